Context: an optimization exercise on an open-source flow, tuned for small area and a short achievable clock period. The choices shown serve that exercise and are no tape-out recipe.
At most, simulation tests tie the RTL to the original design; equivalence was not proved.
Order is by start time. A run may have started before the one above it ended, and the first run may already hold edits.
Some runs may be left out. An edit can pass the tests and still lose a function that they never use.
For runs 2 to 12, 16, 20, 22 and 26, only the layout was checked, not whether the RTL still works.
Power and IR drop assume default switching activity.

### design/flow/config.mk
export PLATFORM = sky130hd
export DESIGN_NAME = adder_tree45
export DESIGN_NICKNAME = adder_tree45
export VERILOG_FILES = /design/flow/design.v
export SDC_FILE = /design/flow/constraint.sdc
export NUM_CORES = 4
export LEC_CHECK = 0
export CAP_MARGIN = 20
export CORE_MARGIN = 2
export CORE_UTILIZATION = 40
export SLEW_MARGIN = 20
### design/flow/constraint.sdc
create_clock -name core_clock -period 5.5 [get_ports {i_clk}]
set_input_delay 1.1000 -clock core_clock [delete_from_list [all_inputs] [get_ports {i_clk}]]
set_output_delay 1.1000 -clock core_clock [all_outputs]
set_load 0.01 [all_outputs]
### design/flow/design.v
module MultiInputAdder_wInputEnable #(
    parameter int NUM_INPUT    = 8,
    parameter int WIDTH_IN     = 16,
    parameter bit IS_SIGNED    = 1,
    parameter int OUTPUT_DELAY = 1,
    parameter int WIDTH_OUT = WIDTH_IN + $clog2(NUM_INPUT)
)
(
    input  logic i_clk, i_ena,
    input  logic [NUM_INPUT-1:0][WIDTH_IN-1:0] i_data,
    input  logic [NUM_INPUT-1:0] i_input_i_enable,
    output logic [WIDTH_OUT-1:0] o_data
);
    generate
        if (WIDTH_IN <= 0) begin : gen_error_DATA_WIDTH_IN
            initial begin
                $error("DATA_WIDTH_IN must be > 0");
            end
        end
    endgenerate
    localparam int TotalLevels      = $clog2(NUM_INPUT);
    localparam int NumLevelPerCycle = (OUTPUT_DELAY > 0) ?
                        (TotalLevels + OUTPUT_DELAY - 1) / OUTPUT_DELAY : TotalLevels;
    logic [WIDTH_OUT-1:0] tree_nodes [TotalLevels+1][NUM_INPUT];
    always_comb begin
        for (int i=0; i<NUM_INPUT; i++) begin
            if (!IS_SIGNED) begin
                if (i_input_i_enable[i] == 1'b1)
                    tree_nodes[0][i] = {{(WIDTH_OUT-WIDTH_IN){1'b0}} , i_data[i]};
                else
                    tree_nodes[0][i] = {(WIDTH_IN){1'b0}};
            end
            else begin
                if (i_input_i_enable[i] == 1'b1)
                    tree_nodes[0][i] = {{(WIDTH_OUT-WIDTH_IN){i_data[i][WIDTH_IN-1]}} , i_data[i]};
                else
                    tree_nodes[0][i] = {(WIDTH_IN){1'b0}};
            end
        end
    end
    generate
        genvar i_level, i_add;
        for (i_level=0; i_level<TotalLevels; i_level++) begin : gen_tree
            localparam int NumInput    = (NUM_INPUT + (1<<i_level) - 1) >> i_level;
            localparam int NumAdd      = NumInput >> 1;
            localparam bit PassThrough = NumInput[0] === 1;
            if ((OUTPUT_DELAY>0) && (i_level+1)%NumLevelPerCycle == 0) begin : gen_seq
                for (i_add=0; i_add<NumAdd; i_add++) begin : gen_seq_add
                    always_ff @(posedge i_clk) begin
                        if (i_ena) begin
                            tree_nodes[i_level+1][i_add] <= tree_nodes[i_level][2*i_add] +
                                                            tree_nodes[i_level][2*i_add+1];
                        end
                    end
                end
                if (PassThrough) begin : gen_seq_passthrough
                    always_ff @(posedge i_clk) begin
                        if (i_ena) begin
                            tree_nodes[i_level+1][NumAdd] <= tree_nodes[i_level][2*NumAdd];
                        end
                    end
                end
            end
            else begin : gen_comb
                for (i_add=0; i_add<NumAdd; i_add++) begin : gen_comb_add
                    always_comb begin
                        tree_nodes[i_level+1][i_add] = tree_nodes[i_level][2*i_add] +
                                                        tree_nodes[i_level][2*i_add+1];
                    end
                end
                if (PassThrough) begin : gen_comb_passthrough
                    always_comb begin
                        tree_nodes[i_level+1][NumAdd] = tree_nodes[i_level][2*NumAdd];
                    end
                end
            end
        end
    endgenerate
    assign o_data = tree_nodes[TotalLevels][0];
endmodule
module adder_tree45 (
    input  logic          i_clk,
    input  logic          i_ena,
    input  logic [719:0]  i_data,
    input  logic [44:0]   i_input_enable,
    output logic [21:0]   o_data
);
    MultiInputAdder_wInputEnable #(
        .NUM_INPUT(45),
        .WIDTH_IN(16),
        .IS_SIGNED(1),
        .OUTPUT_DELAY(5)
    ) u_adder (
        .i_clk(i_clk),
        .i_ena(i_ena),
        .i_data(i_data),
        .i_input_i_enable(i_input_enable),
        .o_data(o_data)
    );
endmodule
### design/flow/run.sh
#!/bin/bash
# synth_recipe.tcl (not shown) runs the flow's synth.tcl, then flattens the netlist and writes it again
# the make line also repeats each setting of config.mk as NAME=value (left out here)
make -C /OpenROAD-flow-scripts/flow DESIGN_CONFIG=/design/flow/config.mk WORK_HOME=/design/flow/orfs CLKGATE_MAP_FILE= SYNTH_SCRIPT=/design/flow/synth_recipe.tcl finish
==> results by group, run 1 <==
STA
  – Worst rel slew slack: between 50% and 60%
  – Period utilization: 89.0%
  – Maximum clock rate: ~200 MHz
  – Hold Vio Cnt, Final: 0
  – Final min period: roughly 4.9 ns
  – Fin Clk Skew: around 0.018 ns
  – Final setup viols: 0
  – Worst slew pin tran: around 0.74 ns
  – Max-slew violation count: 0
  – Fin Setup TNS: 0 ns
  – RSZ-0062 raised after global routing: false

Synthesis
  – Syn_nets: around 5.7k
  – Synth Area per Inst: a little under 10 sq um
  – Number of synthesized register bits: approximately 350
  – Synth unique cells: between 60 and 70
  – Cell taking the most area after synthesis: edfxtp_1
  – Async S/R FF share, synth: 0%
  – Synth Flop Type: edfxtp_1
  – Number of synthesized flops with an enable pin: around 350
  – Sequential area share after synthesis: 26.1%
  – Area share of the largest cell type after synthesis: 26.1%
  – Post-Syn Area: between 0.03 and 0.04 sq mm
  – Synth warnings: 2
  – Largest cells by area after synthesis: edfxtp_1 (26%), fa_1 (26%), inv_1 (9.6%)
  – Post-Syn Instances: ~4.1k

Floorplanning
  – Die H: 320 um
  – Core area: around 0.1 sq mm
  – Top Ports: 789
  – Std-Cell Rows: approximately 120
  – Initial core utilization: approximately two fifths
  – Full die area: between 0.1 and 0.15 sq mm
  – Die width: between 300 and 400 um

Critical path
  – Largest stage delay on the critical path: approximately 0.56 ns
  – Data required time of the critical path: around 5.8 ns
  – CP Launch Type: input port
  – Max FO, Critical Path: 4
  – CP delay by family, top: adder cells
  – CP bufs+invs: 1
  – Most used cell, CP: fa_1
  – Slowest cell on the critical path: fa_1
  – Worst R2R Path Depth: 15
  – Crit-path cells: clkdlybuf4s50_1 > and2_1 > fa_1 > fa_1 > ha_1 > fa_1 > a21o_1 > a211oi_1 > o21ai_1 > o21ba_1 > o221ai_1 > a21oi_1 > a211oi_1 > xnor2_1
  – Crit end category: flip-flop
  – Critical setup path kind: in -> reg
  – Worst Path Arrival: 5.19 ns
  – Critical path depth in cells: 14

CTS
  – Clock latency on the worst-skew pair: 0.56 ns
  – Setup bufs post-CTS: 0
  – Clk pin slew, worst setup/hold paths: 0.06 ns
  – Post-CTS Resized: 0
  – Hold_buf cts: 0
  – Clk sink count: 346
  – H-tree depth: 2
  – CTS Buffer Depth: 3
  – CTS buffer count: between 40 and 50
  – CTS tree: done
  – Root Buffer: clkbuf_16

Global route
  – GRT overflow: 0
  – Initial antenna violation count: 11
  – Number of global-route vias before repair: 31.5k
  – Largest net degree at the start of global routing: 96
  – Gr usage total: a little over a fifth
  – First-pass GRT wire length: roughly 170 mm

Power
  – P per Cell Area: around 540 mW/mm^2
  – Int Power: between 15 and 20 mW
  – Clock network power share: about a tenth
  – Sw Share: between 40% and 50%
  – Cell leakage power: approximately 24 nW
  – Psw: 12.3 mW
  – Flop pwr share: 20.7%
  – Comb power frac: 69.7%
  – Worst IR Drop VDD: 489 uV

Final layout
  – Biggest register: u_adder.tree_nodes
  – Max FFs per register: ~350
  – Seq. cell area: 0.0104 sq mm
  – Most frequent cells in the layout: inv_1 (1,022), clkdlybuf4s50_1 (787), fa_1 (511), and2_1 (508), edfxtp_1 (346)
  – Regs by FF count: u_adder.tree_nodes x346
  – Layout Nets: 6,532
  – Layout cells sized above 1: under 10%
  – Util after Layout: between 50% and 60%
  – Area Overhead vs Synth: 27.8%
  – Most common cell after layout, fill and taps aside: inv_1
  – Multi-input logic area: ~0.025 sq mm
  – Filler cells: a little over 9k

Placed design
  – DP HPWL: 95.7 mm
  – Number of port buffers: between 700 and 800
  – Routability cong.: around 0.90

Status
  – Run status: no timing/DRC/antenna violations

Routing
  – DR vias: 29.8k
  – Routed WL per cell: ~17 um
  – 1st-iter DRT viols: between 1k and 1.5k
  – WL final: approximately 110 mm
  – DRC Markers: 0
  – Routed vias/inst: around 4.7
  – DR pass1 iterations: 5
  – Final antenna-violating net count: 0

Min path
  – Worst hold path class: reg -> reg
  – Hold depth: 1

Job
  – Max-Cap Viols: 0
power groups by stage:
stage | combinational (mW) | clock [mW] | sequential, mW
3_3_place_gp | 19.1 | 0 | 5.71
4_1_cts | 19.3 | 2.73 | 5.69
2_1_floorplan | 13.8 | 0 | 5.51
6_report | 19.1 | 2.65 | 5.67
5_1_grt | 21.7 | 2.83 | 5.76
3_5_place_dp | 19.2 | 0 | 5.73
cells in the mapped netlist, types with 5 or more instances:
cell       instances
o211ai_1          14
a21o_1           104
a31o_1             8
o31ai_1           12
a21oi_1          180
o21ai_0           47
and2_1           508
fa_1             511
ha_1             281
xor2_1            59
a221o_1            5
nand4_1           17
o21bai_1          30
nor2b_1           33
a2111oi_0          5
nand2_1          287
and3_1            12
a211o_1            5
clkbuf_1          49
edfxtp_1         346
nand2b_1          32
a21boi_1           6
inv_1           1022
nor3_1            32
xnor2_1          179
o21ai_1           50
o21a_1            43
nand3_1           22
o41ai_1            8
a31oi_1           27
nor2_1           126
a211oi_1          16
worst paths after layout:
path	slack (ns)	startpoint	end
setup reg to reg	1.47	u_adder.tree_nodes[92][1]	u_adder.tree_nodes[180][21]
hold / removal	0.55	u_adder.tree_nodes[98][0]	u_adder.tree_nodes[182][0]
hold reg to reg	0.55	u_adder.tree_nodes[98][0]	u_adder.tree_nodes[182][0]
setup / recovery	0.61	i_input_enable[5]	u_adder.tree_nodes[91][17]
area by class of cell:
class	count	share of cell area [%]
Antenna cell	8	0.0393
Clock buffer	44	2.04
Clock inverter	26	0.474
Inverter	1022	7.53
Multi-Input combinational cell	2716	50.0
Sequential cell	346	20.4
Tap cell	1287	3.16
Timing Repair Buffer	846	16.4
stage by stage:
stage	total power, mW	cell area (sq um)	hold slack (ns)	worst slack, ns	cells
after global routing	30.3	50900	0.577	0.397	6295
after floorplan	19.3	39900	0.526	0.746	4133
after detailed placement	24.9	49600	0.557	0.0337	6217
after global placement	24.8	49600	0.544	0.0663	6217
after CTS	27.8	50900	0.555	0.643	6287
final	27.4	50900	0.551	0.607	6295
routing by layer:
layer,up-vias,track usage (%),part of all wire [%]
met5,-,0,0
met4,0,6.31,3.0
met3,132,3.69,5.3
met2,704,37.2,49
met1,14300,27.2,42
li1,14700,-,-
logic make-up (layout without fill, tap and decap cells):
logic type | after synthesis | after routing | share of synthesized area [%]
AND/OR/NAND/NOR | 1088 | 1088 | 14.4
XOR/XNOR | 238 | 238 | 5.23
adder cells (fa/ha/maj) | 792 | 792 | 34.5
AO/OA/AOI/OAI | 598 | 598 | 9.76
flip-flops | 346 | 346 | 26.1
other | 0 | 8 | 0
buffers and inverters | 1071 | 1938 | 10.1
worst reg2reg max path, cell delays in order, from the launching register on:
cell	delay, ns
edfxtp_1	0.37
inv_1	0.14
fa_1	0.46
fa_1	0.44
inv_1	0.06
ha_1	0.18
inv_1	0.07
fa_1	0.45
nand2b_1	0.18
a21oi_1	0.29
o211ai_1	0.15
a21boi_1	0.25
a311oi_1	0.20
o21ai_1	0.27
o41ai_1	0.12
a31oi_1	0.22
==> run 2: too many edits to list; what changed since run 1 <==
design/flow/design.v: 100 -> 3998 lines; modules unchanged: 0
  adder_tree45: edited, 20 -> 3998 lines, shown in part
  removed: MultiInputAdder_wInputEnable
==> module adder_tree45, changes in run 2, first 97 of 4006 lines <==
@@ -6,15 +6,3993 @@
     output logic [21:0]   o_data
 );
-    MultiInputAdder_wInputEnable #(
-        .NUM_INPUT(45),
-        .WIDTH_IN(16),
-        .IS_SIGNED(1),
-        .OUTPUT_DELAY(5)
-    ) u_adder (
-        .i_clk(i_clk),
-        .i_ena(i_ena),
-        .i_data(i_data),
-        .i_input_i_enable(i_input_enable),
-        .o_data(o_data)
-    );
+    logic m0_0;
+    logic m0_1;
+    logic m0_2;
+    logic m0_3;
+    logic m0_4;
+    logic m0_5;
+    logic m0_6;
+    logic m0_7;
+    logic m0_8;
+    logic m0_9;
+    logic m0_10;
+    logic m0_11;
+    logic m0_12;
+    logic m0_13;
+    logic m0_14;
+    logic m0_15;
+    logic m1_0;
+    logic m1_1;
+    logic m1_2;
+    logic m1_3;
+    logic m1_4;
+    logic m1_5;
+    logic m1_6;
+    logic m1_7;
+    logic m1_8;
+    logic m1_9;
+    logic m1_10;
+    logic m1_11;
+    logic m1_12;
+    logic m1_13;
+    logic m1_14;
+    logic m1_15;
+    logic m2_0;
+    logic m2_1;
+    logic m2_2;
+    logic m2_3;
+    logic m2_4;
+    logic m2_5;
+    logic m2_6;
+    logic m2_7;
+    logic m2_8;
+    logic m2_9;
+    logic m2_10;
+    logic m2_11;
+    logic m2_12;
+    logic m2_13;
+    logic m2_14;
+    logic m2_15;
+    logic m3_0;
+    logic m3_1;
+    logic m3_2;
+    logic m3_3;
+    logic m3_4;
+    logic m3_5;
+    logic m3_6;
+    logic m3_7;
+    logic m3_8;
+    logic m3_9;
+    logic m3_10;
+    logic m3_11;
+    logic m3_12;
+    logic m3_13;
+    logic m3_14;
+    logic m3_15;
+    logic m4_0;
+    logic m4_1;
+    logic m4_2;
+    logic m4_3;
+    logic m4_4;
+    logic m4_5;
+    logic m4_6;
+    logic m4_7;
+    logic m4_8;
+    logic m4_9;
+    logic m4_10;
+    logic m4_11;
+    logic m4_12;
+    logic m4_13;
+    logic m4_14;
+    logic m4_15;
+    logic m5_0;
+    logic m5_1;
==> run 2 against run 1 <==
Die area fell by 29%. Highest routed layer is now met5. Worst hold slack got worse by 0.037 ns. Cell count fell by 33%. Largest cell class unchanged. Sequential cell count fell by 127. Still clean on timing, DRC and antenna. Critical endpoint is now r1_c10_6. Via count fell by 30%. Wire length rose by 19%. Combinational power fell by about 40%. Fmax rose by 9.6%.
==> results by group, run 2 <==
Status
  – Run status: no timing/DRC/antenna violations

Synthesis
  – Post-Syn Instances: between 2k and 2.5k
  – Synth Area per Inst: about 12 sq um
  – Number of synthesized flops with an enable pin: approximately 220
  – Sequential area share after synthesis: approximately a quarter
  – Area share of the largest cell type after synthesis: just under 50%
  – Async S/R FF share, synth: 0%
  – Most instantiated cells after synthesis: fa_1 (683), inv_1 (604), and2_1 (540)
  – Cell taking the most area after synthesis: fa_1
  – Synth unique cells: around 50
  – Synth warnings: 1
  – Number of synthesized register bits: roughly 220
  – Largest cells by area after synthesis: fa_1 (49%), edfxtp_1 (23%), and2_1 (12%)
  – Synth Flop Type: edfxtp_1
  – Post-Syn Area: ~0.028 sq mm
  – Most common cell in the netlist: fa_1
  – Syn_nets: just under 4k

STA
  – RSZ-0062 raised after global routing: false
  – Hold Vio Cnt, Final: 0
  – Fin Clk Skew: 0.0125 ns
  – Final min period: between 4 and 5 ns
  – Maximum clock rate: ~220 MHz
  – Final setup viols: 0
  – Worst setup margin: around 1.0 ns
  – Fin Setup TNS: 0 ns
  – Period utilization: around 80%
  – Worst slew pin tran: ~1.1 ns
  – Worst rel slew slack: between 20% and 30%
  – Max-slew violation count: 0

Global route
  – GRT overflow: 0
  – First-pass GRT wire length: between 150 and 200 mm
  – Number of global-route vias before repair: approximately 24k
  – Gr usage total: 36.1%
  – Largest net degree at the start of global routing: 107
  – Initial antenna violation count: 27

CTS
  – Root Buffer: clkbuf_16
  – Setup bufs post-CTS: 0
  – CTS Buffer Depth: 3
  – Hold_buf cts: 0
  – CTS buffer count: 26
  – Post-CTS Resized: 0
  – CTS tree: done
  – Clock latency on the worst-skew pair: roughly 0.55 ns
  – H-tree depth: 1
  – Clk pin slew, worst setup/hold paths: 0.06 ns
  – Clk sink count: about 220

Critical path
  – Data required time of the critical path: 5.79 ns
  – Worst R2R Path Depth: 7
  – R2R Setup Slk: 2.10 ns
  – Max FO, Critical Path: 10
  – Reg2reg start: r1_c8_4
  – Reg2Reg Capture Point: r2_c9_1
  – Crit end category: flip-flop
  – CP Launch Type: input port
  – Critical setup path kind: in -> reg
  – Worst Path Arrival: ~4.8 ns

Routing
  – Final antenna-violating net count: 0
  – DR vias: roughly 21k
  – DR pass1 iterations: 5
  – 1st-iter DRT viols: roughly 1.9k
  – WL final: between 100 and 150 mm
  – Routed WL per cell: 30.7 um
  – DRC Markers: 0
  – Routed vias/inst: 4.96

Min path
  – Hold depth: 1
  – Hold EP: r3_o1
  – Hold Crit Start: r2_c1_0
  – Worst hold path class: reg -> reg

Final layout
  – Layout cells sized above 1: 3.20%
  – Filler cells: 6,097
  – Util after Layout: about 55%
  – Most frequent cells in the layout: clkdlybuf4s50_1 (787), fa_1 (683), inv_1 (604), and2_1 (540), edfxtp_1 (219)
  – Final Instance Area: between 0.03 and 0.04 sq mm
  – Area Overhead vs Synth: 36.0%
  – Layout Nets: 4,720
  – Most common cell after layout, fill and taps aside: clkdlybuf4s50_1

Power
  – P per Cell Area: 454 mW/mm^2
  – Cell leakage power: between 15 and 20 nW
  – Worst IR Drop VDD: slightly above 500 uV

Placed design
  – Placed cell areas: about 0.037 sq mm
  – Number of port buffers: a little under 800
  – Routability cong.: a little over 1
  – DP HPWL: about 110 mm
  – DP Worst Slack: just over 0.5 ns

Floorplanning
  – Top Ports: approximately 790
  – Std-Cell Rows: 97
  – Initial core utilization: slightly above 40%
  – Die width: around 270 um
  – Die H: between 200 and 300 um
  – Full die area: ~0.072 sq mm
  – Core area: around 0.07 sq mm

Job
  – Max-Cap Viols: 0
## run 2: cell count changes in the layout (fill, tap and decap cells not counted), sizes merged, moves of 55 or more
cell    before  now
fa         511  683
ha         281   36
nand2      287  190
a21oi      181   16
a21o       105    6
xnor2      179    9
edfxtp     346  219
xor2        59    4
inv       1023  605
o21ai       97    8
nor2       126    6
## run 2: worst max path at each step
stage          endpoint                from  cells past startpoint  slack (ns)
3_5_place_dp    r1_c8_6   i_input_enable[0]                      8        0.52
2_1_floorplan   r1_c1_2  i_input_enable[26]                      9        1.70
5_1_grt        r1_c10_6   i_input_enable[0]                      8        1.06
4_1_cts         r1_c9_7   i_input_enable[0]                      8        1.10
6_report       r1_c10_6   i_input_enable[0]                      7        1.04
3_3_place_gp   r1_c10_6   i_input_enable[0]                      7        0.56
## run 2: power breakdown
part,total (mW),leakage [nW],switching (mW),internal [mW]
Sequential,4.11,2.15,0.387,3.72
Clock,1.86,0.446,0.733,1.13
Combinational,11.4,13.8,6.41,4.94
## run 2: area by class of cell
type	count	area, sq um	share of cell area, %
Sequential cell	219	6580	17.2
Tap cell	940	1180	3.08
Inverter	604	2270	5.94
Clock buffer	29	683	1.79
Antenna cell	23	57.6	0.151
Timing Repair Buffer	844	8340	21.8
Clock inverter	19	224	0.587
Multi-Input combinational cell	1539	18800	49.4
## run 2: stage by stage
| step | total power, mW | instances | hold WS, ns |
|---|---|---|---|
| 2_1_floorplan | 11.0 | 2435 | 0.400 |
| 3_3_place_gp | 15.2 | 4146 | 0.503 |
| 3_5_place_dp | 15.5 | 4146 | 0.502 |
| 4_1_cts | 17.4 | 4194 | 0.515 |
| 5_1_grt | 19.1 | 4202 | 0.555 |
| 6_report | 17.3 | 4217 | 0.515 |
## run 2: metal layers
layer | vias to the layer above | global-route usage (%) | part of all wire, %
li1 | 8660 | - | -
met1 | 10900 | 48.4 | 40
met2 | 1139 | 58.9 | 47
met3 | 186 | 7.36 | 8.8
met4 | 20 | 12.3 | 3.7
met5 | - | 0 | 0.096
## run 2: kinds of logic after synthesis
group | count (synthesis) | share of synthesized area [%]
compound gates | 54 | 1.40
buf+inv | 677 | 9.44
flops | 219 | 23.4
fa+ha+maj | 719 | 50.3
xor+xnor | 13 | 0.406
simple gates | 753 | 15.0
## run 2: critical path: stages
cell,delay [ns]
clkdlybuf4s50_1,0.99
and2_1,0.47
fa_1,0.59
fa_1,0.57
inv_1,0.05
fa_1,0.51
fa_1,0.45
==> run 3, diff against run 2 <==
--- a/design/flow/design.v
+++ b/design/flow/design.v
@@ -1293,14 +1293,57 @@
     logic s17_566, c17_566;
     logic s17_567, c17_567;
+    logic s1_568, c1_568;
+    logic s2_569, c2_569;
+    logic s2_570, c2_570;
+    logic s3_571, c3_571;
+    logic s3_572, c3_572;
+    logic s3_573, c3_573;
+    logic s4_574, c4_574;
+    logic s4_575, c4_575;
+    logic s4_576, c4_576;
+    logic s5_577, c5_577;
+    logic s5_578, c5_578;
+    logic s5_579, c5_579;
+    logic s6_580, c6_580;
+    logic s6_581, c6_581;
+    logic s6_582, c6_582;
+    logic s7_583, c7_583;
+    logic s7_584, c7_584;
+    logic s7_585, c7_585;
+    logic s8_586, c8_586;
+    logic s8_587, c8_587;
+    logic s8_588, c8_588;
+    logic s9_589, c9_589;
+    logic s9_590, c9_590;
+    logic s9_591, c9_591;
+    logic s10_592, c10_592;
+    logic s10_593, c10_593;
+    logic s10_594, c10_594;
+    logic s11_595, c11_595;
+    logic s11_596, c11_596;
+    logic s11_597, c11_597;
+    logic s12_598, c12_598;
+    logic s12_599, c12_599;
+    logic s12_600, c12_600;
+    logic s13_601, c13_601;
+    logic s13_602, c13_602;
+    logic s13_603, c13_603;
+    logic s14_604, c14_604;
+    logic s14_605, c14_605;
+    logic s14_606, c14_606;
+    logic s15_607, c15_607;
+    logic s15_608, c15_608;
+    logic s15_609, c15_609;
+    logic s16_610, c16_610;
+    logic s16_611, c16_611;
+    logic s16_612, c16_612;
+    logic s17_613, c17_613;
+    logic s17_614, c17_614;
+    logic s18_615, c18_615;
     logic r1_c0_0;
     logic r1_c1_0;
-    logic r1_c1_1;
-    logic r1_c1_2;
     logic r1_c2_0;
     logic r1_c2_1;
     logic r1_c2_2;
-    logic r1_c2_3;
-    logic r1_c2_4;
-    logic r1_c2_5;
     logic r1_c3_0;
     logic r1_c3_1;
@@ -1309,8 +1352,4 @@
     logic r1_c3_4;
     logic r1_c3_5;
-    logic r1_c3_6;
-    logic r1_c3_7;
-    logic r1_c3_8;
-    logic r1_c3_9;
     logic r1_c4_0;
     logic r1_c4_1;
@@ -1319,7 +1358,4 @@
     logic r1_c4_4;
     logic r1_c4_5;
-    logic r1_c4_6;
-    logic r1_c4_7;
-    logic r1_c4_8;
     logic r1_c5_0;
     logic r1_c5_1;
@@ -1329,7 +1365,4 @@
     logic r1_c5_5;
     logic r1_c5_6;
-    logic r1_c5_7;
-    logic r1_c5_8;
-    logic r1_c5_9;
     logic r1_c6_0;
     logic r1_c6_1;
@@ -1338,7 +1371,4 @@
     logic r1_c6_4;
     logic r1_c6_5;
-    logic r1_c6_6;
-    logic r1_c6_7;
-    logic r1_c6_8;
     logic r1_c7_0;
     logic r1_c7_1;
@@ -1349,7 +1379,4 @@
     logic r1_c7_6;
     logic r1_c7_7;
-    logic r1_c7_8;
-    logic r1_c7_9;
-    logic r1_c7_10;
     logic r1_c8_0;
     logic r1_c8_1;
@@ -1359,7 +1386,4 @@
     logic r1_c8_5;
     logic r1_c8_6;
-    logic r1_c8_7;
-    logic r1_c8_8;
-    logic r1_c8_9;
     logic r1_c9_0;
     logic r1_c9_1;
@@ -1369,7 +1393,4 @@
     logic r1_c9_5;
     logic r1_c9_6;
-    logic r1_c9_7;
-    logic r1_c9_8;
-    logic r1_c9_9;
     logic r1_c10_0;
     logic r1_c10_1;
@@ -1379,7 +1400,4 @@
     logic r1_c10_5;
     logic r1_c10_6;
-    logic r1_c10_7;
-    logic r1_c10_8;
-    logic r1_c10_9;
     logic r1_c11_0;
     logic r1_c11_1;
@@ -1389,7 +1407,4 @@
     logic r1_c11_5;
     logic r1_c11_6;
-    logic r1_c11_7;
-    logic r1_c11_8;
-    logic r1_c11_9;
     logic r1_c12_0;
     logic r1_c12_1;
@@ -1399,7 +1414,4 @@
     logic r1_c12_5;
     logic r1_c12_6;
-    logic r1_c12_7;
-    logic r1_c12_8;
-    logic r1_c12_9;
     logic r1_c13_0;
     logic r1_c13_1;
@@ -1409,7 +1421,4 @@
     logic r1_c13_5;
     logic r1_c13_6;
-    logic r1_c13_7;
-    logic r1_c13_8;
-    logic r1_c13_9;
     logic r1_c14_0;
     logic r1_c14_1;
@@ -1419,7 +1428,4 @@
     logic r1_c14_5;
     logic r1_c14_6;
-    logic r1_c14_7;
-    logic r1_c14_8;
-    logic r1_c14_9;
     logic r1_c15_0;
     logic r1_c15_1;
@@ -1428,7 +1434,4 @@
     logic r1_c15_4;
     logic r1_c15_5;
-    logic r1_c15_6;
-    logic r1_c15_7;
-    logic r1_c15_8;
     logic r1_c16_0;
     logic r1_c16_1;
@@ -1437,7 +1440,4 @@
     logic r1_c16_4;
     logic r1_c16_5;
-    logic r1_c16_6;
-    logic r1_c16_7;
-    logic r1_c16_8;
     logic r1_c17_0;
     logic r1_c17_1;
@@ -1447,56 +1447,8 @@
     logic r1_c17_5;
     logic r1_c17_6;
-    logic r1_c17_7;
     logic r1_c18_0;
     logic r1_c18_1;
     logic r1_c18_2;
-    logic s1_568, c1_568;
-    logic s2_569, c2_569;
-    logic s2_570, c2_570;
-    logic s3_571, c3_571;
-    logic s3_572, c3_572;
-    logic s3_573, c3_573;
-    logic s4_574, c4_574;
-    logic s4_575, c4_575;
-    logic s4_576, c4_576;
-    logic s5_577, c5_577;
-    logic s5_578, c5_578;
-    logic s5_579, c5_579;
-    logic s6_580, c6_580;
-    logic s6_581, c6_581;
-    logic s6_582, c6_582;
-    logic s7_583, c7_583;
-    logic s7_584, c7_584;
-    logic s7_585, c7_585;
-    logic s8_586, c8_586;
-    logic s8_587, c8_587;
-    logic s8_588, c8_588;
-    logic s9_589, c9_589;
-    logic s9_590, c9_590;
-    logic s9_591, c9_591;
-    logic s10_592, c10_592;
-    logic s10_593, c10_593;
-    logic s10_594, c10_594;
-    logic s11_595, c11_595;
-    logic s11_596, c11_596;
-    logic s11_597, c11_597;
-    logic s12_598, c12_598;
-    logic s12_599, c12_599;
-    logic s12_600, c12_600;
-    logic s13_601, c13_601;
-    logic s13_602, c13_602;
-    logic s13_603, c13_603;
-    logic s14_604, c14_604;
-    logic s14_605, c14_605;
-    logic s14_606, c14_606;
-    logic s15_607, c15_607;
-    logic s15_608, c15_608;
-    logic s15_609, c15_609;
-    logic s16_610, c16_610;
-    logic s16_611, c16_611;
-    logic s16_612, c16_612;
-    logic s17_613, c17_613;
-    logic s17_614, c17_614;
-    logic s18_615, c18_615;
+    logic r1_c19_0;
     logic s2_616, c2_616;
     logic s3_617, c3_617;
@@ -3501,198 +3453,198 @@
     assign s17_567 = c16_498 ^ c16_497 ^ c16_496;
     assign c17_567 = (c16_498 & c16_497) | (c16_498 & c16_496) | (c16_497 & c16_496);
-    assign s1_568 = r1_c1_2 ^ r1_c1_1 ^ r1_c1_0;
-    assign c1_568 = (r1_c1_2 & r1_c1_1) | (r1_c1_2 & r1_c1_0) | (r1_c1_1 & r1_c1_0);
-    assign s2_569 = r1_c2_2 ^ r1_c2_1 ^ r1_c2_0;
-    assign c2_569 = (r1_c2_2 & r1_c2_1) | (r1_c2_2 & r1_c2_0) | (r1_c2_1 & r1_c2_0);
-    assign s2_570 = r1_c2_5 ^ r1_c2_4 ^ r1_c2_3;
-    assign c2_570 = (r1_c2_5 & r1_c2_4) | (r1_c2_5 & r1_c2_3) | (r1_c2_4 & r1_c2_3);
-    assign s3_571 = r1_c3_2 ^ r1_c3_1 ^ r1_c3_0;
-    assign c3_571 = (r1_c3_2 & r1_c3_1) | (r1_c3_2 & r1_c3_0) | (r1_c3_1 & r1_c3_0);
-    assign s3_572 = r1_c3_5 ^ r1_c3_4 ^ r1_c3_3;
-    assign c3_572 = (r1_c3_5 & r1_c3_4) | (r1_c3_5 & r1_c3_3) | (r1_c3_4 & r1_c3_3);
-    assign s3_573 = r1_c3_8 ^ r1_c3_7 ^ r1_c3_6;
-    assign c3_573 = (r1_c3_8 & r1_c3_7) | (r1_c3_8 & r1_c3_6) | (r1_c3_7 & r1_c3_6);
-    assign s4_574 = r1_c4_2 ^ r1_c4_1 ^ r1_c4_0;
-    assign c4_574 = (r1_c4_2 & r1_c4_1) | (r1_c4_2 & r1_c4_0) | (r1_c4_1 & r1_c4_0);
-    assign s4_575 = r1_c4_5 ^ r1_c4_4 ^ r1_c4_3;
-    assign c4_575 = (r1_c4_5 & r1_c4_4) | (r1_c4_5 & r1_c4_3) | (r1_c4_4 & r1_c4_3);
-    assign s4_576 = r1_c4_8 ^ r1_c4_7 ^ r1_c4_6;
-    assign c4_576 = (r1_c4_8 & r1_c4_7) | (r1_c4_8 & r1_c4_6) | (r1_c4_7 & r1_c4_6);
-    assign s5_577 = r1_c5_2 ^ r1_c5_1 ^ r1_c5_0;
-    assign c5_577 = (r1_c5_2 & r1_c5_1) | (r1_c5_2 & r1_c5_0) | (r1_c5_1 & r1_c5_0);
-    assign s5_578 = r1_c5_5 ^ r1_c5_4 ^ r1_c5_3;
-    assign c5_578 = (r1_c5_5 & r1_c5_4) | (r1_c5_5 & r1_c5_3) | (r1_c5_4 & r1_c5_3);
-    assign s5_579 = r1_c5_8 ^ r1_c5_7 ^ r1_c5_6;
-    assign c5_579 = (r1_c5_8 & r1_c5_7) | (r1_c5_8 & r1_c5_6) | (r1_c5_7 & r1_c5_6);
-    assign s6_580 = r1_c6_2 ^ r1_c6_1 ^ r1_c6_0;
-    assign c6_580 = (r1_c6_2 & r1_c6_1) | (r1_c6_2 & r1_c6_0) | (r1_c6_1 & r1_c6_0);
-    assign s6_581 = r1_c6_5 ^ r1_c6_4 ^ r1_c6_3;
-    assign c6_581 = (r1_c6_5 & r1_c6_4) | (r1_c6_5 & r1_c6_3) | (r1_c6_4 & r1_c6_3);
-    assign s6_582 = r1_c6_8 ^ r1_c6_7 ^ r1_c6_6;
-    assign c6_582 = (r1_c6_8 & r1_c6_7) | (r1_c6_8 & r1_c6_6) | (r1_c6_7 & r1_c6_6);
-    assign s7_583 = r1_c7_10 ^ r1_c7_1 ^ r1_c7_0;
-    assign c7_583 = (r1_c7_10 & r1_c7_1) | (r1_c7_10 & r1_c7_0) | (r1_c7_1 & r1_c7_0);
-    assign s7_584 = r1_c7_4 ^ r1_c7_3 ^ r1_c7_2;
-    assign c7_584 = (r1_c7_4 & r1_c7_3) | (r1_c7_4 & r1_c7_2) | (r1_c7_3 & r1_c7_2);
-    assign s7_585 = r1_c7_7 ^ r1_c7_6 ^ r1_c7_5;
-    assign c7_585 = (r1_c7_7 & r1_c7_6) | (r1_c7_7 & r1_c7_5) | (r1_c7_6 & r1_c7_5);
-    assign s8_586 = r1_c8_2 ^ r1_c8_1 ^ r1_c8_0;
-    assign c8_586 = (r1_c8_2 & r1_c8_1) | (r1_c8_2 & r1_c8_0) | (r1_c8_1 & r1_c8_0);
-    assign s8_587 = r1_c8_5 ^ r1_c8_4 ^ r1_c8_3;
-    assign c8_587 = (r1_c8_5 & r1_c8_4) | (r1_c8_5 & r1_c8_3) | (r1_c8_4 & r1_c8_3);
-    assign s8_588 = r1_c8_8 ^ r1_c8_7 ^ r1_c8_6;
-    assign c8_588 = (r1_c8_8 & r1_c8_7) | (r1_c8_8 & r1_c8_6) | (r1_c8_7 & r1_c8_6);
-    assign s9_589 = r1_c9_2 ^ r1_c9_1 ^ r1_c9_0;
-    assign c9_589 = (r1_c9_2 & r1_c9_1) | (r1_c9_2 & r1_c9_0) | (r1_c9_1 & r1_c9_0);
-    assign s9_590 = r1_c9_5 ^ r1_c9_4 ^ r1_c9_3;
-    assign c9_590 = (r1_c9_5 & r1_c9_4) | (r1_c9_5 & r1_c9_3) | (r1_c9_4 & r1_c9_3);
-    assign s9_591 = r1_c9_8 ^ r1_c9_7 ^ r1_c9_6;
-    assign c9_591 = (r1_c9_8 & r1_c9_7) | (r1_c9_8 & r1_c9_6) | (r1_c9_7 & r1_c9_6);
-    assign s10_592 = r1_c10_2 ^ r1_c10_1 ^ r1_c10_0;
-    assign c10_592 = (r1_c10_2 & r1_c10_1) | (r1_c10_2 & r1_c10_0) | (r1_c10_1 & r1_c10_0);
-    assign s10_593 = r1_c10_5 ^ r1_c10_4 ^ r1_c10_3;
-    assign c10_593 = (r1_c10_5 & r1_c10_4) | (r1_c10_5 & r1_c10_3) | (r1_c10_4 & r1_c10_3);
-    assign s10_594 = r1_c10_8 ^ r1_c10_7 ^ r1_c10_6;
-    assign c10_594 = (r1_c10_8 & r1_c10_7) | (r1_c10_8 & r1_c10_6) | (r1_c10_7 & r1_c10_6);
-    assign s11_595 = r1_c11_2 ^ r1_c11_1 ^ r1_c11_0;
-    assign c11_595 = (r1_c11_2 & r1_c11_1) | (r1_c11_2 & r1_c11_0) | (r1_c11_1 & r1_c11_0);
-    assign s11_596 = r1_c11_5 ^ r1_c11_4 ^ r1_c11_3;
-    assign c11_596 = (r1_c11_5 & r1_c11_4) | (r1_c11_5 & r1_c11_3) | (r1_c11_4 & r1_c11_3);
-    assign s11_597 = r1_c11_8 ^ r1_c11_7 ^ r1_c11_6;
-    assign c11_597 = (r1_c11_8 & r1_c11_7) | (r1_c11_8 & r1_c11_6) | (r1_c11_7 & r1_c11_6);
-    assign s12_598 = r1_c12_2 ^ r1_c12_1 ^ r1_c12_0;
-    assign c12_598 = (r1_c12_2 & r1_c12_1) | (r1_c12_2 & r1_c12_0) | (r1_c12_1 & r1_c12_0);
-    assign s12_599 = r1_c12_5 ^ r1_c12_4 ^ r1_c12_3;
-    assign c12_599 = (r1_c12_5 & r1_c12_4) | (r1_c12_5 & r1_c12_3) | (r1_c12_4 & r1_c12_3);
-    assign s12_600 = r1_c12_8 ^ r1_c12_7 ^ r1_c12_6;
-    assign c12_600 = (r1_c12_8 & r1_c12_7) | (r1_c12_8 & r1_c12_6) | (r1_c12_7 & r1_c12_6);
-    assign s13_601 = r1_c13_2 ^ r1_c13_1 ^ r1_c13_0;
-    assign c13_601 = (r1_c13_2 & r1_c13_1) | (r1_c13_2 & r1_c13_0) | (r1_c13_1 & r1_c13_0);
-    assign s13_602 = r1_c13_5 ^ r1_c13_4 ^ r1_c13_3;
-    assign c13_602 = (r1_c13_5 & r1_c13_4) | (r1_c13_5 & r1_c13_3) | (r1_c13_4 & r1_c13_3);
-    assign s13_603 = r1_c13_8 ^ r1_c13_7 ^ r1_c13_6;
-    assign c13_603 = (r1_c13_8 & r1_c13_7) | (r1_c13_8 & r1_c13_6) | (r1_c13_7 & r1_c13_6);
-    assign s14_604 = r1_c14_2 ^ r1_c14_1 ^ r1_c14_0;
-    assign c14_604 = (r1_c14_2 & r1_c14_1) | (r1_c14_2 & r1_c14_0) | (r1_c14_1 & r1_c14_0);
-    assign s14_605 = r1_c14_5 ^ r1_c14_4 ^ r1_c14_3;
-    assign c14_605 = (r1_c14_5 & r1_c14_4) | (r1_c14_5 & r1_c14_3) | (r1_c14_4 & r1_c14_3);
-    assign s14_606 = r1_c14_8 ^ r1_c14_7 ^ r1_c14_6;
-    assign c14_606 = (r1_c14_8 & r1_c14_7) | (r1_c14_8 & r1_c14_6) | (r1_c14_7 & r1_c14_6);
-    assign s15_607 = r1_c15_2 ^ r1_c15_1 ^ r1_c15_0;
-    assign c15_607 = (r1_c15_2 & r1_c15_1) | (r1_c15_2 & r1_c15_0) | (r1_c15_1 & r1_c15_0);
-    assign s15_608 = r1_c15_5 ^ r1_c15_4 ^ r1_c15_3;
-    assign c15_608 = (r1_c15_5 & r1_c15_4) | (r1_c15_5 & r1_c15_3) | (r1_c15_4 & r1_c15_3);
-    assign s15_609 = r1_c15_8 ^ r1_c15_7 ^ r1_c15_6;
-    assign c15_609 = (r1_c15_8 & r1_c15_7) | (r1_c15_8 & r1_c15_6) | (r1_c15_7 & r1_c15_6);
-    assign s16_610 = r1_c16_2 ^ r1_c16_1 ^ r1_c16_0;
-    assign c16_610 = (r1_c16_2 & r1_c16_1) | (r1_c16_2 & r1_c16_0) | (r1_c16_1 & r1_c16_0);
-    assign s16_611 = r1_c16_5 ^ r1_c16_4 ^ r1_c16_3;
-    assign c16_611 = (r1_c16_5 & r1_c16_4) | (r1_c16_5 & r1_c16_3) | (r1_c16_4 & r1_c16_3);
-    assign s16_612 = r1_c16_8 ^ r1_c16_7 ^ r1_c16_6;
-    assign c16_612 = (r1_c16_8 & r1_c16_7) | (r1_c16_8 & r1_c16_6) | (r1_c16_7 & r1_c16_6);
-    assign s17_613 = r1_c17_2 ^ r1_c17_1 ^ r1_c17_0;
-    assign c17_613 = (r1_c17_2 & r1_c17_1) | (r1_c17_2 & r1_c17_0) | (r1_c17_1 & r1_c17_0);
-    assign s17_614 = r1_c17_5 ^ r1_c17_4 ^ r1_c17_3;
-    assign c17_614 = (r1_c17_5 & r1_c17_4) | (r1_c17_5 & r1_c17_3) | (r1_c17_4 & r1_c17_3);
-    assign s18_615 = r1_c18_2 ^ r1_c18_1 ^ r1_c18_0;
-    assign c18_615 = (r1_c18_2 & r1_c18_1) | (r1_c18_2 & r1_c18_0) | (r1_c18_1 & r1_c18_0);
-    assign s2_616 = s2_570 ^ s2_569 ^ c1_568;
-    assign c2_616 = (s2_570 & s2_569) | (s2_570 & c1_568) | (s2_569 & c1_568);
-    assign s3_617 = c2_570 ^ c2_569 ^ r1_c3_9;
-    assign c3_617 = (c2_570 & c2_569) | (c2_570 & r1_c3_9) | (c2_569 & r1_c3_9);
-    assign s3_618 = s3_573 ^ s3_572 ^ s3_571;
-    assign c3_618 = (s3_573 & s3_572) | (s3_573 & s3_571) | (s3_572 & s3_571);
-    assign s4_619 = c3_573 ^ c3_572 ^ c3_571;
-    assign c4_619 = (c3_573 & c3_572) | (c3_573 & c3_571) | (c3_572 & c3_571);
-    assign s4_620 = s4_576 ^ s4_575 ^ s4_574;
-    assign c4_620 = (s4_576 & s4_575) | (s4_576 & s4_574) | (s4_575 & s4_574);
-    assign s5_621 = c4_575 ^ c4_574 ^ r1_c5_9;
-    assign c5_621 = (c4_575 & c4_574) | (c4_575 & r1_c5_9) | (c4_574 & r1_c5_9);
-    assign s5_622 = s5_578 ^ s5_577 ^ c4_576;
-    assign c5_622 = (s5_578 & s5_577) | (s5_578 & c4_576) | (s5_577 & c4_576);
-    assign s6_623 = c5_579 ^ c5_578 ^ c5_577;
-    assign c6_623 = (c5_579 & c5_578) | (c5_579 & c5_577) | (c5_578 & c5_577);
-    assign s6_624 = s6_582 ^ s6_581 ^ s6_580;
-    assign c6_624 = (s6_582 & s6_581) | (s6_582 & s6_580) | (s6_581 & s6_580);
-    assign s7_625 = c6_580 ^ r1_c7_9 ^ r1_c7_8;
-    assign c7_625 = (c6_580 & r1_c7_9) | (c6_580 & r1_c7_8) | (r1_c7_9 & r1_c7_8);
-    assign s7_626 = s7_583 ^ c6_582 ^ c6_581;
-    assign c7_626 = (s7_583 & c6_582) | (s7_583 & c6_581) | (c6_582 & c6_581);
-    assign s8_627 = c7_584 ^ c7_583 ^ r1_c8_9;
-    assign c8_627 = (c7_584 & c7_583) | (c7_584 & r1_c8_9) | (c7_583 & r1_c8_9);
-    assign s8_628 = s8_587 ^ s8_586 ^ c7_585;
-    assign c8_628 = (s8_587 & s8_586) | (s8_587 & c7_585) | (s8_586 & c7_585);
-    assign s9_629 = c8_587 ^ c8_586 ^ r1_c9_9;
-    assign c9_629 = (c8_587 & c8_586) | (c8_587 & r1_c9_9) | (c8_586 & r1_c9_9);
-    assign s9_630 = s9_590 ^ s9_589 ^ c8_588;
-    assign c9_630 = (s9_590 & s9_589) | (s9_590 & c8_588) | (s9_589 & c8_588);
-    assign s10_631 = c9_590 ^ c9_589 ^ r1_c10_9;
-    assign c10_631 = (c9_590 & c9_589) | (c9_590 & r1_c10_9) | (c9_589 & r1_c10_9);
-    assign s10_632 = s10_593 ^ s10_592 ^ c9_591;
-    assign c10_632 = (s10_593 & s10_592) | (s10_593 & c9_591) | (s10_592 & c9_591);
-    assign s11_633 = c10_593 ^ c10_592 ^ r1_c11_9;
-    assign c11_633 = (c10_593 & c10_592) | (c10_593 & r1_c11_9) | (c10_592 & r1_c11_9);
-    assign s11_634 = s11_596 ^ s11_595 ^ c10_594;
-    assign c11_634 = (s11_596 & s11_595) | (s11_596 & c10_594) | (s11_595 & c10_594);
-    assign s12_635 = c11_596 ^ c11_595 ^ r1_c12_9;
-    assign c12_635 = (c11_596 & c11_595) | (c11_596 & r1_c12_9) | (c11_595 & r1_c12_9);
-    assign s12_636 = s12_599 ^ s12_598 ^ c11_597;
-    assign c12_636 = (s12_599 & s12_598) | (s12_599 & c11_597) | (s12_598 & c11_597);
-    assign s13_637 = c12_599 ^ c12_598 ^ r1_c13_9;
-    assign c13_637 = (c12_599 & c12_598) | (c12_599 & r1_c13_9) | (c12_598 & r1_c13_9);
-    assign s13_638 = s13_602 ^ s13_601 ^ c12_600;
-    assign c13_638 = (s13_602 & s13_601) | (s13_602 & c12_600) | (s13_601 & c12_600);
-    assign s14_639 = c13_602 ^ c13_601 ^ r1_c14_9;
-    assign c14_639 = (c13_602 & c13_601) | (c13_602 & r1_c14_9) | (c13_601 & r1_c14_9);
-    assign s14_640 = s14_605 ^ s14_604 ^ c13_603;
-    assign c14_640 = (s14_605 & s14_604) | (s14_605 & c13_603) | (s14_604 & c13_603);
-    assign s15_641 = c14_606 ^ c14_605 ^ c14_604;
-    assign c15_641 = (c14_606 & c14_605) | (c14_606 & c14_604) | (c14_605 & c14_604);
-    assign s15_642 = s15_609 ^ s15_608 ^ s15_607;
-    assign c15_642 = (s15_609 & s15_608) | (s15_609 & s15_607) | (s15_608 & s15_607);
-    assign s16_643 = c15_609 ^ c15_608 ^ c15_607;
-    assign c16_643 = (c15_609 & c15_608) | (c15_609 & c15_607) | (c15_608 & c15_607);
-    assign s16_644 = s16_612 ^ s16_611 ^ s16_610;
-    assign c16_644 = (s16_612 & s16_611) | (s16_612 & s16_610) | (s16_611 & s16_610);
-    assign s17_645 = c16_610 ^ r1_c17_7 ^ r1_c17_6;
-    assign c17_645 = (c16_610 & r1_c17_7) | (c16_610 & r1_c17_6) | (r1_c17_7 & r1_c17_6);
-    assign s17_646 = s17_613 ^ c16_612 ^ c16_611;
-    assign c17_646 = (s17_613 & c16_612) | (s17_613 & c16_611) | (c16_612 & c16_611);
-    assign s18_647 = s18_615 ^ c17_614 ^ c17_613;
-    assign c18_647 = (s18_615 & c17_614) | (s18_615 & c17_613) | (c17_614 & c17_613);
-    assign hs5_1 = c4_619 ^ s5_579;
-    assign hc5_1 = c4_619 & s5_579;
+    assign s1_568 = s1_503 ^ s1_502 ^ c0_501;
+    assign c1_568 = (s1_503 & s1_502) | (s1_503 & c0_501) | (s1_502 & c0_501);
+    assign s2_569 = c1_503 ^ s2_504 ^ c1_502;
+    assign c2_569 = (c1_503 & s2_504) | (c1_503 & c1_502) | (s2_504 & c1_502);
+    assign s2_570 = s2_507 ^ s2_506 ^ s2_505;
+    assign c2_570 = (s2_507 & s2_506) | (s2_507 & s2_505) | (s2_506 & s2_505);
+    assign s3_571 = c2_504 ^ s3_420 ^ s3_419;
+    assign c3_571 = (c2_504 & s3_420) | (c2_504 & s3_419) | (s3_420 & s3_419);
+    assign s3_572 = s3_508 ^ c2_506 ^ c2_505;
+    assign c3_572 = (s3_508 & c2_506) | (s3_508 & c2_505) | (c2_506 & c2_505);
+    assign s3_573 = s3_510 ^ c2_507 ^ s3_509;
+    assign c3_573 = (s3_510 & c2_507) | (s3_510 & s3_509) | (c2_507 & s3_509);
+    assign s4_574 = s4_512 ^ c3_509 ^ c3_508;
+    assign c4_574 = (s4_512 & c3_509) | (s4_512 & c3_508) | (c3_509 & c3_508);
+    assign s4_575 = s4_513 ^ c3_511 ^ c3_510;
+    assign c4_575 = (s4_513 & c3_511) | (s4_513 & c3_510) | (c3_511 & c3_510);
+    assign s4_576 = s4_516 ^ s4_515 ^ s4_514;
+    assign c4_576 = (s4_516 & s4_515) | (s4_516 & s4_514) | (s4_515 & s4_514);
+    assign s5_577 = c4_513 ^ c4_512 ^ s5_433;
+    assign c5_577 = (c4_513 & c4_512) | (c4_513 & s5_433) | (c4_512 & s5_433);
+    assign s5_578 = s5_517 ^ c4_515 ^ c4_514;
+    assign c5_578 = (s5_517 & c4_515) | (s5_517 & c4_514) | (c4_515 & c4_514);
+    assign s5_579 = s5_519 ^ c4_516 ^ s5_518;
+    assign c5_579 = (s5_519 & c4_516) | (s5_519 & s5_518) | (c4_516 & s5_518);
+    assign s6_580 = s6_521 ^ c5_518 ^ c5_517;
+    assign c6_580 = (s6_521 & c5_518) | (s6_521 & c5_517) | (c5_518 & c5_517);
+    assign s6_581 = c5_520 ^ s6_522 ^ c5_519;
+    assign c6_581 = (c5_520 & s6_522) | (c5_520 & c5_519) | (s6_522 & c5_519);
+    assign s6_582 = s6_525 ^ s6_524 ^ s6_523;
+    assign c6_582 = (s6_525 & s6_524) | (s6_525 & s6_523) | (s6_524 & s6_523);
+    assign s7_583 = c6_521 ^ s7_445 ^ s7_444;
+    assign c7_583 = (c6_521 & s7_445) | (c6_521 & s7_444) | (s7_445 & s7_444);
+    assign s7_584 = c6_523 ^ s7_526 ^ c6_522;
+    assign c7_584 = (c6_523 & s7_526) | (c6_523 & c6_522) | (s7_526 & c6_522);
+    assign s7_585 = c6_525 ^ s7_527 ^ c6_524;
+    assign c7_585 = (c6_525 & s7_527) | (c6_525 & c6_524) | (s7_527 & c6_524);
+    assign s8_586 = c7_526 ^ s8_451 ^ s8_450;
+    assign c8_586 = (c7_526 & s8_451) | (c7_526 & s8_450) | (s8_451 & s8_450);
+    assign s8_587 = c7_528 ^ s8_530 ^ c7_527;
+    assign c8_587 = (c7_528 & s8_530) | (c7_528 & c7_527) | (s8_530 & c7_527);
+    assign s8_588 = s8_532 ^ s8_531 ^ c7_529;
+    assign c8_588 = (s8_532 & s8_531) | (s8_532 & c7_529) | (s8_531 & c7_529);
+    assign s9_589 = c8_530 ^ s9_457 ^ s9_456;
+    assign c9_589 = (c8_530 & s9_457) | (c8_530 & s9_456) | (s9_457 & s9_456);
+    assign s9_590 = c8_532 ^ s9_534 ^ c8_531;
+    assign c9_590 = (c8_532 & s9_534) | (c8_532 & c8_531) | (s9_534 & c8_531);
+    assign s9_591 = s9_536 ^ s9_535 ^ c8_533;
+    assign c9_591 = (s9_536 & s9_535) | (s9_536 & c8_533) | (s9_535 & c8_533);
+    assign s10_592 = c9_534 ^ s10_463 ^ s10_462;
+    assign c10_592 = (c9_534 & s10_463) | (c9_534 & s10_462) | (s10_463 & s10_462);
+    assign s10_593 = c9_536 ^ s10_538 ^ c9_535;
+    assign c10_593 = (c9_536 & s10_538) | (c9_536 & c9_535) | (s10_538 & c9_535);
+    assign s10_594 = s10_540 ^ s10_539 ^ c9_537;
+    assign c10_594 = (s10_540 & s10_539) | (s10_540 & c9_537) | (s10_539 & c9_537);
+    assign s11_595 = c10_538 ^ s11_469 ^ s11_468;
+    assign c11_595 = (c10_538 & s11_469) | (c10_538 & s11_468) | (s11_469 & s11_468);
+    assign s11_596 = c10_540 ^ s11_542 ^ c10_539;
+    assign c11_596 = (c10_540 & s11_542) | (c10_540 & c10_539) | (s11_542 & c10_539);
+    assign s11_597 = s11_544 ^ s11_543 ^ c10_541;
+    assign c11_597 = (s11_544 & s11_543) | (s11_544 & c10_541) | (s11_543 & c10_541);
+    assign s12_598 = c11_542 ^ s12_475 ^ s12_474;
+    assign c12_598 = (c11_542 & s12_475) | (c11_542 & s12_474) | (s12_475 & s12_474);
+    assign s12_599 = c11_544 ^ s12_546 ^ c11_543;
+    assign c12_599 = (c11_544 & s12_546) | (c11_544 & c11_543) | (s12_546 & c11_543);
+    assign s12_600 = s12_548 ^ s12_547 ^ c11_545;
+    assign c12_600 = (s12_548 & s12_547) | (s12_548 & c11_545) | (s12_547 & c11_545);
+    assign s13_601 = c12_546 ^ s13_481 ^ s13_480;
+    assign c13_601 = (c12_546 & s13_481) | (c12_546 & s13_480) | (s13_481 & s13_480);
+    assign s13_602 = c12_548 ^ s13_550 ^ c12_547;
+    assign c13_602 = (c12_548 & s13_550) | (c12_548 & c12_547) | (s13_550 & c12_547);
+    assign s13_603 = s13_552 ^ s13_551 ^ c12_549;
+    assign c13_603 = (s13_552 & s13_551) | (s13_552 & c12_549) | (s13_551 & c12_549);
+    assign s14_604 = c13_550 ^ s14_487 ^ s14_486;
+    assign c14_604 = (c13_550 & s14_487) | (c13_550 & s14_486) | (s14_487 & s14_486);
+    assign s14_605 = c13_552 ^ s14_554 ^ c13_551;
+    assign c14_605 = (c13_552 & s14_554) | (c13_552 & c13_551) | (s14_554 & c13_551);
+    assign s14_606 = s14_556 ^ s14_555 ^ c13_553;
+    assign c14_606 = (s14_556 & s14_555) | (s14_556 & c13_553) | (s14_555 & c13_553);
+    assign s15_607 = c14_555 ^ c14_554 ^ s15_494;
+    assign c15_607 = (c14_555 & c14_554) | (c14_555 & s15_494) | (c14_554 & s15_494);
+    assign s15_608 = s15_558 ^ c14_557 ^ c14_556;
+    assign c15_608 = (s15_558 & c14_557) | (s15_558 & c14_556) | (c14_557 & c14_556);
+    assign s15_609 = s15_561 ^ s15_560 ^ s15_559;
+    assign c15_609 = (s15_561 & s15_560) | (s15_561 & s15_559) | (s15_560 & s15_559);
+    assign s16_610 = c15_559 ^ c15_558 ^ s16_499;
+    assign c16_610 = (c15_559 & c15_558) | (c15_559 & s16_499) | (c15_558 & s16_499);
+    assign s16_611 = s16_563 ^ c15_560 ^ s16_562;
+    assign c16_611 = (s16_563 & c15_560) | (s16_563 & s16_562) | (c15_560 & s16_562);
+    assign s16_612 = s16_565 ^ s16_564 ^ c15_561;
+    assign c16_612 = (s16_565 & s16_564) | (s16_565 & c15_561) | (s16_564 & c15_561);
+    assign s17_613 = c16_562 ^ s17_500 ^ c16_499;
+    assign c17_613 = (c16_562 & s17_500) | (c16_562 & c16_499) | (s17_500 & c16_499);
+    assign s17_614 = c16_564 ^ s17_566 ^ c16_563;
+    assign c17_614 = (c16_564 & s17_566) | (c16_564 & c16_563) | (s17_566 & c16_563);
+    assign s18_615 = c17_567 ^ c17_566 ^ c17_500;
+    assign c18_615 = (c17_567 & c17_566) | (c17_567 & c17_500) | (c17_566 & c17_500);
+    assign s2_616 = r1_c2_2 ^ r1_c2_1 ^ r1_c2_0;
+    assign c2_616 = (r1_c2_2 & r1_c2_1) | (r1_c2_2 & r1_c2_0) | (r1_c2_1 & r1_c2_0);
+    assign s3_617 = r1_c3_2 ^ r1_c3_1 ^ r1_c3_0;
+    assign c3_617 = (r1_c3_2 & r1_c3_1) | (r1_c3_2 & r1_c3_0) | (r1_c3_1 & r1_c3_0);
+    assign s3_618 = r1_c3_5 ^ r1_c3_4 ^ r1_c3_3;
+    assign c3_618 = (r1_c3_5 & r1_c3_4) | (r1_c3_5 & r1_c3_3) | (r1_c3_4 & r1_c3_3);
+    assign s4_619 = r1_c4_2 ^ r1_c4_1 ^ r1_c4_0;
+    assign c4_619 = (r1_c4_2 & r1_c4_1) | (r1_c4_2 & r1_c4_0) | (r1_c4_1 & r1_c4_0);
+    assign s4_620 = r1_c4_5 ^ r1_c4_4 ^ r1_c4_3;
+    assign c4_620 = (r1_c4_5 & r1_c4_4) | (r1_c4_5 & r1_c4_3) | (r1_c4_4 & r1_c4_3);
+    assign s5_621 = r1_c5_2 ^ r1_c5_1 ^ r1_c5_0;
+    assign c5_621 = (r1_c5_2 & r1_c5_1) | (r1_c5_2 & r1_c5_0) | (r1_c5_1 & r1_c5_0);
+    assign s5_622 = r1_c5_5 ^ r1_c5_4 ^ r1_c5_3;
+    assign c5_622 = (r1_c5_5 & r1_c5_4) | (r1_c5_5 & r1_c5_3) | (r1_c5_4 & r1_c5_3);
+    assign s6_623 = r1_c6_2 ^ r1_c6_1 ^ r1_c6_0;
+    assign c6_623 = (r1_c6_2 & r1_c6_1) | (r1_c6_2 & r1_c6_0) | (r1_c6_1 & r1_c6_0);
+    assign s6_624 = r1_c6_5 ^ r1_c6_4 ^ r1_c6_3;
+    assign c6_624 = (r1_c6_5 & r1_c6_4) | (r1_c6_5 & r1_c6_3) | (r1_c6_4 & r1_c6_3);
+    assign s7_625 = r1_c7_2 ^ r1_c7_1 ^ r1_c7_0;
+    assign c7_625 = (r1_c7_2 & r1_c7_1) | (r1_c7_2 & r1_c7_0) | (r1_c7_1 & r1_c7_0);
+    assign s7_626 = r1_c7_5 ^ r1_c7_4 ^ r1_c7_3;
+    assign c7_626 = (r1_c7_5 & r1_c7_4) | (r1_c7_5 & r1_c7_3) | (r1_c7_4 & r1_c7_3);
+    assign s8_627 = r1_c8_2 ^ r1_c8_1 ^ r1_c8_0;
+    assign c8_627 = (r1_c8_2 & r1_c8_1) | (r1_c8_2 & r1_c8_0) | (r1_c8_1 & r1_c8_0);
+    assign s8_628 = r1_c8_5 ^ r1_c8_4 ^ r1_c8_3;
+    assign c8_628 = (r1_c8_5 & r1_c8_4) | (r1_c8_5 & r1_c8_3) | (r1_c8_4 & r1_c8_3);
+    assign s9_629 = r1_c9_2 ^ r1_c9_1 ^ r1_c9_0;
+    assign c9_629 = (r1_c9_2 & r1_c9_1) | (r1_c9_2 & r1_c9_0) | (r1_c9_1 & r1_c9_0);
+    assign s9_630 = r1_c9_5 ^ r1_c9_4 ^ r1_c9_3;
+    assign c9_630 = (r1_c9_5 & r1_c9_4) | (r1_c9_5 & r1_c9_3) | (r1_c9_4 & r1_c9_3);
+    assign s10_631 = r1_c10_2 ^ r1_c10_1 ^ r1_c10_0;
+    assign c10_631 = (r1_c10_2 & r1_c10_1) | (r1_c10_2 & r1_c10_0) | (r1_c10_1 & r1_c10_0);
+    assign s10_632 = r1_c10_5 ^ r1_c10_4 ^ r1_c10_3;
+    assign c10_632 = (r1_c10_5 & r1_c10_4) | (r1_c10_5 & r1_c10_3) | (r1_c10_4 & r1_c10_3);
+    assign s11_633 = r1_c11_2 ^ r1_c11_1 ^ r1_c11_0;
+    assign c11_633 = (r1_c11_2 & r1_c11_1) | (r1_c11_2 & r1_c11_0) | (r1_c11_1 & r1_c11_0);
+    assign s11_634 = r1_c11_5 ^ r1_c11_4 ^ r1_c11_3;
+    assign c11_634 = (r1_c11_5 & r1_c11_4) | (r1_c11_5 & r1_c11_3) | (r1_c11_4 & r1_c11_3);
+    assign s12_635 = r1_c12_2 ^ r1_c12_1 ^ r1_c12_0;
+    assign c12_635 = (r1_c12_2 & r1_c12_1) | (r1_c12_2 & r1_c12_0) | (r1_c12_1 & r1_c12_0);
+    assign s12_636 = r1_c12_5 ^ r1_c12_4 ^ r1_c12_3;
+    assign c12_636 = (r1_c12_5 & r1_c12_4) | (r1_c12_5 & r1_c12_3) | (r1_c12_4 & r1_c12_3);
+    assign s13_637 = r1_c13_2 ^ r1_c13_1 ^ r1_c13_0;
+    assign c13_637 = (r1_c13_2 & r1_c13_1) | (r1_c13_2 & r1_c13_0) | (r1_c13_1 & r1_c13_0);
+    assign s13_638 = r1_c13_5 ^ r1_c13_4 ^ r1_c13_3;
+    assign c13_638 = (r1_c13_5 & r1_c13_4) | (r1_c13_5 & r1_c13_3) | (r1_c13_4 & r1_c13_3);
+    assign s14_639 = r1_c14_2 ^ r1_c14_1 ^ r1_c14_0;
+    assign c14_639 = (r1_c14_2 & r1_c14_1) | (r1_c14_2 & r1_c14_0) | (r1_c14_1 & r1_c14_0);
+    assign s14_640 = r1_c14_5 ^ r1_c14_4 ^ r1_c14_3;
+    assign c14_640 = (r1_c14_5 & r1_c14_4) | (r1_c14_5 & r1_c14_3) | (r1_c14_4 & r1_c14_3);
+    assign s15_641 = r1_c15_2 ^ r1_c15_1 ^ r1_c15_0;
+    assign c15_641 = (r1_c15_2 & r1_c15_1) | (r1_c15_2 & r1_c15_0) | (r1_c15_1 & r1_c15_0);
+    assign s15_642 = r1_c15_5 ^ r1_c15_4 ^ r1_c15_3;
+    assign c15_642 = (r1_c15_5 & r1_c15_4) | (r1_c15_5 & r1_c15_3) | (r1_c15_4 & r1_c15_3);
+    assign s16_643 = r1_c16_2 ^ r1_c16_1 ^ r1_c16_0;
+    assign c16_643 = (r1_c16_2 & r1_c16_1) | (r1_c16_2 & r1_c16_0) | (r1_c16_1 & r1_c16_0);
+    assign s16_644 = r1_c16_5 ^ r1_c16_4 ^ r1_c16_3;
+    assign c16_644 = (r1_c16_5 & r1_c16_4) | (r1_c16_5 & r1_c16_3) | (r1_c16_4 & r1_c16_3);
+    assign s17_645 = r1_c17_2 ^ r1_c17_1 ^ r1_c17_0;
+    assign c17_645 = (r1_c17_2 & r1_c17_1) | (r1_c17_2 & r1_c17_0) | (r1_c17_1 & r1_c17_0);
+    assign s17_646 = r1_c17_5 ^ r1_c17_4 ^ r1_c17_3;
+    assign c17_646 = (r1_c17_5 & r1_c17_4) | (r1_c17_5 & r1_c17_3) | (r1_c17_4 & r1_c17_3);
+    assign s18_647 = r1_c18_2 ^ r1_c18_1 ^ r1_c18_0;
+    assign c18_647 = (r1_c18_2 & r1_c18_1) | (r1_c18_2 & r1_c18_0) | (r1_c18_1 & r1_c18_0);
+    assign hs5_1 = c4_619 ^ r1_c5_6;
+    assign hc5_1 = c4_619 & r1_c5_6;
     assign hs6_2 = c5_622 ^ c5_621;
     assign hc6_2 = c5_622 & c5_621;
-    assign s7_648 = c6_623 ^ s7_585 ^ s7_584;
-    assign c7_648 = (c6_623 & s7_585) | (c6_623 & s7_584) | (s7_585 & s7_584);
+    assign s7_648 = c6_623 ^ r1_c7_7 ^ r1_c7_6;
+    assign c7_648 = (c6_623 & r1_c7_7) | (c6_623 & r1_c7_6) | (r1_c7_7 & r1_c7_6);
     assign hs7_3 = s7_625 ^ c6_624;
     assign hc7_3 = s7_625 & c6_624;
-    assign s8_649 = c7_626 ^ c7_625 ^ s8_588;
-    assign c8_649 = (c7_626 & c7_625) | (c7_626 & s8_588) | (c7_625 & s8_588);
+    assign s8_649 = c7_626 ^ c7_625 ^ r1_c8_6;
+    assign c8_649 = (c7_626 & c7_625) | (c7_626 & r1_c8_6) | (c7_625 & r1_c8_6);
     assign hs8_4 = s8_628 ^ s8_627;
     assign hc8_4 = s8_628 & s8_627;
-    assign s9_650 = c8_628 ^ c8_627 ^ s9_591;
-    assign c9_650 = (c8_628 & c8_627) | (c8_628 & s9_591) | (c8_627 & s9_591);
+    assign s9_650 = c8_628 ^ c8_627 ^ r1_c9_6;
+    assign c9_650 = (c8_628 & c8_627) | (c8_628 & r1_c9_6) | (c8_627 & r1_c9_6);
     assign hs9_5 = s9_630 ^ s9_629;
     assign hc9_5 = s9_630 & s9_629;
-    assign s10_651 = c9_630 ^ c9_629 ^ s10_594;
-    assign c10_651 = (c9_630 & c9_629) | (c9_630 & s10_594) | (c9_629 & s10_594);
+    assign s10_651 = c9_630 ^ c9_629 ^ r1_c10_6;
+    assign c10_651 = (c9_630 & c9_629) | (c9_630 & r1_c10_6) | (c9_629 & r1_c10_6);
     assign hs10_6 = s10_632 ^ s10_631;
     assign hc10_6 = s10_632 & s10_631;
-    assign s11_652 = c10_632 ^ c10_631 ^ s11_597;
-    assign c11_652 = (c10_632 & c10_631) | (c10_632 & s11_597) | (c10_631 & s11_597);
+    assign s11_652 = c10_632 ^ c10_631 ^ r1_c11_6;
+    assign c11_652 = (c10_632 & c10_631) | (c10_632 & r1_c11_6) | (c10_631 & r1_c11_6);
     assign hs11_7 = s11_634 ^ s11_633;
     assign hc11_7 = s11_634 & s11_633;
-    assign s12_653 = c11_634 ^ c11_633 ^ s12_600;
-    assign c12_653 = (c11_634 & c11_633) | (c11_634 & s12_600) | (c11_633 & s12_600);
+    assign s12_653 = c11_634 ^ c11_633 ^ r1_c12_6;
+    assign c12_653 = (c11_634 & c11_633) | (c11_634 & r1_c12_6) | (c11_633 & r1_c12_6);
     assign hs12_8 = s12_636 ^ s12_635;
     assign hc12_8 = s12_636 & s12_635;
-    assign s13_654 = c12_636 ^ c12_635 ^ s13_603;
-    assign c13_654 = (c12_636 & c12_635) | (c12_636 & s13_603) | (c12_635 & s13_603);
+    assign s13_654 = c12_636 ^ c12_635 ^ r1_c13_6;
+    assign c13_654 = (c12_636 & c12_635) | (c12_636 & r1_c13_6) | (c12_635 & r1_c13_6);
     assign hs13_9 = s13_638 ^ s13_637;
     assign hc13_9 = s13_638 & s13_637;
-    assign s14_655 = c13_638 ^ c13_637 ^ s14_606;
-    assign c14_655 = (c13_638 & c13_637) | (c13_638 & s14_606) | (c13_637 & s14_606);
+    assign s14_655 = c13_638 ^ c13_637 ^ r1_c14_6;
+    assign c14_655 = (c13_638 & c13_637) | (c13_638 & r1_c14_6) | (c13_637 & r1_c14_6);
     assign hs14_10 = s14_640 ^ s14_639;
     assign hc14_10 = s14_640 & s14_639;
@@ -3701,6 +3653,6 @@
     assign hs16_11 = c15_642 ^ c15_641;
     assign hc16_11 = c15_642 & c15_641;
-    assign s17_657 = c16_644 ^ c16_643 ^ s17_614;
-    assign c17_657 = (c16_644 & c16_643) | (c16_644 & s17_614) | (c16_643 & s17_614);
+    assign s17_657 = c16_644 ^ c16_643 ^ r1_c17_6;
+    assign c17_657 = (c16_644 & c16_643) | (c16_644 & r1_c17_6) | (c16_643 & r1_c17_6);
     assign hs4_12 = c3_618 ^ c3_617;
     assign hc4_12 = c3_618 & c3_617;
@@ -3733,6 +3685,6 @@
     assign s18_671 = s18_647 ^ c17_646 ^ c17_645;
     assign c18_671 = (s18_647 & c17_646) | (s18_647 & c17_645) | (c17_646 & c17_645);
-    assign hs19_13 = c18_615 ^ 1'b1;
-    assign hc19_13 = c18_615 & 1'b1;
+    assign hs19_13 = r1_c19_0 ^ 1'b1;
+    assign hc19_13 = r1_c19_0 & 1'b1;
     assign hs3_14 = s3_617 ^ c2_616;
     assign hc3_14 = s3_617 & c2_616;
@@ -3775,163 +3727,115 @@
         if (i_ena) begin
             r1_c0_0 <= s0_501;
-            r1_c1_0 <= c0_501;
-            r1_c1_1 <= s1_502;
-            r1_c1_2 <= s1_503;
-            r1_c2_0 <= c1_502;
-            r1_c2_1 <= c1_503;
-            r1_c2_2 <= s2_504;
-            r1_c2_3 <= s2_505;
-            r1_c2_4 <= s2_506;
-            r1_c2_5 <= s2_507;
-            r1_c3_0 <= c2_504;
-            r1_c3_1 <= c2_505;
-            r1_c3_2 <= c2_506;
-            r1_c3_3 <= c2_507;
-            r1_c3_4 <= s3_508;
-            r1_c3_5 <= s3_509;
-            r1_c3_6 <= s3_510;
-            r1_c3_7 <= s3_511;
-            r1_c3_8 <= s3_419;
-            r1_c3_9 <= s3_420;
-            r1_c4_0 <= c3_508;
-            r1_c4_1 <= c3_509;
-            r1_c4_2 <= c3_510;
-            r1_c4_3 <= c3_511;
-            r1_c4_4 <= s4_512;
-            r1_c4_5 <= s4_513;
-            r1_c4_6 <= s4_514;
-            r1_c4_7 <= s4_515;
-            r1_c4_8 <= s4_516;
-            r1_c5_0 <= c4_512;
-            r1_c5_1 <= c4_513;
-            r1_c5_2 <= c4_514;
-            r1_c5_3 <= c4_515;
-            r1_c5_4 <= c4_516;
-            r1_c5_5 <= s5_517;
-            r1_c5_6 <= s5_518;
-            r1_c5_7 <= s5_519;
-            r1_c5_8 <= s5_520;
-            r1_c5_9 <= s5_433;
-            r1_c6_0 <= c5_517;
-            r1_c6_1 <= c5_518;
-            r1_c6_2 <= c5_519;
-            r1_c6_3 <= c5_520;
-            r1_c6_4 <= s6_521;
-            r1_c6_5 <= s6_522;
-            r1_c6_6 <= s6_523;
-            r1_c6_7 <= s6_524;
-            r1_c6_8 <= s6_525;
-            r1_c7_0 <= c6_521;
-            r1_c7_1 <= c6_522;
-            r1_c7_2 <= c6_523;
-            r1_c7_3 <= c6_524;
-            r1_c7_4 <= c6_525;
-            r1_c7_5 <= s7_526;
-            r1_c7_6 <= s7_527;
-            r1_c7_7 <= s7_528;
-            r1_c7_8 <= s7_529;
-            r1_c7_9 <= s7_444;
-            r1_c7_10 <= s7_445;
-            r1_c8_0 <= c7_526;
-            r1_c8_1 <= c7_527;
-            r1_c8_2 <= c7_528;
-            r1_c8_3 <= c7_529;
-            r1_c8_4 <= s8_530;
-            r1_c8_5 <= s8_531;
-            r1_c8_6 <= s8_532;
-            r1_c8_7 <= s8_533;
-            r1_c8_8 <= s8_450;
-            r1_c8_9 <= s8_451;
-            r1_c9_0 <= c8_530;
-            r1_c9_1 <= c8_531;
-            r1_c9_2 <= c8_532;
-            r1_c9_3 <= c8_533;
-            r1_c9_4 <= s9_534;
-            r1_c9_5 <= s9_535;
-            r1_c9_6 <= s9_536;
-            r1_c9_7 <= s9_537;
-            r1_c9_8 <= s9_456;
-            r1_c9_9 <= s9_457;
-            r1_c10_0 <= c9_534;
-            r1_c10_1 <= c9_535;
-            r1_c10_2 <= c9_536;
-            r1_c10_3 <= c9_537;
-            r1_c10_4 <= s10_538;
-            r1_c10_5 <= s10_539;
-            r1_c10_6 <= s10_540;
-            r1_c10_7 <= s10_541;
-            r1_c10_8 <= s10_462;
-            r1_c10_9 <= s10_463;
-            r1_c11_0 <= c10_538;
-            r1_c11_1 <= c10_539;
-            r1_c11_2 <= c10_540;
-            r1_c11_3 <= c10_541;
-            r1_c11_4 <= s11_542;
-            r1_c11_5 <= s11_543;
-            r1_c11_6 <= s11_544;
-            r1_c11_7 <= s11_545;
-            r1_c11_8 <= s11_468;
-            r1_c11_9 <= s11_469;
-            r1_c12_0 <= c11_542;
-            r1_c12_1 <= c11_543;
-            r1_c12_2 <= c11_544;
-            r1_c12_3 <= c11_545;
-            r1_c12_4 <= s12_546;
-            r1_c12_5 <= s12_547;
-            r1_c12_6 <= s12_548;
-            r1_c12_7 <= s12_549;
-            r1_c12_8 <= s12_474;
-            r1_c12_9 <= s12_475;
-            r1_c13_0 <= c12_546;
-            r1_c13_1 <= c12_547;
-            r1_c13_2 <= c12_548;
-            r1_c13_3 <= c12_549;
-            r1_c13_4 <= s13_550;
-            r1_c13_5 <= s13_551;
-            r1_c13_6 <= s13_552;
-            r1_c13_7 <= s13_553;
-            r1_c13_8 <= s13_480;
-            r1_c13_9 <= s13_481;
-            r1_c14_0 <= c13_550;
-            r1_c14_1 <= c13_551;
-            r1_c14_2 <= c13_552;
-            r1_c14_3 <= c13_553;
-            r1_c14_4 <= s14_554;
-            r1_c14_5 <= s14_555;
-            r1_c14_6 <= s14_556;
-            r1_c14_7 <= s14_557;
-            r1_c14_8 <= s14_486;
-            r1_c14_9 <= s14_487;
-            r1_c15_0 <= c14_554;
-            r1_c15_1 <= c14_555;
-            r1_c15_2 <= c14_556;
-            r1_c15_3 <= c14_557;
-            r1_c15_4 <= s15_558;
-            r1_c15_5 <= s15_559;
-            r1_c15_6 <= s15_560;
-            r1_c15_7 <= s15_561;
-            r1_c15_8 <= s15_494;
-            r1_c16_0 <= c15_558;
-            r1_c16_1 <= c15_559;
-            r1_c16_2 <= c15_560;
-            r1_c16_3 <= c15_561;
-            r1_c16_4 <= s16_562;
-            r1_c16_5 <= s16_563;
-            r1_c16_6 <= s16_564;
-            r1_c16_7 <= s16_565;
-            r1_c16_8 <= s16_499;
-            r1_c17_0 <= c16_562;
-            r1_c17_1 <= c16_563;
-            r1_c17_2 <= c16_564;
-            r1_c17_3 <= c16_565;
-            r1_c17_4 <= s17_566;
-            r1_c17_5 <= s17_567;
-            r1_c17_6 <= c16_499;
-            r1_c17_7 <= s17_500;
-            r1_c18_0 <= c17_566;
-            r1_c18_1 <= c17_567;
-            r1_c18_2 <= c17_500;
+            r1_c1_0 <= s1_568;
+            r1_c2_0 <= c1_568;
+            r1_c2_1 <= s2_569;
+            r1_c2_2 <= s2_570;
+            r1_c3_0 <= c2_569;
+            r1_c3_1 <= c2_570;
+            r1_c3_2 <= s3_571;
+            r1_c3_3 <= s3_572;
+            r1_c3_4 <= s3_573;
+            r1_c3_5 <= s3_511;
+            r1_c4_0 <= c3_571;
+            r1_c4_1 <= c3_572;
+            r1_c4_2 <= c3_573;
+            r1_c4_3 <= s4_574;
+            r1_c4_4 <= s4_575;
+            r1_c4_5 <= s4_576;
+            r1_c5_0 <= c4_574;
+            r1_c5_1 <= c4_575;
+            r1_c5_2 <= c4_576;
+            r1_c5_3 <= s5_577;
+            r1_c5_4 <= s5_578;
+            r1_c5_5 <= s5_579;
+            r1_c5_6 <= s5_520;
+            r1_c6_0 <= c5_577;
+            r1_c6_1 <= c5_578;
+            r1_c6_2 <= c5_579;
+            r1_c6_3 <= s6_580;
+            r1_c6_4 <= s6_581;
+            r1_c6_5 <= s6_582;
+            r1_c7_0 <= c6_580;
+            r1_c7_1 <= c6_581;
+            r1_c7_2 <= c6_582;
+            r1_c7_3 <= s7_583;
+            r1_c7_4 <= s7_584;
+            r1_c7_5 <= s7_585;
+            r1_c7_6 <= s7_528;
+            r1_c7_7 <= s7_529;
+            r1_c8_0 <= c7_583;
+            r1_c8_1 <= c7_584;
+            r1_c8_2 <= c7_585;
+            r1_c8_3 <= s8_586;
+            r1_c8_4 <= s8_587;
+            r1_c8_5 <= s8_588;
+            r1_c8_6 <= s8_533;
+            r1_c9_0 <= c8_586;
+            r1_c9_1 <= c8_587;
+            r1_c9_2 <= c8_588;
+            r1_c9_3 <= s9_589;
+            r1_c9_4 <= s9_590;
+            r1_c9_5 <= s9_591;
+            r1_c9_6 <= s9_537;
+            r1_c10_0 <= c9_589;
+            r1_c10_1 <= c9_590;
+            r1_c10_2 <= c9_591;
+            r1_c10_3 <= s10_592;
+            r1_c10_4 <= s10_593;
+            r1_c10_5 <= s10_594;
+            r1_c10_6 <= s10_541;
+            r1_c11_0 <= c10_592;
+            r1_c11_1 <= c10_593;
+            r1_c11_2 <= c10_594;
+            r1_c11_3 <= s11_595;
+            r1_c11_4 <= s11_596;
+            r1_c11_5 <= s11_597;
+            r1_c11_6 <= s11_545;
+            r1_c12_0 <= c11_595;
+            r1_c12_1 <= c11_596;
+            r1_c12_2 <= c11_597;
+            r1_c12_3 <= s12_598;
+            r1_c12_4 <= s12_599;
+            r1_c12_5 <= s12_600;
+            r1_c12_6 <= s12_549;
+            r1_c13_0 <= c12_598;
+            r1_c13_1 <= c12_599;
+            r1_c13_2 <= c12_600;
+            r1_c13_3 <= s13_601;
+            r1_c13_4 <= s13_602;
+            r1_c13_5 <= s13_603;
+            r1_c13_6 <= s13_553;
+            r1_c14_0 <= c13_601;
+            r1_c14_1 <= c13_602;
+            r1_c14_2 <= c13_603;
+            r1_c14_3 <= s14_604;
+            r1_c14_4 <= s14_605;
+            r1_c14_5 <= s14_606;
+            r1_c14_6 <= s14_557;
+            r1_c15_0 <= c14_604;
+            r1_c15_1 <= c14_605;
+            r1_c15_2 <= c14_606;
+            r1_c15_3 <= s15_607;
+            r1_c15_4 <= s15_608;
+            r1_c15_5 <= s15_609;
+            r1_c16_0 <= c15_607;
+            r1_c16_1 <= c15_608;
+            r1_c16_2 <= c15_609;
+            r1_c16_3 <= s16_610;
+            r1_c16_4 <= s16_611;
+            r1_c16_5 <= s16_612;
+            r1_c17_0 <= c16_610;
+            r1_c17_1 <= c16_611;
+            r1_c17_2 <= c16_612;
+            r1_c17_3 <= s17_613;
+            r1_c17_4 <= s17_614;
+            r1_c17_5 <= c16_565;
+            r1_c17_6 <= s17_567;
+            r1_c18_0 <= c17_613;
+            r1_c18_1 <= c17_614;
+            r1_c18_2 <= s18_615;
+            r1_c19_0 <= c18_615;
             r2_c0_0 <= r1_c0_0;
-            r2_c1_0 <= s1_568;
+            r2_c1_0 <= r1_c1_0;
             r2_c2_0 <= s2_616;
             r2_c3_0 <= hs3_14;
==> run 3 against run 2 <==
Synthesized cell count is 1.9% lower. Final area down 4.6%. Register-to-register slack gained 0.62 ns. Sequential power is 16% lower. Clock-buffer cell count decreased by 10. Cell count down 3.4%. Fmax shrank 5.9%. Non-clock buffer count shrank 12. Critical path type unchanged.
==> results by group, run 3 <==
Power
  – P per Cell Area: 394 mW/mm^2
  – Worst IR Drop VDD: around 420 uV
  – Psw: approximately 6.4 mW
  – Int Power: 7.96 mW
  – Flop pwr share: about 24%
  – Sw Share: ~44%
  – Clock network power share: 8.2%
  – Comb power frac: between 60% and 70%
  – Cell leakage power: 16.0 nW

Routing
  – Wl on met1: 45.3 mm
  – WL final: about 120 mm
  – Final antenna-violating net count: 0
  – Met3 wire len: between 10 and 15 mm
  – DRC Markers: 0
  – DR top layer: met5
  – Routed vias/inst: 5.04
  – Met2 wire len: slightly below 60 mm
  – DR pass1 iterations: 5
  – 1st-iter DRT viols: ~1.5k
  – DR vias: between 20k and 25k
  – Routed WL per cell: 30.2 um

STA
  – RSZ-0062 raised after global routing: false
  – Hold Vio Cnt, Final: 0
  – Worst setup margin: between 0.7 and 0.8 ns
  – Fin Setup TNS: 0 ns
  – Final min period: between 4 and 5 ns
  – Maximum clock rate: around 210 MHz
  – Worst rel slew slack: 34.6%
  – Period utilization: a little under nine tenths
  – Final setup viols: 0
  – Max-slew violation count: 0
  – Worst slew pin tran: a little under 1 ns
  – Fin Clk Skew: 0.00946 ns

CTS
  – CTS tree: done
  – Root Buffer: clkbuf_16
  – Setup bufs post-CTS: 0
  – Clk pin slew, worst setup/hold paths: ~0.070 ns
  – H-tree depth: 4
  – Post-CTS Resized: 0
  – Hold_buf cts: 0
  – Clock latency on the worst-skew pair: 0.44 ns
  – Clk sink count: 171
  – CTS buffer count: 17
  – CTS Buffer Depth: 2

Synthesis
  – Largest cells by area after synthesis: fa_1 (52%), edfxtp_1 (19%), and2_1 (11%)
  – Synth warnings: 1
  – Most instantiated cells after synthesis: fa_1 (683), inv_1 (632), and2_1 (476)
  – Synth Flop Type: edfxtp_1
  – Post-Syn Area: between 0.02 and 0.03 sq mm
  – Post-Syn Instances: approximately 2.4k
  – Cell taking the most area after synthesis: fa_1
  – Sequential area share after synthesis: 19.4%
  – Number of synthesized flops with an enable pin: between 150 and 200
  – Synth Area per Inst: ~11 sq um
  – Syn_nets: a little under 4k
  – Number of synthesized register bits: 171
  – Area share of the largest cell type after synthesis: between 50% and 60%
  – Most common cell in the netlist: fa_1
  – Synth unique cells: 35
  – Async S/R FF share, synth: 0%

Critical path
  – Data required time of the critical path: roughly 5.7 ns
  – Crit end category: flip-flop
  – Most used cell, CP: fa_1
  – Critical setup path kind: in -> reg
  – CP bufs+invs: 3
  – Crit-path cells: clkdlybuf4s50_1 > buf_4 > and2_1 > fa_1 > fa_1 > inv_1 > fa_1 > fa_1 > fa_1
  – Max FO, Critical Path: 11
  – Worst R2R Path Depth: 6
  – Worst Path Arrival: roughly 4.9 ns
  – Reg2reg start: r1_c9_3
  – R2R Setup Slk: 2.72 ns
  – Largest stage delay on the critical path: a little over 0.7 ns
  – CP Launch Type: input port
  – CP delay by family, top: adder cells
  – Slowest cell on the critical path: clkdlybuf4s50_1
  – Reg2Reg Capture Point: r2_c10_1

Placed design
  – Routability cong.: approximately 0.97
  – DP Worst Slack: about 0.34 ns
  – DP HPWL: about 100 mm
  – Number of port buffers: approximately 800

Floorplanning
  – Std-Cell Rows: 94
  – Die H: 261 um
  – Die width: approximately 260 um
  – Full die area: approximately 0.068 sq mm
  – Initial core utilization: approximately two fifths
  – Top Ports: slightly below 800
  – Core area: 0.0656 sq mm

Min path
  – Hold EP: r2_c0_0
  – Hold depth: 0
  – Worst hold path class: reg -> reg
  – Hold Crit Start: r1_c0_0

Final layout
  – Layout Nets: 4,657
  – Most frequent cells in the layout: clkdlybuf4s50_1 (781), fa_1 (683), inv_1 (632), and2_1 (476), nand2_1 (249)
  – Most common cell after layout, fill and taps aside: clkdlybuf4s50_1
  – Seq. cell area: about 0.0051 sq mm
  – Util after Layout: a little under three fifths
  – Area Overhead vs Synth: 37.7%
  – Multi-input logic area: about 0.019 sq mm
  – Layout cells sized above 1: under 10%
  – Filler cells: 5,716

Global route
  – Largest net degree at the start of global routing: 90
  – Number of global-route vias before repair: approximately 24k
  – Gr usage total: between 30% and 40%
  – GRT overflow: 0
  – First-pass GRT wire length: around 170 mm
  – Initial antenna violation count: 29

Job
  – Max-Cap Viols: 0

Status
  – Run status: no timing/DRC/antenna violations
[run 3: layout make-up]
class                      count  area share (%)
clock buffer                  19            1.19
timing repair buffer         832            23.6
antenna                       27           0.186
tap                          864            2.97
inverter                     632            6.52
sequential                   171            14.1
multi-input combinational   1517            51.1
clock inverter                13           0.382
[run 3: how the worst max path moves through the flow]
stage	start	endpoint	slack (ns)	depth (start not counted)
after floorplan	i_input_enable[17]	r1_c15_5	1.19	10
after global placement	i_input_enable[12]	r1_c15_5	0.37	11
after detailed placement	i_input_enable[12]	r1_c4_5	0.34	11
after CTS	i_input_enable[12]	r1_c4_5	0.81	11
after global routing	i_input_enable[12]	r1_c15_5	0.69	11
final	i_input_enable[5]	r1_c6_5	0.76	9
[run 3: cell families (layout without fill, tap and decap cells)]
kind of cell	count (synthesis)	count (layout)	share of synthesized area, %
simple gates	736	736	15.0
fa+ha+maj	719	719	53.4
buf+inv	700	1496	10.3
flops	171	171	19.4
compound gates	46	46	1.31
xor+xnor	16	16	0.530
other cells	0	27	0
[run 3: power by group through the flow]
stage | Combinational, mW | Clock, mW | Sequential [mW]
global placement | 9.52 | 0 | 3.50
CTS | 9.87 | 1.21 | 3.49
detailed placement | 9.73 | 0 | 3.51
finish | 9.69 | 1.18 | 3.47
floorplan | 5.95 | 0 | 3.32
global route | 11.1 | 1.26 | 3.54
[run 3: metrics by stage]
step	cells	hold WS [ns]	cell area (sq um)	power, mW
after floorplan	2388	0.400	26400	9.26
after global placement	4016	0.405	35800	13.0
after global routing	4058	0.441	36400	15.9
after CTS	4048	0.435	36300	14.6
final	4075	0.431	36400	14.3
after detailed placement	4016	0.418	35800	13.2
[run 3: per-layer routing]
metal	GRT usage, %	vias to the layer above
li1	-	8386
met1	45.7	10600
met2	61.0	1252
met3	9.82	254
met4	17.1	16
met5	0	-
==> run 4, diff against run 3 <==
==> design/flow/design.v: back to that of run 2 <==
==> design/flow/flow/run.sh (new file) <==
#!/bin/bash
# Own layout flow: the standard synthesis, then a netlist pass that removes the
# inverters Yosys's full-adder extraction leaves between full adders (full adders
# are self-dual, so each can work on true or complemented signals), then the standard flow's
# standard layout from floorplan on. Ports are buffered with buf_1 cells.
set -euo pipefail
W=$PWD
R=$W/orfs/results/${FLOW_PLATFORM:-sky130hd}/adder_tree45/base
export BUFFER_PORTS_ARGS="-buffer_cell sky130_fd_sc_hd__buf_1"
bash standard.sh "$R/1_2_yosys.v" > "$W/synth.log" 2>&1
cp "$R/1_2_yosys.v" "$W/1_2_yosys_standard.v"
python3 flow/fixinv.py "$W/1_2_yosys_standard.v" "$R/1_2_yosys.v" > "$W/fixinv.log" 2>&1
bash standard.sh > "$W/layout.log" 2>&1
==> design/flow/flow/fixinv.py (new file) <==
#!/usr/bin/env python3
"""Remove inverters around full adders in a flat sky130hd netlist from Yosys.

A full adder is self-dual: FA(~a,~b,~c) = (~sum, ~cout). Yosys's extract_fa leaves
inverters between full adders; this pass chooses, for every full adder, whether it
computes on true or complemented signals (and, for some gates, the gate or its
complement: and2<->nand2, or2<->nor2, xor2<->xnor2), so that as few inverters as
possible remain. The logic function of every register input and output port is kept.

usage: fixinv.py IN.v OUT.v
"""
import re, sys, random, collections

src = open(sys.argv[1]).read()
OUTPINS = {'X', 'Y', 'Q', 'Q_N', 'SUM', 'COUT', 'HI', 'LO'}
P = 'sky130_fd_sc_hd__'
COMPL = {'and2_1': 'nand2_1', 'nand2_1': 'and2_1', 'or2_1': 'nor2_1', 'nor2_1': 'or2_1',
         'xor2_1': 'xnor2_1', 'xnor2_1': 'xor2_1', 'and3_1': 'nand3_1', 'nand3_1': 'and3_1',
         'or3_1': 'nor3_1', 'nor3_1': 'or3_1'}
AREA = {'and2_1': 6.256, 'nand2_1': 3.7536, 'or2_1': 6.256, 'nor2_1': 3.7536, 'xor2_1': 8.7584,
        'xnor2_1': 8.7584, 'and3_1': 6.256, 'nand3_1': 5.0048, 'or3_1': 6.256, 'nor3_1': 5.0048}
INV_AREA = 3.7536

m = re.search(r'^\s*module\s+(\w+)', src, re.M)
body_start = src.index(';', m.end()) + 1
end = src.rindex('endmodule')
body = src[body_start:end]

# statements of the module body
stmts = [s.strip() for s in body.split(';') if s.strip()]
decls, cells = [], []
cell_re = re.compile(r'^(\S+)\s+(\\\S+\s|\S+)\s*\((.*)\)$', re.S)
ports_out = set()
ports_in = set()
for s in stmts:
    w = s.split(None, 1)[0]
    if w in ('wire', 'input', 'output', 'inout', 'reg'):
        decls.append(s)
        if w in ('input', 'output'):
            mm = re.match(r'(input|output)\s*(\[(\d+):(\d+)\])?\s*(\S+)', s)
            names = []
            if mm.group(2):
                hi, lo = int(mm.group(3)), int(mm.group(4))
                for k in range(min(hi, lo), max(hi, lo) + 1):
                    names.append('%s[%d]' % (mm.group(5), k))
            else:
                names.append(mm.group(5))
            (ports_out if w == 'output' else ports_in).update(names)
        continue
    if w == 'assign':
        sys.exit('assign statements are not handled: ' + s[:80])
    mc = cell_re.match(s)
    if not mc:
        sys.exit('cannot parse: ' + s[:120])
    typ, name, pins = mc.group(1), mc.group(2).strip(), mc.group(3)
    conns = [(p, n.strip()) for p, n in re.findall(r'\.(\w+)\(\s*([^()]*?)\s*\)', pins)]
    cells.append([typ, name, conns])

def short(t):
    return t[len(P):] if t.startswith(P) else t

def is_inv(c):
    return short(c[0]).startswith('inv_')

def is_fa(c):
    return short(c[0]).startswith('fa_')

def is_net(n):
    return n and not re.match(r"^\d+'[bh]", n)

driver = {}
for ci, c in enumerate(cells):
    for p, n in c[2]:
        if p in OUTPINS and is_net(n):
            driver[n] = (ci, p)

# inverters that can be absorbed: output not a port
alias = {}   # net -> input net (net == ~input)
absorbed = set()
for ci, c in enumerate(cells):
    if is_inv(c):
        d = dict(c[2])
        if d['Y'] not in ports_out and is_net(d['A']):
            alias[d['Y']] = d['A']
            absorbed.add(ci)

def root(n):
    q = 0
    while n in alias:
        n = alias[n]; q ^= 1
    return n, q

# loads: (cell index, pin index, root, parity)
loads = collections.defaultdict(list)
for ci, c in enumerate(cells):
    if ci in absorbed:
        continue
    for pi, (p, n) in enumerate(c[2]):
        if p in OUTPINS or not is_net(n):
            continue
        r, q = root(n)
        loads[r].append((ci, pi, q))
roots = set(loads.keys())
for n in ports_out:
    r, q = root(n)
    if n in alias:
        sys.exit('absorbed inverter drives port')

# variables
var_of_cell = {}
nvars = 0
locked = set()
for ci, c in enumerate(cells):
    if ci in absorbed:
        continue
    if is_fa(c) or short(c[0]) in COMPL:
        var_of_cell[ci] = nvars; nvars += 1
        for p, n in c[2]:
            if p in OUTPINS and n in ports_out:
                locked.add(nvars - 1)
val = [0] * nvars
# the value a root net carries physically: root XOR avail
def avail(r):
    d = driver.get(r)
    if d is None:
        return 0
    v = var_of_cell.get(d[0])
    return val[v] if v is not None else 0

def need(ci, q):
    v = var_of_cell.get(ci)
    if v is not None and is_fa(cells[v and ci or ci]):
        return q ^ val[v]
    return q

def root_cost(r):
    a = avail(r)
    for ci, pi, q in loads.get(r, ()):
        if need(ci, q) != a:
            return INV_AREA
    return 0.0

def cell_cost(ci):
    c = cells[ci]; t = short(c[0])
    if t in COMPL:
        return AREA[COMPL[t]] if val[var_of_cell[ci]] else AREA[t]
    return 0.0

# roots touched by each variable: its output roots and its input roots
touch = collections.defaultdict(set)
for ci, v in var_of_cell.items():
    for p, n in cells[ci][2]:
        if not is_net(n):
            continue
        if p in OUTPINS:
            touch[v].add(n)
        elif is_fa(cells[ci]):
            touch[v].add(root(n)[0])

def total():
    return sum(root_cost(r) for r in roots) + sum(cell_cost(ci) for ci in var_of_cell)

cell_of_var = {v: ci for ci, v in var_of_cell.items()}
def local(v):
    return sum(root_cost(r) for r in touch[v]) + cell_cost(cell_of_var[v])

before = total()
# Parity union-find: satisfy as many edge constraints (no inverter) as possible,
# heaviest first; node 'G' stands for every fixed-polarity pin.
parent = {}; par = {}
def find(x):
    if x not in parent:
        parent[x] = x; par[x] = 0
    if parent[x] == x:
        return x, 0
    r, p = find(parent[x])
    parent[x] = r; par[x] ^= p
    return r, par[x]
def union(a, b, q):
    (ra, pa), (rb, pb) = find(a), find(b)
    if ra == rb:
        return (pa ^ pb) == q
    if rb == 'G':
        ra, rb, pa, pb = rb, ra, pb, pa
    parent[rb] = ra; par[rb] = pa ^ pb ^ q
    return True
edges = []
def node(ci):
    v = var_of_cell.get(ci)
    return v if v is not None else 'G'
for r in roots:
    d = driver.get(r)
    src_node = node(d[0]) if d else 'G'
    for ci, pi, q in loads[r]:
        dst = var_of_cell.get(ci)
        dst_node = dst if (dst is not None and is_fa(cells[ci])) else 'G'
        if src_node == 'G' and dst_node == 'G':
            continue
        edges.append((INV_AREA / max(1, len(loads[r])), src_node, dst_node, q))
for ci, v in var_of_cell.items():
    t = short(cells[ci][0])
    if t in COMPL:
        w = AREA[t] - AREA[COMPL[t]]
        edges.append((abs(w), v, 'G', 1 if w > 0 else 0))
    if v in locked:
        edges.append((1e9, v, 'G', 0))
edges.sort(key=lambda e: -e[0])
for w, a, b, q in edges:
    union(a, b, q)
for v in range(nvars):
    val[v] = find(v)[1] ^ find('G')[1] if find(v)[0] == find('G')[0] else find(v)[1]
mid = total()
pass
rng = random.Random(1)
order = list(range(nvars))
best = before
for it in range(50):
    rng.shuffle(order)
    improved = False
    for v in order:
        if v in locked:
            continue
        c0 = local(v)
        val[v] ^= 1
        c1 = local(v)
        if c1 < c0 - 1e-9:
            improved = True
        else:
            val[v] ^= 1
    if not improved:
        break
after = total()

# rewrite
new_cells = []
new_wires = []
inv_net = {}
k = 0
def phys(r, t):
    """net carrying root r with polarity t"""
    global k
    if t == avail(r):
        return r
    if r not in inv_net:
        k += 1
        nn = '_fxinvn%d_' % k
        new_wires.append(nn)
        new_cells.append([P + 'inv_1', '_fxinv_%d_' % k, [('A', r), ('Y', nn)]])
        inv_net[r] = nn
    return inv_net[r]

out_cells = []
for ci, c in enumerate(cells):
    if ci in absorbed:
        continue
    typ = c[0]
    v = var_of_cell.get(ci)
    if v is not None and short(typ) in COMPL and val[v]:
        typ = P + COMPL[short(typ)]
    swapped = typ != c[0]
    conns = []
    for pi, (p, n) in enumerate(c[2]):
        if p in OUTPINS or not is_net(n):
            if swapped and p in ('X', 'Y'):
                p = 'Y' if p == 'X' else 'X'
            conns.append((p, n)); continue
        r, q = root(n)
        t = q ^ val[v] if (v is not None and is_fa(c)) else q
        conns.append((p, phys(r, t)))
    out_cells.append([typ, c[1], conns])
out_cells += new_cells

# physical nets of flipped drivers keep their names; they now carry the complement,
# which is accounted for above via avail(). Write the netlist.
o = [src[:body_start]]
for d in decls:
    o.append('  %s;' % d)
for w in new_wires:
    o.append('  wire %s;' % w)
for typ, name, conns in out_cells:
    nm = name if not name.startswith('\\') else name + ' '
    o.append('  %s %s (\n%s\n  );' % (typ, nm, ',\n'.join('    .%s(%s)' % (p, n) for p, n in conns)))
o.append('endmodule\n')
open(sys.argv[2], 'w').write('\n'.join(o))
ninv_before = sum(1 for c in cells if is_inv(c))
ninv_after = sum(1 for c in out_cells if short(c[0]).startswith('inv_'))
print('fixinv: inverters %d -> %d, cost %.1f -> %.1f, flipped %d of %d' %
      (ninv_before, ninv_after, before, after, sum(val), nvars), file=sys.stderr)
==> design/flow/standard.sh (new file) <==
#!/bin/bash
# synth_recipe.tcl (not shown) runs the flow's synth.tcl, then flattens the netlist and writes it again
# the make line also repeats each setting of config.mk as NAME=value (left out here)
make -C /OpenROAD-flow-scripts/flow DESIGN_CONFIG=/design/flow/config.mk WORK_HOME=/design/flow/orfs CLKGATE_MAP_FILE= SYNTH_SCRIPT=/design/flow/synth_recipe.tcl "${@:-finish}"
removed: design/flow/run.sh
==> run 4 against run 3 <==
Area after synthesis down 5.5%. Combinational power up 6%. Clock skew up 0.0051 ns. Final area down 19%. Clock power up 34%. Cell count down 13%. Utilization down 7.4 points. Clock-buffer cell count up 18. Sequential cell count up 48. Global-route usage up 2.0 points. Highest routed layer unchanged.
==> results by group, run 4 <==
Power
  – Int Power: between 9 and 10 mW
  – Psw: about 6.9 mW
  – Worst IR Drop VDD: between 400 and 500 uV
  – Sw Share: between 40 and 50%
  – Flop pwr share: around 26%
  – Clock network power share: slightly below 10%
  – P per Cell Area: 538 mW/mm^2
  – Cell leakage power: roughly 10 nW
  – Comb power frac: 64.3%
  – Pwr Total: 15.9 mW

CTS
  – Hold_buf cts: 0
  – CTS tree: done
  – Setup bufs post-CTS: 0
  – H-tree depth: 1
  – Clk pin slew, worst setup/hold paths: 0.06 ns
  – Clock latency on the worst-skew pair: approximately 0.54 ns
  – Clk sink count: approximately 220
  – CTS Buffer Depth: 3
  – Post-CTS Resized: 0
  – CTS buffer count: 27
  – Root Buffer: clkbuf_16

Floorplanning
  – Die H: about 250 um
  – Core area: between 0.06 and 0.07 sq mm
  – Std-Cell Rows: 91
  – Full die area: between 0.06 and 0.07 sq mm
  – Initial core utilization: approximately 40%
  – Die width: 254 um
  – Top Ports: roughly 790

Final layout
  – Multi-input logic area: approximately 0.018 sq mm
  – Cell Count, Final, Fillers Out: between 3k and 4k
  – Layout Nets: about 4.2k
  – Util after Layout: between 40% and 50%
  – Layout cells sized above 1: roughly 3.7%
  – Area Overhead vs Synth: 18.7%
  – Filler cells: 5,823
  – Most frequent cells in the layout: buf_1 (754), fa_1 (683), nand2_1 (613), edfxtp_1 (219), and2_1 (117)
  – Most common cell after layout, fill and taps aside: buf_1
  – Seq. cell area: approximately 0.0066 sq mm

Synthesis
  – Synth warnings: 1
  – Synth Area per Inst: about 13 sq um
  – Syn_nets: between 3k and 4k
  – Post-Syn Area: roughly 0.025 sq mm
  – Post-Syn Instances: between 1.5k and 2k

Critical path
  – CP delay by family, top: adder cells
  – Crit end category: flip-flop
  – Data required time of the critical path: ~5.8 ns
  – Worst R2R Path Depth: 5
  – Reg2Reg Capture Point: r2_c9_1
  – Reg2reg start: r1_c8_3
  – Largest stage delay on the critical path: 0.81 ns
  – CP Launch Type: input port
  – R2R Setup Slk: about 2.3 ns
  – Crit-path cells: clkbuf_2 > nand2_1 > fa_1 > fa_1 > fa_1 > fa_1
  – Slowest cell on the critical path: fa_1
  – Worst Path Arrival: 4.44 ns
  – Most used cell, CP: fa_1
  – CP bufs+invs: 1
  – Critical setup path kind: in -> reg
  – Max FO, Critical Path: 16

Min path
  – Hold Crit Start: r1_c0_0
  – Worst hold path class: reg -> reg
  – Hold depth: 0
  – Hold EP: r2_c0_0

STA
  – Worst slew pin tran: about 1.1 ns
  – Max-slew violation count: 0
  – Hold Vio Cnt, Final: 0
  – Worst rel slew slack: slightly below 30%
  – RSZ-0062 raised after global routing: false
  – Fin Setup TNS: 0 ns
  – Fin Clk Skew: 0.0146 ns
  – Worst setup margin: 1.33 ns
  – Period utilization: between 70% and 80%
  – Final setup viols: 0
  – Maximum clock rate: approximately 240 MHz
  – Final min period: ~4.2 ns

Placed design
  – Post-Place Cells: between 3k and 4k
  – Routability cong.: approximately 1.0
  – Number of port buffers: around 800
  – DP Worst Slack: slightly below 0.9 ns
  – DP HPWL: approximately 100 mm

Routing
  – 1st-iter DRT viols: around 2.1k
  – Routed WL per cell: between 30 and 40 um
  – Routed vias/inst: 5.54
  – Final antenna-violating net count: 0
  – DR vias: between 15k and 20k
  – DRC Markers: 0
  – WL final: 124 mm
  – DR pass1 iterations: 5

Global route
  – GRT overflow: 0
  – First-pass GRT wire length: about 170 mm
  – Initial antenna violation count: 20
  – Largest net degree at the start of global routing: about 140
  – Number of global-route vias before repair: 22.0k
  – Gr usage total: roughly two fifths

Job
  – Max-Cap Viols: 0

Status
  – Run status: no timing/DRC/antenna violations
==> run 4: cell types whose count changed in the layout (fill, tap and decap cells not counted), moves of 6 or more <==
cell | before | now
clkbuf_2 | 0 | 33
clkbuf_16 | 17 | 27
buf_2 | 6 | 0
buf_4 | 12 | 27
clkdlybuf4s50_1 | 781 | 0
diode_2 | 27 | 14
nand2_1 | 249 | 613
xor2_1 | 10 | 4
buf_1 | 0 | 754
and2_1 | 476 | 117
clkbuf_1 | 2 | 10
edfxtp_1 | 171 | 219
inv_1 | 632 | 62
buf_12 | 32 | 1
==> run 4: power groups by stage <==
stage | Sequential (mW) | Clock [mW] | Combinational, mW
after floorplan | 4.00 | 0 | 6.63
after global placement | 4.14 | 0 | 10.0
after detailed placement | 4.14 | 0 | 10.3
after CTS | 4.12 | 1.61 | 10.4
after global routing | 4.20 | 1.67 | 11.7
final | 4.11 | 1.58 | 10.3
==> run 4: layout make-up <==
class | instances | share of cell area (%)
clock buffers | 37 | 2.40
inverters | 62 | 0.785
multi-input cells | 1539 | 60.0
clock inverters | 9 | 0.135
diodes | 14 | 0.118
repair buffers | 816 | 10.9
flip-flops and latches | 219 | 22.2
well taps | 837 | 3.53
==> run 4: worst max-delay path by stage <==
| stage | startpoint | to | slack [ns] | cells past startpoint |
|---|---|---|---|---|
| after CTS | i_input_enable[17] | r1_c11_7 | 1.43 | 6 |
| after floorplan | i_input_enable[11] | r1_c15_7 | 1.76 | 7 |
| after global routing | i_input_enable[17] | r1_c11_7 | 1.34 | 6 |
| after global placement | i_input_enable[17] | r1_c11_7 | 0.91 | 6 |
| after detailed placement | i_input_enable[17] | r1_c11_7 | 0.88 | 6 |
| final | i_input_enable[17] | r1_c11_7 | 1.33 | 6 |
==> run 4: worst reg2reg max path, cell delays in order, from the launching register on <==
cell	delay [ns]
edfxtp_1	0.42
fa_1	0.55
fa_1	0.46
fa_1	0.53
fa_1	0.54
fa_1	0.47
==> run 4: metrics by stage <==
step,area [sq um],hold slack (ns)
after global routing,29600,0.443
final,29700,0.424
after floorplan,25000,0.400
after CTS,29600,0.426
after global placement,28900,0.415
after detailed placement,28900,0.413
==> run 4: metal layers <==
layer,GRT usage [%],share of wire [%],vias up
met4,22.0,6.8,8
met5,1.08,0.20,-
met3,10.1,10,325
met1,49.7,37,10300
met2,60.7,46,1429
li1,-,-,7492
==> run 5, diff against run 4 <==
--- a/design/flow/flow/fixinv.py
+++ b/design/flow/flow/fixinv.py
@@ -101,5 +101,5 @@
         r, q = root(n)
         loads[r].append((ci, pi, q))
-roots = set(loads.keys())
+roots = sorted(loads.keys())
 for n in ports_out:
     r, q = root(n)
@@ -189,5 +189,5 @@
     v = var_of_cell.get(ci)
     return v if v is not None else 'G'
-for r in roots:
+for r in sorted(roots):
     d = driver.get(r)
     src_node = node(d[0]) if d else 'G'
@@ -205,9 +205,21 @@
     if v in locked:
         edges.append((1e9, v, 'G', 0))
-edges.sort(key=lambda e: -e[0])
+# 1) join full adders along their connections; 2) give each joined group the
+# polarity that its fixed-polarity neighbours (registers, gates, ports) prefer.
+gedges = []
 for w, a, b, q in edges:
-    union(a, b, q)
+    if a == 'G' or b == 'G':
+        gedges.append((w, b if a == 'G' else a, q))
+    else:
+        union(a, b, q)
+comp_cost = collections.defaultdict(lambda: [0.0, 0.0])
+for w, v, q in gedges:
+    r, p = find(v)
+    comp_cost[r][p ^ q ^ 1] += w
 for v in range(nvars):
-    val[v] = find(v)[1] ^ find('G')[1] if find(v)[0] == find('G')[0] else find(v)[1]
+    r, p = find(v)
+    cc = comp_cost[r]
+    flip = 0 if cc[0] <= cc[1] else 1
+    val[v] = p ^ flip
 mid = total()
 pass
--- a/design/flow/config.mk
+++ b/design/flow/config.mk
@@ -9,3 +9,4 @@
 export CORE_MARGIN = 2
 export CORE_UTILIZATION = 40
+export SETUP_SLACK_MARGIN = 1.5
 export SLEW_MARGIN = 20
==> run 5 against run 4 <==
Final area is 1.3% lower. Total power hardly changed. Sequential cell count stayed put. Critical endpoint is now r1_c5_8. Area after synthesis is 1.3% lower. Critical path type unchanged. Synthesized cell count is 2.3% lower. Clock power is 4% higher. Highest routed layer unchanged. Critical path depth stayed put. Still clean on timing, DRC and antenna. First-iteration DRC count is 15% lower. Register-to-register slack worse by 0.02 ns. Fmax is 3.1% higher. Sequential power is 1% higher.
==> results by group, run 5 <==
Min path
  – Hold EP: r2_c0_0
  – Worst hold path class: reg -> reg
  – Hold Crit Start: r1_c0_0
  – Hold depth: 0

CTS
  – CTS Buffer Depth: 3
  – Clk pin slew, worst setup/hold paths: roughly 0.06 ns
  – Clk sink count: 219
  – Root Buffer: clkbuf_16
  – Clock latency on the worst-skew pair: about 0.54 ns
  – Post-CTS Resized: 0
  – CTS buffer count: 26
  – Hold_buf cts: 0
  – CTS tree: done
  – Setup bufs post-CTS: 0
  – H-tree depth: 1

Floorplanning
  – Std-Cell Rows: 90
  – Top Ports: between 700 and 800
  – Initial core utilization: about two fifths
  – Full die area: ~0.064 sq mm
  – Core area: around 0.061 sq mm
  – Die width: ~250 um
  – Die H: between 200 and 300 um

STA
  – RSZ-0062 raised after global routing: false
  – Final setup viols: 0
  – Worst slew pin tran: 1.07 ns
  – Fin Clk Skew: 0.0206 ns
  – Period utilization: between 70 and 80%
  – Hold Vio Cnt, Final: 0
  – Final min period: roughly 4.0 ns
  – Hold WS: approximately 0.44 ns
  – Max-slew violation count: 0
  – Fin Setup TNS: 0 ns
  – Worst rel slew slack: 28.9%
  – Maximum clock rate: about 250 MHz

Routing
  – DRC Markers: 0
  – WL final: 117 mm
  – Routed WL per cell: between 30 and 40 um
  – 1st-iter DRT viols: between 1.5k and 2k
  – Final antenna-violating net count: 0
  – DR vias: between 15k and 20k
  – Routed vias/inst: 5.53
  – DR pass1 iterations: 7

Power
  – P per Cell Area: ~540 mW/mm^2
  – Comb power frac: between 60% and 70%
  – Int Power: a little over 9 mW
  – Flop pwr share: a little over a quarter
  – Clock network power share: 10.3%
  – Cell leakage power: 9.85 nW
  – Worst IR Drop VDD: roughly 480 uV
  – Sw Share: a little over two fifths
  – Pwr Total: approximately 16 mW
  – Psw: ~6.8 mW

Global route
  – Initial antenna violation count: 13
  – Number of global-route vias before repair: between 20k and 25k
  – First-pass GRT wire length: approximately 160 mm
  – GRT overflow: 0
  – Gr usage total: between 30% and 40%
  – Largest net degree at the start of global routing: between 90 and 100

Critical path
  – Reg2Reg Capture Point: r2_c10_1
  – Reg2reg start: r1_c9_3
  – Worst Path Arrival: between 4 and 5 ns
  – Worst setup path startpoint: i_input_enable[37]
  – R2R Setup Slk: 2.25 ns
  – Critical setup path kind: in -> reg
  – Data required time of the critical path: between 5 and 6 ns
  – Worst R2R Path Depth: 5
  – Max FO, Critical Path: 16
  – Crit end category: flip-flop
  – CP Launch Type: input port

Placed design
  – Post-Place Cells: between 3k and 4k
  – Routability cong.: approximately 1.0
  – Number of port buffers: 788
  – DP HPWL: 96.8 mm

Final layout
  – Layout cells sized above 1: under 10%
  – Area Overhead vs Synth: 18.8%
  – Most frequent cells in the layout: buf_1 (750), fa_1 (683), nand2_1 (681), edfxtp_1 (219), and2_1 (49)
  – Most common cell after layout, fill and taps aside: buf_1
  – Cell Count, Final, Fillers Out: about 3.4k
  – Layout Nets: approximately 4.1k
  – Filler cells: between 5k and 6k

Synthesis
  – Post-Syn Area: roughly 0.025 sq mm
  – Post-Syn Instances: roughly 1.8k
  – Synth Area per Inst: roughly 13 sq um
  – Synth warnings: 1
  – Syn_nets: ~3.3k

Status
  – Run status: no timing/DRC/antenna violations

Job
  – Max-Cap Viols: 0
==> run 5: worst max path at each step <==
stage | to | cells after the start
after floorplan | r1_c15_7 | 6
after global placement | r1_c5_8 | 6
after detailed placement | r1_c5_8 | 6
after CTS | r1_c5_8 | 6
after global routing | r1_c5_8 | 6
final | r1_c5_8 | 6
==> run 5: final cells by class <==
class | instances | area [sq um] | area share [%]
diodes | 15 | 37.5 | 0.128
clock buffers | 29 | 662 | 2.26
clock inverters | 15 | 136 | 0.466
inverters | 18 | 67.6 | 0.231
multi-input cells | 1539 | 17600 | 60.2
flip-flops and latches | 219 | 6580 | 22.5
well taps | 782 | 978 | 3.34
repair buffers | 809 | 3190 | 10.9
==> run 5: through the flow <==
stage,worst slack (ns),util [%],area [sq um]
floorplan,1.79,-,24600
global route,1.54,48.3,29200
CTS,1.58,48.2,29200
finish,1.46,48.3,29300
detailed placement,1.02,46.9,28400
global placement,1.00,46.9,28400
==> run 5: power by group through the flow <==
stage                     clock network, mW  logic, mW  registers (mW)
after floorplan                           0       6.60            4.00
after global placement                    0       10.0            4.18
after detailed placement                  0       10.2            4.19
after CTS                              1.69       10.4            4.17
after global routing                   1.74       11.6            4.24
final                                  1.65       10.1            4.15
==> run 5: worst max-delay path: stages <==
cell and delay, ns:
clkbuf_2 0.72, nand2_1 0.31, fa_1 0.62, fa_1 0.44
fa_1 0.59, fa_1 0.52
==> run 5: layer usage <==
metal	global-route usage [%]	share of wire, %
met1	47.0	37
met2	61.2	48
met3	8.83	9.2
met4	18.5	6.2
met5	0	0.033
==> run 6, diff against run 5 <==
--- a/design/flow/design.v
+++ b/design/flow/design.v
@@ -1226,75 +1226,13 @@
     logic s16_499, c16_499;
     logic s17_500, c17_500;
-    logic s0_501, c0_501;
-    logic s1_502, c1_502;
-    logic s1_503, c1_503;
-    logic s2_504, c2_504;
-    logic s2_505, c2_505;
-    logic s2_506, c2_506;
-    logic s2_507, c2_507;
-    logic s3_508, c3_508;
-    logic s3_509, c3_509;
-    logic s3_510, c3_510;
-    logic s3_511, c3_511;
-    logic s4_512, c4_512;
-    logic s4_513, c4_513;
-    logic s4_514, c4_514;
-    logic s4_515, c4_515;
-    logic s4_516, c4_516;
-    logic s5_517, c5_517;
-    logic s5_518, c5_518;
-    logic s5_519, c5_519;
-    logic s5_520, c5_520;
-    logic s6_521, c6_521;
-    logic s6_522, c6_522;
-    logic s6_523, c6_523;
-    logic s6_524, c6_524;
-    logic s6_525, c6_525;
-    logic s7_526, c7_526;
-    logic s7_527, c7_527;
-    logic s7_528, c7_528;
-    logic s7_529, c7_529;
-    logic s8_530, c8_530;
-    logic s8_531, c8_531;
-    logic s8_532, c8_532;
-    logic s8_533, c8_533;
-    logic s9_534, c9_534;
-    logic s9_535, c9_535;
-    logic s9_536, c9_536;
-    logic s9_537, c9_537;
-    logic s10_538, c10_538;
-    logic s10_539, c10_539;
-    logic s10_540, c10_540;
-    logic s10_541, c10_541;
-    logic s11_542, c11_542;
-    logic s11_543, c11_543;
-    logic s11_544, c11_544;
-    logic s11_545, c11_545;
-    logic s12_546, c12_546;
-    logic s12_547, c12_547;
-    logic s12_548, c12_548;
-    logic s12_549, c12_549;
-    logic s13_550, c13_550;
-    logic s13_551, c13_551;
-    logic s13_552, c13_552;
-    logic s13_553, c13_553;
-    logic s14_554, c14_554;
-    logic s14_555, c14_555;
-    logic s14_556, c14_556;
-    logic s14_557, c14_557;
-    logic s15_558, c15_558;
-    logic s15_559, c15_559;
-    logic s15_560, c15_560;
-    logic s15_561, c15_561;
-    logic s16_562, c16_562;
-    logic s16_563, c16_563;
-    logic s16_564, c16_564;
-    logic s16_565, c16_565;
-    logic s17_566, c17_566;
-    logic s17_567, c17_567;
     logic r1_c0_0;
+    logic r1_c0_1;
+    logic r1_c0_2;
     logic r1_c1_0;
     logic r1_c1_1;
     logic r1_c1_2;
+    logic r1_c1_3;
+    logic r1_c1_4;
+    logic r1_c1_5;
     logic r1_c2_0;
     logic r1_c2_1;
@@ -1303,4 +1241,10 @@
     logic r1_c2_4;
     logic r1_c2_5;
+    logic r1_c2_6;
+    logic r1_c2_7;
+    logic r1_c2_8;
+    logic r1_c2_9;
+    logic r1_c2_10;
+    logic r1_c2_11;
     logic r1_c3_0;
     logic r1_c3_1;
@@ -1313,4 +1257,8 @@
     logic r1_c3_8;
     logic r1_c3_9;
+    logic r1_c3_10;
+    logic r1_c3_11;
+    logic r1_c3_12;
+    logic r1_c3_13;
     logic r1_c4_0;
     logic r1_c4_1;
@@ -1322,4 +1270,10 @@
     logic r1_c4_7;
     logic r1_c4_8;
+    logic r1_c4_9;
+    logic r1_c4_10;
+    logic r1_c4_11;
+    logic r1_c4_12;
+    logic r1_c4_13;
+    logic r1_c4_14;
     logic r1_c5_0;
     logic r1_c5_1;
@@ -1332,4 +1286,7 @@
     logic r1_c5_8;
     logic r1_c5_9;
+    logic r1_c5_10;
+    logic r1_c5_11;
+    logic r1_c5_12;
     logic r1_c6_0;
     logic r1_c6_1;
@@ -1341,4 +1298,10 @@
     logic r1_c6_7;
     logic r1_c6_8;
+    logic r1_c6_9;
+    logic r1_c6_10;
+    logic r1_c6_11;
+    logic r1_c6_12;
+    logic r1_c6_13;
+    logic r1_c6_14;
     logic r1_c7_0;
     logic r1_c7_1;
@@ -1352,4 +1315,7 @@
     logic r1_c7_9;
     logic r1_c7_10;
+    logic r1_c7_11;
+    logic r1_c7_12;
+    logic r1_c7_13;
     logic r1_c8_0;
     logic r1_c8_1;
@@ -1362,4 +1328,8 @@
     logic r1_c8_8;
     logic r1_c8_9;
+    logic r1_c8_10;
+    logic r1_c8_11;
+    logic r1_c8_12;
+    logic r1_c8_13;
     logic r1_c9_0;
     logic r1_c9_1;
@@ -1372,4 +1342,8 @@
     logic r1_c9_8;
     logic r1_c9_9;
+    logic r1_c9_10;
+    logic r1_c9_11;
+    logic r1_c9_12;
+    logic r1_c9_13;
     logic r1_c10_0;
     logic r1_c10_1;
@@ -1382,4 +1356,8 @@
     logic r1_c10_8;
     logic r1_c10_9;
+    logic r1_c10_10;
+    logic r1_c10_11;
+    logic r1_c10_12;
+    logic r1_c10_13;
     logic r1_c11_0;
     logic r1_c11_1;
@@ -1392,4 +1370,8 @@
     logic r1_c11_8;
     logic r1_c11_9;
+    logic r1_c11_10;
+    logic r1_c11_11;
+    logic r1_c11_12;
+    logic r1_c11_13;
     logic r1_c12_0;
     logic r1_c12_1;
@@ -1402,4 +1384,8 @@
     logic r1_c12_8;
     logic r1_c12_9;
+    logic r1_c12_10;
+    logic r1_c12_11;
+    logic r1_c12_12;
+    logic r1_c12_13;
     logic r1_c13_0;
     logic r1_c13_1;
@@ -1412,4 +1398,8 @@
     logic r1_c13_8;
     logic r1_c13_9;
+    logic r1_c13_10;
+    logic r1_c13_11;
+    logic r1_c13_12;
+    logic r1_c13_13;
     logic r1_c14_0;
     logic r1_c14_1;
@@ -1422,4 +1412,8 @@
     logic r1_c14_8;
     logic r1_c14_9;
+    logic r1_c14_10;
+    logic r1_c14_11;
+    logic r1_c14_12;
+    logic r1_c14_13;
     logic r1_c15_0;
     logic r1_c15_1;
@@ -1431,4 +1425,8 @@
     logic r1_c15_7;
     logic r1_c15_8;
+    logic r1_c15_9;
+    logic r1_c15_10;
+    logic r1_c15_11;
+    logic r1_c15_12;
     logic r1_c16_0;
     logic r1_c16_1;
@@ -1440,4 +1438,8 @@
     logic r1_c16_7;
     logic r1_c16_8;
+    logic r1_c16_9;
+    logic r1_c16_10;
+    logic r1_c16_11;
+    logic r1_c16_12;
     logic r1_c17_0;
     logic r1_c17_1;
@@ -1449,6 +1451,71 @@
     logic r1_c17_7;
     logic r1_c18_0;
-    logic r1_c18_1;
-    logic r1_c18_2;
+    logic s0_501, c0_501;
+    logic s1_502, c1_502;
+    logic s1_503, c1_503;
+    logic s2_504, c2_504;
+    logic s2_505, c2_505;
+    logic s2_506, c2_506;
+    logic s2_507, c2_507;
+    logic s3_508, c3_508;
+    logic s3_509, c3_509;
+    logic s3_510, c3_510;
+    logic s3_511, c3_511;
+    logic s4_512, c4_512;
+    logic s4_513, c4_513;
+    logic s4_514, c4_514;
+    logic s4_515, c4_515;
+    logic s4_516, c4_516;
+    logic s5_517, c5_517;
+    logic s5_518, c5_518;
+    logic s5_519, c5_519;
+    logic s5_520, c5_520;
+    logic s6_521, c6_521;
+    logic s6_522, c6_522;
+    logic s6_523, c6_523;
+    logic s6_524, c6_524;
+    logic s6_525, c6_525;
+    logic s7_526, c7_526;
+    logic s7_527, c7_527;
+    logic s7_528, c7_528;
+    logic s7_529, c7_529;
+    logic s8_530, c8_530;
+    logic s8_531, c8_531;
+    logic s8_532, c8_532;
+    logic s8_533, c8_533;
+    logic s9_534, c9_534;
+    logic s9_535, c9_535;
+    logic s9_536, c9_536;
+    logic s9_537, c9_537;
+    logic s10_538, c10_538;
+    logic s10_539, c10_539;
+    logic s10_540, c10_540;
+    logic s10_541, c10_541;
+    logic s11_542, c11_542;
+    logic s11_543, c11_543;
+    logic s11_544, c11_544;
+    logic s11_545, c11_545;
+    logic s12_546, c12_546;
+    logic s12_547, c12_547;
+    logic s12_548, c12_548;
+    logic s12_549, c12_549;
+    logic s13_550, c13_550;
+    logic s13_551, c13_551;
+    logic s13_552, c13_552;
+    logic s13_553, c13_553;
+    logic s14_554, c14_554;
+    logic s14_555, c14_555;
+    logic s14_556, c14_556;
+    logic s14_557, c14_557;
+    logic s15_558, c15_558;
+    logic s15_559, c15_559;
+    logic s15_560, c15_560;
+    logic s15_561, c15_561;
+    logic s16_562, c16_562;
+    logic s16_563, c16_563;
+    logic s16_564, c16_564;
+    logic s16_565, c16_565;
+    logic s17_566, c17_566;
+    logic s17_567, c17_567;
     logic s1_568, c1_568;
     logic s2_569, c2_569;
@@ -1552,37 +1619,4 @@
     logic hs16_11, hc16_11;
     logic s17_657, c17_657;
-    logic hs4_12, hc4_12;
-    logic s5_658, c5_658;
-    logic s6_659, c6_659;
-    logic s7_660, c7_660;
-    logic s8_661, c8_661;
-    logic s9_662, c9_662;
-    logic s10_663, c10_663;
-    logic s11_664, c11_664;
-    logic s12_665, c12_665;
-    logic s13_666, c13_666;
-    logic s14_667, c14_667;
-    logic s15_668, c15_668;
-    logic s16_669, c16_669;
-    logic s17_670, c17_670;
-    logic s18_671, c18_671;
-    logic hs19_13, hc19_13;
-    logic hs3_14, hc3_14;
-    logic s4_672, c4_672;
-    logic s5_673, c5_673;
-    logic s6_674, c6_674;
-    logic s7_675, c7_675;
-    logic s8_676, c8_676;
-    logic s9_677, c9_677;
-    logic s10_678, c10_678;
-    logic s11_679, c11_679;
-    logic s12_680, c12_680;
-    logic s13_681, c13_681;
-    logic s14_682, c14_682;
-    logic s15_683, c15_683;
-    logic s16_684, c16_684;
-    logic s17_685, c17_685;
-    logic s18_686, c18_686;
-    logic s19_687, c19_687;
     logic r2_c0_0;
     logic r2_c1_0;
@@ -1590,38 +1624,100 @@
     logic r2_c3_0;
     logic r2_c3_1;
+    logic r2_c3_2;
     logic r2_c4_0;
     logic r2_c4_1;
+    logic r2_c4_2;
+    logic r2_c4_3;
     logic r2_c5_0;
     logic r2_c5_1;
+    logic r2_c5_2;
+    logic r2_c5_3;
     logic r2_c6_0;
     logic r2_c6_1;
+    logic r2_c6_2;
+    logic r2_c6_3;
     logic r2_c7_0;
     logic r2_c7_1;
+    logic r2_c7_2;
+    logic r2_c7_3;
     logic r2_c8_0;
     logic r2_c8_1;
+    logic r2_c8_2;
+    logic r2_c8_3;
     logic r2_c9_0;
     logic r2_c9_1;
+    logic r2_c9_2;
+    logic r2_c9_3;
     logic r2_c10_0;
     logic r2_c10_1;
+    logic r2_c10_2;
+    logic r2_c10_3;
     logic r2_c11_0;
     logic r2_c11_1;
+    logic r2_c11_2;
+    logic r2_c11_3;
     logic r2_c12_0;
     logic r2_c12_1;
+    logic r2_c12_2;
+    logic r2_c12_3;
     logic r2_c13_0;
     logic r2_c13_1;
+    logic r2_c13_2;
+    logic r2_c13_3;
     logic r2_c14_0;
     logic r2_c14_1;
+    logic r2_c14_2;
+    logic r2_c14_3;
     logic r2_c15_0;
     logic r2_c15_1;
+    logic r2_c15_2;
+    logic r2_c15_3;
     logic r2_c16_0;
     logic r2_c16_1;
+    logic r2_c16_2;
+    logic r2_c16_3;
     logic r2_c17_0;
     logic r2_c17_1;
+    logic r2_c17_2;
+    logic r2_c17_3;
     logic r2_c18_0;
     logic r2_c18_1;
-    logic r2_c19_0;
+    logic r2_c18_2;
+    logic r2_c18_3;
     logic r2_c19_1;
-    logic r2_c20_0;
-    logic r2_c20_1;
+    logic r2_c19_2;
+    logic hs4_12, hc4_12;
+    logic s5_658, c5_658;
+    logic s6_659, c6_659;
+    logic s7_660, c7_660;
+    logic s8_661, c8_661;
+    logic s9_662, c9_662;
+    logic s10_663, c10_663;
+    logic s11_664, c11_664;
+    logic s12_665, c12_665;
+    logic s13_666, c13_666;
+    logic s14_667, c14_667;
+    logic s15_668, c15_668;
+    logic s16_669, c16_669;
+    logic s17_670, c17_670;
+    logic s18_671, c18_671;
+    logic hs19_13, hc19_13;
+    logic hs3_14, hc3_14;
+    logic s4_672, c4_672;
+    logic s5_673, c5_673;
+    logic s6_674, c6_674;
+    logic s7_675, c7_675;
+    logic s8_676, c8_676;
+    logic s9_677, c9_677;
+    logic s10_678, c10_678;
+    logic s11_679, c11_679;
+    logic s12_680, c12_680;
+    logic s13_681, c13_681;
+    logic s14_682, c14_682;
+    logic s15_683, c15_683;
+    logic s16_684, c16_684;
+    logic s17_685, c17_685;
+    logic s18_686, c18_686;
+    logic s19_687, c19_687;
     logic [21:0] fa, fb, fs;
     logic r3_o0;
@@ -3367,238 +3463,238 @@
     assign s17_500 = c16_398 ^ c16_397 ^ c16_396;
     assign c17_500 = (c16_398 & c16_397) | (c16_398 & c16_396) | (c16_397 & c16_396);
-    assign s0_501 = s0_401 ^ s0_245 ^ s0_244;
-    assign c0_501 = (s0_401 & s0_245) | (s0_401 & s0_244) | (s0_245 & s0_244);
-    assign s1_502 = s1_403 ^ s1_402 ^ c0_401;
-    assign c1_502 = (s1_403 & s1_402) | (s1_403 & c0_401) | (s1_402 & c0_401);
-    assign s1_503 = s1_406 ^ s1_405 ^ s1_404;
-    assign c1_503 = (s1_406 & s1_405) | (s1_406 & s1_404) | (s1_405 & s1_404);
-    assign s2_504 = c1_404 ^ c1_403 ^ c1_402;
-    assign c2_504 = (c1_404 & c1_403) | (c1_404 & c1_402) | (c1_403 & c1_402);
-    assign s2_505 = c1_405 ^ s2_408 ^ s2_407;
-    assign c2_505 = (c1_405 & s2_408) | (c1_405 & s2_407) | (s2_408 & s2_407);
-    assign s2_506 = s2_410 ^ s2_409 ^ c1_406;
-    assign c2_506 = (s2_410 & s2_409) | (s2_410 & c1_406) | (s2_409 & c1_406);
-    assign s2_507 = s2_413 ^ s2_412 ^ s2_411;
-    assign c2_507 = (s2_413 & s2_412) | (s2_413 & s2_411) | (s2_412 & s2_411);
-    assign s3_508 = c2_409 ^ c2_408 ^ c2_407;
-    assign c3_508 = (c2_409 & c2_408) | (c2_409 & c2_407) | (c2_408 & c2_407);
-    assign s3_509 = s3_414 ^ c2_411 ^ c2_410;
-    assign c3_509 = (s3_414 & c2_411) | (s3_414 & c2_410) | (c2_411 & c2_410);
-    assign s3_510 = c2_413 ^ c2_412 ^ s3_415;
-    assign c3_510 = (c2_413 & c2_412) | (c2_413 & s3_415) | (c2_412 & s3_415);
-    assign s3_511 = s3_418 ^ s3_417 ^ s3_416;
-    assign c3_511 = (s3_418 & s3_417) | (s3_418 & s3_416) | (s3_417 & s3_416);
-    assign s4_512 = c3_414 ^ s4_285 ^ s4_284;
-    assign c4_512 = (c3_414 & s4_285) | (c3_414 & s4_284) | (s4_285 & s4_284);
-    assign s4_513 = c3_417 ^ c3_416 ^ c3_415;
-    assign c4_513 = (c3_417 & c3_416) | (c3_417 & c3_415) | (c3_416 & c3_415);
-    assign s4_514 = c3_419 ^ s4_421 ^ c3_418;
-    assign c4_514 = (c3_419 & s4_421) | (c3_419 & c3_418) | (s4_421 & c3_418);
-    assign s4_515 = s4_423 ^ s4_422 ^ c3_420;
-    assign c4_515 = (s4_423 & s4_422) | (s4_423 & c3_420) | (s4_422 & c3_420);
-    assign s4_516 = s4_426 ^ s4_425 ^ s4_424;
-    assign c4_516 = (s4_426 & s4_425) | (s4_426 & s4_424) | (s4_425 & s4_424);
-    assign s5_517 = c4_423 ^ c4_422 ^ c4_421;
-    assign c5_517 = (c4_423 & c4_422) | (c4_423 & c4_421) | (c4_422 & c4_421);
-    assign s5_518 = s5_427 ^ c4_425 ^ c4_424;
-    assign c5_518 = (s5_427 & c4_425) | (s5_427 & c4_424) | (c4_425 & c4_424);
-    assign s5_519 = s5_429 ^ c4_426 ^ s5_428;
-    assign c5_519 = (s5_429 & c4_426) | (s5_429 & s5_428) | (c4_426 & s5_428);
-    assign s5_520 = s5_432 ^ s5_431 ^ s5_430;
-    assign c5_520 = (s5_432 & s5_431) | (s5_432 & s5_430) | (s5_431 & s5_430);
-    assign s6_521 = c5_427 ^ s6_305 ^ s6_304;
-    assign c6_521 = (c5_427 & s6_305) | (c5_427 & s6_304) | (s6_305 & s6_304);
-    assign s6_522 = c5_430 ^ c5_429 ^ c5_428;
-    assign c6_522 = (c5_430 & c5_429) | (c5_430 & c5_428) | (c5_429 & c5_428);
-    assign s6_523 = c5_432 ^ s6_434 ^ c5_431;
-    assign c6_523 = (c5_432 & s6_434) | (c5_432 & c5_431) | (s6_434 & c5_431);
-    assign s6_524 = s6_436 ^ s6_435 ^ c5_433;
-    assign c6_524 = (s6_436 & s6_435) | (s6_436 & c5_433) | (s6_435 & c5_433);
-    assign s6_525 = s6_439 ^ s6_438 ^ s6_437;
-    assign c6_525 = (s6_439 & s6_438) | (s6_439 & s6_437) | (s6_438 & s6_437);
-    assign s7_526 = c6_434 ^ s7_315 ^ s7_314;
-    assign c7_526 = (c6_434 & s7_315) | (c6_434 & s7_314) | (s7_315 & s7_314);
-    assign s7_527 = c6_437 ^ c6_436 ^ c6_435;
-    assign c7_527 = (c6_437 & c6_436) | (c6_437 & c6_435) | (c6_436 & c6_435);
-    assign s7_528 = c6_439 ^ s7_440 ^ c6_438;
-    assign c7_528 = (c6_439 & s7_440) | (c6_439 & c6_438) | (s7_440 & c6_438);
-    assign s7_529 = s7_443 ^ s7_442 ^ s7_441;
-    assign c7_529 = (s7_443 & s7_442) | (s7_443 & s7_441) | (s7_442 & s7_441);
-    assign s8_530 = c7_440 ^ s8_325 ^ s8_324;
-    assign c8_530 = (c7_440 & s8_325) | (c7_440 & s8_324) | (s8_325 & s8_324);
-    assign s8_531 = c7_443 ^ c7_442 ^ c7_441;
-    assign c8_531 = (c7_443 & c7_442) | (c7_443 & c7_441) | (c7_442 & c7_441);
-    assign s8_532 = c7_445 ^ s8_446 ^ c7_444;
-    assign c8_532 = (c7_445 & s8_446) | (c7_445 & c7_444) | (s8_446 & c7_444);
-    assign s8_533 = s8_449 ^ s8_448 ^ s8_447;
-    assign c8_533 = (s8_449 & s8_448) | (s8_449 & s8_447) | (s8_448 & s8_447);
-    assign s9_534 = c8_446 ^ s9_335 ^ s9_334;
-    assign c9_534 = (c8_446 & s9_335) | (c8_446 & s9_334) | (s9_335 & s9_334);
-    assign s9_535 = c8_449 ^ c8_448 ^ c8_447;
-    assign c9_535 = (c8_449 & c8_448) | (c8_449 & c8_447) | (c8_448 & c8_447);
-    assign s9_536 = c8_451 ^ s9_452 ^ c8_450;
-    assign c9_536 = (c8_451 & s9_452) | (c8_451 & c8_450) | (s9_452 & c8_450);
-    assign s9_537 = s9_455 ^ s9_454 ^ s9_453;
-    assign c9_537 = (s9_455 & s9_454) | (s9_455 & s9_453) | (s9_454 & s9_453);
-    assign s10_538 = c9_452 ^ s10_345 ^ s10_344;
-    assign c10_538 = (c9_452 & s10_345) | (c9_452 & s10_344) | (s10_345 & s10_344);
-    assign s10_539 = c9_455 ^ c9_454 ^ c9_453;
-    assign c10_539 = (c9_455 & c9_454) | (c9_455 & c9_453) | (c9_454 & c9_453);
-    assign s10_540 = c9_457 ^ s10_458 ^ c9_456;
-    assign c10_540 = (c9_457 & s10_458) | (c9_457 & c9_456) | (s10_458 & c9_456);
-    assign s10_541 = s10_461 ^ s10_460 ^ s10_459;
-    assign c10_541 = (s10_461 & s10_460) | (s10_461 & s10_459) | (s10_460 & s10_459);
-    assign s11_542 = c10_458 ^ s11_355 ^ s11_354;
-    assign c11_542 = (c10_458 & s11_355) | (c10_458 & s11_354) | (s11_355 & s11_354);
-    assign s11_543 = c10_461 ^ c10_460 ^ c10_459;
-    assign c11_543 = (c10_461 & c10_460) | (c10_461 & c10_459) | (c10_460 & c10_459);
-    assign s11_544 = c10_463 ^ s11_464 ^ c10_462;
-    assign c11_544 = (c10_463 & s11_464) | (c10_463 & c10_462) | (s11_464 & c10_462);
-    assign s11_545 = s11_467 ^ s11_466 ^ s11_465;
-    assign c11_545 = (s11_467 & s11_466) | (s11_467 & s11_465) | (s11_466 & s11_465);
-    assign s12_546 = c11_464 ^ s12_365 ^ s12_364;
-    assign c12_546 = (c11_464 & s12_365) | (c11_464 & s12_364) | (s12_365 & s12_364);
-    assign s12_547 = c11_467 ^ c11_466 ^ c11_465;
-    assign c12_547 = (c11_467 & c11_466) | (c11_467 & c11_465) | (c11_466 & c11_465);
-    assign s12_548 = c11_469 ^ s12_470 ^ c11_468;
-    assign c12_548 = (c11_469 & s12_470) | (c11_469 & c11_468) | (s12_470 & c11_468);
-    assign s12_549 = s12_473 ^ s12_472 ^ s12_471;
-    assign c12_549 = (s12_473 & s12_472) | (s12_473 & s12_471) | (s12_472 & s12_471);
-    assign s13_550 = c12_470 ^ s13_375 ^ s13_374;
-    assign c13_550 = (c12_470 & s13_375) | (c12_470 & s13_374) | (s13_375 & s13_374);
-    assign s13_551 = c12_473 ^ c12_472 ^ c12_471;
-    assign c13_551 = (c12_473 & c12_472) | (c12_473 & c12_471) | (c12_472 & c12_471);
-    assign s13_552 = c12_475 ^ s13_476 ^ c12_474;
-    assign c13_552 = (c12_475 & s13_476) | (c12_475 & c12_474) | (s13_476 & c12_474);
-    assign s13_553 = s13_479 ^ s13_478 ^ s13_477;
-    assign c13_553 = (s13_479 & s13_478) | (s13_479 & s13_477) | (s13_478 & s13_477);
-    assign s14_554 = c13_476 ^ s14_385 ^ s14_384;
-    assign c14_554 = (c13_476 & s14_385) | (c13_476 & s14_384) | (s14_385 & s14_384);
-    assign s14_555 = c13_479 ^ c13_478 ^ c13_477;
-    assign c14_555 = (c13_479 & c13_478) | (c13_479 & c13_477) | (c13_478 & c13_477);
-    assign s14_556 = c13_481 ^ s14_482 ^ c13_480;
-    assign c14_556 = (c13_481 & s14_482) | (c13_481 & c13_480) | (s14_482 & c13_480);
-    assign s14_557 = s14_485 ^ s14_484 ^ s14_483;
-    assign c14_557 = (s14_485 & s14_484) | (s14_485 & s14_483) | (s14_484 & s14_483);
-    assign s15_558 = c14_484 ^ c14_483 ^ c14_482;
-    assign c15_558 = (c14_484 & c14_483) | (c14_484 & c14_482) | (c14_483 & c14_482);
-    assign s15_559 = s15_488 ^ c14_486 ^ c14_485;
-    assign c15_559 = (s15_488 & c14_486) | (s15_488 & c14_485) | (c14_486 & c14_485);
-    assign s15_560 = s15_490 ^ c14_487 ^ s15_489;
-    assign c15_560 = (s15_490 & c14_487) | (s15_490 & s15_489) | (c14_487 & s15_489);
-    assign s15_561 = s15_493 ^ s15_492 ^ s15_491;
-    assign c15_561 = (s15_493 & s15_492) | (s15_493 & s15_491) | (s15_492 & s15_491);
-    assign s16_562 = c15_489 ^ c15_488 ^ s16_400;
-    assign c16_562 = (c15_489 & c15_488) | (c15_489 & s16_400) | (c15_488 & s16_400);
-    assign s16_563 = c15_492 ^ c15_491 ^ c15_490;
-    assign c16_563 = (c15_492 & c15_491) | (c15_492 & c15_490) | (c15_491 & c15_490);
-    assign s16_564 = c15_493 ^ s16_496 ^ s16_495;
-    assign c16_564 = (c15_493 & s16_496) | (c15_493 & s16_495) | (s16_496 & s16_495);
-    assign s16_565 = s16_498 ^ s16_497 ^ c15_494;
-    assign c16_565 = (s16_498 & s16_497) | (s16_498 & c15_494) | (s16_497 & c15_494);
-    assign s17_566 = c16_495 ^ c16_400 ^ c16_399;
-    assign c17_566 = (c16_495 & c16_400) | (c16_495 & c16_399) | (c16_400 & c16_399);
-    assign s17_567 = c16_498 ^ c16_497 ^ c16_496;
-    assign c17_567 = (c16_498 & c16_497) | (c16_498 & c16_496) | (c16_497 & c16_496);
-    assign s1_568 = r1_c1_2 ^ r1_c1_1 ^ r1_c1_0;
-    assign c1_568 = (r1_c1_2 & r1_c1_1) | (r1_c1_2 & r1_c1_0) | (r1_c1_1 & r1_c1_0);
-    assign s2_569 = r1_c2_2 ^ r1_c2_1 ^ r1_c2_0;
-    assign c2_569 = (r1_c2_2 & r1_c2_1) | (r1_c2_2 & r1_c2_0) | (r1_c2_1 & r1_c2_0);
-    assign s2_570 = r1_c2_5 ^ r1_c2_4 ^ r1_c2_3;
-    assign c2_570 = (r1_c2_5 & r1_c2_4) | (r1_c2_5 & r1_c2_3) | (r1_c2_4 & r1_c2_3);
-    assign s3_571 = r1_c3_2 ^ r1_c3_1 ^ r1_c3_0;
-    assign c3_571 = (r1_c3_2 & r1_c3_1) | (r1_c3_2 & r1_c3_0) | (r1_c3_1 & r1_c3_0);
-    assign s3_572 = r1_c3_5 ^ r1_c3_4 ^ r1_c3_3;
-    assign c3_572 = (r1_c3_5 & r1_c3_4) | (r1_c3_5 & r1_c3_3) | (r1_c3_4 & r1_c3_3);
-    assign s3_573 = r1_c3_8 ^ r1_c3_7 ^ r1_c3_6;
-    assign c3_573 = (r1_c3_8 & r1_c3_7) | (r1_c3_8 & r1_c3_6) | (r1_c3_7 & r1_c3_6);
-    assign s4_574 = r1_c4_2 ^ r1_c4_1 ^ r1_c4_0;
-    assign c4_574 = (r1_c4_2 & r1_c4_1) | (r1_c4_2 & r1_c4_0) | (r1_c4_1 & r1_c4_0);
-    assign s4_575 = r1_c4_5 ^ r1_c4_4 ^ r1_c4_3;
-    assign c4_575 = (r1_c4_5 & r1_c4_4) | (r1_c4_5 & r1_c4_3) | (r1_c4_4 & r1_c4_3);
-    assign s4_576 = r1_c4_8 ^ r1_c4_7 ^ r1_c4_6;
-    assign c4_576 = (r1_c4_8 & r1_c4_7) | (r1_c4_8 & r1_c4_6) | (r1_c4_7 & r1_c4_6);
-    assign s5_577 = r1_c5_2 ^ r1_c5_1 ^ r1_c5_0;
-    assign c5_577 = (r1_c5_2 & r1_c5_1) | (r1_c5_2 & r1_c5_0) | (r1_c5_1 & r1_c5_0);
-    assign s5_578 = r1_c5_5 ^ r1_c5_4 ^ r1_c5_3;
-    assign c5_578 = (r1_c5_5 & r1_c5_4) | (r1_c5_5 & r1_c5_3) | (r1_c5_4 & r1_c5_3);
-    assign s5_579 = r1_c5_8 ^ r1_c5_7 ^ r1_c5_6;
-    assign c5_579 = (r1_c5_8 & r1_c5_7) | (r1_c5_8 & r1_c5_6) | (r1_c5_7 & r1_c5_6);
-    assign s6_580 = r1_c6_2 ^ r1_c6_1 ^ r1_c6_0;
-    assign c6_580 = (r1_c6_2 & r1_c6_1) | (r1_c6_2 & r1_c6_0) | (r1_c6_1 & r1_c6_0);
-    assign s6_581 = r1_c6_5 ^ r1_c6_4 ^ r1_c6_3;
-    assign c6_581 = (r1_c6_5 & r1_c6_4) | (r1_c6_5 & r1_c6_3) | (r1_c6_4 & r1_c6_3);
-    assign s6_582 = r1_c6_8 ^ r1_c6_7 ^ r1_c6_6;
-    assign c6_582 = (r1_c6_8 & r1_c6_7) | (r1_c6_8 & r1_c6_6) | (r1_c6_7 & r1_c6_6);
-    assign s7_583 = r1_c7_10 ^ r1_c7_1 ^ r1_c7_0;
-    assign c7_583 = (r1_c7_10 & r1_c7_1) | (r1_c7_10 & r1_c7_0) | (r1_c7_1 & r1_c7_0);
-    assign s7_584 = r1_c7_4 ^ r1_c7_3 ^ r1_c7_2;
-    assign c7_584 = (r1_c7_4 & r1_c7_3) | (r1_c7_4 & r1_c7_2) | (r1_c7_3 & r1_c7_2);
-    assign s7_585 = r1_c7_7 ^ r1_c7_6 ^ r1_c7_5;
-    assign c7_585 = (r1_c7_7 & r1_c7_6) | (r1_c7_7 & r1_c7_5) | (r1_c7_6 & r1_c7_5);
-    assign s8_586 = r1_c8_2 ^ r1_c8_1 ^ r1_c8_0;
-    assign c8_586 = (r1_c8_2 & r1_c8_1) | (r1_c8_2 & r1_c8_0) | (r1_c8_1 & r1_c8_0);
-    assign s8_587 = r1_c8_5 ^ r1_c8_4 ^ r1_c8_3;
-    assign c8_587 = (r1_c8_5 & r1_c8_4) | (r1_c8_5 & r1_c8_3) | (r1_c8_4 & r1_c8_3);
-    assign s8_588 = r1_c8_8 ^ r1_c8_7 ^ r1_c8_6;
-    assign c8_588 = (r1_c8_8 & r1_c8_7) | (r1_c8_8 & r1_c8_6) | (r1_c8_7 & r1_c8_6);
-    assign s9_589 = r1_c9_2 ^ r1_c9_1 ^ r1_c9_0;
-    assign c9_589 = (r1_c9_2 & r1_c9_1) | (r1_c9_2 & r1_c9_0) | (r1_c9_1 & r1_c9_0);
-    assign s9_590 = r1_c9_5 ^ r1_c9_4 ^ r1_c9_3;
-    assign c9_590 = (r1_c9_5 & r1_c9_4) | (r1_c9_5 & r1_c9_3) | (r1_c9_4 & r1_c9_3);
-    assign s9_591 = r1_c9_8 ^ r1_c9_7 ^ r1_c9_6;
-    assign c9_591 = (r1_c9_8 & r1_c9_7) | (r1_c9_8 & r1_c9_6) | (r1_c9_7 & r1_c9_6);
-    assign s10_592 = r1_c10_2 ^ r1_c10_1 ^ r1_c10_0;
-    assign c10_592 = (r1_c10_2 & r1_c10_1) | (r1_c10_2 & r1_c10_0) | (r1_c10_1 & r1_c10_0);
-    assign s10_593 = r1_c10_5 ^ r1_c10_4 ^ r1_c10_3;
-    assign c10_593 = (r1_c10_5 & r1_c10_4) | (r1_c10_5 & r1_c10_3) | (r1_c10_4 & r1_c10_3);
-    assign s10_594 = r1_c10_8 ^ r1_c10_7 ^ r1_c10_6;
-    assign c10_594 = (r1_c10_8 & r1_c10_7) | (r1_c10_8 & r1_c10_6) | (r1_c10_7 & r1_c10_6);
-    assign s11_595 = r1_c11_2 ^ r1_c11_1 ^ r1_c11_0;
-    assign c11_595 = (r1_c11_2 & r1_c11_1) | (r1_c11_2 & r1_c11_0) | (r1_c11_1 & r1_c11_0);
-    assign s11_596 = r1_c11_5 ^ r1_c11_4 ^ r1_c11_3;
-    assign c11_596 = (r1_c11_5 & r1_c11_4) | (r1_c11_5 & r1_c11_3) | (r1_c11_4 & r1_c11_3);
-    assign s11_597 = r1_c11_8 ^ r1_c11_7 ^ r1_c11_6;
-    assign c11_597 = (r1_c11_8 & r1_c11_7) | (r1_c11_8 & r1_c11_6) | (r1_c11_7 & r1_c11_6);
-    assign s12_598 = r1_c12_2 ^ r1_c12_1 ^ r1_c12_0;
-    assign c12_598 = (r1_c12_2 & r1_c12_1) | (r1_c12_2 & r1_c12_0) | (r1_c12_1 & r1_c12_0);
-    assign s12_599 = r1_c12_5 ^ r1_c12_4 ^ r1_c12_3;
-    assign c12_599 = (r1_c12_5 & r1_c12_4) | (r1_c12_5 & r1_c12_3) | (r1_c12_4 & r1_c12_3);
-    assign s12_600 = r1_c12_8 ^ r1_c12_7 ^ r1_c12_6;
-    assign c12_600 = (r1_c12_8 & r1_c12_7) | (r1_c12_8 & r1_c12_6) | (r1_c12_7 & r1_c12_6);
-    assign s13_601 = r1_c13_2 ^ r1_c13_1 ^ r1_c13_0;
-    assign c13_601 = (r1_c13_2 & r1_c13_1) | (r1_c13_2 & r1_c13_0) | (r1_c13_1 & r1_c13_0);
-    assign s13_602 = r1_c13_5 ^ r1_c13_4 ^ r1_c13_3;
-    assign c13_602 = (r1_c13_5 & r1_c13_4) | (r1_c13_5 & r1_c13_3) | (r1_c13_4 & r1_c13_3);
-    assign s13_603 = r1_c13_8 ^ r1_c13_7 ^ r1_c13_6;
-    assign c13_603 = (r1_c13_8 & r1_c13_7) | (r1_c13_8 & r1_c13_6) | (r1_c13_7 & r1_c13_6);
-    assign s14_604 = r1_c14_2 ^ r1_c14_1 ^ r1_c14_0;
-    assign c14_604 = (r1_c14_2 & r1_c14_1) | (r1_c14_2 & r1_c14_0) | (r1_c14_1 & r1_c14_0);
-    assign s14_605 = r1_c14_5 ^ r1_c14_4 ^ r1_c14_3;
-    assign c14_605 = (r1_c14_5 & r1_c14_4) | (r1_c14_5 & r1_c14_3) | (r1_c14_4 & r1_c14_3);
-    assign s14_606 = r1_c14_8 ^ r1_c14_7 ^ r1_c14_6;
-    assign c14_606 = (r1_c14_8 & r1_c14_7) | (r1_c14_8 & r1_c14_6) | (r1_c14_7 & r1_c14_6);
-    assign s15_607 = r1_c15_2 ^ r1_c15_1 ^ r1_c15_0;
-    assign c15_607 = (r1_c15_2 & r1_c15_1) | (r1_c15_2 & r1_c15_0) | (r1_c15_1 & r1_c15_0);
-    assign s15_608 = r1_c15_5 ^ r1_c15_4 ^ r1_c15_3;
-    assign c15_608 = (r1_c15_5 & r1_c15_4) | (r1_c15_5 & r1_c15_3) | (r1_c15_4 & r1_c15_3);
-    assign s15_609 = r1_c15_8 ^ r1_c15_7 ^ r1_c15_6;
-    assign c15_609 = (r1_c15_8 & r1_c15_7) | (r1_c15_8 & r1_c15_6) | (r1_c15_7 & r1_c15_6);
-    assign s16_610 = r1_c16_2 ^ r1_c16_1 ^ r1_c16_0;
-    assign c16_610 = (r1_c16_2 & r1_c16_1) | (r1_c16_2 & r1_c16_0) | (r1_c16_1 & r1_c16_0);
-    assign s16_611 = r1_c16_5 ^ r1_c16_4 ^ r1_c16_3;
-    assign c16_611 = (r1_c16_5 & r1_c16_4) | (r1_c16_5 & r1_c16_3) | (r1_c16_4 & r1_c16_3);
-    assign s16_612 = r1_c16_8 ^ r1_c16_7 ^ r1_c16_6;
-    assign c16_612 = (r1_c16_8 & r1_c16_7) | (r1_c16_8 & r1_c16_6) | (r1_c16_7 & r1_c16_6);
-    assign s17_613 = r1_c17_2 ^ r1_c17_1 ^ r1_c17_0;
-    assign c17_613 = (r1_c17_2 & r1_c17_1) | (r1_c17_2 & r1_c17_0) | (r1_c17_1 & r1_c17_0);
-    assign s17_614 = r1_c17_5 ^ r1_c17_4 ^ r1_c17_3;
-    assign c17_614 = (r1_c17_5 & r1_c17_4) | (r1_c17_5 & r1_c17_3) | (r1_c17_4 & r1_c17_3);
-    assign s18_615 = r1_c18_2 ^ r1_c18_1 ^ r1_c18_0;
-    assign c18_615 = (r1_c18_2 & r1_c18_1) | (r1_c18_2 & r1_c18_0) | (r1_c18_1 & r1_c18_0);
+    assign s0_501 = r1_c0_2 ^ r1_c0_1 ^ r1_c0_0;
+    assign c0_501 = (r1_c0_2 & r1_c0_1) | (r1_c0_2 & r1_c0_0) | (r1_c0_1 & r1_c0_0);
+    assign s1_502 = r1_c1_2 ^ r1_c1_1 ^ r1_c1_0;
+    assign c1_502 = (r1_c1_2 & r1_c1_1) | (r1_c1_2 & r1_c1_0) | (r1_c1_1 & r1_c1_0);
+    assign s1_503 = r1_c1_5 ^ r1_c1_4 ^ r1_c1_3;
+    assign c1_503 = (r1_c1_5 & r1_c1_4) | (r1_c1_5 & r1_c1_3) | (r1_c1_4 & r1_c1_3);
+    assign s2_504 = r1_c2_10 ^ r1_c2_1 ^ r1_c2_0;
+    assign c2_504 = (r1_c2_10 & r1_c2_1) | (r1_c2_10 & r1_c2_0) | (r1_c2_1 & r1_c2_0);
+    assign s2_505 = r1_c2_3 ^ r1_c2_2 ^ r1_c2_11;
+    assign c2_505 = (r1_c2_3 & r1_c2_2) | (r1_c2_3 & r1_c2_11) | (r1_c2_2 & r1_c2_11);
+    assign s2_506 = r1_c2_6 ^ r1_c2_5 ^ r1_c2_4;
+    assign c2_506 = (r1_c2_6 & r1_c2_5) | (r1_c2_6 & r1_c2_4) | (r1_c2_5 & r1_c2_4);
+    assign s2_507 = r1_c2_9 ^ r1_c2_8 ^ r1_c2_7;
+    assign c2_507 = (r1_c2_9 & r1_c2_8) | (r1_c2_9 & r1_c2_7) | (r1_c2_8 & r1_c2_7);
+    assign s3_508 = r1_c3_10 ^ r1_c3_1 ^ r1_c3_0;
+    assign c3_508 = (r1_c3_10 & r1_c3_1) | (r1_c3_10 & r1_c3_0) | (r1_c3_1 & r1_c3_0);
+    assign s3_509 = r1_c3_13 ^ r1_c3_12 ^ r1_c3_11;
+    assign c3_509 = (r1_c3_13 & r1_c3_12) | (r1_c3_13 & r1_c3_11) | (r1_c3_12 & r1_c3_11);
+    assign s3_510 = r1_c3_4 ^ r1_c3_3 ^ r1_c3_2;
+    assign c3_510 = (r1_c3_4 & r1_c3_3) | (r1_c3_4 & r1_c3_2) | (r1_c3_3 & r1_c3_2);
+    assign s3_511 = r1_c3_7 ^ r1_c3_6 ^ r1_c3_5;
+    assign c3_511 = (r1_c3_7 & r1_c3_6) | (r1_c3_7 & r1_c3_5) | (r1_c3_6 & r1_c3_5);
+    assign s4_512 = r1_c4_10 ^ r1_c4_1 ^ r1_c4_0;
+    assign c4_512 = (r1_c4_10 & r1_c4_1) | (r1_c4_10 & r1_c4_0) | (r1_c4_1 & r1_c4_0);
+    assign s4_513 = r1_c4_13 ^ r1_c4_12 ^ r1_c4_11;
+    assign c4_513 = (r1_c4_13 & r1_c4_12) | (r1_c4_13 & r1_c4_11) | (r1_c4_12 & r1_c4_11);
+    assign s4_514 = r1_c4_3 ^ r1_c4_2 ^ r1_c4_14;
+    assign c4_514 = (r1_c4_3 & r1_c4_2) | (r1_c4_3 & r1_c4_14) | (r1_c4_2 & r1_c4_14);
+    assign s4_515 = r1_c4_6 ^ r1_c4_5 ^ r1_c4_4;
+    assign c4_515 = (r1_c4_6 & r1_c4_5) | (r1_c4_6 & r1_c4_4) | (r1_c4_5 & r1_c4_4);
+    assign s4_516 = r1_c4_9 ^ r1_c4_8 ^ r1_c4_7;
+    assign c4_516 = (r1_c4_9 & r1_c4_8) | (r1_c4_9 & r1_c4_7) | (r1_c4_8 & r1_c4_7);
+    assign s5_517 = r1_c5_10 ^ r1_c5_1 ^ r1_c5_0;
+    assign c5_517 = (r1_c5_10 & r1_c5_1) | (r1_c5_10 & r1_c5_0) | (r1_c5_1 & r1_c5_0);
+    assign s5_518 = r1_c5_2 ^ r1_c5_12 ^ r1_c5_11;
+    assign c5_518 = (r1_c5_2 & r1_c5_12) | (r1_c5_2 & r1_c5_11) | (r1_c5_12 & r1_c5_11);
+    assign s5_519 = r1_c5_5 ^ r1_c5_4 ^ r1_c5_3;
+    assign c5_519 = (r1_c5_5 & r1_c5_4) | (r1_c5_5 & r1_c5_3) | (r1_c5_4 & r1_c5_3);
+    assign s5_520 = r1_c5_8 ^ r1_c5_7 ^ r1_c5_6;
+    assign c5_520 = (r1_c5_8 & r1_c5_7) | (r1_c5_8 & r1_c5_6) | (r1_c5_7 & r1_c5_6);
+    assign s6_521 = r1_c6_10 ^ r1_c6_1 ^ r1_c6_0;
+    assign c6_521 = (r1_c6_10 & r1_c6_1) | (r1_c6_10 & r1_c6_0) | (r1_c6_1 & r1_c6_0);
+    assign s6_522 = r1_c6_13 ^ r1_c6_12 ^ r1_c6_11;
+    assign c6_522 = (r1_c6_13 & r1_c6_12) | (r1_c6_13 & r1_c6_11) | (r1_c6_12 & r1_c6_11);
+    assign s6_523 = r1_c6_3 ^ r1_c6_2 ^ r1_c6_14;
+    assign c6_523 = (r1_c6_3 & r1_c6_2) | (r1_c6_3 & r1_c6_14) | (r1_c6_2 & r1_c6_14);
+    assign s6_524 = r1_c6_6 ^ r1_c6_5 ^ r1_c6_4;
+    assign c6_524 = (r1_c6_6 & r1_c6_5) | (r1_c6_6 & r1_c6_4) | (r1_c6_5 & r1_c6_4);
+    assign s6_525 = r1_c6_9 ^ r1_c6_8 ^ r1_c6_7;
+    assign c6_525 = (r1_c6_9 & r1_c6_8) | (r1_c6_9 & r1_c6_7) | (r1_c6_8 & r1_c6_7);
+    assign s7_526 = r1_c7_10 ^ r1_c7_1 ^ r1_c7_0;
+    assign c7_526 = (r1_c7_10 & r1_c7_1) | (r1_c7_10 & r1_c7_0) | (r1_c7_1 & r1_c7_0);
+    assign s7_527 = r1_c7_13 ^ r1_c7_12 ^ r1_c7_11;
+    assign c7_527 = (r1_c7_13 & r1_c7_12) | (r1_c7_13 & r1_c7_11) | (r1_c7_12 & r1_c7_11);
+    assign s7_528 = r1_c7_4 ^ r1_c7_3 ^ r1_c7_2;
+    assign c7_528 = (r1_c7_4 & r1_c7_3) | (r1_c7_4 & r1_c7_2) | (r1_c7_3 & r1_c7_2);
+    assign s7_529 = r1_c7_7 ^ r1_c7_6 ^ r1_c7_5;
+    assign c7_529 = (r1_c7_7 & r1_c7_6) | (r1_c7_7 & r1_c7_5) | (r1_c7_6 & r1_c7_5);
+    assign s8_530 = r1_c8_10 ^ r1_c8_1 ^ r1_c8_0;
+    assign c8_530 = (r1_c8_10 & r1_c8_1) | (r1_c8_10 & r1_c8_0) | (r1_c8_1 & r1_c8_0);
+    assign s8_531 = r1_c8_13 ^ r1_c8_12 ^ r1_c8_11;
+    assign c8_531 = (r1_c8_13 & r1_c8_12) | (r1_c8_13 & r1_c8_11) | (r1_c8_12 & r1_c8_11);
+    assign s8_532 = r1_c8_4 ^ r1_c8_3 ^ r1_c8_2;
+    assign c8_532 = (r1_c8_4 & r1_c8_3) | (r1_c8_4 & r1_c8_2) | (r1_c8_3 & r1_c8_2);
+    assign s8_533 = r1_c8_7 ^ r1_c8_6 ^ r1_c8_5;
+    assign c8_533 = (r1_c8_7 & r1_c8_6) | (r1_c8_7 & r1_c8_5) | (r1_c8_6 & r1_c8_5);
+    assign s9_534 = r1_c9_10 ^ r1_c9_1 ^ r1_c9_0;
+    assign c9_534 = (r1_c9_10 & r1_c9_1) | (r1_c9_10 & r1_c9_0) | (r1_c9_1 & r1_c9_0);
+    assign s9_535 = r1_c9_13 ^ r1_c9_12 ^ r1_c9_11;
+    assign c9_535 = (r1_c9_13 & r1_c9_12) | (r1_c9_13 & r1_c9_11) | (r1_c9_12 & r1_c9_11);
+    assign s9_536 = r1_c9_4 ^ r1_c9_3 ^ r1_c9_2;
+    assign c9_536 = (r1_c9_4 & r1_c9_3) | (r1_c9_4 & r1_c9_2) | (r1_c9_3 & r1_c9_2);
+    assign s9_537 = r1_c9_7 ^ r1_c9_6 ^ r1_c9_5;
+    assign c9_537 = (r1_c9_7 & r1_c9_6) | (r1_c9_7 & r1_c9_5) | (r1_c9_6 & r1_c9_5);
+    assign s10_538 = r1_c10_10 ^ r1_c10_1 ^ r1_c10_0;
+    assign c10_538 = (r1_c10_10 & r1_c10_1) | (r1_c10_10 & r1_c10_0) | (r1_c10_1 & r1_c10_0);
+    assign s10_539 = r1_c10_13 ^ r1_c10_12 ^ r1_c10_11;
+    assign c10_539 = (r1_c10_13 & r1_c10_12) | (r1_c10_13 & r1_c10_11) | (r1_c10_12 & r1_c10_11);
+    assign s10_540 = r1_c10_4 ^ r1_c10_3 ^ r1_c10_2;
+    assign c10_540 = (r1_c10_4 & r1_c10_3) | (r1_c10_4 & r1_c10_2) | (r1_c10_3 & r1_c10_2);
+    assign s10_541 = r1_c10_7 ^ r1_c10_6 ^ r1_c10_5;
+    assign c10_541 = (r1_c10_7 & r1_c10_6) | (r1_c10_7 & r1_c10_5) | (r1_c10_6 & r1_c10_5);
+    assign s11_542 = r1_c11_10 ^ r1_c11_1 ^ r1_c11_0;
+    assign c11_542 = (r1_c11_10 & r1_c11_1) | (r1_c11_10 & r1_c11_0) | (r1_c11_1 & r1_c11_0);
+    assign s11_543 = r1_c11_13 ^ r1_c11_12 ^ r1_c11_11;
+    assign c11_543 = (r1_c11_13 & r1_c11_12) | (r1_c11_13 & r1_c11_11) | (r1_c11_12 & r1_c11_11);
+    assign s11_544 = r1_c11_4 ^ r1_c11_3 ^ r1_c11_2;
+    assign c11_544 = (r1_c11_4 & r1_c11_3) | (r1_c11_4 & r1_c11_2) | (r1_c11_3 & r1_c11_2);
+    assign s11_545 = r1_c11_7 ^ r1_c11_6 ^ r1_c11_5;
+    assign c11_545 = (r1_c11_7 & r1_c11_6) | (r1_c11_7 & r1_c11_5) | (r1_c11_6 & r1_c11_5);
+    assign s12_546 = r1_c12_10 ^ r1_c12_1 ^ r1_c12_0;
+    assign c12_546 = (r1_c12_10 & r1_c12_1) | (r1_c12_10 & r1_c12_0) | (r1_c12_1 & r1_c12_0);
+    assign s12_547 = r1_c12_13 ^ r1_c12_12 ^ r1_c12_11;
+    assign c12_547 = (r1_c12_13 & r1_c12_12) | (r1_c12_13 & r1_c12_11) | (r1_c12_12 & r1_c12_11);
+    assign s12_548 = r1_c12_4 ^ r1_c12_3 ^ r1_c12_2;
+    assign c12_548 = (r1_c12_4 & r1_c12_3) | (r1_c12_4 & r1_c12_2) | (r1_c12_3 & r1_c12_2);
+    assign s12_549 = r1_c12_7 ^ r1_c12_6 ^ r1_c12_5;
+    assign c12_549 = (r1_c12_7 & r1_c12_6) | (r1_c12_7 & r1_c12_5) | (r1_c12_6 & r1_c12_5);
+    assign s13_550 = r1_c13_10 ^ r1_c13_1 ^ r1_c13_0;
+    assign c13_550 = (r1_c13_10 & r1_c13_1) | (r1_c13_10 & r1_c13_0) | (r1_c13_1 & r1_c13_0);
+    assign s13_551 = r1_c13_13 ^ r1_c13_12 ^ r1_c13_11;
+    assign c13_551 = (r1_c13_13 & r1_c13_12) | (r1_c13_13 & r1_c13_11) | (r1_c13_12 & r1_c13_11);
+    assign s13_552 = r1_c13_4 ^ r1_c13_3 ^ r1_c13_2;
+    assign c13_552 = (r1_c13_4 & r1_c13_3) | (r1_c13_4 & r1_c13_2) | (r1_c13_3 & r1_c13_2);
+    assign s13_553 = r1_c13_7 ^ r1_c13_6 ^ r1_c13_5;
+    assign c13_553 = (r1_c13_7 & r1_c13_6) | (r1_c13_7 & r1_c13_5) | (r1_c13_6 & r1_c13_5);
+    assign s14_554 = r1_c14_10 ^ r1_c14_1 ^ r1_c14_0;
+    assign c14_554 = (r1_c14_10 & r1_c14_1) | (r1_c14_10 & r1_c14_0) | (r1_c14_1 & r1_c14_0);
+    assign s14_555 = r1_c14_13 ^ r1_c14_12 ^ r1_c14_11;
+    assign c14_555 = (r1_c14_13 & r1_c14_12) | (r1_c14_13 & r1_c14_11) | (r1_c14_12 & r1_c14_11);
+    assign s14_556 = r1_c14_4 ^ r1_c14_3 ^ r1_c14_2;
+    assign c14_556 = (r1_c14_4 & r1_c14_3) | (r1_c14_4 & r1_c14_2) | (r1_c14_3 & r1_c14_2);
+    assign s14_557 = r1_c14_7 ^ r1_c14_6 ^ r1_c14_5;
+    assign c14_557 = (r1_c14_7 & r1_c14_6) | (r1_c14_7 & r1_c14_5) | (r1_c14_6 & r1_c14_5);
+    assign s15_558 = r1_c15_10 ^ r1_c15_1 ^ r1_c15_0;
+    assign c15_558 = (r1_c15_10 & r1_c15_1) | (r1_c15_10 & r1_c15_0) | (r1_c15_1 & r1_c15_0);
+    assign s15_559 = r1_c15_2 ^ r1_c15_12 ^ r1_c15_11;
+    assign c15_559 = (r1_c15_2 & r1_c15_12) | (r1_c15_2 & r1_c15_11) | (r1_c15_12 & r1_c15_11);
+    assign s15_560 = r1_c15_5 ^ r1_c15_4 ^ r1_c15_3;
+    assign c15_560 = (r1_c15_5 & r1_c15_4) | (r1_c15_5 & r1_c15_3) | (r1_c15_4 & r1_c15_3);
+    assign s15_561 = r1_c15_8 ^ r1_c15_7 ^ r1_c15_6;
+    assign c15_561 = (r1_c15_8 & r1_c15_7) | (r1_c15_8 & r1_c15_6) | (r1_c15_7 & r1_c15_6);
+    assign s16_562 = r1_c16_10 ^ r1_c16_1 ^ r1_c16_0;
+    assign c16_562 = (r1_c16_10 & r1_c16_1) | (r1_c16_10 & r1_c16_0) | (r1_c16_1 & r1_c16_0);
+    assign s16_563 = r1_c16_2 ^ r1_c16_12 ^ r1_c16_11;
+    assign c16_563 = (r1_c16_2 & r1_c16_12) | (r1_c16_2 & r1_c16_11) | (r1_c16_12 & r1_c16_11);
+    assign s16_564 = r1_c16_5 ^ r1_c16_4 ^ r1_c16_3;
+    assign c16_564 = (r1_c16_5 & r1_c16_4) | (r1_c16_5 & r1_c16_3) | (r1_c16_4 & r1_c16_3);
+    assign s16_565 = r1_c16_8 ^ r1_c16_7 ^ r1_c16_6;
+    assign c16_565 = (r1_c16_8 & r1_c16_7) | (r1_c16_8 & r1_c16_6) | (r1_c16_7 & r1_c16_6);
+    assign s17_566 = r1_c17_2 ^ r1_c17_1 ^ r1_c17_0;
+    assign c17_566 = (r1_c17_2 & r1_c17_1) | (r1_c17_2 & r1_c17_0) | (r1_c17_1 & r1_c17_0);
+    assign s17_567 = r1_c17_5 ^ r1_c17_4 ^ r1_c17_3;
+    assign c17_567 = (r1_c17_5 & r1_c17_4) | (r1_c17_5 & r1_c17_3) | (r1_c17_4 & r1_c17_3);
+    assign s1_568 = s1_503 ^ s1_502 ^ c0_501;
+    assign c1_568 = (s1_503 & s1_502) | (s1_503 & c0_501) | (s1_502 & c0_501);
+    assign s2_569 = s2_504 ^ c1_503 ^ c1_502;
+    assign c2_569 = (s2_504 & c1_503) | (s2_504 & c1_502) | (c1_503 & c1_502);
+    assign s2_570 = s2_507 ^ s2_506 ^ s2_505;
+    assign c2_570 = (s2_507 & s2_506) | (s2_507 & s2_505) | (s2_506 & s2_505);
+    assign s3_571 = c2_504 ^ r1_c3_9 ^ r1_c3_8;
+    assign c3_571 = (c2_504 & r1_c3_9) | (c2_504 & r1_c3_8) | (r1_c3_9 & r1_c3_8);
+    assign s3_572 = c2_507 ^ c2_506 ^ c2_505;
+    assign c3_572 = (c2_507 & c2_506) | (c2_507 & c2_505) | (c2_506 & c2_505);
+    assign s3_573 = s3_510 ^ s3_509 ^ s3_508;
+    assign c3_573 = (s3_510 & s3_509) | (s3_510 & s3_508) | (s3_509 & s3_508);
+    assign s4_574 = c3_510 ^ c3_509 ^ c3_508;
+    assign c4_574 = (c3_510 & c3_509) | (c3_510 & c3_508) | (c3_509 & c3_508);
+    assign s4_575 = s4_513 ^ s4_512 ^ c3_511;
+    assign c4_575 = (s4_513 & s4_512) | (s4_513 & c3_511) | (s4_512 & c3_511);
+    assign s4_576 = s4_516 ^ s4_515 ^ s4_514;
+    assign c4_576 = (s4_516 & s4_515) | (s4_516 & s4_514) | (s4_515 & s4_514);
+    assign s5_577 = c4_513 ^ c4_512 ^ r1_c5_9;
+    assign c5_577 = (c4_513 & c4_512) | (c4_513 & r1_c5_9) | (c4_512 & r1_c5_9);
+    assign s5_578 = c4_516 ^ c4_515 ^ c4_514;
+    assign c5_578 = (c4_516 & c4_515) | (c4_516 & c4_514) | (c4_515 & c4_514);
+    assign s5_579 = s5_519 ^ s5_518 ^ s5_517;
+    assign c5_579 = (s5_519 & s5_518) | (s5_519 & s5_517) | (s5_518 & s5_517);
+    assign s6_580 = c5_519 ^ c5_518 ^ c5_517;
+    assign c6_580 = (c5_519 & c5_518) | (c5_519 & c5_517) | (c5_518 & c5_517);
+    assign s6_581 = s6_522 ^ s6_521 ^ c5_520;
+    assign c6_581 = (s6_522 & s6_521) | (s6_522 & c5_520) | (s6_521 & c5_520);
+    assign s6_582 = s6_525 ^ s6_524 ^ s6_523;
+    assign c6_582 = (s6_525 & s6_524) | (s6_525 & s6_523) | (s6_524 & s6_523);
+    assign s7_583 = c6_521 ^ r1_c7_9 ^ r1_c7_8;
+    assign c7_583 = (c6_521 & r1_c7_9) | (c6_521 & r1_c7_8) | (r1_c7_9 & r1_c7_8);
+    assign s7_584 = c6_524 ^ c6_523 ^ c6_522;
+    assign c7_584 = (c6_524 & c6_523) | (c6_524 & c6_522) | (c6_523 & c6_522);
+    assign s7_585 = s7_527 ^ s7_526 ^ c6_525;
+    assign c7_585 = (s7_527 & s7_526) | (s7_527 & c6_525) | (s7_526 & c6_525);
+    assign s8_586 = c7_526 ^ r1_c8_9 ^ r1_c8_8;
+    assign c8_586 = (c7_526 & r1_c8_9) | (c7_526 & r1_c8_8) | (r1_c8_9 & r1_c8_8);
+    assign s8_587 = c7_529 ^ c7_528 ^ c7_527;
+    assign c8_587 = (c7_529 & c7_528) | (c7_529 & c7_527) | (c7_528 & c7_527);
+    assign s8_588 = s8_532 ^ s8_531 ^ s8_530;
+    assign c8_588 = (s8_532 & s8_531) | (s8_532 & s8_530) | (s8_531 & s8_530);
+    assign s9_589 = c8_530 ^ r1_c9_9 ^ r1_c9_8;
+    assign c9_589 = (c8_530 & r1_c9_9) | (c8_530 & r1_c9_8) | (r1_c9_9 & r1_c9_8);
+    assign s9_590 = c8_533 ^ c8_532 ^ c8_531;
+    assign c9_590 = (c8_533 & c8_532) | (c8_533 & c8_531) | (c8_532 & c8_531);
+    assign s9_591 = s9_536 ^ s9_535 ^ s9_534;
+    assign c9_591 = (s9_536 & s9_535) | (s9_536 & s9_534) | (s9_535 & s9_534);
+    assign s10_592 = c9_534 ^ r1_c10_9 ^ r1_c10_8;
+    assign c10_592 = (c9_534 & r1_c10_9) | (c9_534 & r1_c10_8) | (r1_c10_9 & r1_c10_8);
+    assign s10_593 = c9_537 ^ c9_536 ^ c9_535;
+    assign c10_593 = (c9_537 & c9_536) | (c9_537 & c9_535) | (c9_536 & c9_535);
+    assign s10_594 = s10_540 ^ s10_539 ^ s10_538;
+    assign c10_594 = (s10_540 & s10_539) | (s10_540 & s10_538) | (s10_539 & s10_538);
+    assign s11_595 = c10_538 ^ r1_c11_9 ^ r1_c11_8;
+    assign c11_595 = (c10_538 & r1_c11_9) | (c10_538 & r1_c11_8) | (r1_c11_9 & r1_c11_8);
+    assign s11_596 = c10_541 ^ c10_540 ^ c10_539;
+    assign c11_596 = (c10_541 & c10_540) | (c10_541 & c10_539) | (c10_540 & c10_539);
+    assign s11_597 = s11_544 ^ s11_543 ^ s11_542;
+    assign c11_597 = (s11_544 & s11_543) | (s11_544 & s11_542) | (s11_543 & s11_542);
+    assign s12_598 = c11_542 ^ r1_c12_9 ^ r1_c12_8;
+    assign c12_598 = (c11_542 & r1_c12_9) | (c11_542 & r1_c12_8) | (r1_c12_9 & r1_c12_8);
+    assign s12_599 = c11_545 ^ c11_544 ^ c11_543;
+    assign c12_599 = (c11_545 & c11_544) | (c11_545 & c11_543) | (c11_544 & c11_543);
+    assign s12_600 = s12_548 ^ s12_547 ^ s12_546;
+    assign c12_600 = (s12_548 & s12_547) | (s12_548 & s12_546) | (s12_547 & s12_546);
+    assign s13_601 = c12_546 ^ r1_c13_9 ^ r1_c13_8;
+    assign c13_601 = (c12_546 & r1_c13_9) | (c12_546 & r1_c13_8) | (r1_c13_9 & r1_c13_8);
+    assign s13_602 = c12_549 ^ c12_548 ^ c12_547;
+    assign c13_602 = (c12_549 & c12_548) | (c12_549 & c12_547) | (c12_548 & c12_547);
+    assign s13_603 = s13_552 ^ s13_551 ^ s13_550;
+    assign c13_603 = (s13_552 & s13_551) | (s13_552 & s13_550) | (s13_551 & s13_550);
+    assign s14_604 = c13_550 ^ r1_c14_9 ^ r1_c14_8;
+    assign c14_604 = (c13_550 & r1_c14_9) | (c13_550 & r1_c14_8) | (r1_c14_9 & r1_c14_8);
+    assign s14_605 = c13_553 ^ c13_552 ^ c13_551;
+    assign c14_605 = (c13_553 & c13_552) | (c13_553 & c13_551) | (c13_552 & c13_551);
+    assign s14_606 = s14_556 ^ s14_555 ^ s14_554;
+    assign c14_606 = (s14_556 & s14_555) | (s14_556 & s14_554) | (s14_555 & s14_554);
+    assign s15_607 = c14_555 ^ c14_554 ^ r1_c15_9;
+    assign c15_607 = (c14_555 & c14_554) | (c14_555 & r1_c15_9) | (c14_554 & r1_c15_9);
+    assign s15_608 = s15_558 ^ c14_557 ^ c14_556;
+    assign c15_608 = (s15_558 & c14_557) | (s15_558 & c14_556) | (c14_557 & c14_556);
+    assign s15_609 = s15_561 ^ s15_560 ^ s15_559;
+    assign c15_609 = (s15_561 & s15_560) | (s15_561 & s15_559) | (s15_560 & s15_559);
+    assign s16_610 = c15_559 ^ c15_558 ^ r1_c16_9;
+    assign c16_610 = (c15_559 & c15_558) | (c15_559 & r1_c16_9) | (c15_558 & r1_c16_9);
+    assign s16_611 = s16_562 ^ c15_561 ^ c15_560;
+    assign c16_611 = (s16_562 & c15_561) | (s16_562 & c15_560) | (c15_561 & c15_560);
+    assign s16_612 = s16_565 ^ s16_564 ^ s16_563;
+    assign c16_612 = (s16_565 & s16_564) | (s16_565 & s16_563) | (s16_564 & s16_563);
+    assign s17_613 = c16_562 ^ r1_c17_7 ^ r1_c17_6;
+    assign c17_613 = (c16_562 & r1_c17_7) | (c16_562 & r1_c17_6) | (r1_c17_7 & r1_c17_6);
+    assign s17_614 = c16_565 ^ c16_564 ^ c16_563;
+    assign c17_614 = (c16_565 & c16_564) | (c16_565 & c16_563) | (c16_564 & c16_563);
+    assign s18_615 = c17_567 ^ c17_566 ^ r1_c18_0;
+    assign c18_615 = (c17_567 & c17_566) | (c17_567 & r1_c18_0) | (c17_566 & r1_c18_0);
     assign s2_616 = s2_570 ^ s2_569 ^ c1_568;
     assign c2_616 = (s2_570 & s2_569) | (s2_570 & c1_568) | (s2_569 & c1_568);
-    assign s3_617 = c2_570 ^ c2_569 ^ r1_c3_9;
-    assign c3_617 = (c2_570 & c2_569) | (c2_570 & r1_c3_9) | (c2_569 & r1_c3_9);
+    assign s3_617 = c2_570 ^ c2_569 ^ s3_511;
+    assign c3_617 = (c2_570 & c2_569) | (c2_570 & s3_511) | (c2_569 & s3_511);
     assign s3_618 = s3_573 ^ s3_572 ^ s3_571;
     assign c3_618 = (s3_573 & s3_572) | (s3_573 & s3_571) | (s3_572 & s3_571);
@@ -3607,6 +3703,6 @@
     assign s4_620 = s4_576 ^ s4_575 ^ s4_574;
     assign c4_620 = (s4_576 & s4_575) | (s4_576 & s4_574) | (s4_575 & s4_574);
-    assign s5_621 = c4_575 ^ c4_574 ^ r1_c5_9;
-    assign c5_621 = (c4_575 & c4_574) | (c4_575 & r1_c5_9) | (c4_574 & r1_c5_9);
+    assign s5_621 = c4_575 ^ c4_574 ^ s5_520;
+    assign c5_621 = (c4_575 & c4_574) | (c4_575 & s5_520) | (c4_574 & s5_520);
     assign s5_622 = s5_578 ^ s5_577 ^ c4_576;
     assign c5_622 = (s5_578 & s5_577) | (s5_578 & c4_576) | (s5_577 & c4_576);
@@ -3615,34 +3711,34 @@
     assign s6_624 = s6_582 ^ s6_581 ^ s6_580;
     assign c6_624 = (s6_582 & s6_581) | (s6_582 & s6_580) | (s6_581 & s6_580);
-    assign s7_625 = c6_580 ^ r1_c7_9 ^ r1_c7_8;
-    assign c7_625 = (c6_580 & r1_c7_9) | (c6_580 & r1_c7_8) | (r1_c7_9 & r1_c7_8);
+    assign s7_625 = c6_580 ^ s7_529 ^ s7_528;
+    assign c7_625 = (c6_580 & s7_529) | (c6_580 & s7_528) | (s7_529 & s7_528);
     assign s7_626 = s7_583 ^ c6_582 ^ c6_581;
     assign c7_626 = (s7_583 & c6_582) | (s7_583 & c6_581) | (c6_582 & c6_581);
-    assign s8_627 = c7_584 ^ c7_583 ^ r1_c8_9;
-    assign c8_627 = (c7_584 & c7_583) | (c7_584 & r1_c8_9) | (c7_583 & r1_c8_9);
+    assign s8_627 = c7_584 ^ c7_583 ^ s8_533;
+    assign c8_627 = (c7_584 & c7_583) | (c7_584 & s8_533) | (c7_583 & s8_533);
     assign s8_628 = s8_587 ^ s8_586 ^ c7_585;
     assign c8_628 = (s8_587 & s8_586) | (s8_587 & c7_585) | (s8_586 & c7_585);
-    assign s9_629 = c8_587 ^ c8_586 ^ r1_c9_9;
-    assign c9_629 = (c8_587 & c8_586) | (c8_587 & r1_c9_9) | (c8_586 & r1_c9_9);
+    assign s9_629 = c8_587 ^ c8_586 ^ s9_537;
+    assign c9_629 = (c8_587 & c8_586) | (c8_587 & s9_537) | (c8_586 & s9_537);
     assign s9_630 = s9_590 ^ s9_589 ^ c8_588;
     assign c9_630 = (s9_590 & s9_589) | (s9_590 & c8_588) | (s9_589 & c8_588);
-    assign s10_631 = c9_590 ^ c9_589 ^ r1_c10_9;
-    assign c10_631 = (c9_590 & c9_589) | (c9_590 & r1_c10_9) | (c9_589 & r1_c10_9);
+    assign s10_631 = c9_590 ^ c9_589 ^ s10_541;
+    assign c10_631 = (c9_590 & c9_589) | (c9_590 & s10_541) | (c9_589 & s10_541);
     assign s10_632 = s10_593 ^ s10_592 ^ c9_591;
     assign c10_632 = (s10_593 & s10_592) | (s10_593 & c9_591) | (s10_592 & c9_591);
-    assign s11_633 = c10_593 ^ c10_592 ^ r1_c11_9;
-    assign c11_633 = (c10_593 & c10_592) | (c10_593 & r1_c11_9) | (c10_592 & r1_c11_9);
+    assign s11_633 = c10_593 ^ c10_592 ^ s11_545;
+    assign c11_633 = (c10_593 & c10_592) | (c10_593 & s11_545) | (c10_592 & s11_545);
     assign s11_634 = s11_596 ^ s11_595 ^ c10_594;
     assign c11_634 = (s11_596 & s11_595) | (s11_596 & c10_594) | (s11_595 & c10_594);
-    assign s12_635 = c11_596 ^ c11_595 ^ r1_c12_9;
-    assign c12_635 = (c11_596 & c11_595) | (c11_596 & r1_c12_9) | (c11_595 & r1_c12_9);
+    assign s12_635 = c11_596 ^ c11_595 ^ s12_549;
+    assign c12_635 = (c11_596 & c11_595) | (c11_596 & s12_549) | (c11_595 & s12_549);
     assign s12_636 = s12_599 ^ s12_598 ^ c11_597;
     assign c12_636 = (s12_599 & s12_598) | (s12_599 & c11_597) | (s12_598 & c11_597);
-    assign s13_637 = c12_599 ^ c12_598 ^ r1_c13_9;
-    assign c13_637 = (c12_599 & c12_598) | (c12_599 & r1_c13_9) | (c12_598 & r1_c13_9);
+    assign s13_637 = c12_599 ^ c12_598 ^ s13_553;
+    assign c13_637 = (c12_599 & c12_598) | (c12_599 & s13_553) | (c12_598 & s13_553);
     assign s13_638 = s13_602 ^ s13_601 ^ c12_600;
     assign c13_638 = (s13_602 & s13_601) | (s13_602 & c12_600) | (s13_601 & c12_600);
-    assign s14_639 = c13_602 ^ c13_601 ^ r1_c14_9;
-    assign c14_639 = (c13_602 & c13_601) | (c13_602 & r1_c14_9) | (c13_601 & r1_c14_9);
+    assign s14_639 = c13_602 ^ c13_601 ^ s14_557;
+    assign c14_639 = (c13_602 & c13_601) | (c13_602 & s14_557) | (c13_601 & s14_557);
     assign s14_640 = s14_605 ^ s14_604 ^ c13_603;
     assign c14_640 = (s14_605 & s14_604) | (s14_605 & c13_603) | (s14_604 & c13_603);
@@ -3655,6 +3751,6 @@
     assign s16_644 = s16_612 ^ s16_611 ^ s16_610;
     assign c16_644 = (s16_612 & s16_611) | (s16_612 & s16_610) | (s16_611 & s16_610);
-    assign s17_645 = c16_610 ^ r1_c17_7 ^ r1_c17_6;
-    assign c17_645 = (c16_610 & r1_c17_7) | (c16_610 & r1_c17_6) | (r1_c17_7 & r1_c17_6);
+    assign s17_645 = c16_610 ^ s17_567 ^ s17_566;
+    assign c17_645 = (c16_610 & s17_567) | (c16_610 & s17_566) | (s17_567 & s17_566);
     assign s17_646 = s17_613 ^ c16_612 ^ c16_611;
     assign c17_646 = (s17_613 & c16_612) | (s17_613 & c16_611) | (c16_612 & c16_611);
@@ -3667,6 +3763,6 @@
     assign s7_648 = c6_623 ^ s7_585 ^ s7_584;
     assign c7_648 = (c6_623 & s7_585) | (c6_623 & s7_584) | (s7_585 & s7_584);
-    assign hs7_3 = s7_625 ^ c6_624;
-    assign hc7_3 = s7_625 & c6_624;
+    assign hs7_3 = c6_624 ^ s7_625;
+    assign hc7_3 = c6_624 & s7_625;
     assign s8_649 = c7_626 ^ c7_625 ^ s8_588;
     assign c8_649 = (c7_626 & c7_625) | (c7_626 & s8_588) | (c7_625 & s8_588);
@@ -3701,274 +3797,370 @@
     assign hs16_11 = c15_642 ^ c15_641;
     assign hc16_11 = c15_642 & c15_641;
-    assign s17_657 = c16_644 ^ c16_643 ^ s17_614;
-    assign c17_657 = (c16_644 & c16_643) | (c16_644 & s17_614) | (c16_643 & s17_614);
-    assign hs4_12 = c3_618 ^ c3_617;
-    assign hc4_12 = c3_618 & c3_617;
-    assign s5_658 = s5_622 ^ s5_621 ^ c4_620;
-    assign c5_658 = (s5_622 & s5_621) | (s5_622 & c4_620) | (s5_621 & c4_620);
-    assign s6_659 = hc5_1 ^ s6_624 ^ s6_623;
-    assign c6_659 = (hc5_1 & s6_624) | (hc5_1 & s6_623) | (s6_624 & s6_623);
-    assign s7_660 = s7_648 ^ hc6_2 ^ s7_626;
-    assign c7_660 = (s7_648 & hc6_2) | (s7_648 & s7_626) | (hc6_2 & s7_626);
-    assign s8_661 = s8_649 ^ hc7_3 ^ c7_648;
-    assign c8_661 = (s8_649 & hc7_3) | (s8_649 & c7_648) | (hc7_3 & c7_648);
-    assign s9_662 = s9_650 ^ hc8_4 ^ c8_649;
-    assign c9_662 = (s9_650 & hc8_4) | (s9_650 & c8_649) | (hc8_4 & c8_649);
-    assign s10_663 = s10_651 ^ hc9_5 ^ c9_650;
-    assign c10_663 = (s10_651 & hc9_5) | (s10_651 & c9_650) | (hc9_5 & c9_650);
-    assign s11_664 = s11_652 ^ hc10_6 ^ c10_651;
-    assign c11_664 = (s11_652 & hc10_6) | (s11_652 & c10_651) | (hc10_6 & c10_651);
-    assign s12_665 = s12_653 ^ hc11_7 ^ c11_652;
-    assign c12_665 = (s12_653 & hc11_7) | (s12_653 & c11_652) | (hc11_7 & c11_652);
-    assign s13_666 = s13_654 ^ hc12_8 ^ c12_653;
-    assign c13_666 = (s13_654 & hc12_8) | (s13_654 & c12_653) | (hc12_8 & c12_653);
-    assign s14_667 = s14_655 ^ hc13_9 ^ c13_654;
-    assign c14_667 = (s14_655 & hc13_9) | (s14_655 & c13_654) | (hc13_9 & c13_654);
-    assign s15_668 = hc14_10 ^ c14_655 ^ s15_642;
-    assign c15_668 = (hc14_10 & c14_655) | (hc14_10 & s15_642) | (c14_655 & s15_642);
-    assign s16_669 = c15_656 ^ s16_644 ^ s16_643;
-    assign c16_669 = (c15_656 & s16_644) | (c15_656 & s16_643) | (s16_644 & s16_643);
-    assign s17_670 = hc16_11 ^ s17_646 ^ s17_645;
-    assign c17_670 = (hc16_11 & s17_646) | (hc16_11 & s17_645) | (s17_646 & s17_645);
-    assign s18_671 = s18_647 ^ c17_646 ^ c17_645;
-    assign c18_671 = (s18_647 & c17_646) | (s18_647 & c17_645) | (c17_646 & c17_645);
-    assign hs19_13 = c18_615 ^ 1'b1;
-    assign hc19_13 = c18_615 & 1'b1;
-    assign hs3_14 = s3_617 ^ c2_616;
-    assign hc3_14 = s3_617 & c2_616;
-    assign s4_672 = hs4_12 ^ s4_620 ^ s4_619;
-    assign c4_672 = (hs4_12 & s4_620) | (hs4_12 & s4_619) | (s4_620 & s4_619);
-    assign s5_673 = s5_658 ^ hs5_1 ^ hc4_12;
-    assign c5_673 = (s5_658 & hs5_1) | (s5_658 & hc4_12) | (hs5_1 & hc4_12);
-    assign s6_674 = s6_659 ^ hs6_2 ^ c5_658;
-    assign c6_674 = (s6_659 & hs6_2) | (s6_659 & c5_658) | (hs6_2 & c5_658);
-    assign s7_675 = s7_660 ^ c6_659 ^ hs7_3;
-    assign c7_675 = (s7_660 & c6_659) | (s7_660 & hs7_3) | (c6_659 & hs7_3);
-    assign s8_676 = s8_661 ^ c7_660 ^ hs8_4;
-    assign c8_676 = (s8_661 & c7_660) | (s8_661 & hs8_4) | (c7_660 & hs8_4);
-    assign s9_677 = s9_662 ^ c8_661 ^ hs9_5;
-    assign c9_677 = (s9_662 & c8_661) | (s9_662 & hs9_5) | (c8_661 & hs9_5);
-    assign s10_678 = s10_663 ^ c9_662 ^ hs10_6;
-    assign c10_678 = (s10_663 & c9_662) | (s10_663 & hs10_6) | (c9_662 & hs10_6);
-    assign s11_679 = s11_664 ^ c10_663 ^ hs11_7;
-    assign c11_679 = (s11_664 & c10_663) | (s11_664 & hs11_7) | (c10_663 & hs11_7);
-    assign s12_680 = s12_665 ^ c11_664 ^ hs12_8;
-    assign c12_680 = (s12_665 & c11_664) | (s12_665 & hs12_8) | (c11_664 & hs12_8);
-    assign s13_681 = s13_666 ^ c12_665 ^ hs13_9;
-    assign c13_681 = (s13_666 & c12_665) | (s13_666 & hs13_9) | (c12_665 & hs13_9);
-    assign s14_682 = s14_667 ^ c13_666 ^ hs14_10;
-    assign c14_682 = (s14_667 & c13_666) | (s14_667 & hs14_10) | (c13_666 & hs14_10);
-    assign s15_683 = s15_668 ^ c14_667 ^ s15_656;
-    assign c15_683 = (s15_668 & c14_667) | (s15_668 & s15_656) | (c14_667 & s15_656);
-    assign s16_684 = s16_669 ^ c15_668 ^ hs16_11;
-    assign c16_684 = (s16_669 & c15_668) | (s16_669 & hs16_11) | (c15_668 & hs16_11);
-    assign s17_685 = s17_670 ^ c16_669 ^ s17_657;
-    assign c17_685 = (s17_670 & c16_669) | (s17_670 & s17_657) | (c16_669 & s17_657);
-    assign s18_686 = c17_670 ^ s18_671 ^ c17_657;
-    assign c18_686 = (c17_670 & s18_671) | (c17_670 & c17_657) | (s18_671 & c17_657);
-    assign s19_687 = c18_671 ^ hs19_13 ^ c18_647;
-    assign c19_687 = (c18_671 & hs19_13) | (c18_671 & c18_647) | (hs19_13 & c18_647);
-    assign fa = {1'b1, r2_c20_0, r2_c19_0, r2_c18_0, r2_c17_0, r2_c16_0, r2_c15_0, r2_c14_0, r2_c13_0, r2_c12_0, r2_c11_0, r2_c10_0, r2_c9_0, r2_c8_0, r2_c7_0, r2_c6_0, r2_c5_0, r2_c4_0, r2_c3_0, r2_c2_0, r2_c1_0, r2_c0_0};
-    assign fb = {1'b0, r2_c20_1, r2_c19_1, r2_c18_1, r2_c17_1, r2_c16_1, r2_c15_1, r2_c14_1, r2_c13_1, r2_c12_1, r2_c11_1, r2_c10_1, r2_c9_1, r2_c8_1, r2_c7_1, r2_c6_1, r2_c5_1, r2_c4_1, r2_c3_1, 1'b0, 1'b0, 1'b0};
+    assign s17_657 = s17_645 ^ c16_643 ^ s17_614;
+    assign c17_657 = (s17_645 & c16_643) | (s17_645 & s17_614) | (c16_643 & s17_614);
+    assign hs4_12 = r2_c4_1 ^ r2_c4_0;
+    assign hc4_12 = r2_c4_1 & r2_c4_0;
+    assign s5_658 = r2_c5_2 ^ r2_c5_1 ^ r2_c5_0;
+    assign c5_658 = (r2_c5_2 & r2_c5_1) | (r2_c5_2 & r2_c5_0) | (r2_c5_1 & r2_c5_0);
+    assign s6_659 = r2_c6_2 ^ r2_c6_1 ^ r2_c6_0;
+    assign c6_659 = (r2_c6_2 & r2_c6_1) | (r2_c6_2 & r2_c6_0) | (r2_c6_1 & r2_c6_0);
+    assign s7_660 = r2_c7_2 ^ r2_c7_1 ^ r2_c7_0;
+    assign c7_660 = (r2_c7_2 & r2_c7_1) | (r2_c7_2 & r2_c7_0) | (r2_c7_1 & r2_c7_0);
+    assign s8_661 = r2_c8_2 ^ r2_c8_1 ^ r2_c8_0;
+    assign c8_661 = (r2_c8_2 & r2_c8_1) | (r2_c8_2 & r2_c8_0) | (r2_c8_1 & r2_c8_0);
+    assign s9_662 = r2_c9_2 ^ r2_c9_1 ^ r2_c9_0;
+    assign c9_662 = (r2_c9_2 & r2_c9_1) | (r2_c9_2 & r2_c9_0) | (r2_c9_1 & r2_c9_0);
+    assign s10_663 = r2_c10_2 ^ r2_c10_1 ^ r2_c10_0;
+    assign c10_663 = (r2_c10_2 & r2_c10_1) | (r2_c10_2 & r2_c10_0) | (r2_c10_1 & r2_c10_0);
+    assign s11_664 = r2_c11_2 ^ r2_c11_1 ^ r2_c11_0;
+    assign c11_664 = (r2_c11_2 & r2_c11_1) | (r2_c11_2 & r2_c11_0) | (r2_c11_1 & r2_c11_0);
+    assign s12_665 = r2_c12_2 ^ r2_c12_1 ^ r2_c12_0;
+    assign c12_665 = (r2_c12_2 & r2_c12_1) | (r2_c12_2 & r2_c12_0) | (r2_c12_1 & r2_c12_0);
+    assign s13_666 = r2_c13_2 ^ r2_c13_1 ^ r2_c13_0;
+    assign c13_666 = (r2_c13_2 & r2_c13_1) | (r2_c13_2 & r2_c13_0) | (r2_c13_1 & r2_c13_0);
+    assign s14_667 = r2_c14_2 ^ r2_c14_1 ^ r2_c14_0;
+    assign c14_667 = (r2_c14_2 & r2_c14_1) | (r2_c14_2 & r2_c14_0) | (r2_c14_1 & r2_c14_0);
+    assign s15_668 = r2_c15_2 ^ r2_c15_1 ^ r2_c15_0;
+    assign c15_668 = (r2_c15_2 & r2_c15_1) | (r2_c15_2 & r2_c15_0) | (r2_c15_1 & r2_c15_0);
+    assign s16_669 = r2_c16_2 ^ r2_c16_1 ^ r2_c16_0;
+    assign c16_669 = (r2_c16_2 & r2_c16_1) | (r2_c16_2 & r2_c16_0) | (r2_c16_1 & r2_c16_0);
+    assign s17_670 = r2_c17_2 ^ r2_c17_1 ^ r2_c17_0;
+    assign c17_670 = (r2_c17_2 & r2_c17_1) | (r2_c17_2 & r2_c17_0) | (r2_c17_1 & r2_c17_0);
+    assign s18_671 = r2_c18_2 ^ r2_c18_1 ^ r2_c18_0;
+    assign c18_671 = (r2_c18_2 & r2_c18_1) | (r2_c18_2 & r2_c18_0) | (r2_c18_1 & r2_c18_0);
+    assign hs19_13 = r2_c19_1 ^ 1'b1;
+    assign hc19_13 = r2_c19_1 & 1'b1;
+    assign hs3_14 = r2_c3_1 ^ r2_c3_0;
+    assign hc3_14 = r2_c3_1 & r2_c3_0;
+    assign s4_672 = hs4_12 ^ r2_c4_3 ^ r2_c4_2;
+    assign c4_672 = (hs4_12 & r2_c4_3) | (hs4_12 & r2_c4_2) | (r2_c4_3 & r2_c4_2);
+    assign s5_673 = s5_658 ^ hc4_12 ^ r2_c5_3;
+    assign c5_673 = (s5_658 & hc4_12) | (s5_658 & r2_c5_3) | (hc4_12 & r2_c5_3);
+    assign s6_674 = s6_659 ^ c5_658 ^ r2_c6_3;
+    assign c6_674 = (s6_659 & c5_658) | (s6_659 & r2_c6_3) | (c5_658 & r2_c6_3);
+    assign s7_675 = s7_660 ^ c6_659 ^ r2_c7_3;
+    assign c7_675 = (s7_660 & c6_659) | (s7_660 & r2_c7_3) | (c6_659 & r2_c7_3);
+    assign s8_676 = s8_661 ^ c7_660 ^ r2_c8_3;
+    assign c8_676 = (s8_661 & c7_660) | (s8_661 & r2_c8_3) | (c7_660 & r2_c8_3);
+    assign s9_677 = s9_662 ^ c8_661 ^ r2_c9_3;
+    assign c9_677 = (s9_662 & c8_661) | (s9_662 & r2_c9_3) | (c8_661 & r2_c9_3);
+    assign s10_678 = s10_663 ^ c9_662 ^ r2_c10_3;
+    assign c10_678 = (s10_663 & c9_662) | (s10_663 & r2_c10_3) | (c9_662 & r2_c10_3);
+    assign s11_679 = s11_664 ^ c10_663 ^ r2_c11_3;
+    assign c11_679 = (s11_664 & c10_663) | (s11_664 & r2_c11_3) | (c10_663 & r2_c11_3);
+    assign s12_680 = s12_665 ^ c11_664 ^ r2_c12_3;
+    assign c12_680 = (s12_665 & c11_664) | (s12_665 & r2_c12_3) | (c11_664 & r2_c12_3);
+    assign s13_681 = s13_666 ^ c12_665 ^ r2_c13_3;
+    assign c13_681 = (s13_666 & c12_665) | (s13_666 & r2_c13_3) | (c12_665 & r2_c13_3);
+    assign s14_682 = s14_667 ^ c13_666 ^ r2_c14_3;
+    assign c14_682 = (s14_667 & c13_666) | (s14_667 & r2_c14_3) | (c13_666 & r2_c14_3);
+    assign s15_683 = s15_668 ^ c14_667 ^ r2_c15_3;
+    assign c15_683 = (s15_668 & c14_667) | (s15_668 & r2_c15_3) | (c14_667 & r2_c15_3);
+    assign s16_684 = s16_669 ^ c15_668 ^ r2_c16_3;
+    assign c16_684 = (s16_669 & c15_668) | (s16_669 & r2_c16_3) | (c15_668 & r2_c16_3);
+    assign s17_685 = s17_670 ^ c16_669 ^ r2_c17_3;
+    assign c17_685 = (s17_670 & c16_669) | (s17_670 & r2_c17_3) | (c16_669 & r2_c17_3);
+    assign s18_686 = s18_671 ^ c17_670 ^ r2_c18_3;
+    assign c18_686 = (s18_671 & c17_670) | (s18_671 & r2_c18_3) | (c17_670 & r2_c18_3);
+    assign s19_687 = hs19_13 ^ c18_671 ^ r2_c19_2;
+    assign c19_687 = (hs19_13 & c18_671) | (hs19_13 & r2_c19_2) | (c18_671 & r2_c19_2);
+    assign fa = {1'b1, c19_687, c18_686, c17_685, c16_684, c15_683, c14_682, c13_681, c12_680, c11_679, c10_678, c9_677, c8_676, c7_675, c6_674, c5_673, c4_672, hc3_14, hs3_14, r2_c2_0, r2_c1_0, r2_c0_0};
+    assign fb = {1'b0, hc19_13, s19_687, s18_686, s17_685, s16_684, s15_683, s14_682, s13_681, s12_680, s11_679, s10_678, s9_677, s8_676, s7_675, s6_674, s5_673, s4_672, r2_c3_2, 1'b0, 1'b0, 1'b0};
     assign fs = fa + fb;
     always_ff @(posedge i_clk) begin
         if (i_ena) begin
-            r1_c0_0 <= s0_501;
-            r1_c1_0 <= c0_501;
-            r1_c1_1 <= s1_502;
-            r1_c1_2 <= s1_503;
-            r1_c2_0 <= c1_502;
-            r1_c2_1 <= c1_503;
-            r1_c2_2 <= s2_504;
-            r1_c2_3 <= s2_505;
-            r1_c2_4 <= s2_506;
-            r1_c2_5 <= s2_507;
-            r1_c3_0 <= c2_504;
-            r1_c3_1 <= c2_505;
-            r1_c3_2 <= c2_506;
-            r1_c3_3 <= c2_507;
-            r1_c3_4 <= s3_508;
-            r1_c3_5 <= s3_509;
-            r1_c3_6 <= s3_510;
-            r1_c3_7 <= s3_511;
-            r1_c3_8 <= s3_419;
-            r1_c3_9 <= s3_420;
-            r1_c4_0 <= c3_508;
-            r1_c4_1 <= c3_509;
-            r1_c4_2 <= c3_510;
-            r1_c4_3 <= c3_511;
-            r1_c4_4 <= s4_512;
-            r1_c4_5 <= s4_513;
-            r1_c4_6 <= s4_514;
-            r1_c4_7 <= s4_515;
-            r1_c4_8 <= s4_516;
-            r1_c5_0 <= c4_512;
-            r1_c5_1 <= c4_513;
-            r1_c5_2 <= c4_514;
-            r1_c5_3 <= c4_515;
-            r1_c5_4 <= c4_516;
-            r1_c5_5 <= s5_517;
-            r1_c5_6 <= s5_518;
-            r1_c5_7 <= s5_519;
-            r1_c5_8 <= s5_520;
-            r1_c5_9 <= s5_433;
-            r1_c6_0 <= c5_517;
-            r1_c6_1 <= c5_518;
-            r1_c6_2 <= c5_519;
-            r1_c6_3 <= c5_520;
-            r1_c6_4 <= s6_521;
-            r1_c6_5 <= s6_522;
-            r1_c6_6 <= s6_523;
-            r1_c6_7 <= s6_524;
-            r1_c6_8 <= s6_525;
-            r1_c7_0 <= c6_521;
-            r1_c7_1 <= c6_522;
-            r1_c7_2 <= c6_523;
-            r1_c7_3 <= c6_524;
-            r1_c7_4 <= c6_525;
-            r1_c7_5 <= s7_526;
-            r1_c7_6 <= s7_527;
-            r1_c7_7 <= s7_528;
-            r1_c7_8 <= s7_529;
-            r1_c7_9 <= s7_444;
-            r1_c7_10 <= s7_445;
-            r1_c8_0 <= c7_526;
-            r1_c8_1 <= c7_527;
-            r1_c8_2 <= c7_528;
-            r1_c8_3 <= c7_529;
-            r1_c8_4 <= s8_530;
-            r1_c8_5 <= s8_531;
-            r1_c8_6 <= s8_532;
-            r1_c8_7 <= s8_533;
-            r1_c8_8 <= s8_450;
-            r1_c8_9 <= s8_451;
-            r1_c9_0 <= c8_530;
-            r1_c9_1 <= c8_531;
-            r1_c9_2 <= c8_532;
-            r1_c9_3 <= c8_533;
-            r1_c9_4 <= s9_534;
-            r1_c9_5 <= s9_535;
-            r1_c9_6 <= s9_536;
-            r1_c9_7 <= s9_537;
-            r1_c9_8 <= s9_456;
-            r1_c9_9 <= s9_457;
-            r1_c10_0 <= c9_534;
-            r1_c10_1 <= c9_535;
-            r1_c10_2 <= c9_536;
-            r1_c10_3 <= c9_537;
-            r1_c10_4 <= s10_538;
-            r1_c10_5 <= s10_539;
-            r1_c10_6 <= s10_540;
-            r1_c10_7 <= s10_541;
-            r1_c10_8 <= s10_462;
-            r1_c10_9 <= s10_463;
-            r1_c11_0 <= c10_538;
-            r1_c11_1 <= c10_539;
-            r1_c11_2 <= c10_540;
-            r1_c11_3 <= c10_541;
-            r1_c11_4 <= s11_542;
-            r1_c11_5 <= s11_543;
-            r1_c11_6 <= s11_544;
-            r1_c11_7 <= s11_545;
-            r1_c11_8 <= s11_468;
-            r1_c11_9 <= s11_469;
-            r1_c12_0 <= c11_542;
-            r1_c12_1 <= c11_543;
-            r1_c12_2 <= c11_544;
-            r1_c12_3 <= c11_545;
-            r1_c12_4 <= s12_546;
-            r1_c12_5 <= s12_547;
-            r1_c12_6 <= s12_548;
-            r1_c12_7 <= s12_549;
-            r1_c12_8 <= s12_474;
-            r1_c12_9 <= s12_475;
-            r1_c13_0 <= c12_546;
-            r1_c13_1 <= c12_547;
-            r1_c13_2 <= c12_548;
-            r1_c13_3 <= c12_549;
-            r1_c13_4 <= s13_550;
-            r1_c13_5 <= s13_551;
-            r1_c13_6 <= s13_552;
-            r1_c13_7 <= s13_553;
-            r1_c13_8 <= s13_480;
-            r1_c13_9 <= s13_481;
-            r1_c14_0 <= c13_550;
-            r1_c14_1 <= c13_551;
-            r1_c14_2 <= c13_552;
-            r1_c14_3 <= c13_553;
-            r1_c14_4 <= s14_554;
-            r1_c14_5 <= s14_555;
-            r1_c14_6 <= s14_556;
-            r1_c14_7 <= s14_557;
-            r1_c14_8 <= s14_486;
-            r1_c14_9 <= s14_487;
-            r1_c15_0 <= c14_554;
-            r1_c15_1 <= c14_555;
-            r1_c15_2 <= c14_556;
-            r1_c15_3 <= c14_557;
-            r1_c15_4 <= s15_558;
-            r1_c15_5 <= s15_559;
-            r1_c15_6 <= s15_560;
-            r1_c15_7 <= s15_561;
-            r1_c15_8 <= s15_494;
-            r1_c16_0 <= c15_558;
-            r1_c16_1 <= c15_559;
-            r1_c16_2 <= c15_560;
-            r1_c16_3 <= c15_561;
-            r1_c16_4 <= s16_562;
-            r1_c16_5 <= s16_563;
-            r1_c16_6 <= s16_564;
-            r1_c16_7 <= s16_565;
-            r1_c16_8 <= s16_499;
-            r1_c17_0 <= c16_562;
-            r1_c17_1 <= c16_563;
-            r1_c17_2 <= c16_564;
-            r1_c17_3 <= c16_565;
-            r1_c17_4 <= s17_566;
-            r1_c17_5 <= s17_567;
-            r1_c17_6 <= c16_499;
-            r1_c17_7 <= s17_500;
-            r1_c18_0 <= c17_566;
-            r1_c18_1 <= c17_567;
-            r1_c18_2 <= c17_500;
-            r2_c0_0 <= r1_c0_0;
+            r1_c0_0 <= s0_401;
+            r1_c0_1 <= s0_244;
+            r1_c0_2 <= s0_245;
+            r1_c1_0 <= c0_401;
+            r1_c1_1 <= s1_402;
+            r1_c1_2 <= s1_403;
+            r1_c1_3 <= s1_404;
+            r1_c1_4 <= s1_405;
+            r1_c1_5 <= s1_406;
+            r1_c2_0 <= c1_402;
+            r1_c2_1 <= c1_403;
+            r1_c2_2 <= c1_404;
+            r1_c2_3 <= c1_405;
+            r1_c2_4 <= c1_406;
+            r1_c2_5 <= s2_407;
+            r1_c2_6 <= s2_408;
+            r1_c2_7 <= s2_409;
+            r1_c2_8 <= s2_410;
+            r1_c2_9 <= s2_411;
+            r1_c2_10 <= s2_412;
+            r1_c2_11 <= s2_413;
+            r1_c3_0 <= c2_407;
+            r1_c3_1 <= c2_408;
+            r1_c3_2 <= c2_409;
+            r1_c3_3 <= c2_410;
+            r1_c3_4 <= c2_411;
+            r1_c3_5 <= c2_412;
+            r1_c3_6 <= c2_413;
+            r1_c3_7 <= s3_414;
+            r1_c3_8 <= s3_415;
+            r1_c3_9 <= s3_416;
+            r1_c3_10 <= s3_417;
+            r1_c3_11 <= s3_418;
+            r1_c3_12 <= s3_419;
+            r1_c3_13 <= s3_420;
+            r1_c4_0 <= c3_414;
+            r1_c4_1 <= c3_415;
+            r1_c4_2 <= c3_416;
+            r1_c4_3 <= c3_417;
+            r1_c4_4 <= c3_418;
+            r1_c4_5 <= c3_419;
+            r1_c4_6 <= c3_420;
+            r1_c4_7 <= s4_421;
+            r1_c4_8 <= s4_422;
+            r1_c4_9 <= s4_423;
+            r1_c4_10 <= s4_424;
+            r1_c4_11 <= s4_425;
+            r1_c4_12 <= s4_426;
+            r1_c4_13 <= s4_284;
+            r1_c4_14 <= s4_285;
+            r1_c5_0 <= c4_421;
+            r1_c5_1 <= c4_422;
+            r1_c5_2 <= c4_423;
+            r1_c5_3 <= c4_424;
+            r1_c5_4 <= c4_425;
+            r1_c5_5 <= c4_426;
+            r1_c5_6 <= s5_427;
+            r1_c5_7 <= s5_428;
+            r1_c5_8 <= s5_429;
+            r1_c5_9 <= s5_430;
+            r1_c5_10 <= s5_431;
+            r1_c5_11 <= s5_432;
+            r1_c5_12 <= s5_433;
+            r1_c6_0 <= c5_427;
+            r1_c6_1 <= c5_428;
+            r1_c6_2 <= c5_429;
+            r1_c6_3 <= c5_430;
+            r1_c6_4 <= c5_431;
+            r1_c6_5 <= c5_432;
+            r1_c6_6 <= c5_433;
+            r1_c6_7 <= s6_434;
+            r1_c6_8 <= s6_435;
+            r1_c6_9 <= s6_436;
+            r1_c6_10 <= s6_437;
+            r1_c6_11 <= s6_438;
+            r1_c6_12 <= s6_439;
+            r1_c6_13 <= s6_304;
+            r1_c6_14 <= s6_305;
+            r1_c7_0 <= c6_434;
+            r1_c7_1 <= c6_435;
+            r1_c7_2 <= c6_436;
+            r1_c7_3 <= c6_437;
+            r1_c7_4 <= c6_438;
+            r1_c7_5 <= c6_439;
+            r1_c7_6 <= s7_440;
+            r1_c7_7 <= s7_441;
+            r1_c7_8 <= s7_442;
+            r1_c7_9 <= s7_443;
+            r1_c7_10 <= s7_444;
+            r1_c7_11 <= s7_445;
+            r1_c7_12 <= s7_314;
+            r1_c7_13 <= s7_315;
+            r1_c8_0 <= c7_440;
+            r1_c8_1 <= c7_441;
+            r1_c8_2 <= c7_442;
+            r1_c8_3 <= c7_443;
+            r1_c8_4 <= c7_444;
+            r1_c8_5 <= c7_445;
+            r1_c8_6 <= s8_446;
+            r1_c8_7 <= s8_447;
+            r1_c8_8 <= s8_448;
+            r1_c8_9 <= s8_449;
+            r1_c8_10 <= s8_450;
+            r1_c8_11 <= s8_451;
+            r1_c8_12 <= s8_324;
+            r1_c8_13 <= s8_325;
+            r1_c9_0 <= c8_446;
+            r1_c9_1 <= c8_447;
+            r1_c9_2 <= c8_448;
+            r1_c9_3 <= c8_449;
+            r1_c9_4 <= c8_450;
+            r1_c9_5 <= c8_451;
+            r1_c9_6 <= s9_452;
+            r1_c9_7 <= s9_453;
+            r1_c9_8 <= s9_454;
+            r1_c9_9 <= s9_455;
+            r1_c9_10 <= s9_456;
+            r1_c9_11 <= s9_457;
+            r1_c9_12 <= s9_334;
+            r1_c9_13 <= s9_335;
+            r1_c10_0 <= c9_452;
+            r1_c10_1 <= c9_453;
+            r1_c10_2 <= c9_454;
+            r1_c10_3 <= c9_455;
+            r1_c10_4 <= c9_456;
+            r1_c10_5 <= c9_457;
+            r1_c10_6 <= s10_458;
+            r1_c10_7 <= s10_459;
+            r1_c10_8 <= s10_460;
+            r1_c10_9 <= s10_461;
+            r1_c10_10 <= s10_462;
+            r1_c10_11 <= s10_463;
+            r1_c10_12 <= s10_344;
+            r1_c10_13 <= s10_345;
+            r1_c11_0 <= c10_458;
+            r1_c11_1 <= c10_459;
+            r1_c11_2 <= c10_460;
+            r1_c11_3 <= c10_461;
+            r1_c11_4 <= c10_462;
+            r1_c11_5 <= c10_463;
+            r1_c11_6 <= s11_464;
+            r1_c11_7 <= s11_465;
+            r1_c11_8 <= s11_466;
+            r1_c11_9 <= s11_467;
+            r1_c11_10 <= s11_468;
+            r1_c11_11 <= s11_469;
+            r1_c11_12 <= s11_354;
+            r1_c11_13 <= s11_355;
+            r1_c12_0 <= c11_464;
+            r1_c12_1 <= c11_465;
+            r1_c12_2 <= c11_466;
+            r1_c12_3 <= c11_467;
+            r1_c12_4 <= c11_468;
+            r1_c12_5 <= c11_469;
+            r1_c12_6 <= s12_470;
+            r1_c12_7 <= s12_471;
+            r1_c12_8 <= s12_472;
+            r1_c12_9 <= s12_473;
+            r1_c12_10 <= s12_474;
+            r1_c12_11 <= s12_475;
+            r1_c12_12 <= s12_364;
+            r1_c12_13 <= s12_365;
+            r1_c13_0 <= c12_470;
+            r1_c13_1 <= c12_471;
+            r1_c13_2 <= c12_472;
+            r1_c13_3 <= c12_473;
+            r1_c13_4 <= c12_474;
+            r1_c13_5 <= c12_475;
+            r1_c13_6 <= s13_476;
+            r1_c13_7 <= s13_477;
+            r1_c13_8 <= s13_478;
+            r1_c13_9 <= s13_479;
+            r1_c13_10 <= s13_480;
+            r1_c13_11 <= s13_481;
+            r1_c13_12 <= s13_374;
+            r1_c13_13 <= s13_375;
+            r1_c14_0 <= c13_476;
+            r1_c14_1 <= c13_477;
+            r1_c14_2 <= c13_478;
+            r1_c14_3 <= c13_479;
+            r1_c14_4 <= c13_480;
+            r1_c14_5 <= c13_481;
+            r1_c14_6 <= s14_482;
+            r1_c14_7 <= s14_483;
+            r1_c14_8 <= s14_484;
+            r1_c14_9 <= s14_485;
+            r1_c14_10 <= s14_486;
+            r1_c14_11 <= s14_487;
+            r1_c14_12 <= s14_384;
+            r1_c14_13 <= s14_385;
+            r1_c15_0 <= c14_482;
+            r1_c15_1 <= c14_483;
+            r1_c15_2 <= c14_484;
+            r1_c15_3 <= c14_485;
+            r1_c15_4 <= c14_486;
+            r1_c15_5 <= c14_487;
+            r1_c15_6 <= s15_488;
+            r1_c15_7 <= s15_489;
+            r1_c15_8 <= s15_490;
+            r1_c15_9 <= s15_491;
+            r1_c15_10 <= s15_492;
+            r1_c15_11 <= s15_493;
+            r1_c15_12 <= s15_494;
+            r1_c16_0 <= c15_488;
+            r1_c16_1 <= c15_489;
+            r1_c16_2 <= c15_490;
+            r1_c16_3 <= c15_491;
+            r1_c16_4 <= c15_492;
+            r1_c16_5 <= c15_493;
+            r1_c16_6 <= c15_494;
+            r1_c16_7 <= s16_495;
+            r1_c16_8 <= s16_496;
+            r1_c16_9 <= s16_497;
+            r1_c16_10 <= s16_498;
+            r1_c16_11 <= s16_499;
+            r1_c16_12 <= s16_400;
+            r1_c17_0 <= c16_495;
+            r1_c17_1 <= c16_496;
+            r1_c17_2 <= c16_497;
+            r1_c17_3 <= c16_498;
+            r1_c17_4 <= c16_499;
+            r1_c17_5 <= s17_500;
+            r1_c17_6 <= c16_399;
+            r1_c17_7 <= c16_400;
+            r1_c18_0 <= c17_500;
+            r2_c0_0 <= s0_501;
             r2_c1_0 <= s1_568;
             r2_c2_0 <= s2_616;
-            r2_c3_0 <= hs3_14;
-            r2_c3_1 <= s3_618;
-            r2_c4_0 <= hc3_14;
-            r2_c4_1 <= s4_672;
-            r2_c5_0 <= c4_672;
-            r2_c5_1 <= s5_673;
-            r2_c6_0 <= c5_673;
-            r2_c6_1 <= s6_674;
-            r2_c7_0 <= c6_674;
-            r2_c7_1 <= s7_675;
-            r2_c8_0 <= c7_675;
-            r2_c8_1 <= s8_676;
-            r2_c9_0 <= c8_676;
-            r2_c9_1 <= s9_677;
-            r2_c10_0 <= c9_677;
-            r2_c10_1 <= s10_678;
-            r2_c11_0 <= c10_678;
-            r2_c11_1 <= s11_679;
-            r2_c12_0 <= c11_679;
-            r2_c12_1 <= s12_680;
-            r2_c13_0 <= c12_680;
-            r2_c13_1 <= s13_681;
-            r2_c14_0 <= c13_681;
-            r2_c14_1 <= s14_682;
-            r2_c15_0 <= c14_682;
-            r2_c15_1 <= s15_683;
-            r2_c16_0 <= c15_683;
-            r2_c16_1 <= s16_684;
-            r2_c17_0 <= c16_684;
-            r2_c17_1 <= s17_685;
-            r2_c18_0 <= c17_685;
-            r2_c18_1 <= s18_686;
-            r2_c19_0 <= c18_686;
-            r2_c19_1 <= s19_687;
-            r2_c20_0 <= c19_687;
-            r2_c20_1 <= hc19_13;
+            r2_c3_0 <= c2_616;
+            r2_c3_1 <= s3_617;
+            r2_c3_2 <= s3_618;
+            r2_c4_0 <= c3_617;
+            r2_c4_1 <= c3_618;
+            r2_c4_2 <= s4_619;
+            r2_c4_3 <= s4_620;
+            r2_c5_0 <= hs5_1;
+            r2_c5_1 <= c4_620;
+            r2_c5_2 <= s5_621;
+            r2_c5_3 <= s5_622;
+            r2_c6_0 <= hc5_1;
+            r2_c6_1 <= hs6_2;
+            r2_c6_2 <= s6_623;
+            r2_c6_3 <= s6_624;
+            r2_c7_0 <= hc6_2;
+            r2_c7_1 <= s7_648;
+            r2_c7_2 <= hs7_3;
+            r2_c7_3 <= s7_626;
+            r2_c8_0 <= c7_648;
+            r2_c8_1 <= hc7_3;
+            r2_c8_2 <= s8_649;
+            r2_c8_3 <= hs8_4;
+            r2_c9_0 <= c8_649;
+            r2_c9_1 <= hc8_4;
+            r2_c9_2 <= s9_650;
+            r2_c9_3 <= hs9_5;
+            r2_c10_0 <= c9_650;
+            r2_c10_1 <= hc9_5;
+            r2_c10_2 <= s10_651;
+            r2_c10_3 <= hs10_6;
+            r2_c11_0 <= c10_651;
+            r2_c11_1 <= hc10_6;
+            r2_c11_2 <= s11_652;
+            r2_c11_3 <= hs11_7;
+            r2_c12_0 <= c11_652;
+            r2_c12_1 <= hc11_7;
+            r2_c12_2 <= s12_653;
+            r2_c12_3 <= hs12_8;
+            r2_c13_0 <= c12_653;
+            r2_c13_1 <= hc12_8;
+            r2_c13_2 <= s13_654;
+            r2_c13_3 <= hs13_9;
+            r2_c14_0 <= c13_654;
+            r2_c14_1 <= hc13_9;
+            r2_c14_2 <= s14_655;
+            r2_c14_3 <= hs14_10;
+            r2_c15_0 <= c14_655;
+            r2_c15_1 <= hc14_10;
+            r2_c15_2 <= s15_656;
+            r2_c15_3 <= s15_642;
+            r2_c16_0 <= c15_656;
+            r2_c16_1 <= hs16_11;
+            r2_c16_2 <= s16_643;
+            r2_c16_3 <= s16_644;
+            r2_c17_0 <= hc16_11;
+            r2_c17_1 <= s17_657;
+            r2_c17_2 <= c16_644;
+            r2_c17_3 <= s17_646;
+            r2_c18_0 <= c17_657;
+            r2_c18_1 <= c17_645;
+            r2_c18_2 <= c17_646;
+            r2_c18_3 <= s18_647;
+            r2_c19_1 <= c18_615;
+            r2_c19_2 <= c18_647;
             r3_o0 <= ~fs[0];
             r3_o1 <= ~fs[1];
==> run 6 against run 5 <==
Still clean on timing, DRC and antenna. Critical path depth down 1. Non-clock buffer count down 16. Via count up 5.4%. First-iteration DRC count up 11%. Area after synthesis up 11%. Synthesized cell count up 4.8%. Final area up 11%. Total power up 16%. Clock power up 52%. Combinational power up 9%. Global-route usage down 2.5 points. Largest cell class unchanged. Largest power group unchanged.
==> results by group, run 6 <==
Power
  – P per Cell Area: 569 mW/mm^2
  – Clock network power share: between 10 and 15%
  – Psw: slightly below 8 mW
  – Worst IR Drop VDD: approximately 550 uV
  – Pwr Total: 18.5 mW
  – Sw Share: between 40% and 50%
  – Int Power: ~11 mW
  – Cell leakage power: roughly 11 nW
  – Comb power frac: 59.2%
  – Flop pwr share: approximately 27%

Critical path
  – CP bufs+invs: 1
  – Reg2reg start: r2_c13_0
  – CP Launch Type: input port
  – Largest stage delay on the critical path: approximately 0.8 ns
  – Max FO, Critical Path: 16
  – R2R Setup Slk: between 2 and 2.5 ns
  – Reg2Reg Capture Point: r3_o20
  – Crit end category: flip-flop
  – Worst Path Arrival: about 4.0 ns
  – Crit-path cells: clkbuf_2 > nand2_1 > fa_1 > fa_1 > fa_1
  – Slowest cell on the critical path: clkbuf_2
  – Critical setup path kind: in -> reg
  – Data required time of the critical path: 5.79 ns
  – Most used cell, CP: fa_1
  – CP delay by family, top: adder cells
  – Worst R2R Path Depth: 8

CTS
  – CTS Buffer Depth: 3
  – H-tree depth: 2
  – Clk pin slew, worst setup/hold paths: roughly 0.060 ns
  – Post-CTS Resized: 0
  – Clock latency on the worst-skew pair: about 0.55 ns
  – Hold_buf cts: 0
  – Clk sink count: approximately 320
  – CTS buffer count: 38
  – Root Buffer: clkbuf_16
  – Setup bufs post-CTS: 0
  – CTS tree: done

Floorplanning
  – Die width: ~270 um
  – Die H: ~270 um
  – Initial core utilization: roughly 40%
  – Core area: 0.0683 sq mm
  – Full die area: roughly 0.071 sq mm
  – Std-Cell Rows: 96
  – Top Ports: between 700 and 800

Status
  – Run status: no timing/DRC/antenna violations

Final layout
  – Layout cells sized above 1: 4.18%
  – Most frequent cells in the layout: buf_1 (742), fa_1 (683), nand2_1 (681), edfxtp_1 (315), and2_1 (51)
  – Most common cell after layout, fill and taps aside: buf_1
  – Filler cells: 6,352
  – Layout Nets: between 4k and 5k
  – Area Overhead vs Synth: 18.5%

Min path
  – Hold Crit Start: r2_c1_0
  – Worst hold path class: reg -> reg
  – Hold depth: 1
  – Hold EP: r3_o1

Global route
  – Initial antenna violation count: 11
  – Met1 GRT Util: approximately 44%
  – GRT overflow: 0
  – Gr usage total: approximately a third
  – Number of global-route vias before repair: between 20k and 25k
  – M2 GR Usage: approximately 55%
  – First-pass GRT wire length: 166 mm
  – Met3 usage: a little under a tenth
  – Most Used Layer, Global Route: met2
  – Largest net degree at the start of global routing: 130

Synthesis
  – Syn_nets: 3,423
  – Synth Area per Inst: ~14 sq um
  – Post-Syn Area: 0.0275 sq mm
  – Synth warnings: 1
  – Post-Syn Instances: roughly 1.9k

Job
  – Max-Cap Viols: 0

STA
  – Worst slew pin tran: ~1.2 ns
  – Fin Clk Skew: approximately 0.02 ns
  – Fin Setup TNS: 0 ns
  – RSZ-0062 raised after global routing: false
  – Period utilization: between 60% and 70%
  – Final min period: 3.70 ns
  – Maximum clock rate: between 200 and 300 MHz
  – Worst setup margin: ~1.8 ns
  – Final setup viols: 0
  – Worst rel slew slack: around 19%
  – Hold Vio Cnt, Final: 0
  – Max-slew violation count: 0

Routing
  – DRC Markers: 0
  – WL final: 122 mm
  – DR pass1 iterations: 5
  – 1st-iter DRT viols: around 2k
  – DR vias: ~20k
  – Routed WL per cell: between 30 and 40 um
  – Final antenna-violating net count: 0
  – Routed vias/inst: about 5.5

Placed design
  – DP HPWL: about 95 mm
  – Routability cong.: between 1 and 1.5
  – Number of port buffers: between 700 and 800
  – DP Worst Slack: ~1.4 ns
==> run 6: per-stage QoR <==
stage | hold slack [ns] | util [%] | instance area (sq um) | instances
final | 0.510 | 47.6 | 32500 | 3618
after global placement | 0.489 | 45.8 | 31300 | 3541
after CTS | 0.510 | 47.6 | 32500 | 3609
after detailed placement | 0.497 | 45.8 | 31300 | 3541
after global routing | 0.527 | 47.6 | 32500 | 3613
after floorplan | 0.487 | - | 27500 | 1937
==> run 6: layer usage <==
metal | wire (um) | up-vias
met4 | 7820 | 8
met1 | 44900 | 10400
li1 | - | 7738
met2 | 56400 | 1526
met3 | 12700 | 350
met5 | 190 | -
==> run 6: worst max path at each step <==
stage                            start  endpoint  slack [ns]  cells past startpoint
detailed placement  i_input_enable[31]  r1_c3_13        1.41                      5
global placement    i_input_enable[22]  r1_c3_13        1.41                      6
CTS                 i_input_enable[22]  r1_c3_13        2.00                      6
global route        i_input_enable[30]  r1_c3_13        1.83                      5
finish              i_input_enable[30]  r1_c3_13        1.80                      5
floorplan           i_input_enable[22]  r1_c3_13        2.29                      5
==> run 6: layout make-up <==
class	instances	area, sq um	area share [%]
antenna	9	22.5	0.0692
inverter	20	75.1	0.231
clock buffer	47	1050	3.22
multi-input combinational	1531	17600	54.0
tap	882	1100	3.39
clock inverter	21	180	0.554
sequential	315	9460	29.1
timing repair buffer	793	3090	9.51
==> run 6: power groups by stage <==
stage	registers, mW	logic, mW	clock network, mW
CTS	5.07	11.2	2.55
global placement	5.09	10.9	0
finish	5.05	11.0	2.50
global route	5.15	12.3	2.65
floorplan	4.91	7.40	0
detailed placement	5.11	11.1	0
==> run 7, diff against run 6 <==
==> design/flow/design.v: back to that of run 2 <==
--- a/design/flow/config.mk
+++ b/design/flow/config.mk
@@ -9,4 +9,4 @@
 export CORE_MARGIN = 2
 export CORE_UTILIZATION = 40
-export SETUP_SLACK_MARGIN = 1.5
+export SETUP_SLACK_MARGIN = 2.5
 export SLEW_MARGIN = 20
==> run 7 against run 6 <==
Still clean. Clock-buffer cell count shrank 20. Global-route usage grew 8.5 points. Clock power shrank about 30%. Sequential share of layout area shrank 11 points. Sequential power shrank 17%. Synthesized cell count shrank 4.5%. Clock skew shrank 0.0016 ns. Sequential cell count shrank 96. Via count grew 5.2%. Non-clock buffer count grew 192. Area after synthesis shrank 10%. Wire length grew 15%. Critical endpoint is now r1_c4_7. Largest power group unchanged.
==> results by group, run 7 <==
Routing
  – 1st-iter DRT viols: about 2.4k
  – Final antenna-violating net count: 0
  – DR pass1 iterations: 8
  – Routed WL per cell: about 39 um
  – DR vias: 21.0k
  – WL final: around 140 mm
  – DRC Markers: 0
  – Routed vias/inst: 5.84

CTS
  – Clk sink count: approximately 220
  – Clk pin slew, worst setup/hold paths: 0.06 ns
  – Clock latency on the worst-skew pair: between 0.5 and 0.6 ns
  – Hold_buf cts: 0
  – CTS tree: done
  – Root Buffer: clkbuf_16
  – CTS Buffer Depth: 3
  – CTS buffer count: 26
  – H-tree depth: 1

Floorplanning
  – Die width: 252 um
  – Initial core utilization: 40.7%
  – Die H: 252 um
  – Top Ports: ~800
  – Std-Cell Rows: 90
  – Full die area: about 0.064 sq mm
  – Core area: between 0.06 and 0.07 sq mm

STA
  – Worst rel slew slack: 29.8%
  – Worst slew pin tran: about 1.1 ns
  – Fin Clk Skew: between 0.015 and 0.02 ns
  – Max-slew violation count: 0
  – Fin Setup TNS: 0 ns
  – Final setup viols: 0
  – Final min period: approximately 3.3 ns
  – RSZ-0062 raised after global routing: true
  – Maximum clock rate: ~300 MHz
  – Hold Vio Cnt, Final: 0
  – Period utilization: about 60%

Global route
  – Number of global-route vias before repair: ~23k
  – Largest net degree at the start of global routing: between 80 and 90
  – First-pass GRT wire length: ~180 mm
  – M2 GR Usage: 66.9%
  – GRT overflow: 0
  – Met1 GRT Util: between 50% and 60%
  – Gr usage total: a little over two fifths
  – Initial antenna violation count: 9
  – Most Used Layer, Global Route: met2
  – Met3 usage: around an eighth

Power
  – Int Power: a little over 10 mW
  – Comb power frac: 65.9%
  – Sw Share: 42.2%
  – Cell leakage power: between 10 and 15 nW
  – Psw: approximately 7.4 mW
  – Clock network power share: 10.1%
  – P per Cell Area: roughly 490 mW/mm^2
  – Worst IR Drop VDD: 534 uV
  – Flop pwr share: about a quarter

Synthesis
  – Syn_nets: ~3.3k
  – Synth warnings: 1
  – Synth Area per Inst: 13.3 sq um
  – Post-Syn Instances: roughly 1.8k
  – Post-Syn Area: between 0.02 and 0.025 sq mm

Critical path
  – Reg2Reg Capture Point: r2_c14_1
  – CP Capture Point: r1_c4_7
  – Data required time of the critical path: ~5.8 ns
  – CP Launch Type: input port
  – Worst setup path startpoint: i_input_enable[36]
  – Worst R2R Path Depth: 5
  – Reg2reg start: r1_c13_1
  – R2R Setup Slk: approximately 2.5 ns
  – Worst Path Arrival: around 3.6 ns
  – Crit end category: flip-flop
  – Max FO, Critical Path: 7
  – Critical setup path kind: in -> reg

Job
  – Max-Cap Viols: 0

Placed design
  – Number of port buffers: ~790
  – Placed cell areas: 0.0302 sq mm
  – DP HPWL: around 100 mm
  – Post-Place Cells: roughly 3.4k
  – Routability cong.: between 0.9 and 1

Final layout
  – Most frequent cells in the layout: buf_1 (737), fa_2 (525), nand2_1 (435), edfxtp_1 (219), fa_1 (158)
  – Cell Count, Final, Fillers Out: around 3.6k
  – Final Instance Area: 0.0354 sq mm
  – Area Overhead vs Synth: 43.8%
  – Util after Layout: 58.5%
  – Layout Nets: around 4.3k
  – Filler cells: roughly 4.9k
  – Layout cells sized above 1: about two fifths
  – Most common cell after layout, fill and taps aside: buf_1

Status
  – Run status: no timing/DRC/antenna violations

Min path
  – Worst hold path class: reg -> reg
  – Hold depth: 0
==> run 7: through the flow <==
step | hold WS (ns) | total power, mW | setup slack, ns
2_1_floorplan | 0.400 | 10.9 | 1.98
3_3_place_gp | 0.466 | 14.6 | 0.962
3_5_place_dp | 0.448 | 15.0 | 0.984
4_1_cts | 0.464 | 17.2 | 2.21
5_1_grt | 0.468 | 18.7 | 2.22
6_report | 0.461 | 17.4 | 2.20
==> run 7: layout make-up <==
cell class,count,area [sq um],share of cell area [%]
diodes,9,22.5,0.0635
clock buffers,27,654,1.85
clock inverters,21,213,0.600
inverters,18,67.6,0.191
multi-input cells,1539,20100,56.8
flip-flops and latches,219,6580,18.6
well taps,782,978,2.76
repair buffers,985,6800,19.2
==> run 7: what timing repair did <==
item	in CTS	in global routing
endpoints found under the setup margin	178	109
gates resized for setup	530	105
setup buffers	98	36
pin swaps	277	179
hold endpoints to repair	0	0
gates cloned	23	3
==> run 7: worst min path at each step <==
stage	from	end	slack, ns
floorplan	r1_c0_0	r2_c0_0	0.40
global placement	r1_c0_0	r2_c0_0	0.47
detailed placement	r1_c0_0	r2_c0_0	0.45
CTS	r1_c0_0	r2_c0_0	0.46
global route	r1_c0_0	r2_c0_0	0.47
finish	r1_c0_0	r2_c0_0	0.46
==> run 7: routing by layer <==
layer	routed length, um	share of wire (%)	vias to the layer above
li1	-	-	7770
met1	49600	35	11100
met2	62800	45	1716
met3	16100	12	467
met4	11500	8.2	2
met5	14	0.010	-
==> run 7: critical path, stage by stage <==
cell	delay, ns
buf_12	0.12
buf_16	0.17
buf_12	0.16
buf_6	0.11
nand2_4	0.08
fa_2	0.46
fa_2	0.38
fa_2	0.57
fa_2	0.42
==> run 7: power by group through the flow <==
stage          Clock (mW)  Sequential (mW)  Combinational [mW]
2_1_floorplan           0             4.00                6.93
3_3_place_gp            0             4.18                10.4
3_5_place_dp            0             4.19                10.8
4_1_cts              1.77             4.18                11.3
5_1_grt              1.84             4.24                12.6
6_report             1.76             4.18                11.5
==> run 8, diff against run 7 <==
==> design/flow/design.v: back to that of run 6 <==
--- a/design/flow/config.mk
+++ b/design/flow/config.mk
@@ -8,5 +8,5 @@
 export CAP_MARGIN = 20
 export CORE_MARGIN = 2
-export CORE_UTILIZATION = 40
+export CORE_UTILIZATION = 60
 export SETUP_SLACK_MARGIN = 2.5
 export SLEW_MARGIN = 20
==> run 8 against run 7 <==
The flow now stops in I/O pin placement. Synthesized cell count rose by 4.8%. Area after synthesis rose by 11%.
==> results by group, run 8 <==
Synthesis
  – Post-Syn Instances: approximately 1.9k
  – Post-Syn Area: about 0.027 sq mm
  – Synth warnings: 1
  – Synth Area per Inst: between 10 and 15 sq um
  – Syn_nets: between 3k and 4k

Status
  – Run status: did not finish
  – Last stage: I/O pin placement
  – Tool error: [ERROR PPL-0024] Number of IO pins (789) exceeds maximum number of available positions (782). Increase the die perimeter from 871.90um to 1073.04um.

Floorplanning
  – Die width: 218 um
  – Std-Cell Rows: 78
  – Die H: 218 um
  – Initial core utilization: around three fifths
==> run 9, diff against run 8 <==
--- a/design/flow/config.mk
+++ b/design/flow/config.mk
@@ -8,5 +8,5 @@
 export CAP_MARGIN = 20
 export CORE_MARGIN = 2
-export CORE_UTILIZATION = 60
+export CORE_UTILIZATION = 40
 export SETUP_SLACK_MARGIN = 2.5
 export SLEW_MARGIN = 20
==> run 9 against run 8 <==
Now clean on timing, DRC and antenna. Area after synthesis unchanged. Synthesized cell count is the same.
==> results by group, run 9 <==
Synthesis
  – Synth warnings: 1
  – Post-Syn Instances: just under 2k
  – Syn_nets: between 3k and 4k
  – Synth Area per Inst: 14.2 sq um
  – Post-Syn Area: between 0.02 and 0.03 sq mm

STA
  – Max-slew violation count: 0
  – Maximum clock rate: between 300 and 400 MHz
  – Hold Vio Cnt, Final: 0
  – Final min period: 3.20 ns
  – Worst rel slew slack: 48.1%
  – Fin Clk Skew: between 0.01 and 0.015 ns
  – Fin Setup TNS: 0 ns
  – Worst slew pin tran: a little under 0.8 ns
  – RSZ-0062 raised after global routing: true
  – Period utilization: approximately 58%
  – Final setup viols: 0

CTS
  – Root Buffer: clkbuf_16
  – Clk sink count: about 320
  – Hold_buf cts: 0
  – CTS Buffer Depth: 3
  – Clock latency on the worst-skew pair: around 0.54 ns
  – H-tree depth: 2
  – CTS tree: done
  – CTS buffer count: 38
  – Clk pin slew, worst setup/hold paths: approximately 0.06 ns

Final layout
  – Filler cells: ~6.2k
  – Most frequent cells in the layout: buf_1 (742), fa_1 (674), nand2_1 (624), edfxtp_1 (315), nand2_2 (47)
  – Most common cell after layout, fill and taps aside: buf_1
  – Layout Nets: 4,198
  – Area Overhead vs Synth: 22.2%
  – Layout cells sized above 1: 8.58%
  – Cell Count, Final, Fillers Out: about 3.6k

Critical path
  – Reg2reg start: r2_c11_1
  – Critical path depth in cells: 8
  – CP Launch Type: flip-flop
  – CP Capture Point: r3_o20
  – Worst R2R Path Depth: 8
  – Worst setup path startpoint: r2_c11_1
  – Slowest cell on the critical path: fa_2
  – CP delay by family, top: adder cells
  – Max FO, Critical Path: 3
  – Reg2Reg Capture Point: r3_o20
  – Crit-path cells: fa_1 > fa_2 > ha_4 > a21oi_4 > o22ai_4 > or4_4 > o21ba_4 > xnor2_4
  – Largest stage delay on the critical path: around 0.63 ns
  – CP bufs+invs: 0
  – Data required time of the critical path: just under 6 ns
  – Worst Path Arrival: 3.48 ns
  – R2R Setup Slk: about 2.3 ns
  – Crit end category: flip-flop
  – Critical setup path kind: reg -> reg

Floorplanning
  – Std-Cell Rows: 96
  – Die width: around 270 um
  – Initial core utilization: about 40%
  – Core area: about 0.07 sq mm
  – Top Ports: a little under 800
  – Die H: around 270 um
  – Full die area: slightly above 0.07 sq mm

Routing
  – DR vias: 20.0k
  – DR pass1 iterations: 6
  – Routed WL per cell: 33.7 um
  – WL final: around 120 mm
  – DRC Markers: 0
  – Routed vias/inst: between 5 and 6
  – Final antenna-violating net count: 0
  – 1st-iter DRT viols: ~1.9k

Global route
  – First-pass GRT wire length: 167 mm
  – Number of global-route vias before repair: ~23k
  – Initial antenna violation count: 12
  – Largest net degree at the start of global routing: roughly 130
  – Gr usage total: about a third
  – GRT overflow: 0

Job
  – Max-Cap Viols: 0

Status
  – Run status: no timing/DRC/antenna violations

Power
  – P per Cell Area: ~630 mW/mm^2
  – Worst IR Drop VDD: between 700 and 800 uV
  – Cell leakage power: roughly 11 nW
  – Pwr Total: ~21 mW

Min path
  – Worst hold path class: reg -> reg

Placed design
  – DP HPWL: 94.5 mm
  – Routability cong.: around 0.98
  – Post-Place Cells: 3,545
  – Number of port buffers: roughly 800
-- run 9: how the worst min path moves through the flow --
stage | from | cells after the start | to
final | r2_c1_0 | 1 | r3_o1
after global routing | r2_c1_0 | 1 | r3_o1
after CTS | r2_c1_0 | 1 | r3_o1
after detailed placement | r2_c1_0 | 1 | r3_o1
after global placement | r2_c2_0 | 1 | r3_o2
after floorplan | r2_c0_0 | 1 | r3_o0
-- run 9: power breakdown --
group          internal (mW)  switching, mW
combinational           6.14           7.23
sequential              4.56          0.526
clock                   1.58           1.04
total                   12.3           8.79
-- run 9: layer usage --
layer | wire length [um] | track usage [%] | share of wire (%) | up-vias
met5 | 163 | 1.04 | 0.13 | -
met3 | 13300 | 9.91 | 11 | 373
met4 | 8720 | 20.5 | 7.1 | 10
met1 | 44000 | 43.8 | 36 | 10400
li1 | - | - | - | 7761
met2 | 56100 | 55.1 | 46 | 1533
-- run 9: what timing repair did --
item | in CTS | in global routing
hold endpoints to repair | 0 | 0
pin swaps | 17 | 23
setup endpoints to repair | 210 | 43
resized for setup | 120 | 38
buffers inserted | 3 | 6
-- run 9: final cells by class --
type | instances | area, sq um | share of cell area [%]
well taps | 882 | 1100 | 3.29
inverters | 20 | 75.1 | 0.224
diodes | 7 | 17.5 | 0.0522
clock buffers | 45 | 998 | 2.97
multi-input cells | 1531 | 18100 | 54.0
flip-flops and latches | 315 | 9460 | 28.2
clock inverters | 22 | 274 | 0.816
repair buffers | 806 | 3520 | 10.5
-- run 9: per-stage QoR --
step                      hold WS, ns  cell area, sq um  worst slack, ns  util (%)
after floorplan                 0.487             28200             2.40         -
after global placement          0.492             31500             1.45      46.1
after detailed placement        0.494             31500             1.40      46.1
after CTS                       0.507             33400             2.27      48.8
after global routing            0.526             33600             2.23      49.1
final                           0.509             33600             2.30      49.1
==> run 10: too many edits to list; what changed since run 9 <==
design/flow/design.v: 4190 -> 4109 lines; modules unchanged: 0
  adder_tree45: edited, 4190 -> 4109 lines, shown in part
==> module adder_tree45, changes in run 10, first 72 of 4899 lines <==
@@ -741,10 +741,10 @@
     logic s0_14, c0_14;
     logic s0_15, c0_15;
-    logic s1_16, c1_16;
-    logic s1_17, c1_17;
-    logic s1_18, c1_18;
-    logic s1_19, c1_19;
-    logic s1_20, c1_20;
-    logic s1_21, c1_21;
+    logic s0_16, c0_16;
+    logic s0_17, c0_17;
+    logic s0_18, c0_18;
+    logic s0_19, c0_19;
+    logic s0_20, c0_20;
+    logic s0_21, c0_21;
     logic s1_22, c1_22;
     logic s1_23, c1_23;
@@ -756,319 +756,319 @@
     logic s1_29, c1_29;
     logic s1_30, c1_30;
-    logic s2_31, c2_31;
-    logic s2_32, c2_32;
-    logic s2_33, c2_33;
-    logic s2_34, c2_34;
-    logic s2_35, c2_35;
-    logic s2_36, c2_36;
-    logic s2_37, c2_37;
-    logic s2_38, c2_38;
-    logic s2_39, c2_39;
-    logic s2_40, c2_40;
-    logic s2_41, c2_41;
-    logic s2_42, c2_42;
-    logic s2_43, c2_43;
-    logic s2_44, c2_44;
-    logic s2_45, c2_45;
-    logic s3_46, c3_46;
-    logic s3_47, c3_47;
-    logic s3_48, c3_48;
-    logic s3_49, c3_49;
-    logic s3_50, c3_50;
-    logic s3_51, c3_51;
-    logic s3_52, c3_52;
-    logic s3_53, c3_53;
-    logic s3_54, c3_54;
-    logic s3_55, c3_55;
-    logic s3_56, c3_56;
-    logic s3_57, c3_57;
-    logic s3_58, c3_58;
-    logic s3_59, c3_59;
-    logic s3_60, c3_60;
-    logic s4_61, c4_61;
-    logic s4_62, c4_62;
-    logic s4_63, c4_63;
-    logic s4_64, c4_64;
-    logic s4_65, c4_65;
-    logic s4_66, c4_66;
-    logic s4_67, c4_67;
-    logic s4_68, c4_68;
-    logic s4_69, c4_69;
-    logic s4_70, c4_70;
-    logic s4_71, c4_71;
-    logic s4_72, c4_72;
-    logic s4_73, c4_73;
-    logic s4_74, c4_74;
-    logic s4_75, c4_75;
-    logic s5_76, c5_76;
-    logic s5_77, c5_77;
-    logic s5_78, c5_78;
-    logic s5_79, c5_79;
-    logic s5_80, c5_80;
-    logic s5_81, c5_81;
-    logic s5_82, c5_82;
==> run 10 against run 9 <==
Combinational power fell by 14%. Synthesized cell count decreased by 1.5%. Critical endpoint is now r2_c8_1. Wire length shrank 2.1%. Worst hold slack improved by 0.0071 ns. Clock skew rose by 0.0018 ns. Critical path type unchanged. Utilization rose by 1.5 points. Clock power fell by 25%. Still clean on timing, DRC and antenna. Clock-buffer cell count decreased by 9. Highest routed layer unchanged.
==> results by group, run 10 <==
Status
  – Run status: no timing/DRC/antenna violations

STA
  – Fin Setup TNS: 0 ns
  – Hold WS: ~0.52 ns
  – Worst rel slew slack: 39.8%
  – Final min period: approximately 3.3 ns
  – Maximum clock rate: approximately 310 MHz
  – Worst setup margin: approximately 2.2 ns
  – Hold Vio Cnt, Final: 0
  – Worst slew pin tran: around 0.9 ns
  – Fin Clk Skew: between 0.01 and 0.015 ns
  – RSZ-0062 raised after global routing: true
  – Max-slew violation count: 0
  – Final setup viols: 0
  – Period utilization: between 50 and 60%

Min path
  – Worst hold path class: reg -> reg
  – Hold Crit Start: r2_c0_0

CTS
  – Clock latency on the worst-skew pair: about 0.57 ns
  – Clk sink count: 273
  – H-tree depth: 1
  – CTS Buffer Depth: 3
  – Clk pin slew, worst setup/hold paths: 0.06 ns
  – Root Buffer: clkbuf_16
  – Hold_buf cts: 0
  – CTS tree: done
  – CTS buffer count: 31

Critical path
  – Critical setup path kind: reg -> reg
  – Crit end category: flip-flop
  – Worst Path Arrival: roughly 3.6 ns
  – CP Launch Type: flip-flop
  – Slowest cell on the critical path: fa_2
  – Largest stage delay on the critical path: between 0.6 and 0.7 ns
  – Most used cell, CP: fa_2
  – Worst setup path startpoint: r1_c7_10
  – Max FO, Critical Path: 1
  – CP delay by family, top: adder cells
  – Crit-path cells: fa_2 > fa_2 > fa_2 > fa_2 > fa_1
  – Data required time of the critical path: around 5.8 ns
  – Reg2reg start: r1_c7_10
  – CP bufs+invs: 0

Routing
  – Routed vias/inst: roughly 5.5
  – Routed WL per cell: roughly 34 um
  – DRC Markers: 0
  – DR pass1 iterations: 6
  – WL final: roughly 120 mm
  – DR vias: 19.5k
  – 1st-iter DRT viols: 1,795
  – Final antenna-violating net count: 0

Final layout
  – Layout Nets: between 4k and 5k
  – Cell Count, Final, Fillers Out: ~3.6k
  – Area Overhead vs Synth: 24.9%
  – Filler cells: 5,805
  – Layout cells sized above 1: between 10% and 20%
  – Util after Layout: between 50% and 60%
  – Most frequent cells in the layout: buf_1 (742), nand2_1 (590), fa_1 (405), fa_2 (279), edfxtp_1 (273)
  – Most common cell after layout, fill and taps aside: buf_1
  – Final Instance Area: ~0.033 sq mm

Job
  – Max-Cap Viols: 0

Synthesis
  – Post-Syn Area: ~0.026 sq mm
  – Post-Syn Instances: around 1.9k
  – Synth warnings: 1
  – Synth Area per Inst: between 10 and 15 sq um
  – Syn_nets: around 3.4k

Global route
  – Initial antenna violation count: 4
  – First-pass GRT wire length: 163 mm
  – GRT overflow: 0
  – Largest net degree at the start of global routing: around 140
  – Gr usage total: a little over a third
  – Number of global-route vias before repair: roughly 22k

Floorplanning
  – Std-Cell Rows: 93
  – Core area: roughly 0.065 sq mm
  – Top Ports: 789
  – Full die area: 0.0676 sq mm
  – Die width: 260 um
  – Initial core utilization: roughly two fifths
  – Die H: approximately 260 um

Placed design
  – Post-Place Cells: 3,493
  – Routability cong.: between 0.9 and 1
  – DP Worst Slack: approximately 1.2 ns
  – Placed cell areas: between 0.03 and 0.04 sq mm
  – Number of port buffers: a little under 800
  – DP HPWL: ~96 mm

Power
  – Worst IR Drop VDD: about 400 uV
  – Cell leakage power: around 11 nW
  – P per Cell Area: 551 mW/mm^2
  – Pwr Total: approximately 18 mW
==> run 10: cell types whose count changed in the layout (fill, tap and decap cells not counted), moves of 10 or more <==
cell,change
clkbuf_8,-15
ha_1,+10
nand2_1,-34
nand2_2,+34
ha_4,-11
fa_2,+270
clkbuf_16,+10
inv_1,+14
edfxtp_1,-42
fa_1,-269
==> run 10: what timing repair did <==
item | 4_1_cts | 5_1_grt
endpoints found under the setup margin | 233 | 34
gates resized for setup | 172 | 47
buffers inserted | 0 | 4
pin swaps | 30 | 39
==> run 10: final cells by class <==
type / instances / area (sq um) / share of cell area (%)
Multi-Input combinational cell: 1527 / 18600 / 56.8
Sequential cell: 273 / 8200 / 25.0
Timing Repair Buffer: 808 / 3830 / 11.7
Tap cell: 855 / 1070 / 3.26
Clock buffer: 36 / 795 / 2.42
Inverter: 34 / 128 / 0.389
Clock inverter: 17 / 124 / 0.378
Antenna cell: 3 / 7.51 / 0.0229
==> run 10: layer usage <==
layer	share of wire (%)	vias up	GRT usage (%)
met5	0.033	-	0
li1	-	7582	-
met2	48	1316	57.2
met4	4.6	6	13.5
met1	38	10300	46.5
met3	9.6	263	8.93
==> run 10: worst register-to-register path, cell delays in order (launching register included) <==
cell and delay [ns]:
edfxtp_1 0.57, fa_2 0.61, fa_2 0.48, fa_2 0.37, fa_2 0.55, fa_1 0.41
==> run 10: power by group <==
part           total (mW)  leakage, nW  internal, mW  switching (mW)
combinational        11.5         7.75          5.23            6.22
sequential           4.65         2.69          4.18           0.468
clock                1.96        0.454          1.11           0.854
==> run 10: final timing paths <==
check / slack (ns) / endpoint / cells after the start
max: 2.24 / r2_c8_1 / 5
min: 0.52 / r3_o0 / 1
max reg2reg: 2.24 / r2_c8_1 / 5
min reg2reg: 0.52 / r3_o0 / 1
--- run 11: outline of the changes from run 10 ---
design/flow/design.v: 4109 -> 4065 lines; modules unchanged: 0
  adder_tree45: edited, 4109 -> 4065 lines, shown in part
==> module adder_tree45, changes in run 11, first 68 of 3934 lines <==
@@ -808,7 +808,7 @@
     logic s2_81, c2_81;
     logic s2_82, c2_82;
-    logic s3_83, c3_83;
-    logic s3_84, c3_84;
-    logic s3_85, c3_85;
+    logic s2_83, c2_83;
+    logic s2_84, c2_84;
+    logic s2_85, c2_85;
     logic s3_86, c3_86;
     logic s3_87, c3_87;
@@ -840,9 +840,9 @@
     logic s3_113, c3_113;
     logic s3_114, c3_114;
-    logic s4_115, c4_115;
-    logic s4_116, c4_116;
-    logic s4_117, c4_117;
-    logic s4_118, c4_118;
-    logic s4_119, c4_119;
+    logic s3_115, c3_115;
+    logic s3_116, c3_116;
+    logic s3_117, c3_117;
+    logic s3_118, c3_118;
+    logic s3_119, c3_119;
     logic s4_120, c4_120;
     logic s4_121, c4_121;
@@ -872,11 +872,11 @@
     logic s4_145, c4_145;
     logic s4_146, c4_146;
-    logic s5_147, c5_147;
-    logic s5_148, c5_148;
-    logic s5_149, c5_149;
-    logic s5_150, c5_150;
-    logic s5_151, c5_151;
-    logic s5_152, c5_152;
-    logic s5_153, c5_153;
+    logic s4_147, c4_147;
+    logic s4_148, c4_148;
+    logic s4_149, c4_149;
+    logic s4_150, c4_150;
+    logic s4_151, c4_151;
+    logic s4_152, c4_152;
+    logic s4_153, c4_153;
     logic s5_154, c5_154;
     logic s5_155, c5_155;
@@ -904,13 +904,13 @@
     logic s5_177, c5_177;
     logic s5_178, c5_178;
-    logic s6_179, c6_179;
-    logic s6_180, c6_180;
-    logic s6_181, c6_181;
-    logic s6_182, c6_182;
-    logic s6_183, c6_183;
-    logic s6_184, c6_184;
-    logic s6_185, c6_185;
-    logic s6_186, c6_186;
-    logic s6_187, c6_187;
+    logic s5_179, c5_179;
+    logic s5_180, c5_180;
+    logic s5_181, c5_181;
+    logic s5_182, c5_182;
+    logic s5_183, c5_183;
+    logic s5_184, c5_184;
+    logic s5_185, c5_185;
+    logic s5_186, c5_186;
+    logic s5_187, c5_187;
     logic s6_188, c6_188;
     logic s6_189, c6_189;
==> run 11 against run 10 <==
Still clean on timing, DRC and antenna. Total power fell by 5.8%. Wire length rose by 9.4%. Clock-buffer cell count fell by 4. Sequential power fell by 5.6%. Non-clock buffer count rose by 143. Combinational power fell by 8%. Cell count rose by 3.5%. Worst hold slack got worse by 0.014 ns. Critical path depth rose by 3. Clock power rose by 2%. Sequential share of layout area fell by 3.7 points. Utilization rose by 5.3 points. Critical path type is now in -> reg.
==> results by group, run 11 <==
Final layout
  – Most common cell after layout, fill and taps aside: buf_1
  – Util after Layout: 55.9%
  – Layout cells sized above 1: about 33%
  – Final Instance Area: 0.0353 sq mm
  – Filler cells: roughly 5.3k
  – Layout Nets: roughly 4.3k
  – Area Overhead vs Synth: 38.4%
  – Most frequent cells in the layout: buf_1 (741), nand2_1 (484), fa_2 (444), edfxtp_1 (251), fa_1 (241)

Floorplanning
  – Die H: about 260 um
  – Die width: around 260 um
  – Core area: about 0.063 sq mm
  – Full die area: between 0.06 and 0.07 sq mm
  – Initial core utilization: just over 40%
  – Top Ports: ~790
  – Std-Cell Rows: approximately 90

Power
  – Worst IR Drop VDD: ~440 uV
  – P per Cell Area: 483 mW/mm^2
  – Cell leakage power: around 12 nW

CTS
  – CTS Buffer Depth: 3
  – Root Buffer: clkbuf_16
  – Clk sink count: approximately 250
  – CTS tree: done
  – H-tree depth: 1
  – Hold_buf cts: 0
  – Clk pin slew, worst setup/hold paths: roughly 0.06 ns
  – Clock latency on the worst-skew pair: 0.57 ns
  – CTS buffer count: 29

Critical path
  – Data required time of the critical path: 5.81 ns
  – Worst R2R Path Depth: 10
  – Worst Path Arrival: ~3.5 ns
  – CP Launch Type: input port
  – Crit end category: flip-flop
  – Critical setup path kind: in -> reg
  – Reg2reg start: r2_c7_2
  – Largest stage delay on the critical path: 0.54 ns
  – Slowest cell on the critical path: fa_2
  – Reg2Reg Capture Point: r3_o20
  – CP bufs+invs: 3
  – Max FO, Critical Path: 8
  – CP delay by family, top: adder cells
  – Crit-path cells: clkbuf_16 > buf_16 > buf_4 > nand2_4 > fa_2 > fa_2 > fa_2 > fa_2
  – Most used cell, CP: fa_2
  – R2R Setup Slk: 2.55 ns

Placed design
  – Routability cong.: around 0.98
  – DP HPWL: roughly 94 mm
  – DP Worst Slack: ~1.0 ns
  – Number of port buffers: ~800
  – Placed cell areas: about 0.031 sq mm

STA
  – Hold Vio Cnt, Final: 0
  – Worst setup margin: approximately 2.3 ns
  – Maximum clock rate: around 320 MHz
  – Final setup viols: 0
  – Worst rel slew slack: approximately 31%
  – Fin Setup TNS: 0 ns
  – Period utilization: between 50% and 60%
  – Max-slew violation count: 0
  – Worst slew pin tran: 1.04 ns
  – Hold WS: 0.502 ns
  – RSZ-0062 raised after global routing: true
  – Fin Clk Skew: around 0.029 ns
  – Final min period: roughly 3.2 ns

Global route
  – Number of global-route vias before repair: 23.2k
  – GRT overflow: 0
  – First-pass GRT wire length: approximately 170 mm
  – Gr usage total: approximately two fifths
  – Initial antenna violation count: 14
  – Largest net degree at the start of global routing: 96

Routing
  – Final antenna-violating net count: 0
  – DRC Markers: 0
  – DR top layer: met5
  – Wl on met1: 46.5 mm
  – 1st-iter DRT viols: roughly 2.4k
  – Routed vias/inst: 5.58
  – DR pass1 iterations: 6
  – WL final: around 130 mm
  – Routed WL per cell: roughly 36 um
  – Met2 wire len: a little under 60 mm
  – Met3 wire len: approximately 14 mm
  – DR vias: 20.5k

Synthesis
  – Post-Syn Instances: 1,875
  – Syn_nets: ~3.4k
  – Post-Syn Area: 0.0255 sq mm
  – Synth Area per Inst: between 10 and 15 sq um
  – Synth warnings: 1

Min path
  – Hold depth: 1
  – Hold Crit Start: r2_c0_0
  – Hold EP: r3_o0
  – Worst hold path class: reg -> reg

Job
  – Max-Cap Viols: 0

Status
  – Run status: no timing/DRC/antenna violations
-- run 11: power by group --
part / total (mW) / switching [mW] / leakage [nW] / internal (mW)
logic: 10.6 / 5.80 / 9.06 / 4.85
clock network: 2.00 / 0.801 / 0.475 / 1.20
registers: 4.39 / 0.469 / 2.46 / 3.92
total: 17.0 / 7.07 / 12.0 / 9.96
-- run 11: worst max path at each step --
| stage | start | end | cells after the start |
|---|---|---|---|
| global route | i_input_enable[40] | r1_c16_7 | 7 |
| detailed placement | i_input_enable[22] | r1_c5_10 | 6 |
| floorplan | i_input_enable[33] | r1_c16_7 | 6 |
| finish | i_input_enable[0] | r1_c4_10 | 8 |
| global placement | i_input_enable[22] | r1_c5_10 | 6 |
| CTS | i_input_enable[0] | r1_c16_7 | 7 |
-- run 11: routing by layer --
metal | vias up | track usage (%)
met3 | 439 | 11.2
met1 | 10700 | 47.8
li1 | 7792 | -
met2 | 1587 | 61.5
met5 | - | 0
met4 | 4 | 23.2
-- run 11: final cells by class --
| cell class | instances | area [sq um] | share of cell area [%] |
|---|---|---|---|
| Antenna cell | 19 | 47.5 | 0.135 |
| Clock buffer | 32 | 737 | 2.09 |
| Clock inverter | 22 | 239 | 0.677 |
| Inverter | 39 | 146 | 0.415 |
| Multi-Input combinational cell | 1516 | 19400 | 55.1 |
| Sequential cell | 251 | 7540 | 21.4 |
| Tap cell | 846 | 1060 | 3.00 |
| Timing Repair Buffer | 951 | 6080 | 17.2 |
-- run 11: per-stage QoR --
stage | power [mW] | cells
after global routing | 18.4 | 3663
final | 17.0 | 3676
after global placement | 14.0 | 3469
after CTS | 16.8 | 3604
after detailed placement | 14.2 | 3469
after floorplan | 10.8 | 1875
-- run 11: worst register-to-register path, cell delays in order, from the launching register on --
cell,delay (ns)
edfxtp_1,0.41
fa_1,0.52
fa_2,0.43
ha_4,0.28
buf_4,0.10
nand2b_1,0.08
o211ai_1,0.19
buf_4,0.17
nand2_2,0.10
o2111a_1,0.28
nor3_2,0.21
-- run 11: repair_timing --
action | in CTS | in global routing
cloned | 12 | 9
pin swaps | 90 | 122
setup endpoints to repair | 180 | 43
resized for setup | 250 | 80
buffers inserted | 69 | 44
## Run 12: large edit since run 11, in outline
design/flow/design.v: 4065 -> 3983 lines; modules unchanged: 0
  adder_tree45: edited, 4065 -> 3983 lines, shown in part
==> module adder_tree45, changes in run 12, first 70 of 4125 lines <==
@@ -747,5 +747,5 @@
     logic s0_20, c0_20;
     logic s0_21, c0_21;
-    logic s1_22, c1_22;
+    logic s0_22, c0_22;
     logic s1_23, c1_23;
     logic s1_24, c1_24;
@@ -777,7 +777,7 @@
     logic s1_50, c1_50;
     logic s1_51, c1_51;
-    logic s2_52, c2_52;
-    logic s2_53, c2_53;
-    logic s2_54, c2_54;
+    logic s1_52, c1_52;
+    logic s1_53, c1_53;
+    logic s1_54, c1_54;
     logic s2_55, c2_55;
     logic s2_56, c2_56;
@@ -811,8 +811,8 @@
     logic s2_84, c2_84;
     logic s2_85, c2_85;
-    logic s3_86, c3_86;
-    logic s3_87, c3_87;
-    logic s3_88, c3_88;
-    logic s3_89, c3_89;
+    logic s2_86, c2_86;
+    logic s2_87, c2_87;
+    logic s2_88, c2_88;
+    logic s2_89, c2_89;
     logic s3_90, c3_90;
     logic s3_91, c3_91;
@@ -845,9 +845,9 @@
     logic s3_118, c3_118;
     logic s3_119, c3_119;
-    logic s4_120, c4_120;
-    logic s4_121, c4_121;
-    logic s4_122, c4_122;
-    logic s4_123, c4_123;
-    logic s4_124, c4_124;
+    logic s3_120, c3_120;
+    logic s3_121, c3_121;
+    logic s3_122, c3_122;
+    logic s3_123, c3_123;
+    logic s3_124, c3_124;
     logic s4_125, c4_125;
     logic s4_126, c4_126;
@@ -879,11 +879,11 @@
     logic s4_152, c4_152;
     logic s4_153, c4_153;
-    logic s5_154, c5_154;
-    logic s5_155, c5_155;
-    logic s5_156, c5_156;
-    logic s5_157, c5_157;
-    logic s5_158, c5_158;
-    logic s5_159, c5_159;
-    logic s5_160, c5_160;
+    logic s4_154, c4_154;
+    logic s4_155, c4_155;
+    logic s4_156, c4_156;
+    logic s4_157, c4_157;
+    logic s4_158, c4_158;
+    logic s4_159, c4_159;
+    logic s4_160, c4_160;
     logic s5_161, c5_161;
     logic s5_162, c5_162;
@@ -913,13 +913,13 @@
     logic s5_186, c5_186;
     logic s5_187, c5_187;
-    logic s6_188, c6_188;
-    logic s6_189, c6_189;
==> run 12 against run 11 <==
Via count is 5.1% lower. Register-to-register slack better by 0.05 ns. Synthesized cell count is 2.7% lower. Global-route usage is 1.3 points higher. Clock power is 26% lower. Fmax is 6.8% lower.
==> results by group, run 12 <==
Synthesis
  – Post-Syn Area: approximately 0.024 sq mm
  – Post-Syn Instances: around 1.8k
  – Synth warnings: 1
  – Syn_nets: 3,310
  – Synth Area per Inst: ~13 sq um

Placed design
  – Routability cong.: around 1
  – Post-Place Cells: ~3.4k
  – Number of port buffers: 788
  – DP Worst Slack: 0.890 ns
  – Placed cell areas: around 0.03 sq mm
  – DP HPWL: roughly 100 mm

CTS
  – CTS Buffer Depth: 3
  – CTS buffer count: 24
  – Clk pin slew, worst setup/hold paths: 0.06 ns
  – CTS tree: done
  – H-tree depth: 1
  – Clock latency on the worst-skew pair: approximately 0.52 ns
  – Clk sink count: 210
  – Root Buffer: clkbuf_16

Final layout
  – Most common cell after layout, fill and taps aside: buf_1
  – Most frequent cells in the layout: buf_1 (738), fa_2 (528), nand2_1 (406), edfxtp_1 (210), nand2_2 (160)
  – Seq. cell area: between 0.006 and 0.007 sq mm
  – Cell Count, Final, Fillers Out: between 3k and 4k
  – Filler cells: ~5k
  – Multi-input logic area: 0.0201 sq mm
  – Layout cells sized above 1: about two fifths
  – Layout Nets: roughly 4.2k
  – Final Instance Area: roughly 0.035 sq mm
  – Area Overhead vs Synth: 42.8%

Global route
  – Gr usage total: roughly 40%
  – First-pass GRT wire length: roughly 170 mm
  – Met3 usage: under 10%
  – Most Used Layer, Global Route: met2
  – Initial antenna violation count: 15
  – GRT overflow: 0
  – M2 GR Usage: 63.5%
  – Number of global-route vias before repair: around 22k
  – Met1 GRT Util: ~52%
  – Largest net degree at the start of global routing: roughly 140

STA
  – Worst rel slew slack: 49.0%
  – Final setup viols: 0
  – Hold Vio Cnt, Final: 0
  – Fin Setup TNS: 0 ns
  – Maximum clock rate: 295 MHz
  – Final min period: between 3 and 4 ns
  – Max-slew violation count: 0
  – RSZ-0062 raised after global routing: true
  – Period utilization: between 60% and 70%
  – Worst slew pin tran: roughly 0.76 ns
  – Worst setup margin: between 2 and 2.5 ns
  – Fin Clk Skew: between 0.015 and 0.02 ns

Min path
  – Worst hold path class: reg -> reg

Floorplanning
  – Std-Cell Rows: 90
  – Core area: 0.0601 sq mm
  – Top Ports: around 790
  – Full die area: approximately 0.063 sq mm
  – Die width: approximately 250 um
  – Initial core utilization: 40.3%
  – Die H: around 250 um

Power
  – Sw Share: 41.7%
  – Psw: ~6.4 mW
  – Flop pwr share: roughly a quarter
  – Worst IR Drop VDD: between 200 and 300 uV
  – Cell leakage power: 11.8 nW
  – P per Cell Area: between 400 and 500 mW/mm^2
  – Comb power frac: 64.6%
  – Int Power: 8.94 mW
  – Clock network power share: 9.7%

Routing
  – DRC Markers: 0
  – Final antenna-violating net count: 0
  – 1st-iter DRT viols: approximately 1.9k
  – DR pass1 iterations: 5
  – Routed vias/inst: 5.50
  – Routed WL per cell: 35.5 um
  – WL final: 125 mm
  – DR vias: 19.4k

Critical path
  – Worst Path Arrival: around 3.7 ns
  – Data required time of the critical path: ~5.8 ns
  – Max FO, Critical Path: 5
  – Crit end category: flip-flop
  – CP Launch Type: input port
  – Critical setup path kind: in -> reg

Status
  – Run status: no timing/DRC/antenna violations

Job
  – Max-Cap Viols: 0
## run 12: layout make-up
type | instances | share of cell area, %
clock buffer | 31 | 1.87
tap | 782 | 2.83
clock inverter | 11 | 0.163
inverter | 34 | 0.369
multi-input combinational | 1512 | 58.2
timing repair buffer | 943 | 18.2
antenna | 11 | 0.0796
sequential | 210 | 18.2
## run 12: per-stage QoR
step | utilization [%] | hold WS (ns) | total power, mW
CTS | 56.7 | 0.421 | 15.4
global placement | 50.1 | 0.408 | 13.2
detailed placement | 50.1 | 0.407 | 13.4
finish | 57.5 | 0.425 | 15.3
floorplan | - | 0.400 | 10.0
global route | 57.5 | 0.425 | 16.6
## run 12: routing by layer
metal	up-vias	share of wire [%]	wire, um
met5	-	0.0080	10
met4	2	7.2	9030
met3	319	9.2	11600
met2	1329	46	57900
met1	10300	37	46900
li1	7548	-	-
## run 12: worst paths after layout
path         slack [ns]  cells past startpoint         startpoint       to
max                2.11                      8  i_input_enable[1]  r1_c4_7
min                0.42                      0            r1_c0_0  r2_c0_0
max reg2reg        2.60                      8            r2_c4_0   r3_o21
min reg2reg        0.42                      0            r1_c0_0  r2_c0_0
## run 12: power by group through the flow
stage	Clock [mW]	Sequential [mW]	Combinational (mW)
after CTS	1.50	3.95	9.93
after global routing	1.57	4.01	11.0
after floorplan	0	3.77	6.23
final	1.49	3.94	9.90
after global placement	0	3.96	9.23
after detailed placement	0	3.98	9.47
## run 12: worst max-delay path, stage by stage
cell	delay [ns]
clkbuf_16	0.16
buf_12	0.17
buf_6	0.12
nand2_2	0.05
fa_2	0.53
fa_2	0.46
fa_2	0.62
fa_2	0.43
## run 12: timing repair
action,4_1_cts,5_1_grt
pin swaps,267,156
hold buffers,0,0
cloned,15,2
buffers inserted,84,11
hold endpoints to repair,0,0
gates resized for setup,441,93
endpoints found under the setup margin,148,121
## Run 13: large edit since run 12, in outline
design/flow/design.v: 3983 -> 4165 lines; modules unchanged: 0
  adder_tree45: edited, 3983 -> 4165 lines, shown in part
==> module adder_tree45, changes in run 13, first 70 of 4543 lines <==
@@ -747,5 +747,5 @@
     logic s0_20, c0_20;
     logic s0_21, c0_21;
-    logic s0_22, c0_22;
+    logic s1_22, c1_22;
     logic s1_23, c1_23;
     logic s1_24, c1_24;
@@ -777,7 +777,7 @@
     logic s1_50, c1_50;
     logic s1_51, c1_51;
-    logic s1_52, c1_52;
-    logic s1_53, c1_53;
-    logic s1_54, c1_54;
+    logic s2_52, c2_52;
+    logic s2_53, c2_53;
+    logic s2_54, c2_54;
     logic s2_55, c2_55;
     logic s2_56, c2_56;
@@ -808,11 +808,11 @@
     logic s2_81, c2_81;
     logic s2_82, c2_82;
-    logic s2_83, c2_83;
-    logic s2_84, c2_84;
-    logic s2_85, c2_85;
-    logic s2_86, c2_86;
-    logic s2_87, c2_87;
-    logic s2_88, c2_88;
-    logic s2_89, c2_89;
+    logic s3_83, c3_83;
+    logic s3_84, c3_84;
+    logic s3_85, c3_85;
+    logic s3_86, c3_86;
+    logic s3_87, c3_87;
+    logic s3_88, c3_88;
+    logic s3_89, c3_89;
     logic s3_90, c3_90;
     logic s3_91, c3_91;
@@ -839,15 +839,15 @@
     logic s3_112, c3_112;
     logic s3_113, c3_113;
-    logic s3_114, c3_114;
-    logic s3_115, c3_115;
-    logic s3_116, c3_116;
-    logic s3_117, c3_117;
-    logic s3_118, c3_118;
-    logic s3_119, c3_119;
-    logic s3_120, c3_120;
-    logic s3_121, c3_121;
-    logic s3_122, c3_122;
-    logic s3_123, c3_123;
-    logic s3_124, c3_124;
+    logic s4_114, c4_114;
+    logic s4_115, c4_115;
+    logic s4_116, c4_116;
+    logic s4_117, c4_117;
+    logic s4_118, c4_118;
+    logic s4_119, c4_119;
+    logic s4_120, c4_120;
+    logic s4_121, c4_121;
+    logic s4_122, c4_122;
+    logic s4_123, c4_123;
+    logic s4_124, c4_124;
     logic s4_125, c4_125;
     logic s4_126, c4_126;
@@ -870,20 +870,20 @@
     logic s4_143, c4_143;
     logic s4_144, c4_144;
-    logic s4_145, c4_145;
-    logic s4_146, c4_146;
-    logic s4_147, c4_147;
==> run 13 against run 12 <==
Wire length fell by 2.2%. Still clean. Largest power group unchanged. Sequential share of layout area rose by 9.2 points. Final area fell by 4.6%. Cell count rose by 2.0%.
==> results by group, run 13 <==
Final layout
  – Most common cell after layout, fill and taps aside: buf_1
  – Area Overhead vs Synth: 22.1%
  – Most frequent cells in the layout: buf_1 (742), nand2_1 (654), fa_1 (612), edfxtp_1 (301), fa_2 (72)
  – Filler cells: between 6k and 7k
  – Final Instance Area: approximately 0.033 sq mm
  – Layout Nets: 4,189
  – Layout cells sized above 1: around a tenth

Global route
  – Gr usage total: 35.6%
  – First-pass GRT wire length: 168 mm
  – Number of global-route vias before repair: around 23k
  – Initial antenna violation count: 12
  – GRT overflow: 0
  – Largest net degree at the start of global routing: 93

Placed design
  – Routability cong.: between 0.9 and 1
  – Number of port buffers: slightly below 800
  – Placed cell areas: roughly 0.031 sq mm
  – DP HPWL: just under 100 mm

STA
  – Period utilization: between 50 and 60%
  – Hold Vio Cnt, Final: 0
  – Hold WS: between 0.5 and 0.6 ns
  – Worst slew pin tran: ~1.1 ns
  – Max-slew violation count: 0
  – Final min period: around 3.1 ns
  – Maximum clock rate: between 300 and 400 MHz
  – Fin Clk Skew: ~0.026 ns
  – RSZ-0062 raised after global routing: true
  – Worst rel slew slack: 26.6%
  – Fin Setup TNS: 0 ns
  – Final setup viols: 0

Power
  – Cell leakage power: between 10 and 15 nW
  – P per Cell Area: ~600 mW/mm^2
  – Worst IR Drop VDD: 609 uV

Floorplanning
  – Initial core utilization: 40.3%
  – Core area: approximately 0.067 sq mm
  – Std-Cell Rows: 95
  – Die width: 264 um
  – Full die area: around 0.07 sq mm
  – Top Ports: slightly below 800
  – Die H: between 200 and 300 um

Routing
  – 1st-iter DRT viols: 2,330
  – Final antenna-violating net count: 0
  – Routed WL per cell: roughly 34 um
  – DRC Markers: 0
  – DR vias: roughly 20k
  – DR pass1 iterations: 6
  – WL final: roughly 120 mm
  – Routed vias/inst: about 5.5

Critical path
  – Worst Path Arrival: 3.44 ns
  – CP Capture Point: r3_o18
  – Max FO, Critical Path: 4
  – Worst R2R Path Depth: 8
  – Largest stage delay on the critical path: about 0.54 ns
  – Crit-path cells: fa_1 > fa_2 > ha_4 > a31oi_2 > a22o_1 > a32o_2 > or3_4 > a31oi_4
  – Crit end category: flip-flop
  – CP Launch Type: flip-flop
  – Reg2Reg Capture Point: r3_o18
  – Worst setup path startpoint: r2_c6_0
  – Reg2reg start: r2_c6_0
  – Data required time of the critical path: between 5 and 6 ns
  – R2R Setup Slk: roughly 2.4 ns
  – Slowest cell on the critical path: fa_1
  – Critical setup path kind: reg -> reg

Min path
  – Worst hold path class: reg -> reg

CTS
  – CTS buffer count: 37
  – Clk sink count: 301
  – Clock latency on the worst-skew pair: about 0.55 ns
  – Root Buffer: clkbuf_16
  – CTS tree: done
  – H-tree depth: 2
  – CTS Buffer Depth: 3
  – Clk pin slew, worst setup/hold paths: 0.06 ns

Synthesis
  – Post-Syn Area: 0.0270 sq mm
  – Synth Area per Inst: roughly 14 sq um
  – Synth warnings: 1
  – Post-Syn Instances: 1,927
  – Syn_nets: ~3.4k

Job
  – Max-Cap Viols: 0

Status
  – Run status: no timing/DRC/antenna violations
[run 13: cell count changes in the layout (fill, tap and decap cells not counted), moves of 91 or more]
| cell | before | now |
|---|---|---|
| nand2_2 | 160 | 21 |
| fa_1 | 156 | 612 |
| fa_2 | 528 | 72 |
| nand2_4 | 111 | 4 |
| edfxtp_1 | 210 | 301 |
| nand2_1 | 406 | 654 |
[run 13: worst max-delay path, delay by kind of cell (launching register included)]
family / cells / cell delay (ns)
AOI/OAI and AO/OA: 4 / 0.94
and+or+nand+nor: 1 / 0.34
DFF: 1 / 0.39
adders and majority gates: 3 / 1.22
[run 13: area by class of cell]
| class | instances | area [sq um] | share of cell area [%] |
|---|---|---|---|
| diodes | 5 | 12.5 | 0.0379 |
| clock buffers | 47 | 1010 | 3.05 |
| clock inverters | 14 | 110 | 0.334 |
| inverters | 32 | 120 | 0.364 |
| multi-input cells | 1522 | 18100 | 54.9 |
| flip-flops and latches | 301 | 9040 | 27.4 |
| well taps | 873 | 1090 | 3.31 |
| repair buffers | 810 | 3510 | 10.6 |
[run 13: through the flow]
| step | cells | setup slack [ns] | total power [mW] | util [%] |
|---|---|---|---|---|
| floorplan | 1927 | 2.38 | 11.4 | - |
| global placement | 3525 | 1.42 | 15.4 | 46.3 |
| detailed placement | 3525 | 1.34 | 15.6 | 46.3 |
| CTS | 3593 | 2.40 | 19.4 | 48.9 |
| global route | 3600 | 2.35 | 21.3 | 49.2 |
| finish | 3604 | 2.40 | 19.7 | 49.2 |
[run 13: worst min path at each step]
| stage | from | to | slack (ns) | cells past startpoint |
|---|---|---|---|---|
| finish | r2_c1_0 | r3_o1 | 0.51 | 1 |
| global placement | r2_c0_0 | r3_o0 | 0.49 | 1 |
| detailed placement | r2_c0_0 | r3_o0 | 0.49 | 1 |
| global route | r2_c1_0 | r3_o1 | 0.53 | 1 |
| floorplan | r2_c0_0 | r3_o0 | 0.49 | 1 |
| CTS | r2_c1_0 | r3_o1 | 0.51 | 1 |
[run 13: layer usage]
metal / vias up / wire (um) / GRT usage (%)
li1: 7697 / - / -
met1: 10400 / 45900 / 46.0
met2: 1370 / 57500 / 57.4
met3: 332 / 12600 / 9.14
met4: 14 / 6430 / 15.2
met5: - / 195 / 0
[run 13: what timing repair did]
action,CTS,global route
hold buffers,0,0
pin swaps,17,23
resized for setup,119,39
setup endpoints to repair,206,26
buffers inserted,7,6
[run 13: report_power, final]
group	switching [mW]	internal [mW]
logic	6.93	5.69
clock network	0.967	1.34
registers	0.472	4.34
total	8.37	11.4
==> run 14, diff against run 13 <==
--- a/design/flow/config.mk
+++ b/design/flow/config.mk
@@ -9,4 +9,3 @@
 export CORE_MARGIN = 2
 export CORE_UTILIZATION = 40
-export SETUP_SLACK_MARGIN = 2.5
 export SLEW_MARGIN = 20
==> run 14 against run 13 <==
Still clean on timing, DRC and antenna. Sequential power about the same. Sequential cell count unchanged. Cell count decreased by 0.11%. Sequential share of layout area increased by 0.76 points. Clock power increased by 8.7%. Register-to-register slack got worse by 0.49 ns. First-iteration DRC count decreased by 5.3%. Total power decreased by 9.3%. Global-route usage decreased by 0.48 points. Area after synthesis unchanged. Fmax decreased by 16%. Final area decreased by 2.7%. Critical path type is now in -> reg. Largest cell class unchanged. Largest power group unchanged.
==> results by group, run 14 <==
Status
  – Run status: no timing/DRC/antenna violations

Global route
  – First-pass GRT wire length: around 170 mm
  – Number of global-route vias before repair: between 20k and 25k
  – Largest net degree at the start of global routing: 151
  – Initial antenna violation count: 12
  – Gr usage total: 35.1%
  – GRT overflow: 0

Critical path
  – Critical setup path kind: in -> reg
  – Crit end category: flip-flop
  – Worst Path Arrival: slightly below 4 ns
  – R2R Setup Slk: 1.91 ns
  – CP Launch Type: input port
  – Max FO, Critical Path: 16
  – Data required time of the critical path: around 5.7 ns

Synthesis
  – Syn_nets: around 3.4k
  – Post-Syn Area: 0.0270 sq mm
  – Post-Syn Instances: between 1.5k and 2k
  – Synth Area per Inst: between 10 and 15 sq um
  – Synth warnings: 1

STA
  – Max-slew violation count: 0
  – Maximum clock rate: roughly 270 MHz
  – Fin Setup TNS: 0 ns
  – Worst slew pin tran: 1.17 ns
  – Worst rel slew slack: approximately 22%
  – Final setup viols: 0
  – Fin Clk Skew: between 0.01 and 0.015 ns
  – Period utilization: approximately two thirds
  – Hold Vio Cnt, Final: 0
  – Final min period: about 3.7 ns
  – RSZ-0062 raised after global routing: false

Job
  – Max-Cap Viols: 0

Routing
  – Routed WL per cell: ~33 um
  – WL final: 120 mm
  – DRC Markers: 0
  – DR vias: 19.9k
  – DR pass1 iterations: 6
  – Routed vias/inst: 5.52
  – Final antenna-violating net count: 0
  – 1st-iter DRT viols: between 2k and 2.5k

Placed design
  – Post-Place Cells: around 3.5k
  – Number of port buffers: between 700 and 800
  – DP HPWL: around 95 mm
  – Routability cong.: approximately 0.94

CTS
  – H-tree depth: 2
  – CTS tree: done
  – CTS Buffer Depth: 3
  – Clk sink count: 301
  – Post-CTS Resized: 0
  – Clk pin slew, worst setup/hold paths: roughly 0.060 ns
  – CTS buffer count: 37
  – Hold_buf cts: 0
  – Root Buffer: clkbuf_16
  – Clock latency on the worst-skew pair: ~0.54 ns
  – Setup bufs post-CTS: 0

Floorplanning
  – Std-Cell Rows: 95
  – Die width: 264 um
  – Die H: around 260 um
  – Core area: between 0.06 and 0.07 sq mm
  – Full die area: between 0.06 and 0.07 sq mm
  – Top Ports: between 700 and 800
  – Initial core utilization: roughly 40%

Final layout
  – Most common cell after layout, fill and taps aside: buf_1
  – Multi-input logic area: around 0.017 sq mm
  – Filler cells: between 6k and 7k
  – Layout Nets: around 4.2k
  – Area Overhead vs Synth: 18.8%
  – Layout cells sized above 1: 3.91%
  – Cell Count, Final, Fillers Out: 3,600
  – Most frequent cells in the layout: buf_1 (742), fa_1 (684), nand2_1 (679), edfxtp_1 (301)
  – Seq. cell area: around 0.0090 sq mm

Min path
  – Worst hold path class: reg -> reg

Power
  – Worst IR Drop VDD: 514 uV
  – Cell leakage power: roughly 11 nW
  – Pwr Total: around 18 mW
  – P per Cell Area: between 500 and 600 mW/mm^2
## run 14: layout make-up
cell class / instances / area share [%]
Clock buffer: 45 / 3.11
Tap cell: 873 / 3.40
Sequential cell: 301 / 28.2
Clock inverter: 21 / 0.741
Multi-Input combinational cell: 1522 / 54.5
Antenna cell: 13 / 0.101
Inverter: 32 / 0.374
Timing Repair Buffer: 793 / 9.60
## run 14: final timing paths
path	startpoint	end	cells past startpoint
worst max register to register	r2_c6_0	r3_o18	8
worst min register to register	r2_c2_0	r3_o2	1
worst max-delay path	i_input_enable[17]	r1_c10_3	5
worst min-delay path	r2_c2_0	r3_o2	1
## run 14: worst max-delay path, stage by stage
cell and delay, ns:
clkbuf_2 0.80, nand2_1 0.19, fa_1 0.56, fa_1 0.61, fa_1 0.62
## run 14: power by group
part           leakage [nW]  internal [mW]  switching [mW]
logic                  7.36           4.39            6.20
registers              2.96           4.34           0.456
clock network         0.596           1.53           0.981
total                  10.9           10.3            7.64
## run 14: stage by stage
stage	utilization (%)	setup WS (ns)	hold WS (ns)	area, sq um
2_1_floorplan	-	2.07	0.487	27000
3_3_place_gp	46.0	1.35	0.490	30800
3_5_place_dp	46.0	1.35	0.502	30800
4_1_cts	47.8	1.88	0.516	32100
5_1_grt	47.8	1.79	0.538	32100
6_report	47.9	1.82	0.512	32100
## run 14: layer usage
layer	up-vias	track usage (%)	share of wire, %
met3	343	8.94	10
met1	10400	47.3	39
met2	1470	53.6	45
met4	6	17.1	5.8
li1	7680	-	-
met5	-	0	0.038
==> run 15, diff against run 14 <==
--- a/design/flow/config.mk
+++ b/design/flow/config.mk
@@ -9,3 +9,5 @@
 export CORE_MARGIN = 2
 export CORE_UTILIZATION = 40
+export CTS_BUF_LIST = sky130_fd_sc_hd__clkbuf_4 sky130_fd_sc_hd__clkbuf_8
+export SETUP_SLACK_MARGIN = 2.5
 export SLEW_MARGIN = 20
==> run 15 against run 14 <==
Via count grew 0.55%. Critical endpoint is now r1_c2_12. Clock power shrank about 20%. Still clean. Non-clock buffer count grew 14. Total power grew 8.0%. Clock skew grew 0.034 ns. Cell count grew 1.1%. Critical path type unchanged. Fmax grew 19%. Utilization grew 0.79 points. Sequential cell count is the same. Sequential power is essentially flat. Die area is the same. Wire length grew 2.3%.
==> results by group, run 15 <==
Status
  – Run status: no timing/DRC/antenna violations

Routing
  – 1st-iter DRT viols: approximately 1.9k
  – Routed WL per cell: between 30 and 40 um
  – DRC Markers: 0
  – DR pass1 iterations: 6
  – Routed vias/inst: ~5.5
  – DR vias: between 15k and 20k
  – Final antenna-violating net count: 0
  – WL final: roughly 120 mm

Floorplanning
  – Die H: between 200 and 300 um
  – Die width: approximately 260 um
  – Full die area: around 0.070 sq mm
  – Core area: 0.0670 sq mm
  – Std-Cell Rows: 95
  – Top Ports: just under 800
  – Initial core utilization: between 40% and 50%

Global route
  – First-pass GRT wire length: about 170 mm
  – GRT overflow: 0
  – Initial antenna violation count: 10
  – Largest net degree at the start of global routing: 93
  – Gr usage total: a little over a third
  – Number of global-route vias before repair: about 23k

Final layout
  – Most common cell after layout, fill and taps aside: buf_1
  – Most frequent cells in the layout: buf_1 (742), nand2_1 (654), fa_1 (616), edfxtp_1 (301), fa_2 (68)
  – Filler cells: 6,226
  – Layout cells sized above 1: under 10%
  – Layout Nets: 4,204
  – Area Overhead vs Synth: 20.8%
  – Util after Layout: roughly half

Placed design
  – DP HPWL: a little under 100 mm
  – Number of port buffers: 788
  – DP Worst Slack: between 1 and 1.5 ns
  – Routability cong.: around 1

Critical path
  – Max FO, Critical Path: 16
  – Worst Path Arrival: about 3.5 ns
  – Data required time of the critical path: 5.86 ns
  – CP Launch Type: input port
  – Critical setup path kind: in -> reg
  – Crit end category: flip-flop

Power
  – Cell leakage power: 11.0 nW
  – P per Cell Area: just under 600 mW/mm^2
  – Pwr Total: 19.3 mW
  – Worst IR Drop VDD: 593 uV

STA
  – Final min period: between 3 and 4 ns
  – Fin Setup TNS: 0 ns
  – RSZ-0062 raised after global routing: true
  – Worst slew pin tran: 1.09 ns
  – Worst setup margin: 2.41 ns
  – Worst rel slew slack: between 20% and 30%
  – Final setup viols: 0
  – Max-slew violation count: 0
  – Hold Vio Cnt, Final: 0
  – Maximum clock rate: roughly 320 MHz
  – Hold WS: a little over 0.5 ns
  – Fin Clk Skew: 0.0469 ns
  – Period utilization: a little under three fifths

CTS
  – Root Buffer: clkbuf_8
  – Clk pin slew, worst setup/hold paths: 0.07 ns
  – CTS tree: done
  – CTS buffer count: between 50 and 60
  – Clk sink count: 301
  – Hold_buf cts: 0
  – CTS Buffer Depth: 3
  – Clock latency on the worst-skew pair: approximately 0.65 ns
  – H-tree depth: 2

Synthesis
  – Synth warnings: 1
  – Post-Syn Area: 0.0270 sq mm
  – Synth Area per Inst: around 14 sq um
  – Post-Syn Instances: a little under 2k
  – Syn_nets: between 3k and 4k

Job
  – Max-Cap Viols: 0

Min path
  – Worst hold path class: reg -> reg
-- run 15: path summary, 6_finish.rpt --
kind                    to  depth (start not counted)  slack [ns]                from
setup / recovery  r1_c2_12                          5        2.41  i_input_enable[33]
hold / removal       r3_o1                          1        0.51             r2_c1_0
setup reg to reg    r3_o18                          8        2.43             r2_c6_0
hold reg to reg      r3_o1                          1        0.51             r2_c1_0
-- run 15: where the power goes --
part / internal, mW / leakage, nW / switching [mW]
combinational: 5.59 / 7.51 / 6.92
clock: 1.01 / 0.537 / 1.00
sequential: 4.34 / 2.96 / 0.472
-- run 15: repair_timing --
item | CTS | global route
resized for setup | 84 | 37
setup buffers | 4 | 6
setup endpoints to repair | 204 | 38
endpoints found under the hold margin | 0 | 0
pin swaps | 12 | 17
-- run 15: metal layers --
| layer | GRT usage, % | share of wire (%) | vias to the layer above |
|---|---|---|---|
| li1 | - | - | 7752 |
| met2 | 57.7 | 47 | 1386 |
| met4 | 15.0 | 4.9 | 16 |
| met3 | 8.68 | 10 | 302 |
| met1 | 46.5 | 37 | 10500 |
| met5 | 0 | 0.085 | - |
-- run 15: critical path, cell delays in order --
cell and delay (ns):
clkbuf_4 0.49, nand2_1 0.23, fa_1 0.55, fa_1 0.59
fa_2 0.49
-- run 15: through the flow --
| step | instance area (sq um) | instances |
|---|---|---|
| after global placement | 31100 | 3525 |
| final | 32600 | 3640 |
| after detailed placement | 31100 | 3525 |
| after floorplan | 27600 | 1927 |
| after CTS | 32400 | 3629 |
| after global routing | 32600 | 3637 |
-- run 15: final cells by class --
type | instances | area, sq um | share of cell area (%)
Sequential cell | 301 | 9040 | 27.7
Antenna cell | 5 | 12.5 | 0.0384
Clock buffer | 65 | 832 | 2.55
Multi-Input combinational cell | 1522 | 18000 | 55.3
Inverter | 32 | 120 | 0.368
Tap cell | 873 | 1090 | 3.35
Clock inverter | 35 | 165 | 0.506
Timing Repair Buffer | 807 | 3320 | 10.2
## Run 16: large edit since run 15, in outline
design/flow/design.v: 4165 -> 4137 lines; modules unchanged: 0
  adder_tree45: edited, 4165 -> 4137 lines, shown in part
==> module adder_tree45, changes in run 16, first 68 of 3316 lines <==
@@ -839,5 +839,5 @@
     logic s3_112, c3_112;
     logic s3_113, c3_113;
-    logic s4_114, c4_114;
+    logic s3_114, c3_114;
     logic s4_115, c4_115;
     logic s4_116, c4_116;
@@ -870,6 +870,6 @@
     logic s4_143, c4_143;
     logic s4_144, c4_144;
-    logic s5_145, c5_145;
-    logic s5_146, c5_146;
+    logic s4_145, c4_145;
+    logic s4_146, c4_146;
     logic s5_147, c5_147;
     logic s5_148, c5_148;
@@ -901,7 +901,7 @@
     logic s5_174, c5_174;
     logic s5_175, c5_175;
-    logic s6_176, c6_176;
-    logic s6_177, c6_177;
-    logic s6_178, c6_178;
+    logic s5_176, c5_176;
+    logic s5_177, c5_177;
+    logic s5_178, c5_178;
     logic s6_179, c6_179;
     logic s6_180, c6_180;
@@ -932,8 +932,8 @@
     logic s6_205, c6_205;
     logic s6_206, c6_206;
-    logic s7_207, c7_207;
-    logic s7_208, c7_208;
-    logic s7_209, c7_209;
-    logic s7_210, c7_210;
+    logic s6_207, c6_207;
+    logic s6_208, c6_208;
+    logic s6_209, c6_209;
+    logic s6_210, c6_210;
     logic s7_211, c7_211;
     logic s7_212, c7_212;
@@ -963,9 +963,9 @@
     logic s7_236, c7_236;
     logic s7_237, c7_237;
-    logic s8_238, c8_238;
-    logic s8_239, c8_239;
-    logic s8_240, c8_240;
-    logic s8_241, c8_241;
-    logic s8_242, c8_242;
+    logic s7_238, c7_238;
+    logic s7_239, c7_239;
+    logic s7_240, c7_240;
+    logic s7_241, c7_241;
+    logic s7_242, c7_242;
     logic s8_243, c8_243;
     logic s8_244, c8_244;
@@ -994,10 +994,10 @@
     logic s8_267, c8_267;
     logic s8_268, c8_268;
-    logic s9_269, c9_269;
-    logic s9_270, c9_270;
-    logic s9_271, c9_271;
-    logic s9_272, c9_272;
-    logic s9_273, c9_273;
-    logic s9_274, c9_274;
+    logic s8_269, c8_269;
+    logic s8_270, c8_270;
+    logic s8_271, c8_271;
+    logic s8_272, c8_272;
--- a/design/flow/config.mk
+++ b/design/flow/config.mk
@@ -9,5 +9,4 @@
 export CORE_MARGIN = 2
 export CORE_UTILIZATION = 40
-export CTS_BUF_LIST = sky130_fd_sc_hd__clkbuf_4 sky130_fd_sc_hd__clkbuf_8
 export SETUP_SLACK_MARGIN = 2.5
 export SLEW_MARGIN = 20
==> run 16 against run 15 <==
Critical path type unchanged. Critical path depth rose by 2. Sequential power fell by 2%. Fmax rose by 1.4%. Still clean. Non-clock buffer count rose by 16. Total power rose by 5.7%.
==> results by group, run 16 <==
Status
  – Run status: no timing/DRC/antenna violations

Critical path
  – Crit-path cells: clkbuf_16 > buf_6 > nand2_2 > fa_2 > fa_2 > fa_2 > fa_2
  – Data required time of the critical path: around 5.8 ns
  – CP Launch Type: input port
  – Crit end category: flip-flop
  – Critical setup path kind: in -> reg
  – Largest stage delay on the critical path: 0.48 ns
  – Most used cell, CP: fa_2
  – Worst Path Arrival: between 3 and 4 ns
  – Slowest cell on the critical path: fa_2
  – Max FO, Critical Path: 13

Floorplanning
  – Top Ports: approximately 790
  – Die H: 262 um
  – Core area: 0.0659 sq mm
  – Initial core utilization: 40.5%
  – Std-Cell Rows: between 90 and 100
  – Die width: between 200 and 300 um
  – Full die area: around 0.07 sq mm

STA
  – Fin Setup TNS: 0 ns
  – Max-slew violation count: 0
  – Final min period: ~3.0 ns
  – Period utilization: a little under three fifths
  – Maximum clock rate: about 330 MHz
  – Worst rel slew slack: 35.2%
  – Hold Vio Cnt, Final: 0
  – Fin Clk Skew: around 0.043 ns
  – Hold WS: around 0.52 ns
  – Final setup viols: 0
  – Worst setup margin: approximately 2.5 ns
  – Worst slew pin tran: 0.972 ns
  – RSZ-0062 raised after global routing: true

Final layout
  – Most common cell after layout, fill and taps aside: buf_1
  – Layout Nets: roughly 4.2k
  – Most frequent cells in the layout: buf_1 (741), nand2_1 (574), fa_1 (475), edfxtp_1 (287), fa_2 (209)
  – Cell Count, Final, Fillers Out: about 3.6k
  – Area Overhead vs Synth: 27.3%
  – Filler cells: between 5k and 6k
  – Util after Layout: about half
  – Layout cells sized above 1: 18.3%

Power
  – Cell leakage power: roughly 11 nW
  – Worst IR Drop VDD: about 810 uV
  – P per Cell Area: around 600 mW/mm^2

Global route
  – Number of global-route vias before repair: around 22k
  – Largest net degree at the start of global routing: about 160
  – Initial antenna violation count: 9
  – Gr usage total: 36.0%
  – GRT overflow: 0
  – First-pass GRT wire length: approximately 170 mm

Placed design
  – Routability cong.: 0.982
  – Number of port buffers: 788
  – DP HPWL: 96.9 mm
  – DP Worst Slack: roughly 1.2 ns
  – Post-Place Cells: 3,504

CTS
  – Hold_buf cts: 0
  – CTS buffer count: 35
  – Clock latency on the worst-skew pair: ~0.55 ns
  – CTS tree: done
  – CTS Buffer Depth: 3
  – Clk sink count: 287
  – Clk pin slew, worst setup/hold paths: approximately 0.06 ns
  – Root Buffer: clkbuf_16
  – H-tree depth: 2

Routing
  – 1st-iter DRT viols: 1,975
  – Met3 wire len: between 10 and 15 mm
  – DR vias: a little under 20k
  – Wl on met1: between 40 and 50 mm
  – Final antenna-violating net count: 0
  – Met2 wire len: around 60 mm
  – Routed vias/inst: roughly 5.5
  – DRC Markers: 0
  – WL final: 123 mm
  – DR top layer: met5
  – DR pass1 iterations: 6
  – Routed WL per cell: between 30 and 40 um

Synthesis
  – Syn_nets: 3,401
  – Synth Area per Inst: approximately 14 sq um
  – Synth warnings: 1
  – Post-Syn Area: between 0.02 and 0.03 sq mm
  – Post-Syn Instances: roughly 1.9k

Job
  – Max-Cap Viols: 0

Min path
  – Worst hold path class: reg -> reg
## run 16: through the flow
stage	instance area [sq um]	total power, mW
floorplan	28100	11.6
global placement	31400	15.9
detailed placement	31400	16.0
CTS	33500	20.0
global route	33900	21.9
finish	33900	20.4
## run 16: worst paths after layout
path | from | end | slack [ns] | cells after the start
worst min-delay path | r2_c0_0 | r3_o0 | 0.52 | 1
worst min register to register | r2_c0_0 | r3_o0 | 0.52 | 1
worst max register to register | r2_c6_2 | r3_o17 | 2.52 | 9
worst max-delay path | i_input_enable[25] | r1_c9_12 | 2.45 | 7
## run 16: power by group
part	switching [mW]	internal (mW)	total [mW]
combinational	7.47	5.90	13.4
sequential	0.458	4.25	4.71
clock	0.952	1.40	2.35
total	8.88	11.5	20.4
## run 16: routing by layer
metal	up-vias	GRT usage [%]
li1	7664	-
met1	10400	47.1
met3	267	7.26
met2	1361	59.6
met4	6	14.0
met5	-	0
## run 16: layout make-up
class                           instances  area [sq um]  area share, %
Antenna cell                            5          12.5         0.0369
Clock buffer                           43           927           2.73
Clock inverter                         21           224          0.661
Inverter                               36           135          0.399
Multi-Input combinational cell       1519         18800           55.4
Sequential cell                       287          8620           25.4
Tap cell                              864          1080           3.19
Timing Repair Buffer                  823          4110           12.1
## run 16: repair_timing
item	4_1_cts	5_1_grt
pin swaps	23	21
endpoints found under the setup margin	218	25
setup buffers	5	20
resized for setup	172	35
## run 16: critical path: cells and delay by family
kind          cells  cell delay, ns
buf+inv           2            0.42
simple gates      1            0.08
fa+ha+maj         4            1.70
==> run 17, diff against run 16 <==
==> design/flow/design.v: back to that of run 13 <==
--- a/design/flow/config.mk
+++ b/design/flow/config.mk
@@ -9,4 +9,4 @@
 export CORE_MARGIN = 2
 export CORE_UTILIZATION = 40
-export SETUP_SLACK_MARGIN = 2.5
+export SETUP_SLACK_MARGIN = 2.3
 export SLEW_MARGIN = 20
==> run 17 against run 16 <==
Via count increased by 1.2%. Register-to-register slack got worse by 0.16 ns. First-iteration DRC count increased by 0.81%. Non-clock buffer count is 32 lower. Sequential power rose by 2%. Clock-buffer cell count increased by 1. Total power is 8.3% lower.
==> results by group, run 17 <==
Routing
  – Met3 wire len: 11.7 mm
  – WL final: 122 mm
  – DRC Markers: 0
  – Routed vias/inst: around 5.5
  – DR vias: approximately 20k
  – Final antenna-violating net count: 0
  – Met2 wire len: 57.4 mm
  – 1st-iter DRT viols: 1,991
  – Wl on met1: approximately 47 mm
  – DR pass1 iterations: 5
  – Routed WL per cell: 34.0 um
  – DR top layer: met5

Power
  – Worst IR Drop VDD: around 650 uV
  – P per Cell Area: between 500 and 600 mW/mm^2
  – Flop pwr share: 25.6%
  – Cell leakage power: 11.0 nW
  – Comb power frac: around three fifths
  – Psw: ~8 mW
  – Sw Share: 42.3%
  – Int Power: 10.8 mW
  – Clock network power share: about 14%

Floorplanning
  – Die width: about 260 um
  – Std-Cell Rows: 95
  – Initial core utilization: approximately 40%
  – Full die area: between 0.06 and 0.07 sq mm
  – Die H: ~260 um
  – Top Ports: between 700 and 800
  – Core area: about 0.067 sq mm

STA
  – Final setup viols: 0
  – Worst slew pin tran: approximately 0.87 ns
  – Worst setup margin: roughly 2.3 ns
  – Worst rel slew slack: 41.8%
  – Period utilization: between 50 and 60%
  – Final min period: 3.24 ns
  – Maximum clock rate: about 310 MHz
  – Fin Setup TNS: 0 ns
  – Hold Vio Cnt, Final: 0
  – Fin Clk Skew: 0.0333 ns
  – RSZ-0062 raised after global routing: true
  – Max-slew violation count: 0

CTS
  – Clock latency on the worst-skew pair: approximately 0.57 ns
  – Clk sink count: ~300
  – Root Buffer: clkbuf_16
  – CTS buffer count: 38
  – Hold_buf cts: 0
  – CTS Buffer Depth: 3
  – CTS tree: done
  – H-tree depth: 2
  – Clk pin slew, worst setup/hold paths: ~0.06 ns

Placed design
  – DP HPWL: between 90 and 100 mm
  – DP Worst Slack: 1.28 ns
  – Placed cell areas: between 0.03 and 0.04 sq mm
  – Number of port buffers: just under 800
  – Routability cong.: between 0.9 and 1
  – Post-Place Cells: about 3.5k

Global route
  – Number of global-route vias before repair: 22.6k
  – First-pass GRT wire length: around 170 mm
  – Gr usage total: between 30% and 40%
  – Largest net degree at the start of global routing: ~150
  – GRT overflow: 0
  – Initial antenna violation count: 13

Job
  – Max-Cap Viols: 0

Synthesis
  – Syn_nets: around 3.4k
  – Post-Syn Instances: 1,927
  – Synth warnings: 1
  – Post-Syn Area: around 0.027 sq mm
  – Synth Area per Inst: about 14 sq um

Critical path
  – Crit end category: flip-flop
  – Data required time of the critical path: 5.80 ns
  – CP Launch Type: input port
  – Max FO, Critical Path: 16
  – Critical setup path kind: in -> reg
  – Worst Path Arrival: between 3 and 4 ns

Status
  – Run status: no timing/DRC/antenna violations

Final layout
  – Most common cell after layout, fill and taps aside: buf_1
  – Most frequent cells in the layout: buf_1 (742), fa_1 (682), nand2_1 (679), edfxtp_1 (301), and2_1 (45)
  – Layout cells sized above 1: roughly 4.6%
  – Cell Count, Final, Fillers Out: around 3.6k
  – Area Overhead vs Synth: 20.0%
  – Final Instance Area: about 0.032 sq mm
  – Layout Nets: between 4k and 5k

Min path
  – Worst hold path class: reg -> reg
-- run 17: per-layer routing --
metal  up-vias  track usage (%)
met1     10600             46.9
met4        10             16.1
met2      1418             56.9
li1       7677                -
met5         -             1.04
met3       283             7.57
-- run 17: final timing paths --
path,start,endpoint,slack [ns],cells past startpoint
worst min-delay path,r2_c0_0,r3_o0,0.51,1
worst min register to register,r2_c0_0,r3_o0,0.51,1
worst max-delay path,i_input_enable[6],r1_c0_2,2.26,5
worst max register to register,r2_c9_0,r3_o18,2.36,8
-- run 17: area by class of cell --
cell class	instances	area, sq um
Fill cell	6189	34600
Multi-Input combinational cell	1522	17700
Sequential cell	301	9040
Timing Repair Buffer	791	3190
Tap cell	873	1090
Clock buffer	44	995
Clock inverter	23	292
Inverter	32	120
Antenna cell	9	22.5
-- run 17: power groups by stage --
stage               Sequential [mW]  Clock, mW  Combinational (mW)
finish                         4.80       2.60                11.3
global route                   4.88       2.73                12.7
CTS                            4.81       2.65                11.1
detailed placement             4.85          0                10.5
global placement               4.84          0                10.3
floorplan                      4.65          0                6.71
-- run 17: critical path, stage by stage --
cell,delay [ns]
buf_2,0.60
nand2_1,0.24
fa_1,0.56
fa_1,0.60
fa_1,0.43
-- run 17: timing repair --
item | 4_1_cts | 5_1_grt
pin swaps | 2 | 6
resized for setup | 52 | 23
setup endpoints to repair | 164 | 18
setup buffers | 0 | 1
-- run 17: through the flow --
| stage | util, % | hold WS [ns] | total power [mW] |
|---|---|---|---|
| 2_1_floorplan | - | 0.487 | 11.4 |
| 3_3_place_gp | 45.9 | 0.497 | 15.1 |
| 3_5_place_dp | 45.9 | 0.499 | 15.4 |
| 4_1_cts | 48.2 | 0.512 | 18.5 |
| 5_1_grt | 48.3 | 0.535 | 20.3 |
| 6_report | 48.3 | 0.509 | 18.7 |
==> run 18, diff against run 17 <==
--- a/design/flow/config.mk
+++ b/design/flow/config.mk
@@ -9,4 +9,4 @@
 export CORE_MARGIN = 2
 export CORE_UTILIZATION = 40
-export SETUP_SLACK_MARGIN = 2.3
+export SETUP_SLACK_MARGIN = 2.7
 export SLEW_MARGIN = 20
==> run 18 against run 17 <==
Still clean. Clock skew fell by 0.022 ns. Sequential share of layout area fell by 2.0 points. Worst setup slack improved by 0.17 ns.
==> results by group, run 18 <==
Status
  – Run status: no timing/DRC/antenna violations

Synthesis
  – Synth warnings: 1
  – Synth Area per Inst: between 10 and 15 sq um
  – Post-Syn Area: between 0.02 and 0.03 sq mm
  – Post-Syn Instances: 1,927
  – Syn_nets: roughly 3.4k

Job
  – Max-Cap Viols: 0

Critical path
  – CP delay by family, top: adder cells
  – Critical path depth in cells: 8
  – Data required time of the critical path: about 5.9 ns
  – Reg2reg start: r2_c6_0
  – Critical setup path kind: reg -> reg
  – Crit-path cells: fa_1 > fa_2 > ha_4 > a31oi_4 > a22o_1 > a32o_2 > or3_4 > a31oi_4
  – Reg2Reg Capture Point: r3_o18
  – Largest stage delay on the critical path: approximately 0.48 ns
  – CP Capture Point: r3_o18
  – Max FO, Critical Path: 4
  – CP Launch Type: flip-flop
  – Worst R2R Path Depth: 8
  – Worst Path Arrival: 3.43 ns
  – R2R Setup Slk: ~2.4 ns
  – CP bufs+invs: 0
  – Crit end category: flip-flop
  – Worst setup path startpoint: r2_c6_0
  – Slowest cell on the critical path: fa_1
  – Most used cell, CP: a31oi_4

Routing
  – 1st-iter DRT viols: between 2k and 2.5k
  – WL final: about 120 mm
  – DRC Markers: 0
  – DR vias: about 20k
  – Routed WL per cell: ~34 um
  – Final antenna-violating net count: 0
  – Routed vias/inst: around 5.6
  – DR pass1 iterations: 5

STA
  – Maximum clock rate: between 300 and 400 MHz
  – Max-slew violation count: 0
  – Worst rel slew slack: 35.7%
  – Fin Clk Skew: about 0.011 ns
  – Hold Vio Cnt, Final: 0
  – Final setup viols: 0
  – Fin Setup TNS: 0 ns
  – Hold WS: about 0.51 ns
  – Worst setup margin: approximately 2.4 ns
  – Worst slew pin tran: between 0.9 and 1 ns
  – Period utilization: ~56%
  – RSZ-0062 raised after global routing: true
  – Final min period: between 3 and 4 ns

Global route
  – Number of global-route vias before repair: about 23k
  – Largest net degree at the start of global routing: ~130
  – Gr usage total: 35.4%
  – Initial antenna violation count: 11
  – First-pass GRT wire length: 167 mm
  – GRT overflow: 0

Placed design
  – Number of port buffers: slightly below 800
  – Routability cong.: 0.982
  – DP Worst Slack: 1.28 ns
  – DP HPWL: between 90 and 100 mm
  – Placed cell areas: about 0.032 sq mm

CTS
  – H-tree depth: 2
  – CTS Buffer Depth: 3
  – Clk sink count: 301
  – CTS buffer count: 37
  – CTS tree: done
  – Clock latency on the worst-skew pair: 0.55 ns
  – Clk pin slew, worst setup/hold paths: about 0.060 ns
  – Root Buffer: clkbuf_16

Floorplanning
  – Die H: ~260 um
  – Top Ports: a little under 800
  – Full die area: just under 0.07 sq mm
  – Initial core utilization: roughly 40%
  – Die width: 264 um
  – Core area: between 0.06 and 0.07 sq mm
  – Std-Cell Rows: 95

Final layout
  – Final Instance Area: between 0.03 and 0.04 sq mm
  – Filler cells: a little under 6k
  – Util after Layout: approximately 52%
  – Most frequent cells in the layout: buf_1 (741), nand2_1 (525), fa_2 (357), fa_1 (327), edfxtp_1 (301)
  – Layout Nets: between 4k and 5k
  – Most common cell after layout, fill and taps aside: buf_1
  – Area Overhead vs Synth: 29.2%
  – Layout cells sized above 1: 25.0%

Power
  – Worst IR Drop VDD: slightly below 600 uV
  – P per Cell Area: 584 mW/mm^2
  – Cell leakage power: around 12 nW

Min path
  – Worst hold path class: reg -> reg
[run 18: worst reg2reg max path: stages, from the launching register on]
cell and delay (ns):
edfxtp_1 0.45, fa_1 0.48, fa_2 0.38, ha_4 0.32
a31oi_4 0.10, a22o_1 0.23, a32o_2 0.34, or3_4 0.36
a31oi_4 0.23
[run 18: worst min path at each step]
stage	startpoint	end	slack, ns	cells past startpoint
floorplan	r2_c0_0	r3_o0	0.49	1
global placement	r2_c1_0	r3_o1	0.49	1
detailed placement	r2_c1_0	r3_o1	0.51	1
CTS	r2_c0_0	r3_o0	0.51	1
global route	r2_c0_0	r3_o0	0.52	1
finish	r2_c0_0	r3_o0	0.51	1
[run 18: final cells by class]
class,count,area [sq um],area share (%)
multi-input combinational,1522,19400,55.6
sequential,301,9040,25.9
timing repair buffer,815,4070,11.7
tap,873,1090,3.13
clock buffer,43,948,2.72
clock inverter,20,209,0.599
inverter,32,120,0.344
antenna,6,15.0,0.0430
[run 18: power breakdown]
| part | leakage [nW] | switching [mW] | total (mW) | internal [mW] |
|---|---|---|---|---|
| registers | 2.96 | 0.488 | 4.83 | 4.34 |
| logic | 8.05 | 7.09 | 13.2 | 6.07 |
| clock network | 0.552 | 0.973 | 2.39 | 1.42 |
[run 18: what timing repair did]
item                       CTS  global route
hold buffers                 0             0
setup endpoints to repair  231            36
pin swaps                   38            29
buffers inserted            11             5
resized for setup          234            30
gates cloned                 1             1
[run 18: routing by layer]
layer	track usage (%)	share of wire [%]
met4	15.0	5.3
met3	10.7	11
met2	56.2	47
met1	45.4	38
met5	0.832	0.094
[run 18: through the flow]
step	instances	power [mW]
finish	3612	20.4
global placement	3524	15.4
CTS	3600	19.9
global route	3611	21.9
detailed placement	3525	15.7
floorplan	1927	11.6
==> run 19, diff against run 18 <==
--- a/design/flow/design.v
+++ b/design/flow/design.v
@@ -1708,5 +1708,6 @@
     logic hs19_12, hc19_12;
     logic [21:0] fa_a, fa_b;
-    logic [21:0] fsum;
+    logic [11:0] flo;
+    logic [10:0] fhi;
     logic r3_o0;
     logic r3_o1;
@@ -1720,15 +1721,17 @@
     logic r3_o9;
     logic r3_o10;
-    logic r3_o11;
-    logic r3_o12;
-    logic r3_o13;
-    logic r3_o14;
-    logic r3_o15;
-    logic r3_o16;
-    logic r3_o17;
-    logic r3_o18;
-    logic r3_o19;
-    logic r3_o20;
-    logic r3_o21;
+    logic r3_h0;
+    logic r3_h1;
+    logic r3_h2;
+    logic r3_h3;
+    logic r3_h4;
+    logic r3_h5;
+    logic r3_h6;
+    logic r3_h7;
+    logic r3_h8;
+    logic r3_h9;
+    logic r3_h10;
+    logic r3_cy;
+    logic [10:0] r3_hi, o_hi;
     assign m0_0 = ~(i_input_enable[0] & i_data[0]);
     assign m0_1 = ~(i_input_enable[0] & i_data[1]);
@@ -3855,5 +3858,8 @@
     assign fa_a = {r2_c21_0, r2_c20_0, hs19_12, c17_688, hc16_11, hs16_11, hc14_10, hc13_9, hc12_8, hc11_7, hc10_6, hc9_5, hc8_4, hc7_3, hs7_3, s6_675, s5_673, hs4_1, s3_672, r2_c2_0, r2_c1_0, r2_c0_0};
     assign fa_b = {1'b0, hc19_12, c18_689, s18_689, s17_688, c15_685, s15_685, hs14_10, hs13_9, hs12_8, hs11_7, hs10_6, hs9_5, hs8_4, c6_675, 1'b0, hs5_2, c3_672, 1'b0, 1'b0, 1'b0, 1'b0};
-    assign fsum = fa_a + fa_b;
+    assign flo = {1'b0, fa_a[10:0]} + {1'b0, fa_b[10:0]};
+    assign fhi = fa_a[21:11] + fa_b[21:11];
+    assign r3_hi = {r3_h10, r3_h9, r3_h8, r3_h7, r3_h6, r3_h5, r3_h4, r3_h3, r3_h2, r3_h1, r3_h0};
+    assign o_hi = ~(r3_hi + {10'd0, r3_cy});
     always_ff @(posedge i_clk) begin
         if (i_ena) begin
@@ -4138,28 +4144,29 @@
             r2_c20_0 <= c19_671;
             r2_c21_0 <= 1'b1;
-            r3_o0 <= ~fsum[0];
-            r3_o1 <= ~fsum[1];
-            r3_o2 <= ~fsum[2];
-            r3_o3 <= ~fsum[3];
-            r3_o4 <= ~fsum[4];
-            r3_o5 <= ~fsum[5];
-            r3_o6 <= ~fsum[6];
-            r3_o7 <= ~fsum[7];
-            r3_o8 <= ~fsum[8];
-            r3_o9 <= ~fsum[9];
-            r3_o10 <= ~fsum[10];
-            r3_o11 <= ~fsum[11];
-            r3_o12 <= ~fsum[12];
-            r3_o13 <= ~fsum[13];
-            r3_o14 <= ~fsum[14];
-            r3_o15 <= ~fsum[15];
-            r3_o16 <= ~fsum[16];
-            r3_o17 <= ~fsum[17];
-            r3_o18 <= ~fsum[18];
-            r3_o19 <= ~fsum[19];
-            r3_o20 <= ~fsum[20];
-            r3_o21 <= ~fsum[21];
+            r3_o0 <= ~flo[0];
+            r3_o1 <= ~flo[1];
+            r3_o2 <= ~flo[2];
+            r3_o3 <= ~flo[3];
+            r3_o4 <= ~flo[4];
+            r3_o5 <= ~flo[5];
+            r3_o6 <= ~flo[6];
+            r3_o7 <= ~flo[7];
+            r3_o8 <= ~flo[8];
+            r3_o9 <= ~flo[9];
+            r3_o10 <= ~flo[10];
+            r3_h0 <= fhi[0];
+            r3_h1 <= fhi[1];
+            r3_h2 <= fhi[2];
+            r3_h3 <= fhi[3];
+            r3_h4 <= fhi[4];
+            r3_h5 <= fhi[5];
+            r3_h6 <= fhi[6];
+            r3_h7 <= fhi[7];
+            r3_h8 <= fhi[8];
+            r3_h9 <= fhi[9];
+            r3_h10 <= fhi[10];
+            r3_cy <= flo[11];
         end
     end
-    assign o_data = {r3_o21, r3_o20, r3_o19, r3_o18, r3_o17, r3_o16, r3_o15, r3_o14, r3_o13, r3_o12, r3_o11, r3_o10, r3_o9, r3_o8, r3_o7, r3_o6, r3_o5, r3_o4, r3_o3, r3_o2, r3_o1, r3_o0};
+    assign o_data = {o_hi, r3_o10, r3_o9, r3_o8, r3_o7, r3_o6, r3_o5, r3_o4, r3_o3, r3_o2, r3_o1, r3_o0};
 endmodule
--- a/design/flow/config.mk
+++ b/design/flow/config.mk
@@ -9,4 +9,4 @@
 export CORE_MARGIN = 2
 export CORE_UTILIZATION = 40
-export SETUP_SLACK_MARGIN = 2.7
+export SETUP_SLACK_MARGIN = 2.5
 export SLEW_MARGIN = 20
==> run 19 against run 18 <==
The run now fails in netlist read-in after synthesis.
==> results by group, run 19 <==
Status
  – Tool error: [ERROR STA-0171] /design/flow/orfs/results/sky130hd/adder_tree45/base/1_2_yosys.v line 2815, syntax error
  – Last stage: netlist read-in after synthesis
  – Run status: did not finish

Synthesis
  – Synth warnings: 1
==> run 20, diff against run 19 <==
--- a/design/flow/design.v
+++ b/design/flow/design.v
@@ -1708,6 +1708,6 @@
     logic hs19_12, hc19_12;
     logic [21:0] fa_a, fa_b;
-    logic [11:0] flo;
-    logic [10:0] fhi;
+    logic [8:0] flo;
+    logic [13:0] fhi;
     logic r3_o0;
     logic r3_o1;
@@ -1718,7 +1718,4 @@
     logic r3_o6;
     logic r3_o7;
-    logic r3_o8;
-    logic r3_o9;
-    logic r3_o10;
     logic r3_h0;
     logic r3_h1;
@@ -1732,6 +1729,9 @@
     logic r3_h9;
     logic r3_h10;
+    logic r3_h11;
+    logic r3_h12;
+    logic r3_h13;
     logic r3_cy;
-    logic [10:0] r3_hi, o_hi;
+    logic [13:0] r3_hi, o_hi;
     assign m0_0 = ~(i_input_enable[0] & i_data[0]);
     assign m0_1 = ~(i_input_enable[0] & i_data[1]);
@@ -3858,8 +3858,8 @@
     assign fa_a = {r2_c21_0, r2_c20_0, hs19_12, c17_688, hc16_11, hs16_11, hc14_10, hc13_9, hc12_8, hc11_7, hc10_6, hc9_5, hc8_4, hc7_3, hs7_3, s6_675, s5_673, hs4_1, s3_672, r2_c2_0, r2_c1_0, r2_c0_0};
     assign fa_b = {1'b0, hc19_12, c18_689, s18_689, s17_688, c15_685, s15_685, hs14_10, hs13_9, hs12_8, hs11_7, hs10_6, hs9_5, hs8_4, c6_675, 1'b0, hs5_2, c3_672, 1'b0, 1'b0, 1'b0, 1'b0};
-    assign flo = {1'b0, fa_a[10:0]} + {1'b0, fa_b[10:0]};
-    assign fhi = fa_a[21:11] + fa_b[21:11];
-    assign r3_hi = {r3_h10, r3_h9, r3_h8, r3_h7, r3_h6, r3_h5, r3_h4, r3_h3, r3_h2, r3_h1, r3_h0};
-    assign o_hi = ~(r3_hi + {10'd0, r3_cy});
+    assign flo = {1'b0, fa_a[7:0]} + {1'b0, fa_b[7:0]};
+    assign fhi = fa_a[21:8] + fa_b[21:8];
+    assign r3_hi = {r3_h13, r3_h12, r3_h11, r3_h10, r3_h9, r3_h8, r3_h7, r3_h6, r3_h5, r3_h4, r3_h3, r3_h2, r3_h1, r3_h0};
+    assign o_hi = ~(r3_hi + {13'd0, r3_cy});
     always_ff @(posedge i_clk) begin
         if (i_ena) begin
@@ -4152,7 +4152,4 @@
             r3_o6 <= ~flo[6];
             r3_o7 <= ~flo[7];
-            r3_o8 <= ~flo[8];
-            r3_o9 <= ~flo[9];
-            r3_o10 <= ~flo[10];
             r3_h0 <= fhi[0];
             r3_h1 <= fhi[1];
@@ -4166,7 +4163,10 @@
             r3_h9 <= fhi[9];
             r3_h10 <= fhi[10];
-            r3_cy <= flo[11];
+            r3_h11 <= fhi[11];
+            r3_h12 <= fhi[12];
+            r3_h13 <= fhi[13];
+            r3_cy <= flo[8];
         end
     end
-    assign o_data = {o_hi, r3_o10, r3_o9, r3_o8, r3_o7, r3_o6, r3_o5, r3_o4, r3_o3, r3_o2, r3_o1, r3_o0};
+    assign o_data = {o_hi, r3_o7, r3_o6, r3_o5, r3_o4, r3_o3, r3_o2, r3_o1, r3_o0};
 endmodule
==> run 20 against run 19 <==
The flow again stops in netlist read-in after synthesis.
==> results by group, run 20 <==
Status
  – Last stage: netlist read-in after synthesis
  – Run status: did not finish
  – Tool error: [ERROR STA-0171] /design/flow/orfs/results/sky130hd/adder_tree45/base/1_2_yosys.v line 2833, syntax error

Synthesis
  – Synth warnings: 1
==> run 21, diff against run 20 <==
==> design/flow/design.v: back to that of run 13 <==
--- a/design/flow/flow/fixinv.py
+++ b/design/flow/flow/fixinv.py
@@ -287,10 +287,10 @@
 o = [src[:body_start]]
 for d in decls:
-    o.append('  %s;' % d)
+    o.append('  %s ;' % d)
 for w in new_wires:
     o.append('  wire %s;' % w)
 for typ, name, conns in out_cells:
     nm = name if not name.startswith('\\') else name + ' '
-    o.append('  %s %s (\n%s\n  );' % (typ, nm, ',\n'.join('    .%s(%s)' % (p, n) for p, n in conns)))
+    o.append('  %s %s (\n%s\n  );' % (typ, nm, ',\n'.join('    .%s(%s)' % (p, n + ' ' if n.startswith('\\') else n) for p, n in conns)))
 o.append('endmodule\n')
 open(sys.argv[2], 'w').write('\n'.join(o))
--- a/design/flow/config.mk
+++ b/design/flow/config.mk
@@ -9,4 +9,5 @@
 export CORE_MARGIN = 2
 export CORE_UTILIZATION = 40
-export SETUP_SLACK_MARGIN = 2.5
+export SETUP_SLACK_MARGIN = 2.6
 export SLEW_MARGIN = 20
+export TNS_END_PERCENT = 10
==> run 21 against run 20 <==
Now clean on timing, DRC and antenna.
==> results by group, run 21 <==
Placed design
  – DP HPWL: 98.0 mm
  – Routability cong.: roughly 0.98
  – Placed cell areas: slightly above 0.03 sq mm
  – DP Worst Slack: between 1 and 1.5 ns
  – Number of port buffers: approximately 800
  – Post-Place Cells: between 3k and 4k

Routing
  – Met3 wire len: ~12 mm
  – DR pass1 iterations: 6
  – DR top layer: met5
  – Wl on met1: ~46 mm
  – 1st-iter DRT viols: 1,905
  – WL final: ~120 mm
  – Routed WL per cell: roughly 34 um
  – DRC Markers: 0
  – Met2 wire len: 56.4 mm
  – Routed vias/inst: 5.55
  – Final antenna-violating net count: 0
  – DR vias: ~20k

Floorplanning
  – Die H: 264 um
  – Die width: between 200 and 300 um
  – Std-Cell Rows: 95
  – Core area: ~0.067 sq mm
  – Top Ports: between 700 and 800
  – Full die area: between 0.06 and 0.07 sq mm
  – Initial core utilization: between 40% and 50%

CTS
  – CTS buffer count: 37
  – Clk pin slew, worst setup/hold paths: ~0.05 ns
  – CTS tree: done
  – Root Buffer: clkbuf_16
  – Clock latency on the worst-skew pair: approximately 0.55 ns
  – Clk sink count: 301
  – H-tree depth: 2
  – CTS Buffer Depth: 3

Power
  – Int Power: around 12 mW
  – Pwr Total: just over 20 mW
  – Worst IR Drop VDD: ~730 uV
  – Sw Share: between 40 and 50%
  – P per Cell Area: between 600 and 700 mW/mm^2
  – Cell leakage power: between 10 and 15 nW
  – Psw: approximately 8.6 mW
  – Flop pwr share: between 20% and 30%
  – Comb power frac: 64.4%
  – Clock network power share: 11.9%

Synthesis
  – Synth warnings: 1
  – Synth Area per Inst: 14.0 sq um
  – Post-Syn Area: roughly 0.027 sq mm
  – Syn_nets: approximately 3.4k
  – Post-Syn Instances: 1,927

Final layout
  – Layout Nets: roughly 4.2k
  – Seq. cell area: roughly 0.0090 sq mm
  – Area Overhead vs Synth: 22.7%
  – Cell Count, Final, Fillers Out: approximately 3.6k
  – Layout cells sized above 1: 7.76%
  – Filler cells: about 6.1k
  – Multi-input logic area: roughly 0.018 sq mm
  – Most frequent cells in the layout: buf_1 (742), nand2_1 (669), fa_1 (640), edfxtp_1 (301)
  – Util after Layout: 49.4%
  – Most common cell after layout, fill and taps aside: buf_1
  – Final Instance Area: 0.0331 sq mm

STA
  – Period utilization: around 56%
  – Worst setup margin: 2.43 ns
  – RSZ-0062 raised after global routing: true
  – Fin Setup TNS: 0 ns
  – Worst slew pin tran: 0.812 ns
  – Worst rel slew slack: between 40% and 50%
  – Final min period: between 3 and 4 ns
  – Hold Vio Cnt, Final: 0
  – Max-slew violation count: 0
  – Final setup viols: 0
  – Fin Clk Skew: ~0.024 ns
  – Maximum clock rate: approximately 330 MHz
  – Hold WS: 0.518 ns

Global route
  – Gr usage total: between 30% and 40%
  – Number of global-route vias before repair: between 20k and 25k
  – Initial antenna violation count: 15
  – Largest net degree at the start of global routing: between 90 and 100
  – GRT overflow: 0
  – First-pass GRT wire length: 169 mm

Critical path
  – Critical setup path kind: reg -> reg
  – Crit end category: flip-flop
  – R2R Setup Slk: around 2.4 ns
  – Worst Path Arrival: approximately 3.3 ns
  – Data required time of the critical path: roughly 5.8 ns
  – CP Launch Type: flip-flop
  – Max FO, Critical Path: 6

Job
  – Max-Cap Viols: 0

Min path
  – Worst hold path class: reg -> reg

Status
  – Run status: no timing/DRC/antenna violations
[run 21: layout make-up]
cell class | count | area share, %
multi-input cells | 1522 | 54.4
flip-flops and latches | 301 | 27.3
repair buffers | 811 | 11.2
well taps | 873 | 3.30
clock buffers | 45 | 2.88
clock inverters | 20 | 0.604
inverters | 32 | 0.362
diodes | 7 | 0.0528
[run 21: metal layers]
metal | global-route usage [%] | up-vias
met5 | 0 | -
met4 | 20.2 | 8
met3 | 9.27 | 346
met2 | 55.6 | 1416
met1 | 45.9 | 10500
li1 | - | 7710
[run 21: power groups by stage]
stage / combinational, mW / sequential (mW) / clock, mW
after global placement: 10.6 / 4.83 / 0
after detailed placement: 10.8 / 4.84 / 0
after global routing: 14.3 / 4.88 / 2.53
after CTS: 12.7 / 4.80 / 2.44
after floorplan: 6.73 / 4.65 / 0
final: 13.0 / 4.80 / 2.40
[run 21: final timing paths]
kind              startpoint      to  cells after the start
setup / recovery    r2_c15_2  r3_o20                      7
hold / removal       r2_c0_0   r3_o0                      1
setup reg to reg    r2_c15_2  r3_o20                      7
hold reg to reg      r2_c0_0   r3_o0                      1
[run 21: worst max-delay path, cell delays in order, from the launching register on]
cell,delay [ns]
edfxtp_1,0.39
fa_1,0.53
fa_1,0.42
ha_2,0.43
nand4_1,0.19
or3_1,0.44
o22ai_2,0.22
xnor2_4,0.16
[run 21: repair_timing]
action	4_1_cts	5_1_grt
pin swaps	27	5
hold buffers	0	0
setup buffers	10	2
gates resized for setup	154	31
endpoints found under the setup margin	220	101
==> run 22, diff against run 21 <==
==> design/flow/design.v: back to that of run 20 <==
--- a/design/flow/config.mk
+++ b/design/flow/config.mk
@@ -9,5 +9,4 @@
 export CORE_MARGIN = 2
 export CORE_UTILIZATION = 40
-export SETUP_SLACK_MARGIN = 2.6
+export SETUP_SLACK_MARGIN = 2.5
 export SLEW_MARGIN = 20
-export TNS_END_PERCENT = 10
==> run 22 against run 21 <==
Sequential power rose by 1%. Final area fell by 0.28%. Register-to-register slack improved by 0.12 ns. Area after synthesis rose by 0.18%. Clock-buffer cell count fell by 1. Sequential cell count rose by 1. Global-route usage fell by 0.83 points. Clock power rose by 12%. Cell count rose by 0.36%. Critical path depth fell by 1. Clock skew barely moved. Critical endpoint is now o_data[18]. Largest cell class unchanged.
==> results by group, run 22 <==
Job
  – Max-Cap Viols: 0

Critical path
  – Max FO, Critical Path: 4
  – CP Launch Type: flip-flop
  – R2R Setup Slk: 2.55 ns
  – Crit end category: output pin
  – Worst Path Arrival: roughly 2.0 ns
  – Critical setup path kind: reg -> out
  – Data required time of the critical path: around 4.4 ns

Synthesis
  – Post-Syn Instances: between 1.5k and 2k
  – Synth warnings: 1
  – Post-Syn Area: 0.0271 sq mm
  – Syn_nets: 3,419
  – Synth Area per Inst: roughly 14 sq um

Floorplanning
  – Core area: ~0.067 sq mm
  – Std-Cell Rows: between 90 and 100
  – Full die area: approximately 0.07 sq mm
  – Top Ports: slightly below 800
  – Initial core utilization: between 40% and 50%
  – Die width: 264 um
  – Die H: around 260 um

Routing
  – 1st-iter DRT viols: 1,964
  – DR pass1 iterations: 5
  – Routed vias/inst: between 5 and 6
  – DR vias: ~20k
  – Final antenna-violating net count: 0
  – Routed WL per cell: ~33 um
  – WL final: about 120 mm
  – DRC Markers: 0

STA
  – Period utilization: between 50 and 60%
  – Fin Setup TNS: 0 ns
  – Worst slew pin tran: a little over 0.8 ns
  – Final setup viols: 0
  – Maximum clock rate: 318 MHz
  – Max-slew violation count: 0
  – Worst rel slew slack: between 40% and 50%
  – Worst setup margin: between 2 and 2.5 ns
  – Final min period: between 3 and 4 ns
  – Hold Vio Cnt, Final: 0
  – RSZ-0062 raised after global routing: true
  – Fin Clk Skew: about 0.024 ns
  – Hold WS: 0.505 ns

Global route
  – First-pass GRT wire length: ~170 mm
  – GRT overflow: 0
  – Number of global-route vias before repair: between 20k and 25k
  – Initial antenna violation count: 11
  – Gr usage total: a little over a third
  – Largest net degree at the start of global routing: ~130

CTS
  – Clock latency on the worst-skew pair: 0.56 ns
  – CTS tree: done
  – Clk sink count: roughly 300
  – H-tree depth: 2
  – Clk pin slew, worst setup/hold paths: about 0.050 ns
  – Hold_buf cts: 0
  – Root Buffer: clkbuf_16
  – CTS buffer count: 40
  – CTS Buffer Depth: 3

Final layout
  – Layout cells sized above 1: around 9%
  – Most common cell after layout, fill and taps aside: buf_1
  – Util after Layout: about half
  – Most frequent cells in the layout: buf_1 (733), nand2_1 (662), fa_1 (617), edfxtp_1 (302), fa_2 (68)
  – Layout Nets: 4,203
  – Area Overhead vs Synth: 22.2%

Min path
  – Worst hold path class: reg -> reg

Placed design
  – DP HPWL: 95.2 mm
  – Number of port buffers: just under 800
  – Routability cong.: 0.967
  – DP Worst Slack: about 1.4 ns

Power
  – P per Cell Area: between 500 and 600 mW/mm^2
  – Worst IR Drop VDD: just under 500 uV
  – Pwr Total: 17.6 mW
  – Cell leakage power: about 11 nW

Status
  – Run status: no timing/DRC/antenna violations
==> run 22: path summary, 6_finish.rpt <==
kind	start	endpoint	depth (start not counted)
setup reg to reg	r1_c8_2	r2_c12_2	5
setup / recovery	r3_h0	o_data[18]	6
hold / removal	r2_c1_0	r3_o1	1
hold reg to reg	r2_c1_0	r3_o1	1
==> run 22: power breakdown <==
group	switching [mW]	total, mW	internal [mW]
registers	0.514	4.85	4.34
logic	5.56	10.1	4.50
clock network	1.04	2.68	1.64
total	7.11	17.6	10.5
==> run 22: cell type report <==
| type | count | area (sq um) |
|---|---|---|
| well taps | 873 | 1090 |
| fillers | 6145 | 34000 |
| diodes | 7 | 17.5 |
| flip-flops and latches | 302 | 9070 |
| clock inverters | 27 | 298 |
| repair buffers | 798 | 3390 |
| multi-input cells | 1537 | 18000 |
| clock buffers | 44 | 1040 |
| inverters | 36 | 135 |
==> run 22: through the flow <==
step / instances / instance area (sq um)
after floorplan: 1931 / 27600
after global placement: 3539 / 31200
after detailed placement: 3539 / 31200
after CTS: 3615 / 33000
after global routing: 3621 / 33100
final: 3624 / 33100
==> run 22: per-layer routing <==
layer  wire length (um)  global-route usage, %
met1              45200                   45.2
met2              55700                   55.2
met3              12800                   9.60
met4               6460                   16.1
met5                 40                      0
==> run 22: timing repair <==
item | 4_1_cts | 5_1_grt
endpoints found under the setup margin | 213 | 36
resized for setup | 109 | 32
buffers inserted | 5 | 2
pin swaps | 10 | 13
==> run 22: critical path, cell delays in order, from the launching register on <==
cell	delay, ns
edfxtp_1	0.43
ha_4	0.21
ha_4	0.17
and3_4	0.16
nand4_1	0.11
xor2_1	0.23
buf_2	0.18
==> run 23, diff against run 22 <==
--- a/design/flow/design.v
+++ b/design/flow/design.v
@@ -1708,6 +1708,6 @@
     logic hs19_12, hc19_12;
     logic [21:0] fa_a, fa_b;
-    logic [8:0] flo;
-    logic [13:0] fhi;
+    logic [11:0] flo;
+    logic [10:0] fhi;
     logic r3_o0;
     logic r3_o1;
@@ -1718,4 +1718,7 @@
     logic r3_o6;
     logic r3_o7;
+    logic r3_o8;
+    logic r3_o9;
+    logic r3_o10;
     logic r3_h0;
     logic r3_h1;
@@ -1729,9 +1732,6 @@
     logic r3_h9;
     logic r3_h10;
-    logic r3_h11;
-    logic r3_h12;
-    logic r3_h13;
     logic r3_cy;
-    logic [13:0] r3_hi, o_hi;
+    logic [10:0] r3_hi, o_hi;
     assign m0_0 = ~(i_input_enable[0] & i_data[0]);
     assign m0_1 = ~(i_input_enable[0] & i_data[1]);
@@ -3858,8 +3858,8 @@
     assign fa_a = {r2_c21_0, r2_c20_0, hs19_12, c17_688, hc16_11, hs16_11, hc14_10, hc13_9, hc12_8, hc11_7, hc10_6, hc9_5, hc8_4, hc7_3, hs7_3, s6_675, s5_673, hs4_1, s3_672, r2_c2_0, r2_c1_0, r2_c0_0};
     assign fa_b = {1'b0, hc19_12, c18_689, s18_689, s17_688, c15_685, s15_685, hs14_10, hs13_9, hs12_8, hs11_7, hs10_6, hs9_5, hs8_4, c6_675, 1'b0, hs5_2, c3_672, 1'b0, 1'b0, 1'b0, 1'b0};
-    assign flo = {1'b0, fa_a[7:0]} + {1'b0, fa_b[7:0]};
-    assign fhi = fa_a[21:8] + fa_b[21:8];
-    assign r3_hi = {r3_h13, r3_h12, r3_h11, r3_h10, r3_h9, r3_h8, r3_h7, r3_h6, r3_h5, r3_h4, r3_h3, r3_h2, r3_h1, r3_h0};
-    assign o_hi = ~(r3_hi + {13'd0, r3_cy});
+    assign flo = {1'b0, fa_a[10:0]} + {1'b0, fa_b[10:0]};
+    assign fhi = fa_a[21:11] + fa_b[21:11];
+    assign r3_hi = {r3_h10, r3_h9, r3_h8, r3_h7, r3_h6, r3_h5, r3_h4, r3_h3, r3_h2, r3_h1, r3_h0};
+    assign o_hi = ~(r3_hi + {10'd0, r3_cy});
     always_ff @(posedge i_clk) begin
         if (i_ena) begin
@@ -4152,4 +4152,7 @@
             r3_o6 <= ~flo[6];
             r3_o7 <= ~flo[7];
+            r3_o8 <= ~flo[8];
+            r3_o9 <= ~flo[9];
+            r3_o10 <= ~flo[10];
             r3_h0 <= fhi[0];
             r3_h1 <= fhi[1];
@@ -4163,10 +4166,7 @@
             r3_h9 <= fhi[9];
             r3_h10 <= fhi[10];
-            r3_h11 <= fhi[11];
-            r3_h12 <= fhi[12];
-            r3_h13 <= fhi[13];
-            r3_cy <= flo[8];
+            r3_cy <= flo[11];
         end
     end
-    assign o_data = {o_hi, r3_o7, r3_o6, r3_o5, r3_o4, r3_o3, r3_o2, r3_o1, r3_o0};
+    assign o_data = {o_hi, r3_o10, r3_o9, r3_o8, r3_o7, r3_o6, r3_o5, r3_o4, r3_o3, r3_o2, r3_o1, r3_o0};
 endmodule
--- a/design/flow/config.mk
+++ b/design/flow/config.mk
@@ -9,4 +9,5 @@
 export CORE_MARGIN = 2
 export CORE_UTILIZATION = 40
+export PLACE_DENSITY = 0.75
 export SETUP_SLACK_MARGIN = 2.5
 export SLEW_MARGIN = 20
==> run 23 against run 22 <==
Still clean on timing, DRC and antenna. Wire length down 0.91%. Clock-buffer cell count down 2. Via count up 0.49%. Cell count down 0.52%. Final area down 0.50%. Register-to-register slack worse by 0.06 ns. Clock power down about 10%. First-iteration DRC count up 20%. Die area down 0.51%. Highest routed layer unchanged.
==> results by group, run 23 <==
Routing
  – Routed WL per cell: approximately 33 um
  – Routed vias/inst: approximately 5.6
  – Final antenna-violating net count: 0
  – DR pass1 iterations: 5
  – DR vias: a little over 20k
  – WL final: approximately 120 mm
  – DRC Markers: 0
  – 1st-iter DRT viols: 2,366

Final layout
  – Layout Nets: 4,192
  – Final Instance Area: about 0.033 sq mm
  – Layout cells sized above 1: ~8.9%
  – Most common cell after layout, fill and taps aside: buf_1
  – Most frequent cells in the layout: buf_1 (742), nand2_1 (657), fa_1 (623), edfxtp_1 (302), fa_2 (62)
  – Util after Layout: between 40% and 50%
  – Area Overhead vs Synth: 22.2%
  – Cell Count, Final, Fillers Out: between 3k and 4k

Synthesis
  – Post-Syn Area: ~0.027 sq mm
  – Syn_nets: between 3k and 4k
  – Synth warnings: 1
  – Post-Syn Instances: 1,911
  – Synth Area per Inst: 14.1 sq um

Power
  – Worst IR Drop VDD: around 390 uV
  – Cell leakage power: approximately 11 nW
  – P per Cell Area: approximately 510 mW/mm^2
  – Pwr Total: 16.9 mW

Placed design
  – DP HPWL: 93.5 mm
  – DP Worst Slack: between 1 and 1.5 ns
  – Routability cong.: about 0.97
  – Post-Place Cells: 3,529
  – Placed cell areas: roughly 0.031 sq mm
  – Number of port buffers: a little under 800

CTS
  – CTS Buffer Depth: 3
  – Clk sink count: just over 300
  – Root Buffer: clkbuf_16
  – H-tree depth: 2
  – CTS buffer count: 37
  – Hold_buf cts: 0
  – Clock latency on the worst-skew pair: about 0.56 ns
  – CTS tree: done
  – Clk pin slew, worst setup/hold paths: roughly 0.060 ns

Floorplanning
  – Initial core utilization: approximately two fifths
  – Top Ports: about 790
  – Die width: 263 um
  – Core area: 0.0669 sq mm
  – Die H: between 200 and 300 um
  – Std-Cell Rows: between 90 and 100
  – Full die area: 0.0694 sq mm

STA
  – Hold Vio Cnt, Final: 0
  – Max-slew violation count: 0
  – Fin Clk Skew: around 0.026 ns
  – Fin Setup TNS: 0 ns
  – Final setup viols: 0
  – Period utilization: ~57%
  – Worst setup margin: approximately 2.4 ns
  – Hold WS: 0.537 ns
  – Worst slew pin tran: between 0.7 and 0.8 ns
  – Final min period: roughly 3.1 ns
  – Worst rel slew slack: 50.3%
  – Maximum clock rate: 319 MHz
  – RSZ-0062 raised after global routing: true

Status
  – Run status: no timing/DRC/antenna violations

Global route
  – Largest net degree at the start of global routing: 111
  – Number of global-route vias before repair: 22.7k
  – Initial antenna violation count: 14
  – GRT overflow: 0
  – Gr usage total: about a third
  – First-pass GRT wire length: 163 mm

Critical path
  – Worst Path Arrival: 2.03 ns
  – Critical setup path kind: reg -> out
  – Crit end category: output pin
  – Data required time of the critical path: 4.40 ns
  – CP Launch Type: flip-flop
  – Max FO, Critical Path: 5

Min path
  – Worst hold path class: reg -> reg

Job
  – Max-Cap Viols: 0
-- run 23: critical path, stage by stage (launching register included) --
cell	delay, ns
edfxtp_1	0.49
ha_4	0.23
ha_4	0.20
buf_6	0.13
nand3_4	0.06
xor2_2	0.20
buf_2	0.17
-- run 23: report_power, final --
group          total [mW]  switching [mW]  internal (mW)
registers            4.86           0.513           4.35
logic                9.67            5.31           4.36
clock network        2.40            1.02           1.38
-- run 23: final timing paths --
path / start / end / slack [ns] / depth (start not counted)
setup reg to reg: r2_c11_2 / r3_h10 / 2.49 / 10
setup / recovery: r3_cy / o_data[17] / 2.37 / 6
hold reg to reg: r2_c1_0 / r3_o1 / 0.54 / 1
hold / removal: r2_c1_0 / r3_o1 / 0.54 / 1
-- run 23: per-layer routing --
| layer | track usage [%] | share of wire, % |
|---|---|---|
| met4 | 16.9 | 5.8 |
| met5 | 0.208 | 0.080 |
| met1 | 43.7 | 36 |
| met2 | 51.8 | 44 |
| met3 | 14.8 | 14 |
-- run 23: what timing repair did --
item	in CTS	in global routing
resized for setup	120	37
buffers inserted	5	4
setup endpoints to repair	219	43
pin swaps	11	9
-- run 23: final cells by class --
type                            instances  area, sq um
Fill cell                            5904        34000
Multi-Input combinational cell       1515        17900
Sequential cell                       302         9070
Timing Repair Buffer                  813         3540
Tap cell                              873         1090
Clock buffer                           42          945
Clock inverter                         21          208
Inverter                               35          131
Antenna cell                            4         10.0
==> run 24, diff against run 23 <==
--- a/design/flow/config.mk
+++ b/design/flow/config.mk
@@ -9,5 +9,4 @@
 export CORE_MARGIN = 2
 export CORE_UTILIZATION = 40
-export PLACE_DENSITY = 0.75
 export SETUP_SLACK_MARGIN = 2.5
 export SLEW_MARGIN = 20
==> run 24 against run 23 <==
Combinational power is 0.9% lower. Register-to-register slack improved by 0.06 ns. Critical path depth is 1 lower. Sequential share of layout area increased by 0.11 points. Synthesized cell count unchanged. Non-clock buffer count fell by 7. Utilization decreased by 0.19 points. Worst hold slack worse by 0.030 ns. Critical path type is now in -> reg. Critical endpoint is now r1_c6_13. Largest power group unchanged. Highest routed layer unchanged.
==> results by group, run 24 <==
CTS
  – Hold_buf cts: 0
  – Root Buffer: clkbuf_16
  – Clk sink count: roughly 300
  – Clk pin slew, worst setup/hold paths: around 0.06 ns
  – CTS buffer count: 35
  – CTS tree: done
  – Clock latency on the worst-skew pair: 0.53 ns
  – H-tree depth: 2
  – CTS Buffer Depth: 3

Synthesis
  – Post-Syn Area: between 0.02 and 0.03 sq mm
  – Post-Syn Instances: 1,911
  – Synth warnings: 1
  – Synth Area per Inst: roughly 14 sq um
  – Syn_nets: 3,399

Routing
  – Routed vias/inst: about 5.5
  – Met3 wire len: around 11 mm
  – DRC Markers: 0
  – 1st-iter DRT viols: around 2.0k
  – Final antenna-violating net count: 0
  – DR top layer: met5
  – Routed WL per cell: ~34 um
  – Wl on met1: around 47 mm
  – WL final: around 120 mm
  – Met2 wire len: around 57 mm
  – DR pass1 iterations: 5
  – DR vias: just under 20k

Min path
  – Worst hold path class: reg -> reg
  – Hold Crit Start: r2_c0_0
  – Hold EP: r3_o0
  – Hold depth: 1

Critical path
  – Largest stage delay on the critical path: ~0.75 ns
  – Reg2Reg Capture Point: r3_h8
  – R2R Setup Slk: between 2 and 3 ns
  – CP delay by family, top: adder cells
  – Reg2reg start: r2_c11_0
  – CP Launch Type: input port
  – Crit end category: flip-flop
  – Crit-path cells: clkbuf_8 > nand2_1 > fa_1 > fa_1 > fa_1
  – Worst Path Arrival: approximately 3.3 ns
  – Slowest cell on the critical path: fa_1
  – Most used cell, CP: fa_1
  – Worst R2R Path Depth: 10
  – CP bufs+invs: 1
  – Data required time of the critical path: about 5.8 ns
  – Critical setup path kind: in -> reg
  – Max FO, Critical Path: 16

Power
  – Worst IR Drop VDD: between 300 and 400 uV
  – Cell leakage power: approximately 11 nW
  – P per Cell Area: 506 mW/mm^2

Floorplanning
  – Core area: about 0.067 sq mm
  – Die H: 263 um
  – Initial core utilization: around two fifths
  – Std-Cell Rows: 95
  – Die width: about 260 um
  – Full die area: between 0.06 and 0.07 sq mm
  – Top Ports: just under 800

Global route
  – Gr usage total: between 30 and 40%
  – First-pass GRT wire length: about 170 mm
  – Initial antenna violation count: 10
  – GRT overflow: 0
  – Largest net degree at the start of global routing: approximately 110
  – Number of global-route vias before repair: about 23k

STA
  – Worst rel slew slack: 50.6%
  – Final setup viols: 0
  – Worst slew pin tran: around 0.74 ns
  – Period utilization: roughly 55%
  – Final min period: just over 3 ns
  – Fin Setup TNS: 0 ns
  – RSZ-0062 raised after global routing: true
  – Maximum clock rate: approximately 330 MHz
  – Fin Clk Skew: approximately 0.014 ns
  – Max-slew violation count: 0
  – Hold Vio Cnt, Final: 0

Final layout
  – Cell Count, Final, Fillers Out: 3,599
  – Layout Nets: approximately 4.2k
  – Layout cells sized above 1: 8.47%
  – Util after Layout: around half
  – Most common cell after layout, fill and taps aside: buf_1
  – Final Instance Area: 0.0328 sq mm
  – Area Overhead vs Synth: 21.7%
  – Most frequent cells in the layout: buf_1 (736), nand2_1 (656), fa_1 (626), edfxtp_1 (302), fa_2 (59)

Placed design
  – Placed cell areas: approximately 0.031 sq mm
  – Post-Place Cells: about 3.5k
  – Routability cong.: a little under 1
  – Number of port buffers: approximately 800
  – DP HPWL: 96.9 mm

Job
  – Max-Cap Viols: 0

Status
  – Run status: no timing/DRC/antenna violations
run 24: cell count changes in the layout (fill, tap and decap cells not counted), moves of 3 or more:
cell      previous run  this run
buf_1              742       736
clkinv_2             9         4
diode_2              4         9
clkbuf_8            23        26
fa_1               623       626
fa_2                62        59
nand3_2              2         5
run 24: timing repair:
action                                  in CTS  in global routing
buffers inserted                             6                  4
hold endpoints to repair                     0                  0
endpoints found under the setup margin     208                 29
pin swaps                                   13                 13
resized for setup                          113                 43
run 24: layout make-up:
cell class,count,area [sq um]
fill,6109,34200
multi-input combinational,1515,17900
sequential,302,9070
timing repair buffer,806,3530
tap,873,1090
clock buffer,42,902
clock inverter,17,144
inverter,35,131
antenna,9,22.5
run 24: worst max path at each step:
| stage | from | endpoint | cells past startpoint |
|---|---|---|---|
| 2_1_floorplan | i_input_enable[10] | r1_c15_13 | 6 |
| 4_1_cts | r2_c11_2 | r3_h8 | 10 |
| 3_5_place_dp | i_input_enable[25] | r1_c7_13 | 5 |
| 5_1_grt | r3_cy | o_data[21] | 6 |
| 3_3_place_gp | i_input_enable[6] | r1_c4_11 | 5 |
| 6_report | i_input_enable[1] | r1_c6_13 | 5 |
run 24: metal layers:
layer | track usage (%) | vias up
met1 | 47.9 | 10500
li1 | - | 7651
met3 | 7.68 | 298
met5 | 0.624 | -
met4 | 15.6 | 2
met2 | 56.1 | 1373
run 24: where the power goes:
part	internal (mW)	leakage (nW)	switching [mW]	total (mW)
clock network	1.26	0.507	0.931	2.19
registers	4.34	2.97	0.473	4.82
logic	4.29	7.58	5.29	9.58
total	9.90	11.1	6.69	16.6
run 24: worst reg2reg max path: cells and delay by family, from the launching register on:
kind	cells	cell delay [ns]
buffers and inverters	1	0.06
adder cells (fa/ha/maj)	4	1.34
AND/OR/NAND/NOR	1	0.04
XOR/XNOR	1	0.12
flip-flops	1	0.41
AO/OA/AOI/OAI	3	0.74
run 24: per-stage QoR:
step	setup slack, ns	total power [mW]	hold WS, ns
floorplan	2.38	10.6	0.487
global placement	1.04	13.9	0.496
detailed placement	1.34	14.1	0.496
CTS	2.44	16.6	0.508
global route	2.45	18.1	0.531
finish	2.46	16.6	0.507
==> run 25, diff against run 24 <==
--- a/design/flow/config.mk
+++ b/design/flow/config.mk
@@ -9,4 +9,6 @@
 export CORE_MARGIN = 2
 export CORE_UTILIZATION = 40
+export CTS_BUF_LIST = sky130_fd_sc_hd__clkbuf_8
+export CTS_CLUSTER_SIZE = 30
 export SETUP_SLACK_MARGIN = 2.5
 export SLEW_MARGIN = 20
==> run 25 against run 24 <==
Final area shrank 0.77%. Sequential cell count unchanged. Non-clock buffer count unchanged. Cell count is 0.83% higher. Critical endpoint is now o_data[19]. Worst setup slack lost 0.050 ns. First-iteration DRC count fell by 3.9%.
==> results by group, run 25 <==
Critical path
  – Max FO, Critical Path: 5
  – Worst Path Arrival: about 2 ns
  – Slowest cell on the critical path: edfxtp_1
  – Most used cell, CP: ha_4
  – Data required time of the critical path: 4.40 ns
  – Crit end category: output pin
  – Largest stage delay on the critical path: 0.43 ns
  – Critical setup path kind: reg -> out
  – Crit-path cells: ha_4 > ha_4 > nand3_2 > xor2_2 > buf_2
  – CP Launch Type: flip-flop

CTS
  – CTS Buffer Depth: 3
  – H-tree depth: 2
  – Clock latency on the worst-skew pair: a little over 0.6 ns
  – Clk pin slew, worst setup/hold paths: approximately 0.060 ns
  – Clk sink count: 302
  – Root Buffer: clkbuf_8
  – Hold_buf cts: 0
  – CTS buffer count: 52
  – CTS tree: done

Floorplanning
  – Die H: about 260 um
  – Full die area: about 0.069 sq mm
  – Core area: between 0.06 and 0.07 sq mm
  – Top Ports: around 790
  – Die width: ~260 um
  – Std-Cell Rows: 95
  – Initial core utilization: about 40%

Final layout
  – Util after Layout: approximately half
  – Layout Nets: 4,200
  – Cell Count, Final, Fillers Out: ~3.6k
  – Most frequent cells in the layout: buf_1 (735), nand2_1 (656), fa_1 (630), edfxtp_1 (302), clkbuf_8 (62)
  – Area Overhead vs Synth: 20.8%
  – Layout cells sized above 1: under 10%
  – Most common cell after layout, fill and taps aside: buf_1

Min path
  – Worst hold path class: reg -> reg

Placed design
  – Post-Place Cells: ~3.5k
  – Routability cong.: roughly 0.97
  – DP HPWL: 96.9 mm
  – DP Worst Slack: around 1.3 ns
  – Number of port buffers: a little under 800

Synthesis
  – Post-Syn Area: roughly 0.027 sq mm
  – Synth Area per Inst: 14.1 sq um
  – Post-Syn Instances: ~1.9k
  – Syn_nets: about 3.4k
  – Synth warnings: 1

Power
  – P per Cell Area: around 500 mW/mm^2
  – Worst IR Drop VDD: slightly below 400 uV
  – Cell leakage power: roughly 11 nW

Routing
  – WL final: between 100 and 150 mm
  – Final antenna-violating net count: 0
  – Routed vias/inst: 5.48
  – DRC Markers: 0
  – DR vias: between 15k and 20k
  – Routed WL per cell: 33.6 um
  – DR pass1 iterations: 5
  – 1st-iter DRT viols: 1,923

Global route
  – GRT overflow: 0
  – Gr usage total: 35.7%
  – Largest net degree at the start of global routing: 113
  – First-pass GRT wire length: 167 mm
  – Number of global-route vias before repair: about 23k
  – Initial antenna violation count: 12

Job
  – Max-Cap Viols: 0

STA
  – Final min period: roughly 3.1 ns
  – Hold WS: 0.504 ns
  – Period utilization: between 50% and 60%
  – Worst rel slew slack: 50.0%
  – Worst slew pin tran: around 0.75 ns
  – Fin Clk Skew: around 0.03 ns
  – Final setup viols: 0
  – Hold Vio Cnt, Final: 0
  – Worst setup margin: 2.41 ns
  – Maximum clock rate: 323 MHz
  – RSZ-0062 raised after global routing: true
  – Fin Setup TNS: 0 ns
  – Max-slew violation count: 0

Status
  – Run status: no timing/DRC/antenna violations
-- run 25: final timing paths --
check / slack (ns) / cells past startpoint / to / from
setup / recovery: 2.41 / 5 / o_data[19] / r3_cy
setup reg to reg: 2.55 / 5 / r2_c8_2 / r1_c5_13
hold reg to reg: 0.50 / 1 / r3_o0 / r2_c0_0
hold / removal: 0.50 / 1 / r3_o0 / r2_c0_0
-- run 25: report_power, final --
group / total, mW / internal, mW / switching (mW) / leakage [nW]
Clock: 1.86 / 0.930 / 0.926 / 0.514
Combinational: 9.58 / 4.29 / 5.29 / 7.55
Sequential: 4.83 / 4.35 / 0.481 / 2.97
-- run 25: layout make-up --
cell class | instances | area [sq um]
clock buffers | 53 | 729
fillers | 6154 | 34400
clock inverters | 36 | 165
multi-input cells | 1515 | 17900
repair buffers | 806 | 3400
flip-flops and latches | 302 | 9070
well taps | 873 | 1090
diodes | 9 | 22.5
inverters | 35 | 131
-- run 25: layer usage --
layer / GRT usage (%) / part of all wire (%) / vias up
met5: 0.624 / 0.038 / -
met4: 15.6 / 5.2 / 6
met3: 8.06 / 9.8 / 303
met2: 56.3 / 46 / 1420
met1: 47.6 / 39 / 10500
li1: - / - / 7686
-- run 25: through the flow --
stage	power, mW	instance area (sq um)
after floorplan	10.6	27500
after global placement	13.9	31000
after detailed placement	14.1	31000
after CTS	16.3	32300
after global routing	17.8	32500
final	16.3	32500
-- run 25: worst max-delay path, delay by kind of cell, from the launching register on --
kind / cells / cell delay [ns]
flip-flops: 1 / 0.43
adder cells (fa/ha/maj): 2 / 0.40
XOR/XNOR: 1 / 0.25
buffers and inverters: 1 / 0.19
AND/OR/NAND/NOR: 1 / 0.09
-- run 25: repair_timing --
item | in CTS | in global routing
endpoints found under the setup margin | 207 | 33
endpoints found under the hold margin | 0 | 0
pin swaps | 15 | 14
buffers inserted | 6 | 4
gates resized for setup | 99 | 39
## Run 26: large edit since run 25, in outline
design/flow/design.v: 4172 -> 4224 lines; modules unchanged: 0
  adder_tree45: edited, 4172 -> 4224 lines, shown in part
==> module adder_tree45, changes in run 26, first 70 of 4269 lines <==
@@ -746,5 +746,5 @@
     logic s0_19, c0_19;
     logic s0_20, c0_20;
-    logic s0_21, c0_21;
+    logic s1_21, c1_21;
     logic s1_22, c1_22;
     logic s1_23, c1_23;
@@ -774,7 +774,7 @@
     logic s1_47, c1_47;
     logic s1_48, c1_48;
-    logic s1_49, c1_49;
-    logic s1_50, c1_50;
-    logic s1_51, c1_51;
+    logic s2_49, c2_49;
+    logic s2_50, c2_50;
+    logic s2_51, c2_51;
     logic s2_52, c2_52;
     logic s2_53, c2_53;
@@ -804,8 +804,8 @@
     logic s2_77, c2_77;
     logic s2_78, c2_78;
-    logic s2_79, c2_79;
-    logic s2_80, c2_80;
-    logic s2_81, c2_81;
-    logic s2_82, c2_82;
+    logic s3_79, c3_79;
+    logic s3_80, c3_80;
+    logic s3_81, c3_81;
+    logic s3_82, c3_82;
     logic s3_83, c3_83;
     logic s3_84, c3_84;
@@ -834,9 +834,9 @@
     logic s3_107, c3_107;
     logic s3_108, c3_108;
-    logic s3_109, c3_109;
-    logic s3_110, c3_110;
-    logic s3_111, c3_111;
-    logic s3_112, c3_112;
-    logic s3_113, c3_113;
+    logic s4_109, c4_109;
+    logic s4_110, c4_110;
+    logic s4_111, c4_111;
+    logic s4_112, c4_112;
+    logic s4_113, c4_113;
     logic s4_114, c4_114;
     logic s4_115, c4_115;
@@ -864,10 +864,10 @@
     logic s4_137, c4_137;
     logic s4_138, c4_138;
-    logic s4_139, c4_139;
-    logic s4_140, c4_140;
-    logic s4_141, c4_141;
-    logic s4_142, c4_142;
-    logic s4_143, c4_143;
-    logic s4_144, c4_144;
+    logic s5_139, c5_139;
+    logic s5_140, c5_140;
+    logic s5_141, c5_141;
+    logic s5_142, c5_142;
+    logic s5_143, c5_143;
+    logic s5_144, c5_144;
     logic s5_145, c5_145;
     logic s5_146, c5_146;
@@ -894,11 +894,11 @@
     logic s5_167, c5_167;
     logic s5_168, c5_168;
-    logic s5_169, c5_169;
-    logic s5_170, c5_170;
-    logic s5_171, c5_171;
-    logic s5_172, c5_172;
--- a/design/flow/config.mk
+++ b/design/flow/config.mk
@@ -9,6 +9,4 @@
 export CORE_MARGIN = 2
 export CORE_UTILIZATION = 40
-export CTS_BUF_LIST = sky130_fd_sc_hd__clkbuf_8
-export CTS_CLUSTER_SIZE = 30
 export SETUP_SLACK_MARGIN = 2.5
 export SLEW_MARGIN = 20
==> run 26 against run 25 <==
First-iteration DRC count is 2.4% lower. Combinational power is 18% higher. Sequential share of layout area rose by 1.3 points. Area after synthesis is 3.0% higher. Highest routed layer unchanged. Sequential cell count increased by 26. Cell count rose by 1.9%. Register-to-register slack got worse by 0.40 ns. Via count is 1.3% higher. Critical path depth grew 4. Fmax shrank 7.6%. Wire length fell by 0.51%. Clock-buffer cell count decreased by 2. Still clean.
==> results by group, run 26 <==
Routing
  – DR vias: 20.1k
  – DRC Markers: 0
  – 1st-iter DRT viols: 1,877
  – DR pass1 iterations: 5
  – WL final: between 100 and 150 mm
  – Routed vias/inst: 5.44
  – Routed WL per cell: 32.8 um
  – Final antenna-violating net count: 0

STA
  – Hold Vio Cnt, Final: 0
  – Period utilization: about three fifths
  – Final min period: approximately 3.3 ns
  – Fin Clk Skew: a little under 0.01 ns
  – Worst rel slew slack: between 50% and 60%
  – Worst slew pin tran: between 0.7 and 0.8 ns
  – Max-slew violation count: 0
  – RSZ-0062 raised after global routing: true
  – Maximum clock rate: around 300 MHz
  – Final setup viols: 0
  – Fin Setup TNS: 0 ns

CTS
  – CTS Buffer Depth: 3
  – CTS tree: done
  – Root Buffer: clkbuf_16
  – Hold_buf cts: 0
  – CTS buffer count: 39
  – Clock latency on the worst-skew pair: about 0.55 ns
  – H-tree depth: 2
  – Clk sink count: approximately 330
  – Clk pin slew, worst setup/hold paths: around 0.060 ns

Placed design
  – Placed cell areas: ~0.032 sq mm
  – Routability cong.: 0.980
  – Number of port buffers: ~790
  – Post-Place Cells: ~3.6k
  – DP HPWL: 95.5 mm

Final layout
  – Most frequent cells in the layout: buf_1 (742), nand2_1 (670), fa_1 (598), edfxtp_1 (328), fa_2 (88)
  – Area Overhead vs Synth: 21.8%
  – Most common cell after layout, fill and taps aside: buf_1
  – Util after Layout: between 40 and 50%
  – Final Instance Area: 0.0338 sq mm
  – Layout cells sized above 1: under 10%
  – Layout Nets: approximately 4.2k
  – Filler cells: between 6k and 7k
  – Cell Count, Final, Fillers Out: between 3k and 4k

Power
  – Pwr Total: 19.0 mW
  – Sw Share: between 40% and 50%
  – Psw: between 7 and 8 mW
  – Clock network power share: 13.6%
  – P per Cell Area: roughly 560 mW/mm^2
  – Flop pwr share: a little over a quarter
  – Comb power frac: around three fifths
  – Worst IR Drop VDD: 802 uV
  – Cell leakage power: 11.4 nW
  – Int Power: 11.2 mW

Synthesis
  – Syn_nets: roughly 3.4k
  – Synth Area per Inst: 14.3 sq um
  – Post-Syn Instances: around 1.9k
  – Post-Syn Area: roughly 0.028 sq mm
  – Synth warnings: 1

Min path
  – Worst hold path class: reg -> reg
  – Hold EP: r3_o0
  – Hold Crit Start: r2_c0_0
  – Hold depth: 1

Critical path
  – Reg2Reg Capture Point: r3_h8
  – Worst Path Arrival: 3.63 ns
  – R2R Setup Slk: 2.15 ns
  – Critical setup path kind: reg -> reg
  – Worst R2R Path Depth: 9
  – Crit end category: flip-flop
  – Reg2reg start: r2_c11_0
  – Max FO, Critical Path: 3
  – Data required time of the critical path: roughly 5.8 ns
  – CP Launch Type: flip-flop

Global route
  – Number of global-route vias before repair: approximately 23k
  – Gr usage total: around a third
  – First-pass GRT wire length: roughly 170 mm
  – GRT overflow: 0
  – Largest net degree at the start of global routing: roughly 130
  – Initial antenna violation count: 12

Floorplanning
  – Std-Cell Rows: 96
  – Core area: 0.0686 sq mm
  – Full die area: just over 0.07 sq mm
  – Die H: between 200 and 300 um
  – Die width: roughly 270 um
  – Initial core utilization: approximately 40%
  – Top Ports: 789

Job
  – Max-Cap Viols: 0

Status
  – Run status: no timing/DRC/antenna violations
run 26: area by class of cell:
cell class | instances | area [sq um] | share of cell area [%]
Antenna cell | 7 | 17.5 | 0.0519
Clock buffer | 51 | 1060 | 3.15
Clock inverter | 18 | 183 | 0.541
Inverter | 36 | 135 | 0.400
Multi-Input combinational cell | 1513 | 17900 | 53.0
Sequential cell | 328 | 9850 | 29.2
Tap cell | 931 | 1160 | 3.45
Timing Repair Buffer | 815 | 3460 | 10.3
run 26: power by group through the flow:
stage	Combinational (mW)	Sequential, mW	Clock, mW
after global routing	12.6	5.22	2.73
final	11.3	5.12	2.59
after CTS	11.3	5.14	2.64
after floorplan	6.57	4.97	0
after detailed placement	10.6	5.17	0
after global placement	10.3	5.16	0
run 26: metrics by stage:
stage	setup WS (ns)	hold WS (ns)
after floorplan	2.23	0.487
after global placement	1.35	0.491
after detailed placement	1.33	0.497
after CTS	2.13	0.510
after global routing	2.00	0.528
final	2.15	0.507
run 26: what timing repair did:
item                                    4_1_cts  5_1_grt
setup buffers                                 7        4
pin swaps                                    18        8
hold endpoints to repair                      0        0
endpoints found under the setup margin      189       49
gates resized for setup                      90       36
run 26: critical path: stages, from the launching register on:
cell and delay [ns]:
edfxtp_1 0.39, fa_1 0.57, fa_1 0.42, ha_1 0.29, ha_2 0.19, fa_2 0.34
a21o_1 0.20, a2111oi_4 0.39, a21oi_2 0.12, xor2_2 0.18
run 26: worst max-delay path by stage:
stage                                   from         to  slack (ns)  depth (start not counted)
after floorplan                     r2_c11_2      r3_h8        2.23                          9
after global placement    i_input_enable[20]  r1_c11_13        1.35                          5
after detailed placement  i_input_enable[20]  r1_c11_13        1.33                          5
after CTS                           r2_c11_0      r3_h8        2.13                          9
after global routing                r2_c11_0      r3_h8        2.00                          9
final                               r2_c11_0      r3_h8        2.15                          9
run 26: routing by layer:
layer	routed length, um	GRT usage (%)	up-vias
met5	70	0.554	-
li1	-	-	7789
met4	7380	17.6	4
met2	56100	54.0	1493
met1	44200	44.2	10500
met3	13600	9.59	332
==> run 27: too many edits to list; what changed since run 26 <==
design/flow/design.v: 4224 -> 4168 lines; modules unchanged: 0
  adder_tree45: edited, 4224 -> 4168 lines, shown in part
==> module adder_tree45, changes in run 27, first 70 of 4324 lines <==
@@ -746,5 +746,5 @@
     logic s0_19, c0_19;
     logic s0_20, c0_20;
-    logic s1_21, c1_21;
+    logic s0_21, c0_21;
     logic s1_22, c1_22;
     logic s1_23, c1_23;
@@ -774,7 +774,7 @@
     logic s1_47, c1_47;
     logic s1_48, c1_48;
-    logic s2_49, c2_49;
-    logic s2_50, c2_50;
-    logic s2_51, c2_51;
+    logic s1_49, c1_49;
+    logic s1_50, c1_50;
+    logic s1_51, c1_51;
     logic s2_52, c2_52;
     logic s2_53, c2_53;
@@ -804,8 +804,8 @@
     logic s2_77, c2_77;
     logic s2_78, c2_78;
-    logic s3_79, c3_79;
-    logic s3_80, c3_80;
-    logic s3_81, c3_81;
-    logic s3_82, c3_82;
+    logic s2_79, c2_79;
+    logic s2_80, c2_80;
+    logic s2_81, c2_81;
+    logic s2_82, c2_82;
     logic s3_83, c3_83;
     logic s3_84, c3_84;
@@ -834,9 +834,9 @@
     logic s3_107, c3_107;
     logic s3_108, c3_108;
-    logic s4_109, c4_109;
-    logic s4_110, c4_110;
-    logic s4_111, c4_111;
-    logic s4_112, c4_112;
-    logic s4_113, c4_113;
+    logic s3_109, c3_109;
+    logic s3_110, c3_110;
+    logic s3_111, c3_111;
+    logic s3_112, c3_112;
+    logic s3_113, c3_113;
     logic s4_114, c4_114;
     logic s4_115, c4_115;
@@ -864,10 +864,10 @@
     logic s4_137, c4_137;
     logic s4_138, c4_138;
-    logic s5_139, c5_139;
-    logic s5_140, c5_140;
-    logic s5_141, c5_141;
-    logic s5_142, c5_142;
-    logic s5_143, c5_143;
-    logic s5_144, c5_144;
+    logic s4_139, c4_139;
+    logic s4_140, c4_140;
+    logic s4_141, c4_141;
+    logic s4_142, c4_142;
+    logic s4_143, c4_143;
+    logic s4_144, c4_144;
     logic s5_145, c5_145;
     logic s5_146, c5_146;
@@ -894,11 +894,11 @@
     logic s5_167, c5_167;
     logic s5_168, c5_168;
-    logic s6_169, c6_169;
-    logic s6_170, c6_170;
-    logic s6_171, c6_171;
-    logic s6_172, c6_172;
==> run 27 against run 26 <==
Highest routed layer unchanged. Register-to-register slack improved by 0.39 ns. Clock-buffer cell count fell by 3. Total power fell by 13%. Clock skew rose by 0.011 ns. Combinational power fell by 17%. Still clean on timing, DRC and antenna. Worst hold slack improved by 0.0026 ns. Clock power fell by 11%. Wire length fell by 3.7%. Critical path type is now in -> reg. First-iteration DRC count rose by 18%.
==> results by group, run 27 <==
Status
  – Run status: no timing/DRC/antenna violations

STA
  – Fin Setup TNS: 0 ns
  – Period utilization: a little under three fifths
  – RSZ-0062 raised after global routing: true
  – Final setup viols: 0
  – Hold Vio Cnt, Final: 0
  – Worst slew pin tran: ~0.8 ns
  – Max-slew violation count: 0
  – Worst rel slew slack: 46.1%
  – Fin Clk Skew: approximately 0.021 ns
  – Maximum clock rate: ~330 MHz
  – Final min period: 3.04 ns

Critical path
  – Data required time of the critical path: between 5 and 6 ns
  – CP delay by family, top: adder cells
  – Critical setup path kind: in -> reg
  – Worst Path Arrival: 3.33 ns
  – Slowest cell on the critical path: fa_1
  – Reg2Reg Capture Point: r2_c8_2
  – Reg2reg start: r1_c5_2
  – R2R Setup Slk: approximately 2.5 ns
  – Max FO, Critical Path: 16
  – Critical path depth in cells: 5
  – Crit-path cells: clkbuf_8 > nand2_1 > fa_1 > fa_1 > fa_1
  – Most used cell, CP: fa_1
  – Largest stage delay on the critical path: between 0.6 and 0.7 ns
  – Crit end category: flip-flop
  – Worst R2R Path Depth: 5
  – CP bufs+invs: 1
  – CP Launch Type: input port

Min path
  – Hold EP: r3_o3
  – Hold Crit Start: r2_c3_0
  – Hold depth: 1
  – Worst hold path class: reg -> reg

Routing
  – Final antenna-violating net count: 0
  – WL final: 117 mm
  – DR vias: ~20k
  – DRC Markers: 0
  – 1st-iter DRT viols: about 2.2k
  – DR pass1 iterations: 6
  – Routed vias/inst: 5.52
  – Routed WL per cell: around 33 um

Floorplanning
  – Top Ports: a little under 800
  – Die width: roughly 260 um
  – Initial core utilization: roughly 41%
  – Core area: ~0.066 sq mm
  – Full die area: approximately 0.069 sq mm
  – Die H: approximately 260 um
  – Std-Cell Rows: 94

Synthesis
  – Syn_nets: around 3.4k
  – Synth warnings: 1
  – Post-Syn Area: between 0.02 and 0.03 sq mm
  – Synth Area per Inst: between 10 and 15 sq um
  – Post-Syn Instances: approximately 1.9k

Power
  – Worst IR Drop VDD: slightly below 400 uV
  – Cell leakage power: 11.1 nW
  – P per Cell Area: 507 mW/mm^2

Final layout
  – Layout Nets: approximately 4.2k
  – Filler cells: between 5k and 6k
  – Util after Layout: between 40% and 50%
  – Most frequent cells in the layout: buf_1 (736), nand2_1 (650), fa_1 (613), edfxtp_1 (300), fa_2 (73)
  – Area Overhead vs Synth: 21.6%
  – Most common cell after layout, fill and taps aside: buf_1
  – Multi-input logic area: around 0.018 sq mm
  – Layout cells sized above 1: under 10%
  – Seq. cell area: around 0.009 sq mm

Global route
  – Number of global-route vias before repair: 22.4k
  – First-pass GRT wire length: between 150 and 200 mm
  – Initial antenna violation count: 5
  – Gr usage total: 34.4%
  – GRT overflow: 0
  – Largest net degree at the start of global routing: 127

Placed design
  – Number of port buffers: 788
  – Routability cong.: 1.01
  – DP HPWL: slightly below 90 mm

CTS
  – H-tree depth: 2
  – CTS tree: done
  – CTS Buffer Depth: 3
  – Root Buffer: clkbuf_16
  – Clk pin slew, worst setup/hold paths: about 0.060 ns
  – Clk sink count: 300
  – CTS buffer count: 37
  – Hold_buf cts: 0
  – Clock latency on the worst-skew pair: approximately 0.55 ns

Job
  – Max-Cap Viols: 0
[run 27: what timing repair did]
item	in CTS	in global routing
buffers inserted	6	8
cloned	0	0
resized for setup	97	38
endpoints found under the setup margin	205	44
pin swaps	5	13
[run 27: through the flow]
| stage | instances | setup WS, ns | hold WS, ns | cell area [sq um] | total power [mW] |
|---|---|---|---|---|---|
| after floorplan | 1897 | 2.38 | 0.487 | 27400 | 10.6 |
| after global placement | 3495 | 1.30 | 0.493 | 30900 | 13.7 |
| after detailed placement | 3495 | 1.33 | 0.498 | 30900 | 13.9 |
| after CTS | 3568 | 2.50 | 0.514 | 32500 | 16.6 |
| after global routing | 3576 | 2.50 | 0.530 | 32600 | 18.1 |
| final | 3577 | 2.46 | 0.509 | 32600 | 16.5 |
[run 27: report_power, final]
part / total [mW] / internal [mW] / switching, mW
combinational: 9.41 / 4.37 / 5.04
clock: 2.31 / 1.34 / 0.970
sequential: 4.80 / 4.33 / 0.477
total: 16.5 / 10.0 / 6.48
[run 27: worst max-delay path by stage]
| stage | start | end | slack, ns |
|---|---|---|---|
| after CTS | r3_cy | o_data[20] | 2.50 |
| after detailed placement | i_input_enable[27] | r1_c4_13 | 1.33 |
| final | i_input_enable[25] | r1_c6_13 | 2.46 |
| after global placement | i_input_enable[27] | r1_c4_13 | 1.30 |
| after floorplan | i_input_enable[10] | r1_c15_13 | 2.38 |
| after global routing | r3_cy | o_data[21] | 2.50 |
[run 27: routing by layer]
layer  GRT usage (%)  vias up  share of wire, %
li1                -     7583                 -
met4            16.8        6               6.2
met5               0        -             0.044
met3            9.62      332                11
met2            54.3     1554                46
met1            44.0    10300                37
[run 27: final cells by class]
type,count,share of cell area (%)
diodes,1,0.00767
clock buffers,48,3.10
clock inverters,19,0.365
inverters,37,0.426
multi-input cells,1500,54.5
flip-flops and latches,300,27.6
well taps,864,3.32
repair buffers,808,10.7
==> run 28, diff against run 27 <==
--- a/design/flow/config.mk
+++ b/design/flow/config.mk
@@ -9,4 +9,6 @@
 export CORE_MARGIN = 2
 export CORE_UTILIZATION = 40
+export CTS_BUF_LIST = sky130_fd_sc_hd__clkbuf_8
+export CTS_CLUSTER_SIZE = 30
 export SETUP_SLACK_MARGIN = 2.5
 export SLEW_MARGIN = 20
==> run 28 against run 27 <==
Die area is the same. Largest power group unchanged. Sequential power hardly changed. Cell count increased by 0.95%. Via count up 1.3%. Worst setup slack got worse by 0.014 ns. Register-to-register slack got worse by 0.02 ns. Still clean on timing, DRC and antenna. Area after synthesis unchanged. Clock skew increased by 0.0019 ns. Total power fell by 0.75%. Clock power is 8.7% lower. Combinational power rose by 0.7%.
==> results by group, run 28 <==
STA
  – Fin Clk Skew: 0.0230 ns
  – Final setup viols: 0
  – Worst slew pin tran: 0.772 ns
  – Maximum clock rate: between 300 and 400 MHz
  – Fin Setup TNS: 0 ns
  – RSZ-0062 raised after global routing: true
  – Period utilization: between 50% and 60%
  – Hold Vio Cnt, Final: 0
  – Final min period: 3.06 ns
  – Max-slew violation count: 0
  – Worst rel slew slack: roughly half

Critical path
  – Critical setup path kind: in -> reg
  – CP Launch Type: input port
  – Reg2reg start: r1_c7_11
  – R2R Setup Slk: ~2.5 ns
  – Crit end category: flip-flop
  – Worst Path Arrival: between 3 and 4 ns
  – Worst R2R Path Depth: 5
  – Reg2Reg Capture Point: r2_c10_2
  – Max FO, Critical Path: 17
  – Data required time of the critical path: 5.83 ns

Floorplanning
  – Std-Cell Rows: 94
  – Top Ports: about 800
  – Die width: around 260 um
  – Core area: 0.0661 sq mm
  – Initial core utilization: 40.6%
  – Die H: approximately 260 um
  – Full die area: 0.0691 sq mm

CTS
  – Clock latency on the worst-skew pair: slightly above 0.6 ns
  – Clk sink count: 300
  – CTS Buffer Depth: 3
  – CTS buffer count: between 50 and 60
  – Root Buffer: clkbuf_8
  – Hold_buf cts: 0
  – Clk pin slew, worst setup/hold paths: approximately 0.06 ns
  – H-tree depth: 2
  – CTS tree: done

Min path
  – Hold EP: r3_o3
  – Hold depth: 1
  – Worst hold path class: reg -> reg
  – Hold Crit Start: r2_c3_0

Placed design
  – Number of port buffers: roughly 790
  – DP HPWL: between 80 and 90 mm
  – Routability cong.: about 1
  – Post-Place Cells: ~3.5k

Routing
  – DR pass1 iterations: 5
  – DRC Markers: 0
  – Routed vias/inst: 5.53
  – Routed WL per cell: roughly 32 um
  – 1st-iter DRT viols: between 2k and 2.5k
  – DR vias: around 20k
  – Final antenna-violating net count: 0
  – WL final: approximately 120 mm

Final layout
  – Cell Count, Final, Fillers Out: about 3.6k
  – Most common cell after layout, fill and taps aside: buf_1
  – Layout cells sized above 1: about a tenth
  – Seq. cell area: 0.00901 sq mm
  – Area Overhead vs Synth: 21.3%
  – Filler cells: 5,981
  – Most frequent cells in the layout: buf_1 (735), nand2_1 (650), fa_1 (615), edfxtp_1 (300), fa_2 (71)
  – Multi-input logic area: 0.0178 sq mm
  – Util after Layout: slightly below 50%
  – Layout Nets: ~4.2k

Global route
  – Initial antenna violation count: 8
  – Gr usage total: between 30% and 40%
  – GRT overflow: 0
  – Number of global-route vias before repair: 22.7k
  – Largest net degree at the start of global routing: approximately 130
  – First-pass GRT wire length: around 160 mm

Status
  – Run status: no timing/DRC/antenna violations

Power
  – P per Cell Area: 504 mW/mm^2
  – Worst IR Drop VDD: ~420 uV
  – Cell leakage power: 11.1 nW
  – Pwr Total: 16.4 mW

Synthesis
  – Synth Area per Inst: 14.1 sq um
  – Synth warnings: 1
  – Post-Syn Area: 0.0268 sq mm
  – Post-Syn Instances: between 1.5k and 2k
  – Syn_nets: ~3.4k

Job
  – Max-Cap Viols: 0
## run 28: metal layers
metal | up-vias | part of all wire [%] | GRT usage, %
met4 | 4 | 6.5 | 18.0
li1 | 7630 | - | -
met1 | 10400 | 37 | 43.9
met2 | 1542 | 46 | 54.2
met3 | 365 | 10 | 9.56
met5 | - | 0.027 | 0
## run 28: worst max-delay path, cell delays in order
cell,delay [ns]
clkbuf_8,0.33
nand2_1,0.24
fa_1,0.69
fa_1,0.49
fa_1,0.51
## run 28: worst max-delay path by stage
stage | startpoint | to | slack [ns] | cells after the start
2_1_floorplan | i_input_enable[10] | r1_c15_13 | 2.38 | 6
3_3_place_gp | i_input_enable[27] | r1_c4_13 | 1.30 | 5
3_5_place_dp | i_input_enable[27] | r1_c4_13 | 1.33 | 5
4_1_cts | r3_h3 | o_data[21] | 2.41 | 5
5_1_grt | r3_h4 | o_data[21] | 2.42 | 5
6_report | i_input_enable[27] | r1_c4_13 | 2.44 | 5
## run 28: cell type report
type / instances / share of cell area (%)
well taps: 864 / 3.32
diodes: 3 / 0.0231
clock inverters: 46 / 0.938
clock buffers: 55 / 2.33
inverters: 37 / 0.435
repair buffers: 806 / 10.5
multi-input cells: 1500 / 54.8
flip-flops and latches: 300 / 27.7
## run 28: timing repair
item                                    in CTS  in global routing
setup buffers                                8                  4
endpoints found under the setup margin     206                 44
pin swaps                                    7                 18
endpoints found under the hold margin        0                  0
resized for setup                           96                 34
## run 28: metrics by stage
step | cell area [sq um] | hold slack (ns) | worst slack [ns]
after floorplan | 27400 | 0.487 | 2.38
final | 32500 | 0.495 | 2.44
after global routing | 32500 | 0.528 | 2.42
after global placement | 30900 | 0.493 | 1.30
after CTS | 32400 | 0.495 | 2.41
after detailed placement | 30900 | 0.498 | 1.33
## run 28: power breakdown
group          total (mW)  internal [mW]  switching (mW)  leakage [nW]
clock                2.11           1.12           0.990         0.581
sequential           4.81           4.33           0.484          2.95
combinational        9.48           4.41            5.07          7.52
total                16.4           9.85            6.55          11.1
==> run 29, diff against run 28 <==
--- a/design/flow/config.mk
+++ b/design/flow/config.mk
@@ -6,5 +6,5 @@
 export NUM_CORES = 4
 export LEC_CHECK = 0
-export CAP_MARGIN = 20
+export CAP_MARGIN = 5
 export CORE_MARGIN = 2
 export CORE_UTILIZATION = 40
@@ -12,3 +12,3 @@
 export CTS_CLUSTER_SIZE = 30
 export SETUP_SLACK_MARGIN = 2.5
-export SLEW_MARGIN = 20
+export SLEW_MARGIN = 5
==> run 29 against run 28 <==
Largest power group unchanged. Combinational power about the same. Critical path depth unchanged. First-iteration DRC count unchanged. Sequential power about the same. Fmax unchanged. Clock power about the same.
==> results by group, run 29 <==
Critical path
  – Most used cell, CP: fa_1
  – Data required time of the critical path: a little under 6 ns
  – Crit-path cells: clkbuf_8 > nand2_1 > fa_1 > fa_1 > fa_1
  – CP bufs+invs: 1
  – Critical setup path kind: in -> reg
  – Slowest cell on the critical path: fa_1
  – Crit end category: flip-flop
  – Max FO, Critical Path: 17
  – CP Launch Type: input port
  – CP delay by family, top: adder cells
  – Worst Path Arrival: ~3.4 ns
  – R2R Setup Slk: roughly 2.5 ns
  – Largest stage delay on the critical path: ~0.7 ns

Final layout
  – Filler cells: 5,981
  – Layout cells sized above 1: 9.69%
  – Most common cell after layout, fill and taps aside: buf_1
  – Cell Count, Final, Fillers Out: approximately 3.6k
  – Most frequent cells in the layout: buf_1 (735), nand2_1 (650), fa_1 (615), edfxtp_1 (300), fa_2 (71)
  – Layout Nets: about 4.2k
  – Area Overhead vs Synth: 21.3%

CTS
  – H-tree depth: 2
  – Clock latency on the worst-skew pair: approximately 0.61 ns
  – CTS Buffer Depth: 3
  – Clk sink count: 300
  – Clk pin slew, worst setup/hold paths: 0.06 ns
  – Root Buffer: clkbuf_8
  – CTS buffer count: 54
  – CTS tree: done

Routing
  – Final antenna-violating net count: 0
  – Routed vias/inst: 5.53
  – DR pass1 iterations: 5
  – Routed WL per cell: ~32 um
  – 1st-iter DRT viols: between 2k and 2.5k
  – DR vias: approximately 20k
  – WL final: 117 mm
  – DRC Markers: 0

Global route
  – Largest net degree at the start of global routing: about 130
  – Number of global-route vias before repair: 22.7k
  – GRT overflow: 0
  – Initial antenna violation count: 8
  – Gr usage total: approximately 34%
  – First-pass GRT wire length: 164 mm

Floorplanning
  – Std-Cell Rows: 94
  – Die width: approximately 260 um
  – Initial core utilization: about two fifths
  – Core area: about 0.066 sq mm
  – Full die area: 0.0691 sq mm
  – Die H: about 260 um
  – Top Ports: about 790

STA
  – RSZ-0062 raised after global routing: true
  – Fin Clk Skew: approximately 0.023 ns
  – Final min period: around 3.1 ns
  – Hold Vio Cnt, Final: 0
  – Max-slew violation count: 0
  – Worst slew pin tran: 0.772 ns
  – Worst rel slew slack: around half
  – Maximum clock rate: roughly 330 MHz
  – Final setup viols: 0
  – Fin Setup TNS: 0 ns
  – Period utilization: approximately 56%

Synthesis
  – Synth warnings: 1
  – Synth Area per Inst: approximately 14 sq um
  – Post-Syn Area: around 0.027 sq mm
  – Syn_nets: roughly 3.4k
  – Post-Syn Instances: roughly 1.9k

Status
  – Run status: no timing/DRC/antenna violations

Job
  – Max-Cap Viols: 0

Placed design
  – Number of port buffers: between 700 and 800
  – DP HPWL: about 90 mm
  – Post-Place Cells: between 3k and 4k
  – Routability cong.: 1.01

Power
  – P per Cell Area: 504 mW/mm^2
  – Cell leakage power: around 11 nW
  – Worst IR Drop VDD: 421 uV

Min path
  – Worst hold path class: reg -> reg
[run 29: stage by stage]
| step | power (mW) | cell area (sq um) | utilization [%] | setup slack (ns) | hold slack [ns] |
|---|---|---|---|---|---|
| 2_1_floorplan | 10.6 | 27400 | - | 2.38 | 0.487 |
| 3_3_place_gp | 13.7 | 30900 | 46.8 | 1.30 | 0.493 |
| 3_5_place_dp | 13.9 | 30900 | 46.8 | 1.33 | 0.498 |
| 4_1_cts | 16.5 | 32400 | 49.1 | 2.41 | 0.495 |
| 5_1_grt | 17.9 | 32500 | 49.2 | 2.42 | 0.528 |
| 6_report | 16.4 | 32500 | 49.2 | 2.44 | 0.495 |
[run 29: worst reg2reg max path, stage by stage (launching register included)]
cell	delay, ns
edfxtp_1	0.43
fa_1	0.49
fa_1	0.49
fa_1	0.47
fa_1	0.40
fa_1	0.44
[run 29: report_power, final]
part	switching [mW]	internal [mW]	leakage, nW
clock network	0.990	1.12	0.581
logic	5.07	4.41	7.52
registers	0.484	4.33	2.95
[run 29: worst paths after layout]
path,start,end,cells after the start
max,i_input_enable[27],r1_c4_13,5
min,r2_c3_0,r3_o3,1
max reg2reg,r1_c7_11,r2_c10_2,5
min reg2reg,r2_c3_0,r3_o3,1
[run 29: cell type report]
| cell class | count | area, sq um | share of cell area (%) |
|---|---|---|---|
| antenna | 3 | 7.51 | 0.0231 |
| clock buffer | 55 | 757 | 2.33 |
| clock inverter | 46 | 305 | 0.938 |
| inverter | 37 | 141 | 0.435 |
| multi-input combinational | 1500 | 17800 | 54.8 |
| sequential | 300 | 9010 | 27.7 |
| tap | 864 | 1080 | 3.32 |
| timing repair buffer | 806 | 3400 | 10.5 |
[run 29: timing repair]
item / CTS / global route
gates resized for setup: 96 / 34
pin swaps: 7 / 18
buffers inserted: 8 / 4
hold buffers: 0 / 0
hold endpoints to repair: 0 / 0
setup endpoints to repair: 206 / 44
[run 29: metal layers]
layer	GRT usage, %	part of all wire (%)
met5	0	0.027
met1	43.9	37
met3	9.56	10
met2	54.2	46
met4	18.0	6.5

==> static timing again, ports no longer ideal <==
The results above use ideal ports. As a check the final layouts listed here were re-extracted and re-timed, cells and wires unchanged.
Step 1 sets driving cells, clkbuf_16 on the clock port and buf_2 on the other inputs (assumed; they add their load-dependent delay and slew).
Step 2 moves the port delays by t, midway between the first and last clock arrival at a register: inputs arrive t later, outputs are due t later. That takes back most of the time a late clock gives input paths.
a / b / c = ideal ports / drivers / drivers and shift; a / b = the first two.
| run | t, ns | slack for setup (ns) | worst hold slack (ns) | worst setup path at the end | clock arrival spread, ns |
|---|---|---|---|---|---|
| run 1 | 0.618 | 0.607 / 0.651 / 0.033 | 0.551 / 0.551 / 0.551 | input to register | 0.019 / 0.018 |
| run 2 | 0.610 | 1.037 / 1.083 / 0.473 | 0.515 / 0.515 / 0.515 | input to register | 0.015 / 0.014 |
| run 3 | 0.505 | 0.758 / 0.796 / 0.291 | 0.431 / 0.431 / 0.431 | input to register | 0.011 / 0.012 |
| run 4 | 0.599 | 1.333 / 1.377 / 0.778 | 0.424 / 0.424 / 0.424 | input to register | 0.018 / 0.018 |
| run 5 | 0.602 | 1.459 / 1.502 / 0.900 | 0.440 / 0.440 / 0.440 | input to register | 0.023 / 0.022 |
| run 6 | 0.607 | 1.802 / 1.843 / 1.237 | 0.510 / 0.510 / 0.510 | input to register | 0.021 / 0.021 |
| run 7 | 0.591 | 2.203 / 2.095 / 1.504 | 0.461 / 0.461 / 0.461 | input to register | 0.020 / 0.020 |
| run 9 | 0.598 | 2.301 / 2.301 / 1.908 | 0.509 / 0.509 / 0.509 | input to register | 0.022 / 0.022 |
| run 10 | 0.619 | 2.242 / 2.242 / 1.858 | 0.516 / 0.516 / 0.516 | input to register | 0.014 / 0.015 |
| run 11 | 0.619 | 2.336 / 2.178 / 1.559 | 0.502 / 0.502 / 0.502 | input to register | 0.029 / 0.030 |
| run 12 | 0.570 | 2.105 / 1.973 / 1.403 | 0.425 / 0.425 / 0.425 | input to register | 0.017 / 0.017 |
| run 13 | 0.585 | 2.398 / 2.398 / 1.910 | 0.515 / 0.515 / 0.515 | input to register | 0.026 / 0.027 |
| run 14 | 0.587 | 1.817 / 1.839 / 1.252 | 0.512 / 0.512 / 0.512 | input to register | 0.015 / 0.015 |
| run 15 | 0.673 | 2.409 / 2.425 / 1.752 | 0.506 / 0.506 / 0.506 | input to register | 0.047 / 0.047 |
| run 16 | 0.601 | 2.450 / 2.453 / 1.852 | 0.521 / 0.521 / 0.521 | input to register | 0.044 / 0.043 |
| run 17 | 0.609 | 2.264 / 2.294 / 1.685 | 0.509 / 0.509 / 0.509 | input to register | 0.035 / 0.034 |
| run 18 | 0.603 | 2.435 / 2.435 / 2.038 | 0.515 / 0.515 / 0.515 | input to register | 0.016 / 0.016 |
| run 21 | 0.585 | 2.433 / 2.433 / 1.900 | 0.518 / 0.518 / 0.518 | input to register | 0.028 / 0.028 |
| run 22 | 0.607 | 2.359 / 2.295 / 1.892 | 0.505 / 0.505 / 0.505 | input to register | 0.024 / 0.024 |
| run 23 | 0.613 | 2.367 / 2.301 / 1.868 | 0.537 / 0.537 / 0.537 | input to register | 0.026 / 0.026 |
| run 24 | 0.588 | 2.459 / 2.436 / 1.893 | 0.507 / 0.507 / 0.507 | input to register | 0.015 / 0.016 |
| run 25 | 0.665 | 2.408 / 2.346 / 1.816 | 0.504 / 0.504 / 0.504 | input to register | 0.030 / 0.030 |
| run 26 | 0.595 | 2.154 / 2.154 / 1.858 | 0.507 / 0.507 / 0.507 | input to register | 0.015 / 0.015 |
| run 27 | 0.593 | 2.455 / 2.476 / 1.882 | 0.509 / 0.509 / 0.509 | input to register | 0.022 / 0.023 |
| run 28 | 0.659 | 2.441 / 2.452 / 1.793 | 0.495 / 0.495 / 0.495 | input to register | 0.028 / 0.028 |
| run 29 | 0.659 | 2.441 / 2.452 / 1.793 | 0.495 / 0.495 / 0.495 | input to register | 0.028 / 0.028 |
After both steps every run listed still meets setup and hold. For run 11, which loses most, drivers alone change the setup slack by -0.158 ns; drivers and shift together by -0.777 ns.
